Background: an optimization exercise with open tools, aiming at small area and a short achievable clock period. Do not read the settings as production practice.
RTL that was checked went through simulation tests only; none was proved equivalent to the original.
Order is by start time. A run may have started before the one above it ended, and the first run may already hold edits.
Some runs may be left out. An edit can pass the tests and still lose a function that they never use.
The RTL of runs 1, 2 and 4 to 6 was laid out without a check of its function.
The flow treats the clock pin as an ideal source, which a real chip does not have.

===== design/flow/run.sh =====
#!/bin/bash
# synth_recipe.tcl (not shown) runs the flow's synth.tcl, then flattens the netlist and writes it again
# the make line also repeats each setting of config.mk as NAME=value (left out here)
make -C /OpenROAD-flow-scripts/flow DESIGN_CONFIG=/design/flow/config.mk WORK_HOME=/design/flow/orfs CLKGATE_MAP_FILE= SYNTH_SCRIPT=/design/flow/synth_recipe.tcl finish

===== design/flow/config.mk =====
export PLATFORM = sky130hd
export DESIGN_NAME = MemPUF
export DESIGN_NICKNAME = MemPUF
export VERILOG_FILES = /design/flow/design.v
export SDC_FILE = /design/flow/constraint.sdc
export NUM_CORES = 4
export LEC_CHECK = 0
export CAP_MARGIN = 20
export CORE_MARGIN = 2
export CORE_UTILIZATION = 40
export PLACE_DENSITY = 0.6
export SLEW_MARGIN = 20

===== design/flow/constraint.sdc =====
create_clock -name core_clock -period 10.0 [get_ports {clk}]
set_input_delay 2.0000 -clock core_clock [delete_from_list [all_inputs] [get_ports {clk}]]
set_output_delay 2.0000 -clock core_clock [all_outputs]
set_load 0.01 [all_outputs]

===== design/flow/design.v =====
`timescale 1ns/1ps
module MemRan #(
    parameter integer KA = 8,    
    parameter integer KB = 8     
)(
    input  wire clk,
    input  wire rst_n,
    input  wire vin_valid,
    input  wire act,             
    output reg  [4:0] s
);
    wire wrap = s[4] ? (s[3:0] == KB + 1) : (s[3:0] == KA + 1);
    always @(posedge clk or negedge rst_n) begin
        if (!rst_n)
            s <= 5'd0;
        else if (vin_valid) begin
            if (wrap)
                s <= 5'b10000;
            else if (act)
                s[3:0] <= s[3:0] + 4'd1;
        end
    end
endmodule
`timescale 1ns/1ps
module MemPUF (
    input  wire clk,
    input  wire rst_n,
    input  wire vin_valid,
    input  wire [7:0] C,
    output reg  [7:0] R
);
    wire [4:0] s0_77;
    MemRan #(.KA(7), .KB(7)) u_s0_77 (.clk(clk), .rst_n(rst_n), .vin_valid(vin_valid), .act(C[0]), .s(s0_77));
    wire w_s0_77 = s0_77[3];
    wire [4:0] s0_78;
    MemRan #(.KA(7), .KB(8)) u_s0_78 (.clk(clk), .rst_n(rst_n), .vin_valid(vin_valid), .act(C[0]), .s(s0_78));
    wire w_s0_78 = s0_78[3] & (~s0_78[4] | s0_78[0]);
    wire [4:0] s0_88;
    MemRan #(.KA(8), .KB(8)) u_s0_88 (.clk(clk), .rst_n(rst_n), .vin_valid(vin_valid), .act(C[0]), .s(s0_88));
    wire w_s0_88 = s0_88[3] & s0_88[0];
    wire [4:0] s1_77;
    MemRan #(.KA(7), .KB(7)) u_s1_77 (.clk(clk), .rst_n(rst_n), .vin_valid(vin_valid), .act(~C[0]), .s(s1_77));
    wire w_s1_77 = s1_77[3];
    wire [4:0] s1_88;
    MemRan #(.KA(8), .KB(8)) u_s1_88 (.clk(clk), .rst_n(rst_n), .vin_valid(vin_valid), .act(~C[0]), .s(s1_88));
    wire w_s1_88 = s1_88[3] & s1_88[0];
    wire [4:0] s2_77;
    MemRan #(.KA(7), .KB(7)) u_s2_77 (.clk(clk), .rst_n(rst_n), .vin_valid(vin_valid), .act(C[1]), .s(s2_77));
    wire w_s2_77 = s2_77[3];
    wire [4:0] s2_88;
    MemRan #(.KA(8), .KB(8)) u_s2_88 (.clk(clk), .rst_n(rst_n), .vin_valid(vin_valid), .act(C[1]), .s(s2_88));
    wire w_s2_88 = s2_88[3] & s2_88[0];
    wire [4:0] s3_77;
    MemRan #(.KA(7), .KB(7)) u_s3_77 (.clk(clk), .rst_n(rst_n), .vin_valid(vin_valid), .act(~C[1]), .s(s3_77));
    wire w_s3_77 = s3_77[3];
    wire [4:0] s3_78;
    MemRan #(.KA(7), .KB(8)) u_s3_78 (.clk(clk), .rst_n(rst_n), .vin_valid(vin_valid), .act(~C[1]), .s(s3_78));
    wire w_s3_78 = s3_78[3] & (~s3_78[4] | s3_78[0]);
    wire [4:0] s3_88;
    MemRan #(.KA(8), .KB(8)) u_s3_88 (.clk(clk), .rst_n(rst_n), .vin_valid(vin_valid), .act(~C[1]), .s(s3_88));
    wire w_s3_88 = s3_88[3] & s3_88[0];
    wire [4:0] s4_77;
    MemRan #(.KA(7), .KB(7)) u_s4_77 (.clk(clk), .rst_n(rst_n), .vin_valid(vin_valid), .act(C[2]), .s(s4_77));
    wire w_s4_77 = s4_77[3];
    wire [4:0] s4_88;
    MemRan #(.KA(8), .KB(8)) u_s4_88 (.clk(clk), .rst_n(rst_n), .vin_valid(vin_valid), .act(C[2]), .s(s4_88));
    wire w_s4_88 = s4_88[3] & s4_88[0];
    wire [4:0] s5_77;
    MemRan #(.KA(7), .KB(7)) u_s5_77 (.clk(clk), .rst_n(rst_n), .vin_valid(vin_valid), .act(~C[2]), .s(s5_77));
    wire w_s5_77 = s5_77[3];
    wire [4:0] s5_88;
    MemRan #(.KA(8), .KB(8)) u_s5_88 (.clk(clk), .rst_n(rst_n), .vin_valid(vin_valid), .act(~C[2]), .s(s5_88));
    wire w_s5_88 = s5_88[3] & s5_88[0];
    wire [4:0] s6_77;
    MemRan #(.KA(7), .KB(7)) u_s6_77 (.clk(clk), .rst_n(rst_n), .vin_valid(vin_valid), .act(C[3]), .s(s6_77));
    wire w_s6_77 = s6_77[3];
    wire [4:0] s6_88;
    MemRan #(.KA(8), .KB(8)) u_s6_88 (.clk(clk), .rst_n(rst_n), .vin_valid(vin_valid), .act(C[3]), .s(s6_88));
    wire w_s6_88 = s6_88[3] & s6_88[0];
    wire [4:0] s7_77;
    MemRan #(.KA(7), .KB(7)) u_s7_77 (.clk(clk), .rst_n(rst_n), .vin_valid(vin_valid), .act(~C[3]), .s(s7_77));
    wire w_s7_77 = s7_77[3];
    wire [4:0] s7_88;
    MemRan #(.KA(8), .KB(8)) u_s7_88 (.clk(clk), .rst_n(rst_n), .vin_valid(vin_valid), .act(~C[3]), .s(s7_88));
    wire w_s7_88 = s7_88[3] & s7_88[0];
    wire [4:0] s8_77;
    MemRan #(.KA(7), .KB(7)) u_s8_77 (.clk(clk), .rst_n(rst_n), .vin_valid(vin_valid), .act(C[4]), .s(s8_77));
    wire w_s8_77 = s8_77[3];
    wire [4:0] s8_88;
    MemRan #(.KA(8), .KB(8)) u_s8_88 (.clk(clk), .rst_n(rst_n), .vin_valid(vin_valid), .act(C[4]), .s(s8_88));
    wire w_s8_88 = s8_88[3] & s8_88[0];
    wire [4:0] s9_77;
    MemRan #(.KA(7), .KB(7)) u_s9_77 (.clk(clk), .rst_n(rst_n), .vin_valid(vin_valid), .act(~C[4]), .s(s9_77));
    wire w_s9_77 = s9_77[3];
    wire [4:0] s9_88;
    MemRan #(.KA(8), .KB(8)) u_s9_88 (.clk(clk), .rst_n(rst_n), .vin_valid(vin_valid), .act(~C[4]), .s(s9_88));
    wire w_s9_88 = s9_88[3] & s9_88[0];
    wire [4:0] s10_77;
    MemRan #(.KA(7), .KB(7)) u_s10_77 (.clk(clk), .rst_n(rst_n), .vin_valid(vin_valid), .act(C[5]), .s(s10_77));
    wire w_s10_77 = s10_77[3];
    wire [4:0] s10_88;
    MemRan #(.KA(8), .KB(8)) u_s10_88 (.clk(clk), .rst_n(rst_n), .vin_valid(vin_valid), .act(C[5]), .s(s10_88));
    wire w_s10_88 = s10_88[3] & s10_88[0];
    wire [4:0] s11_77;
    MemRan #(.KA(7), .KB(7)) u_s11_77 (.clk(clk), .rst_n(rst_n), .vin_valid(vin_valid), .act(~C[5]), .s(s11_77));
    wire w_s11_77 = s11_77[3];
    wire [4:0] s11_88;
    MemRan #(.KA(8), .KB(8)) u_s11_88 (.clk(clk), .rst_n(rst_n), .vin_valid(vin_valid), .act(~C[5]), .s(s11_88));
    wire w_s11_88 = s11_88[3] & s11_88[0];
    wire [4:0] s12_77;
    MemRan #(.KA(7), .KB(7)) u_s12_77 (.clk(clk), .rst_n(rst_n), .vin_valid(vin_valid), .act(C[6]), .s(s12_77));
    wire w_s12_77 = s12_77[3];
    wire [4:0] s12_88;
    MemRan #(.KA(8), .KB(8)) u_s12_88 (.clk(clk), .rst_n(rst_n), .vin_valid(vin_valid), .act(C[6]), .s(s12_88));
    wire w_s12_88 = s12_88[3] & s12_88[0];
    wire [4:0] s13_77;
    MemRan #(.KA(7), .KB(7)) u_s13_77 (.clk(clk), .rst_n(rst_n), .vin_valid(vin_valid), .act(~C[6]), .s(s13_77));
    wire w_s13_77 = s13_77[3];
    wire [4:0] s13_88;
    MemRan #(.KA(8), .KB(8)) u_s13_88 (.clk(clk), .rst_n(rst_n), .vin_valid(vin_valid), .act(~C[6]), .s(s13_88));
    wire w_s13_88 = s13_88[3] & s13_88[0];
    wire [4:0] s14_77;
    MemRan #(.KA(7), .KB(7)) u_s14_77 (.clk(clk), .rst_n(rst_n), .vin_valid(vin_valid), .act(C[7]), .s(s14_77));
    wire w_s14_77 = s14_77[3];
    wire [4:0] s14_78;
    MemRan #(.KA(7), .KB(8)) u_s14_78 (.clk(clk), .rst_n(rst_n), .vin_valid(vin_valid), .act(C[7]), .s(s14_78));
    wire w_s14_78 = s14_78[3] & (~s14_78[4] | s14_78[0]);
    wire [4:0] s14_88;
    MemRan #(.KA(8), .KB(8)) u_s14_88 (.clk(clk), .rst_n(rst_n), .vin_valid(vin_valid), .act(C[7]), .s(s14_88));
    wire w_s14_88 = s14_88[3] & s14_88[0];
    wire [4:0] s15_88;
    MemRan #(.KA(8), .KB(8)) u_s15_88 (.clk(clk), .rst_n(rst_n), .vin_valid(vin_valid), .act(~C[7]), .s(s15_88));
    wire w_s15_88 = s15_88[3] & s15_88[0];
    wire fs0 = s4_88[4] ^ s4_88[0] ^ s6_88[4];
    wire fc0 = (s4_88[4] & s4_88[0]) | (s4_88[4] & s6_88[4]) | (s4_88[0] & s6_88[4]);
    wire fs1 = s6_88[2] ^ s9_77[4] ^ s9_77[0];
    wire fc1 = (s6_88[2] & s9_77[4]) | (s6_88[2] & s9_77[0]) | (s9_77[4] & s9_77[0]);
    wire fs2 = s1_88[2] ^ s3_77[3] ^ s4_77[0];
    wire fc2 = (s1_88[2] & s3_77[3]) | (s1_88[2] & s4_77[0]) | (s3_77[3] & s4_77[0]);
    wire fs3 = s4_77[2] ^ s6_88[1] ^ s9_77[1];
    wire fc3 = (s4_77[2] & s6_88[1]) | (s4_77[2] & s9_77[1]) | (s6_88[1] & s9_77[1]);
    wire fs4 = s9_77[3] ^ s14_77[1] ^ ~s1_88[0];
    wire fc4 = (s9_77[3] & s14_77[1]) | (s9_77[3] & ~s1_88[0]) | (s14_77[1] & ~s1_88[0]);
    wire fs5 = s1_88[3] ^ s4_77[1] ^ s4_77[3];
    wire fc5 = (s1_88[3] & s4_77[1]) | (s1_88[3] & s4_77[3]) | (s4_77[1] & s4_77[3]);
    wire fs6 = s6_88[2] ^ s9_77[2] ^ s12_88[0];
    wire fc6 = (s6_88[2] & s9_77[2]) | (s6_88[2] & s12_88[0]) | (s9_77[2] & s12_88[0]);
    wire fs7 = ~s14_77[2] ^ s1_88[1] ^ s3_77[2];
    wire fc7 = (~s14_77[2] & s1_88[1]) | (~s14_77[2] & s3_77[2]) | (s1_88[1] & s3_77[2]);
    wire fs8 = s4_88[1] ^ s4_88[3];
    wire fc8 = s4_88[1] | s4_88[3];
    wire fs9 = s4_77[2] ^ s6_88[0] ^ s6_88[3];
    wire fc9 = (s4_77[2] & s6_88[0]) | (s4_77[2] & s6_88[3]) | (s6_88[0] & s6_88[3]);
    wire fs10 = s9_77[3] ^ s12_88[1] ^ s14_77[3];
    wire fc10 = (s9_77[3] & s12_88[1]) | (s9_77[3] & s14_77[3]) | (s12_88[1] & s14_77[3]);
    wire fs11 = s1_88[2] ^ s3_77[3] ^ s4_88[0];
    wire fc11 = (s1_88[2] & s3_77[3]) | (s1_88[2] & s4_88[0]) | (s3_77[3] & s4_88[0]);
    wire fs12 = s4_77[3] ^ s6_88[1] ^ s12_88[0];
    wire fc12 = (s4_77[3] & s6_88[1]) | (s4_77[3] & s12_88[0]) | (s6_88[1] & s12_88[0]);
    wire fs13 = s12_88[2] ^ s13_77[0] ^ ~s1_88[0];
    wire fc13 = (s12_88[2] & s13_77[0]) | (s12_88[2] & ~s1_88[0]) | (s13_77[0] & ~s1_88[0]);
    wire fs14 = s1_88[3] ^ s3_77[0] ^ s4_77[0];
    wire fc14 = (s1_88[3] & s3_77[0]) | (s1_88[3] & s4_77[0]) | (s3_77[0] & s4_77[0]);
    wire fs15 = s4_88[1] ^ s4_88[3] ^ s7_88[3];
    wire fc15 = (s4_88[1] & s4_88[3]) | (s4_88[1] & s7_88[3]) | (s4_88[3] & s7_88[3]);
    wire fs16 = s12_88[4] ^ s12_88[1] ^ s12_88[3];
    wire fc16 = (s12_88[4] & s12_88[1]) | (s12_88[4] & s12_88[3]) | (s12_88[1] & s12_88[3]);
    wire fs17 = s13_77[4] ^ s13_77[1] ^ s14_77[4];
    wire fc17 = (s13_77[4] & s13_77[1]) | (s13_77[4] & s14_77[4]) | (s13_77[1] & s14_77[4]);
    wire fs18 = fs0 ^ fs1 ^ ~s1_88[1];
    wire fc18 = (fs0 & fs1) | (fs0 & ~s1_88[1]) | (fs1 & ~s1_88[1]);
    wire fs19 = s3_77[4] ^ s3_77[1] ^ s4_77[4];
    wire fc19 = (s3_77[4] & s3_77[1]) | (s3_77[4] & s4_77[4]) | (s3_77[1] & s4_77[4]);
    wire fs20 = s4_77[1] ^ s4_88[2] ^ s7_88[4];
    wire fc20 = (s4_77[1] & s4_88[2]) | (s4_77[1] & s7_88[4]) | (s4_88[2] & s7_88[4]);
    wire fs21 = s1_88[0] ^ s3_77[0] ^ s4_77[0];
    wire fc21 = (s1_88[0] & s3_77[0]) | (s1_88[0] & s4_77[0]) | (s3_77[0] & s4_77[0]);
    wire fs22 = s4_88[1] ^ s6_88[3] ^ s9_77[1];
    wire fc22 = (s4_88[1] & s6_88[3]) | (s4_88[1] & s9_77[1]) | (s6_88[3] & s9_77[1]);
    wire fs23 = s12_88[2] ^ s13_77[2] ^ fc0;
    wire fc23 = (s12_88[2] & s13_77[2]) | (s12_88[2] & fc0) | (s13_77[2] & fc0);
    wire fs24 = ~fc1 ^ s1_88[2] ^ s3_77[2];
    wire fc24 = (~fc1 & s1_88[2]) | (~fc1 & s3_77[2]) | (s1_88[2] & s3_77[2]);
    wire fs25 = s4_77[2] ^ s4_88[3] ^ s7_88[0];
    wire fc25 = (s4_77[2] & s4_88[3]) | (s4_77[2] & s7_88[0]) | (s4_88[3] & s7_88[0]);
    wire fs26 = s11_88[0] ^ s11_88[2];
    wire fc26 = s11_88[0] | s11_88[2];
    wire fs27 = s1_88[1] ^ s3_77[1] ^ s4_77[1];
    wire fc27 = (s1_88[1] & s3_77[1]) | (s1_88[1] & s4_77[1]) | (s3_77[1] & s4_77[1]);
    wire fs28 = s4_88[2] ^ s9_77[2] ^ s12_88[3];
    wire fc28 = (s4_88[2] & s9_77[2]) | (s4_88[2] & s12_88[3]) | (s9_77[2] & s12_88[3]);
    wire fs29 = ~s13_77[3] ^ s1_88[3] ^ s3_77[3];
    wire fc29 = (~s13_77[3] & s1_88[3]) | (~s13_77[3] & s3_77[3]) | (s1_88[3] & s3_77[3]);
    wire fs30 = s4_77[3] ^ s7_88[1] ^ s9_77[0];
    wire fc30 = (s4_77[3] & s7_88[1]) | (s4_77[3] & s9_77[0]) | (s7_88[1] & s9_77[0]);
    wire fs31 = s11_88[1] ^ s11_88[3] ^ s13_77[1];
    wire fc31 = (s11_88[1] & s11_88[3]) | (s11_88[1] & s13_77[1]) | (s11_88[3] & s13_77[1]);
    wire fs32 = s1_88[2] ^ s3_77[2];
    wire fc32 = s1_88[2] & s3_77[2];
    wire fs33 = s1_88[0] ^ s3_77[1];
    wire fc33 = s1_88[0] & s3_77[1];
    wire fs34 = s1_88[1] ^ s3_77[2] ^ s4_77[1];
    wire fc34 = (s1_88[1] & s3_77[2]) | (s1_88[1] & s4_77[1]) | (s3_77[2] & s4_77[1]);
    wire fs35 = s6_88[0] ^ s9_77[0] ^ s9_77[2];
    wire fc35 = (s6_88[0] & s9_77[0]) | (s6_88[0] & s9_77[2]) | (s9_77[0] & s9_77[2]);
    wire fs36 = s14_77[0] ^ s3_77[0];
    wire fc36 = s14_77[0] & ~s3_77[0];
    wire fs37 = fs2 ^ fs3 ^ fs4;
    wire fc37 = (fs2 & fs3) | (fs2 & fs4) | (fs3 & fs4);
    wire fs38 = s3_77[1] ^ s4_88[0] ^ s4_88[2];
    wire fc38 = (s3_77[1] & s4_88[0]) | (s3_77[1] & s4_88[2]) | (s4_88[0] & s4_88[2]);
    wire fs39 = s7_88[0] ^ s7_88[2] ^ s11_88[0];
    wire fc39 = (s7_88[0] & s7_88[2]) | (s7_88[0] & s11_88[0]) | (s7_88[2] & s11_88[0]);
    wire fs40 = s11_88[3] ^ s12_88[3];
    wire fc40 = s11_88[3] | s12_88[3];
    wire fs41 = fc2 ^ fc3 ^ fc4;
    wire fc41 = (fc2 & fc3) | (fc2 & fc4) | (fc3 & fc4);
    wire fs42 = fs5 ^ fs6 ^ fs8;
    wire fc42 = (fs5 & fs6) | (fs5 & fs8) | (fs6 & fs8);
    wire fs43 = s7_88[1] ^ s7_88[3] ^ s11_88[1];
    wire fc43 = (s7_88[1] & s7_88[3]) | (s7_88[1] & s11_88[1]) | (s7_88[3] & s11_88[1]);
    wire fs44 = s13_77[1] ^ s14_77[0] ^ fs7;
    wire fc44 = (s13_77[1] & s14_77[0]) | (s13_77[1] & fs7) | (s14_77[0] & fs7);
    wire fs45 = fc5 ^ fc6 ^ fs9;
    wire fc45 = (fc5 & fc6) | (fc5 & fs9) | (fc6 & fs9);
    wire fs46 = ~fs10 ^ s4_88[2] ^ s7_88[2];
    wire fc46 = (~fs10 & s4_88[2]) | (~fs10 & s7_88[2]) | (s4_88[2] & s7_88[2]);
    wire fs47 = s11_88[2] ^ s13_77[2] ^ s14_77[1];
    wire fc47 = (s11_88[2] & s13_77[2]) | (s11_88[2] & s14_77[1]) | (s13_77[2] & s14_77[1]);
    wire fs48 = fc7 ^ fc8 ^ fs11;
    wire fc48 = (fc7 & fc8) | (fc7 & fs11) | (fc8 & fs11);
    wire fs49 = fc9 ^ fc10 ^ fs12;
    wire fc49 = (fc9 & fc10) | (fc9 & fs12) | (fc10 & fs12);
    wire fs50 = ~fs13 ^ s11_88[0] ^ s11_88[3];
    wire fc50 = (~fs13 & s11_88[0]) | (~fs13 & s11_88[3]) | (s11_88[0] & s11_88[3]);
    wire fs51 = s13_77[3] ^ s14_77[0] ^ s14_77[2];
    wire fc51 = (s13_77[3] & s14_77[0]) | (s13_77[3] & s14_77[2]) | (s14_77[0] & s14_77[2]);
    wire fs52 = fc11 ^ fs14 ^ fs15;
    wire fc52 = (fc11 & fs14) | (fc11 & fs15) | (fs14 & fs15);
    wire fs53 = fc12 ^ fc13 ^ fs16;
    wire fc53 = (fc12 & fc13) | (fc12 & fs16) | (fc13 & fs16);
    wire fs54 = fs17 ^ fs18 ^ ~s11_88[4];
    wire fc54 = (fs17 & fs18) | (fs17 & ~s11_88[4]) | (fs18 & ~s11_88[4]);
    wire fs55 = s11_88[1] ^ s14_77[1] ^ s14_77[3];
    wire fc55 = (s11_88[1] & s14_77[1]) | (s11_88[1] & s14_77[3]) | (s14_77[1] & s14_77[3]);
    wire fs56 = fc14 ^ fc15 ^ fs19;
    wire fc56 = (fc14 & fc15) | (fc14 & fs19) | (fc15 & fs19);
    wire fs57 = fc16 ^ fc17 ^ fc18;
    wire fc57 = (fc16 & fc17) | (fc16 & fc18) | (fc17 & fc18);
    wire fs58 = fs21 ^ fs22 ^ fs23;
    wire fc58 = (fs21 & fs22) | (fs21 & fs23) | (fs22 & fs23);
    wire fs59 = ~fs26 ^ s13_77[0] ^ s14_77[2];
    wire fc59 = (~fs26 & s13_77[0]) | (~fs26 & s14_77[2]) | (s13_77[0] & s14_77[2]);
    wire fs60 = fc19 ^ fc20 ^ fs24;
    wire fc60 = (fc19 & fc20) | (fc19 & fs24) | (fc20 & fs24);
    wire fs61 = fc21 ^ fc22 ^ fc23;
    wire fc61 = (fc21 & fc22) | (fc21 & fc23) | (fc22 & fc23);
    wire fs62 = fs27 ^ fs28 ^ ~s14_77[3];
    wire fc62 = (fs27 & fs28) | (fs27 & ~s14_77[3]) | (fs28 & ~s14_77[3]);
    wire fs63 = fc24 ^ fc25 ^ fc26;
    wire fc63 = (fc24 & fc25) | (fc24 & fc26) | (fc25 & fc26);
    wire fs64 = fs29 ^ fs30 ^ fs31;
    wire fc64 = (fs29 & fs30) | (fs29 & fs31) | (fs30 & fs31);
    wire fs65 = s4_77[2] ^ s4_88[3] ^ s9_77[3];
    wire fc65 = (s4_77[2] & s4_88[3]) | (s4_77[2] & s9_77[3]) | (s4_88[3] & s9_77[3]);
    wire fs66 = fc27 ^ fc28 ^ fs32;
    wire fc66 = (fc27 & fc28) | (fc27 & fs32) | (fc28 & fs32);
    wire fs67 = s7_88[2] ^ s9_77[1] ^ s11_88[2];
    wire fc67 = (s7_88[2] & s9_77[1]) | (s7_88[2] & s11_88[2]) | (s9_77[1] & s11_88[2]);
    wire fs68 = s13_77[2] ^ fc29 ^ fc30;
    wire fc68 = (s13_77[2] & fc29) | (s13_77[2] & fc30) | (fc29 & fc30);
    wire fs69 = s1_88[3] ^ s3_77[3] ^ s4_77[3];
    wire fc69 = (s1_88[3] & s3_77[3]) | (s1_88[3] & s4_77[3]) | (s3_77[3] & s4_77[3]);
    wire fs70 = ~fc32 ^ s7_88[3] ^ s9_77[2];
    wire fc70 = (~fc32 & s7_88[3]) | (~fc32 & s9_77[2]) | (s7_88[3] & s9_77[2]);
    wire fs71 = s3_77[0] ^ s4_77[0] ^ s7_88[0];
    wire fc71 = (s3_77[0] & s4_77[0]) | (s3_77[0] & s7_88[0]) | (s4_77[0] & s7_88[0]);
    wire fs72 = ~s11_88[0] ^ s4_88[0] ^ s6_88[0];
    wire fc72 = (~s11_88[0] & s4_88[0]) | (~s11_88[0] & s6_88[0]) | (s4_88[0] & s6_88[0]);
    wire fs73 = s9_77[0] ^ s9_77[3];
    wire fc73 = s9_77[0] | s9_77[3];
    wire fs74 = s3_77[1] ^ s4_77[1] ^ s7_88[1];
    wire fc74 = (s3_77[1] & s4_77[1]) | (s3_77[1] & s7_88[1]) | (s4_77[1] & s7_88[1]);
    wire fs75 = ~s11_88[1] ^ s4_88[1] ^ s6_88[1];
    wire fc75 = (~s11_88[1] & s4_88[1]) | (~s11_88[1] & s6_88[1]) | (s4_88[1] & s6_88[1]);
    wire fs76 = s9_77[1] ^ s12_88[1];
    wire fc76 = s9_77[1] | s12_88[1];
    wire fs77 = s3_77[2] ^ s4_77[2] ^ s7_88[2];
    wire fc77 = (s3_77[2] & s4_77[2]) | (s3_77[2] & s7_88[2]) | (s4_77[2] & s7_88[2]);
    wire fs78 = ~s11_88[2] ^ s4_88[2] ^ s6_88[2];
    wire fc78 = (~s11_88[2] & s4_88[2]) | (~s11_88[2] & s6_88[2]) | (s4_88[2] & s6_88[2]);
    wire fs79 = s9_77[2] ^ s12_88[2];
    wire fc79 = s9_77[2] | s12_88[2];
    wire fs80 = s3_77[3] ^ s4_77[3] ^ s7_88[3];
    wire fc80 = (s3_77[3] & s4_77[3]) | (s3_77[3] & s7_88[3]) | (s4_77[3] & s7_88[3]);
    wire fs81 = ~s11_88[3] ^ s4_88[3] ^ s6_88[3];
    wire fc81 = (~s11_88[3] & s4_88[3]) | (~s11_88[3] & s6_88[3]) | (s4_88[3] & s6_88[3]);
    wire fs82 = s9_77[3] ^ s12_88[3];
    wire fc82 = s9_77[3] | s12_88[3];
    wire fs83 = w_s4_88 ^ w_s6_88 ^ w_s9_77;
    wire fc83 = (w_s4_88 & w_s6_88) | (w_s4_88 & w_s9_77) | (w_s6_88 & w_s9_77);
    wire fs84 = w_s12_88 ^ w_s13_77 ^ w_s14_77;
    wire fc84 = (w_s12_88 & w_s13_77) | (w_s12_88 & w_s14_77) | (w_s13_77 & w_s14_77);
    wire fs85 = w_s3_77 ^ w_s4_77;
    wire fc85 = w_s3_77 | w_s4_77;
    wire fs86 = s4_77[0] ^ s9_77[1] ^ fs33;
    wire fc86 = (s4_77[0] & s9_77[1]) | (s4_77[0] & fs33) | (s9_77[1] & fs33);
    wire fs87 = s4_88[0] ^ s7_88[0];
    wire fc87 = s4_88[0] | s7_88[0];
    wire fs88 = fc33 ^ fs34 ^ fs35;
    wire fc88 = (fc33 & fs34) | (fc33 & fs35) | (fs34 & fs35);
    wire fs89 = s4_88[1] ^ s7_88[1] ^ s11_88[2];
    wire fc89 = (s4_88[1] & s7_88[1]) | (s4_88[1] & s11_88[2]) | (s7_88[1] & s11_88[2]);
    wire fs90 = s12_88[2] ^ s14_77[2];
    wire fc90 = s12_88[2] | s14_77[2];
    wire fs91 = fc34 ^ fc35 ^ fc36;
    wire fc91 = (fc34 & fc35) | (fc34 & fc36) | (fc35 & fc36);
    wire fs92 = fs37 ^ fs40 ^ ~s13_77[0];
    wire fc92 = (fs37 & fs40) | (fs37 & ~s13_77[0]) | (fs40 & ~s13_77[0]);
    wire fs93 = s14_77[3] ^ fs38 ^ fs39;
    wire fc93 = (s14_77[3] & fs38) | (s14_77[3] & fs39) | (fs38 & fs39);
    wire fs94 = fc37 ^ fs41 ^ fs42;
    wire fc94 = (fc37 & fs41) | (fc37 & fs42) | (fs41 & fs42);
    wire fs95 = fc38 ^ fc39 ^ fc40;
    wire fc95 = (fc38 & fc39) | (fc38 & fc40) | (fc39 & fc40);
    wire fs96 = fs43 ^ fs44 ^ ~1'b1;
    wire fc96 = (fs43 & fs44) | (fs43 & ~1'b1) | (fs44 & ~1'b1);
    wire fs97 = fc41 ^ fc42 ^ fs45;
    wire fc97 = (fc41 & fc42) | (fc41 & fs45) | (fc42 & fs45);
    wire fs98 = fc43 ^ fc44 ^ fs46;
    wire fc98 = (fc43 & fc44) | (fc43 & fs46) | (fc44 & fs46);
    wire fs99 = fs47 ^ fs48 ^ ~1'b1;
    wire fc99 = (fs47 & fs48) | (fs47 & ~1'b1) | (fs48 & ~1'b1);
    wire fs100 = fc45 ^ fs49 ^ ~fc46;
    wire fc100 = (fc45 & fs49) | (fc45 & ~fc46) | (fs49 & ~fc46);
    wire fs101 = fc47 ^ fc48 ^ fs50;
    wire fc101 = (fc47 & fc48) | (fc47 & fs50) | (fc48 & fs50);
    wire fs102 = fs51 ^ fs52 ^ ~1'b1;
    wire fc102 = (fs51 & fs52) | (fs51 & ~1'b1) | (fs52 & ~1'b1);
    wire fs103 = fc49 ^ fs53 ^ fs54;
    wire fc103 = (fc49 & fs53) | (fc49 & fs54) | (fs53 & fs54);
    wire fs104 = fs20 ^ fc50 ^ fc51;
    wire fc104 = (fs20 & fc50) | (fs20 & fc51) | (fc50 & fc51);
    wire fs105 = fc52 ^ fs55 ^ fs56;
    wire fc105 = (fc52 & fs55) | (fc52 & fs56) | (fs55 & fs56);
    wire fs106 = fc53 ^ fc54 ^ fs57;
    wire fc106 = (fc53 & fc54) | (fc53 & fs57) | (fc54 & fs57);
    wire fs107 = ~fs58 ^ fs25 ^ fc55;
    wire fc107 = (~fs58 & fs25) | (~fs58 & fc55) | (fs25 & fc55);
    wire fs108 = fc56 ^ fs59 ^ fs60;
    wire fc108 = (fc56 & fs59) | (fc56 & fs60) | (fs59 & fs60);
    wire fs109 = fc57 ^ fc58 ^ fs61;
    wire fc109 = (fc57 & fc58) | (fc57 & fs61) | (fc58 & fs61);
    wire fs110 = ~fs62 ^ fc59 ^ fc60;
    wire fc110 = (~fs62 & fc59) | (~fs62 & fc60) | (fc59 & fc60);
    wire fs111 = fs63 ^ fs64 ^ ~1'b1;
    wire fc111 = (fs63 & fs64) | (fs63 & ~1'b1) | (fs64 & ~1'b1);
    wire fs112 = fc61 ^ fc62 ^ fs65;
    wire fc112 = (fc61 & fc62) | (fc61 & fs65) | (fc62 & fs65);
    wire fs113 = ~fs66 ^ fc31 ^ fc63;
    wire fc113 = (~fs66 & fc31) | (~fs66 & fc63) | (fc31 & fc63);
    wire fs114 = fc64 ^ fs67 ^ fs68;
    wire fc114 = (fc64 & fs67) | (fc64 & fs68) | (fs67 & fs68);
    wire fs115 = fc65 ^ fc66 ^ fs69;
    wire fc115 = (fc65 & fc66) | (fc65 & fs69) | (fc66 & fs69);
    wire fs116 = s11_88[3] ^ s13_77[3] ^ fc67;
    wire fc116 = (s11_88[3] & s13_77[3]) | (s11_88[3] & fc67) | (s13_77[3] & fc67);
    wire fs117 = fc68 ^ fs70 ^ ~1'b1;
    wire fc117 = (fc68 & fs70) | (fc68 & ~1'b1) | (fs70 & ~1'b1);
    wire fs118 = fc69 ^ fs71 ^ fs73;
    wire fc118 = (fc69 & fs71) | (fc69 & fs73) | (fs71 & fs73);
    wire fs119 = s12_88[0] ^ s13_77[0] ^ s14_77[0];
    wire fc119 = (s12_88[0] & s13_77[0]) | (s12_88[0] & s14_77[0]) | (s13_77[0] & s14_77[0]);
    wire fs120 = fc70 ^ fs72 ^ ~1'b1;
    wire fc120 = (fc70 & fs72) | (fc70 & ~1'b1) | (fs72 & ~1'b1);
    wire fs121 = fc71 ^ fs74 ^ fs76;
    wire fc121 = (fc71 & fs74) | (fc71 & fs76) | (fs74 & fs76);
    wire fs122 = s13_77[1] ^ s14_77[1] ^ fc72;
    wire fc122 = (s13_77[1] & s14_77[1]) | (s13_77[1] & fc72) | (s14_77[1] & fc72);
    wire fs123 = fc73 ^ fs75 ^ ~1'b1;
    wire fc123 = (fc73 & fs75) | (fc73 & ~1'b1) | (fs75 & ~1'b1);
    wire fs124 = fc74 ^ fs77 ^ fs79;
    wire fc124 = (fc74 & fs77) | (fc74 & fs79) | (fs77 & fs79);
    wire fs125 = s13_77[2] ^ s14_77[2] ^ fc75;
    wire fc125 = (s13_77[2] & s14_77[2]) | (s13_77[2] & fc75) | (s14_77[2] & fc75);
    wire fs126 = fc76 ^ fs78 ^ ~1'b1;
    wire fc126 = (fc76 & fs78) | (fc76 & ~1'b1) | (fs78 & ~1'b1);
    wire fs127 = fc77 ^ fs80 ^ fs82;
    wire fc127 = (fc77 & fs80) | (fc77 & fs82) | (fs80 & fs82);
    wire fs128 = s13_77[3] ^ s14_77[3] ^ fc78;
    wire fc128 = (s13_77[3] & s14_77[3]) | (s13_77[3] & fc78) | (s14_77[3] & fc78);
    wire fs129 = fc79 ^ fs81 ^ ~1'b1;
    wire fc129 = (fc79 & fs81) | (fc79 & ~1'b1) | (fs81 & ~1'b1);
    wire fs130 = fc80 ^ fs83 ^ fs84;
    wire fc130 = (fc80 & fs83) | (fc80 & fs84) | (fs83 & fs84);
    wire fs131 = ~fs85 ^ w_s7_88 ^ w_s11_88;
    wire fc131 = (~fs85 & w_s7_88) | (~fs85 & w_s11_88) | (w_s7_88 & w_s11_88);
    wire fs132 = fc81 ^ fc82 ^ ~1'b1;
    wire fc132 = (fc81 & fc82) | (fc81 & ~1'b1) | (fc82 & ~1'b1);
    wire fs133 = s3_77[0] ^ s9_77[0];
    wire fc133 = s3_77[0] & s9_77[0];
    wire fs134 = fs86 ^ fs87 ^ ~s11_88[1];
    wire fc134 = (fs86 & fs87) | (fs86 & ~s11_88[1]) | (fs87 & ~s11_88[1]);
    wire fs135 = s12_88[1] ^ s14_77[1];
    wire fc135 = s12_88[1] | s14_77[1];
    wire fs136 = fc86 ^ fs88 ^ fs90;
    wire fc136 = (fc86 & fs88) | (fc86 & fs90) | (fs88 & fs90);
    wire fs137 = fs36 ^ fc87 ^ fs89;
    wire fc137 = (fs36 & fc87) | (fs36 & fs89) | (fc87 & fs89);
    wire fs138 = fc88 ^ fs91 ^ fs92;
    wire fc138 = (fc88 & fs91) | (fc88 & fs92) | (fs91 & fs92);
    wire fs139 = fc89 ^ fc90 ^ fs93;
    wire fc139 = (fc89 & fc90) | (fc89 & fs93) | (fc90 & fs93);
    wire fs140 = fc91 ^ fc92 ^ fs94;
    wire fc140 = (fc91 & fc92) | (fc91 & fs94) | (fc92 & fs94);
    wire fs141 = fc93 ^ fs95 ^ fs96;
    wire fc141 = (fc93 & fs95) | (fc93 & fs96) | (fs95 & fs96);
    wire fs142 = fc94 ^ fs97 ^ ~fc95;
    wire fc142 = (fc94 & fs97) | (fc94 & ~fc95) | (fs97 & ~fc95);
    wire fs143 = fc96 ^ fs98 ^ fs99;
    wire fc143 = (fc96 & fs98) | (fc96 & fs99) | (fs98 & fs99);
    wire fs144 = fc97 ^ fs100 ^ ~fc98;
    wire fc144 = (fc97 & fs100) | (fc97 & ~fc98) | (fs100 & ~fc98);
    wire fs145 = fc99 ^ fs101 ^ fs102;
    wire fc145 = (fc99 & fs101) | (fc99 & fs102) | (fs101 & fs102);
    wire fs146 = fc100 ^ fs103 ^ ~fc101;
    wire fc146 = (fc100 & fs103) | (fc100 & ~fc101) | (fs103 & ~fc101);
    wire fs147 = fc102 ^ fs104 ^ fs105;
    wire fc147 = (fc102 & fs104) | (fc102 & fs105) | (fs104 & fs105);
    wire fs148 = fc103 ^ fs106 ^ ~fc104;
    wire fc148 = (fc103 & fs106) | (fc103 & ~fc104) | (fs106 & ~fc104);
    wire fs149 = fc105 ^ fs107 ^ fs108;
    wire fc149 = (fc105 & fs107) | (fc105 & fs108) | (fs107 & fs108);
    wire fs150 = fc106 ^ fs109 ^ ~fc107;
    wire fc150 = (fc106 & fs109) | (fc106 & ~fc107) | (fs109 & ~fc107);
    wire fs151 = fc108 ^ fs110 ^ fs111;
    wire fc151 = (fc108 & fs110) | (fc108 & fs111) | (fs110 & fs111);
    wire fs152 = fc109 ^ fs112 ^ ~fc110;
    wire fc152 = (fc109 & fs112) | (fc109 & ~fc110) | (fs112 & ~fc110);
    wire fs153 = fc111 ^ fs113 ^ fs114;
    wire fc153 = (fc111 & fs113) | (fc111 & fs114) | (fs113 & fs114);
    wire fs154 = fc112 ^ fs115 ^ ~fc113;
    wire fc154 = (fc112 & fs115) | (fc112 & ~fc113) | (fs115 & ~fc113);
    wire fs155 = fc114 ^ fs116 ^ fs117;
    wire fc155 = (fc114 & fs116) | (fc114 & fs117) | (fs116 & fs117);
    wire fs156 = fc115 ^ fs118 ^ ~fc116;
    wire fc156 = (fc115 & fs118) | (fc115 & ~fc116) | (fs118 & ~fc116);
    wire fs157 = fc117 ^ fs119 ^ fs120;
    wire fc157 = (fc117 & fs119) | (fc117 & fs120) | (fs119 & fs120);
    wire fs158 = fc118 ^ fs121 ^ ~fc119;
    wire fc158 = (fc118 & fs121) | (fc118 & ~fc119) | (fs121 & ~fc119);
    wire fs159 = fc120 ^ fs122 ^ fs123;
    wire fc159 = (fc120 & fs122) | (fc120 & fs123) | (fs122 & fs123);
    wire fs160 = fc121 ^ fs124 ^ ~fc122;
    wire fc160 = (fc121 & fs124) | (fc121 & ~fc122) | (fs124 & ~fc122);
    wire fs161 = fc123 ^ fs125 ^ fs126;
    wire fc161 = (fc123 & fs125) | (fc123 & fs126) | (fs125 & fs126);
    wire fs162 = fc124 ^ fs127 ^ ~fc125;
    wire fc162 = (fc124 & fs127) | (fc124 & ~fc125) | (fs127 & ~fc125);
    wire fs163 = fc126 ^ fs128 ^ fs129;
    wire fc163 = (fc126 & fs128) | (fc126 & fs129) | (fs128 & fs129);
    wire fs164 = fc127 ^ fs130 ^ ~fc128;
    wire fc164 = (fc127 & fs130) | (fc127 & ~fc128) | (fs130 & ~fc128);
    wire fs165 = fc129 ^ fs131 ^ fs132;
    wire fc165 = (fc129 & fs131) | (fc129 & fs132) | (fs131 & fs132);
    wire fs166 = fc83 ^ fc84 ^ fc130;
    wire fc166 = (fc83 & fc84) | (fc83 & fc130) | (fc84 & fc130);
    wire fs167 = fc85 ^ fc131 ^ fc132;
    wire fc167 = (fc85 & fc131) | (fc85 & fc132) | (fc131 & fc132);
    wire fs168 = fs133 ^ s11_88[0];
    wire fc168 = fs133 & ~s11_88[0];
    wire fs169 = fc133 ^ fs134 ^ fs135;
    wire fc169 = (fc133 & fs134) | (fc133 & fs135) | (fs134 & fs135);
    wire fs170 = fc134 ^ fs136 ^ ~fc135;
    wire fc170 = (fc134 & fs136) | (fc134 & ~fc135) | (fs136 & ~fc135);
    wire fs171 = fc136 ^ fs138 ^ ~fc137;
    wire fc171 = (fc136 & fs138) | (fc136 & ~fc137) | (fs138 & ~fc137);
    wire fs172 = fc138 ^ fs140 ^ ~fc139;
    wire fc172 = (fc138 & fs140) | (fc138 & ~fc139) | (fs140 & ~fc139);
    wire fs173 = fc140 ^ fs142 ^ ~fc141;
    wire fc173 = (fc140 & fs142) | (fc140 & ~fc141) | (fs142 & ~fc141);
    wire fs174 = fc142 ^ fs144 ^ ~fc143;
    wire fc174 = (fc142 & fs144) | (fc142 & ~fc143) | (fs144 & ~fc143);
    wire fs175 = fc144 ^ fs146 ^ ~fc145;
    wire fc175 = (fc144 & fs146) | (fc144 & ~fc145) | (fs146 & ~fc145);
    wire fs176 = fc146 ^ fs148 ^ ~fc147;
    wire fc176 = (fc146 & fs148) | (fc146 & ~fc147) | (fs148 & ~fc147);
    wire fs177 = fc148 ^ fs150 ^ ~fc149;
    wire fc177 = (fc148 & fs150) | (fc148 & ~fc149) | (fs150 & ~fc149);
    wire fs178 = fc150 ^ fs152 ^ ~fc151;
    wire fc178 = (fc150 & fs152) | (fc150 & ~fc151) | (fs152 & ~fc151);
    wire fs179 = fc152 ^ fs154 ^ ~fc153;
    wire fc179 = (fc152 & fs154) | (fc152 & ~fc153) | (fs154 & ~fc153);
    wire fs180 = fc154 ^ fs156 ^ ~fc155;
    wire fc180 = (fc154 & fs156) | (fc154 & ~fc155) | (fs156 & ~fc155);
    wire fs181 = fc156 ^ fs158 ^ ~fc157;
    wire fc181 = (fc156 & fs158) | (fc156 & ~fc157) | (fs158 & ~fc157);
    wire fs182 = fc158 ^ fs160 ^ ~fc159;
    wire fc182 = (fc158 & fs160) | (fc158 & ~fc159) | (fs160 & ~fc159);
    wire fs183 = fc160 ^ fs162 ^ ~fc161;
    wire fc183 = (fc160 & fs162) | (fc160 & ~fc161) | (fs162 & ~fc161);
    wire fs184 = fc162 ^ fs164 ^ ~fc163;
    wire fc184 = (fc162 & fs164) | (fc162 & ~fc163) | (fs164 & ~fc163);
    wire fs185 = fc164 ^ fs166 ^ ~fc165;
    wire fc185 = (fc164 & fs166) | (fc164 & ~fc165) | (fs166 & ~fc165);
    wire fs186 = fc166 ^ fc167;
    wire fc186 = fc166 & ~fc167;
    wire fs187 = s12_88[0] ^ s14_77[0];
    wire fc187 = s12_88[0] | s14_77[0];
    wire fs188 = fc168 ^ fs169 ^ 1'b1;
    wire fc188 = (fc168 & fs169) | (fc168 & 1'b1) | (fs169 & 1'b1);
    wire fs189 = fc169 ^ fs170 ^ ~fs137;
    wire fc189 = (fc169 & fs170) | (fc169 & ~fs137) | (fs170 & ~fs137);
    wire fs190 = fc170 ^ fs171 ^ ~fs139;
    wire fc190 = (fc170 & fs171) | (fc170 & ~fs139) | (fs171 & ~fs139);
    wire fs191 = fc171 ^ fs172 ^ ~fs141;
    wire fc191 = (fc171 & fs172) | (fc171 & ~fs141) | (fs172 & ~fs141);
    wire fs192 = fc172 ^ fs173 ^ ~fs143;
    wire fc192 = (fc172 & fs173) | (fc172 & ~fs143) | (fs173 & ~fs143);
    wire fs193 = fc173 ^ fs174 ^ ~fs145;
    wire fc193 = (fc173 & fs174) | (fc173 & ~fs145) | (fs174 & ~fs145);
    wire fs194 = fc174 ^ fs175 ^ ~fs147;
    wire fc194 = (fc174 & fs175) | (fc174 & ~fs147) | (fs175 & ~fs147);
    wire fs195 = fc175 ^ fs176 ^ ~fs149;
    wire fc195 = (fc175 & fs176) | (fc175 & ~fs149) | (fs176 & ~fs149);
    wire fs196 = fc176 ^ fs177 ^ ~fs151;
    wire fc196 = (fc176 & fs177) | (fc176 & ~fs151) | (fs177 & ~fs151);
    wire fs197 = fc177 ^ fs178 ^ ~fs153;
    wire fc197 = (fc177 & fs178) | (fc177 & ~fs153) | (fs178 & ~fs153);
    wire fs198 = fc178 ^ fs179 ^ ~fs155;
    wire fc198 = (fc178 & fs179) | (fc178 & ~fs155) | (fs179 & ~fs155);
    wire fs199 = fc179 ^ fs180 ^ ~fs157;
    wire fc199 = (fc179 & fs180) | (fc179 & ~fs157) | (fs180 & ~fs157);
    wire fs200 = fc180 ^ fs181 ^ ~fs159;
    wire fc200 = (fc180 & fs181) | (fc180 & ~fs159) | (fs181 & ~fs159);
    wire fs201 = fc181 ^ fs182 ^ ~fs161;
    wire fc201 = (fc181 & fs182) | (fc181 & ~fs161) | (fs182 & ~fs161);
    wire fs202 = fc182 ^ fs183 ^ ~fs163;
    wire fc202 = (fc182 & fs183) | (fc182 & ~fs163) | (fs183 & ~fs163);
    wire fs203 = fc183 ^ fs184 ^ ~fs165;
    wire fc203 = (fc183 & fs184) | (fc183 & ~fs165) | (fs184 & ~fs165);
    wire fs204 = fc184 ^ fs185 ^ ~fs167;
    wire fc204 = (fc184 & fs185) | (fc184 & ~fs167) | (fs185 & ~fs167);
    wire fs205 = fc185 ^ ~fs186 ^ 1'b1;
    wire fc205 = (fc185 & ~fs186) | (fc185 & 1'b1) | (~fs186 & 1'b1);
    wire [19:0] ra0 = {fc186, fc204, fc203, fc202, fc201, fc200, fc199, fc198, fc197, fc196, fc195, fc194, fc193, fc192, fc191, fc190, fc189, fc188, ~fc187, ~fs168};
    wire [19:0] rb0 = {fc205, fs205, fs204, fs203, fs202, fs201, fs200, fs199, fs198, fs197, fs196, fs195, fs194, fs193, fs192, fs191, fs190, fs189, fs188, fs187};
    wire [19:0] sum0 = ra0 + rb0;
    wire fs206 = s0_88[4] ^ s0_88[1] ^ s1_88[1];
    wire fc206 = (s0_88[4] & s0_88[1]) | (s0_88[4] & s1_88[1]) | (s0_88[1] & s1_88[1]);
    wire fs207 = s2_88[4] ^ s2_88[1] ^ s3_88[4];
    wire fc207 = (s2_88[4] & s2_88[1]) | (s2_88[4] & s3_88[4]) | (s2_88[1] & s3_88[4]);
    wire fs208 = s3_88[2] ^ s4_77[4];
    wire fc208 = s3_88[2] & s4_77[4];
    wire fs209 = s0_88[3] ^ s2_88[3];
    wire fc209 = s0_88[3] & s2_88[3];
    wire fs210 = s0_88[0] ^ s1_88[0] ^ s2_88[0];
    wire fc210 = (s0_88[0] & s1_88[0]) | (s0_88[0] & s2_88[0]) | (s1_88[0] & s2_88[0]);
    wire fs211 = s3_88[1] ^ s5_88[0] ^ s5_88[2];
    wire fc211 = (s3_88[1] & s5_88[0]) | (s3_88[1] & s5_88[2]) | (s5_88[0] & s5_88[2]);
    wire fs212 = s5_77[4] ^ s5_88[1] ^ s5_88[3];
    wire fc212 = (s5_77[4] & s5_88[1]) | (s5_77[4] & s5_88[3]) | (s5_88[1] & s5_88[3]);
    wire fs213 = s6_88[4] ^ s10_77[4] ^ s11_77[4];
    wire fc213 = (s6_88[4] & s10_77[4]) | (s6_88[4] & s11_77[4]) | (s10_77[4] & s11_77[4]);
    wire fs214 = s12_77[4] ^ s12_77[3] ^ s13_77[4];
    wire fc214 = (s12_77[4] & s12_77[3]) | (s12_77[4] & s13_77[4]) | (s12_77[3] & s13_77[4]);
    wire fs215 = fs206 ^ fs207 ^ fs208;
    wire fc215 = (fs206 & fs207) | (fs206 & fs208) | (fs207 & fs208);
    wire fs216 = s1_88[4] ^ s1_88[3] ^ s5_77[1];
    wire fc216 = (s1_88[4] & s1_88[3]) | (s1_88[4] & s5_77[1]) | (s1_88[3] & s5_77[1]);
    wire fs217 = s5_77[3] ^ s5_88[4];
    wire fc217 = s5_77[3] | s5_88[4];
    wire fs218 = s0_88[0] ^ s0_88[2] ^ s1_88[2];
    wire fc218 = (s0_88[0] & s0_88[2]) | (s0_88[0] & s1_88[2]) | (s0_88[2] & s1_88[2]);
    wire fs219 = s2_88[2] ^ s3_88[0] ^ s3_88[3];
    wire fc219 = (s2_88[2] & s3_88[0]) | (s2_88[2] & s3_88[3]) | (s3_88[0] & s3_88[3]);
    wire fs220 = s5_88[2] ^ s6_77[0] ^ s6_88[0];
    wire fc220 = (s5_88[2] & s6_77[0]) | (s5_88[2] & s6_88[0]) | (s6_77[0] & s6_88[0]);
    wire fs221 = fc206 ^ fc207 ^ fc208;
    wire fc221 = (fc206 & fc207) | (fc206 & fc208) | (fc207 & fc208);
    wire fs222 = s1_88[0] ^ s5_77[2] ^ s5_88[0];
    wire fc222 = (s1_88[0] & s5_77[2]) | (s1_88[0] & s5_88[0]) | (s5_77[2] & s5_88[0]);
    wire fs223 = s6_77[2] ^ s7_88[2] ^ s10_77[0];
    wire fc223 = (s6_77[2] & s7_88[2]) | (s6_77[2] & s10_77[0]) | (s7_88[2] & s10_77[0]);
    wire fs224 = s11_77[3] ^ s12_77[0];
    wire fc224 = s11_77[3] | s12_77[0];
    wire fs225 = s0_88[1] ^ s0_88[3] ^ s1_88[3];
    wire fc225 = (s0_88[1] & s0_88[3]) | (s0_88[1] & s1_88[3]) | (s0_88[3] & s1_88[3]);
    wire fs226 = s2_88[3] ^ s3_88[1] ^ s5_88[3];
    wire fc226 = (s2_88[3] & s3_88[1]) | (s2_88[3] & s5_88[3]) | (s3_88[1] & s5_88[3]);
    wire fs227 = s6_77[1] ^ s6_88[1] ^ ~s1_88[1];
    wire fc227 = (s6_77[1] & s6_88[1]) | (s6_77[1] & ~s1_88[1]) | (s6_88[1] & ~s1_88[1]);
    wire fs228 = s5_77[3] ^ s5_88[1] ^ s6_77[3];
    wire fc228 = (s5_77[3] & s5_88[1]) | (s5_77[3] & s6_77[3]) | (s5_88[1] & s6_77[3]);
    wire fs229 = s0_88[2] ^ s2_88[2] ^ s5_77[2];
    wire fc229 = (s0_88[2] & s2_88[2]) | (s0_88[2] & s5_77[2]) | (s2_88[2] & s5_77[2]);
    wire fs230 = s5_88[0] ^ s6_88[0];
    wire fc230 = s5_88[0] & s6_88[0];
    wire fs231 = s5_77[3] ^ s5_88[1] ^ s6_77[0];
    wire fc231 = (s5_77[3] & s5_88[1]) | (s5_77[3] & s6_77[0]) | (s5_88[1] & s6_77[0]);
    wire fs232 = s6_88[1] ^ s10_77[2] ^ s13_77[0];
    wire fc232 = (s6_88[1] & s10_77[2]) | (s6_88[1] & s13_77[0]) | (s10_77[2] & s13_77[0]);
    wire fs233 = s13_77[3] ^ s14_78[3] ^ fs209;
    wire fc233 = (s13_77[3] & s14_78[3]) | (s13_77[3] & fs209) | (s14_78[3] & fs209);
    wire fs234 = s1_88[2] ^ s3_88[0] ^ s4_77[0];
    wire fc234 = (s1_88[2] & s3_88[0]) | (s1_88[2] & s4_77[0]) | (s3_88[0] & s4_77[0]);
    wire fs235 = s5_88[0] ^ s5_88[2] ^ s6_77[1];
    wire fc235 = (s5_88[0] & s5_88[2]) | (s5_88[0] & s6_77[1]) | (s5_88[2] & s6_77[1]);
    wire fs236 = s6_88[2] ^ s10_77[3] ^ s12_77[0];
    wire fc236 = (s6_88[2] & s10_77[3]) | (s6_88[2] & s12_77[0]) | (s10_77[3] & s12_77[0]);
    wire fs237 = s13_77[1] ^ fc209 ^ ~s1_88[0];
    wire fc237 = (s13_77[1] & fc209) | (s13_77[1] & ~s1_88[0]) | (fc209 & ~s1_88[0]);
    wire fs238 = s1_88[3] ^ s3_88[1] ^ s4_77[1];
    wire fc238 = (s1_88[3] & s3_88[1]) | (s1_88[3] & s4_77[1]) | (s3_88[1] & s4_77[1]);
    wire fs239 = s5_77[0] ^ s10_77[0];
    wire fc239 = s5_77[0] | s10_77[0];
    wire fs240 = s3_88[0] ^ s5_88[1] ^ s5_88[3];
    wire fc240 = (s3_88[0] & s5_88[1]) | (s3_88[0] & s5_88[3]) | (s5_88[1] & s5_88[3]);
    wire fs241 = s6_77[2] ^ s6_88[3] ^ s12_77[1];
    wire fc241 = (s6_77[2] & s6_88[3]) | (s6_77[2] & s12_77[1]) | (s6_88[3] & s12_77[1]);
    wire fs242 = ~s13_77[2] ^ s1_88[1] ^ s3_88[2];
    wire fc242 = (~s13_77[2] & s1_88[1]) | (~s13_77[2] & s3_88[2]) | (s1_88[1] & s3_88[2]);
    wire fs243 = s4_77[2] ^ s5_77[1] ^ s10_77[1];
    wire fc243 = (s4_77[2] & s5_77[1]) | (s4_77[2] & s10_77[1]) | (s5_77[1] & s10_77[1]);
    wire fs244 = s11_77[0] ^ s11_77[3] ^ s12_77[3];
    wire fc244 = (s11_77[0] & s11_77[3]) | (s11_77[0] & s12_77[3]) | (s11_77[3] & s12_77[3]);
    wire fs245 = s6_77[3] ^ s12_77[2] ^ s13_77[3];
    wire fc245 = (s6_77[3] & s12_77[2]) | (s6_77[3] & s13_77[3]) | (s12_77[2] & s13_77[3]);
    wire fs246 = fs210 ^ fs211 ^ ~s1_88[2];
    wire fc246 = (fs210 & fs211) | (fs210 & ~s1_88[2]) | (fs211 & ~s1_88[2]);
    wire fs247 = s3_88[3] ^ s4_77[3] ^ s5_77[0];
    wire fc247 = (s3_88[3] & s4_77[3]) | (s3_88[3] & s5_77[0]) | (s4_77[3] & s5_77[0]);
    wire fs248 = s5_77[2] ^ s6_77[0] ^ s7_88[0];
    wire fc248 = (s5_77[2] & s6_77[0]) | (s5_77[2] & s7_88[0]) | (s6_77[0] & s7_88[0]);
    wire fs249 = s10_77[2] ^ s11_77[1] ^ s12_77[0];
    wire fc249 = (s10_77[2] & s11_77[1]) | (s10_77[2] & s12_77[0]) | (s11_77[1] & s12_77[0]);
    wire fs250 = s13_77[1] ^ s15_88[0];
    wire fc250 = s13_77[1] | s15_88[0];
    wire fs251 = fc210 ^ fc211 ^ fs212;
    wire fc251 = (fc210 & fc211) | (fc210 & fs212) | (fc211 & fs212);
    wire fs252 = fs213 ^ fs214 ^ fs215;
    wire fc252 = (fs213 & fs214) | (fs213 & fs215) | (fs214 & fs215);
    wire fs253 = ~fs217 ^ s6_77[4] ^ s6_77[1];
    wire fc253 = (~fs217 & s6_77[4]) | (~fs217 & s6_77[1]) | (s6_77[4] & s6_77[1]);
    wire fs254 = s7_88[4] ^ s7_88[1] ^ s10_77[3];
    wire fc254 = (s7_88[4] & s7_88[1]) | (s7_88[4] & s10_77[3]) | (s7_88[1] & s10_77[3]);
    wire fs255 = s11_77[2] ^ s12_77[1] ^ s13_77[2];
    wire fc255 = (s11_77[2] & s12_77[1]) | (s11_77[2] & s13_77[2]) | (s12_77[1] & s13_77[2]);
    wire fs256 = s15_88[4] ^ s15_88[1] ^ s15_88[3];
    wire fc256 = (s15_88[4] & s15_88[1]) | (s15_88[4] & s15_88[3]) | (s15_88[1] & s15_88[3]);
    wire fs257 = fc212 ^ fc213 ^ fc214;
    wire fc257 = (fc212 & fc213) | (fc212 & fc214) | (fc213 & fc214);
    wire fs258 = fc215 ^ fs218 ^ fs219;
    wire fc258 = (fc215 & fs218) | (fc215 & fs219) | (fs218 & fs219);
    wire fs259 = fs220 ^ fs221 ^ fs224;
    wire fc259 = (fs220 & fs221) | (fs220 & fs224) | (fs221 & fs224);
    wire fs260 = s12_77[2] ^ s13_77[0] ^ s13_77[3];
    wire fc260 = (s12_77[2] & s13_77[0]) | (s12_77[2] & s13_77[3]) | (s13_77[0] & s13_77[3]);
    wire fs261 = s15_88[0] ^ s15_88[2] ^ fc216;
    wire fc261 = (s15_88[0] & s15_88[2]) | (s15_88[0] & fc216) | (s15_88[2] & fc216);
    wire fs262 = fc217 ^ fs222 ^ fs223;
    wire fc262 = (fc217 & fs222) | (fc217 & fs223) | (fs222 & fs223);
    wire fs263 = fc218 ^ fc219 ^ fc220;
    wire fc263 = (fc218 & fc219) | (fc218 & fc220) | (fc219 & fc220);
    wire fs264 = fc221 ^ fs225 ^ fs226;
    wire fc264 = (fc221 & fs225) | (fc221 & fs226) | (fs225 & fs226);
    wire fs265 = ~fs227 ^ s7_88[3] ^ s10_77[1];
    wire fc265 = (~fs227 & s7_88[3]) | (~fs227 & s10_77[1]) | (s7_88[3] & s10_77[1]);
    wire fs266 = s12_77[1] ^ s12_77[3] ^ s13_77[1];
    wire fc266 = (s12_77[1] & s12_77[3]) | (s12_77[1] & s13_77[1]) | (s12_77[3] & s13_77[1]);
    wire fs267 = s15_88[1] ^ s15_88[3] ^ fc222;
    wire fc267 = (s15_88[1] & s15_88[3]) | (s15_88[1] & fc222) | (s15_88[3] & fc222);
    wire fs268 = fc223 ^ fc224 ^ fs228;
    wire fc268 = (fc223 & fc224) | (fc223 & fs228) | (fc224 & fs228);
    wire fs269 = s0_88[2] ^ s3_88[2] ^ s6_77[2];
    wire fc269 = (s0_88[2] & s3_88[2]) | (s0_88[2] & s6_77[2]) | (s3_88[2] & s6_77[2]);
    wire fs270 = s6_88[2] ^ fc225 ^ fc226;
    wire fc270 = (s6_88[2] & fc225) | (s6_88[2] & fc226) | (fc225 & fc226);
    wire fs271 = ~fc227 ^ s1_88[2] ^ s5_88[2];
    wire fc271 = (~fc227 & s1_88[2]) | (~fc227 & s5_88[2]) | (s1_88[2] & s5_88[2]);
    wire fs272 = s10_77[2] ^ s12_77[2] ^ s13_77[2];
    wire fc272 = (s10_77[2] & s12_77[2]) | (s10_77[2] & s13_77[2]) | (s12_77[2] & s13_77[2]);
    wire fs273 = s0_88[3] ^ s3_88[3];
    wire fc273 = s0_88[3] & s3_88[3];
    wire fs274 = s1_88[0] ^ s5_88[0] ^ s6_77[0];
    wire fc274 = (s1_88[0] & s5_88[0]) | (s1_88[0] & s6_77[0]) | (s5_88[0] & s6_77[0]);
    wire fs275 = s7_88[0] ^ s15_88[0];
    wire fc275 = s7_88[0] & s15_88[0];
    wire fs276 = s1_88[1] ^ s5_88[1] ^ s6_77[1];
    wire fc276 = (s1_88[1] & s5_88[1]) | (s1_88[1] & s6_77[1]) | (s5_88[1] & s6_77[1]);
    wire fs277 = s7_88[1] ^ s15_88[1] ^ ~s0_88[1];
    wire fc277 = (s7_88[1] & s15_88[1]) | (s7_88[1] & ~s0_88[1]) | (s15_88[1] & ~s0_88[1]);
    wire fs278 = s2_88[1] ^ s3_88[1];
    wire fc278 = s2_88[1] | s3_88[1];
    wire fs279 = s1_88[2] ^ s5_88[2] ^ s6_77[2];
    wire fc279 = (s1_88[2] & s5_88[2]) | (s1_88[2] & s6_77[2]) | (s5_88[2] & s6_77[2]);
    wire fs280 = s7_88[2] ^ s15_88[2] ^ ~s0_88[2];
    wire fc280 = (s7_88[2] & s15_88[2]) | (s7_88[2] & ~s0_88[2]) | (s15_88[2] & ~s0_88[2]);
    wire fs281 = s2_88[2] ^ s3_88[2];
    wire fc281 = s2_88[2] | s3_88[2];
    wire fs282 = s1_88[3] ^ s5_88[3] ^ s6_77[3];
    wire fc282 = (s1_88[3] & s5_88[3]) | (s1_88[3] & s6_77[3]) | (s5_88[3] & s6_77[3]);
    wire fs283 = s7_88[3] ^ s15_88[3] ^ ~s0_88[3];
    wire fc283 = (s7_88[3] & s15_88[3]) | (s7_88[3] & ~s0_88[3]) | (s15_88[3] & ~s0_88[3]);
    wire fs284 = s2_88[3] ^ s3_88[3];
    wire fc284 = s2_88[3] | s3_88[3];
    wire fs285 = w_s0_88 ^ w_s2_88 ^ w_s3_88;
    wire fc285 = (w_s0_88 & w_s2_88) | (w_s0_88 & w_s3_88) | (w_s2_88 & w_s3_88);
    wire fs286 = w_s4_77 ^ w_s5_77 ^ w_s6_88;
    wire fc286 = (w_s4_77 & w_s5_77) | (w_s4_77 & w_s6_88) | (w_s5_77 & w_s6_88);
    wire fs287 = w_s10_77 ^ w_s11_77 ^ w_s12_77;
    wire fc287 = (w_s10_77 & w_s11_77) | (w_s10_77 & w_s12_77) | (w_s11_77 & w_s12_77);
    wire fs288 = s0_88[0] ^ s2_88[0];
    wire fc288 = s0_88[0] & s2_88[0];
    wire fs289 = s0_88[1] ^ s2_88[1] ^ s5_77[1];
    wire fc289 = (s0_88[1] & s2_88[1]) | (s0_88[1] & s5_77[1]) | (s2_88[1] & s5_77[1]);
    wire fs290 = s10_77[0] ^ s13_77[1];
    wire fc290 = s10_77[0] & s13_77[1];
    wire fs291 = s10_77[1] ^ s13_77[2] ^ s14_78[2];
    wire fc291 = (s10_77[1] & s13_77[2]) | (s10_77[1] & s14_78[2]) | (s13_77[2] & s14_78[2]);
    wire fs292 = fs229 ^ fs230 ^ ~s1_88[1];
    wire fc292 = (fs229 & fs230) | (fs229 & ~s1_88[1]) | (fs230 & ~s1_88[1]);
    wire fs293 = s4_77[2] ^ s11_77[0] ^ s11_77[2];
    wire fc293 = (s4_77[2] & s11_77[0]) | (s4_77[2] & s11_77[2]) | (s11_77[0] & s11_77[2]);
    wire fs294 = fc229 ^ fc230 ^ fs231;
    wire fc294 = (fc229 & fc230) | (fc229 & fs231) | (fc230 & fs231);
    wire fs295 = fs232 ^ fs233 ^ ~s4_77[3];
    wire fc295 = (fs232 & fs233) | (fs232 & ~s4_77[3]) | (fs233 & ~s4_77[3]);
    wire fs296 = s11_77[1] ^ s11_77[3] ^ s12_77[1];
    wire fc296 = (s11_77[1] & s11_77[3]) | (s11_77[1] & s12_77[1]) | (s11_77[3] & s12_77[1]);
    wire fs297 = s12_77[3] ^ s15_88[1];
    wire fc297 = s12_77[3] | s15_88[1];
    wire fs298 = fc231 ^ fc232 ^ fc233;
    wire fc298 = (fc231 & fc232) | (fc231 & fc233) | (fc232 & fc233);
    wire fs299 = fs235 ^ fs236 ^ fs237;
    wire fc299 = (fs235 & fs236) | (fs235 & fs237) | (fs236 & fs237);
    wire fs300 = ~fs239 ^ s11_77[2] ^ s12_77[2];
    wire fc300 = (~fs239 & s11_77[2]) | (~fs239 & s12_77[2]) | (s11_77[2] & s12_77[2]);
    wire fs301 = s15_88[0] ^ s15_88[2] ^ fc234;
    wire fc301 = (s15_88[0] & s15_88[2]) | (s15_88[0] & fc234) | (s15_88[2] & fc234);
    wire fs302 = fc235 ^ fc236 ^ fc237;
    wire fc302 = (fc235 & fc236) | (fc235 & fc237) | (fc236 & fc237);
    wire fs303 = fs240 ^ fs241 ^ ~s13_77[0];
    wire fc303 = (fs240 & fs241) | (fs240 & ~s13_77[0]) | (fs241 & ~s13_77[0]);
    wire fs304 = s15_88[1] ^ s15_88[3] ^ fc238;
    wire fc304 = (s15_88[1] & s15_88[3]) | (s15_88[1] & fc238) | (s15_88[3] & fc238);
    wire fs305 = fc239 ^ fs242 ^ fs243;
    wire fc305 = (fc239 & fs242) | (fc239 & fs243) | (fs242 & fs243);
    wire fs306 = fc240 ^ fc241 ^ fs245;
    wire fc306 = (fc240 & fc241) | (fc240 & fs245) | (fc241 & fs245);
    wire fs307 = fs246 ^ fs250 ^ ~s15_88[2];
    wire fc307 = (fs246 & fs250) | (fs246 & ~s15_88[2]) | (fs250 & ~s15_88[2]);
    wire fs308 = fc242 ^ fc243 ^ fc244;
    wire fc308 = (fc242 & fc243) | (fc242 & fc244) | (fc243 & fc244);
    wire fs309 = fs247 ^ fs248 ^ fs249;
    wire fc309 = (fs247 & fs248) | (fs247 & fs249) | (fs248 & fs249);
    wire fs310 = fc245 ^ fc246 ^ fs251;
    wire fc310 = (fc245 & fc246) | (fc245 & fs251) | (fc246 & fs251);
    wire fs311 = ~fs252 ^ fs216 ^ fc247;
    wire fc311 = (~fs252 & fs216) | (~fs252 & fc247) | (fs216 & fc247);
    wire fs312 = fc248 ^ fc249 ^ fc250;
    wire fc312 = (fc248 & fc249) | (fc248 & fc250) | (fc249 & fc250);
    wire fs313 = fs253 ^ fs254 ^ fs255;
    wire fc313 = (fs253 & fs254) | (fs253 & fs255) | (fs254 & fs255);
    wire fs314 = fc251 ^ fc252 ^ fs257;
    wire fc314 = (fc251 & fc252) | (fc251 & fs257) | (fc252 & fs257);
    wire fs315 = fs258 ^ fs259 ^ ~fc253;
    wire fc315 = (fs258 & fs259) | (fs258 & ~fc253) | (fs259 & ~fc253);
    wire fs316 = fc254 ^ fc255 ^ fc256;
    wire fc316 = (fc254 & fc255) | (fc254 & fc256) | (fc255 & fc256);
    wire fs317 = fs260 ^ fs261 ^ fs262;
    wire fc317 = (fs260 & fs261) | (fs260 & fs262) | (fs261 & fs262);
    wire fs318 = fc257 ^ fc258 ^ fc259;
    wire fc318 = (fc257 & fc258) | (fc257 & fc259) | (fc258 & fc259);
    wire fs319 = fs263 ^ fs264 ^ ~fc260;
    wire fc319 = (fs263 & fs264) | (fs263 & ~fc260) | (fs264 & ~fc260);
    wire fs320 = fc261 ^ fc262 ^ fs265;
    wire fc320 = (fc261 & fc262) | (fc261 & fs265) | (fc262 & fs265);
    wire fs321 = fs266 ^ fs267 ^ fs268;
    wire fc321 = (fs266 & fs267) | (fs266 & fs268) | (fs267 & fs268);
    wire fs322 = fc263 ^ fc264 ^ fs269;
    wire fc322 = (fc263 & fc264) | (fc263 & fs269) | (fc264 & fs269);
    wire fs323 = ~fs270 ^ s15_88[2] ^ fc228;
    wire fc323 = (~fs270 & s15_88[2]) | (~fs270 & fc228) | (s15_88[2] & fc228);
    wire fs324 = fc265 ^ fc266 ^ fc267;
    wire fc324 = (fc265 & fc266) | (fc265 & fc267) | (fc266 & fc267);
    wire fs325 = fc268 ^ fs271 ^ fs272;
    wire fc325 = (fc268 & fs271) | (fc268 & fs272) | (fs271 & fs272);
    wire fs326 = s6_77[3] ^ s6_88[3] ^ fc269;
    wire fc326 = (s6_77[3] & s6_88[3]) | (s6_77[3] & fc269) | (s6_88[3] & fc269);
    wire fs327 = fc270 ^ fs273 ^ ~s1_88[3];
    wire fc327 = (fc270 & fs273) | (fc270 & ~s1_88[3]) | (fs273 & ~s1_88[3]);
    wire fs328 = s5_88[3] ^ s10_77[3] ^ s12_77[3];
    wire fc328 = (s5_88[3] & s10_77[3]) | (s5_88[3] & s12_77[3]) | (s10_77[3] & s12_77[3]);
    wire fs329 = s13_77[3] ^ s15_88[3] ^ fc271;
    wire fc329 = (s13_77[3] & s15_88[3]) | (s13_77[3] & fc271) | (s15_88[3] & fc271);
    wire fs330 = fc273 ^ fs274 ^ fs275;
    wire fc330 = (fc273 & fs274) | (fc273 & fs275) | (fs274 & fs275);
    wire fs331 = s0_88[0] ^ s2_88[0] ^ s3_88[0];
    wire fc331 = (s0_88[0] & s2_88[0]) | (s0_88[0] & s3_88[0]) | (s2_88[0] & s3_88[0]);
    wire fs332 = s4_77[0] ^ s5_77[0] ^ s6_88[0];
    wire fc332 = (s4_77[0] & s5_77[0]) | (s4_77[0] & s6_88[0]) | (s5_77[0] & s6_88[0]);
    wire fs333 = s10_77[0] ^ s11_77[0] ^ s12_77[0];
    wire fc333 = (s10_77[0] & s11_77[0]) | (s10_77[0] & s12_77[0]) | (s11_77[0] & s12_77[0]);
    wire fs334 = fc274 ^ fc275 ^ fs276;
    wire fc334 = (fc274 & fc275) | (fc274 & fs276) | (fc275 & fs276);
    wire fs335 = fs277 ^ fs278 ^ ~s4_77[1];
    wire fc335 = (fs277 & fs278) | (fs277 & ~s4_77[1]) | (fs278 & ~s4_77[1]);
    wire fs336 = s5_77[1] ^ s6_88[1] ^ s10_77[1];
    wire fc336 = (s5_77[1] & s6_88[1]) | (s5_77[1] & s10_77[1]) | (s6_88[1] & s10_77[1]);
    wire fs337 = s11_77[1] ^ s12_77[1] ^ s13_77[1];
    wire fc337 = (s11_77[1] & s12_77[1]) | (s11_77[1] & s13_77[1]) | (s12_77[1] & s13_77[1]);
    wire fs338 = fc276 ^ fc277 ^ fs279;
    wire fc338 = (fc276 & fc277) | (fc276 & fs279) | (fc277 & fs279);
    wire fs339 = fs280 ^ fs281 ^ ~s4_77[2];
    wire fc339 = (fs280 & fs281) | (fs280 & ~s4_77[2]) | (fs281 & ~s4_77[2]);
    wire fs340 = s5_77[2] ^ s6_88[2] ^ s10_77[2];
    wire fc340 = (s5_77[2] & s6_88[2]) | (s5_77[2] & s10_77[2]) | (s6_88[2] & s10_77[2]);
    wire fs341 = s11_77[2] ^ s12_77[2] ^ s13_77[2];
    wire fc341 = (s11_77[2] & s12_77[2]) | (s11_77[2] & s13_77[2]) | (s12_77[2] & s13_77[2]);
    wire fs342 = fc279 ^ fc280 ^ fs282;
    wire fc342 = (fc279 & fc280) | (fc279 & fs282) | (fc280 & fs282);
    wire fs343 = fs283 ^ fs284 ^ ~s4_77[3];
    wire fc343 = (fs283 & fs284) | (fs283 & ~s4_77[3]) | (fs284 & ~s4_77[3]);
    wire fs344 = s5_77[3] ^ s6_88[3] ^ s10_77[3];
    wire fc344 = (s5_77[3] & s6_88[3]) | (s5_77[3] & s10_77[3]) | (s6_88[3] & s10_77[3]);
    wire fs345 = s11_77[3] ^ s12_77[3] ^ s13_77[3];
    wire fc345 = (s11_77[3] & s12_77[3]) | (s11_77[3] & s13_77[3]) | (s12_77[3] & s13_77[3]);
    wire fs346 = w_s13_77 ^ fc282 ^ fc283;
    wire fc346 = (w_s13_77 & fc282) | (w_s13_77 & fc283) | (fc282 & fc283);
    wire fs347 = fs285 ^ fs286 ^ fs287;
    wire fc347 = (fs285 & fs286) | (fs285 & fs287) | (fs286 & fs287);
    wire fs348 = w_s1_88 ^ w_s5_88 ^ w_s6_77;
    wire fc348 = (w_s1_88 & w_s5_88) | (w_s1_88 & w_s6_77) | (w_s5_88 & w_s6_77);
    wire fs349 = w_s7_88 ^ w_s15_88 ^ fc284;
    wire fc349 = (w_s7_88 & w_s15_88) | (w_s7_88 & fc284) | (w_s15_88 & fc284);
    wire fs350 = s5_77[0] ^ s13_77[0] ^ s14_78[0];
    wire fc350 = (s5_77[0] & s13_77[0]) | (s5_77[0] & s14_78[0]) | (s13_77[0] & s14_78[0]);
    wire fs351 = fs288 ^ s4_77[0];
    wire fc351 = fs288 & ~s4_77[0];
    wire fs352 = s14_78[1] ^ fc288 ^ fs289;
    wire fc352 = (s14_78[1] & fc288) | (s14_78[1] & fs289) | (fc288 & fs289);
    wire fs353 = ~fs290 ^ s1_88[0] ^ s4_77[1];
    wire fc353 = (~fs290 & s1_88[0]) | (~fs290 & s4_77[1]) | (s1_88[0] & s4_77[1]);
    wire fs354 = s11_77[1] ^ s12_77[1];
    wire fc354 = s11_77[1] | s12_77[1];
    wire fs355 = fc289 ^ fc290 ^ fs291;
    wire fc355 = (fc289 & fc290) | (fc289 & fs291) | (fc290 & fs291);
    wire fs356 = ~fs292 ^ s12_77[0] ^ s12_77[2];
    wire fc356 = (~fs292 & s12_77[0]) | (~fs292 & s12_77[2]) | (s12_77[0] & s12_77[2]);
    wire fs357 = s15_88[0] ^ s15_88[2] ^ fs293;
    wire fc357 = (s15_88[0] & s15_88[2]) | (s15_88[0] & fs293) | (s15_88[2] & fs293);
    wire fs358 = fc291 ^ fc292 ^ fs294;
    wire fc358 = (fc291 & fc292) | (fc291 & fs294) | (fc292 & fs294);
    wire fs359 = fs295 ^ fs297 ^ ~s15_88[3];
    wire fc359 = (fs295 & fs297) | (fs295 & ~s15_88[3]) | (fs297 & ~s15_88[3]);
    wire fs360 = fs234 ^ fc293 ^ fs296;
    wire fc360 = (fs234 & fc293) | (fs234 & fs296) | (fc293 & fs296);
    wire fs361 = fc294 ^ fc295 ^ fs298;
    wire fc361 = (fc294 & fc295) | (fc294 & fs298) | (fc295 & fs298);
    wire fs362 = ~fs299 ^ fs238 ^ fc296;
    wire fc362 = (~fs299 & fs238) | (~fs299 & fc296) | (fs238 & fc296);
    wire fs363 = fc297 ^ fs300 ^ fs301;
    wire fc363 = (fc297 & fs300) | (fc297 & fs301) | (fs300 & fs301);
    wire fs364 = fc298 ^ fc299 ^ fs302;
    wire fc364 = (fc298 & fc299) | (fc298 & fs302) | (fc299 & fs302);
    wire fs365 = ~fs303 ^ fs244 ^ fc300;
    wire fc365 = (~fs303 & fs244) | (~fs303 & fc300) | (fs244 & fc300);
    wire fs366 = fc301 ^ fs304 ^ fs305;
    wire fc366 = (fc301 & fs304) | (fc301 & fs305) | (fs304 & fs305);
    wire fs367 = fc302 ^ fc303 ^ fs306;
    wire fc367 = (fc302 & fc303) | (fc302 & fs306) | (fc303 & fs306);
    wire fs368 = ~fs307 ^ fc304 ^ fc305;
    wire fc368 = (~fs307 & fc304) | (~fs307 & fc305) | (fc304 & fc305);
    wire fs369 = fs308 ^ fs309 ^ ~1'b1;
    wire fc369 = (fs308 & fs309) | (fs308 & ~1'b1) | (fs309 & ~1'b1);
    wire fs370 = fc306 ^ fc307 ^ fs310;
    wire fc370 = (fc306 & fc307) | (fc306 & fs310) | (fc307 & fs310);
    wire fs371 = fs256 ^ fc308 ^ fc309;
    wire fc371 = (fs256 & fc308) | (fs256 & fc309) | (fc308 & fc309);
    wire fs372 = fs311 ^ fs312 ^ fs313;
    wire fc372 = (fs311 & fs312) | (fs311 & fs313) | (fs312 & fs313);
    wire fs373 = fc310 ^ fs314 ^ fs315;
    wire fc373 = (fc310 & fs314) | (fc310 & fs315) | (fs314 & fs315);
    wire fs374 = fc311 ^ fc312 ^ fc313;
    wire fc374 = (fc311 & fc312) | (fc311 & fc313) | (fc312 & fc313);
    wire fs375 = fs316 ^ fs317 ^ ~1'b1;
    wire fc375 = (fs316 & fs317) | (fs316 & ~1'b1) | (fs317 & ~1'b1);
    wire fs376 = fc314 ^ fc315 ^ fs318;
    wire fc376 = (fc314 & fc315) | (fc314 & fs318) | (fc315 & fs318);
    wire fs377 = ~fs319 ^ fc316 ^ fc317;
    wire fc377 = (~fs319 & fc316) | (~fs319 & fc317) | (fc316 & fc317);
    wire fs378 = fs320 ^ fs321 ^ ~1'b1;
    wire fc378 = (fs320 & fs321) | (fs320 & ~1'b1) | (fs321 & ~1'b1);
    wire fs379 = fc318 ^ fc319 ^ fs322;
    wire fc379 = (fc318 & fc319) | (fc318 & fs322) | (fc319 & fs322);
    wire fs380 = fc320 ^ fc321 ^ fs323;
    wire fc380 = (fc320 & fc321) | (fc320 & fs323) | (fc321 & fs323);
    wire fs381 = fs324 ^ fs325 ^ ~1'b1;
    wire fc381 = (fs324 & fs325) | (fs324 & ~1'b1) | (fs325 & ~1'b1);
    wire fs382 = fc322 ^ fs326 ^ fs327;
    wire fc382 = (fc322 & fs326) | (fc322 & fs327) | (fs326 & fs327);
    wire fs383 = fc272 ^ fc323 ^ fc324;
    wire fc383 = (fc272 & fc323) | (fc272 & fc324) | (fc323 & fc324);
    wire fs384 = fc325 ^ fs328 ^ fs329;
    wire fc384 = (fc325 & fs328) | (fc325 & fs329) | (fs328 & fs329);
    wire fs385 = fc326 ^ fc327 ^ fs330;
    wire fc385 = (fc326 & fc327) | (fc326 & fs330) | (fc327 & fs330);
    wire fs386 = s13_77[0] ^ fc328 ^ fc329;
    wire fc386 = (s13_77[0] & fc328) | (s13_77[0] & fc329) | (fc328 & fc329);
    wire fs387 = fs331 ^ fs332 ^ fs333;
    wire fc387 = (fs331 & fs332) | (fs331 & fs333) | (fs332 & fs333);
    wire fs388 = fc330 ^ fs334 ^ fs335;
    wire fc388 = (fc330 & fs334) | (fc330 & fs335) | (fs334 & fs335);
    wire fs389 = fc331 ^ fc332 ^ fc333;
    wire fc389 = (fc331 & fc332) | (fc331 & fc333) | (fc332 & fc333);
    wire fs390 = fs336 ^ fs337 ^ ~1'b1;
    wire fc390 = (fs336 & fs337) | (fs336 & ~1'b1) | (fs337 & ~1'b1);
    wire fs391 = fc334 ^ fc335 ^ fs338;
    wire fc391 = (fc334 & fc335) | (fc334 & fs338) | (fc335 & fs338);
    wire fs392 = ~fs339 ^ fc278 ^ fc336;
    wire fc392 = (~fs339 & fc278) | (~fs339 & fc336) | (fc278 & fc336);
    wire fs393 = fc337 ^ fs340 ^ fs341;
    wire fc393 = (fc337 & fs340) | (fc337 & fs341) | (fs340 & fs341);
    wire fs394 = fc338 ^ fc339 ^ fs342;
    wire fc394 = (fc338 & fc339) | (fc338 & fs342) | (fc339 & fs342);
    wire fs395 = ~fs343 ^ fc281 ^ fc340;
    wire fc395 = (~fs343 & fc281) | (~fs343 & fc340) | (fc281 & fc340);
    wire fs396 = fc341 ^ fs344 ^ fs345;
    wire fc396 = (fc341 & fs344) | (fc341 & fs345) | (fs344 & fs345);
    wire fs397 = fc342 ^ fc343 ^ fs346;
    wire fc397 = (fc342 & fc343) | (fc342 & fs346) | (fc343 & fs346);
    wire fs398 = ~fs347 ^ fc344 ^ fc345;
    wire fc398 = (~fs347 & fc344) | (~fs347 & fc345) | (fc344 & fc345);
    wire fs399 = fs348 ^ fs349 ^ ~1'b1;
    wire fc399 = (fs348 & fs349) | (fs348 & ~1'b1) | (fs349 & ~1'b1);
    wire fs400 = fc285 ^ fc286 ^ fc287;
    wire fc400 = (fc285 & fc286) | (fc285 & fc287) | (fc286 & fc287);
    wire fs401 = fc346 ^ fc347 ^ ~fc348;
    wire fc401 = (fc346 & fc347) | (fc346 & ~fc348) | (fc347 & ~fc348);
    wire fs402 = ~fs350 ^ s11_77[0] ^ s12_77[0];
    wire fc402 = (~fs350 & s11_77[0]) | (~fs350 & s12_77[0]) | (s11_77[0] & s12_77[0]);
    wire fs403 = fc350 ^ fc351 ^ fs352;
    wire fc403 = (fc350 & fc351) | (fc350 & fs352) | (fc351 & fs352);
    wire fs404 = fs354 ^ s15_88[1];
    wire fc404 = fs354 & ~s15_88[1];
    wire fs405 = fc352 ^ fs355 ^ ~fc353;
    wire fc405 = (fc352 & fs355) | (fc352 & ~fc353) | (fs355 & ~fc353);
    wire fs406 = fc354 ^ fs356 ^ fs357;
    wire fc406 = (fc354 & fs356) | (fc354 & fs357) | (fs356 & fs357);
    wire fs407 = fc355 ^ fs358 ^ fs359;
    wire fc407 = (fc355 & fs358) | (fc355 & fs359) | (fs358 & fs359);
    wire fs408 = fc356 ^ fc357 ^ fs360;
    wire fc408 = (fc356 & fc357) | (fc356 & fs360) | (fc357 & fs360);
    wire fs409 = fc358 ^ fc359 ^ fs361;
    wire fc409 = (fc358 & fc359) | (fc358 & fs361) | (fc359 & fs361);
    wire fs410 = fc360 ^ fs362 ^ fs363;
    wire fc410 = (fc360 & fs362) | (fc360 & fs363) | (fs362 & fs363);
    wire fs411 = fc361 ^ fs364 ^ ~fc362;
    wire fc411 = (fc361 & fs364) | (fc361 & ~fc362) | (fs364 & ~fc362);
    wire fs412 = fc363 ^ fs365 ^ fs366;
    wire fc412 = (fc363 & fs365) | (fc363 & fs366) | (fs365 & fs366);
    wire fs413 = fc364 ^ fs367 ^ ~fc365;
    wire fc413 = (fc364 & fs367) | (fc364 & ~fc365) | (fs367 & ~fc365);
    wire fs414 = fc366 ^ fs368 ^ fs369;
    wire fc414 = (fc366 & fs368) | (fc366 & fs369) | (fs368 & fs369);
    wire fs415 = fc367 ^ fs370 ^ ~fc368;
    wire fc415 = (fc367 & fs370) | (fc367 & ~fc368) | (fs370 & ~fc368);
    wire fs416 = fc369 ^ fs371 ^ fs372;
    wire fc416 = (fc369 & fs371) | (fc369 & fs372) | (fs371 & fs372);
    wire fs417 = fc370 ^ fs373 ^ ~fc371;
    wire fc417 = (fc370 & fs373) | (fc370 & ~fc371) | (fs373 & ~fc371);
    wire fs418 = fc372 ^ fs374 ^ fs375;
    wire fc418 = (fc372 & fs374) | (fc372 & fs375) | (fs374 & fs375);
    wire fs419 = fc373 ^ fs376 ^ ~fc374;
    wire fc419 = (fc373 & fs376) | (fc373 & ~fc374) | (fs376 & ~fc374);
    wire fs420 = fc375 ^ fs377 ^ fs378;
    wire fc420 = (fc375 & fs377) | (fc375 & fs378) | (fs377 & fs378);
    wire fs421 = fc376 ^ fs379 ^ ~fc377;
    wire fc421 = (fc376 & fs379) | (fc376 & ~fc377) | (fs379 & ~fc377);
    wire fs422 = fc378 ^ fs380 ^ fs381;
    wire fc422 = (fc378 & fs380) | (fc378 & fs381) | (fs380 & fs381);
    wire fs423 = fc379 ^ fs382 ^ ~fc380;
    wire fc423 = (fc379 & fs382) | (fc379 & ~fc380) | (fs382 & ~fc380);
    wire fs424 = fc381 ^ fs383 ^ fs384;
    wire fc424 = (fc381 & fs383) | (fc381 & fs384) | (fs383 & fs384);
    wire fs425 = fc382 ^ fs385 ^ ~fc383;
    wire fc425 = (fc382 & fs385) | (fc382 & ~fc383) | (fs385 & ~fc383);
    wire fs426 = fc384 ^ fs386 ^ fs387;
    wire fc426 = (fc384 & fs386) | (fc384 & fs387) | (fs386 & fs387);
    wire fs427 = fc385 ^ fs388 ^ ~fc386;
    wire fc427 = (fc385 & fs388) | (fc385 & ~fc386) | (fs388 & ~fc386);
    wire fs428 = fc387 ^ fs389 ^ fs390;
    wire fc428 = (fc387 & fs389) | (fc387 & fs390) | (fs389 & fs390);
    wire fs429 = fc388 ^ fs391 ^ ~fc389;
    wire fc429 = (fc388 & fs391) | (fc388 & ~fc389) | (fs391 & ~fc389);
    wire fs430 = fc390 ^ fs392 ^ fs393;
    wire fc430 = (fc390 & fs392) | (fc390 & fs393) | (fs392 & fs393);
    wire fs431 = fc391 ^ fs394 ^ ~fc392;
    wire fc431 = (fc391 & fs394) | (fc391 & ~fc392) | (fs394 & ~fc392);
    wire fs432 = fc393 ^ fs395 ^ fs396;
    wire fc432 = (fc393 & fs395) | (fc393 & fs396) | (fs395 & fs396);
    wire fs433 = fc394 ^ fs397 ^ ~fc395;
    wire fc433 = (fc394 & fs397) | (fc394 & ~fc395) | (fs397 & ~fc395);
    wire fs434 = fc396 ^ fs398 ^ fs399;
    wire fc434 = (fc396 & fs398) | (fc396 & fs399) | (fs398 & fs399);
    wire fs435 = fc397 ^ fs400 ^ fs401;
    wire fc435 = (fc397 & fs400) | (fc397 & fs401) | (fs400 & fs401);
    wire fs436 = fc349 ^ fc398 ^ fc399;
    wire fc436 = (fc349 & fc398) | (fc349 & fc399) | (fc398 & fc399);
    wire fs437 = s15_88[0] ^ fs351;
    wire fc437 = s15_88[0] | fs351;
    wire fs438 = ~fs403 ^ fs353 ^ fc402;
    wire fc438 = (~fs403 & fs353) | (~fs403 & fc402) | (fs353 & fc402);
    wire fs439 = fc403 ^ fc404 ^ fs405;
    wire fc439 = (fc403 & fc404) | (fc403 & fs405) | (fc404 & fs405);
    wire fs440 = fc405 ^ fs407 ^ ~fc406;
    wire fc440 = (fc405 & fs407) | (fc405 & ~fc406) | (fs407 & ~fc406);
    wire fs441 = fc407 ^ fs409 ^ ~fc408;
    wire fc441 = (fc407 & fs409) | (fc407 & ~fc408) | (fs409 & ~fc408);
    wire fs442 = fc409 ^ fs411 ^ ~fc410;
    wire fc442 = (fc409 & fs411) | (fc409 & ~fc410) | (fs411 & ~fc410);
    wire fs443 = fc411 ^ fs413 ^ ~fc412;
    wire fc443 = (fc411 & fs413) | (fc411 & ~fc412) | (fs413 & ~fc412);
    wire fs444 = fc413 ^ fs415 ^ ~fc414;
    wire fc444 = (fc413 & fs415) | (fc413 & ~fc414) | (fs415 & ~fc414);
    wire fs445 = fc415 ^ fs417 ^ ~fc416;
    wire fc445 = (fc415 & fs417) | (fc415 & ~fc416) | (fs417 & ~fc416);
    wire fs446 = fc417 ^ fs419 ^ ~fc418;
    wire fc446 = (fc417 & fs419) | (fc417 & ~fc418) | (fs419 & ~fc418);
    wire fs447 = fc419 ^ fs421 ^ ~fc420;
    wire fc447 = (fc419 & fs421) | (fc419 & ~fc420) | (fs421 & ~fc420);
    wire fs448 = fc421 ^ fs423 ^ ~fc422;
    wire fc448 = (fc421 & fs423) | (fc421 & ~fc422) | (fs423 & ~fc422);
    wire fs449 = fc423 ^ fs425 ^ ~fc424;
    wire fc449 = (fc423 & fs425) | (fc423 & ~fc424) | (fs425 & ~fc424);
    wire fs450 = fc425 ^ fs427 ^ ~fc426;
    wire fc450 = (fc425 & fs427) | (fc425 & ~fc426) | (fs427 & ~fc426);
    wire fs451 = fc427 ^ fs429 ^ ~fc428;
    wire fc451 = (fc427 & fs429) | (fc427 & ~fc428) | (fs429 & ~fc428);
    wire fs452 = fc429 ^ fs431 ^ ~fc430;
    wire fc452 = (fc429 & fs431) | (fc429 & ~fc430) | (fs431 & ~fc430);
    wire fs453 = fc431 ^ fs433 ^ ~fc432;
    wire fc453 = (fc431 & fs433) | (fc431 & ~fc432) | (fs433 & ~fc432);
    wire fs454 = fc433 ^ fs435 ^ ~fc434;
    wire fc454 = (fc433 & fs435) | (fc433 & ~fc434) | (fs435 & ~fc434);
    wire fs455 = fc400 ^ fc401 ^ fc435;
    wire fc455 = (fc400 & fc401) | (fc400 & fc435) | (fc401 & fc435);
    wire fs456 = fs437 ^ fs402;
    wire fc456 = fs437 & ~fs402;
    wire fs457 = fs404 ^ fc437 ^ fs438;
    wire fc457 = (fs404 & fc437) | (fs404 & fs438) | (fc437 & fs438);
    wire fs458 = ~fs439 ^ fs406 ^ fc438;
    wire fc458 = (~fs439 & fs406) | (~fs439 & fc438) | (fs406 & fc438);
    wire fs459 = fc439 ^ fs440 ^ ~fs408;
    wire fc459 = (fc439 & fs440) | (fc439 & ~fs408) | (fs440 & ~fs408);
    wire fs460 = fc440 ^ fs441 ^ ~fs410;
    wire fc460 = (fc440 & fs441) | (fc440 & ~fs410) | (fs441 & ~fs410);
    wire fs461 = fc441 ^ fs442 ^ ~fs412;
    wire fc461 = (fc441 & fs442) | (fc441 & ~fs412) | (fs442 & ~fs412);
    wire fs462 = fc442 ^ fs443 ^ ~fs414;
    wire fc462 = (fc442 & fs443) | (fc442 & ~fs414) | (fs443 & ~fs414);
    wire fs463 = fc443 ^ fs444 ^ ~fs416;
    wire fc463 = (fc443 & fs444) | (fc443 & ~fs416) | (fs444 & ~fs416);
    wire fs464 = fc444 ^ fs445 ^ ~fs418;
    wire fc464 = (fc444 & fs445) | (fc444 & ~fs418) | (fs445 & ~fs418);
    wire fs465 = fc445 ^ fs446 ^ ~fs420;
    wire fc465 = (fc445 & fs446) | (fc445 & ~fs420) | (fs446 & ~fs420);
    wire fs466 = fc446 ^ fs447 ^ ~fs422;
    wire fc466 = (fc446 & fs447) | (fc446 & ~fs422) | (fs447 & ~fs422);
    wire fs467 = fc447 ^ fs448 ^ ~fs424;
    wire fc467 = (fc447 & fs448) | (fc447 & ~fs424) | (fs448 & ~fs424);
    wire fs468 = fc448 ^ fs449 ^ ~fs426;
    wire fc468 = (fc448 & fs449) | (fc448 & ~fs426) | (fs449 & ~fs426);
    wire fs469 = fc449 ^ fs450 ^ ~fs428;
    wire fc469 = (fc449 & fs450) | (fc449 & ~fs428) | (fs450 & ~fs428);
    wire fs470 = fc450 ^ fs451 ^ ~fs430;
    wire fc470 = (fc450 & fs451) | (fc450 & ~fs430) | (fs451 & ~fs430);
    wire fs471 = fc451 ^ fs452 ^ ~fs432;
    wire fc471 = (fc451 & fs452) | (fc451 & ~fs432) | (fs452 & ~fs432);
    wire fs472 = fc452 ^ fs453 ^ ~fs434;
    wire fc472 = (fc452 & fs453) | (fc452 & ~fs434) | (fs453 & ~fs434);
    wire fs473 = fc453 ^ fs454 ^ ~fs436;
    wire fc473 = (fc453 & fs454) | (fc453 & ~fs436) | (fs454 & ~fs436);
    wire fs474 = fc454 ^ fs455 ^ ~fc436;
    wire fc474 = (fc454 & fs455) | (fc454 & ~fc436) | (fs455 & ~fc436);
    wire [20:0] ra1 = {1'b1, fc455, fc473, fc472, fc471, fc470, fc469, fc468, fc467, fc466, fc465, fc464, fc463, fc462, fc461, fc460, fc459, ~fc458, ~fc457, fc456, 1'b1};
    wire [20:0] rb1 = {1'b0, fc474, fs474, fs473, fs472, fs471, fs470, fs469, fs468, fs467, fs466, fs465, fs464, fs463, fs462, fs461, fs460, fs459, ~fs458, ~fs457, ~fs456};
    wire [20:0] sum1 = ra1 + rb1;
    wire fs475 = s0_77[4] ^ s1_77[3] ^ s1_88[4];
    wire fc475 = (s0_77[4] & s1_77[3]) | (s0_77[4] & s1_88[4]) | (s1_77[3] & s1_88[4]);
    wire fs476 = s1_88[1] ^ s2_77[1] ^ s2_77[3];
    wire fc476 = (s1_88[1] & s2_77[1]) | (s1_88[1] & s2_77[3]) | (s2_77[1] & s2_77[3]);
    wire fs477 = s3_88[0] ^ s3_88[3] ^ s4_77[4];
    wire fc477 = (s3_88[0] & s3_88[3]) | (s3_88[0] & s4_77[4]) | (s3_88[3] & s4_77[4]);
    wire fs478 = s4_88[0] ^ s5_77[0] ^ s5_77[2];
    wire fc478 = (s4_88[0] & s5_77[0]) | (s4_88[0] & s5_77[2]) | (s5_77[0] & s5_77[2]);
    wire fs479 = s6_77[4] ^ s6_77[2] ^ s7_77[0];
    wire fc479 = (s6_77[4] & s6_77[2]) | (s6_77[4] & s7_77[0]) | (s6_77[2] & s7_77[0]);
    wire fs480 = s8_77[4] ^ s12_88[4] ^ s13_77[4];
    wire fc480 = (s8_77[4] & s12_88[4]) | (s8_77[4] & s13_77[4]) | (s12_88[4] & s13_77[4]);
    wire fs481 = s1_77[0] ^ s1_88[0] ^ s1_88[2];
    wire fc481 = (s1_77[0] & s1_88[0]) | (s1_77[0] & s1_88[2]) | (s1_88[0] & s1_88[2]);
    wire fs482 = s2_77[0] ^ s2_77[2] ^ s3_88[1];
    wire fc482 = (s2_77[0] & s2_77[2]) | (s2_77[0] & s3_88[1]) | (s2_77[2] & s3_88[1]);
    wire fs483 = s0_77[0] ^ s0_77[2] ^ s1_77[1];
    wire fc483 = (s0_77[0] & s0_77[2]) | (s0_77[0] & s1_77[1]) | (s0_77[2] & s1_77[1]);
    wire fs484 = s1_88[0] ^ s1_88[2];
    wire fc484 = s1_88[0] & s1_88[2];
    wire fs485 = s0_77[1] ^ s0_77[3] ^ s1_77[2];
    wire fc485 = (s0_77[1] & s0_77[3]) | (s0_77[1] & s1_77[2]) | (s0_77[3] & s1_77[2]);
    wire fs486 = s1_88[1] ^ s1_88[3] ^ s2_77[2];
    wire fc486 = (s1_88[1] & s1_88[3]) | (s1_88[1] & s2_77[2]) | (s1_88[3] & s2_77[2]);
    wire fs487 = s4_77[3] ^ s4_88[2] ^ s5_77[2];
    wire fc487 = (s4_77[3] & s4_88[2]) | (s4_77[3] & s5_77[2]) | (s4_88[2] & s5_77[2]);
    wire fs488 = s6_77[2] ^ s6_88[1] ^ s6_88[3];
    wire fc488 = (s6_77[2] & s6_88[1]) | (s6_77[2] & s6_88[3]) | (s6_88[1] & s6_88[3]);
    wire fs489 = s8_77[1] ^ s8_77[3] ^ s8_88[1];
    wire fc489 = (s8_77[1] & s8_77[3]) | (s8_77[1] & s8_88[1]) | (s8_77[3] & s8_88[1]);
    wire fs490 = s9_88[1] ^ s9_88[3];
    wire fc490 = s9_88[1] & s9_88[3];
    wire fs491 = s0_77[2] ^ s1_77[0] ^ s1_77[3];
    wire fc491 = (s0_77[2] & s1_77[0]) | (s0_77[2] & s1_77[3]) | (s1_77[0] & s1_77[3]);
    wire fs492 = s1_88[2] ^ s2_77[0] ^ s2_77[3];
    wire fc492 = (s1_88[2] & s2_77[0]) | (s1_88[2] & s2_77[3]) | (s2_77[0] & s2_77[3]);
    wire fs493 = s3_88[0] ^ s4_88[3] ^ s5_77[3];
    wire fc493 = (s3_88[0] & s4_88[3]) | (s3_88[0] & s5_77[3]) | (s4_88[3] & s5_77[3]);
    wire fs494 = s6_77[3] ^ s6_88[2] ^ s8_77[2];
    wire fc494 = (s6_77[3] & s6_88[2]) | (s6_77[3] & s8_77[2]) | (s6_88[2] & s8_77[2]);
    wire fs495 = s8_88[2] ^ s9_88[2] ^ s12_77[1];
    wire fc495 = (s8_88[2] & s9_88[2]) | (s8_88[2] & s12_77[1]) | (s9_88[2] & s12_77[1]);
    wire fs496 = s12_88[2] ^ s13_77[1] ^ ~s4_77[1];
    wire fc496 = (s12_88[2] & s13_77[1]) | (s12_88[2] & ~s4_77[1]) | (s13_77[1] & ~s4_77[1]);
    wire fs497 = s4_88[1] ^ s6_77[1];
    wire fc497 = s4_88[1] | s6_77[1];
    wire fs498 = s0_77[3] ^ s1_77[1] ^ s1_88[3];
    wire fc498 = (s0_77[3] & s1_77[1]) | (s0_77[3] & s1_88[3]) | (s1_77[1] & s1_88[3]);
    wire fs499 = s2_77[1] ^ s3_88[1] ^ s5_77[0];
    wire fc499 = (s2_77[1] & s3_88[1]) | (s2_77[1] & s5_77[0]) | (s3_88[1] & s5_77[0]);
    wire fs500 = s6_77[0] ^ s6_88[3] ^ s8_77[3];
    wire fc500 = (s6_77[0] & s6_88[3]) | (s6_77[0] & s8_77[3]) | (s6_88[3] & s8_77[3]);
    wire fs501 = s8_88[3] ^ s9_88[3] ^ s12_77[2];
    wire fc501 = (s8_88[3] & s9_88[3]) | (s8_88[3] & s12_77[2]) | (s9_88[3] & s12_77[2]);
    wire fs502 = s12_88[3] ^ s13_77[2] ^ s15_88[0];
    wire fc502 = (s12_88[3] & s13_77[2]) | (s12_88[3] & s15_88[0]) | (s13_77[2] & s15_88[0]);
    wire fs503 = s0_77[0] ^ s4_77[0] ^ s4_77[2];
    wire fc503 = (s0_77[0] & s4_77[0]) | (s0_77[0] & s4_77[2]) | (s4_77[0] & s4_77[2]);
    wire fs504 = s4_88[2] ^ s6_77[2] ^ s6_88[1];
    wire fc504 = (s4_88[2] & s6_77[2]) | (s4_88[2] & s6_88[1]) | (s6_77[2] & s6_88[1]);
    wire fs505 = s7_77[0] ^ s7_77[2] ^ s8_88[1];
    wire fc505 = (s7_77[0] & s7_77[2]) | (s7_77[0] & s8_88[1]) | (s7_77[2] & s8_88[1]);
    wire fs506 = s1_77[2] ^ s1_88[0] ^ s2_77[0];
    wire fc506 = (s1_77[2] & s1_88[0]) | (s1_77[2] & s2_77[0]) | (s1_88[0] & s2_77[0]);
    wire fs507 = s2_77[2] ^ s3_88[2] ^ s5_77[1];
    wire fc507 = (s2_77[2] & s3_88[2]) | (s2_77[2] & s5_77[1]) | (s3_88[2] & s5_77[1]);
    wire fs508 = s6_77[1] ^ s12_77[3] ^ s13_77[3];
    wire fc508 = (s6_77[1] & s12_77[3]) | (s6_77[1] & s13_77[3]) | (s12_77[3] & s13_77[3]);
    wire fs509 = ~s15_88[1] ^ s0_77[1] ^ s4_77[1];
    wire fc509 = (~s15_88[1] & s0_77[1]) | (~s15_88[1] & s4_77[1]) | (s0_77[1] & s4_77[1]);
    wire fs510 = s4_77[3] ^ s4_88[3] ^ s6_77[3];
    wire fc510 = (s4_77[3] & s4_88[3]) | (s4_77[3] & s6_77[3]) | (s4_88[3] & s6_77[3]);
    wire fs511 = s6_88[2] ^ s7_77[1] ^ s7_77[3];
    wire fc511 = (s6_88[2] & s7_77[1]) | (s6_88[2] & s7_77[3]) | (s7_77[1] & s7_77[3]);
    wire fs512 = s8_88[2] ^ s9_88[1];
    wire fc512 = s8_88[2] | s9_88[1];
    wire fs513 = s15_88[0] ^ s15_88[2] ^ fs475;
    wire fc513 = (s15_88[0] & s15_88[2]) | (s15_88[0] & fs475) | (s15_88[2] & fs475);
    wire fs514 = fs476 ^ fs477 ^ fs478;
    wire fc514 = (fs476 & fs477) | (fs476 & fs478) | (fs477 & fs478);
    wire fs515 = fs479 ^ fs480 ^ ~s0_77[2];
    wire fc515 = (fs479 & fs480) | (fs479 & ~s0_77[2]) | (fs480 & ~s0_77[2]);
    wire fs516 = s1_77[4] ^ s2_77[4] ^ s3_88[4];
    wire fc516 = (s1_77[4] & s2_77[4]) | (s1_77[4] & s3_88[4]) | (s2_77[4] & s3_88[4]);
    wire fs517 = s4_77[2] ^ s4_88[4] ^ s5_77[4];
    wire fc517 = (s4_77[2] & s4_88[4]) | (s4_77[2] & s5_77[4]) | (s4_88[4] & s5_77[4]);
    wire fs518 = s6_77[0] ^ s6_88[4] ^ s6_88[3];
    wire fc518 = (s6_77[0] & s6_88[4]) | (s6_77[0] & s6_88[3]) | (s6_88[4] & s6_88[3]);
    wire fs519 = s7_77[2] ^ s8_88[4] ^ s8_88[3];
    wire fc519 = (s7_77[2] & s8_88[4]) | (s7_77[2] & s8_88[3]) | (s8_88[4] & s8_88[3]);
    wire fs520 = s9_88[2] ^ s12_77[4] ^ s12_77[2];
    wire fc520 = (s9_88[2] & s12_77[4]) | (s9_88[2] & s12_77[2]) | (s12_77[4] & s12_77[2]);
    wire fs521 = s4_88[1] ^ s5_77[1] ^ s5_77[3];
    wire fc521 = (s4_88[1] & s5_77[1]) | (s4_88[1] & s5_77[3]) | (s5_77[1] & s5_77[3]);
    wire fs522 = s6_77[3] ^ s7_77[1] ^ s12_77[0];
    wire fc522 = (s6_77[3] & s7_77[1]) | (s6_77[3] & s12_77[0]) | (s7_77[1] & s12_77[0]);
    wire fs523 = s15_88[1] ^ s15_88[3] ^ fc475;
    wire fc523 = (s15_88[1] & s15_88[3]) | (s15_88[1] & fc475) | (s15_88[3] & fc475);
    wire fs524 = fc476 ^ fc477 ^ fc478;
    wire fc524 = (fc476 & fc477) | (fc476 & fc478) | (fc477 & fc478);
    wire fs525 = fc479 ^ fc480 ^ fs481;
    wire fc525 = (fc479 & fc480) | (fc479 & fs481) | (fc480 & fs481);
    wire fs526 = ~fs482 ^ s0_77[3] ^ s4_77[3];
    wire fc526 = (~fs482 & s0_77[3]) | (~fs482 & s4_77[3]) | (s0_77[3] & s4_77[3]);
    wire fs527 = s6_77[1] ^ s6_88[0] ^ s7_77[3];
    wire fc527 = (s6_77[1] & s6_88[0]) | (s6_77[1] & s7_77[3]) | (s6_88[0] & s7_77[3]);
    wire fs528 = s8_77[0] ^ s8_88[0] ^ s9_88[3];
    wire fc528 = (s8_77[0] & s8_88[0]) | (s8_77[0] & s9_88[3]) | (s8_88[0] & s9_88[3]);
    wire fs529 = s12_77[3] ^ s12_88[1];
    wire fc529 = s12_77[3] | s12_88[1];
    wire fs530 = s1_77[1] ^ s1_88[1] ^ s1_88[3];
    wire fc530 = (s1_77[1] & s1_88[1]) | (s1_77[1] & s1_88[3]) | (s1_88[1] & s1_88[3]);
    wire fs531 = s2_77[1] ^ s2_77[3] ^ s3_88[2];
    wire fc531 = (s2_77[1] & s2_77[3]) | (s2_77[1] & s3_88[2]) | (s2_77[3] & s3_88[2]);
    wire fs532 = s4_88[2] ^ s5_77[2] ^ s7_77[2];
    wire fc532 = (s4_88[2] & s5_77[2]) | (s4_88[2] & s7_77[2]) | (s5_77[2] & s7_77[2]);
    wire fs533 = s12_77[1] ^ s12_88[0] ^ s15_88[2];
    wire fc533 = (s12_77[1] & s12_88[0]) | (s12_77[1] & s15_88[2]) | (s12_88[0] & s15_88[2]);
    wire fs534 = fc481 ^ fc482 ^ ~s3_88[0];
    wire fc534 = (fc481 & fc482) | (fc481 & ~s3_88[0]) | (fc482 & ~s3_88[0]);
    wire fs535 = s4_88[0] ^ s6_77[2] ^ s6_88[1];
    wire fc535 = (s4_88[0] & s6_77[2]) | (s4_88[0] & s6_88[1]) | (s6_77[2] & s6_88[1]);
    wire fs536 = s8_77[1] ^ s8_88[1] ^ s12_88[2];
    wire fc536 = (s8_77[1] & s8_88[1]) | (s8_77[1] & s12_88[2]) | (s8_88[1] & s12_88[2]);
    wire fs537 = s1_77[2] ^ s1_88[2] ^ s2_77[2];
    wire fc537 = (s1_77[2] & s1_88[2]) | (s1_77[2] & s2_77[2]) | (s1_88[2] & s2_77[2]);
    wire fs538 = s3_88[3] ^ s4_88[3] ^ s5_77[3];
    wire fc538 = (s3_88[3] & s4_88[3]) | (s3_88[3] & s5_77[3]) | (s4_88[3] & s5_77[3]);
    wire fs539 = s7_77[3] ^ s12_77[2] ^ s12_88[1];
    wire fc539 = (s7_77[3] & s12_77[2]) | (s7_77[3] & s12_88[1]) | (s12_77[2] & s12_88[1]);
    wire fs540 = s1_77[0] ^ s2_77[0];
    wire fc540 = s1_77[0] & s2_77[0];
    wire fs541 = s0_77[1] ^ s1_77[0] ^ s1_88[1];
    wire fc541 = (s0_77[1] & s1_77[0]) | (s0_77[1] & s1_88[1]) | (s1_77[0] & s1_88[1]);
    wire fs542 = s2_77[0] ^ s4_77[1];
    wire fc542 = s2_77[0] & s4_77[1];
    wire fs543 = s2_77[1] ^ s4_77[2] ^ s4_88[1];
    wire fc543 = (s2_77[1] & s4_77[2]) | (s2_77[1] & s4_88[1]) | (s4_77[2] & s4_88[1]);
    wire fs544 = s5_77[1] ^ s6_77[1] ^ s6_88[0];
    wire fc544 = (s5_77[1] & s6_77[1]) | (s5_77[1] & s6_88[0]) | (s6_77[1] & s6_88[0]);
    wire fs545 = s6_88[2] ^ s8_77[0] ^ s8_77[2];
    wire fc545 = (s6_88[2] & s8_77[0]) | (s6_88[2] & s8_77[2]) | (s8_77[0] & s8_77[2]);
    wire fs546 = s8_88[0] ^ s9_88[0] ^ s9_88[2];
    wire fc546 = (s8_88[0] & s9_88[0]) | (s8_88[0] & s9_88[2]) | (s9_88[0] & s9_88[2]);
    wire fs547 = s12_77[0] ^ s12_88[1] ^ s13_77[0];
    wire fc547 = (s12_77[0] & s12_88[1]) | (s12_77[0] & s13_77[0]) | (s12_88[1] & s13_77[0]);
    wire fs548 = s13_77[3] ^ fc483 ^ fc484;
    wire fc548 = (s13_77[3] & fc483) | (s13_77[3] & fc484) | (fc483 & fc484);
    wire fs549 = fs485 ^ fs486 ^ fs487;
    wire fc549 = (fs485 & fs486) | (fs485 & fs487) | (fs486 & fs487);
    wire fs550 = fs488 ^ fs489 ^ fs490;
    wire fc550 = (fs488 & fs489) | (fs488 & fs490) | (fs489 & fs490);
    wire fs551 = s4_77[0] ^ s4_88[0] ^ s6_77[0];
    wire fc551 = (s4_77[0] & s4_88[0]) | (s4_77[0] & s6_77[0]) | (s4_88[0] & s6_77[0]);
    wire fs552 = fc485 ^ fc486 ^ fc487;
    wire fc552 = (fc485 & fc486) | (fc485 & fc487) | (fc486 & fc487);
    wire fs553 = fc488 ^ fc489 ^ fc490;
    wire fc553 = (fc488 & fc489) | (fc488 & fc490) | (fc489 & fc490);
    wire fs554 = fs491 ^ fs492 ^ fs493;
    wire fc554 = (fs491 & fs492) | (fs491 & fs493) | (fs492 & fs493);
    wire fs555 = fs494 ^ fs495 ^ fs496;
    wire fc555 = (fs494 & fs495) | (fs494 & fs496) | (fs495 & fs496);
    wire fs556 = ~fs497 ^ s6_88[0] ^ s7_77[1];
    wire fc556 = (~fs497 & s6_88[0]) | (~fs497 & s7_77[1]) | (s6_88[0] & s7_77[1]);
    wire fs557 = s7_77[3] ^ s8_88[0];
    wire fc557 = s7_77[3] | s8_88[0];
    wire fs558 = fc491 ^ fc492 ^ fc493;
    wire fc558 = (fc491 & fc492) | (fc491 & fc493) | (fc492 & fc493);
    wire fs559 = fc494 ^ fc495 ^ fc496;
    wire fc559 = (fc494 & fc495) | (fc494 & fc496) | (fc495 & fc496);
    wire fs560 = fs498 ^ fs499 ^ fs500;
    wire fc560 = (fs498 & fs499) | (fs498 & fs500) | (fs499 & fs500);
    wire fs561 = fs501 ^ fs502 ^ ~s9_88[0];
    wire fc561 = (fs501 & fs502) | (fs501 & ~s9_88[0]) | (fs502 & ~s9_88[0]);
    wire fs562 = s12_77[0] ^ s12_88[1] ^ fc497;
    wire fc562 = (s12_77[0] & s12_88[1]) | (s12_77[0] & fc497) | (s12_88[1] & fc497);
    wire fs563 = fs503 ^ fs504 ^ fs505;
    wire fc563 = (fs503 & fs504) | (fs503 & fs505) | (fs504 & fs505);
    wire fs564 = fc498 ^ fc499 ^ fc500;
    wire fc564 = (fc498 & fc499) | (fc498 & fc500) | (fc499 & fc500);
    wire fs565 = fc501 ^ fc502 ^ fs506;
    wire fc565 = (fc501 & fc502) | (fc501 & fs506) | (fc502 & fs506);
    wire fs566 = fs507 ^ fs508 ^ fs512;
    wire fc566 = (fs507 & fs508) | (fs507 & fs512) | (fs508 & fs512);
    wire fs567 = s12_77[1] ^ s12_88[2] ^ s13_77[0];
    wire fc567 = (s12_77[1] & s12_88[2]) | (s12_77[1] & s13_77[0]) | (s12_88[2] & s13_77[0]);
    wire fs568 = fc503 ^ fc504 ^ fc505;
    wire fc568 = (fc503 & fc504) | (fc503 & fc505) | (fc504 & fc505);
    wire fs569 = fs509 ^ fs510 ^ fs511;
    wire fc569 = (fs509 & fs510) | (fs509 & fs511) | (fs510 & fs511);
    wire fs570 = fc506 ^ fc507 ^ fc508;
    wire fc570 = (fc506 & fc507) | (fc506 & fc508) | (fc507 & fc508);
    wire fs571 = fs513 ^ fs514 ^ fs515;
    wire fc571 = (fs513 & fs514) | (fs513 & fs515) | (fs514 & fs515);
    wire fs572 = s12_88[0] ^ s12_88[3] ^ s13_77[1];
    wire fc572 = (s12_88[0] & s12_88[3]) | (s12_88[0] & s13_77[1]) | (s12_88[3] & s13_77[1]);
    wire fs573 = s15_88[4] ^ fc509 ^ fc510;
    wire fc573 = (s15_88[4] & fc509) | (s15_88[4] & fc510) | (fc509 & fc510);
    wire fs574 = fc511 ^ fc512 ^ fs516;
    wire fc574 = (fc511 & fc512) | (fc511 & fs516) | (fc512 & fs516);
    wire fs575 = fs517 ^ fs518 ^ fs519;
    wire fc575 = (fs517 & fs518) | (fs517 & fs519) | (fs518 & fs519);
    wire fs576 = fc513 ^ fc514 ^ fc515;
    wire fc576 = (fc513 & fc514) | (fc513 & fc515) | (fc514 & fc515);
    wire fs577 = fs521 ^ fs522 ^ fs523;
    wire fc577 = (fs521 & fs522) | (fs521 & fs523) | (fs522 & fs523);
    wire fs578 = fs524 ^ fs525 ^ fs529;
    wire fc578 = (fs524 & fs525) | (fs524 & fs529) | (fs525 & fs529);
    wire fs579 = s13_77[2] ^ fc516 ^ fc517;
    wire fc579 = (s13_77[2] & fc516) | (s13_77[2] & fc517) | (fc516 & fc517);
    wire fs580 = fc518 ^ fc519 ^ fc520;
    wire fc580 = (fc518 & fc519) | (fc518 & fc520) | (fc519 & fc520);
    wire fs581 = fs526 ^ fs527 ^ fs528;
    wire fc581 = (fs526 & fs527) | (fs526 & fs528) | (fs527 & fs528);
    wire fs582 = fc521 ^ fc522 ^ fc523;
    wire fc582 = (fc521 & fc522) | (fc521 & fc523) | (fc522 & fc523);
    wire fs583 = fc524 ^ fc525 ^ fs530;
    wire fc583 = (fc524 & fc525) | (fc524 & fs530) | (fc525 & fs530);
    wire fs584 = fs531 ^ fs532 ^ fs533;
    wire fc584 = (fs531 & fs532) | (fs531 & fs533) | (fs532 & fs533);
    wire fs585 = ~fs534 ^ s13_77[3] ^ s15_88[0];
    wire fc585 = (~fs534 & s13_77[3]) | (~fs534 & s15_88[0]) | (s13_77[3] & s15_88[0]);
    wire fs586 = fc526 ^ fc527 ^ fc528;
    wire fc586 = (fc526 & fc527) | (fc526 & fc528) | (fc527 & fc528);
    wire fs587 = fc529 ^ fs535 ^ fs536;
    wire fc587 = (fc529 & fs535) | (fc529 & fs536) | (fs535 & fs536);
    wire fs588 = s15_88[3] ^ fc530 ^ fc531;
    wire fc588 = (s15_88[3] & fc530) | (s15_88[3] & fc531) | (fc530 & fc531);
    wire fs589 = fc532 ^ fc533 ^ fc534;
    wire fc589 = (fc532 & fc533) | (fc532 & fc534) | (fc533 & fc534);
    wire fs590 = fs537 ^ fs538 ^ fs539;
    wire fc590 = (fs537 & fs538) | (fs537 & fs539) | (fs538 & fs539);
    wire fs591 = s3_88[1] ^ s4_88[1] ^ s6_77[3];
    wire fc591 = (s3_88[1] & s4_88[1]) | (s3_88[1] & s6_77[3]) | (s4_88[1] & s6_77[3]);
    wire fs592 = s6_88[2] ^ s8_77[2] ^ s8_88[2];
    wire fc592 = (s6_88[2] & s8_77[2]) | (s6_88[2] & s8_88[2]) | (s8_77[2] & s8_88[2]);
    wire fs593 = s12_88[3] ^ s15_88[1] ^ fc535;
    wire fc593 = (s12_88[3] & s15_88[1]) | (s12_88[3] & fc535) | (s15_88[1] & fc535);
    wire fs594 = s1_77[3] ^ s1_88[3] ^ s2_77[3];
    wire fc594 = (s1_77[3] & s1_88[3]) | (s1_77[3] & s2_77[3]) | (s1_88[3] & s2_77[3]);
    wire fs595 = s12_77[3] ^ s12_88[2] ^ fc537;
    wire fc595 = (s12_77[3] & s12_88[2]) | (s12_77[3] & fc537) | (s12_88[2] & fc537);
    wire fs596 = fc538 ^ fc539 ^ ~s3_88[2];
    wire fc596 = (fc538 & fc539) | (fc538 & ~s3_88[2]) | (fc539 & ~s3_88[2]);
    wire fs597 = s4_88[2] ^ s6_88[3];
    wire fc597 = s4_88[2] | s6_88[3];
    wire fs598 = s3_88[0] ^ s4_88[0] ^ s5_77[0];
    wire fc598 = (s3_88[0] & s4_88[0]) | (s3_88[0] & s5_77[0]) | (s4_88[0] & s5_77[0]);
    wire fs599 = s6_88[0] ^ s8_88[0] ^ s12_77[0];
    wire fc599 = (s6_88[0] & s8_88[0]) | (s6_88[0] & s12_77[0]) | (s8_88[0] & s12_77[0]);
    wire fs600 = s12_88[3] ^ s15_88[0] ^ fs540;
    wire fc600 = (s12_88[3] & s15_88[0]) | (s12_88[3] & fs540) | (s15_88[0] & fs540);
    wire fs601 = s0_77[0] ^ s1_88[0] ^ s3_88[3];
    wire fc601 = (s0_77[0] & s1_88[0]) | (s0_77[0] & s3_88[3]) | (s1_88[0] & s3_88[3]);
    wire fs602 = s4_77[0] ^ s4_88[3] ^ s6_77[0];
    wire fc602 = (s4_77[0] & s4_88[3]) | (s4_77[0] & s6_77[0]) | (s4_88[3] & s6_77[0]);
    wire fs603 = s1_77[1] ^ s2_77[1] ^ s3_88[1];
    wire fc603 = (s1_77[1] & s2_77[1]) | (s1_77[1] & s3_88[1]) | (s2_77[1] & s3_88[1]);
    wire fs604 = s4_88[1] ^ s5_77[1] ^ s6_88[1];
    wire fc604 = (s4_88[1] & s5_77[1]) | (s4_88[1] & s6_88[1]) | (s5_77[1] & s6_88[1]);
    wire fs605 = s8_88[1] ^ s12_77[1] ^ s15_88[1];
    wire fc605 = (s8_88[1] & s12_77[1]) | (s8_88[1] & s15_88[1]) | (s12_77[1] & s15_88[1]);
    wire fs606 = ~fc540 ^ s0_77[1] ^ s1_88[1];
    wire fc606 = (~fc540 & s0_77[1]) | (~fc540 & s1_88[1]) | (s0_77[1] & s1_88[1]);
    wire fs607 = s4_77[1] ^ s6_77[1];
    wire fc607 = s4_77[1] | s6_77[1];
    wire fs608 = s1_77[2] ^ s2_77[2] ^ s3_88[2];
    wire fc608 = (s1_77[2] & s2_77[2]) | (s1_77[2] & s3_88[2]) | (s2_77[2] & s3_88[2]);
    wire fs609 = s4_88[2] ^ s5_77[2] ^ s6_88[2];
    wire fc609 = (s4_88[2] & s5_77[2]) | (s4_88[2] & s6_88[2]) | (s5_77[2] & s6_88[2]);
    wire fs610 = s8_88[2] ^ s12_77[2] ^ s15_88[2];
    wire fc610 = (s8_88[2] & s12_77[2]) | (s8_88[2] & s15_88[2]) | (s12_77[2] & s15_88[2]);
    wire fs611 = s0_77[2] ^ s1_88[2] ^ s4_77[2];
    wire fc611 = (s0_77[2] & s1_88[2]) | (s0_77[2] & s4_77[2]) | (s1_88[2] & s4_77[2]);
    wire fs612 = s6_77[2] ^ s8_77[2];
    wire fc612 = s6_77[2] | s8_77[2];
    wire fs613 = s1_77[3] ^ s2_77[3] ^ s3_88[3];
    wire fc613 = (s1_77[3] & s2_77[3]) | (s1_77[3] & s3_88[3]) | (s2_77[3] & s3_88[3]);
    wire fs614 = s4_88[3] ^ s5_77[3] ^ s6_88[3];
    wire fc614 = (s4_88[3] & s5_77[3]) | (s4_88[3] & s6_88[3]) | (s5_77[3] & s6_88[3]);
    wire fs615 = s8_88[3] ^ s12_77[3] ^ s15_88[3];
    wire fc615 = (s8_88[3] & s12_77[3]) | (s8_88[3] & s15_88[3]) | (s12_77[3] & s15_88[3]);
    wire fs616 = s0_77[3] ^ s1_88[3] ^ s4_77[3];
    wire fc616 = (s0_77[3] & s1_88[3]) | (s0_77[3] & s4_77[3]) | (s1_88[3] & s4_77[3]);
    wire fs617 = s6_77[3] ^ s8_77[3];
    wire fc617 = s6_77[3] | s8_77[3];
    wire fs618 = w_s0_77 ^ w_s1_88 ^ w_s4_77;
    wire fc618 = (w_s0_77 & w_s1_88) | (w_s0_77 & w_s4_77) | (w_s1_88 & w_s4_77);
    wire fs619 = w_s6_77 ^ w_s8_77 ^ w_s12_88;
    wire fc619 = (w_s6_77 & w_s8_77) | (w_s6_77 & w_s12_88) | (w_s8_77 & w_s12_88);
    wire fs620 = ~w_s13_77 ^ w_s1_77 ^ w_s2_77;
    wire fc620 = (~w_s13_77 & w_s1_77) | (~w_s13_77 & w_s2_77) | (w_s1_77 & w_s2_77);
    wire fs621 = w_s3_88 ^ w_s4_88 ^ w_s5_77;
    wire fc621 = (w_s3_88 & w_s4_88) | (w_s3_88 & w_s5_77) | (w_s4_88 & w_s5_77);
    wire fs622 = w_s6_88 ^ w_s8_88;
    wire fc622 = w_s6_88 | w_s8_88;
    wire fs623 = s0_77[0] ^ s1_88[0];
    wire fc623 = s0_77[0] & s1_88[0];
    wire fs624 = s4_88[0] ^ s5_77[0] ^ s6_77[0];
    wire fc624 = (s4_88[0] & s5_77[0]) | (s4_88[0] & s6_77[0]) | (s5_77[0] & s6_77[0]);
    wire fs625 = s6_88[1] ^ s8_77[1] ^ s9_88[1];
    wire fc625 = (s6_88[1] & s8_77[1]) | (s6_88[1] & s9_88[1]) | (s8_77[1] & s9_88[1]);
    wire fs626 = s13_77[1] ^ fs541;
    wire fc626 = s13_77[1] & fs541;
    wire fs627 = s12_88[0] ^ s13_77[2] ^ fs483;
    wire fc627 = (s12_88[0] & s13_77[2]) | (s12_88[0] & fs483) | (s13_77[2] & fs483);
    wire fs628 = fs484 ^ fc541 ^ fc542;
    wire fc628 = (fs484 & fc541) | (fs484 & fc542) | (fc541 & fc542);
    wire fs629 = fs543 ^ fs544 ^ fs545;
    wire fc629 = (fs543 & fs544) | (fs543 & fs545) | (fs544 & fs545);
    wire fs630 = fs546 ^ s7_77[1];
    wire fc630 = fs546 & ~s7_77[1];
    wire fs631 = fc543 ^ fc544 ^ fc545;
    wire fc631 = (fc543 & fc544) | (fc543 & fc545) | (fc544 & fc545);
    wire fs632 = fc546 ^ fs547 ^ fs548;
    wire fc632 = (fc546 & fs547) | (fc546 & fs548) | (fs547 & fs548);
    wire fs633 = fs549 ^ fs550 ^ ~s7_77[0];
    wire fc633 = (fs549 & fs550) | (fs549 & ~s7_77[0]) | (fs550 & ~s7_77[0]);
    wire fs634 = s7_77[2] ^ s8_88[3] ^ s12_88[3];
    wire fc634 = (s7_77[2] & s8_88[3]) | (s7_77[2] & s12_88[3]) | (s8_88[3] & s12_88[3]);
    wire fs635 = fc547 ^ fc548 ^ fc549;
    wire fc635 = (fc547 & fc548) | (fc547 & fc549) | (fc548 & fc549);
    wire fs636 = fc550 ^ fs552 ^ fs553;
    wire fc636 = (fc550 & fs552) | (fc550 & fs553) | (fs552 & fs553);
    wire fs637 = fs554 ^ fs555 ^ fs557;
    wire fc637 = (fs554 & fs555) | (fs554 & fs557) | (fs555 & fs557);
    wire fs638 = s12_88[0] ^ fc551 ^ fs556;
    wire fc638 = (s12_88[0] & fc551) | (s12_88[0] & fs556) | (fc551 & fs556);
    wire fs639 = fc552 ^ fc553 ^ fc554;
    wire fc639 = (fc552 & fc553) | (fc552 & fc554) | (fc553 & fc554);
    wire fs640 = fc555 ^ fs558 ^ fs559;
    wire fc640 = (fc555 & fs558) | (fc555 & fs559) | (fs558 & fs559);
    wire fs641 = fs560 ^ fs561 ^ ~fc556;
    wire fc641 = (fs560 & fs561) | (fs560 & ~fc556) | (fs561 & ~fc556);
    wire fs642 = fc557 ^ fs562 ^ fs563;
    wire fc642 = (fc557 & fs562) | (fc557 & fs563) | (fs562 & fs563);
    wire fs643 = fc558 ^ fc559 ^ fc560;
    wire fc643 = (fc558 & fc559) | (fc558 & fc560) | (fc559 & fc560);
    wire fs644 = fc561 ^ fs564 ^ fs565;
    wire fc644 = (fc561 & fs564) | (fc561 & fs565) | (fs564 & fs565);
    wire fs645 = ~fs566 ^ fc562 ^ fc563;
    wire fc645 = (~fs566 & fc562) | (~fs566 & fc563) | (fc562 & fc563);
    wire fs646 = fs567 ^ fs568 ^ fs569;
    wire fc646 = (fs567 & fs568) | (fs567 & fs569) | (fs568 & fs569);
    wire fs647 = fc564 ^ fc565 ^ fc566;
    wire fc647 = (fc564 & fc565) | (fc564 & fc566) | (fc565 & fc566);
    wire fs648 = fs570 ^ fs571 ^ ~fs520;
    wire fc648 = (fs570 & fs571) | (fs570 & ~fs520) | (fs571 & ~fs520);
    wire fs649 = fc567 ^ fc568 ^ fc569;
    wire fc649 = (fc567 & fc568) | (fc567 & fc569) | (fc568 & fc569);
    wire fs650 = fs572 ^ fs573 ^ fs574;
    wire fc650 = (fs572 & fs573) | (fs572 & fs574) | (fs573 & fs574);
    wire fs651 = fc570 ^ fc571 ^ fs576;
    wire fc651 = (fc570 & fc571) | (fc570 & fs576) | (fc571 & fs576);
    wire fs652 = fs577 ^ fs578 ^ ~fc572;
    wire fc652 = (fs577 & fs578) | (fs577 & ~fc572) | (fs578 & ~fc572);
    wire fs653 = fc573 ^ fc574 ^ fc575;
    wire fc653 = (fc573 & fc574) | (fc573 & fc575) | (fc574 & fc575);
    wire fs654 = fs579 ^ fs580 ^ fs581;
    wire fc654 = (fs579 & fs580) | (fs579 & fs581) | (fs580 & fs581);
    wire fs655 = fc576 ^ fc577 ^ fc578;
    wire fc655 = (fc576 & fc577) | (fc576 & fc578) | (fc577 & fc578);
    wire fs656 = fs582 ^ fs583 ^ fs584;
    wire fc656 = (fs582 & fs583) | (fs582 & fs584) | (fs583 & fs584);
    wire fs657 = fc579 ^ fc580 ^ fc581;
    wire fc657 = (fc579 & fc580) | (fc579 & fc581) | (fc580 & fc581);
    wire fs658 = fs585 ^ fs586 ^ fs587;
    wire fc658 = (fs585 & fs586) | (fs585 & fs587) | (fs586 & fs587);
    wire fs659 = fc582 ^ fc583 ^ fc584;
    wire fc659 = (fc582 & fc583) | (fc582 & fc584) | (fc583 & fc584);
    wire fs660 = fs588 ^ fs589 ^ fs590;
    wire fc660 = (fs588 & fs589) | (fs588 & fs590) | (fs589 & fs590);
    wire fs661 = fc536 ^ fc585 ^ fc586;
    wire fc661 = (fc536 & fc585) | (fc536 & fc586) | (fc585 & fc586);
    wire fs662 = fc587 ^ fs591 ^ fs592;
    wire fc662 = (fc587 & fs591) | (fc587 & fs592) | (fs591 & fs592);
    wire fs663 = fc588 ^ fc589 ^ fc590;
    wire fc663 = (fc588 & fc589) | (fc588 & fc590) | (fc589 & fc590);
    wire fs664 = fs594 ^ fs595 ^ fs596;
    wire fc664 = (fs594 & fs595) | (fs594 & fs596) | (fs595 & fs596);
    wire fs665 = ~fs597 ^ s8_77[3] ^ s8_88[3];
    wire fc665 = (~fs597 & s8_77[3]) | (~fs597 & s8_88[3]) | (s8_77[3] & s8_88[3]);
    wire fs666 = s15_88[2] ^ fc591 ^ fc592;
    wire fc666 = (s15_88[2] & fc591) | (s15_88[2] & fc592) | (fc591 & fc592);
    wire fs667 = fc594 ^ fc595 ^ fc596;
    wire fc667 = (fc594 & fc595) | (fc594 & fc596) | (fc595 & fc596);
    wire fs668 = fs598 ^ fs599 ^ fs600;
    wire fc668 = (fs598 & fs599) | (fs598 & fs600) | (fs599 & fs600);
    wire fs669 = s8_77[0] ^ s12_88[0] ^ s13_77[0];
    wire fc669 = (s8_77[0] & s12_88[0]) | (s8_77[0] & s13_77[0]) | (s12_88[0] & s13_77[0]);
    wire fs670 = s15_88[3] ^ fc597 ^ fs601;
    wire fc670 = (s15_88[3] & fc597) | (s15_88[3] & fs601) | (fc597 & fs601);
    wire fs671 = fc598 ^ fc599 ^ fc600;
    wire fc671 = (fc598 & fc599) | (fc598 & fc600) | (fc599 & fc600);
    wire fs672 = fs603 ^ fs604 ^ fs605;
    wire fc672 = (fs603 & fs604) | (fs603 & fs605) | (fs604 & fs605);
    wire fs673 = ~fs607 ^ s8_77[1] ^ s12_88[1];
    wire fc673 = (~fs607 & s8_77[1]) | (~fs607 & s12_88[1]) | (s8_77[1] & s12_88[1]);
    wire fs674 = s13_77[1] ^ fc601 ^ fc602;
    wire fc674 = (s13_77[1] & fc601) | (s13_77[1] & fc602) | (fc601 & fc602);
    wire fs675 = fc603 ^ fc604 ^ fc605;
    wire fc675 = (fc603 & fc604) | (fc603 & fc605) | (fc604 & fc605);
    wire fs676 = fs608 ^ fs609 ^ fs610;
    wire fc676 = (fs608 & fs609) | (fs608 & fs610) | (fs609 & fs610);
    wire fs677 = ~fs612 ^ s12_88[2] ^ s13_77[2];
    wire fc677 = (~fs612 & s12_88[2]) | (~fs612 & s13_77[2]) | (s12_88[2] & s13_77[2]);
    wire fs678 = fc606 ^ fc607 ^ fs611;
    wire fc678 = (fc606 & fc607) | (fc606 & fs611) | (fc607 & fs611);
    wire fs679 = fc608 ^ fc609 ^ fc610;
    wire fc679 = (fc608 & fc609) | (fc608 & fc610) | (fc609 & fc610);
    wire fs680 = fs613 ^ fs614 ^ fs615;
    wire fc680 = (fs613 & fs614) | (fs613 & fs615) | (fs614 & fs615);
    wire fs681 = ~fs617 ^ s12_88[3] ^ s13_77[3];
    wire fc681 = (~fs617 & s12_88[3]) | (~fs617 & s13_77[3]) | (s12_88[3] & s13_77[3]);
    wire fs682 = fc611 ^ fc612 ^ fs616;
    wire fc682 = (fc611 & fc612) | (fc611 & fs616) | (fc612 & fs616);
    wire fs683 = fc613 ^ fc614 ^ fc615;
    wire fc683 = (fc613 & fc614) | (fc613 & fc615) | (fc614 & fc615);
    wire fs684 = fs618 ^ fs619 ^ fs622;
    wire fc684 = (fs618 & fs619) | (fs618 & fs622) | (fs619 & fs622);
    wire fs685 = w_s12_77 ^ w_s15_88 ^ fc616;
    wire fc685 = (w_s12_77 & w_s15_88) | (w_s12_77 & fc616) | (w_s15_88 & fc616);
    wire fs686 = fc617 ^ fs620 ^ fs621;
    wire fc686 = (fc617 & fs620) | (fc617 & fs621) | (fs620 & fs621);
    wire fs687 = fc618 ^ fc619;
    wire fc687 = fc618 & fc619;
    wire fs688 = s4_77[0] ^ s6_88[0] ^ s8_77[0];
    wire fc688 = (s4_77[0] & s6_88[0]) | (s4_77[0] & s8_77[0]) | (s6_88[0] & s8_77[0]);
    wire fs689 = s9_88[0] ^ s13_77[0];
    wire fc689 = s9_88[0] & s13_77[0];
    wire fs690 = fs542 ^ fc623 ^ fs624;
    wire fc690 = (fs542 & fc623) | (fs542 & fs624) | (fc623 & fs624);
    wire fs691 = fs625 ^ fs626 ^ ~s7_77[0];
    wire fc691 = (fs625 & fs626) | (fs625 & ~s7_77[0]) | (fs626 & ~s7_77[0]);
    wire fs692 = s8_88[1] ^ s12_88[1];
    wire fc692 = s8_88[1] | s12_88[1];
    wire fs693 = fc624 ^ fc625 ^ fc626;
    wire fc693 = (fc624 & fc625) | (fc624 & fc626) | (fc625 & fc626);
    wire fs694 = fs627 ^ fs628 ^ fs629;
    wire fc694 = (fs627 & fs628) | (fs627 & fs629) | (fs628 & fs629);
    wire fs695 = s8_88[2] ^ s12_88[2] ^ fs630;
    wire fc695 = (s8_88[2] & s12_88[2]) | (s8_88[2] & fs630) | (s12_88[2] & fs630);
    wire fs696 = fc627 ^ fc628 ^ fc629;
    wire fc696 = (fc627 & fc628) | (fc627 & fc629) | (fc628 & fc629);
    wire fs697 = fc630 ^ fs631 ^ fs632;
    wire fc697 = (fc630 & fs631) | (fc630 & fs632) | (fs631 & fs632);
    wire fs698 = ~fs633 ^ fs551 ^ fs634;
    wire fc698 = (~fs633 & fs551) | (~fs633 & fs634) | (fs551 & fs634);
    wire fs699 = fc631 ^ fc632 ^ fc633;
    wire fc699 = (fc631 & fc632) | (fc631 & fc633) | (fc632 & fc633);
    wire fs700 = fs635 ^ fs636 ^ fs637;
    wire fc700 = (fs635 & fs636) | (fs635 & fs637) | (fs636 & fs637);
    wire fs701 = fc634 ^ fs638 ^ ~1'b1;
    wire fc701 = (fc634 & fs638) | (fc634 & ~1'b1) | (fs638 & ~1'b1);
    wire fs702 = fc635 ^ fc636 ^ fc637;
    wire fc702 = (fc635 & fc636) | (fc635 & fc637) | (fc636 & fc637);
    wire fs703 = fs639 ^ fs640 ^ fs641;
    wire fc703 = (fs639 & fs640) | (fs639 & fs641) | (fs640 & fs641);
    wire fs704 = fc638 ^ fs642 ^ ~1'b1;
    wire fc704 = (fc638 & fs642) | (fc638 & ~1'b1) | (fs642 & ~1'b1);
    wire fs705 = fc639 ^ fc640 ^ fc641;
    wire fc705 = (fc639 & fc640) | (fc639 & fc641) | (fc640 & fc641);
    wire fs706 = fs643 ^ fs644 ^ ~fc642;
    wire fc706 = (fs643 & fs644) | (fs643 & ~fc642) | (fs644 & ~fc642);
    wire fs707 = fs645 ^ fs646 ^ ~1'b1;
    wire fc707 = (fs645 & fs646) | (fs645 & ~1'b1) | (fs646 & ~1'b1);
    wire fs708 = fc643 ^ fc644 ^ fs647;
    wire fc708 = (fc643 & fc644) | (fc643 & fs647) | (fc644 & fs647);
    wire fs709 = ~fs648 ^ fs575 ^ fc645;
    wire fc709 = (~fs648 & fs575) | (~fs648 & fc645) | (fs575 & fc645);
    wire fs710 = fc646 ^ fs649 ^ fs650;
    wire fc710 = (fc646 & fs649) | (fc646 & fs650) | (fs649 & fs650);
    wire fs711 = fc647 ^ fc648 ^ fs651;
    wire fc711 = (fc647 & fc648) | (fc647 & fs651) | (fc648 & fs651);
    wire fs712 = ~fs652 ^ fc649 ^ fc650;
    wire fc712 = (~fs652 & fc649) | (~fs652 & fc650) | (fc649 & fc650);
    wire fs713 = fs653 ^ fs654 ^ ~1'b1;
    wire fc713 = (fs653 & fs654) | (fs653 & ~1'b1) | (fs654 & ~1'b1);
    wire fs714 = fc651 ^ fc652 ^ fs655;
    wire fc714 = (fc651 & fc652) | (fc651 & fs655) | (fc652 & fs655);
    wire fs715 = ~fs656 ^ fc653 ^ fc654;
    wire fc715 = (~fs656 & fc653) | (~fs656 & fc654) | (fc653 & fc654);
    wire fs716 = fs657 ^ fs658 ^ ~1'b1;
    wire fc716 = (fs657 & fs658) | (fs657 & ~1'b1) | (fs658 & ~1'b1);
    wire fs717 = fc655 ^ fc656 ^ fs659;
    wire fc717 = (fc655 & fc656) | (fc655 & fs659) | (fc656 & fs659);
    wire fs718 = ~fs660 ^ fs593 ^ fc657;
    wire fc718 = (~fs660 & fs593) | (~fs660 & fc657) | (fs593 & fc657);
    wire fs719 = fc658 ^ fs661 ^ fs662;
    wire fc719 = (fc658 & fs661) | (fc658 & fs662) | (fs661 & fs662);
    wire fs720 = fc659 ^ fc660 ^ fs663;
    wire fc720 = (fc659 & fc660) | (fc659 & fs663) | (fc660 & fs663);
    wire fs721 = ~fs664 ^ fc593 ^ fc661;
    wire fc721 = (~fs664 & fc593) | (~fs664 & fc661) | (fc593 & fc661);
    wire fs722 = fc662 ^ fs665 ^ fs666;
    wire fc722 = (fc662 & fs665) | (fc662 & fs666) | (fs665 & fs666);
    wire fs723 = fc663 ^ fc664 ^ fs667;
    wire fc723 = (fc663 & fc664) | (fc663 & fs667) | (fc664 & fs667);
    wire fs724 = ~fs668 ^ fs602 ^ fc665;
    wire fc724 = (~fs668 & fs602) | (~fs668 & fc665) | (fs602 & fc665);
    wire fs725 = fc666 ^ fs669 ^ fs670;
    wire fc725 = (fc666 & fs669) | (fc666 & fs670) | (fs669 & fs670);
    wire fs726 = fc667 ^ fc668 ^ fs671;
    wire fc726 = (fc667 & fc668) | (fc667 & fs671) | (fc668 & fs671);
    wire fs727 = ~fs672 ^ fs606 ^ fc669;
    wire fc727 = (~fs672 & fs606) | (~fs672 & fc669) | (fs606 & fc669);
    wire fs728 = fc670 ^ fs673 ^ fs674;
    wire fc728 = (fc670 & fs673) | (fc670 & fs674) | (fs673 & fs674);
    wire fs729 = fc671 ^ fc672 ^ fs675;
    wire fc729 = (fc671 & fc672) | (fc671 & fs675) | (fc672 & fs675);
    wire fs730 = ~fs676 ^ fc673 ^ fc674;
    wire fc730 = (~fs676 & fc673) | (~fs676 & fc674) | (fc673 & fc674);
    wire fs731 = fs677 ^ fs678 ^ ~1'b1;
    wire fc731 = (fs677 & fs678) | (fs677 & ~1'b1) | (fs678 & ~1'b1);
    wire fs732 = fc675 ^ fc676 ^ fs679;
    wire fc732 = (fc675 & fc676) | (fc675 & fs679) | (fc676 & fs679);
    wire fs733 = ~fs680 ^ fc677 ^ fc678;
    wire fc733 = (~fs680 & fc677) | (~fs680 & fc678) | (fc677 & fc678);
    wire fs734 = fs681 ^ fs682 ^ ~1'b1;
    wire fc734 = (fs681 & fs682) | (fs681 & ~1'b1) | (fs682 & ~1'b1);
    wire fs735 = fc679 ^ fc680 ^ fs683;
    wire fc735 = (fc679 & fc680) | (fc679 & fs683) | (fc680 & fs683);
    wire fs736 = ~fs684 ^ fc681 ^ fc682;
    wire fc736 = (~fs684 & fc681) | (~fs684 & fc682) | (fc681 & fc682);
    wire fs737 = fs685 ^ fs686 ^ ~1'b1;
    wire fc737 = (fs685 & fs686) | (fs685 & ~1'b1) | (fs686 & ~1'b1);
    wire fs738 = fc683 ^ fc684 ^ fs687;
    wire fc738 = (fc683 & fc684) | (fc683 & fs687) | (fc684 & fs687);
    wire fs739 = fc620 ^ fc621 ^ fc622;
    wire fc739 = (fc620 & fc621) | (fc620 & fc622) | (fc621 & fc622);
    wire fs740 = fc685 ^ fc686 ^ ~1'b1;
    wire fc740 = (fc685 & fc686) | (fc685 & ~1'b1) | (fc686 & ~1'b1);
    wire fs741 = fs623 ^ fs688 ^ fs689;
    wire fc741 = (fs623 & fs688) | (fs623 & fs689) | (fs688 & fs689);
    wire fs742 = fc688 ^ fc689 ^ fs690;
    wire fc742 = (fc688 & fc689) | (fc688 & fs690) | (fc689 & fs690);
    wire fs743 = fs691 ^ fs692;
    wire fc743 = fs691 & fs692;
    wire fs744 = fc690 ^ fc691 ^ fs693;
    wire fc744 = (fc690 & fc691) | (fc690 & fs693) | (fc691 & fs693);
    wire fs745 = ~fs694 ^ fc692 ^ fs695;
    wire fc745 = (~fs694 & fc692) | (~fs694 & fs695) | (fc692 & fs695);
    wire fs746 = fc693 ^ fc694 ^ fs696;
    wire fc746 = (fc693 & fc694) | (fc693 & fs696) | (fc694 & fs696);
    wire fs747 = ~fs697 ^ fc695 ^ fs698;
    wire fc747 = (~fs697 & fc695) | (~fs697 & fs698) | (fc695 & fs698);
    wire fs748 = fc696 ^ fc697 ^ fs699;
    wire fc748 = (fc696 & fc697) | (fc696 & fs699) | (fc697 & fs699);
    wire fs749 = ~fs700 ^ fc698 ^ fs701;
    wire fc749 = (~fs700 & fc698) | (~fs700 & fs701) | (fc698 & fs701);
    wire fs750 = fc699 ^ fc700 ^ fs702;
    wire fc750 = (fc699 & fc700) | (fc699 & fs702) | (fc700 & fs702);
    wire fs751 = ~fs703 ^ fc701 ^ fs704;
    wire fc751 = (~fs703 & fc701) | (~fs703 & fs704) | (fc701 & fs704);
    wire fs752 = fc702 ^ fc703 ^ fs705;
    wire fc752 = (fc702 & fc703) | (fc702 & fs705) | (fc703 & fs705);
    wire fs753 = ~fs706 ^ fc704 ^ fs707;
    wire fc753 = (~fs706 & fc704) | (~fs706 & fs707) | (fc704 & fs707);
    wire fs754 = fc705 ^ fc706 ^ fs708;
    wire fc754 = (fc705 & fc706) | (fc705 & fs708) | (fc706 & fs708);
    wire fs755 = fc707 ^ fs709 ^ fs710;
    wire fc755 = (fc707 & fs709) | (fc707 & fs710) | (fs709 & fs710);
    wire fs756 = fc708 ^ fs711 ^ ~fc709;
    wire fc756 = (fc708 & fs711) | (fc708 & ~fc709) | (fs711 & ~fc709);
    wire fs757 = fc710 ^ fs712 ^ fs713;
    wire fc757 = (fc710 & fs712) | (fc710 & fs713) | (fs712 & fs713);
    wire fs758 = fc711 ^ fs714 ^ ~fc712;
    wire fc758 = (fc711 & fs714) | (fc711 & ~fc712) | (fs714 & ~fc712);
    wire fs759 = fc713 ^ fs715 ^ fs716;
    wire fc759 = (fc713 & fs715) | (fc713 & fs716) | (fs715 & fs716);
    wire fs760 = fc714 ^ fs717 ^ ~fc715;
    wire fc760 = (fc714 & fs717) | (fc714 & ~fc715) | (fs717 & ~fc715);
    wire fs761 = fc716 ^ fs718 ^ fs719;
    wire fc761 = (fc716 & fs718) | (fc716 & fs719) | (fs718 & fs719);
    wire fs762 = fc717 ^ fs720 ^ ~fc718;
    wire fc762 = (fc717 & fs720) | (fc717 & ~fc718) | (fs720 & ~fc718);
    wire fs763 = fc719 ^ fs721 ^ fs722;
    wire fc763 = (fc719 & fs721) | (fc719 & fs722) | (fs721 & fs722);
    wire fs764 = fc720 ^ fs723 ^ ~fc721;
    wire fc764 = (fc720 & fs723) | (fc720 & ~fc721) | (fs723 & ~fc721);
    wire fs765 = fc722 ^ fs724 ^ fs725;
    wire fc765 = (fc722 & fs724) | (fc722 & fs725) | (fs724 & fs725);
    wire fs766 = fc723 ^ fs726 ^ ~fc724;
    wire fc766 = (fc723 & fs726) | (fc723 & ~fc724) | (fs726 & ~fc724);
    wire fs767 = fc725 ^ fs727 ^ fs728;
    wire fc767 = (fc725 & fs727) | (fc725 & fs728) | (fs727 & fs728);
    wire fs768 = fc726 ^ fs729 ^ ~fc727;
    wire fc768 = (fc726 & fs729) | (fc726 & ~fc727) | (fs729 & ~fc727);
    wire fs769 = fc728 ^ fs730 ^ fs731;
    wire fc769 = (fc728 & fs730) | (fc728 & fs731) | (fs730 & fs731);
    wire fs770 = fc729 ^ fs732 ^ ~fc730;
    wire fc770 = (fc729 & fs732) | (fc729 & ~fc730) | (fs732 & ~fc730);
    wire fs771 = fc731 ^ fs733 ^ fs734;
    wire fc771 = (fc731 & fs733) | (fc731 & fs734) | (fs733 & fs734);
    wire fs772 = fc732 ^ fs735 ^ ~fc733;
    wire fc772 = (fc732 & fs735) | (fc732 & ~fc733) | (fs735 & ~fc733);
    wire fs773 = fc734 ^ fs736 ^ fs737;
    wire fc773 = (fc734 & fs736) | (fc734 & fs737) | (fs736 & fs737);
    wire fs774 = fc735 ^ fs738 ^ ~fc736;
    wire fc774 = (fc735 & fs738) | (fc735 & ~fc736) | (fs738 & ~fc736);
    wire fs775 = fc737 ^ fs739 ^ fs740;
    wire fc775 = (fc737 & fs739) | (fc737 & fs740) | (fs739 & fs740);
    wire fs776 = fc687 ^ fc738 ^ ~fc739;
    wire fc776 = (fc687 & fc738) | (fc687 & ~fc739) | (fc738 & ~fc739);
    wire fs777 = 1'b1 ^ fc740;
    wire fc777 = 1'b1 & ~fc740;
    wire fs778 = fs741 ^ s8_88[0];
    wire fc778 = fs741 & ~s8_88[0];
    wire fs779 = fc741 ^ fs742 ^ fs743;
    wire fc779 = (fc741 & fs742) | (fc741 & fs743) | (fs742 & fs743);
    wire fs780 = fc742 ^ fc743 ^ fs744;
    wire fc780 = (fc742 & fc743) | (fc742 & fs744) | (fc743 & fs744);
    wire fs781 = fc744 ^ fs746 ^ ~fc745;
    wire fc781 = (fc744 & fs746) | (fc744 & ~fc745) | (fs746 & ~fc745);
    wire fs782 = fc746 ^ fs748 ^ ~fc747;
    wire fc782 = (fc746 & fs748) | (fc746 & ~fc747) | (fs748 & ~fc747);
    wire fs783 = fc748 ^ fs750 ^ ~fc749;
    wire fc783 = (fc748 & fs750) | (fc748 & ~fc749) | (fs750 & ~fc749);
    wire fs784 = fc750 ^ fs752 ^ ~fc751;
    wire fc784 = (fc750 & fs752) | (fc750 & ~fc751) | (fs752 & ~fc751);
    wire fs785 = fc752 ^ fs754 ^ ~fc753;
    wire fc785 = (fc752 & fs754) | (fc752 & ~fc753) | (fs754 & ~fc753);
    wire fs786 = fc754 ^ fs756 ^ ~fc755;
    wire fc786 = (fc754 & fs756) | (fc754 & ~fc755) | (fs756 & ~fc755);
    wire fs787 = fc756 ^ fs758 ^ ~fc757;
    wire fc787 = (fc756 & fs758) | (fc756 & ~fc757) | (fs758 & ~fc757);
    wire fs788 = fc758 ^ fs760 ^ ~fc759;
    wire fc788 = (fc758 & fs760) | (fc758 & ~fc759) | (fs760 & ~fc759);
    wire fs789 = fc760 ^ fs762 ^ ~fc761;
    wire fc789 = (fc760 & fs762) | (fc760 & ~fc761) | (fs762 & ~fc761);
    wire fs790 = fc762 ^ fs764 ^ ~fc763;
    wire fc790 = (fc762 & fs764) | (fc762 & ~fc763) | (fs764 & ~fc763);
    wire fs791 = fc764 ^ fs766 ^ ~fc765;
    wire fc791 = (fc764 & fs766) | (fc764 & ~fc765) | (fs766 & ~fc765);
    wire fs792 = fc766 ^ fs768 ^ ~fc767;
    wire fc792 = (fc766 & fs768) | (fc766 & ~fc767) | (fs768 & ~fc767);
    wire fs793 = fc768 ^ fs770 ^ ~fc769;
    wire fc793 = (fc768 & fs770) | (fc768 & ~fc769) | (fs770 & ~fc769);
    wire fs794 = fc770 ^ fs772 ^ ~fc771;
    wire fc794 = (fc770 & fs772) | (fc770 & ~fc771) | (fs772 & ~fc771);
    wire fs795 = fc772 ^ fs774 ^ ~fc773;
    wire fc795 = (fc772 & fs774) | (fc772 & ~fc773) | (fs774 & ~fc773);
    wire fs796 = fc774 ^ fs776 ^ ~fc775;
    wire fc796 = (fc774 & fs776) | (fc774 & ~fc775) | (fs776 & ~fc775);
    wire fs797 = fc776 ^ fc777;
    wire fc797 = fc776 & fc777;
    wire fs798 = s12_88[0] ^ fs778;
    wire fc798 = s12_88[0] | fs778;
    wire fs799 = fc778 ^ fs779 ^ 1'b1;
    wire fc799 = (fc778 & fs779) | (fc778 & 1'b1) | (fs779 & 1'b1);
    wire fs800 = fc779 ^ fs780 ^ ~fs745;
    wire fc800 = (fc779 & fs780) | (fc779 & ~fs745) | (fs780 & ~fs745);
    wire fs801 = fc780 ^ fs781 ^ ~fs747;
    wire fc801 = (fc780 & fs781) | (fc780 & ~fs747) | (fs781 & ~fs747);
    wire fs802 = fc781 ^ fs782 ^ ~fs749;
    wire fc802 = (fc781 & fs782) | (fc781 & ~fs749) | (fs782 & ~fs749);
    wire fs803 = fc782 ^ fs783 ^ ~fs751;
    wire fc803 = (fc782 & fs783) | (fc782 & ~fs751) | (fs783 & ~fs751);
    wire fs804 = fc783 ^ fs784 ^ ~fs753;
    wire fc804 = (fc783 & fs784) | (fc783 & ~fs753) | (fs784 & ~fs753);
    wire fs805 = fc784 ^ fs785 ^ ~fs755;
    wire fc805 = (fc784 & fs785) | (fc784 & ~fs755) | (fs785 & ~fs755);
    wire fs806 = fc785 ^ fs786 ^ ~fs757;
    wire fc806 = (fc785 & fs786) | (fc785 & ~fs757) | (fs786 & ~fs757);
    wire fs807 = fc786 ^ fs787 ^ ~fs759;
    wire fc807 = (fc786 & fs787) | (fc786 & ~fs759) | (fs787 & ~fs759);
    wire fs808 = fc787 ^ fs788 ^ ~fs761;
    wire fc808 = (fc787 & fs788) | (fc787 & ~fs761) | (fs788 & ~fs761);
    wire fs809 = fc788 ^ fs789 ^ ~fs763;
    wire fc809 = (fc788 & fs789) | (fc788 & ~fs763) | (fs789 & ~fs763);
    wire fs810 = fc789 ^ fs790 ^ ~fs765;
    wire fc810 = (fc789 & fs790) | (fc789 & ~fs765) | (fs790 & ~fs765);
    wire fs811 = fc790 ^ fs791 ^ ~fs767;
    wire fc811 = (fc790 & fs791) | (fc790 & ~fs767) | (fs791 & ~fs767);
    wire fs812 = fc791 ^ fs792 ^ ~fs769;
    wire fc812 = (fc791 & fs792) | (fc791 & ~fs769) | (fs792 & ~fs769);
    wire fs813 = fc792 ^ fs793 ^ ~fs771;
    wire fc813 = (fc792 & fs793) | (fc792 & ~fs771) | (fs793 & ~fs771);
    wire fs814 = fc793 ^ fs794 ^ ~fs773;
    wire fc814 = (fc793 & fs794) | (fc793 & ~fs773) | (fs794 & ~fs773);
    wire fs815 = fc794 ^ fs795 ^ ~fs775;
    wire fc815 = (fc794 & fs795) | (fc794 & ~fs775) | (fs795 & ~fs775);
    wire fs816 = fc795 ^ fs796 ^ ~fs777;
    wire fc816 = (fc795 & fs796) | (fc795 & ~fs777) | (fs796 & ~fs777);
    wire fs817 = fc796 ^ fs797 ^ 1'b1;
    wire fc817 = (fc796 & fs797) | (fc796 & 1'b1) | (fs797 & 1'b1);
    wire [20:0] ra2 = {fc797, fc816, fc815, fc814, fc813, fc812, fc811, fc810, fc809, fc808, fc807, fc806, fc805, fc804, fc803, fc802, fc801, fc800, fc799, ~fc798, 1'b1};
    wire [20:0] rb2 = {fc817, fs817, fs816, fs815, fs814, fs813, fs812, fs811, fs810, fs809, fs808, fs807, fs806, fs805, fs804, fs803, fs802, fs801, fs800, fs799, fs798};
    wire [20:0] sum2 = ra2 + rb2;
    wire fs818 = s0_78[4] ^ s0_78[3];
    wire fc818 = s0_78[4] & s0_78[3];
    wire fs819 = s0_78[3] ^ s1_88[3];
    wire fc819 = s0_78[3] & s1_88[3];
    wire fs820 = s0_88[0] ^ s0_88[3] ^ s1_88[3];
    wire fc820 = (s0_88[0] & s0_88[3]) | (s0_88[0] & s1_88[3]) | (s0_88[3] & s1_88[3]);
    wire fs821 = s2_88[4] ^ s2_88[1] ^ s4_77[3];
    wire fc821 = (s2_88[4] & s2_88[1]) | (s2_88[4] & s4_77[3]) | (s2_88[1] & s4_77[3]);
    wire fs822 = s5_77[4] ^ s5_77[0] ^ s5_77[2];
    wire fc822 = (s5_77[4] & s5_77[0]) | (s5_77[4] & s5_77[2]) | (s5_77[0] & s5_77[2]);
    wire fs823 = s6_88[4] ^ s6_88[0] ^ s6_88[2];
    wire fc823 = (s6_88[4] & s6_88[0]) | (s6_88[4] & s6_88[2]) | (s6_88[0] & s6_88[2]);
    wire fs824 = s7_88[4] ^ s8_77[3];
    wire fc824 = s7_88[4] & s8_77[3];
    wire fs825 = s0_88[1] ^ s2_88[2] ^ s4_77[0];
    wire fc825 = (s0_88[1] & s2_88[2]) | (s0_88[1] & s4_77[0]) | (s2_88[2] & s4_77[0]);
    wire fs826 = s5_77[1] ^ s5_77[3];
    wire fc826 = s5_77[1] & s5_77[3];
    wire fs827 = s0_78[2] ^ s1_88[2] ^ s5_88[1];
    wire fc827 = (s0_78[2] & s1_88[2]) | (s0_78[2] & s5_88[1]) | (s1_88[2] & s5_88[1]);
    wire fs828 = s5_88[2] ^ s6_88[0] ^ s7_88[2];
    wire fc828 = (s5_88[2] & s6_88[0]) | (s5_88[2] & s7_88[2]) | (s6_88[0] & s7_88[2]);
    wire fs829 = s15_88[0] ^ s15_88[3] ^ fs819;
    wire fc829 = (s15_88[0] & s15_88[3]) | (s15_88[0] & fs819) | (s15_88[3] & fs819);
    wire fs830 = s0_78[1] ^ s1_88[1] ^ s2_88[1];
    wire fc830 = (s0_78[1] & s1_88[1]) | (s0_78[1] & s2_88[1]) | (s1_88[1] & s2_88[1]);
    wire fs831 = s4_77[3] ^ s5_77[0];
    wire fc831 = s4_77[3] | s5_77[0];
    wire fs832 = s0_78[0] ^ s0_88[0] ^ s1_88[0];
    wire fc832 = (s0_78[0] & s0_88[0]) | (s0_78[0] & s1_88[0]) | (s0_88[0] & s1_88[0]);
    wire fs833 = s4_77[0] ^ s5_88[3] ^ s6_88[1];
    wire fc833 = (s4_77[0] & s5_88[3]) | (s4_77[0] & s6_88[1]) | (s5_88[3] & s6_88[1]);
    wire fs834 = s7_88[3] ^ s8_77[0] ^ s15_88[1];
    wire fc834 = (s7_88[3] & s8_77[0]) | (s7_88[3] & s15_88[1]) | (s8_77[0] & s15_88[1]);
    wire fs835 = ~fc819 ^ s0_78[2] ^ s1_88[2];
    wire fc835 = (~fc819 & s0_78[2]) | (~fc819 & s1_88[2]) | (s0_78[2] & s1_88[2]);
    wire fs836 = s2_88[2] ^ s5_77[1];
    wire fc836 = s2_88[2] | s5_77[1];
    wire fs837 = s0_78[1] ^ s0_88[1] ^ s1_88[1];
    wire fc837 = (s0_78[1] & s0_88[1]) | (s0_78[1] & s1_88[1]) | (s0_88[1] & s1_88[1]);
    wire fs838 = s4_77[1] ^ s5_77[0] ^ s6_88[0];
    wire fc838 = (s4_77[1] & s5_77[0]) | (s4_77[1] & s6_88[0]) | (s5_77[0] & s6_88[0]);
    wire fs839 = s6_88[2] ^ s8_77[1] ^ s15_88[2];
    wire fc839 = (s6_88[2] & s8_77[1]) | (s6_88[2] & s15_88[2]) | (s8_77[1] & s15_88[2]);
    wire fs840 = s0_78[3] ^ s1_88[3] ^ s2_88[3];
    wire fc840 = (s0_78[3] & s1_88[3]) | (s0_78[3] & s2_88[3]) | (s1_88[3] & s2_88[3]);
    wire fs841 = s5_77[2] ^ s5_88[0] ^ s5_88[2];
    wire fc841 = (s5_77[2] & s5_88[0]) | (s5_77[2] & s5_88[2]) | (s5_88[0] & s5_88[2]);
    wire fs842 = s0_78[2] ^ s0_88[2] ^ s1_88[2];
    wire fc842 = (s0_78[2] & s0_88[2]) | (s0_78[2] & s1_88[2]) | (s0_88[2] & s1_88[2]);
    wire fs843 = s2_88[0] ^ s4_77[2] ^ s5_77[1];
    wire fc843 = (s2_88[0] & s4_77[2]) | (s2_88[0] & s5_77[1]) | (s4_77[2] & s5_77[1]);
    wire fs844 = s6_88[1] ^ s6_88[3] ^ s8_77[2];
    wire fc844 = (s6_88[1] & s6_88[3]) | (s6_88[1] & s8_77[2]) | (s6_88[3] & s8_77[2]);
    wire fs845 = ~s15_88[3] ^ s5_77[3] ^ s5_88[1];
    wire fc845 = (~s15_88[3] & s5_77[3]) | (~s15_88[3] & s5_88[1]) | (s5_77[3] & s5_88[1]);
    wire fs846 = s5_88[3] ^ s7_88[1];
    wire fc846 = s5_88[3] | s7_88[1];
    wire fs847 = s15_88[0] ^ fs818 ^ fs820;
    wire fc847 = (s15_88[0] & fs818) | (s15_88[0] & fs820) | (fs818 & fs820);
    wire fs848 = fs821 ^ fs822 ^ fs823;
    wire fc848 = (fs821 & fs822) | (fs821 & fs823) | (fs822 & fs823);
    wire fs849 = ~fs824 ^ s0_88[4] ^ s1_88[4];
    wire fc849 = (~fs824 & s0_88[4]) | (~fs824 & s1_88[4]) | (s0_88[4] & s1_88[4]);
    wire fs850 = s4_77[4] ^ s5_88[4] ^ s5_88[2];
    wire fc850 = (s4_77[4] & s5_88[4]) | (s4_77[4] & s5_88[2]) | (s5_88[4] & s5_88[2]);
    wire fs851 = s7_88[2] ^ s8_77[4] ^ s8_77[1];
    wire fc851 = (s7_88[2] & s8_77[4]) | (s7_88[2] & s8_77[1]) | (s8_77[4] & s8_77[1]);
    wire fs852 = s12_88[4] ^ s12_88[1];
    wire fc852 = s12_88[4] | s12_88[1];
    wire fs853 = s6_88[1] ^ s6_88[3] ^ s7_88[0];
    wire fc853 = (s6_88[1] & s6_88[3]) | (s6_88[1] & s7_88[0]) | (s6_88[3] & s7_88[0]);
    wire fs854 = s8_77[0] ^ s15_88[1] ^ fc818;
    wire fc854 = (s8_77[0] & s15_88[1]) | (s8_77[0] & fc818) | (s15_88[1] & fc818);
    wire fs855 = fc820 ^ fc821 ^ fc822;
    wire fc855 = (fc820 & fc821) | (fc820 & fc822) | (fc821 & fc822);
    wire fs856 = fc823 ^ fc824 ^ fs825;
    wire fc856 = (fc823 & fc824) | (fc823 & fs825) | (fc824 & fs825);
    wire fs857 = ~fs826 ^ s1_88[0] ^ s5_88[3];
    wire fc857 = (~fs826 & s1_88[0]) | (~fs826 & s5_88[3]) | (s1_88[0] & s5_88[3]);
    wire fs858 = s7_88[3] ^ s8_77[2] ^ s12_88[2];
    wire fc858 = (s7_88[3] & s8_77[2]) | (s7_88[3] & s12_88[2]) | (s8_77[2] & s12_88[2]);
    wire fs859 = s0_88[2] ^ s2_88[3] ^ s4_77[1];
    wire fc859 = (s0_88[2] & s2_88[3]) | (s0_88[2] & s4_77[1]) | (s2_88[3] & s4_77[1]);
    wire fs860 = s5_77[2] ^ s6_88[2] ^ s7_88[1];
    wire fc860 = (s5_77[2] & s6_88[2]) | (s5_77[2] & s7_88[1]) | (s6_88[2] & s7_88[1]);
    wire fs861 = s8_77[1] ^ s15_88[2] ^ fc825;
    wire fc861 = (s8_77[1] & s15_88[2]) | (s8_77[1] & fc825) | (s15_88[2] & fc825);
    wire fs862 = ~fc826 ^ s0_88[0] ^ s1_88[1];
    wire fc862 = (~fc826 & s0_88[0]) | (~fc826 & s1_88[1]) | (s0_88[0] & s1_88[1]);
    wire fs863 = s5_77[0] ^ s8_77[3];
    wire fc863 = s5_77[0] | s8_77[3];
    wire fs864 = s0_88[3] ^ s4_77[2] ^ s5_77[3];
    wire fc864 = (s0_88[3] & s4_77[2]) | (s0_88[3] & s5_77[3]) | (s4_77[2] & s5_77[3]);
    wire fs865 = s6_88[3] ^ s7_88[2] ^ s8_77[2];
    wire fc865 = (s6_88[3] & s7_88[2]) | (s6_88[3] & s8_77[2]) | (s7_88[2] & s8_77[2]);
    wire fs866 = s0_88[0] ^ s1_88[0] ^ s4_77[0];
    wire fc866 = (s0_88[0] & s1_88[0]) | (s0_88[0] & s4_77[0]) | (s1_88[0] & s4_77[0]);
    wire fs867 = s5_88[0] ^ s8_77[0];
    wire fc867 = s5_88[0] & s8_77[0];
    wire fs868 = s0_88[1] ^ s1_88[1];
    wire fc868 = s0_88[1] & s1_88[1];
    wire fs869 = s0_88[2] ^ s1_88[2];
    wire fc869 = s0_88[2] & s1_88[2];
    wire fs870 = s0_88[3] ^ s1_88[3];
    wire fc870 = s0_88[3] & s1_88[3];
    wire fs871 = w_s0_78 ^ w_s2_88;
    wire fc871 = w_s0_78 & w_s2_88;
    wire fs872 = s0_78[1] ^ s1_88[1];
    wire fc872 = s0_78[1] & s1_88[1];
    wire fs873 = s7_88[1] ^ s15_88[2] ^ fs827;
    wire fc873 = (s7_88[1] & s15_88[2]) | (s7_88[1] & fs827) | (s15_88[2] & fs827);
    wire fs874 = s0_78[0] ^ s1_88[0] ^ s2_88[0];
    wire fc874 = (s0_78[0] & s1_88[0]) | (s0_78[0] & s2_88[0]) | (s1_88[0] & s2_88[0]);
    wire fs875 = s4_77[2] ^ s5_77[2];
    wire fc875 = s4_77[2] | s5_77[2];
    wire fs876 = fc827 ^ fs828 ^ fs829;
    wire fc876 = (fc827 & fs828) | (fc827 & fs829) | (fs828 & fs829);
    wire fs877 = ~fs831 ^ s5_77[3] ^ s5_88[0];
    wire fc877 = (~fs831 & s5_77[3]) | (~fs831 & s5_88[0]) | (s5_77[3] & s5_88[0]);
    wire fs878 = s6_88[3] ^ s8_77[1] ^ s8_77[3];
    wire fc878 = (s6_88[3] & s8_77[1]) | (s6_88[3] & s8_77[3]) | (s8_77[1] & s8_77[3]);
    wire fs879 = s12_88[1] ^ s12_88[3];
    wire fc879 = s12_88[1] | s12_88[3];
    wire fs880 = fc828 ^ fc829 ^ fs832;
    wire fc880 = (fc828 & fc829) | (fc828 & fs832) | (fc829 & fs832);
    wire fs881 = fs833 ^ fs834 ^ fs836;
    wire fc881 = (fs833 & fs834) | (fs833 & fs836) | (fs834 & fs836);
    wire fs882 = s5_88[1] ^ s8_77[2] ^ s12_88[2];
    wire fc882 = (s5_88[1] & s8_77[2]) | (s5_88[1] & s12_88[2]) | (s8_77[2] & s12_88[2]);
    wire fs883 = fc830 ^ fc831 ^ fs835;
    wire fc883 = (fc830 & fc831) | (fc830 & fs835) | (fc831 & fs835);
    wire fs884 = fc832 ^ fc833 ^ fc834;
    wire fc884 = (fc832 & fc833) | (fc832 & fc834) | (fc833 & fc834);
    wire fs885 = fs837 ^ fs838 ^ fs839;
    wire fc885 = (fs837 & fs838) | (fs837 & fs839) | (fs838 & fs839);
    wire fs886 = s7_88[0] ^ s8_77[3] ^ s12_88[3];
    wire fc886 = (s7_88[0] & s8_77[3]) | (s7_88[0] & s12_88[3]) | (s8_77[3] & s12_88[3]);
    wire fs887 = fc835 ^ fc836 ^ fs840;
    wire fc887 = (fc835 & fc836) | (fc835 & fs840) | (fc836 & fs840);
    wire fs888 = fc837 ^ fc838 ^ fc839;
    wire fc888 = (fc837 & fc838) | (fc837 & fc839) | (fc838 & fc839);
    wire fs889 = fs842 ^ fs843 ^ fs844;
    wire fc889 = (fs842 & fs843) | (fs842 & fs844) | (fs843 & fs844);
    wire fs890 = ~fs846 ^ s8_77[0] ^ s12_88[0];
    wire fc890 = (~fs846 & s8_77[0]) | (~fs846 & s12_88[0]) | (s8_77[0] & s12_88[0]);
    wire fs891 = fc840 ^ fc841 ^ fs845;
    wire fc891 = (fc840 & fc841) | (fc840 & fs845) | (fc841 & fs845);
    wire fs892 = fc842 ^ fc843 ^ fc844;
    wire fc892 = (fc842 & fc843) | (fc842 & fc844) | (fc843 & fc844);
    wire fs893 = fs847 ^ fs848 ^ fs852;
    wire fc893 = (fs847 & fs848) | (fs847 & fs852) | (fs848 & fs852);
    wire fs894 = s15_88[4] ^ fc845 ^ fc846;
    wire fc894 = (s15_88[4] & fc845) | (s15_88[4] & fc846) | (fc845 & fc846);
    wire fs895 = fs849 ^ fs850 ^ fs851;
    wire fc895 = (fs849 & fs850) | (fs849 & fs851) | (fs850 & fs851);
    wire fs896 = fc847 ^ fc848 ^ fs853;
    wire fc896 = (fc847 & fc848) | (fc847 & fs853) | (fc848 & fs853);
    wire fs897 = fs854 ^ fs855 ^ fs856;
    wire fc897 = (fs854 & fs855) | (fs854 & fs856) | (fs855 & fs856);
    wire fs898 = fc849 ^ fc850 ^ fc851;
    wire fc898 = (fc849 & fc850) | (fc849 & fc851) | (fc850 & fc851);
    wire fs899 = fc852 ^ fs857 ^ fs858;
    wire fc899 = (fc852 & fs857) | (fc852 & fs858) | (fs857 & fs858);
    wire fs900 = fc853 ^ fc854 ^ fc855;
    wire fc900 = (fc853 & fc854) | (fc853 & fc855) | (fc854 & fc855);
    wire fs901 = fc856 ^ fs859 ^ fs860;
    wire fc901 = (fc856 & fs859) | (fc856 & fs860) | (fs859 & fs860);
    wire fs902 = fs861 ^ fs863 ^ ~s12_88[3];
    wire fc902 = (fs861 & fs863) | (fs861 & ~s12_88[3]) | (fs863 & ~s12_88[3]);
    wire fs903 = s15_88[0] ^ fc857 ^ fc858;
    wire fc903 = (s15_88[0] & fc857) | (s15_88[0] & fc858) | (fc857 & fc858);
    wire fs904 = s15_88[3] ^ fc859 ^ fc860;
    wire fc904 = (s15_88[3] & fc859) | (s15_88[3] & fc860) | (fc859 & fc860);
    wire fs905 = fc861 ^ fs864 ^ fs865;
    wire fc905 = (fc861 & fs864) | (fc861 & fs865) | (fs864 & fs865);
    wire fs906 = s0_88[1] ^ s1_88[2] ^ s5_77[1];
    wire fc906 = (s0_88[1] & s1_88[2]) | (s0_88[1] & s5_77[1]) | (s1_88[2] & s5_77[1]);
    wire fs907 = s15_88[1] ^ fc862 ^ fc863;
    wire fc907 = (s15_88[1] & fc862) | (s15_88[1] & fc863) | (fc862 & fc863);
    wire fs908 = s4_77[3] ^ s7_88[3] ^ s8_77[3];
    wire fc908 = (s4_77[3] & s7_88[3]) | (s4_77[3] & s8_77[3]) | (s7_88[3] & s8_77[3]);
    wire fs909 = fc864 ^ fc865 ^ ~s0_88[2];
    wire fc909 = (fc864 & fc865) | (fc864 & ~s0_88[2]) | (fc865 & ~s0_88[2]);
    wire fs910 = s12_88[0] ^ s15_88[0] ^ fs866;
    wire fc910 = (s12_88[0] & s15_88[0]) | (s12_88[0] & fs866) | (s15_88[0] & fs866);
    wire fs911 = ~fs867 ^ s0_78[0] ^ s0_88[3];
    wire fc911 = (~fs867 & s0_78[0]) | (~fs867 & s0_88[3]) | (s0_78[0] & s0_88[3]);
    wire fs912 = s2_88[0] ^ s5_77[0] ^ s5_77[3];
    wire fc912 = (s2_88[0] & s5_77[0]) | (s2_88[0] & s5_77[3]) | (s5_77[0] & s5_77[3]);
    wire fs913 = s4_77[1] ^ s5_88[1] ^ s8_77[1];
    wire fc913 = (s4_77[1] & s5_88[1]) | (s4_77[1] & s8_77[1]) | (s5_88[1] & s8_77[1]);
    wire fs914 = s12_88[1] ^ s15_88[1] ^ fc866;
    wire fc914 = (s12_88[1] & s15_88[1]) | (s12_88[1] & fc866) | (s15_88[1] & fc866);
    wire fs915 = fc867 ^ fs868 ^ ~s0_78[1];
    wire fc915 = (fc867 & fs868) | (fc867 & ~s0_78[1]) | (fs868 & ~s0_78[1]);
    wire fs916 = s2_88[1] ^ s5_77[1];
    wire fc916 = s2_88[1] | s5_77[1];
    wire fs917 = s4_77[2] ^ s5_88[2] ^ s8_77[2];
    wire fc917 = (s4_77[2] & s5_88[2]) | (s4_77[2] & s8_77[2]) | (s5_88[2] & s8_77[2]);
    wire fs918 = s12_88[2] ^ s15_88[2] ^ fc868;
    wire fc918 = (s12_88[2] & s15_88[2]) | (s12_88[2] & fc868) | (s15_88[2] & fc868);
    wire fs919 = ~fs869 ^ s0_78[2] ^ s2_88[2];
    wire fc919 = (~fs869 & s0_78[2]) | (~fs869 & s2_88[2]) | (s0_78[2] & s2_88[2]);
    wire fs920 = s5_77[2] ^ s6_88[2] ^ s7_88[2];
    wire fc920 = (s5_77[2] & s6_88[2]) | (s5_77[2] & s7_88[2]) | (s6_88[2] & s7_88[2]);
    wire fs921 = s4_77[3] ^ s5_88[3] ^ s8_77[3];
    wire fc921 = (s4_77[3] & s5_88[3]) | (s4_77[3] & s8_77[3]) | (s5_88[3] & s8_77[3]);
    wire fs922 = s12_88[3] ^ s15_88[3] ^ fc869;
    wire fc922 = (s12_88[3] & s15_88[3]) | (s12_88[3] & fc869) | (s15_88[3] & fc869);
    wire fs923 = ~fs870 ^ s0_78[3] ^ s2_88[3];
    wire fc923 = (~fs870 & s0_78[3]) | (~fs870 & s2_88[3]) | (s0_78[3] & s2_88[3]);
    wire fs924 = s5_77[3] ^ s6_88[3] ^ s7_88[3];
    wire fc924 = (s5_77[3] & s6_88[3]) | (s5_77[3] & s7_88[3]) | (s6_88[3] & s7_88[3]);
    wire fs925 = w_s5_77 ^ w_s6_88 ^ w_s7_88;
    wire fc925 = (w_s5_77 & w_s6_88) | (w_s5_77 & w_s7_88) | (w_s6_88 & w_s7_88);
    wire fs926 = fc870 ^ fs871 ^ ~w_s0_88;
    wire fc926 = (fc870 & fs871) | (fc870 & ~w_s0_88) | (fs871 & ~w_s0_88);
    wire fs927 = w_s1_88 ^ w_s4_77 ^ w_s5_88;
    wire fc927 = (w_s1_88 & w_s4_77) | (w_s1_88 & w_s5_88) | (w_s4_77 & w_s5_88);
    wire fs928 = w_s8_77 ^ w_s12_88 ^ w_s15_88;
    wire fc928 = (w_s8_77 & w_s12_88) | (w_s8_77 & w_s15_88) | (w_s12_88 & w_s15_88);
    wire fs929 = s0_78[0] ^ s1_88[0] ^ s15_88[0];
    wire fc929 = (s0_78[0] & s1_88[0]) | (s0_78[0] & s15_88[0]) | (s1_88[0] & s15_88[0]);
    wire fs930 = s5_88[0] ^ s7_88[0] ^ s15_88[1];
    wire fc930 = (s5_88[0] & s7_88[0]) | (s5_88[0] & s15_88[1]) | (s7_88[0] & s15_88[1]);
    wire fs931 = ~fs872 ^ s4_77[1] ^ s5_77[1];
    wire fc931 = (~fs872 & s4_77[1]) | (~fs872 & s5_77[1]) | (s4_77[1] & s5_77[1]);
    wire fs932 = fc872 ^ fs873 ^ fs875;
    wire fc932 = (fc872 & fs873) | (fc872 & fs875) | (fs873 & fs875);
    wire fs933 = s6_88[2] ^ s8_77[0] ^ s8_77[2];
    wire fc933 = (s6_88[2] & s8_77[0]) | (s6_88[2] & s8_77[2]) | (s8_77[0] & s8_77[2]);
    wire fs934 = s12_88[0] ^ s12_88[2];
    wire fc934 = s12_88[0] | s12_88[2];
    wire fs935 = fc873 ^ fs876 ^ fs879;
    wire fc935 = (fc873 & fs876) | (fc873 & fs879) | (fs876 & fs879);
    wire fs936 = fs830 ^ fc874 ^ fc875;
    wire fc936 = (fs830 & fc874) | (fs830 & fc875) | (fc874 & fc875);
    wire fs937 = fs877 ^ fs878 ^ ~1'b1;
    wire fc937 = (fs877 & fs878) | (fs877 & ~1'b1) | (fs878 & ~1'b1);
    wire fs938 = fc876 ^ fs880 ^ fs881;
    wire fc938 = (fc876 & fs880) | (fc876 & fs881) | (fs880 & fs881);
    wire fs939 = fc877 ^ fc878 ^ fc879;
    wire fc939 = (fc877 & fc878) | (fc877 & fc879) | (fc878 & fc879);
    wire fs940 = fs882 ^ fs883 ^ ~1'b1;
    wire fc940 = (fs882 & fs883) | (fs882 & ~1'b1) | (fs883 & ~1'b1);
    wire fs941 = fc880 ^ fc881 ^ fs884;
    wire fc941 = (fc880 & fc881) | (fc880 & fs884) | (fc881 & fs884);
    wire fs942 = ~fs885 ^ fs841 ^ fc882;
    wire fc942 = (~fs885 & fs841) | (~fs885 & fc882) | (fs841 & fc882);
    wire fs943 = fc883 ^ fs886 ^ fs887;
    wire fc943 = (fc883 & fs886) | (fc883 & fs887) | (fs886 & fs887);
    wire fs944 = fc884 ^ fc885 ^ fs888;
    wire fc944 = (fc884 & fc885) | (fc884 & fs888) | (fc885 & fs888);
    wire fs945 = ~fs889 ^ fc886 ^ fc887;
    wire fc945 = (~fs889 & fc886) | (~fs889 & fc887) | (fc886 & fc887);
    wire fs946 = fs890 ^ fs891 ^ ~1'b1;
    wire fc946 = (fs890 & fs891) | (fs890 & ~1'b1) | (fs891 & ~1'b1);
    wire fs947 = fc888 ^ fc889 ^ fs892;
    wire fc947 = (fc888 & fc889) | (fc888 & fs892) | (fc889 & fs892);
    wire fs948 = ~fs893 ^ fc890 ^ fc891;
    wire fc948 = (~fs893 & fc890) | (~fs893 & fc891) | (fc890 & fc891);
    wire fs949 = fs894 ^ fs895 ^ ~1'b1;
    wire fc949 = (fs894 & fs895) | (fs894 & ~1'b1) | (fs895 & ~1'b1);
    wire fs950 = fc892 ^ fc893 ^ fs896;
    wire fc950 = (fc892 & fc893) | (fc892 & fs896) | (fc893 & fs896);
    wire fs951 = ~fs897 ^ fc894 ^ fc895;
    wire fc951 = (~fs897 & fc894) | (~fs897 & fc895) | (fc894 & fc895);
    wire fs952 = fs898 ^ fs899 ^ ~1'b1;
    wire fc952 = (fs898 & fs899) | (fs898 & ~1'b1) | (fs899 & ~1'b1);
    wire fs953 = fc896 ^ fc897 ^ fs900;
    wire fc953 = (fc896 & fc897) | (fc896 & fs900) | (fc897 & fs900);
    wire fs954 = fs901 ^ fs902 ^ ~fs862;
    wire fc954 = (fs901 & fs902) | (fs901 & ~fs862) | (fs902 & ~fs862);
    wire fs955 = fc898 ^ fc899 ^ fs903;
    wire fc955 = (fc898 & fc899) | (fc898 & fs903) | (fc899 & fs903);
    wire fs956 = fc900 ^ fc901 ^ fc902;
    wire fc956 = (fc900 & fc901) | (fc900 & fc902) | (fc901 & fc902);
    wire fs957 = fs904 ^ fs905 ^ ~fc903;
    wire fc957 = (fs904 & fs905) | (fs904 & ~fc903) | (fs905 & ~fc903);
    wire fs958 = fs906 ^ fs907 ^ ~1'b1;
    wire fc958 = (fs906 & fs907) | (fs906 & ~1'b1) | (fs907 & ~1'b1);
    wire fs959 = fc904 ^ fc905 ^ fs908;
    wire fc959 = (fc904 & fc905) | (fc904 & fs908) | (fc905 & fs908);
    wire fs960 = ~fs909 ^ s1_88[3] ^ s5_77[2];
    wire fc960 = (~fs909 & s1_88[3]) | (~fs909 & s5_77[2]) | (s1_88[3] & s5_77[2]);
    wire fs961 = s15_88[2] ^ fc906 ^ fc907;
    wire fc961 = (s15_88[2] & fc906) | (s15_88[2] & fc907) | (fc906 & fc907);
    wire fs962 = fc908 ^ fc909 ^ fs910;
    wire fc962 = (fc908 & fc909) | (fc908 & fs910) | (fc909 & fs910);
    wire fs963 = s6_88[0] ^ s7_88[0] ^ s15_88[3];
    wire fc963 = (s6_88[0] & s7_88[0]) | (s6_88[0] & s15_88[3]) | (s7_88[0] & s15_88[3]);
    wire fs964 = fs911 ^ fs912 ^ ~1'b1;
    wire fc964 = (fs911 & fs912) | (fs911 & ~1'b1) | (fs912 & ~1'b1);
    wire fs965 = fc910 ^ fs913 ^ fs914;
    wire fc965 = (fc910 & fs913) | (fc910 & fs914) | (fs913 & fs914);
    wire fs966 = fs915 ^ fs916 ^ ~s6_88[1];
    wire fc966 = (fs915 & fs916) | (fs915 & ~s6_88[1]) | (fs916 & ~s6_88[1]);
    wire fs967 = s7_88[1] ^ fc911 ^ fc912;
    wire fc967 = (s7_88[1] & fc911) | (s7_88[1] & fc912) | (fc911 & fc912);
    wire fs968 = fc913 ^ fc914 ^ fc915;
    wire fc968 = (fc913 & fc914) | (fc913 & fc915) | (fc914 & fc915);
    wire fs969 = fs917 ^ fs918 ^ ~fc916;
    wire fc969 = (fs917 & fs918) | (fs917 & ~fc916) | (fs918 & ~fc916);
    wire fs970 = fs919 ^ fs920 ^ ~1'b1;
    wire fc970 = (fs919 & fs920) | (fs919 & ~1'b1) | (fs920 & ~1'b1);
    wire fs971 = fc917 ^ fc918 ^ fs921;
    wire fc971 = (fc917 & fc918) | (fc917 & fs921) | (fc918 & fs921);
    wire fs972 = ~fs922 ^ fc919 ^ fc920;
    wire fc972 = (~fs922 & fc919) | (~fs922 & fc920) | (fc919 & fc920);
    wire fs973 = fs923 ^ fs924 ^ ~1'b1;
    wire fc973 = (fs923 & fs924) | (fs923 & ~1'b1) | (fs924 & ~1'b1);
    wire fs974 = fc921 ^ fc922 ^ fs925;
    wire fc974 = (fc921 & fc922) | (fc921 & fs925) | (fc922 & fs925);
    wire fs975 = ~fs926 ^ fc923 ^ fc924;
    wire fc975 = (~fs926 & fc923) | (~fs926 & fc924) | (fc923 & fc924);
    wire fs976 = fs927 ^ fs928 ^ ~1'b1;
    wire fc976 = (fs927 & fs928) | (fs927 & ~1'b1) | (fs928 & ~1'b1);
    wire fs977 = fc871 ^ fc925 ^ fc926;
    wire fc977 = (fc871 & fc925) | (fc871 & fc926) | (fc925 & fc926);
    wire fs978 = fc927 ^ fc928;
    wire fc978 = fc927 | fc928;
    wire fs979 = ~fs929 ^ s4_77[0] ^ s5_77[0];
    wire fc979 = (~fs929 & s4_77[0]) | (~fs929 & s5_77[0]) | (s4_77[0] & s5_77[0]);
    wire fs980 = fc929 ^ fs930 ^ ~s6_88[1];
    wire fc980 = (fc929 & fs930) | (fc929 & ~s6_88[1]) | (fs930 & ~s6_88[1]);
    wire fs981 = s8_77[1] ^ s12_88[1];
    wire fc981 = s8_77[1] | s12_88[1];
    wire fs982 = fc930 ^ fs932 ^ fs934;
    wire fc982 = (fc930 & fs932) | (fc930 & fs934) | (fs932 & fs934);
    wire fs983 = fs874 ^ fc931 ^ fs933;
    wire fc983 = (fs874 & fc931) | (fs874 & fs933) | (fc931 & fs933);
    wire fs984 = fc932 ^ fs935 ^ ~fc933;
    wire fc984 = (fc932 & fs935) | (fc932 & ~fc933) | (fs935 & ~fc933);
    wire fs985 = fc934 ^ fs936 ^ fs937;
    wire fc985 = (fc934 & fs936) | (fc934 & fs937) | (fs936 & fs937);
    wire fs986 = fc935 ^ fs938 ^ ~fc936;
    wire fc986 = (fc935 & fs938) | (fc935 & ~fc936) | (fs938 & ~fc936);
    wire fs987 = fc937 ^ fs939 ^ fs940;
    wire fc987 = (fc937 & fs939) | (fc937 & fs940) | (fs939 & fs940);
    wire fs988 = fc938 ^ fs941 ^ ~fc939;
    wire fc988 = (fc938 & fs941) | (fc938 & ~fc939) | (fs941 & ~fc939);
    wire fs989 = fc940 ^ fs942 ^ fs943;
    wire fc989 = (fc940 & fs942) | (fc940 & fs943) | (fs942 & fs943);
    wire fs990 = fc941 ^ fs944 ^ ~fc942;
    wire fc990 = (fc941 & fs944) | (fc941 & ~fc942) | (fs944 & ~fc942);
    wire fs991 = fc943 ^ fs945 ^ fs946;
    wire fc991 = (fc943 & fs945) | (fc943 & fs946) | (fs945 & fs946);
    wire fs992 = fc944 ^ fs947 ^ ~fc945;
    wire fc992 = (fc944 & fs947) | (fc944 & ~fc945) | (fs947 & ~fc945);
    wire fs993 = fc946 ^ fs948 ^ fs949;
    wire fc993 = (fc946 & fs948) | (fc946 & fs949) | (fs948 & fs949);
    wire fs994 = fc947 ^ fs950 ^ ~fc948;
    wire fc994 = (fc947 & fs950) | (fc947 & ~fc948) | (fs950 & ~fc948);
    wire fs995 = fc949 ^ fs951 ^ fs952;
    wire fc995 = (fc949 & fs951) | (fc949 & fs952) | (fs951 & fs952);
    wire fs996 = fc950 ^ fs953 ^ fs954;
    wire fc996 = (fc950 & fs953) | (fc950 & fs954) | (fs953 & fs954);
    wire fs997 = fc951 ^ fc952 ^ fs955;
    wire fc997 = (fc951 & fc952) | (fc951 & fs955) | (fc952 & fs955);
    wire fs998 = fc953 ^ fc954 ^ fs956;
    wire fc998 = (fc953 & fc954) | (fc953 & fs956) | (fc954 & fs956);
    wire fs999 = ~fs957 ^ fc955 ^ fs958;
    wire fc999 = (~fs957 & fc955) | (~fs957 & fs958) | (fc955 & fs958);
    wire fs1000 = fc956 ^ fc957 ^ fs959;
    wire fc1000 = (fc956 & fc957) | (fc956 & fs959) | (fc957 & fs959);
    wire fs1001 = fc958 ^ fs960 ^ fs961;
    wire fc1001 = (fc958 & fs960) | (fc958 & fs961) | (fs960 & fs961);
    wire fs1002 = fc959 ^ fs962 ^ ~fc960;
    wire fc1002 = (fc959 & fs962) | (fc959 & ~fc960) | (fs962 & ~fc960);
    wire fs1003 = fc961 ^ fs963 ^ fs964;
    wire fc1003 = (fc961 & fs963) | (fc961 & fs964) | (fs963 & fs964);
    wire fs1004 = fc962 ^ fs965 ^ fs966;
    wire fc1004 = (fc962 & fs965) | (fc962 & fs966) | (fs965 & fs966);
    wire fs1005 = fc963 ^ fc964 ^ fs967;
    wire fc1005 = (fc963 & fc964) | (fc963 & fs967) | (fc964 & fs967);
    wire fs1006 = fc965 ^ fc966 ^ fs968;
    wire fc1006 = (fc965 & fc966) | (fc965 & fs968) | (fc966 & fs968);
    wire fs1007 = ~fs969 ^ fc967 ^ fs970;
    wire fc1007 = (~fs969 & fc967) | (~fs969 & fs970) | (fc967 & fs970);
    wire fs1008 = fc968 ^ fc969 ^ fs971;
    wire fc1008 = (fc968 & fc969) | (fc968 & fs971) | (fc969 & fs971);
    wire fs1009 = fc970 ^ fs972 ^ fs973;
    wire fc1009 = (fc970 & fs972) | (fc970 & fs973) | (fs972 & fs973);
    wire fs1010 = fc971 ^ fs974 ^ ~fc972;
    wire fc1010 = (fc971 & fs974) | (fc971 & ~fc972) | (fs974 & ~fc972);
    wire fs1011 = fc973 ^ fs975 ^ fs976;
    wire fc1011 = (fc973 & fs975) | (fc973 & fs976) | (fs975 & fs976);
    wire fs1012 = fc974 ^ fs977 ^ fs978;
    wire fc1012 = (fc974 & fs977) | (fc974 & fs978) | (fs977 & fs978);
    wire fs1013 = fc975 ^ fc976 ^ ~1'b1;
    wire fc1013 = (fc975 & fc976) | (fc975 & ~1'b1) | (fc976 & ~1'b1);
    wire fs1014 = s6_88[0] ^ s8_77[0];
    wire fc1014 = s6_88[0] | s8_77[0];
    wire fs1015 = fs980 ^ fs981 ^ ~fs931;
    wire fc1015 = (fs980 & fs981) | (fs980 & ~fs931) | (fs981 & ~fs931);
    wire fs1016 = fc980 ^ fs982 ^ ~fc981;
    wire fc1016 = (fc980 & fs982) | (fc980 & ~fc981) | (fs982 & ~fc981);
    wire fs1017 = fc982 ^ fs984 ^ ~fc983;
    wire fc1017 = (fc982 & fs984) | (fc982 & ~fc983) | (fs984 & ~fc983);
    wire fs1018 = fc984 ^ fs986 ^ ~fc985;
    wire fc1018 = (fc984 & fs986) | (fc984 & ~fc985) | (fs986 & ~fc985);
    wire fs1019 = fc986 ^ fs988 ^ ~fc987;
    wire fc1019 = (fc986 & fs988) | (fc986 & ~fc987) | (fs988 & ~fc987);
    wire fs1020 = fc988 ^ fs990 ^ ~fc989;
    wire fc1020 = (fc988 & fs990) | (fc988 & ~fc989) | (fs990 & ~fc989);
    wire fs1021 = fc990 ^ fs992 ^ ~fc991;
    wire fc1021 = (fc990 & fs992) | (fc990 & ~fc991) | (fs992 & ~fc991);
    wire fs1022 = fc992 ^ fs994 ^ ~fc993;
    wire fc1022 = (fc992 & fs994) | (fc992 & ~fc993) | (fs994 & ~fc993);
    wire fs1023 = fc994 ^ fs996 ^ ~fc995;
    wire fc1023 = (fc994 & fs996) | (fc994 & ~fc995) | (fs996 & ~fc995);
    wire fs1024 = fc996 ^ fs998 ^ ~fc997;
    wire fc1024 = (fc996 & fs998) | (fc996 & ~fc997) | (fs998 & ~fc997);
    wire fs1025 = fc998 ^ fs1000 ^ ~fc999;
    wire fc1025 = (fc998 & fs1000) | (fc998 & ~fc999) | (fs1000 & ~fc999);
    wire fs1026 = fc1000 ^ fs1002 ^ ~fc1001;
    wire fc1026 = (fc1000 & fs1002) | (fc1000 & ~fc1001) | (fs1002 & ~fc1001);
    wire fs1027 = fc1002 ^ fs1004 ^ ~fc1003;
    wire fc1027 = (fc1002 & fs1004) | (fc1002 & ~fc1003) | (fs1004 & ~fc1003);
    wire fs1028 = fc1004 ^ fs1006 ^ ~fc1005;
    wire fc1028 = (fc1004 & fs1006) | (fc1004 & ~fc1005) | (fs1006 & ~fc1005);
    wire fs1029 = fc1006 ^ fs1008 ^ ~fc1007;
    wire fc1029 = (fc1006 & fs1008) | (fc1006 & ~fc1007) | (fs1008 & ~fc1007);
    wire fs1030 = fc1008 ^ fs1010 ^ ~fc1009;
    wire fc1030 = (fc1008 & fs1010) | (fc1008 & ~fc1009) | (fs1010 & ~fc1009);
    wire fs1031 = fc1010 ^ fs1012 ^ ~fc1011;
    wire fc1031 = (fc1010 & fs1012) | (fc1010 & ~fc1011) | (fs1012 & ~fc1011);
    wire fs1032 = fc977 ^ fc1012 ^ ~fc978;
    wire fc1032 = (fc977 & fc1012) | (fc977 & ~fc978) | (fc1012 & ~fc978);
    wire fs1033 = fs1014 ^ s12_88[0];
    wire fc1033 = fs1014 & ~s12_88[0];
    wire fs1034 = ~fs1015 ^ fc979 ^ fc1014;
    wire fc1034 = (~fs1015 & fc979) | (~fs1015 & fc1014) | (fc979 & fc1014);
    wire fs1035 = fc1015 ^ fs1016 ^ ~fs983;
    wire fc1035 = (fc1015 & fs1016) | (fc1015 & ~fs983) | (fs1016 & ~fs983);
    wire fs1036 = fc1016 ^ fs1017 ^ ~fs985;
    wire fc1036 = (fc1016 & fs1017) | (fc1016 & ~fs985) | (fs1017 & ~fs985);
    wire fs1037 = fc1017 ^ fs1018 ^ ~fs987;
    wire fc1037 = (fc1017 & fs1018) | (fc1017 & ~fs987) | (fs1018 & ~fs987);
    wire fs1038 = fc1018 ^ fs1019 ^ ~fs989;
    wire fc1038 = (fc1018 & fs1019) | (fc1018 & ~fs989) | (fs1019 & ~fs989);
    wire fs1039 = fc1019 ^ fs1020 ^ ~fs991;
    wire fc1039 = (fc1019 & fs1020) | (fc1019 & ~fs991) | (fs1020 & ~fs991);
    wire fs1040 = fc1020 ^ fs1021 ^ ~fs993;
    wire fc1040 = (fc1020 & fs1021) | (fc1020 & ~fs993) | (fs1021 & ~fs993);
    wire fs1041 = fc1021 ^ fs1022 ^ ~fs995;
    wire fc1041 = (fc1021 & fs1022) | (fc1021 & ~fs995) | (fs1022 & ~fs995);
    wire fs1042 = fc1022 ^ fs1023 ^ ~fs997;
    wire fc1042 = (fc1022 & fs1023) | (fc1022 & ~fs997) | (fs1023 & ~fs997);
    wire fs1043 = fc1023 ^ fs1024 ^ ~fs999;
    wire fc1043 = (fc1023 & fs1024) | (fc1023 & ~fs999) | (fs1024 & ~fs999);
    wire fs1044 = fc1024 ^ fs1025 ^ ~fs1001;
    wire fc1044 = (fc1024 & fs1025) | (fc1024 & ~fs1001) | (fs1025 & ~fs1001);
    wire fs1045 = fc1025 ^ fs1026 ^ ~fs1003;
    wire fc1045 = (fc1025 & fs1026) | (fc1025 & ~fs1003) | (fs1026 & ~fs1003);
    wire fs1046 = fc1026 ^ fs1027 ^ ~fs1005;
    wire fc1046 = (fc1026 & fs1027) | (fc1026 & ~fs1005) | (fs1027 & ~fs1005);
    wire fs1047 = fc1027 ^ fs1028 ^ ~fs1007;
    wire fc1047 = (fc1027 & fs1028) | (fc1027 & ~fs1007) | (fs1028 & ~fs1007);
    wire fs1048 = fc1028 ^ fs1029 ^ ~fs1009;
    wire fc1048 = (fc1028 & fs1029) | (fc1028 & ~fs1009) | (fs1029 & ~fs1009);
    wire fs1049 = fc1029 ^ fs1030 ^ ~fs1011;
    wire fc1049 = (fc1029 & fs1030) | (fc1029 & ~fs1011) | (fs1030 & ~fs1011);
    wire fs1050 = fc1030 ^ fs1031 ^ ~fs1013;
    wire fc1050 = (fc1030 & fs1031) | (fc1030 & ~fs1013) | (fs1031 & ~fs1013);
    wire fs1051 = fc1031 ^ fs1032 ^ ~fc1013;
    wire fc1051 = (fc1031 & fs1032) | (fc1031 & ~fc1013) | (fs1032 & ~fc1013);
    wire [19:0] ra3 = {fc1032, fc1050, fc1049, fc1048, fc1047, fc1046, fc1045, fc1044, fc1043, fc1042, fc1041, fc1040, fc1039, fc1038, fc1037, fc1036, fc1035, ~fc1034, fc1033, ~fs979};
    wire [19:0] rb3 = {fc1051, fs1051, fs1050, fs1049, fs1048, fs1047, fs1046, fs1045, fs1044, fs1043, fs1042, fs1041, fs1040, fs1039, fs1038, fs1037, fs1036, fs1035, ~fs1034, ~fs1033};
    wire [19:0] sum3 = ra3 + rb3;
    wire fs1052 = s3_78[4] ^ s4_88[4] ^ s4_88[2];
    wire fc1052 = (s3_78[4] & s4_88[4]) | (s3_78[4] & s4_88[2]) | (s4_88[4] & s4_88[2]);
    wire fs1053 = s6_77[4] ^ s7_77[4] ^ s7_77[3];
    wire fc1053 = (s6_77[4] & s7_77[4]) | (s6_77[4] & s7_77[3]) | (s7_77[4] & s7_77[3]);
    wire fs1054 = s7_88[2] ^ s9_77[4] ^ s10_77[4];
    wire fc1054 = (s7_88[2] & s9_77[4]) | (s7_88[2] & s10_77[4]) | (s9_77[4] & s10_77[4]);
    wire fs1055 = s11_88[4] ^ s11_88[0] ^ s12_88[3];
    wire fc1055 = (s11_88[4] & s11_88[0]) | (s11_88[4] & s12_88[3]) | (s11_88[0] & s12_88[3]);
    wire fs1056 = s14_77[4] ^ fs1052 ^ ~s0_77[4];
    wire fc1056 = (s14_77[4] & fs1052) | (s14_77[4] & ~s0_77[4]) | (fs1052 & ~s0_77[4]);
    wire fs1057 = s0_77[0] ^ s2_88[4];
    wire fc1057 = s0_77[0] | s2_88[4];
    wire fs1058 = s4_88[0] ^ s4_88[3] ^ s7_88[3];
    wire fc1058 = (s4_88[0] & s4_88[3]) | (s4_88[0] & s7_88[3]) | (s4_88[3] & s7_88[3]);
    wire fs1059 = s11_88[1] ^ fc1052 ^ ~s0_77[1];
    wire fc1059 = (s11_88[1] & fc1052) | (s11_88[1] & ~s0_77[1]) | (fc1052 & ~s0_77[1]);
    wire fs1060 = s2_88[0] ^ s2_88[2] ^ s6_77[1];
    wire fc1060 = (s2_88[0] & s2_88[2]) | (s2_88[0] & s6_77[1]) | (s2_88[2] & s6_77[1]);
    wire fs1061 = s7_77[1] ^ s7_88[0];
    wire fc1061 = s7_77[1] | s7_88[0];
    wire fs1062 = s0_77[0] ^ s4_88[1] ^ s11_88[2];
    wire fc1062 = (s0_77[0] & s4_88[1]) | (s0_77[0] & s11_88[2]) | (s4_88[1] & s11_88[2]);
    wire fs1063 = ~s13_77[0] ^ s0_77[2] ^ s2_88[1];
    wire fc1063 = (~s13_77[0] & s0_77[2]) | (~s13_77[0] & s2_88[1]) | (s0_77[2] & s2_88[1]);
    wire fs1064 = s2_88[2] ^ s3_78[0] ^ s4_88[0];
    wire fc1064 = (s2_88[2] & s3_78[0]) | (s2_88[2] & s4_88[0]) | (s3_78[0] & s4_88[0]);
    wire fs1065 = s7_77[3] ^ s7_88[2] ^ s10_77[3];
    wire fc1065 = (s7_77[3] & s7_88[2]) | (s7_77[3] & s10_77[3]) | (s7_88[2] & s10_77[3]);
    wire fs1066 = s13_77[3] ^ s14_77[3];
    wire fc1066 = s13_77[3] & s14_77[3];
    wire fs1067 = s2_88[3] ^ s3_78[1] ^ s4_88[1];
    wire fc1067 = (s2_88[3] & s3_78[1]) | (s2_88[3] & s4_88[1]) | (s3_78[1] & s4_88[1]);
    wire fs1068 = s7_77[0] ^ s7_88[3] ^ s12_88[0];
    wire fc1068 = (s7_77[0] & s7_88[3]) | (s7_77[0] & s12_88[0]) | (s7_88[3] & s12_88[0]);
    wire fs1069 = s0_77[1] ^ s0_77[3] ^ s2_88[1];
    wire fc1069 = (s0_77[1] & s0_77[3]) | (s0_77[1] & s2_88[1]) | (s0_77[3] & s2_88[1]);
    wire fs1070 = s6_77[0] ^ s6_77[2];
    wire fc1070 = s6_77[0] | s6_77[2];
    wire fs1071 = s3_78[2] ^ s4_88[0] ^ s4_88[2];
    wire fc1071 = (s3_78[2] & s4_88[0]) | (s3_78[2] & s4_88[2]) | (s4_88[0] & s4_88[2]);
    wire fs1072 = s7_77[1] ^ s7_88[0] ^ s12_88[1];
    wire fc1072 = (s7_77[1] & s7_88[0]) | (s7_77[1] & s12_88[1]) | (s7_88[0] & s12_88[1]);
    wire fs1073 = s0_77[2] ^ s2_88[2] ^ s6_77[1];
    wire fc1073 = (s0_77[2] & s2_88[2]) | (s0_77[2] & s6_77[1]) | (s2_88[2] & s6_77[1]);
    wire fs1074 = s6_77[3] ^ s7_88[2] ^ s9_77[2];
    wire fc1074 = (s6_77[3] & s7_88[2]) | (s6_77[3] & s9_77[2]) | (s7_88[2] & s9_77[2]);
    wire fs1075 = s3_78[3] ^ s4_88[1] ^ s4_88[3];
    wire fc1075 = (s3_78[3] & s4_88[1]) | (s3_78[3] & s4_88[3]) | (s4_88[1] & s4_88[3]);
    wire fs1076 = s7_77[2] ^ s7_88[1] ^ s12_88[2];
    wire fc1076 = (s7_77[2] & s7_88[1]) | (s7_77[2] & s12_88[2]) | (s7_88[1] & s12_88[2]);
    wire fs1077 = s0_77[3] ^ s2_88[0] ^ s2_88[3];
    wire fc1077 = (s0_77[3] & s2_88[0]) | (s0_77[3] & s2_88[3]) | (s2_88[0] & s2_88[3]);
    wire fs1078 = s6_77[2] ^ s7_88[3] ^ s9_77[0];
    wire fc1078 = (s6_77[2] & s7_88[3]) | (s6_77[2] & s9_77[0]) | (s7_88[3] & s9_77[0]);
    wire fs1079 = s9_77[3] ^ s10_77[0];
    wire fc1079 = s9_77[3] | s10_77[0];
    wire fs1080 = fs1053 ^ fs1054 ^ fs1055;
    wire fc1080 = (fs1053 & fs1054) | (fs1053 & fs1055) | (fs1054 & fs1055);
    wire fs1081 = fs1056 ^ fs1057 ^ ~s2_88[1];
    wire fc1081 = (fs1056 & fs1057) | (fs1056 & ~s2_88[1]) | (fs1057 & ~s2_88[1]);
    wire fs1082 = s6_77[0] ^ s6_77[3] ^ s7_77[0];
    wire fc1082 = (s6_77[0] & s6_77[3]) | (s6_77[0] & s7_77[0]) | (s6_77[3] & s7_77[0]);
    wire fs1083 = s7_88[4] ^ s9_77[1] ^ s10_77[1];
    wire fc1083 = (s7_88[4] & s9_77[1]) | (s7_88[4] & s10_77[1]) | (s9_77[1] & s10_77[1]);
    wire fs1084 = s11_88[2] ^ s12_88[4] ^ s12_88[1];
    wire fc1084 = (s11_88[2] & s12_88[4]) | (s11_88[2] & s12_88[1]) | (s12_88[4] & s12_88[1]);
    wire fs1085 = s13_77[4] ^ s13_77[0];
    wire fc1085 = s13_77[4] | s13_77[0];
    wire fs1086 = fc1053 ^ fc1054 ^ fc1055;
    wire fc1086 = (fc1053 & fc1054) | (fc1053 & fc1055) | (fc1054 & fc1055);
    wire fs1087 = fc1056 ^ fs1058 ^ fs1059;
    wire fc1087 = (fc1056 & fs1058) | (fc1056 & fs1059) | (fs1058 & fs1059);
    wire fs1088 = ~fs1061 ^ s9_77[0] ^ s9_77[2];
    wire fc1088 = (~fs1061 & s9_77[0]) | (~fs1061 & s9_77[2]) | (s9_77[0] & s9_77[2]);
    wire fs1089 = s10_77[0] ^ s10_77[2] ^ s11_88[3];
    wire fc1089 = (s10_77[0] & s10_77[2]) | (s10_77[0] & s11_88[3]) | (s10_77[2] & s11_88[3]);
    wire fs1090 = s12_88[0] ^ s12_88[2] ^ s13_77[1];
    wire fc1090 = (s12_88[0] & s12_88[2]) | (s12_88[0] & s13_77[1]) | (s12_88[2] & s13_77[1]);
    wire fs1091 = s14_77[1] ^ fc1057 ^ fs1060;
    wire fc1091 = (s14_77[1] & fc1057) | (s14_77[1] & fs1060) | (fc1057 & fs1060);
    wire fs1092 = fc1058 ^ fc1059 ^ fs1062;
    wire fc1092 = (fc1058 & fc1059) | (fc1058 & fs1062) | (fc1059 & fs1062);
    wire fs1093 = s2_88[3] ^ s6_77[2] ^ s7_77[2];
    wire fc1093 = (s2_88[3] & s6_77[2]) | (s2_88[3] & s7_77[2]) | (s6_77[2] & s7_77[2]);
    wire fs1094 = s7_88[1] ^ s9_77[1] ^ s9_77[3];
    wire fc1094 = (s7_88[1] & s9_77[1]) | (s7_88[1] & s9_77[3]) | (s9_77[1] & s9_77[3]);
    wire fs1095 = s10_77[1] ^ s10_77[3] ^ s12_88[1];
    wire fc1095 = (s10_77[1] & s10_77[3]) | (s10_77[1] & s12_88[1]) | (s10_77[3] & s12_88[1]);
    wire fs1096 = s12_88[3] ^ s13_77[2] ^ s14_77[2];
    wire fc1096 = (s12_88[3] & s13_77[2]) | (s12_88[3] & s14_77[2]) | (s13_77[2] & s14_77[2]);
    wire fs1097 = fc1060 ^ fc1061 ^ fs1063;
    wire fc1097 = (fc1060 & fc1061) | (fc1060 & fs1063) | (fc1061 & fs1063);
    wire fs1098 = s0_77[1] ^ s4_88[2] ^ s11_88[3];
    wire fc1098 = (s0_77[1] & s4_88[2]) | (s0_77[1] & s11_88[3]) | (s4_88[2] & s11_88[3]);
    wire fs1099 = s13_77[1] ^ fc1062 ^ ~s0_77[3];
    wire fc1099 = (s13_77[1] & fc1062) | (s13_77[1] & ~s0_77[3]) | (fc1062 & ~s0_77[3]);
    wire fs1100 = s2_88[2] ^ s6_77[3] ^ s7_77[3];
    wire fc1100 = (s2_88[2] & s6_77[3]) | (s2_88[2] & s7_77[3]) | (s6_77[3] & s7_77[3]);
    wire fs1101 = s7_88[2] ^ s9_77[2] ^ s10_77[2];
    wire fc1101 = (s7_88[2] & s9_77[2]) | (s7_88[2] & s10_77[2]) | (s9_77[2] & s10_77[2]);
    wire fs1102 = s12_88[2] ^ s13_77[3] ^ s14_77[3];
    wire fc1102 = (s12_88[2] & s13_77[3]) | (s12_88[2] & s14_77[3]) | (s13_77[3] & s14_77[3]);
    wire fs1103 = s0_77[0] ^ s0_77[3] ^ s2_88[0];
    wire fc1103 = (s0_77[0] & s0_77[3]) | (s0_77[0] & s2_88[0]) | (s0_77[3] & s2_88[0]);
    wire fs1104 = s7_88[0] ^ s12_88[0];
    wire fc1104 = s7_88[0] & s12_88[0];
    wire fs1105 = s0_77[1] ^ s2_88[1] ^ s7_88[1];
    wire fc1105 = (s0_77[1] & s2_88[1]) | (s0_77[1] & s7_88[1]) | (s2_88[1] & s7_88[1]);
    wire fs1106 = s12_88[1] ^ s13_77[1];
    wire fc1106 = s12_88[1] & s13_77[1];
    wire fs1107 = s0_77[2] ^ s2_88[2] ^ s7_88[2];
    wire fc1107 = (s0_77[2] & s2_88[2]) | (s0_77[2] & s7_88[2]) | (s2_88[2] & s7_88[2]);
    wire fs1108 = s12_88[2] ^ s13_77[2];
    wire fc1108 = s12_88[2] & s13_77[2];
    wire fs1109 = s0_77[3] ^ s2_88[3] ^ s7_88[3];
    wire fc1109 = (s0_77[3] & s2_88[3]) | (s0_77[3] & s7_88[3]) | (s2_88[3] & s7_88[3]);
    wire fs1110 = s12_88[3] ^ s13_77[3];
    wire fc1110 = s12_88[3] & s13_77[3];
    wire fs1111 = w_s3_78 ^ w_s4_88 ^ w_s6_77;
    wire fc1111 = (w_s3_78 & w_s4_88) | (w_s3_78 & w_s6_77) | (w_s4_88 & w_s6_77);
    wire fs1112 = s2_88[1] ^ s7_77[2] ^ s7_88[1];
    wire fc1112 = (s2_88[1] & s7_77[2]) | (s2_88[1] & s7_88[1]) | (s7_77[2] & s7_88[1]);
    wire fs1113 = s10_77[2] ^ s13_77[2];
    wire fc1113 = s10_77[2] & s13_77[2];
    wire fs1114 = fs1064 ^ fs1065 ^ fs1066;
    wire fc1114 = (fs1064 & fs1065) | (fs1064 & fs1066) | (fs1065 & fs1066);
    wire fs1115 = s0_77[0] ^ s0_77[2] ^ s2_88[0];
    wire fc1115 = (s0_77[0] & s0_77[2]) | (s0_77[0] & s2_88[0]) | (s0_77[2] & s2_88[0]);
    wire fs1116 = s3_78[3] ^ s6_77[1] ^ s7_88[0];
    wire fc1116 = (s3_78[3] & s6_77[1]) | (s3_78[3] & s7_88[0]) | (s6_77[1] & s7_88[0]);
    wire fs1117 = fc1064 ^ fc1065 ^ fc1066;
    wire fc1117 = (fc1064 & fc1065) | (fc1064 & fc1066) | (fc1065 & fc1066);
    wire fs1118 = fs1067 ^ fs1068 ^ fs1070;
    wire fc1118 = (fs1067 & fs1068) | (fs1067 & fs1070) | (fs1068 & fs1070);
    wire fs1119 = s7_88[1] ^ s9_77[1] ^ s11_88[2];
    wire fc1119 = (s7_88[1] & s9_77[1]) | (s7_88[1] & s11_88[2]) | (s9_77[1] & s11_88[2]);
    wire fs1120 = s12_88[3] ^ s13_77[1];
    wire fc1120 = s12_88[3] | s13_77[1];
    wire fs1121 = fc1067 ^ fc1068 ^ fs1071;
    wire fc1121 = (fc1067 & fc1068) | (fc1067 & fs1071) | (fc1068 & fs1071);
    wire fs1122 = ~fs1072 ^ s11_88[0] ^ s11_88[3];
    wire fc1122 = (~fs1072 & s11_88[0]) | (~fs1072 & s11_88[3]) | (s11_88[0] & s11_88[3]);
    wire fs1123 = s13_77[2] ^ s14_77[1] ^ fc1069;
    wire fc1123 = (s13_77[2] & s14_77[1]) | (s13_77[2] & fc1069) | (s14_77[1] & fc1069);
    wire fs1124 = fc1070 ^ fs1073 ^ fs1074;
    wire fc1124 = (fc1070 & fs1073) | (fc1070 & fs1074) | (fs1073 & fs1074);
    wire fs1125 = fc1071 ^ fc1072 ^ fs1075;
    wire fc1125 = (fc1071 & fc1072) | (fc1071 & fs1075) | (fc1072 & fs1075);
    wire fs1126 = fs1076 ^ fs1079 ^ ~s11_88[1];
    wire fc1126 = (fs1076 & fs1079) | (fs1076 & ~s11_88[1]) | (fs1079 & ~s11_88[1]);
    wire fs1127 = s12_88[0] ^ s13_77[3] ^ s14_77[2];
    wire fc1127 = (s12_88[0] & s13_77[3]) | (s12_88[0] & s14_77[2]) | (s13_77[3] & s14_77[2]);
    wire fs1128 = fc1073 ^ fc1074 ^ fs1077;
    wire fc1128 = (fc1073 & fc1074) | (fc1073 & fs1077) | (fc1074 & fs1077);
    wire fs1129 = fc1075 ^ fc1076 ^ fs1080;
    wire fc1129 = (fc1075 & fc1076) | (fc1075 & fs1080) | (fc1076 & fs1080);
    wire fs1130 = fs1081 ^ fs1085 ^ ~s14_77[0];
    wire fc1130 = (fs1081 & fs1085) | (fs1081 & ~s14_77[0]) | (fs1085 & ~s14_77[0]);
    wire fs1131 = s14_77[3] ^ fc1077 ^ fc1078;
    wire fc1131 = (s14_77[3] & fc1077) | (s14_77[3] & fc1078) | (fc1077 & fc1078);
    wire fs1132 = fc1079 ^ fs1082 ^ fs1083;
    wire fc1132 = (fc1079 & fs1082) | (fc1079 & fs1083) | (fs1082 & fs1083);
    wire fs1133 = fc1080 ^ fc1081 ^ fs1086;
    wire fc1133 = (fc1080 & fc1081) | (fc1080 & fs1086) | (fc1081 & fs1086);
    wire fs1134 = ~fs1087 ^ fc1082 ^ fc1083;
    wire fc1134 = (~fs1087 & fc1082) | (~fs1087 & fc1083) | (fc1082 & fc1083);
    wire fs1135 = fc1084 ^ fc1085 ^ fs1088;
    wire fc1135 = (fc1084 & fc1085) | (fc1084 & fs1088) | (fc1085 & fs1088);
    wire fs1136 = fs1089 ^ fs1090 ^ fs1091;
    wire fc1136 = (fs1089 & fs1090) | (fs1089 & fs1091) | (fs1090 & fs1091);
    wire fs1137 = fc1086 ^ fc1087 ^ fs1092;
    wire fc1137 = (fc1086 & fc1087) | (fc1086 & fs1092) | (fc1087 & fs1092);
    wire fs1138 = fc1088 ^ fc1089 ^ fc1090;
    wire fc1138 = (fc1088 & fc1089) | (fc1088 & fc1090) | (fc1089 & fc1090);
    wire fs1139 = fc1091 ^ fs1093 ^ fs1094;
    wire fc1139 = (fc1091 & fs1093) | (fc1091 & fs1094) | (fs1093 & fs1094);
    wire fs1140 = fs1095 ^ fs1096 ^ fs1097;
    wire fc1140 = (fs1095 & fs1096) | (fs1095 & fs1097) | (fs1096 & fs1097);
    wire fs1141 = fc1092 ^ fs1098 ^ fs1099;
    wire fc1141 = (fc1092 & fs1098) | (fc1092 & fs1099) | (fs1098 & fs1099);
    wire fs1142 = fc1063 ^ fc1093 ^ fc1094;
    wire fc1142 = (fc1063 & fc1093) | (fc1063 & fc1094) | (fc1093 & fc1094);
    wire fs1143 = fc1095 ^ fc1096 ^ fc1097;
    wire fc1143 = (fc1095 & fc1096) | (fc1095 & fc1097) | (fc1096 & fc1097);
    wire fs1144 = fs1100 ^ fs1101 ^ fs1102;
    wire fc1144 = (fs1100 & fs1101) | (fs1100 & fs1102) | (fs1101 & fs1102);
    wire fs1145 = s0_77[2] ^ s4_88[3] ^ s13_77[2];
    wire fc1145 = (s0_77[2] & s4_88[3]) | (s0_77[2] & s13_77[2]) | (s4_88[3] & s13_77[2]);
    wire fs1146 = fc1098 ^ fc1099 ^ ~s2_88[3];
    wire fc1146 = (fc1098 & fc1099) | (fc1098 & ~s2_88[3]) | (fc1099 & ~s2_88[3]);
    wire fs1147 = s7_88[3] ^ s9_77[3] ^ s10_77[3];
    wire fc1147 = (s7_88[3] & s9_77[3]) | (s7_88[3] & s10_77[3]) | (s9_77[3] & s10_77[3]);
    wire fs1148 = s12_88[3] ^ fc1100 ^ fc1101;
    wire fc1148 = (s12_88[3] & fc1100) | (s12_88[3] & fc1101) | (fc1100 & fc1101);
    wire fs1149 = s13_77[0] ^ s13_77[3] ^ fs1103;
    wire fc1149 = (s13_77[0] & s13_77[3]) | (s13_77[0] & fs1103) | (s13_77[3] & fs1103);
    wire fs1150 = ~fs1104 ^ s3_78[0] ^ s4_88[0];
    wire fc1150 = (~fs1104 & s3_78[0]) | (~fs1104 & s4_88[0]) | (s3_78[0] & s4_88[0]);
    wire fs1151 = s6_77[0] ^ s7_77[0] ^ s9_77[0];
    wire fc1151 = (s6_77[0] & s7_77[0]) | (s6_77[0] & s9_77[0]) | (s7_77[0] & s9_77[0]);
    wire fs1152 = s10_77[0] ^ s11_88[0] ^ s14_77[0];
    wire fc1152 = (s10_77[0] & s11_88[0]) | (s10_77[0] & s14_77[0]) | (s11_88[0] & s14_77[0]);
    wire fs1153 = fc1103 ^ fc1104 ^ fs1105;
    wire fc1153 = (fc1103 & fc1104) | (fc1103 & fs1105) | (fc1104 & fs1105);
    wire fs1154 = ~fs1106 ^ s3_78[1] ^ s4_88[1];
    wire fc1154 = (~fs1106 & s3_78[1]) | (~fs1106 & s4_88[1]) | (s3_78[1] & s4_88[1]);
    wire fs1155 = s6_77[1] ^ s7_77[1] ^ s9_77[1];
    wire fc1155 = (s6_77[1] & s7_77[1]) | (s6_77[1] & s9_77[1]) | (s7_77[1] & s9_77[1]);
    wire fs1156 = s10_77[1] ^ s11_88[1] ^ s14_77[1];
    wire fc1156 = (s10_77[1] & s11_88[1]) | (s10_77[1] & s14_77[1]) | (s11_88[1] & s14_77[1]);
    wire fs1157 = fc1105 ^ fc1106 ^ fs1107;
    wire fc1157 = (fc1105 & fc1106) | (fc1105 & fs1107) | (fc1106 & fs1107);
    wire fs1158 = ~fs1108 ^ s3_78[2] ^ s4_88[2];
    wire fc1158 = (~fs1108 & s3_78[2]) | (~fs1108 & s4_88[2]) | (s3_78[2] & s4_88[2]);
    wire fs1159 = s6_77[2] ^ s7_77[2] ^ s9_77[2];
    wire fc1159 = (s6_77[2] & s7_77[2]) | (s6_77[2] & s9_77[2]) | (s7_77[2] & s9_77[2]);
    wire fs1160 = s10_77[2] ^ s11_88[2] ^ s14_77[2];
    wire fc1160 = (s10_77[2] & s11_88[2]) | (s10_77[2] & s14_77[2]) | (s11_88[2] & s14_77[2]);
    wire fs1161 = fc1107 ^ fc1108 ^ fs1109;
    wire fc1161 = (fc1107 & fc1108) | (fc1107 & fs1109) | (fc1108 & fs1109);
    wire fs1162 = ~fs1110 ^ s3_78[3] ^ s4_88[3];
    wire fc1162 = (~fs1110 & s3_78[3]) | (~fs1110 & s4_88[3]) | (s3_78[3] & s4_88[3]);
    wire fs1163 = s6_77[3] ^ s7_77[3] ^ s9_77[3];
    wire fc1163 = (s6_77[3] & s7_77[3]) | (s6_77[3] & s9_77[3]) | (s7_77[3] & s9_77[3]);
    wire fs1164 = s10_77[3] ^ s11_88[3] ^ s14_77[3];
    wire fc1164 = (s10_77[3] & s11_88[3]) | (s10_77[3] & s14_77[3]) | (s11_88[3] & s14_77[3]);
    wire fs1165 = w_s7_77 ^ w_s9_77 ^ w_s10_77;
    wire fc1165 = (w_s7_77 & w_s9_77) | (w_s7_77 & w_s10_77) | (w_s9_77 & w_s10_77);
    wire fs1166 = w_s11_88 ^ w_s14_77 ^ fc1109;
    wire fc1166 = (w_s11_88 & w_s14_77) | (w_s11_88 & fc1109) | (w_s14_77 & fc1109);
    wire fs1167 = fc1110 ^ fs1111 ^ ~w_s0_77;
    wire fc1167 = (fc1110 & fs1111) | (fc1110 & ~w_s0_77) | (fs1111 & ~w_s0_77);
    wire fs1168 = w_s2_88 ^ w_s7_88 ^ w_s12_88;
    wire fc1168 = (w_s2_88 & w_s7_88) | (w_s2_88 & w_s12_88) | (w_s7_88 & w_s12_88);
    wire fs1169 = s2_88[0] ^ s7_77[1] ^ s7_88[0];
    wire fc1169 = (s2_88[0] & s7_77[1]) | (s2_88[0] & s7_88[0]) | (s7_77[1] & s7_88[0]);
    wire fs1170 = s10_77[1] ^ s13_77[1];
    wire fc1170 = s10_77[1] & s13_77[1];
    wire fs1171 = s14_77[2] ^ fs1112 ^ fs1113;
    wire fc1171 = (s14_77[2] & fs1112) | (s14_77[2] & fs1113) | (fs1112 & fs1113);
    wire fs1172 = s0_77[1] ^ s3_78[2] ^ s6_77[0];
    wire fc1172 = (s0_77[1] & s3_78[2]) | (s0_77[1] & s6_77[0]) | (s3_78[2] & s6_77[0]);
    wire fs1173 = s11_88[0] ^ s12_88[1];
    wire fc1173 = s11_88[0] | s12_88[1];
    wire fs1174 = fc1112 ^ fc1113 ^ fs1114;
    wire fc1174 = (fc1112 & fc1113) | (fc1112 & fs1114) | (fc1113 & fs1114);
    wire fs1175 = s9_77[0] ^ s11_88[1] ^ s12_88[2];
    wire fc1175 = (s9_77[0] & s11_88[1]) | (s9_77[0] & s12_88[2]) | (s11_88[1] & s12_88[2]);
    wire fs1176 = s13_77[0] ^ fs1115 ^ fs1116;
    wire fc1176 = (s13_77[0] & fs1115) | (s13_77[0] & fs1116) | (fs1115 & fs1116);
    wire fs1177 = fc1114 ^ fs1117 ^ fs1118;
    wire fc1177 = (fc1114 & fs1117) | (fc1114 & fs1118) | (fs1117 & fs1118);
    wire fs1178 = ~fs1120 ^ s14_77[0] ^ fs1069;
    wire fc1178 = (~fs1120 & s14_77[0]) | (~fs1120 & fs1069) | (s14_77[0] & fs1069);
    wire fs1179 = fc1115 ^ fc1116 ^ fs1119;
    wire fc1179 = (fc1115 & fc1116) | (fc1115 & fs1119) | (fc1116 & fs1119);
    wire fs1180 = fc1117 ^ fc1118 ^ fs1121;
    wire fc1180 = (fc1117 & fc1118) | (fc1117 & fs1121) | (fc1118 & fs1121);
    wire fs1181 = fc1119 ^ fc1120 ^ fs1122;
    wire fc1181 = (fc1119 & fc1120) | (fc1119 & fs1122) | (fc1120 & fs1122);
    wire fs1182 = fs1123 ^ fs1124 ^ ~1'b1;
    wire fc1182 = (fs1123 & fs1124) | (fs1123 & ~1'b1) | (fs1124 & ~1'b1);
    wire fs1183 = fc1121 ^ fs1125 ^ fs1126;
    wire fc1183 = (fc1121 & fs1125) | (fc1121 & fs1126) | (fs1125 & fs1126);
    wire fs1184 = fs1078 ^ fc1122 ^ fc1123;
    wire fc1184 = (fs1078 & fc1122) | (fs1078 & fc1123) | (fc1122 & fc1123);
    wire fs1185 = fc1124 ^ fs1127 ^ fs1128;
    wire fc1185 = (fc1124 & fs1127) | (fc1124 & fs1128) | (fs1127 & fs1128);
    wire fs1186 = fc1125 ^ fc1126 ^ fs1129;
    wire fc1186 = (fc1125 & fc1126) | (fc1125 & fs1129) | (fc1126 & fs1129);
    wire fs1187 = ~fs1130 ^ fs1084 ^ fc1127;
    wire fc1187 = (~fs1130 & fs1084) | (~fs1130 & fc1127) | (fs1084 & fc1127);
    wire fs1188 = fc1128 ^ fs1131 ^ fs1132;
    wire fc1188 = (fc1128 & fs1131) | (fc1128 & fs1132) | (fs1131 & fs1132);
    wire fs1189 = fc1129 ^ fc1130 ^ fs1133;
    wire fc1189 = (fc1129 & fc1130) | (fc1129 & fs1133) | (fc1130 & fs1133);
    wire fs1190 = fc1131 ^ fc1132 ^ fs1134;
    wire fc1190 = (fc1131 & fc1132) | (fc1131 & fs1134) | (fc1132 & fs1134);
    wire fs1191 = fs1135 ^ fs1136 ^ ~1'b1;
    wire fc1191 = (fs1135 & fs1136) | (fs1135 & ~1'b1) | (fs1136 & ~1'b1);
    wire fs1192 = fc1133 ^ fs1137 ^ ~fc1134;
    wire fc1192 = (fc1133 & fs1137) | (fc1133 & ~fc1134) | (fs1137 & ~fc1134);
    wire fs1193 = fc1135 ^ fc1136 ^ fs1138;
    wire fc1193 = (fc1135 & fc1136) | (fc1135 & fs1138) | (fc1136 & fs1138);
    wire fs1194 = fs1139 ^ fs1140 ^ ~1'b1;
    wire fc1194 = (fs1139 & fs1140) | (fs1139 & ~1'b1) | (fs1140 & ~1'b1);
    wire fs1195 = fc1137 ^ fs1141 ^ ~fc1138;
    wire fc1195 = (fc1137 & fs1141) | (fc1137 & ~fc1138) | (fs1141 & ~fc1138);
    wire fs1196 = fc1139 ^ fc1140 ^ fs1142;
    wire fc1196 = (fc1139 & fc1140) | (fc1139 & fs1142) | (fc1140 & fs1142);
    wire fs1197 = fs1143 ^ fs1144 ^ ~1'b1;
    wire fc1197 = (fs1143 & fs1144) | (fs1143 & ~1'b1) | (fs1144 & ~1'b1);
    wire fs1198 = fc1141 ^ fs1145 ^ fs1146;
    wire fc1198 = (fc1141 & fs1145) | (fc1141 & fs1146) | (fs1145 & fs1146);
    wire fs1199 = fc1102 ^ fc1142 ^ fc1143;
    wire fc1199 = (fc1102 & fc1142) | (fc1102 & fc1143) | (fc1142 & fc1143);
    wire fs1200 = fc1144 ^ fs1147 ^ fs1148;
    wire fc1200 = (fc1144 & fs1147) | (fc1144 & fs1148) | (fs1147 & fs1148);
    wire fs1201 = fc1145 ^ fc1146 ^ fs1149;
    wire fc1201 = (fc1145 & fc1146) | (fc1145 & fs1149) | (fc1146 & fs1149);
    wire fs1202 = fc1147 ^ fc1148 ^ fs1150;
    wire fc1202 = (fc1147 & fc1148) | (fc1147 & fs1150) | (fc1148 & fs1150);
    wire fs1203 = fs1151 ^ fs1152 ^ ~1'b1;
    wire fc1203 = (fs1151 & fs1152) | (fs1151 & ~1'b1) | (fs1152 & ~1'b1);
    wire fs1204 = fc1149 ^ fs1153 ^ ~fc1150;
    wire fc1204 = (fc1149 & fs1153) | (fc1149 & ~fc1150) | (fs1153 & ~fc1150);
    wire fs1205 = fc1151 ^ fc1152 ^ fs1154;
    wire fc1205 = (fc1151 & fc1152) | (fc1151 & fs1154) | (fc1152 & fs1154);
    wire fs1206 = fs1155 ^ fs1156 ^ ~1'b1;
    wire fc1206 = (fs1155 & fs1156) | (fs1155 & ~1'b1) | (fs1156 & ~1'b1);
    wire fs1207 = fc1153 ^ fs1157 ^ ~fc1154;
    wire fc1207 = (fc1153 & fs1157) | (fc1153 & ~fc1154) | (fs1157 & ~fc1154);
    wire fs1208 = fc1155 ^ fc1156 ^ fs1158;
    wire fc1208 = (fc1155 & fc1156) | (fc1155 & fs1158) | (fc1156 & fs1158);
    wire fs1209 = fs1159 ^ fs1160 ^ ~1'b1;
    wire fc1209 = (fs1159 & fs1160) | (fs1159 & ~1'b1) | (fs1160 & ~1'b1);
    wire fs1210 = fc1157 ^ fs1161 ^ ~fc1158;
    wire fc1210 = (fc1157 & fs1161) | (fc1157 & ~fc1158) | (fs1161 & ~fc1158);
    wire fs1211 = fc1159 ^ fc1160 ^ fs1162;
    wire fc1211 = (fc1159 & fc1160) | (fc1159 & fs1162) | (fc1160 & fs1162);
    wire fs1212 = fs1163 ^ fs1164 ^ ~1'b1;
    wire fc1212 = (fs1163 & fs1164) | (fs1163 & ~1'b1) | (fs1164 & ~1'b1);
    wire fs1213 = fc1161 ^ fs1165 ^ fs1166;
    wire fc1213 = (fc1161 & fs1165) | (fc1161 & fs1166) | (fs1165 & fs1166);
    wire fs1214 = ~fs1167 ^ w_s13_77 ^ fc1162;
    wire fc1214 = (~fs1167 & w_s13_77) | (~fs1167 & fc1162) | (w_s13_77 & fc1162);
    wire fs1215 = fc1163 ^ fc1164 ^ fs1168;
    wire fc1215 = (fc1163 & fc1164) | (fc1163 & fs1168) | (fc1164 & fs1168);
    wire fs1216 = fc1111 ^ fc1165 ^ fc1166;
    wire fc1216 = (fc1111 & fc1165) | (fc1111 & fc1166) | (fc1165 & fc1166);
    wire fs1217 = fc1167 ^ fc1168;
    wire fc1217 = fc1167 & ~fc1168;
    wire fs1218 = s7_77[0] ^ s10_77[0];
    wire fc1218 = s7_77[0] & s10_77[0];
    wire fs1219 = s14_77[1] ^ fs1169 ^ fs1170;
    wire fc1219 = (s14_77[1] & fs1169) | (s14_77[1] & fs1170) | (fs1169 & fs1170);
    wire fs1220 = s0_77[0] ^ s3_78[1];
    wire fc1220 = s0_77[0] | s3_78[1];
    wire fs1221 = fc1169 ^ fc1170 ^ fs1171;
    wire fc1221 = (fc1169 & fc1170) | (fc1169 & fs1171) | (fc1170 & fs1171);
    wire fs1222 = fs1173 ^ ~fs1172 ^ 1'b1;
    wire fc1222 = (fs1173 & ~fs1172) | (fs1173 & 1'b1) | (~fs1172 & 1'b1);
    wire fs1223 = fc1171 ^ fs1174 ^ ~fc1172;
    wire fc1223 = (fc1171 & fs1174) | (fc1171 & ~fc1172) | (fs1174 & ~fc1172);
    wire fs1224 = fc1173 ^ fs1175 ^ fs1176;
    wire fc1224 = (fc1173 & fs1175) | (fc1173 & fs1176) | (fs1175 & fs1176);
    wire fs1225 = fc1174 ^ fs1177 ^ ~fc1175;
    wire fc1225 = (fc1174 & fs1177) | (fc1174 & ~fc1175) | (fs1177 & ~fc1175);
    wire fs1226 = fc1176 ^ fs1178 ^ fs1179;
    wire fc1226 = (fc1176 & fs1178) | (fc1176 & fs1179) | (fs1178 & fs1179);
    wire fs1227 = fc1177 ^ fs1180 ^ ~fc1178;
    wire fc1227 = (fc1177 & fs1180) | (fc1177 & ~fc1178) | (fs1180 & ~fc1178);
    wire fs1228 = fc1179 ^ fs1181 ^ fs1182;
    wire fc1228 = (fc1179 & fs1181) | (fc1179 & fs1182) | (fs1181 & fs1182);
    wire fs1229 = fc1180 ^ fs1183 ^ ~fc1181;
    wire fc1229 = (fc1180 & fs1183) | (fc1180 & ~fc1181) | (fs1183 & ~fc1181);
    wire fs1230 = fc1182 ^ fs1184 ^ fs1185;
    wire fc1230 = (fc1182 & fs1184) | (fc1182 & fs1185) | (fs1184 & fs1185);
    wire fs1231 = fc1183 ^ fs1186 ^ ~fc1184;
    wire fc1231 = (fc1183 & fs1186) | (fc1183 & ~fc1184) | (fs1186 & ~fc1184);
    wire fs1232 = fc1185 ^ fs1187 ^ fs1188;
    wire fc1232 = (fc1185 & fs1187) | (fc1185 & fs1188) | (fs1187 & fs1188);
    wire fs1233 = fc1186 ^ fs1189 ^ ~fc1187;
    wire fc1233 = (fc1186 & fs1189) | (fc1186 & ~fc1187) | (fs1189 & ~fc1187);
    wire fs1234 = fc1188 ^ fs1190 ^ fs1191;
    wire fc1234 = (fc1188 & fs1190) | (fc1188 & fs1191) | (fs1190 & fs1191);
    wire fs1235 = fc1189 ^ fs1192 ^ ~fc1190;
    wire fc1235 = (fc1189 & fs1192) | (fc1189 & ~fc1190) | (fs1192 & ~fc1190);
    wire fs1236 = fc1191 ^ fs1193 ^ fs1194;
    wire fc1236 = (fc1191 & fs1193) | (fc1191 & fs1194) | (fs1193 & fs1194);
    wire fs1237 = fc1192 ^ fs1195 ^ ~fc1193;
    wire fc1237 = (fc1192 & fs1195) | (fc1192 & ~fc1193) | (fs1195 & ~fc1193);
    wire fs1238 = fc1194 ^ fs1196 ^ fs1197;
    wire fc1238 = (fc1194 & fs1196) | (fc1194 & fs1197) | (fs1196 & fs1197);
    wire fs1239 = fc1195 ^ fs1198 ^ ~fc1196;
    wire fc1239 = (fc1195 & fs1198) | (fc1195 & ~fc1196) | (fs1198 & ~fc1196);
    wire fs1240 = fc1197 ^ fs1199 ^ fs1200;
    wire fc1240 = (fc1197 & fs1199) | (fc1197 & fs1200) | (fs1199 & fs1200);
    wire fs1241 = fc1198 ^ fs1201 ^ ~fc1199;
    wire fc1241 = (fc1198 & fs1201) | (fc1198 & ~fc1199) | (fs1201 & ~fc1199);
    wire fs1242 = fc1200 ^ fs1202 ^ fs1203;
    wire fc1242 = (fc1200 & fs1202) | (fc1200 & fs1203) | (fs1202 & fs1203);
    wire fs1243 = fc1201 ^ fs1204 ^ ~fc1202;
    wire fc1243 = (fc1201 & fs1204) | (fc1201 & ~fc1202) | (fs1204 & ~fc1202);
    wire fs1244 = fc1203 ^ fs1205 ^ fs1206;
    wire fc1244 = (fc1203 & fs1205) | (fc1203 & fs1206) | (fs1205 & fs1206);
    wire fs1245 = fc1204 ^ fs1207 ^ ~fc1205;
    wire fc1245 = (fc1204 & fs1207) | (fc1204 & ~fc1205) | (fs1207 & ~fc1205);
    wire fs1246 = fc1206 ^ fs1208 ^ fs1209;
    wire fc1246 = (fc1206 & fs1208) | (fc1206 & fs1209) | (fs1208 & fs1209);
    wire fs1247 = fc1207 ^ fs1210 ^ ~fc1208;
    wire fc1247 = (fc1207 & fs1210) | (fc1207 & ~fc1208) | (fs1210 & ~fc1208);
    wire fs1248 = fc1209 ^ fs1211 ^ fs1212;
    wire fc1248 = (fc1209 & fs1211) | (fc1209 & fs1212) | (fs1211 & fs1212);
    wire fs1249 = fc1210 ^ fs1213 ^ ~fc1211;
    wire fc1249 = (fc1210 & fs1213) | (fc1210 & ~fc1211) | (fs1213 & ~fc1211);
    wire fs1250 = fc1212 ^ fs1214 ^ fs1215;
    wire fc1250 = (fc1212 & fs1214) | (fc1212 & fs1215) | (fs1214 & fs1215);
    wire fs1251 = fc1213 ^ fs1216 ^ ~fc1214;
    wire fc1251 = (fc1213 & fs1216) | (fc1213 & ~fc1214) | (fs1216 & ~fc1214);
    wire fs1252 = fc1215 ^ fs1217 ^ ~1'b1;
    wire fc1252 = (fc1215 & fs1217) | (fc1215 & ~1'b1) | (fs1217 & ~1'b1);
    wire fs1253 = s13_77[0] ^ s14_77[0];
    wire fc1253 = s13_77[0] & s14_77[0];
    wire fs1254 = fc1218 ^ fs1219 ^ fs1220;
    wire fc1254 = (fc1218 & fs1219) | (fc1218 & fs1220) | (fs1219 & fs1220);
    wire fs1255 = fc1219 ^ fs1221 ^ fs1222;
    wire fc1255 = (fc1219 & fs1221) | (fc1219 & fs1222) | (fs1221 & fs1222);
    wire fs1256 = fc1221 ^ fc1222 ^ fs1223;
    wire fc1256 = (fc1221 & fc1222) | (fc1221 & fs1223) | (fc1222 & fs1223);
    wire fs1257 = fc1223 ^ fs1225 ^ ~fc1224;
    wire fc1257 = (fc1223 & fs1225) | (fc1223 & ~fc1224) | (fs1225 & ~fc1224);
    wire fs1258 = fc1225 ^ fs1227 ^ ~fc1226;
    wire fc1258 = (fc1225 & fs1227) | (fc1225 & ~fc1226) | (fs1227 & ~fc1226);
    wire fs1259 = fc1227 ^ fs1229 ^ ~fc1228;
    wire fc1259 = (fc1227 & fs1229) | (fc1227 & ~fc1228) | (fs1229 & ~fc1228);
    wire fs1260 = fc1229 ^ fs1231 ^ ~fc1230;
    wire fc1260 = (fc1229 & fs1231) | (fc1229 & ~fc1230) | (fs1231 & ~fc1230);
    wire fs1261 = fc1231 ^ fs1233 ^ ~fc1232;
    wire fc1261 = (fc1231 & fs1233) | (fc1231 & ~fc1232) | (fs1233 & ~fc1232);
    wire fs1262 = fc1233 ^ fs1235 ^ ~fc1234;
    wire fc1262 = (fc1233 & fs1235) | (fc1233 & ~fc1234) | (fs1235 & ~fc1234);
    wire fs1263 = fc1235 ^ fs1237 ^ ~fc1236;
    wire fc1263 = (fc1235 & fs1237) | (fc1235 & ~fc1236) | (fs1237 & ~fc1236);
    wire fs1264 = fc1237 ^ fs1239 ^ ~fc1238;
    wire fc1264 = (fc1237 & fs1239) | (fc1237 & ~fc1238) | (fs1239 & ~fc1238);
    wire fs1265 = fc1239 ^ fs1241 ^ ~fc1240;
    wire fc1265 = (fc1239 & fs1241) | (fc1239 & ~fc1240) | (fs1241 & ~fc1240);
    wire fs1266 = fc1241 ^ fs1243 ^ ~fc1242;
    wire fc1266 = (fc1241 & fs1243) | (fc1241 & ~fc1242) | (fs1243 & ~fc1242);
    wire fs1267 = fc1243 ^ fs1245 ^ ~fc1244;
    wire fc1267 = (fc1243 & fs1245) | (fc1243 & ~fc1244) | (fs1245 & ~fc1244);
    wire fs1268 = fc1245 ^ fs1247 ^ ~fc1246;
    wire fc1268 = (fc1245 & fs1247) | (fc1245 & ~fc1246) | (fs1247 & ~fc1246);
    wire fs1269 = fc1247 ^ fs1249 ^ ~fc1248;
    wire fc1269 = (fc1247 & fs1249) | (fc1247 & ~fc1248) | (fs1249 & ~fc1248);
    wire fs1270 = fc1249 ^ fs1251 ^ ~fc1250;
    wire fc1270 = (fc1249 & fs1251) | (fc1249 & ~fc1250) | (fs1251 & ~fc1250);
    wire fs1271 = fc1216 ^ fc1217 ^ fc1251;
    wire fc1271 = (fc1216 & fc1217) | (fc1216 & fc1251) | (fc1217 & fc1251);
    wire fs1272 = fs1218 ^ fs1253;
    wire fc1272 = fs1218 & fs1253;
    wire fs1273 = fc1253 ^ fs1254 ^ ~s12_88[0];
    wire fc1273 = (fc1253 & fs1254) | (fc1253 & ~s12_88[0]) | (fs1254 & ~s12_88[0]);
    wire fs1274 = fc1254 ^ fs1255 ^ ~fc1220;
    wire fc1274 = (fc1254 & fs1255) | (fc1254 & ~fc1220) | (fs1255 & ~fc1220);
    wire fs1275 = fc1255 ^ fs1256 ^ ~fs1224;
    wire fc1275 = (fc1255 & fs1256) | (fc1255 & ~fs1224) | (fs1256 & ~fs1224);
    wire fs1276 = fc1256 ^ fs1257 ^ ~fs1226;
    wire fc1276 = (fc1256 & fs1257) | (fc1256 & ~fs1226) | (fs1257 & ~fs1226);
    wire fs1277 = fc1257 ^ fs1258 ^ ~fs1228;
    wire fc1277 = (fc1257 & fs1258) | (fc1257 & ~fs1228) | (fs1258 & ~fs1228);
    wire fs1278 = fc1258 ^ fs1259 ^ ~fs1230;
    wire fc1278 = (fc1258 & fs1259) | (fc1258 & ~fs1230) | (fs1259 & ~fs1230);
    wire fs1279 = fc1259 ^ fs1260 ^ ~fs1232;
    wire fc1279 = (fc1259 & fs1260) | (fc1259 & ~fs1232) | (fs1260 & ~fs1232);
    wire fs1280 = fc1260 ^ fs1261 ^ ~fs1234;
    wire fc1280 = (fc1260 & fs1261) | (fc1260 & ~fs1234) | (fs1261 & ~fs1234);
    wire fs1281 = fc1261 ^ fs1262 ^ ~fs1236;
    wire fc1281 = (fc1261 & fs1262) | (fc1261 & ~fs1236) | (fs1262 & ~fs1236);
    wire fs1282 = fc1262 ^ fs1263 ^ ~fs1238;
    wire fc1282 = (fc1262 & fs1263) | (fc1262 & ~fs1238) | (fs1263 & ~fs1238);
    wire fs1283 = fc1263 ^ fs1264 ^ ~fs1240;
    wire fc1283 = (fc1263 & fs1264) | (fc1263 & ~fs1240) | (fs1264 & ~fs1240);
    wire fs1284 = fc1264 ^ fs1265 ^ ~fs1242;
    wire fc1284 = (fc1264 & fs1265) | (fc1264 & ~fs1242) | (fs1265 & ~fs1242);
    wire fs1285 = fc1265 ^ fs1266 ^ ~fs1244;
    wire fc1285 = (fc1265 & fs1266) | (fc1265 & ~fs1244) | (fs1266 & ~fs1244);
    wire fs1286 = fc1266 ^ fs1267 ^ ~fs1246;
    wire fc1286 = (fc1266 & fs1267) | (fc1266 & ~fs1246) | (fs1267 & ~fs1246);
    wire fs1287 = fc1267 ^ fs1268 ^ ~fs1248;
    wire fc1287 = (fc1267 & fs1268) | (fc1267 & ~fs1248) | (fs1268 & ~fs1248);
    wire fs1288 = fc1268 ^ fs1269 ^ ~fs1250;
    wire fc1288 = (fc1268 & fs1269) | (fc1268 & ~fs1250) | (fs1269 & ~fs1250);
    wire fs1289 = fc1269 ^ fs1270 ^ ~fs1252;
    wire fc1289 = (fc1269 & fs1270) | (fc1269 & ~fs1252) | (fs1270 & ~fs1252);
    wire fs1290 = fc1270 ^ fs1271 ^ ~fc1252;
    wire fc1290 = (fc1270 & fs1271) | (fc1270 & ~fc1252) | (fs1271 & ~fc1252);
    wire [19:0] ra4 = {fc1271, fc1289, fc1288, fc1287, fc1286, fc1285, fc1284, fc1283, fc1282, fc1281, fc1280, fc1279, fc1278, fc1277, fc1276, fc1275, fc1274, fc1273, fc1272, ~s3_78[0]};
    wire [19:0] rb4 = {fc1290, fs1290, fs1289, fs1288, fs1287, fs1286, fs1285, fs1284, fs1283, fs1282, fs1281, fs1280, fs1279, fs1278, fs1277, fs1276, fs1275, fs1274, fs1273, fs1272};
    wire [19:0] sum4 = ra4 + rb4;
    wire fs1291 = s0_77[2] ^ s1_77[4];
    wire fc1291 = s0_77[2] & s1_77[4];
    wire fs1292 = s0_77[1] ^ s1_77[1] ^ s3_88[2];
    wire fc1292 = (s0_77[1] & s1_77[1]) | (s0_77[1] & s3_88[2]) | (s1_77[1] & s3_88[2]);
    wire fs1293 = s8_77[1] ^ s9_77[3];
    wire fc1293 = s8_77[1] & s9_77[3];
    wire fs1294 = s1_77[0] ^ s1_77[2] ^ s3_88[4];
    wire fc1294 = (s1_77[0] & s1_77[2]) | (s1_77[0] & s3_88[4]) | (s1_77[2] & s3_88[4]);
    wire fs1295 = s3_88[0] ^ s3_88[3] ^ s8_77[4];
    wire fc1295 = (s3_88[0] & s3_88[3]) | (s3_88[0] & s8_77[4]) | (s3_88[3] & s8_77[4]);
    wire fs1296 = s8_77[0] ^ s8_77[2] ^ s9_77[0];
    wire fc1296 = (s8_77[0] & s8_77[2]) | (s8_77[0] & s9_77[0]) | (s8_77[2] & s9_77[0]);
    wire fs1297 = s10_88[4] ^ s10_88[2] ^ s12_77[1];
    wire fc1297 = (s10_88[4] & s10_88[2]) | (s10_88[4] & s12_77[1]) | (s10_88[2] & s12_77[1]);
    wire fs1298 = s13_77[4] ^ s14_88[1] ^ s14_88[3];
    wire fc1298 = (s13_77[4] & s14_88[1]) | (s13_77[4] & s14_88[3]) | (s14_88[1] & s14_88[3]);
    wire fs1299 = fs1291 ^ s0_77[4];
    wire fc1299 = fs1291 & ~s0_77[4];
    wire fs1300 = s0_77[3] ^ s1_77[1] ^ s1_77[3];
    wire fc1300 = (s0_77[3] & s1_77[1]) | (s0_77[3] & s1_77[3]) | (s1_77[1] & s1_77[3]);
    wire fs1301 = s3_88[1] ^ s4_77[0] ^ s8_77[1];
    wire fc1301 = (s3_88[1] & s4_77[0]) | (s3_88[1] & s8_77[1]) | (s4_77[0] & s8_77[1]);
    wire fs1302 = s8_77[3] ^ s9_77[1] ^ s10_88[3];
    wire fc1302 = (s8_77[3] & s9_77[1]) | (s8_77[3] & s10_88[3]) | (s9_77[1] & s10_88[3]);
    wire fs1303 = s12_77[0] ^ s12_77[2];
    wire fc1303 = s12_77[0] & s12_77[2];
    wire fs1304 = s1_77[2] ^ s3_88[2] ^ s4_77[1];
    wire fc1304 = (s1_77[2] & s3_88[2]) | (s1_77[2] & s4_77[1]) | (s3_88[2] & s4_77[1]);
    wire fs1305 = s9_77[0] ^ s9_77[2] ^ s10_88[1];
    wire fc1305 = (s9_77[0] & s9_77[2]) | (s9_77[0] & s10_88[1]) | (s9_77[2] & s10_88[1]);
    wire fs1306 = s13_77[0] ^ s13_77[3] ^ ~s0_77[0];
    wire fc1306 = (s13_77[0] & s13_77[3]) | (s13_77[0] & ~s0_77[0]) | (s13_77[3] & ~s0_77[0]);
    wire fs1307 = s3_88[0] ^ s9_77[1] ^ s9_77[3];
    wire fc1307 = (s3_88[0] & s9_77[1]) | (s3_88[0] & s9_77[3]) | (s9_77[1] & s9_77[3]);
    wire fs1308 = s10_88[2] ^ s13_77[1] ^ s14_88[0];
    wire fc1308 = (s10_88[2] & s13_77[1]) | (s10_88[2] & s14_88[0]) | (s13_77[1] & s14_88[0]);
    wire fs1309 = s0_77[0] ^ s1_77[0] ^ s3_88[1];
    wire fc1309 = (s0_77[0] & s1_77[0]) | (s0_77[0] & s3_88[1]) | (s1_77[0] & s3_88[1]);
    wire fs1310 = s8_77[0] ^ s9_77[2] ^ s10_88[0];
    wire fc1310 = (s8_77[0] & s9_77[2]) | (s8_77[0] & s10_88[0]) | (s9_77[2] & s10_88[0]);
    wire fs1311 = s10_88[3] ^ s13_77[2];
    wire fc1311 = s10_88[3] & s13_77[2];
    wire fs1312 = s10_88[1] ^ s12_77[0] ^ s13_77[3];
    wire fc1312 = (s10_88[1] & s12_77[0]) | (s10_88[1] & s13_77[3]) | (s12_77[0] & s13_77[3]);
    wire fs1313 = s14_88[0] ^ s14_88[2] ^ fs1292;
    wire fc1313 = (s14_88[0] & s14_88[2]) | (s14_88[0] & fs1292) | (s14_88[2] & fs1292);
    wire fs1314 = ~fs1293 ^ s0_77[3] ^ s1_77[3];
    wire fc1314 = (~fs1293 & s0_77[3]) | (~fs1293 & s1_77[3]) | (s0_77[3] & s1_77[3]);
    wire fs1315 = s4_77[0] ^ s6_77[0] ^ s6_77[2];
    wire fc1315 = (s4_77[0] & s6_77[0]) | (s4_77[0] & s6_77[2]) | (s6_77[0] & s6_77[2]);
    wire fs1316 = s8_77[3] ^ s8_88[0];
    wire fc1316 = s8_77[3] | s8_88[0];
    wire fs1317 = fc1292 ^ fc1293 ^ fs1294;
    wire fc1317 = (fc1292 & fc1293) | (fc1292 & fs1294) | (fc1293 & fs1294);
    wire fs1318 = fs1295 ^ fs1296 ^ fs1297;
    wire fc1318 = (fs1295 & fs1296) | (fs1295 & fs1297) | (fs1296 & fs1297);
    wire fs1319 = ~fs1298 ^ s4_77[4] ^ s4_77[1];
    wire fc1319 = (~fs1298 & s4_77[4]) | (~fs1298 & s4_77[1]) | (s4_77[4] & s4_77[1]);
    wire fs1320 = s6_77[1] ^ s6_77[3] ^ s8_88[4];
    wire fc1320 = (s6_77[1] & s6_77[3]) | (s6_77[1] & s8_88[4]) | (s6_77[3] & s8_88[4]);
    wire fs1321 = s8_88[1] ^ s9_77[4] ^ s9_77[2];
    wire fc1321 = (s8_88[1] & s9_77[4]) | (s8_88[1] & s9_77[2]) | (s9_77[4] & s9_77[2]);
    wire fs1322 = s12_77[4] ^ s12_77[3];
    wire fc1322 = s12_77[4] | s12_77[3];
    wire fs1323 = s14_88[2] ^ fc1291 ^ fc1294;
    wire fc1323 = (s14_88[2] & fc1291) | (s14_88[2] & fc1294) | (fc1291 & fc1294);
    wire fs1324 = fc1295 ^ fc1296 ^ fc1297;
    wire fc1324 = (fc1295 & fc1296) | (fc1295 & fc1297) | (fc1296 & fc1297);
    wire fs1325 = fc1298 ^ fc1299 ^ fs1300;
    wire fc1325 = (fc1298 & fc1299) | (fc1298 & fs1300) | (fc1299 & fs1300);
    wire fs1326 = fs1301 ^ fs1302 ^ fs1303;
    wire fc1326 = (fs1301 & fs1302) | (fs1301 & fs1303) | (fs1302 & fs1303);
    wire fs1327 = s4_77[2] ^ s5_88[0] ^ s6_77[2];
    wire fc1327 = (s4_77[2] & s5_88[0]) | (s4_77[2] & s6_77[2]) | (s5_88[0] & s6_77[2]);
    wire fs1328 = s8_88[0] ^ s8_88[2] ^ s9_77[3];
    wire fc1328 = (s8_88[0] & s8_88[2]) | (s8_88[0] & s9_77[3]) | (s8_88[2] & s9_77[3]);
    wire fs1329 = s8_77[2] ^ s9_77[2] ^ s12_77[1];
    wire fc1329 = (s8_77[2] & s9_77[2]) | (s8_77[2] & s12_77[1]) | (s9_77[2] & s12_77[1]);
    wire fs1330 = s12_77[3] ^ s14_88[3] ^ fc1300;
    wire fc1330 = (s12_77[3] & s14_88[3]) | (s12_77[3] & fc1300) | (s14_88[3] & fc1300);
    wire fs1331 = fc1301 ^ fc1302 ^ fc1303;
    wire fc1331 = (fc1301 & fc1302) | (fc1301 & fc1303) | (fc1302 & fc1303);
    wire fs1332 = ~fs1304 ^ s1_77[0] ^ s4_77[3];
    wire fc1332 = (~fs1304 & s1_77[0]) | (~fs1304 & s4_77[3]) | (s1_77[0] & s4_77[3]);
    wire fs1333 = s5_88[1] ^ s6_77[3] ^ s8_77[0];
    wire fc1333 = (s5_88[1] & s6_77[3]) | (s5_88[1] & s8_77[0]) | (s6_77[3] & s8_77[0]);
    wire fs1334 = s8_88[1] ^ s8_88[3] ^ s13_77[3];
    wire fc1334 = (s8_88[1] & s8_88[3]) | (s8_88[1] & s13_77[3]) | (s8_88[3] & s13_77[3]);
    wire fs1335 = s1_77[3] ^ s3_88[3] ^ s4_77[2];
    wire fc1335 = (s1_77[3] & s3_88[3]) | (s1_77[3] & s4_77[2]) | (s3_88[3] & s4_77[2]);
    wire fs1336 = s8_77[3] ^ s9_77[3] ^ s12_77[2];
    wire fc1336 = (s8_77[3] & s9_77[3]) | (s8_77[3] & s12_77[2]) | (s9_77[3] & s12_77[2]);
    wire fs1337 = fc1304 ^ s1_77[1];
    wire fc1337 = fc1304 & ~s1_77[1];
    wire fs1338 = s9_77[1] ^ s10_88[0];
    wire fc1338 = s9_77[1] & s10_88[0];
    wire fs1339 = fs1305 ^ fs1306 ^ ~s1_77[0];
    wire fc1339 = (fs1305 & fs1306) | (fs1305 & ~s1_77[0]) | (fs1306 & ~s1_77[0]);
    wire fs1340 = s1_77[2] ^ s5_88[2] ^ s8_77[0];
    wire fc1340 = (s1_77[2] & s5_88[2]) | (s1_77[2] & s8_77[0]) | (s5_88[2] & s8_77[0]);
    wire fs1341 = s8_77[3] ^ s8_88[0];
    wire fc1341 = s8_77[3] | s8_88[0];
    wire fs1342 = fc1305 ^ fc1306 ^ fs1307;
    wire fc1342 = (fc1305 & fc1306) | (fc1305 & fs1307) | (fc1306 & fs1307);
    wire fs1343 = ~fs1308 ^ s0_77[1] ^ s1_77[1];
    wire fc1343 = (~fs1308 & s0_77[1]) | (~fs1308 & s1_77[1]) | (s0_77[1] & s1_77[1]);
    wire fs1344 = s1_77[3] ^ s5_88[3] ^ s6_77[0];
    wire fc1344 = (s1_77[3] & s5_88[3]) | (s1_77[3] & s6_77[0]) | (s5_88[3] & s6_77[0]);
    wire fs1345 = s8_77[1] ^ s8_88[1];
    wire fc1345 = s8_77[1] | s8_88[1];
    wire fs1346 = s14_88[1] ^ fc1307 ^ fc1308;
    wire fc1346 = (s14_88[1] & fc1307) | (s14_88[1] & fc1308) | (fc1307 & fc1308);
    wire fs1347 = fs1309 ^ fs1310 ^ fs1311;
    wire fc1347 = (fs1309 & fs1310) | (fs1309 & fs1311) | (fs1310 & fs1311);
    wire fs1348 = s0_77[2] ^ s1_77[2] ^ s6_77[1];
    wire fc1348 = (s0_77[2] & s1_77[2]) | (s0_77[2] & s6_77[1]) | (s1_77[2] & s6_77[1]);
    wire fs1349 = s8_77[2] ^ s8_88[2] ^ s9_77[0];
    wire fc1349 = (s8_77[2] & s8_88[2]) | (s8_77[2] & s9_77[0]) | (s8_88[2] & s9_77[0]);
    wire fs1350 = fc1309 ^ fc1310 ^ fc1311;
    wire fc1350 = (fc1309 & fc1310) | (fc1309 & fc1311) | (fc1310 & fc1311);
    wire fs1351 = fs1312 ^ fs1313 ^ fs1316;
    wire fc1351 = (fs1312 & fs1313) | (fs1312 & fs1316) | (fs1313 & fs1316);
    wire fs1352 = s8_88[3] ^ s9_77[1] ^ s12_77[2];
    wire fc1352 = (s8_88[3] & s9_77[1]) | (s8_88[3] & s12_77[2]) | (s9_77[1] & s12_77[2]);
    wire fs1353 = s13_77[0] ^ fs1314 ^ fs1315;
    wire fc1353 = (s13_77[0] & fs1314) | (s13_77[0] & fs1315) | (fs1314 & fs1315);
    wire fs1354 = fc1312 ^ fc1313 ^ fs1317;
    wire fc1354 = (fc1312 & fc1313) | (fc1312 & fs1317) | (fc1313 & fs1317);
    wire fs1355 = fs1318 ^ fs1322 ^ ~s13_77[1];
    wire fc1355 = (fs1318 & fs1322) | (fs1318 & ~s13_77[1]) | (fs1322 & ~s13_77[1]);
    wire fs1356 = fs1299 ^ fc1314 ^ fc1315;
    wire fc1356 = (fs1299 & fc1314) | (fs1299 & fc1315) | (fc1314 & fc1315);
    wire fs1357 = fc1316 ^ fs1319 ^ fs1320;
    wire fc1357 = (fc1316 & fs1319) | (fc1316 & fs1320) | (fs1319 & fs1320);
    wire fs1358 = fc1317 ^ fc1318 ^ fs1323;
    wire fc1358 = (fc1317 & fc1318) | (fc1317 & fs1323) | (fc1318 & fs1323);
    wire fs1359 = fs1324 ^ fs1325 ^ fs1326;
    wire fc1359 = (fs1324 & fs1325) | (fs1324 & fs1326) | (fs1325 & fs1326);
    wire fs1360 = s13_77[2] ^ fc1319 ^ fc1320;
    wire fc1360 = (s13_77[2] & fc1319) | (s13_77[2] & fc1320) | (fc1319 & fc1320);
    wire fs1361 = fc1321 ^ fc1322 ^ fs1327;
    wire fc1361 = (fc1321 & fc1322) | (fc1321 & fs1327) | (fc1322 & fs1327);
    wire fs1362 = fc1323 ^ fc1324 ^ fc1325;
    wire fc1362 = (fc1323 & fc1324) | (fc1323 & fc1325) | (fc1324 & fc1325);
    wire fs1363 = fc1326 ^ fs1329 ^ fs1330;
    wire fc1363 = (fc1326 & fs1329) | (fc1326 & fs1330) | (fs1329 & fs1330);
    wire fs1364 = ~fs1331 ^ fc1327 ^ fc1328;
    wire fc1364 = (~fs1331 & fc1327) | (~fs1331 & fc1328) | (fc1327 & fc1328);
    wire fs1365 = fs1332 ^ fs1333 ^ fs1334;
    wire fc1365 = (fs1332 & fs1333) | (fs1332 & fs1334) | (fs1333 & fs1334);
    wire fs1366 = fc1329 ^ fc1330 ^ fc1331;
    wire fc1366 = (fc1329 & fc1330) | (fc1329 & fc1331) | (fc1330 & fc1331);
    wire fs1367 = fs1335 ^ fs1336 ^ ~s5_88[2];
    wire fc1367 = (fs1335 & fs1336) | (fs1335 & ~s5_88[2]) | (fs1336 & ~s5_88[2]);
    wire fs1368 = s8_77[1] ^ s8_88[2] ^ fc1332;
    wire fc1368 = (s8_77[1] & s8_88[2]) | (s8_77[1] & fc1332) | (s8_88[2] & fc1332);
    wire fs1369 = fc1333 ^ fc1334 ^ fs1337;
    wire fc1369 = (fc1333 & fc1334) | (fc1333 & fs1337) | (fc1334 & fs1337);
    wire fs1370 = s4_77[3] ^ s12_77[3] ^ fc1335;
    wire fc1370 = (s4_77[3] & s12_77[3]) | (s4_77[3] & fc1335) | (s12_77[3] & fc1335);
    wire fs1371 = fc1336 ^ fc1337 ^ ~s1_77[2];
    wire fc1371 = (fc1336 & fc1337) | (fc1336 & ~s1_77[2]) | (fc1337 & ~s1_77[2]);
    wire fs1372 = s5_88[3] ^ s8_77[2];
    wire fc1372 = s5_88[3] | s8_77[2];
    wire fs1373 = s0_77[0] ^ s4_77[0] ^ s8_88[0];
    wire fc1373 = (s0_77[0] & s4_77[0]) | (s0_77[0] & s8_88[0]) | (s4_77[0] & s8_88[0]);
    wire fs1374 = s9_77[0] ^ s12_77[0] ^ ~s1_77[0];
    wire fc1374 = (s9_77[0] & s12_77[0]) | (s9_77[0] & ~s1_77[0]) | (s12_77[0] & ~s1_77[0]);
    wire fs1375 = s1_77[3] ^ s3_88[0] ^ s8_77[0];
    wire fc1375 = (s1_77[3] & s3_88[0]) | (s1_77[3] & s8_77[0]) | (s3_88[0] & s8_77[0]);
    wire fs1376 = s8_77[3] ^ s10_88[0];
    wire fc1376 = s8_77[3] | s10_88[0];
    wire fs1377 = s0_77[1] ^ s4_77[1] ^ s8_88[1];
    wire fc1377 = (s0_77[1] & s4_77[1]) | (s0_77[1] & s8_88[1]) | (s4_77[1] & s8_88[1]);
    wire fs1378 = s9_77[1] ^ s12_77[1] ^ ~s1_77[1];
    wire fc1378 = (s9_77[1] & s12_77[1]) | (s9_77[1] & ~s1_77[1]) | (s12_77[1] & ~s1_77[1]);
    wire fs1379 = s3_88[1] ^ s8_77[1];
    wire fc1379 = s3_88[1] | s8_77[1];
    wire fs1380 = s0_77[2] ^ s4_77[2] ^ s8_88[2];
    wire fc1380 = (s0_77[2] & s4_77[2]) | (s0_77[2] & s8_88[2]) | (s4_77[2] & s8_88[2]);
    wire fs1381 = s9_77[2] ^ s12_77[2] ^ ~s1_77[2];
    wire fc1381 = (s9_77[2] & s12_77[2]) | (s9_77[2] & ~s1_77[2]) | (s12_77[2] & ~s1_77[2]);
    wire fs1382 = s3_88[2] ^ s8_77[2];
    wire fc1382 = s3_88[2] | s8_77[2];
    wire fs1383 = s0_77[3] ^ s4_77[3] ^ s8_88[3];
    wire fc1383 = (s0_77[3] & s4_77[3]) | (s0_77[3] & s8_88[3]) | (s4_77[3] & s8_88[3]);
    wire fs1384 = s9_77[3] ^ s12_77[3] ^ ~s1_77[3];
    wire fc1384 = (s9_77[3] & s12_77[3]) | (s9_77[3] & ~s1_77[3]) | (s12_77[3] & ~s1_77[3]);
    wire fs1385 = s3_88[3] ^ s8_77[3];
    wire fc1385 = s3_88[3] | s8_77[3];
    wire fs1386 = w_s1_77 ^ w_s3_88 ^ w_s8_77;
    wire fc1386 = (w_s1_77 & w_s3_88) | (w_s1_77 & w_s8_77) | (w_s3_88 & w_s8_77);
    wire fs1387 = w_s10_88 ^ w_s13_77 ^ ~w_s0_77;
    wire fc1387 = (w_s10_88 & w_s13_77) | (w_s10_88 & ~w_s0_77) | (w_s13_77 & ~w_s0_77);
    wire fs1388 = w_s4_77 ^ w_s8_88;
    wire fc1388 = w_s4_77 | w_s8_88;
    wire fs1389 = s9_77[0] ^ s13_77[1] ^ ~s1_77[0];
    wire fc1389 = (s9_77[0] & s13_77[1]) | (s9_77[0] & ~s1_77[0]) | (s13_77[1] & ~s1_77[0]);
    wire fs1390 = s5_88[0] ^ s8_77[1];
    wire fc1390 = s5_88[0] | s8_77[1];
    wire fs1391 = s13_77[2] ^ fs1338 ^ ~s1_77[1];
    wire fc1391 = (s13_77[2] & fs1338) | (s13_77[2] & ~s1_77[1]) | (fs1338 & ~s1_77[1]);
    wire fs1392 = s5_88[1] ^ s8_77[2] ^ s8_88[2];
    wire fc1392 = (s5_88[1] & s8_77[2]) | (s5_88[1] & s8_88[2]) | (s8_77[2] & s8_88[2]);
    wire fs1393 = s10_88[2] ^ s12_77[2];
    wire fc1393 = s10_88[2] | s12_77[2];
    wire fs1394 = fc1338 ^ fs1339 ^ fs1341;
    wire fc1394 = (fc1338 & fs1339) | (fc1338 & fs1341) | (fs1339 & fs1341);
    wire fs1395 = s8_88[3] ^ s10_88[3] ^ s12_77[3];
    wire fc1395 = (s8_88[3] & s10_88[3]) | (s8_88[3] & s12_77[3]) | (s10_88[3] & s12_77[3]);
    wire fs1396 = s14_88[3] ^ fs1340 ^ ~1'b1;
    wire fc1396 = (s14_88[3] & fs1340) | (s14_88[3] & ~1'b1) | (fs1340 & ~1'b1);
    wire fs1397 = fc1339 ^ fs1342 ^ fs1345;
    wire fc1397 = (fc1339 & fs1342) | (fc1339 & fs1345) | (fs1342 & fs1345);
    wire fs1398 = s12_77[0] ^ fc1340 ^ fc1341;
    wire fc1398 = (s12_77[0] & fc1340) | (s12_77[0] & fc1341) | (fc1340 & fc1341);
    wire fs1399 = fs1343 ^ fs1344 ^ ~1'b1;
    wire fc1399 = (fs1343 & fs1344) | (fs1343 & ~1'b1) | (fs1344 & ~1'b1);
    wire fs1400 = fc1342 ^ fs1346 ^ fs1347;
    wire fc1400 = (fc1342 & fs1346) | (fc1342 & fs1347) | (fs1346 & fs1347);
    wire fs1401 = s12_77[1] ^ fc1343 ^ fc1344;
    wire fc1401 = (s12_77[1] & fc1343) | (s12_77[1] & fc1344) | (fc1343 & fc1344);
    wire fs1402 = fc1345 ^ fs1348 ^ fs1349;
    wire fc1402 = (fc1345 & fs1348) | (fc1345 & fs1349) | (fs1348 & fs1349);
    wire fs1403 = fc1346 ^ fc1347 ^ fs1350;
    wire fc1403 = (fc1346 & fc1347) | (fc1346 & fs1350) | (fc1347 & fs1350);
    wire fs1404 = ~fs1351 ^ fc1348 ^ fc1349;
    wire fc1404 = (~fs1351 & fc1348) | (~fs1351 & fc1349) | (fc1348 & fc1349);
    wire fs1405 = fs1352 ^ fs1353 ^ ~1'b1;
    wire fc1405 = (fs1352 & fs1353) | (fs1352 & ~1'b1) | (fs1353 & ~1'b1);
    wire fs1406 = fc1350 ^ fc1351 ^ fs1354;
    wire fc1406 = (fc1350 & fc1351) | (fc1350 & fs1354) | (fc1351 & fs1354);
    wire fs1407 = ~fs1355 ^ fs1321 ^ fc1352;
    wire fc1407 = (~fs1355 & fs1321) | (~fs1355 & fc1352) | (fs1321 & fc1352);
    wire fs1408 = fc1353 ^ fs1356 ^ fs1357;
    wire fc1408 = (fc1353 & fs1356) | (fc1353 & fs1357) | (fs1356 & fs1357);
    wire fs1409 = fc1354 ^ fc1355 ^ fs1358;
    wire fc1409 = (fc1354 & fc1355) | (fc1354 & fs1358) | (fc1355 & fs1358);
    wire fs1410 = ~fs1359 ^ fs1328 ^ fc1356;
    wire fc1410 = (~fs1359 & fs1328) | (~fs1359 & fc1356) | (fs1328 & fc1356);
    wire fs1411 = fc1357 ^ fs1360 ^ fs1361;
    wire fc1411 = (fc1357 & fs1360) | (fc1357 & fs1361) | (fs1360 & fs1361);
    wire fs1412 = fc1358 ^ fc1359 ^ fs1362;
    wire fc1412 = (fc1358 & fc1359) | (fc1358 & fs1362) | (fc1359 & fs1362);
    wire fs1413 = ~fs1363 ^ fc1360 ^ fc1361;
    wire fc1413 = (~fs1363 & fc1360) | (~fs1363 & fc1361) | (fc1360 & fc1361);
    wire fs1414 = fs1364 ^ fs1365 ^ ~1'b1;
    wire fc1414 = (fs1364 & fs1365) | (fs1364 & ~1'b1) | (fs1365 & ~1'b1);
    wire fs1415 = fc1362 ^ fc1363 ^ fs1366;
    wire fc1415 = (fc1362 & fc1363) | (fc1362 & fs1366) | (fc1363 & fs1366);
    wire fs1416 = ~fs1367 ^ fc1364 ^ fc1365;
    wire fc1416 = (~fs1367 & fc1364) | (~fs1367 & fc1365) | (fc1364 & fc1365);
    wire fs1417 = fs1368 ^ fs1369 ^ ~1'b1;
    wire fc1417 = (fs1368 & fs1369) | (fs1368 & ~1'b1) | (fs1369 & ~1'b1);
    wire fs1418 = fc1366 ^ fc1367 ^ fs1370;
    wire fc1418 = (fc1366 & fc1367) | (fc1366 & fs1370) | (fc1367 & fs1370);
    wire fs1419 = fs1371 ^ fs1372 ^ ~s8_88[3];
    wire fc1419 = (fs1371 & fs1372) | (fs1371 & ~s8_88[3]) | (fs1372 & ~s8_88[3]);
    wire fs1420 = fc1368 ^ fc1369 ^ ~1'b1;
    wire fc1420 = (fc1368 & fc1369) | (fc1368 & ~1'b1) | (fc1369 & ~1'b1);
    wire fs1421 = fc1370 ^ fc1371 ^ fs1373;
    wire fc1421 = (fc1370 & fc1371) | (fc1370 & fs1373) | (fc1371 & fs1373);
    wire fs1422 = fs1374 ^ fs1376 ^ ~s13_77[0];
    wire fc1422 = (fs1374 & fs1376) | (fs1374 & ~s13_77[0]) | (fs1376 & ~s13_77[0]);
    wire fs1423 = fc1372 ^ fs1375 ^ ~1'b1;
    wire fc1423 = (fc1372 & fs1375) | (fc1372 & ~1'b1) | (fs1375 & ~1'b1);
    wire fs1424 = fc1373 ^ fc1374 ^ fs1377;
    wire fc1424 = (fc1373 & fc1374) | (fc1373 & fs1377) | (fc1374 & fs1377);
    wire fs1425 = fs1378 ^ fs1379 ^ ~s10_88[1];
    wire fc1425 = (fs1378 & fs1379) | (fs1378 & ~s10_88[1]) | (fs1379 & ~s10_88[1]);
    wire fs1426 = s13_77[1] ^ fc1375 ^ fc1376;
    wire fc1426 = (s13_77[1] & fc1375) | (s13_77[1] & fc1376) | (fc1375 & fc1376);
    wire fs1427 = fc1377 ^ fc1378 ^ fs1380;
    wire fc1427 = (fc1377 & fc1378) | (fc1377 & fs1380) | (fc1378 & fs1380);
    wire fs1428 = fs1381 ^ fs1382 ^ ~s10_88[2];
    wire fc1428 = (fs1381 & fs1382) | (fs1381 & ~s10_88[2]) | (fs1382 & ~s10_88[2]);
    wire fs1429 = s13_77[2] ^ fc1379 ^ ~1'b1;
    wire fc1429 = (s13_77[2] & fc1379) | (s13_77[2] & ~1'b1) | (fc1379 & ~1'b1);
    wire fs1430 = fc1380 ^ fc1381 ^ fs1383;
    wire fc1430 = (fc1380 & fc1381) | (fc1380 & fs1383) | (fc1381 & fs1383);
    wire fs1431 = fs1384 ^ fs1385 ^ ~s10_88[3];
    wire fc1431 = (fs1384 & fs1385) | (fs1384 & ~s10_88[3]) | (fs1385 & ~s10_88[3]);
    wire fs1432 = s13_77[3] ^ fc1382 ^ ~1'b1;
    wire fc1432 = (s13_77[3] & fc1382) | (s13_77[3] & ~1'b1) | (fc1382 & ~1'b1);
    wire fs1433 = fc1383 ^ fc1384 ^ fs1386;
    wire fc1433 = (fc1383 & fc1384) | (fc1383 & fs1386) | (fc1384 & fs1386);
    wire fs1434 = fs1387 ^ fs1388 ^ ~w_s9_77;
    wire fc1434 = (fs1387 & fs1388) | (fs1387 & ~w_s9_77) | (fs1388 & ~w_s9_77);
    wire fs1435 = w_s12_77 ^ fc1385 ^ ~1'b1;
    wire fc1435 = (w_s12_77 & fc1385) | (w_s12_77 & ~1'b1) | (fc1385 & ~1'b1);
    wire fs1436 = ~s13_77[0] ^ s8_77[0] ^ s8_88[0];
    wire fc1436 = (~s13_77[0] & s8_77[0]) | (~s13_77[0] & s8_88[0]) | (s8_77[0] & s8_88[0]);
    wire fs1437 = fs1389 ^ fs1390 ^ ~s8_88[1];
    wire fc1437 = (fs1389 & fs1390) | (fs1389 & ~s8_88[1]) | (fs1390 & ~s8_88[1]);
    wire fs1438 = s10_88[1] ^ s12_77[1];
    wire fc1438 = s10_88[1] | s12_77[1];
    wire fs1439 = fc1389 ^ fs1391 ^ fs1393;
    wire fc1439 = (fc1389 & fs1391) | (fc1389 & fs1393) | (fs1391 & fs1393);
    wire fs1440 = s14_88[2] ^ fc1390 ^ fs1392;
    wire fc1440 = (s14_88[2] & fc1390) | (s14_88[2] & fs1392) | (fc1390 & fs1392);
    wire fs1441 = fc1391 ^ fs1394 ^ ~fc1392;
    wire fc1441 = (fc1391 & fs1394) | (fc1391 & ~fc1392) | (fs1394 & ~fc1392);
    wire fs1442 = fc1393 ^ fs1395 ^ fs1396;
    wire fc1442 = (fc1393 & fs1395) | (fc1393 & fs1396) | (fs1395 & fs1396);
    wire fs1443 = fc1394 ^ fs1397 ^ ~fc1395;
    wire fc1443 = (fc1394 & fs1397) | (fc1394 & ~fc1395) | (fs1397 & ~fc1395);
    wire fs1444 = fc1396 ^ fs1398 ^ fs1399;
    wire fc1444 = (fc1396 & fs1398) | (fc1396 & fs1399) | (fs1398 & fs1399);
    wire fs1445 = fc1397 ^ fs1400 ^ ~fc1398;
    wire fc1445 = (fc1397 & fs1400) | (fc1397 & ~fc1398) | (fs1400 & ~fc1398);
    wire fs1446 = fc1399 ^ fs1401 ^ fs1402;
    wire fc1446 = (fc1399 & fs1401) | (fc1399 & fs1402) | (fs1401 & fs1402);
    wire fs1447 = fc1400 ^ fs1403 ^ ~fc1401;
    wire fc1447 = (fc1400 & fs1403) | (fc1400 & ~fc1401) | (fs1403 & ~fc1401);
    wire fs1448 = fc1402 ^ fs1404 ^ fs1405;
    wire fc1448 = (fc1402 & fs1404) | (fc1402 & fs1405) | (fs1404 & fs1405);
    wire fs1449 = fc1403 ^ fs1406 ^ ~fc1404;
    wire fc1449 = (fc1403 & fs1406) | (fc1403 & ~fc1404) | (fs1406 & ~fc1404);
    wire fs1450 = fc1405 ^ fs1407 ^ fs1408;
    wire fc1450 = (fc1405 & fs1407) | (fc1405 & fs1408) | (fs1407 & fs1408);
    wire fs1451 = fc1406 ^ fs1409 ^ ~fc1407;
    wire fc1451 = (fc1406 & fs1409) | (fc1406 & ~fc1407) | (fs1409 & ~fc1407);
    wire fs1452 = fc1408 ^ fs1410 ^ fs1411;
    wire fc1452 = (fc1408 & fs1410) | (fc1408 & fs1411) | (fs1410 & fs1411);
    wire fs1453 = fc1409 ^ fs1412 ^ ~fc1410;
    wire fc1453 = (fc1409 & fs1412) | (fc1409 & ~fc1410) | (fs1412 & ~fc1410);
    wire fs1454 = fc1411 ^ fs1413 ^ fs1414;
    wire fc1454 = (fc1411 & fs1413) | (fc1411 & fs1414) | (fs1413 & fs1414);
    wire fs1455 = fc1412 ^ fs1415 ^ ~fc1413;
    wire fc1455 = (fc1412 & fs1415) | (fc1412 & ~fc1413) | (fs1415 & ~fc1413);
    wire fs1456 = fc1414 ^ fs1416 ^ fs1417;
    wire fc1456 = (fc1414 & fs1416) | (fc1414 & fs1417) | (fs1416 & fs1417);
    wire fs1457 = fc1415 ^ fs1418 ^ fs1419;
    wire fc1457 = (fc1415 & fs1418) | (fc1415 & fs1419) | (fs1418 & fs1419);
    wire fs1458 = fc1416 ^ fc1417 ^ fs1420;
    wire fc1458 = (fc1416 & fc1417) | (fc1416 & fs1420) | (fc1417 & fs1420);
    wire fs1459 = fc1418 ^ fc1419 ^ fs1421;
    wire fc1459 = (fc1418 & fc1419) | (fc1418 & fs1421) | (fc1419 & fs1421);
    wire fs1460 = ~fs1422 ^ fc1420 ^ fs1423;
    wire fc1460 = (~fs1422 & fc1420) | (~fs1422 & fs1423) | (fc1420 & fs1423);
    wire fs1461 = fc1421 ^ fc1422 ^ fs1424;
    wire fc1461 = (fc1421 & fc1422) | (fc1421 & fs1424) | (fc1422 & fs1424);
    wire fs1462 = ~fs1425 ^ fc1423 ^ fs1426;
    wire fc1462 = (~fs1425 & fc1423) | (~fs1425 & fs1426) | (fc1423 & fs1426);
    wire fs1463 = fc1424 ^ fc1425 ^ fs1427;
    wire fc1463 = (fc1424 & fc1425) | (fc1424 & fs1427) | (fc1425 & fs1427);
    wire fs1464 = ~fs1428 ^ fc1426 ^ fs1429;
    wire fc1464 = (~fs1428 & fc1426) | (~fs1428 & fs1429) | (fc1426 & fs1429);
    wire fs1465 = fc1427 ^ fc1428 ^ fs1430;
    wire fc1465 = (fc1427 & fc1428) | (fc1427 & fs1430) | (fc1428 & fs1430);
    wire fs1466 = ~fs1431 ^ fc1429 ^ fs1432;
    wire fc1466 = (~fs1431 & fc1429) | (~fs1431 & fs1432) | (fc1429 & fs1432);
    wire fs1467 = fc1430 ^ fc1431 ^ fs1433;
    wire fc1467 = (fc1430 & fc1431) | (fc1430 & fs1433) | (fc1431 & fs1433);
    wire fs1468 = ~fs1434 ^ fc1432 ^ fs1435;
    wire fc1468 = (~fs1434 & fc1432) | (~fs1434 & fs1435) | (fc1432 & fs1435);
    wire fs1469 = fc1386 ^ fc1387 ^ fc1433;
    wire fc1469 = (fc1386 & fc1387) | (fc1386 & fc1433) | (fc1387 & fc1433);
    wire fs1470 = ~fc1434 ^ fc1388 ^ fc1435;
    wire fc1470 = (~fc1434 & fc1388) | (~fc1434 & fc1435) | (fc1388 & fc1435);
    wire fs1471 = s10_88[0] ^ s12_77[0];
    wire fc1471 = s10_88[0] | s12_77[0];
    wire fs1472 = fs1437 ^ fs1438 ^ ~s14_88[1];
    wire fc1472 = (fs1437 & fs1438) | (fs1437 & ~s14_88[1]) | (fs1438 & ~s14_88[1]);
    wire fs1473 = fc1437 ^ fs1439 ^ ~fc1438;
    wire fc1473 = (fc1437 & fs1439) | (fc1437 & ~fc1438) | (fs1439 & ~fc1438);
    wire fs1474 = fc1439 ^ fs1441 ^ ~fc1440;
    wire fc1474 = (fc1439 & fs1441) | (fc1439 & ~fc1440) | (fs1441 & ~fc1440);
    wire fs1475 = fc1441 ^ fs1443 ^ ~fc1442;
    wire fc1475 = (fc1441 & fs1443) | (fc1441 & ~fc1442) | (fs1443 & ~fc1442);
    wire fs1476 = fc1443 ^ fs1445 ^ ~fc1444;
    wire fc1476 = (fc1443 & fs1445) | (fc1443 & ~fc1444) | (fs1445 & ~fc1444);
    wire fs1477 = fc1445 ^ fs1447 ^ ~fc1446;
    wire fc1477 = (fc1445 & fs1447) | (fc1445 & ~fc1446) | (fs1447 & ~fc1446);
    wire fs1478 = fc1447 ^ fs1449 ^ ~fc1448;
    wire fc1478 = (fc1447 & fs1449) | (fc1447 & ~fc1448) | (fs1449 & ~fc1448);
    wire fs1479 = fc1449 ^ fs1451 ^ ~fc1450;
    wire fc1479 = (fc1449 & fs1451) | (fc1449 & ~fc1450) | (fs1451 & ~fc1450);
    wire fs1480 = fc1451 ^ fs1453 ^ ~fc1452;
    wire fc1480 = (fc1451 & fs1453) | (fc1451 & ~fc1452) | (fs1453 & ~fc1452);
    wire fs1481 = fc1453 ^ fs1455 ^ ~fc1454;
    wire fc1481 = (fc1453 & fs1455) | (fc1453 & ~fc1454) | (fs1455 & ~fc1454);
    wire fs1482 = fc1455 ^ fs1457 ^ ~fc1456;
    wire fc1482 = (fc1455 & fs1457) | (fc1455 & ~fc1456) | (fs1457 & ~fc1456);
    wire fs1483 = fc1457 ^ fs1459 ^ ~fc1458;
    wire fc1483 = (fc1457 & fs1459) | (fc1457 & ~fc1458) | (fs1459 & ~fc1458);
    wire fs1484 = fc1459 ^ fs1461 ^ ~fc1460;
    wire fc1484 = (fc1459 & fs1461) | (fc1459 & ~fc1460) | (fs1461 & ~fc1460);
    wire fs1485 = fc1461 ^ fs1463 ^ ~fc1462;
    wire fc1485 = (fc1461 & fs1463) | (fc1461 & ~fc1462) | (fs1463 & ~fc1462);
    wire fs1486 = fc1463 ^ fs1465 ^ ~fc1464;
    wire fc1486 = (fc1463 & fs1465) | (fc1463 & ~fc1464) | (fs1465 & ~fc1464);
    wire fs1487 = fc1465 ^ fs1467 ^ ~fc1466;
    wire fc1487 = (fc1465 & fs1467) | (fc1465 & ~fc1466) | (fs1467 & ~fc1466);
    wire fs1488 = fc1467 ^ fs1469 ^ ~fc1468;
    wire fc1488 = (fc1467 & fs1469) | (fc1467 & ~fc1468) | (fs1469 & ~fc1468);
    wire fs1489 = fc1469 ^ fc1470;
    wire fc1489 = fc1469 & ~fc1470;
    wire fs1490 = fs1471 ^ s14_88[0];
    wire fc1490 = fs1471 & ~s14_88[0];
    wire fs1491 = ~fs1472 ^ fc1436 ^ fc1471;
    wire fc1491 = (~fs1472 & fc1436) | (~fs1472 & fc1471) | (fc1436 & fc1471);
    wire fs1492 = fc1472 ^ fs1473 ^ ~fs1440;
    wire fc1492 = (fc1472 & fs1473) | (fc1472 & ~fs1440) | (fs1473 & ~fs1440);
    wire fs1493 = fc1473 ^ fs1474 ^ ~fs1442;
    wire fc1493 = (fc1473 & fs1474) | (fc1473 & ~fs1442) | (fs1474 & ~fs1442);
    wire fs1494 = fc1474 ^ fs1475 ^ ~fs1444;
    wire fc1494 = (fc1474 & fs1475) | (fc1474 & ~fs1444) | (fs1475 & ~fs1444);
    wire fs1495 = fc1475 ^ fs1476 ^ ~fs1446;
    wire fc1495 = (fc1475 & fs1476) | (fc1475 & ~fs1446) | (fs1476 & ~fs1446);
    wire fs1496 = fc1476 ^ fs1477 ^ ~fs1448;
    wire fc1496 = (fc1476 & fs1477) | (fc1476 & ~fs1448) | (fs1477 & ~fs1448);
    wire fs1497 = fc1477 ^ fs1478 ^ ~fs1450;
    wire fc1497 = (fc1477 & fs1478) | (fc1477 & ~fs1450) | (fs1478 & ~fs1450);
    wire fs1498 = fc1478 ^ fs1479 ^ ~fs1452;
    wire fc1498 = (fc1478 & fs1479) | (fc1478 & ~fs1452) | (fs1479 & ~fs1452);
    wire fs1499 = fc1479 ^ fs1480 ^ ~fs1454;
    wire fc1499 = (fc1479 & fs1480) | (fc1479 & ~fs1454) | (fs1480 & ~fs1454);
    wire fs1500 = fc1480 ^ fs1481 ^ ~fs1456;
    wire fc1500 = (fc1480 & fs1481) | (fc1480 & ~fs1456) | (fs1481 & ~fs1456);
    wire fs1501 = fc1481 ^ fs1482 ^ ~fs1458;
    wire fc1501 = (fc1481 & fs1482) | (fc1481 & ~fs1458) | (fs1482 & ~fs1458);
    wire fs1502 = fc1482 ^ fs1483 ^ ~fs1460;
    wire fc1502 = (fc1482 & fs1483) | (fc1482 & ~fs1460) | (fs1483 & ~fs1460);
    wire fs1503 = fc1483 ^ fs1484 ^ ~fs1462;
    wire fc1503 = (fc1483 & fs1484) | (fc1483 & ~fs1462) | (fs1484 & ~fs1462);
    wire fs1504 = fc1484 ^ fs1485 ^ ~fs1464;
    wire fc1504 = (fc1484 & fs1485) | (fc1484 & ~fs1464) | (fs1485 & ~fs1464);
    wire fs1505 = fc1485 ^ fs1486 ^ ~fs1466;
    wire fc1505 = (fc1485 & fs1486) | (fc1485 & ~fs1466) | (fs1486 & ~fs1466);
    wire fs1506 = fc1486 ^ fs1487 ^ ~fs1468;
    wire fc1506 = (fc1486 & fs1487) | (fc1486 & ~fs1468) | (fs1487 & ~fs1468);
    wire fs1507 = fc1487 ^ fs1488 ^ ~fs1470;
    wire fc1507 = (fc1487 & fs1488) | (fc1487 & ~fs1470) | (fs1488 & ~fs1470);
    wire fs1508 = fc1488 ^ ~fs1489 ^ 1'b1;
    wire fc1508 = (fc1488 & ~fs1489) | (fc1488 & 1'b1) | (~fs1489 & 1'b1);
    wire [19:0] ra5 = {fc1489, fc1507, fc1506, fc1505, fc1504, fc1503, fc1502, fc1501, fc1500, fc1499, fc1498, fc1497, fc1496, fc1495, fc1494, fc1493, fc1492, ~fc1491, fc1490, ~fs1436};
    wire [19:0] rb5 = {fc1508, fs1508, fs1507, fs1506, fs1505, fs1504, fs1503, fs1502, fs1501, fs1500, fs1499, fs1498, fs1497, fs1496, fs1495, fs1494, fs1493, fs1492, ~fs1491, ~fs1490};
    wire [19:0] sum5 = ra5 + rb5;
    wire fs1509 = s1_77[4] ^ s1_77[0] ^ s1_77[3];
    wire fc1509 = (s1_77[4] & s1_77[0]) | (s1_77[4] & s1_77[3]) | (s1_77[0] & s1_77[3]);
    wire fs1510 = s3_77[4] ^ s4_77[2] ^ s7_88[4];
    wire fc1510 = (s3_77[4] & s4_77[2]) | (s3_77[4] & s7_88[4]) | (s4_77[2] & s7_88[4]);
    wire fs1511 = s7_88[0] ^ s7_88[2] ^ s8_77[2];
    wire fc1511 = (s7_88[0] & s7_88[2]) | (s7_88[0] & s8_77[2]) | (s7_88[2] & s8_77[2]);
    wire fs1512 = s1_77[3] ^ s4_77[0] ^ s4_77[2];
    wire fc1512 = (s1_77[3] & s4_77[0]) | (s1_77[3] & s4_77[2]) | (s4_77[0] & s4_77[2]);
    wire fs1513 = s1_77[0] ^ s4_77[1];
    wire fc1513 = s1_77[0] & s4_77[1];
    wire fs1514 = s1_77[1] ^ s4_77[0] ^ s4_77[2];
    wire fc1514 = (s1_77[1] & s4_77[0]) | (s1_77[1] & s4_77[2]) | (s4_77[0] & s4_77[2]);
    wire fs1515 = s5_77[2] ^ s7_88[0];
    wire fc1515 = s5_77[2] & s7_88[0];
    wire fs1516 = s9_88[4] ^ s9_88[2] ^ s10_88[4];
    wire fc1516 = (s9_88[4] & s9_88[2]) | (s9_88[4] & s10_88[4]) | (s9_88[2] & s10_88[4]);
    wire fs1517 = s10_88[0] ^ s10_88[2] ^ s12_77[4];
    wire fc1517 = (s10_88[0] & s10_88[2]) | (s10_88[0] & s12_77[4]) | (s10_88[2] & s12_77[4]);
    wire fs1518 = s12_77[2] ^ s12_88[2] ^ s15_88[4];
    wire fc1518 = (s12_77[2] & s12_88[2]) | (s12_77[2] & s15_88[4]) | (s12_88[2] & s15_88[4]);
    wire fs1519 = s15_88[3] ^ fs1509 ^ fs1510;
    wire fc1519 = (s15_88[3] & fs1509) | (s15_88[3] & fs1510) | (fs1509 & fs1510);
    wire fs1520 = fs1511 ^ s3_77[3];
    wire fc1520 = fs1511 & ~s3_77[3];
    wire fs1521 = s1_77[1] ^ s4_77[3] ^ s7_88[1];
    wire fc1521 = (s1_77[1] & s4_77[3]) | (s1_77[1] & s7_88[1]) | (s4_77[3] & s7_88[1]);
    wire fs1522 = s7_88[3] ^ s8_77[3] ^ s9_88[3];
    wire fc1522 = (s7_88[3] & s8_77[3]) | (s7_88[3] & s9_88[3]) | (s8_77[3] & s9_88[3]);
    wire fs1523 = s10_88[1] ^ s10_88[3] ^ s12_77[3];
    wire fc1523 = (s10_88[1] & s10_88[3]) | (s10_88[1] & s12_77[3]) | (s10_88[3] & s12_77[3]);
    wire fs1524 = s12_88[3] ^ s14_77[0] ^ fc1509;
    wire fc1524 = (s12_88[3] & s14_77[0]) | (s12_88[3] & fc1509) | (s14_77[0] & fc1509);
    wire fs1525 = s1_77[2] ^ s4_77[1] ^ s5_77[1];
    wire fc1525 = (s1_77[2] & s4_77[1]) | (s1_77[2] & s5_77[1]) | (s4_77[1] & s5_77[1]);
    wire fs1526 = s7_88[1] ^ s8_77[0];
    wire fc1526 = s7_88[1] & s8_77[0];
    wire fs1527 = s5_77[0] ^ s5_77[2] ^ s7_88[2];
    wire fc1527 = (s5_77[0] & s5_77[2]) | (s5_77[0] & s7_88[2]) | (s5_77[2] & s7_88[2]);
    wire fs1528 = s8_77[1] ^ s8_77[3] ^ s9_88[2];
    wire fc1528 = (s8_77[1] & s8_77[3]) | (s8_77[1] & s9_88[2]) | (s8_77[3] & s9_88[2]);
    wire fs1529 = s11_88[1] ^ s12_77[0] ^ s12_88[1];
    wire fc1529 = (s11_88[1] & s12_77[0]) | (s11_88[1] & s12_88[1]) | (s12_77[0] & s12_88[1]);
    wire fs1530 = s12_88[3] ^ s13_88[3] ^ s14_77[1];
    wire fc1530 = (s12_88[3] & s13_88[3]) | (s12_88[3] & s14_77[1]) | (s13_88[3] & s14_77[1]);
    wire fs1531 = s4_77[3] ^ s5_77[1] ^ s5_77[3];
    wire fc1531 = (s4_77[3] & s5_77[1]) | (s4_77[3] & s5_77[3]) | (s5_77[1] & s5_77[3]);
    wire fs1532 = s7_88[3] ^ s8_77[2] ^ s9_88[3];
    wire fc1532 = (s7_88[3] & s8_77[2]) | (s7_88[3] & s9_88[3]) | (s8_77[2] & s9_88[3]);
    wire fs1533 = s11_88[2] ^ s12_77[1] ^ s12_88[2];
    wire fc1533 = (s11_88[2] & s12_77[1]) | (s11_88[2] & s12_88[2]) | (s12_77[1] & s12_88[2]);
    wire fs1534 = s14_77[2] ^ s15_88[0] ^ fc1512;
    wire fc1534 = (s14_77[2] & s15_88[0]) | (s14_77[2] & fc1512) | (s15_88[0] & fc1512);
    wire fs1535 = ~fs1513 ^ s3_77[0] ^ s9_88[1];
    wire fc1535 = (~fs1513 & s3_77[0]) | (~fs1513 & s9_88[1]) | (s3_77[0] & s9_88[1]);
    wire fs1536 = s8_77[0] ^ s8_77[3] ^ s9_88[0];
    wire fc1536 = (s8_77[0] & s8_77[3]) | (s8_77[0] & s9_88[0]) | (s8_77[3] & s9_88[0]);
    wire fs1537 = s10_88[0] ^ s11_88[3] ^ s12_77[0];
    wire fc1537 = (s10_88[0] & s11_88[3]) | (s10_88[0] & s12_77[0]) | (s11_88[3] & s12_77[0]);
    wire fs1538 = s12_77[2] ^ s12_88[0] ^ s12_88[3];
    wire fc1538 = (s12_77[2] & s12_88[0]) | (s12_77[2] & s12_88[3]) | (s12_88[0] & s12_88[3]);
    wire fs1539 = s14_77[3] ^ s15_88[1] ^ fc1513;
    wire fc1539 = (s14_77[3] & s15_88[1]) | (s14_77[3] & fc1513) | (s15_88[1] & fc1513);
    wire fs1540 = fs1514 ^ fs1515 ^ ~s3_77[1];
    wire fc1540 = (fs1514 & fs1515) | (fs1514 & ~s3_77[1]) | (fs1515 & ~s3_77[1]);
    wire fs1541 = s9_88[2] ^ s10_88[2];
    wire fc1541 = s9_88[2] | s10_88[2];
    wire fs1542 = s1_77[2] ^ s4_77[1] ^ s4_77[3];
    wire fc1542 = (s1_77[2] & s4_77[1]) | (s1_77[2] & s4_77[3]) | (s4_77[1] & s4_77[3]);
    wire fs1543 = s5_77[3] ^ s7_88[1] ^ s8_77[1];
    wire fc1543 = (s5_77[3] & s7_88[1]) | (s5_77[3] & s8_77[1]) | (s7_88[1] & s8_77[1]);
    wire fs1544 = s9_88[1] ^ s10_88[1] ^ s12_77[1];
    wire fc1544 = (s9_88[1] & s10_88[1]) | (s9_88[1] & s12_77[1]) | (s10_88[1] & s12_77[1]);
    wire fs1545 = s12_77[3] ^ s12_88[1] ^ s15_88[2];
    wire fc1545 = (s12_77[3] & s12_88[1]) | (s12_77[3] & s15_88[2]) | (s12_88[1] & s15_88[2]);
    wire fs1546 = fc1514 ^ fc1515 ^ ~s3_77[2];
    wire fc1546 = (fc1514 & fc1515) | (fc1514 & ~s3_77[2]) | (fc1515 & ~s3_77[2]);
    wire fs1547 = s9_88[3] ^ s10_88[3] ^ s13_88[2];
    wire fc1547 = (s9_88[3] & s10_88[3]) | (s9_88[3] & s13_88[2]) | (s10_88[3] & s13_88[2]);
    wire fs1548 = fs1516 ^ fs1517 ^ fs1518;
    wire fc1548 = (fs1516 & fs1517) | (fs1516 & fs1518) | (fs1517 & fs1518);
    wire fs1549 = ~fs1519 ^ s4_77[4] ^ s5_77[4];
    wire fc1549 = (~fs1519 & s4_77[4]) | (~fs1519 & s5_77[4]) | (s4_77[4] & s5_77[4]);
    wire fs1550 = s5_77[0] ^ s8_77[4] ^ s11_88[4];
    wire fc1550 = (s5_77[0] & s8_77[4]) | (s5_77[0] & s11_88[4]) | (s8_77[4] & s11_88[4]);
    wire fs1551 = s11_88[0] ^ s12_77[0] ^ s12_88[4];
    wire fc1551 = (s11_88[0] & s12_77[0]) | (s11_88[0] & s12_88[4]) | (s12_77[0] & s12_88[4]);
    wire fs1552 = s12_88[0] ^ s13_88[4] ^ s13_88[3];
    wire fc1552 = (s12_88[0] & s13_88[4]) | (s12_88[0] & s13_88[3]) | (s13_88[4] & s13_88[3]);
    wire fs1553 = s14_77[4] ^ s14_77[3] ^ s15_88[0];
    wire fc1553 = (s14_77[4] & s14_77[3]) | (s14_77[4] & s15_88[0]) | (s14_77[3] & s15_88[0]);
    wire fs1554 = fc1510 ^ fc1511 ^ fc1516;
    wire fc1554 = (fc1510 & fc1511) | (fc1510 & fc1516) | (fc1511 & fc1516);
    wire fs1555 = fc1517 ^ fc1518 ^ fc1519;
    wire fc1555 = (fc1517 & fc1518) | (fc1517 & fc1519) | (fc1518 & fc1519);
    wire fs1556 = fc1520 ^ fs1521 ^ fs1522;
    wire fc1556 = (fc1520 & fs1521) | (fc1520 & fs1522) | (fs1521 & fs1522);
    wire fs1557 = fs1523 ^ fs1524 ^ ~s3_77[0];
    wire fc1557 = (fs1523 & fs1524) | (fs1523 & ~s3_77[0]) | (fs1524 & ~s3_77[0]);
    wire fs1558 = s5_77[1] ^ s11_88[1] ^ s12_77[1];
    wire fc1558 = (s5_77[1] & s11_88[1]) | (s5_77[1] & s12_77[1]) | (s11_88[1] & s12_77[1]);
    wire fs1559 = s12_88[1] ^ s13_88[0] ^ s15_88[1];
    wire fc1559 = (s12_88[1] & s13_88[0]) | (s12_88[1] & s15_88[1]) | (s13_88[0] & s15_88[1]);
    wire fs1560 = s1_77[2] ^ s5_77[0] ^ s7_88[2];
    wire fc1560 = (s1_77[2] & s5_77[0]) | (s1_77[2] & s7_88[2]) | (s5_77[0] & s7_88[2]);
    wire fs1561 = s10_88[2] ^ s14_77[1] ^ s15_88[0];
    wire fc1561 = (s10_88[2] & s14_77[1]) | (s10_88[2] & s15_88[0]) | (s14_77[1] & s15_88[0]);
    wire fs1562 = fc1521 ^ fc1522 ^ fc1523;
    wire fc1562 = (fc1521 & fc1522) | (fc1521 & fc1523) | (fc1522 & fc1523);
    wire fs1563 = ~fc1524 ^ s1_77[0] ^ s3_77[1];
    wire fc1563 = (~fc1524 & s1_77[0]) | (~fc1524 & s3_77[1]) | (s1_77[0] & s3_77[1]);
    wire fs1564 = s5_77[2] ^ s11_88[2] ^ s12_77[2];
    wire fc1564 = (s5_77[2] & s11_88[2]) | (s5_77[2] & s12_77[2]) | (s11_88[2] & s12_77[2]);
    wire fs1565 = s12_88[2] ^ s13_88[1] ^ s15_88[2];
    wire fc1565 = (s12_88[2] & s13_88[1]) | (s12_88[2] & s15_88[2]) | (s13_88[1] & s15_88[2]);
    wire fs1566 = s1_77[3] ^ s5_77[1] ^ s7_88[3];
    wire fc1566 = (s1_77[3] & s5_77[1]) | (s1_77[3] & s7_88[3]) | (s5_77[1] & s7_88[3]);
    wire fs1567 = s10_88[3] ^ s14_77[2] ^ s15_88[1];
    wire fc1567 = (s10_88[3] & s14_77[2]) | (s10_88[3] & s15_88[1]) | (s14_77[2] & s15_88[1]);
    wire fs1568 = s1_77[1] ^ s3_77[2] ^ s5_77[3];
    wire fc1568 = (s1_77[1] & s3_77[2]) | (s1_77[1] & s5_77[3]) | (s3_77[2] & s5_77[3]);
    wire fs1569 = s11_88[3] ^ s12_77[3] ^ s12_88[3];
    wire fc1569 = (s11_88[3] & s12_77[3]) | (s11_88[3] & s12_88[3]) | (s12_77[3] & s12_88[3]);
    wire fs1570 = s4_77[0] ^ s5_77[0] ^ s5_77[3];
    wire fc1570 = (s4_77[0] & s5_77[0]) | (s4_77[0] & s5_77[3]) | (s5_77[0] & s5_77[3]);
    wire fs1571 = s8_77[0] ^ s11_88[0] ^ s12_88[0];
    wire fc1571 = (s8_77[0] & s11_88[0]) | (s8_77[0] & s12_88[0]) | (s11_88[0] & s12_88[0]);
    wire fs1572 = s4_77[1] ^ s5_77[1] ^ s8_77[1];
    wire fc1572 = (s4_77[1] & s5_77[1]) | (s4_77[1] & s8_77[1]) | (s5_77[1] & s8_77[1]);
    wire fs1573 = s11_88[1] ^ s12_88[1];
    wire fc1573 = s11_88[1] & s12_88[1];
    wire fs1574 = s4_77[2] ^ s5_77[2] ^ s8_77[2];
    wire fc1574 = (s4_77[2] & s5_77[2]) | (s4_77[2] & s8_77[2]) | (s5_77[2] & s8_77[2]);
    wire fs1575 = s11_88[2] ^ s12_88[2];
    wire fc1575 = s11_88[2] & s12_88[2];
    wire fs1576 = s4_77[3] ^ s5_77[3] ^ s8_77[3];
    wire fc1576 = (s4_77[3] & s5_77[3]) | (s4_77[3] & s8_77[3]) | (s5_77[3] & s8_77[3]);
    wire fs1577 = s11_88[3] ^ s12_88[3];
    wire fc1577 = s11_88[3] & s12_88[3];
    wire fs1578 = w_s1_77 ^ w_s3_77 ^ w_s7_88;
    wire fc1578 = (w_s1_77 & w_s3_77) | (w_s1_77 & w_s7_88) | (w_s3_77 & w_s7_88);
    wire fs1579 = w_s9_88 ^ w_s10_88;
    wire fc1579 = w_s9_88 & w_s10_88;
    wire fs1580 = s1_77[1] ^ s4_77[0] ^ s5_77[0];
    wire fc1580 = (s1_77[1] & s4_77[0]) | (s1_77[1] & s5_77[0]) | (s4_77[0] & s5_77[0]);
    wire fs1581 = s7_88[0] ^ s8_77[1] ^ s9_88[0];
    wire fc1581 = (s7_88[0] & s8_77[1]) | (s7_88[0] & s9_88[0]) | (s8_77[1] & s9_88[0]);
    wire fs1582 = s8_77[2] ^ s9_88[1] ^ s11_88[0];
    wire fc1582 = (s8_77[2] & s9_88[1]) | (s8_77[2] & s11_88[0]) | (s9_88[1] & s11_88[0]);
    wire fs1583 = s12_88[0] ^ s12_88[2] ^ s13_88[2];
    wire fc1583 = (s12_88[0] & s12_88[2]) | (s12_88[0] & s13_88[2]) | (s12_88[2] & s13_88[2]);
    wire fs1584 = s14_77[0] ^ s14_77[2] ^ fs1525;
    wire fc1584 = (s14_77[0] & s14_77[2]) | (s14_77[0] & fs1525) | (s14_77[2] & fs1525);
    wire fs1585 = s14_77[3] ^ fs1512 ^ fc1525;
    wire fc1585 = (s14_77[3] & fs1512) | (s14_77[3] & fc1525) | (fs1512 & fc1525);
    wire fs1586 = fc1526 ^ fs1527 ^ fs1528;
    wire fc1586 = (fc1526 & fs1527) | (fc1526 & fs1528) | (fs1527 & fs1528);
    wire fs1587 = fs1529 ^ fs1530 ^ ~s3_77[3];
    wire fc1587 = (fs1529 & fs1530) | (fs1529 & ~s3_77[3]) | (fs1530 & ~s3_77[3]);
    wire fs1588 = s9_88[0] ^ s10_88[0];
    wire fc1588 = s9_88[0] | s10_88[0];
    wire fs1589 = fc1527 ^ fc1528 ^ fc1529;
    wire fc1589 = (fc1527 & fc1528) | (fc1527 & fc1529) | (fc1528 & fc1529);
    wire fs1590 = fc1530 ^ fs1531 ^ fs1532;
    wire fc1590 = (fc1530 & fs1531) | (fc1530 & fs1532) | (fs1531 & fs1532);
    wire fs1591 = fs1533 ^ fs1534 ^ ~s10_88[1];
    wire fc1591 = (fs1533 & fs1534) | (fs1533 & ~s10_88[1]) | (fs1534 & ~s10_88[1]);
    wire fs1592 = s10_88[3] ^ s13_88[0] ^ s14_77[0];
    wire fc1592 = (s10_88[3] & s13_88[0]) | (s10_88[3] & s14_77[0]) | (s13_88[0] & s14_77[0]);
    wire fs1593 = fc1531 ^ fc1532 ^ fc1533;
    wire fc1593 = (fc1531 & fc1532) | (fc1531 & fc1533) | (fc1532 & fc1533);
    wire fs1594 = fc1534 ^ fs1536 ^ fs1537;
    wire fc1594 = (fc1534 & fs1536) | (fc1534 & fs1537) | (fs1536 & fs1537);
    wire fs1595 = fs1538 ^ fs1539 ^ fs1540;
    wire fc1595 = (fs1538 & fs1539) | (fs1538 & fs1540) | (fs1539 & fs1540);
    wire fs1596 = ~fs1541 ^ s13_88[1] ^ s14_77[1];
    wire fc1596 = (~fs1541 & s13_88[1]) | (~fs1541 & s14_77[1]) | (s13_88[1] & s14_77[1]);
    wire fs1597 = fc1536 ^ fc1537 ^ fc1538;
    wire fc1597 = (fc1536 & fc1537) | (fc1536 & fc1538) | (fc1537 & fc1538);
    wire fs1598 = fc1539 ^ fc1540 ^ fs1542;
    wire fc1598 = (fc1539 & fc1540) | (fc1539 & fs1542) | (fc1540 & fs1542);
    wire fs1599 = fs1543 ^ fs1544 ^ fs1545;
    wire fc1599 = (fs1543 & fs1544) | (fs1543 & fs1545) | (fs1544 & fs1545);
    wire fs1600 = ~fs1546 ^ s14_77[2] ^ fc1541;
    wire fc1600 = (~fs1546 & s14_77[2]) | (~fs1546 & fc1541) | (s14_77[2] & fc1541);
    wire fs1601 = fc1542 ^ fc1543 ^ fc1544;
    wire fc1601 = (fc1542 & fc1543) | (fc1542 & fc1544) | (fc1543 & fc1544);
    wire fs1602 = fc1545 ^ fc1546 ^ fs1548;
    wire fc1602 = (fc1545 & fc1546) | (fc1545 & fs1548) | (fc1546 & fs1548);
    wire fs1603 = fs1520 ^ fc1547 ^ fs1549;
    wire fc1603 = (fs1520 & fc1547) | (fs1520 & fs1549) | (fc1547 & fs1549);
    wire fs1604 = fs1550 ^ fs1551 ^ fs1552;
    wire fc1604 = (fs1550 & fs1551) | (fs1550 & fs1552) | (fs1551 & fs1552);
    wire fs1605 = fc1548 ^ fs1554 ^ fs1555;
    wire fc1605 = (fc1548 & fs1554) | (fc1548 & fs1555) | (fs1554 & fs1555);
    wire fs1606 = fs1556 ^ fs1557 ^ ~fc1549;
    wire fc1606 = (fs1556 & fs1557) | (fs1556 & ~fc1549) | (fs1557 & ~fc1549);
    wire fs1607 = fc1550 ^ fc1551 ^ fc1552;
    wire fc1607 = (fc1550 & fc1551) | (fc1550 & fc1552) | (fc1551 & fc1552);
    wire fs1608 = fc1553 ^ fs1558 ^ fs1559;
    wire fc1608 = (fc1553 & fs1558) | (fc1553 & fs1559) | (fs1558 & fs1559);
    wire fs1609 = fc1554 ^ fc1555 ^ fc1556;
    wire fc1609 = (fc1554 & fc1555) | (fc1554 & fc1556) | (fc1555 & fc1556);
    wire fs1610 = fc1557 ^ fs1560 ^ fs1561;
    wire fc1610 = (fc1557 & fs1560) | (fc1557 & fs1561) | (fs1560 & fs1561);
    wire fs1611 = ~fs1562 ^ fc1558 ^ fc1559;
    wire fc1611 = (~fs1562 & fc1558) | (~fs1562 & fc1559) | (fc1558 & fc1559);
    wire fs1612 = fs1563 ^ fs1564 ^ fs1565;
    wire fc1612 = (fs1563 & fs1564) | (fs1563 & fs1565) | (fs1564 & fs1565);
    wire fs1613 = fc1560 ^ fc1561 ^ fc1562;
    wire fc1613 = (fc1560 & fc1561) | (fc1560 & fc1562) | (fc1561 & fc1562);
    wire fs1614 = fs1566 ^ fs1567 ^ ~s13_88[2];
    wire fc1614 = (fs1566 & fs1567) | (fs1566 & ~s13_88[2]) | (fs1567 & ~s13_88[2]);
    wire fs1615 = s15_88[3] ^ fc1563 ^ fc1564;
    wire fc1615 = (s15_88[3] & fc1563) | (s15_88[3] & fc1564) | (fc1563 & fc1564);
    wire fs1616 = fc1565 ^ fs1568 ^ fs1569;
    wire fc1616 = (fc1565 & fs1568) | (fc1565 & fs1569) | (fs1568 & fs1569);
    wire fs1617 = s5_77[2] ^ s14_77[3] ^ s15_88[2];
    wire fc1617 = (s5_77[2] & s14_77[3]) | (s5_77[2] & s15_88[2]) | (s14_77[3] & s15_88[2]);
    wire fs1618 = fc1566 ^ fc1567 ^ ~s1_77[2];
    wire fc1618 = (fc1566 & fc1567) | (fc1566 & ~s1_77[2]) | (fc1567 & ~s1_77[2]);
    wire fs1619 = s3_77[3] ^ s13_88[3];
    wire fc1619 = s3_77[3] | s13_88[3];
    wire fs1620 = s13_88[0] ^ s14_77[0] ^ s15_88[3];
    wire fc1620 = (s13_88[0] & s14_77[0]) | (s13_88[0] & s15_88[3]) | (s14_77[0] & s15_88[3]);
    wire fs1621 = fs1570 ^ fs1571 ^ ~s1_77[0];
    wire fc1621 = (fs1570 & fs1571) | (fs1570 & ~s1_77[0]) | (fs1571 & ~s1_77[0]);
    wire fs1622 = s1_77[3] ^ s3_77[0] ^ s7_88[0];
    wire fc1622 = (s1_77[3] & s3_77[0]) | (s1_77[3] & s7_88[0]) | (s3_77[0] & s7_88[0]);
    wire fs1623 = s9_88[0] ^ s10_88[0];
    wire fc1623 = s9_88[0] | s10_88[0];
    wire fs1624 = s13_88[1] ^ s14_77[1] ^ fc1570;
    wire fc1624 = (s13_88[1] & s14_77[1]) | (s13_88[1] & fc1570) | (s14_77[1] & fc1570);
    wire fs1625 = fc1571 ^ fs1572 ^ fs1573;
    wire fc1625 = (fc1571 & fs1572) | (fc1571 & fs1573) | (fs1572 & fs1573);
    wire fs1626 = s1_77[1] ^ s3_77[1] ^ s7_88[1];
    wire fc1626 = (s1_77[1] & s3_77[1]) | (s1_77[1] & s7_88[1]) | (s3_77[1] & s7_88[1]);
    wire fs1627 = s9_88[1] ^ s10_88[1] ^ s12_77[1];
    wire fc1627 = (s9_88[1] & s10_88[1]) | (s9_88[1] & s12_77[1]) | (s10_88[1] & s12_77[1]);
    wire fs1628 = s13_88[2] ^ s14_77[2] ^ fc1572;
    wire fc1628 = (s13_88[2] & s14_77[2]) | (s13_88[2] & fc1572) | (s14_77[2] & fc1572);
    wire fs1629 = fc1573 ^ fs1574 ^ fs1575;
    wire fc1629 = (fc1573 & fs1574) | (fc1573 & fs1575) | (fs1574 & fs1575);
    wire fs1630 = s1_77[2] ^ s3_77[2] ^ s7_88[2];
    wire fc1630 = (s1_77[2] & s3_77[2]) | (s1_77[2] & s7_88[2]) | (s3_77[2] & s7_88[2]);
    wire fs1631 = s9_88[2] ^ s10_88[2] ^ s12_77[2];
    wire fc1631 = (s9_88[2] & s10_88[2]) | (s9_88[2] & s12_77[2]) | (s10_88[2] & s12_77[2]);
    wire fs1632 = s13_88[3] ^ s14_77[3] ^ fc1574;
    wire fc1632 = (s13_88[3] & s14_77[3]) | (s13_88[3] & fc1574) | (s14_77[3] & fc1574);
    wire fs1633 = fc1575 ^ fs1576 ^ fs1577;
    wire fc1633 = (fc1575 & fs1576) | (fc1575 & fs1577) | (fs1576 & fs1577);
    wire fs1634 = s1_77[3] ^ s3_77[3] ^ s7_88[3];
    wire fc1634 = (s1_77[3] & s3_77[3]) | (s1_77[3] & s7_88[3]) | (s3_77[3] & s7_88[3]);
    wire fs1635 = s9_88[3] ^ s10_88[3] ^ s12_77[3];
    wire fc1635 = (s9_88[3] & s10_88[3]) | (s9_88[3] & s12_77[3]) | (s10_88[3] & s12_77[3]);
    wire fs1636 = w_s12_77 ^ w_s15_88 ^ fc1576;
    wire fc1636 = (w_s12_77 & w_s15_88) | (w_s12_77 & fc1576) | (w_s15_88 & fc1576);
    wire fs1637 = fc1577 ^ fs1578 ^ fs1579;
    wire fc1637 = (fc1577 & fs1578) | (fc1577 & fs1579) | (fs1578 & fs1579);
    wire fs1638 = w_s4_77 ^ w_s5_77 ^ w_s8_77;
    wire fc1638 = (w_s4_77 & w_s5_77) | (w_s4_77 & w_s8_77) | (w_s5_77 & w_s8_77);
    wire fs1639 = w_s11_88 ^ w_s12_88 ^ w_s13_88;
    wire fc1639 = (w_s11_88 & w_s12_88) | (w_s11_88 & w_s13_88) | (w_s12_88 & w_s13_88);
    wire fs1640 = s1_77[0] ^ s8_77[0] ^ s12_88[0];
    wire fc1640 = (s1_77[0] & s8_77[0]) | (s1_77[0] & s12_88[0]) | (s8_77[0] & s12_88[0]);
    wire fs1641 = s12_88[1] ^ s13_88[1] ^ s14_77[1];
    wire fc1641 = (s12_88[1] & s13_88[1]) | (s12_88[1] & s14_77[1]) | (s13_88[1] & s14_77[1]);
    wire fs1642 = fs1580 ^ fs1581 ^ ~s3_77[1];
    wire fc1642 = (fs1580 & fs1581) | (fs1580 & ~s3_77[1]) | (fs1581 & ~s3_77[1]);
    wire fs1643 = fs1526 ^ fc1580 ^ fc1581;
    wire fc1643 = (fs1526 & fc1580) | (fs1526 & fc1581) | (fc1580 & fc1581);
    wire fs1644 = fs1582 ^ fs1583 ^ fs1584;
    wire fc1644 = (fs1582 & fs1583) | (fs1582 & fs1584) | (fs1583 & fs1584);
    wire fs1645 = s3_77[2] ^ s10_88[1];
    wire fc1645 = s3_77[2] | s10_88[1];
    wire fs1646 = fc1582 ^ fc1583 ^ fc1584;
    wire fc1646 = (fc1582 & fc1583) | (fc1582 & fc1584) | (fc1583 & fc1584);
    wire fs1647 = fs1585 ^ fs1586 ^ fs1587;
    wire fc1647 = (fs1585 & fs1586) | (fs1585 & fs1587) | (fs1586 & fs1587);
    wire fs1648 = ~fs1588 ^ s10_88[2] ^ s11_88[3];
    wire fc1648 = (~fs1588 & s10_88[2]) | (~fs1588 & s11_88[3]) | (s10_88[2] & s11_88[3]);
    wire fs1649 = fc1585 ^ fc1586 ^ fc1587;
    wire fc1649 = (fc1585 & fc1586) | (fc1585 & fc1587) | (fc1586 & fc1587);
    wire fs1650 = fs1589 ^ fs1590 ^ fs1591;
    wire fc1650 = (fs1589 & fs1590) | (fs1589 & fs1591) | (fs1590 & fs1591);
    wire fs1651 = fs1535 ^ fc1588 ^ fs1592;
    wire fc1651 = (fs1535 & fc1588) | (fs1535 & fs1592) | (fc1588 & fs1592);
    wire fs1652 = fc1589 ^ fc1590 ^ fc1591;
    wire fc1652 = (fc1589 & fc1590) | (fc1589 & fc1591) | (fc1590 & fc1591);
    wire fs1653 = fs1593 ^ fs1594 ^ fs1595;
    wire fc1653 = (fs1593 & fs1594) | (fs1593 & fs1595) | (fs1594 & fs1595);
    wire fs1654 = fc1535 ^ fc1592 ^ fs1596;
    wire fc1654 = (fc1535 & fc1592) | (fc1535 & fs1596) | (fc1592 & fs1596);
    wire fs1655 = fc1593 ^ fc1594 ^ fc1595;
    wire fc1655 = (fc1593 & fc1594) | (fc1593 & fc1595) | (fc1594 & fc1595);
    wire fs1656 = fs1597 ^ fs1598 ^ fs1599;
    wire fc1656 = (fs1597 & fs1598) | (fs1597 & fs1599) | (fs1598 & fs1599);
    wire fs1657 = fs1547 ^ fc1596 ^ fs1600;
    wire fc1657 = (fs1547 & fc1596) | (fs1547 & fs1600) | (fc1596 & fs1600);
    wire fs1658 = fc1597 ^ fc1598 ^ fc1599;
    wire fc1658 = (fc1597 & fc1598) | (fc1597 & fc1599) | (fc1598 & fc1599);
    wire fs1659 = fs1601 ^ fs1602 ^ ~fs1553;
    wire fc1659 = (fs1601 & fs1602) | (fs1601 & ~fs1553) | (fs1602 & ~fs1553);
    wire fs1660 = fc1600 ^ fs1603 ^ fs1604;
    wire fc1660 = (fc1600 & fs1603) | (fc1600 & fs1604) | (fs1603 & fs1604);
    wire fs1661 = fc1601 ^ fc1602 ^ fs1605;
    wire fc1661 = (fc1601 & fc1602) | (fc1601 & fs1605) | (fc1602 & fs1605);
    wire fs1662 = ~fs1606 ^ fc1603 ^ fc1604;
    wire fc1662 = (~fs1606 & fc1603) | (~fs1606 & fc1604) | (fc1603 & fc1604);
    wire fs1663 = fs1607 ^ fs1608 ^ ~1'b1;
    wire fc1663 = (fs1607 & fs1608) | (fs1607 & ~1'b1) | (fs1608 & ~1'b1);
    wire fs1664 = fc1605 ^ fc1606 ^ fs1609;
    wire fc1664 = (fc1605 & fc1606) | (fc1605 & fs1609) | (fc1606 & fs1609);
    wire fs1665 = ~fs1610 ^ fc1607 ^ fc1608;
    wire fc1665 = (~fs1610 & fc1607) | (~fs1610 & fc1608) | (fc1607 & fc1608);
    wire fs1666 = fs1611 ^ fs1612 ^ ~1'b1;
    wire fc1666 = (fs1611 & fs1612) | (fs1611 & ~1'b1) | (fs1612 & ~1'b1);
    wire fs1667 = fc1609 ^ fc1610 ^ fs1613;
    wire fc1667 = (fc1609 & fc1610) | (fc1609 & fs1613) | (fc1610 & fs1613);
    wire fs1668 = ~fs1614 ^ fc1611 ^ fc1612;
    wire fc1668 = (~fs1614 & fc1611) | (~fs1614 & fc1612) | (fc1611 & fc1612);
    wire fs1669 = fs1615 ^ fs1616 ^ ~1'b1;
    wire fc1669 = (fs1615 & fs1616) | (fs1615 & ~1'b1) | (fs1616 & ~1'b1);
    wire fs1670 = fc1613 ^ fc1614 ^ fs1617;
    wire fc1670 = (fc1613 & fc1614) | (fc1613 & fs1617) | (fc1614 & fs1617);
    wire fs1671 = fs1618 ^ fs1619 ^ ~fc1568;
    wire fc1671 = (fs1618 & fs1619) | (fs1618 & ~fc1568) | (fs1619 & ~fc1568);
    wire fs1672 = fc1569 ^ fc1615 ^ fc1616;
    wire fc1672 = (fc1569 & fc1615) | (fc1569 & fc1616) | (fc1615 & fc1616);
    wire fs1673 = fc1617 ^ fc1618 ^ fs1620;
    wire fc1673 = (fc1617 & fc1618) | (fc1617 & fs1620) | (fc1618 & fs1620);
    wire fs1674 = fs1621 ^ fs1623 ^ ~s12_77[0];
    wire fc1674 = (fs1621 & fs1623) | (fs1621 & ~s12_77[0]) | (fs1623 & ~s12_77[0]);
    wire fs1675 = s15_88[0] ^ fc1619 ^ fs1622;
    wire fc1675 = (s15_88[0] & fc1619) | (s15_88[0] & fs1622) | (fc1619 & fs1622);
    wire fs1676 = fc1620 ^ fc1621 ^ fs1624;
    wire fc1676 = (fc1620 & fc1621) | (fc1620 & fs1624) | (fc1621 & fs1624);
    wire fs1677 = ~fs1625 ^ s15_88[1] ^ fc1622;
    wire fc1677 = (~fs1625 & s15_88[1]) | (~fs1625 & fc1622) | (s15_88[1] & fc1622);
    wire fs1678 = fc1623 ^ fs1626 ^ fs1627;
    wire fc1678 = (fc1623 & fs1626) | (fc1623 & fs1627) | (fs1626 & fs1627);
    wire fs1679 = fc1624 ^ fc1625 ^ fs1628;
    wire fc1679 = (fc1624 & fc1625) | (fc1624 & fs1628) | (fc1625 & fs1628);
    wire fs1680 = ~fs1629 ^ s15_88[2] ^ fc1626;
    wire fc1680 = (~fs1629 & s15_88[2]) | (~fs1629 & fc1626) | (s15_88[2] & fc1626);
    wire fs1681 = fc1627 ^ fs1630 ^ fs1631;
    wire fc1681 = (fc1627 & fs1630) | (fc1627 & fs1631) | (fs1630 & fs1631);
    wire fs1682 = fc1628 ^ fc1629 ^ fs1632;
    wire fc1682 = (fc1628 & fc1629) | (fc1628 & fs1632) | (fc1629 & fs1632);
    wire fs1683 = ~fs1633 ^ s15_88[3] ^ fc1630;
    wire fc1683 = (~fs1633 & s15_88[3]) | (~fs1633 & fc1630) | (s15_88[3] & fc1630);
    wire fs1684 = fc1631 ^ fs1634 ^ fs1635;
    wire fc1684 = (fc1631 & fs1634) | (fc1631 & fs1635) | (fs1634 & fs1635);
    wire fs1685 = fc1632 ^ fc1633 ^ fs1636;
    wire fc1685 = (fc1632 & fc1633) | (fc1632 & fs1636) | (fc1633 & fs1636);
    wire fs1686 = ~fs1637 ^ w_s14_77 ^ fc1634;
    wire fc1686 = (~fs1637 & w_s14_77) | (~fs1637 & fc1634) | (w_s14_77 & fc1634);
    wire fs1687 = fc1635 ^ fs1638 ^ fs1639;
    wire fc1687 = (fc1635 & fs1638) | (fc1635 & fs1639) | (fs1638 & fs1639);
    wire fs1688 = fc1578 ^ fc1579 ^ fc1636;
    wire fc1688 = (fc1578 & fc1579) | (fc1578 & fc1636) | (fc1579 & fc1636);
    wire fs1689 = ~fc1637 ^ fc1638 ^ fc1639;
    wire fc1689 = (~fc1637 & fc1638) | (~fc1637 & fc1639) | (fc1638 & fc1639);
    wire fs1690 = s13_88[0] ^ s14_77[0] ^ fs1640;
    wire fc1690 = (s13_88[0] & s14_77[0]) | (s13_88[0] & fs1640) | (s14_77[0] & fs1640);
    wire fs1691 = fc1640 ^ fs1641 ^ fs1642;
    wire fc1691 = (fc1640 & fs1641) | (fc1640 & fs1642) | (fs1641 & fs1642);
    wire fs1692 = s10_88[0] ^ s11_88[1];
    wire fc1692 = s10_88[0] | s11_88[1];
    wire fs1693 = fc1641 ^ fc1642 ^ fs1643;
    wire fc1693 = (fc1641 & fc1642) | (fc1641 & fs1643) | (fc1642 & fs1643);
    wire fs1694 = fs1644 ^ fs1645 ^ ~s11_88[2];
    wire fc1694 = (fs1644 & fs1645) | (fs1644 & ~s11_88[2]) | (fs1645 & ~s11_88[2]);
    wire fs1695 = fc1643 ^ fc1644 ^ fs1646;
    wire fc1695 = (fc1643 & fc1644) | (fc1643 & fs1646) | (fc1644 & fs1646);
    wire fs1696 = ~fs1647 ^ fc1645 ^ fs1648;
    wire fc1696 = (~fs1647 & fc1645) | (~fs1647 & fs1648) | (fc1645 & fs1648);
    wire fs1697 = fc1646 ^ fc1647 ^ fs1649;
    wire fc1697 = (fc1646 & fc1647) | (fc1646 & fs1649) | (fc1647 & fs1649);
    wire fs1698 = ~fs1650 ^ fc1648 ^ fs1651;
    wire fc1698 = (~fs1650 & fc1648) | (~fs1650 & fs1651) | (fc1648 & fs1651);
    wire fs1699 = fc1649 ^ fc1650 ^ fs1652;
    wire fc1699 = (fc1649 & fc1650) | (fc1649 & fs1652) | (fc1650 & fs1652);
    wire fs1700 = ~fs1653 ^ fc1651 ^ fs1654;
    wire fc1700 = (~fs1653 & fc1651) | (~fs1653 & fs1654) | (fc1651 & fs1654);
    wire fs1701 = fc1652 ^ fc1653 ^ fs1655;
    wire fc1701 = (fc1652 & fc1653) | (fc1652 & fs1655) | (fc1653 & fs1655);
    wire fs1702 = ~fs1656 ^ fc1654 ^ fs1657;
    wire fc1702 = (~fs1656 & fc1654) | (~fs1656 & fs1657) | (fc1654 & fs1657);
    wire fs1703 = fc1655 ^ fc1656 ^ fs1658;
    wire fc1703 = (fc1655 & fc1656) | (fc1655 & fs1658) | (fc1656 & fs1658);
    wire fs1704 = ~fs1659 ^ fc1657 ^ fs1660;
    wire fc1704 = (~fs1659 & fc1657) | (~fs1659 & fs1660) | (fc1657 & fs1660);
    wire fs1705 = fc1658 ^ fc1659 ^ fs1661;
    wire fc1705 = (fc1658 & fc1659) | (fc1658 & fs1661) | (fc1659 & fs1661);
    wire fs1706 = fc1660 ^ fs1662 ^ fs1663;
    wire fc1706 = (fc1660 & fs1662) | (fc1660 & fs1663) | (fs1662 & fs1663);
    wire fs1707 = fc1661 ^ fs1664 ^ ~fc1662;
    wire fc1707 = (fc1661 & fs1664) | (fc1661 & ~fc1662) | (fs1664 & ~fc1662);
    wire fs1708 = fc1663 ^ fs1665 ^ fs1666;
    wire fc1708 = (fc1663 & fs1665) | (fc1663 & fs1666) | (fs1665 & fs1666);
    wire fs1709 = fc1664 ^ fs1667 ^ ~fc1665;
    wire fc1709 = (fc1664 & fs1667) | (fc1664 & ~fc1665) | (fs1667 & ~fc1665);
    wire fs1710 = fc1666 ^ fs1668 ^ fs1669;
    wire fc1710 = (fc1666 & fs1668) | (fc1666 & fs1669) | (fs1668 & fs1669);
    wire fs1711 = fc1667 ^ fs1670 ^ fs1671;
    wire fc1711 = (fc1667 & fs1670) | (fc1667 & fs1671) | (fs1670 & fs1671);
    wire fs1712 = fc1668 ^ fc1669 ^ fs1672;
    wire fc1712 = (fc1668 & fc1669) | (fc1668 & fs1672) | (fc1669 & fs1672);
    wire fs1713 = fc1670 ^ fc1671 ^ fs1673;
    wire fc1713 = (fc1670 & fc1671) | (fc1670 & fs1673) | (fc1671 & fs1673);
    wire fs1714 = ~fs1674 ^ fc1672 ^ fs1675;
    wire fc1714 = (~fs1674 & fc1672) | (~fs1674 & fs1675) | (fc1672 & fs1675);
    wire fs1715 = fc1673 ^ fc1674 ^ fs1676;
    wire fc1715 = (fc1673 & fc1674) | (fc1673 & fs1676) | (fc1674 & fs1676);
    wire fs1716 = fc1675 ^ fs1677 ^ fs1678;
    wire fc1716 = (fc1675 & fs1677) | (fc1675 & fs1678) | (fs1677 & fs1678);
    wire fs1717 = fc1676 ^ fs1679 ^ ~fc1677;
    wire fc1717 = (fc1676 & fs1679) | (fc1676 & ~fc1677) | (fs1679 & ~fc1677);
    wire fs1718 = fc1678 ^ fs1680 ^ fs1681;
    wire fc1718 = (fc1678 & fs1680) | (fc1678 & fs1681) | (fs1680 & fs1681);
    wire fs1719 = fc1679 ^ fs1682 ^ ~fc1680;
    wire fc1719 = (fc1679 & fs1682) | (fc1679 & ~fc1680) | (fs1682 & ~fc1680);
    wire fs1720 = fc1681 ^ fs1683 ^ fs1684;
    wire fc1720 = (fc1681 & fs1683) | (fc1681 & fs1684) | (fs1683 & fs1684);
    wire fs1721 = fc1682 ^ fs1685 ^ ~fc1683;
    wire fc1721 = (fc1682 & fs1685) | (fc1682 & ~fc1683) | (fs1685 & ~fc1683);
    wire fs1722 = fc1684 ^ fs1686 ^ fs1687;
    wire fc1722 = (fc1684 & fs1686) | (fc1684 & fs1687) | (fs1686 & fs1687);
    wire fs1723 = fc1685 ^ fs1688 ^ ~fc1686;
    wire fc1723 = (fc1685 & fs1688) | (fc1685 & ~fc1686) | (fs1688 & ~fc1686);
    wire fs1724 = fc1687 ^ fs1689 ^ ~1'b1;
    wire fc1724 = (fc1687 & fs1689) | (fc1687 & ~1'b1) | (fs1689 & ~1'b1);
    wire fs1725 = fs1690 ^ s3_77[0];
    wire fc1725 = fs1690 & ~s3_77[0];
    wire fs1726 = fc1690 ^ fs1691 ^ fs1692;
    wire fc1726 = (fc1690 & fs1691) | (fc1690 & fs1692) | (fs1691 & fs1692);
    wire fs1727 = fc1691 ^ fs1693 ^ fs1694;
    wire fc1727 = (fc1691 & fs1693) | (fc1691 & fs1694) | (fs1693 & fs1694);
    wire fs1728 = fc1693 ^ fc1694 ^ fs1695;
    wire fc1728 = (fc1693 & fc1694) | (fc1693 & fs1695) | (fc1694 & fs1695);
    wire fs1729 = fc1695 ^ fs1697 ^ ~fc1696;
    wire fc1729 = (fc1695 & fs1697) | (fc1695 & ~fc1696) | (fs1697 & ~fc1696);
    wire fs1730 = fc1697 ^ fs1699 ^ ~fc1698;
    wire fc1730 = (fc1697 & fs1699) | (fc1697 & ~fc1698) | (fs1699 & ~fc1698);
    wire fs1731 = fc1699 ^ fs1701 ^ ~fc1700;
    wire fc1731 = (fc1699 & fs1701) | (fc1699 & ~fc1700) | (fs1701 & ~fc1700);
    wire fs1732 = fc1701 ^ fs1703 ^ ~fc1702;
    wire fc1732 = (fc1701 & fs1703) | (fc1701 & ~fc1702) | (fs1703 & ~fc1702);
    wire fs1733 = fc1703 ^ fs1705 ^ ~fc1704;
    wire fc1733 = (fc1703 & fs1705) | (fc1703 & ~fc1704) | (fs1705 & ~fc1704);
    wire fs1734 = fc1705 ^ fs1707 ^ ~fc1706;
    wire fc1734 = (fc1705 & fs1707) | (fc1705 & ~fc1706) | (fs1707 & ~fc1706);
    wire fs1735 = fc1707 ^ fs1709 ^ ~fc1708;
    wire fc1735 = (fc1707 & fs1709) | (fc1707 & ~fc1708) | (fs1709 & ~fc1708);
    wire fs1736 = fc1709 ^ fs1711 ^ ~fc1710;
    wire fc1736 = (fc1709 & fs1711) | (fc1709 & ~fc1710) | (fs1711 & ~fc1710);
    wire fs1737 = fc1711 ^ fs1713 ^ ~fc1712;
    wire fc1737 = (fc1711 & fs1713) | (fc1711 & ~fc1712) | (fs1713 & ~fc1712);
    wire fs1738 = fc1713 ^ fs1715 ^ ~fc1714;
    wire fc1738 = (fc1713 & fs1715) | (fc1713 & ~fc1714) | (fs1715 & ~fc1714);
    wire fs1739 = fc1715 ^ fs1717 ^ ~fc1716;
    wire fc1739 = (fc1715 & fs1717) | (fc1715 & ~fc1716) | (fs1717 & ~fc1716);
    wire fs1740 = fc1717 ^ fs1719 ^ ~fc1718;
    wire fc1740 = (fc1717 & fs1719) | (fc1717 & ~fc1718) | (fs1719 & ~fc1718);
    wire fs1741 = fc1719 ^ fs1721 ^ ~fc1720;
    wire fc1741 = (fc1719 & fs1721) | (fc1719 & ~fc1720) | (fs1721 & ~fc1720);
    wire fs1742 = fc1721 ^ fs1723 ^ ~fc1722;
    wire fc1742 = (fc1721 & fs1723) | (fc1721 & ~fc1722) | (fs1723 & ~fc1722);
    wire fs1743 = fc1688 ^ fc1723 ^ ~fc1689;
    wire fc1743 = (fc1688 & fc1723) | (fc1688 & ~fc1689) | (fc1723 & ~fc1689);
    wire fs1744 = s11_88[0] ^ fs1725;
    wire fc1744 = s11_88[0] | fs1725;
    wire fs1745 = fc1725 ^ fs1726 ^ 1'b1;
    wire fc1745 = (fc1725 & fs1726) | (fc1725 & 1'b1) | (fs1726 & 1'b1);
    wire fs1746 = fc1726 ^ fs1727 ^ ~fc1692;
    wire fc1746 = (fc1726 & fs1727) | (fc1726 & ~fc1692) | (fs1727 & ~fc1692);
    wire fs1747 = fc1727 ^ fs1728 ^ ~fs1696;
    wire fc1747 = (fc1727 & fs1728) | (fc1727 & ~fs1696) | (fs1728 & ~fs1696);
    wire fs1748 = fc1728 ^ fs1729 ^ ~fs1698;
    wire fc1748 = (fc1728 & fs1729) | (fc1728 & ~fs1698) | (fs1729 & ~fs1698);
    wire fs1749 = fc1729 ^ fs1730 ^ ~fs1700;
    wire fc1749 = (fc1729 & fs1730) | (fc1729 & ~fs1700) | (fs1730 & ~fs1700);
    wire fs1750 = fc1730 ^ fs1731 ^ ~fs1702;
    wire fc1750 = (fc1730 & fs1731) | (fc1730 & ~fs1702) | (fs1731 & ~fs1702);
    wire fs1751 = fc1731 ^ fs1732 ^ ~fs1704;
    wire fc1751 = (fc1731 & fs1732) | (fc1731 & ~fs1704) | (fs1732 & ~fs1704);
    wire fs1752 = fc1732 ^ fs1733 ^ ~fs1706;
    wire fc1752 = (fc1732 & fs1733) | (fc1732 & ~fs1706) | (fs1733 & ~fs1706);
    wire fs1753 = fc1733 ^ fs1734 ^ ~fs1708;
    wire fc1753 = (fc1733 & fs1734) | (fc1733 & ~fs1708) | (fs1734 & ~fs1708);
    wire fs1754 = fc1734 ^ fs1735 ^ ~fs1710;
    wire fc1754 = (fc1734 & fs1735) | (fc1734 & ~fs1710) | (fs1735 & ~fs1710);
    wire fs1755 = fc1735 ^ fs1736 ^ ~fs1712;
    wire fc1755 = (fc1735 & fs1736) | (fc1735 & ~fs1712) | (fs1736 & ~fs1712);
    wire fs1756 = fc1736 ^ fs1737 ^ ~fs1714;
    wire fc1756 = (fc1736 & fs1737) | (fc1736 & ~fs1714) | (fs1737 & ~fs1714);
    wire fs1757 = fc1737 ^ fs1738 ^ ~fs1716;
    wire fc1757 = (fc1737 & fs1738) | (fc1737 & ~fs1716) | (fs1738 & ~fs1716);
    wire fs1758 = fc1738 ^ fs1739 ^ ~fs1718;
    wire fc1758 = (fc1738 & fs1739) | (fc1738 & ~fs1718) | (fs1739 & ~fs1718);
    wire fs1759 = fc1739 ^ fs1740 ^ ~fs1720;
    wire fc1759 = (fc1739 & fs1740) | (fc1739 & ~fs1720) | (fs1740 & ~fs1720);
    wire fs1760 = fc1740 ^ fs1741 ^ ~fs1722;
    wire fc1760 = (fc1740 & fs1741) | (fc1740 & ~fs1722) | (fs1741 & ~fs1722);
    wire fs1761 = fc1741 ^ fs1742 ^ ~fs1724;
    wire fc1761 = (fc1741 & fs1742) | (fc1741 & ~fs1724) | (fs1742 & ~fs1724);
    wire fs1762 = fc1742 ^ fs1743 ^ ~fc1724;
    wire fc1762 = (fc1742 & fs1743) | (fc1742 & ~fc1724) | (fs1743 & ~fc1724);
    wire [19:0] ra6 = {fc1743, fc1761, fc1760, fc1759, fc1758, fc1757, fc1756, fc1755, fc1754, fc1753, fc1752, fc1751, fc1750, fc1749, fc1748, fc1747, fc1746, fc1745, ~fc1744, 1'b1};
    wire [19:0] rb6 = {fc1762, fs1762, fs1761, fs1760, fs1759, fs1758, fs1757, fs1756, fs1755, fs1754, fs1753, fs1752, fs1751, fs1750, fs1749, fs1748, fs1747, fs1746, fs1745, fs1744};
    wire [19:0] sum6 = ra6 + rb6;
    wire fs1763 = s0_77[4] ^ s2_77[4] ^ s2_77[0];
    wire fc1763 = (s0_77[4] & s2_77[4]) | (s0_77[4] & s2_77[0]) | (s2_77[4] & s2_77[0]);
    wire fs1764 = s2_77[3] ^ s3_77[1] ^ s4_77[4];
    wire fc1764 = (s2_77[3] & s3_77[1]) | (s2_77[3] & s4_77[4]) | (s3_77[1] & s4_77[4]);
    wire fs1765 = s4_77[3] ^ s7_77[4] ^ s7_88[2];
    wire fc1765 = (s4_77[3] & s7_77[4]) | (s4_77[3] & s7_88[2]) | (s7_77[4] & s7_88[2]);
    wire fs1766 = s10_77[4] ^ s10_77[0] ^ s12_77[1];
    wire fc1766 = (s10_77[4] & s10_77[0]) | (s10_77[4] & s12_77[1]) | (s10_77[0] & s12_77[1]);
    wire fs1767 = s12_77[3] ^ s13_77[2];
    wire fc1767 = s12_77[3] & s13_77[2];
    wire fs1768 = s2_77[1] ^ s3_77[2] ^ s7_88[3];
    wire fc1768 = (s2_77[1] & s3_77[2]) | (s2_77[1] & s7_88[3]) | (s3_77[2] & s7_88[3]);
    wire fs1769 = s9_77[0] ^ s10_77[1] ^ s12_77[2];
    wire fc1769 = (s9_77[0] & s10_77[1]) | (s9_77[0] & s12_77[2]) | (s10_77[1] & s12_77[2]);
    wire fs1770 = s13_77[3] ^ s14_77[0] ^ s15_88[1];
    wire fc1770 = (s13_77[3] & s14_77[0]) | (s13_77[3] & s15_88[1]) | (s14_77[0] & s15_88[1]);
    wire fs1771 = s2_77[2] ^ s3_77[3] ^ s9_77[1];
    wire fc1771 = (s2_77[2] & s3_77[3]) | (s2_77[2] & s9_77[1]) | (s3_77[3] & s9_77[1]);
    wire fs1772 = s2_77[0] ^ s3_77[2] ^ s4_77[0];
    wire fc1772 = (s2_77[0] & s3_77[2]) | (s2_77[0] & s4_77[0]) | (s3_77[2] & s4_77[0]);
    wire fs1773 = s9_77[3] ^ s10_77[3];
    wire fc1773 = s9_77[3] & s10_77[3];
    wire fs1774 = s2_77[1] ^ s3_77[3] ^ s4_77[1];
    wire fc1774 = (s2_77[1] & s3_77[3]) | (s2_77[1] & s4_77[1]) | (s3_77[3] & s4_77[1]);
    wire fs1775 = s7_88[0] ^ s12_77[1] ^ s13_77[0];
    wire fc1775 = (s7_88[0] & s12_77[1]) | (s7_88[0] & s13_77[0]) | (s12_77[1] & s13_77[0]);
    wire fs1776 = s2_77[2] ^ s3_77[0] ^ s4_77[2];
    wire fc1776 = (s2_77[2] & s3_77[0]) | (s2_77[2] & s4_77[2]) | (s3_77[0] & s4_77[2]);
    wire fs1777 = s7_88[1] ^ s12_77[0] ^ s12_77[2];
    wire fc1777 = (s7_88[1] & s12_77[0]) | (s7_88[1] & s12_77[2]) | (s12_77[0] & s12_77[2]);
    wire fs1778 = s13_77[1] ^ s13_77[3] ^ ~s4_77[0];
    wire fc1778 = (s13_77[1] & s13_77[3]) | (s13_77[1] & ~s4_77[0]) | (s13_77[3] & ~s4_77[0]);
    wire fs1779 = s7_77[3] ^ s9_77[0] ^ s9_77[2];
    wire fc1779 = (s7_77[3] & s9_77[0]) | (s7_77[3] & s9_77[2]) | (s9_77[0] & s9_77[2]);
    wire fs1780 = s15_88[0] ^ fs1763 ^ fs1764;
    wire fc1780 = (s15_88[0] & fs1763) | (s15_88[0] & fs1764) | (fs1763 & fs1764);
    wire fs1781 = fs1765 ^ fs1766 ^ fs1767;
    wire fc1781 = (fs1765 & fs1766) | (fs1765 & fs1767) | (fs1766 & fs1767);
    wire fs1782 = s0_77[0] ^ s4_77[1] ^ s7_88[4];
    wire fc1782 = (s0_77[0] & s4_77[1]) | (s0_77[0] & s7_88[4]) | (s4_77[1] & s7_88[4]);
    wire fs1783 = s9_77[4] ^ s9_77[1] ^ s9_77[3];
    wire fc1783 = (s9_77[4] & s9_77[1]) | (s9_77[4] & s9_77[3]) | (s9_77[1] & s9_77[3]);
    wire fs1784 = s11_88[4] ^ s11_88[1] ^ s11_88[3];
    wire fc1784 = (s11_88[4] & s11_88[1]) | (s11_88[4] & s11_88[3]) | (s11_88[1] & s11_88[3]);
    wire fs1785 = fc1763 ^ fc1764 ^ fc1765;
    wire fc1785 = (fc1763 & fc1764) | (fc1763 & fc1765) | (fc1764 & fc1765);
    wire fs1786 = fc1766 ^ fc1767 ^ fs1768;
    wire fc1786 = (fc1766 & fc1767) | (fc1766 & fs1768) | (fc1767 & fs1768);
    wire fs1787 = fs1769 ^ fs1770 ^ ~s0_77[1];
    wire fc1787 = (fs1769 & fs1770) | (fs1769 & ~s0_77[1]) | (fs1770 & ~s0_77[1]);
    wire fs1788 = s4_77[2] ^ s7_77[0] ^ s7_88[0];
    wire fc1788 = (s4_77[2] & s7_77[0]) | (s4_77[2] & s7_88[0]) | (s7_77[0] & s7_88[0]);
    wire fs1789 = s9_77[2] ^ s11_88[2] ^ s12_77[0];
    wire fc1789 = (s9_77[2] & s11_88[2]) | (s9_77[2] & s12_77[0]) | (s11_88[2] & s12_77[0]);
    wire fs1790 = s13_77[1] ^ s14_77[2];
    wire fc1790 = s13_77[1] | s14_77[2];
    wire fs1791 = s10_77[2] ^ s12_77[3] ^ s14_77[1];
    wire fc1791 = (s10_77[2] & s12_77[3]) | (s10_77[2] & s14_77[1]) | (s12_77[3] & s14_77[1]);
    wire fs1792 = s15_88[2] ^ fc1768 ^ fc1769;
    wire fc1792 = (s15_88[2] & fc1768) | (s15_88[2] & fc1769) | (fc1768 & fc1769);
    wire fs1793 = fc1770 ^ fs1771 ^ ~s0_77[2];
    wire fc1793 = (fc1770 & fs1771) | (fc1770 & ~s0_77[2]) | (fs1771 & ~s0_77[2]);
    wire fs1794 = s2_77[0] ^ s4_77[3] ^ s7_77[1];
    wire fc1794 = (s2_77[0] & s4_77[3]) | (s2_77[0] & s7_77[1]) | (s4_77[3] & s7_77[1]);
    wire fs1795 = s7_88[1] ^ s9_77[3] ^ s10_77[0];
    wire fc1795 = (s7_88[1] & s9_77[3]) | (s7_88[1] & s10_77[0]) | (s9_77[3] & s10_77[0]);
    wire fs1796 = s11_88[3] ^ s12_77[1] ^ s13_77[2];
    wire fc1796 = (s11_88[3] & s12_77[1]) | (s11_88[3] & s13_77[2]) | (s12_77[1] & s13_77[2]);
    wire fs1797 = s2_77[3] ^ s9_77[2] ^ s10_77[3];
    wire fc1797 = (s2_77[3] & s9_77[2]) | (s2_77[3] & s10_77[3]) | (s9_77[2] & s10_77[3]);
    wire fs1798 = s14_77[2] ^ s15_88[3] ^ fc1771;
    wire fc1798 = (s14_77[2] & s15_88[3]) | (s14_77[2] & fc1771) | (s15_88[3] & fc1771);
    wire fs1799 = s0_77[3] ^ s2_77[1] ^ s7_77[2];
    wire fc1799 = (s0_77[3] & s2_77[1]) | (s0_77[3] & s7_77[2]) | (s2_77[1] & s7_77[2]);
    wire fs1800 = s3_77[0] ^ s3_77[2] ^ s9_77[1];
    wire fc1800 = (s3_77[0] & s3_77[2]) | (s3_77[0] & s9_77[1]) | (s3_77[2] & s9_77[1]);
    wire fs1801 = s3_77[1] ^ s3_77[3] ^ s9_77[2];
    wire fc1801 = (s3_77[1] & s3_77[3]) | (s3_77[1] & s9_77[2]) | (s3_77[3] & s9_77[2]);
    wire fs1802 = s10_77[2] ^ s13_77[0] ^ s14_77[2];
    wire fc1802 = (s10_77[2] & s13_77[0]) | (s10_77[2] & s14_77[2]) | (s13_77[0] & s14_77[2]);
    wire fs1803 = s15_88[2] ^ s0_77[3];
    wire fc1803 = s15_88[2] & ~s0_77[3];
    wire fs1804 = s12_77[0] ^ s13_77[1] ^ s14_77[3];
    wire fc1804 = (s12_77[0] & s13_77[1]) | (s12_77[0] & s14_77[3]) | (s13_77[1] & s14_77[3]);
    wire fs1805 = s15_88[3] ^ fs1772 ^ fs1773;
    wire fc1805 = (s15_88[3] & fs1772) | (s15_88[3] & fs1773) | (fs1772 & fs1773);
    wire fs1806 = s7_77[1] ^ s9_77[0] ^ s11_88[0];
    wire fc1806 = (s7_77[1] & s9_77[0]) | (s7_77[1] & s11_88[0]) | (s9_77[0] & s11_88[0]);
    wire fs1807 = s11_88[2] ^ s14_77[0];
    wire fc1807 = s11_88[2] | s14_77[0];
    wire fs1808 = s13_77[2] ^ fc1772 ^ fc1773;
    wire fc1808 = (s13_77[2] & fc1772) | (s13_77[2] & fc1773) | (fc1772 & fc1773);
    wire fs1809 = fs1774 ^ fs1775 ^ ~s7_77[2];
    wire fc1809 = (fs1774 & fs1775) | (fs1774 & ~s7_77[2]) | (fs1775 & ~s7_77[2]);
    wire fs1810 = s9_77[1] ^ s11_88[1] ^ s11_88[3];
    wire fc1810 = (s9_77[1] & s11_88[1]) | (s9_77[1] & s11_88[3]) | (s11_88[1] & s11_88[3]);
    wire fs1811 = s14_77[1] ^ s15_88[0] ^ s15_88[2];
    wire fc1811 = (s14_77[1] & s15_88[0]) | (s14_77[1] & s15_88[2]) | (s15_88[0] & s15_88[2]);
    wire fs1812 = fc1774 ^ fc1775 ^ fs1776;
    wire fc1812 = (fc1774 & fc1775) | (fc1774 & fs1776) | (fc1775 & fs1776);
    wire fs1813 = fs1777 ^ fs1778 ^ ~s11_88[0];
    wire fc1813 = (fs1777 & fs1778) | (fs1777 & ~s11_88[0]) | (fs1778 & ~s11_88[0]);
    wire fs1814 = s11_88[2] ^ s14_77[0] ^ s14_77[2];
    wire fc1814 = (s11_88[2] & s14_77[0]) | (s11_88[2] & s14_77[2]) | (s14_77[0] & s14_77[2]);
    wire fs1815 = s15_88[1] ^ s15_88[3] ^ fs1779;
    wire fc1815 = (s15_88[1] & s15_88[3]) | (s15_88[1] & fs1779) | (s15_88[3] & fs1779);
    wire fs1816 = fc1776 ^ fc1777 ^ fc1778;
    wire fc1816 = (fc1776 & fc1777) | (fc1776 & fc1778) | (fc1777 & fc1778);
    wire fs1817 = fs1780 ^ fs1781 ^ ~s13_77[0];
    wire fc1817 = (fs1780 & fs1781) | (fs1780 & ~s13_77[0]) | (fs1781 & ~s13_77[0]);
    wire fs1818 = s14_77[1] ^ s14_77[3] ^ s15_88[2];
    wire fc1818 = (s14_77[1] & s14_77[3]) | (s14_77[1] & s15_88[2]) | (s14_77[3] & s15_88[2]);
    wire fs1819 = fc1779 ^ fs1782 ^ fs1783;
    wire fc1819 = (fc1779 & fs1782) | (fc1779 & fs1783) | (fs1782 & fs1783);
    wire fs1820 = fc1780 ^ fc1781 ^ fs1785;
    wire fc1820 = (fc1780 & fc1781) | (fc1780 & fs1785) | (fc1781 & fs1785);
    wire fs1821 = fs1786 ^ fs1787 ^ fs1790;
    wire fc1821 = (fs1786 & fs1787) | (fs1786 & fs1790) | (fs1787 & fs1790);
    wire fs1822 = s15_88[3] ^ fc1782 ^ fc1783;
    wire fc1822 = (s15_88[3] & fc1782) | (s15_88[3] & fc1783) | (fc1782 & fc1783);
    wire fs1823 = fc1784 ^ fs1788 ^ fs1789;
    wire fc1823 = (fc1784 & fs1788) | (fc1784 & fs1789) | (fs1788 & fs1789);
    wire fs1824 = fc1785 ^ fc1786 ^ fc1787;
    wire fc1824 = (fc1785 & fc1786) | (fc1785 & fc1787) | (fc1786 & fc1787);
    wire fs1825 = fs1791 ^ fs1792 ^ fs1793;
    wire fc1825 = (fs1791 & fs1792) | (fs1791 & fs1793) | (fs1792 & fs1793);
    wire fs1826 = s14_77[3] ^ fc1788 ^ fc1789;
    wire fc1826 = (s14_77[3] & fc1788) | (s14_77[3] & fc1789) | (fc1788 & fc1789);
    wire fs1827 = fc1790 ^ fs1794 ^ fs1795;
    wire fc1827 = (fc1790 & fs1794) | (fc1790 & fs1795) | (fs1794 & fs1795);
    wire fs1828 = fc1791 ^ fc1792 ^ fc1793;
    wire fc1828 = (fc1791 & fc1792) | (fc1791 & fc1793) | (fc1792 & fc1793);
    wire fs1829 = fs1797 ^ fs1798 ^ ~s7_88[2];
    wire fc1829 = (fs1797 & fs1798) | (fs1797 & ~s7_88[2]) | (fs1798 & ~s7_88[2]);
    wire fs1830 = s10_77[1] ^ s12_77[2] ^ s13_77[3];
    wire fc1830 = (s10_77[1] & s12_77[2]) | (s10_77[1] & s13_77[3]) | (s12_77[2] & s13_77[3]);
    wire fs1831 = fc1794 ^ fc1795 ^ fc1796;
    wire fc1831 = (fc1794 & fc1795) | (fc1794 & fc1796) | (fc1795 & fc1796);
    wire fs1832 = s9_77[3] ^ s14_77[3] ^ fc1797;
    wire fc1832 = (s9_77[3] & s14_77[3]) | (s9_77[3] & fc1797) | (s14_77[3] & fc1797);
    wire fs1833 = ~fc1798 ^ s2_77[2] ^ s7_77[3];
    wire fc1833 = (~fc1798 & s2_77[2]) | (~fc1798 & s7_77[3]) | (s2_77[2] & s7_77[3]);
    wire fs1834 = s7_88[3] ^ s10_77[2];
    wire fc1834 = s7_88[3] | s10_77[2];
    wire fs1835 = s7_88[0] ^ s9_77[0] ^ s11_88[0];
    wire fc1835 = (s7_88[0] & s9_77[0]) | (s7_88[0] & s11_88[0]) | (s9_77[0] & s11_88[0]);
    wire fs1836 = s0_77[0] ^ s2_77[0] ^ s2_77[3];
    wire fc1836 = (s0_77[0] & s2_77[0]) | (s0_77[0] & s2_77[3]) | (s2_77[0] & s2_77[3]);
    wire fs1837 = s7_88[1] ^ s9_77[1];
    wire fc1837 = s7_88[1] & s9_77[1];
    wire fs1838 = s7_88[2] ^ s9_77[2];
    wire fc1838 = s7_88[2] & s9_77[2];
    wire fs1839 = s7_88[3] ^ s9_77[3];
    wire fc1839 = s7_88[3] & s9_77[3];
    wire fs1840 = w_s0_77 ^ w_s2_77;
    wire fc1840 = w_s0_77 & w_s2_77;
    wire fs1841 = s3_77[1] ^ s9_77[0] ^ s10_77[0];
    wire fc1841 = (s3_77[1] & s9_77[0]) | (s3_77[1] & s10_77[0]) | (s9_77[0] & s10_77[0]);
    wire fs1842 = s14_77[0] ^ s15_88[0];
    wire fc1842 = s14_77[0] & s15_88[0];
    wire fs1843 = s10_77[1] ^ s14_77[1] ^ s15_88[1];
    wire fc1843 = (s10_77[1] & s14_77[1]) | (s10_77[1] & s15_88[1]) | (s14_77[1] & s15_88[1]);
    wire fs1844 = ~fs1800 ^ s0_77[2] ^ s2_77[2];
    wire fc1844 = (~fs1800 & s0_77[2]) | (~fs1800 & s2_77[2]) | (s0_77[2] & s2_77[2]);
    wire fs1845 = s7_77[2] ^ s11_88[0];
    wire fc1845 = s7_77[2] | s11_88[0];
    wire fs1846 = fc1800 ^ fs1801 ^ fs1802;
    wire fc1846 = (fc1800 & fs1801) | (fc1800 & fs1802) | (fs1801 & fs1802);
    wire fs1847 = s2_77[3] ^ s7_77[0] ^ s7_77[3];
    wire fc1847 = (s2_77[3] & s7_77[0]) | (s2_77[3] & s7_77[3]) | (s7_77[0] & s7_77[3]);
    wire fs1848 = s11_88[1] ^ s15_88[0] ^ fs1803;
    wire fc1848 = (s11_88[1] & s15_88[0]) | (s11_88[1] & fs1803) | (s15_88[0] & fs1803);
    wire fs1849 = fc1801 ^ fc1802 ^ fc1803;
    wire fc1849 = (fc1801 & fc1802) | (fc1801 & fc1803) | (fc1802 & fc1803);
    wire fs1850 = fs1804 ^ fs1805 ^ fs1807;
    wire fc1850 = (fs1804 & fs1805) | (fs1804 & fs1807) | (fs1805 & fs1807);
    wire fs1851 = s15_88[1] ^ fs1806 ^ ~1'b1;
    wire fc1851 = (s15_88[1] & fs1806) | (s15_88[1] & ~1'b1) | (fs1806 & ~1'b1);
    wire fs1852 = fc1804 ^ fc1805 ^ fs1808;
    wire fc1852 = (fc1804 & fc1805) | (fc1804 & fs1808) | (fc1805 & fs1808);
    wire fs1853 = ~fs1809 ^ fc1806 ^ fc1807;
    wire fc1853 = (~fs1809 & fc1806) | (~fs1809 & fc1807) | (fc1806 & fc1807);
    wire fs1854 = fs1810 ^ fs1811 ^ ~1'b1;
    wire fc1854 = (fs1810 & fs1811) | (fs1810 & ~1'b1) | (fs1811 & ~1'b1);
    wire fs1855 = fc1808 ^ fc1809 ^ fs1812;
    wire fc1855 = (fc1808 & fc1809) | (fc1808 & fs1812) | (fc1809 & fs1812);
    wire fs1856 = ~fs1813 ^ fc1810 ^ fc1811;
    wire fc1856 = (~fs1813 & fc1810) | (~fs1813 & fc1811) | (fc1810 & fc1811);
    wire fs1857 = fs1814 ^ fs1815 ^ ~1'b1;
    wire fc1857 = (fs1814 & fs1815) | (fs1814 & ~1'b1) | (fs1815 & ~1'b1);
    wire fs1858 = fc1812 ^ fc1813 ^ fs1816;
    wire fc1858 = (fc1812 & fc1813) | (fc1812 & fs1816) | (fc1813 & fs1816);
    wire fs1859 = ~fs1817 ^ fs1784 ^ fc1814;
    wire fc1859 = (~fs1817 & fs1784) | (~fs1817 & fc1814) | (fs1784 & fc1814);
    wire fs1860 = fc1815 ^ fs1818 ^ fs1819;
    wire fc1860 = (fc1815 & fs1818) | (fc1815 & fs1819) | (fs1818 & fs1819);
    wire fs1861 = fc1816 ^ fc1817 ^ fs1820;
    wire fc1861 = (fc1816 & fc1817) | (fc1816 & fs1820) | (fc1817 & fs1820);
    wire fs1862 = ~fs1821 ^ fc1818 ^ fc1819;
    wire fc1862 = (~fs1821 & fc1818) | (~fs1821 & fc1819) | (fc1818 & fc1819);
    wire fs1863 = fs1822 ^ fs1823 ^ ~1'b1;
    wire fc1863 = (fs1822 & fs1823) | (fs1822 & ~1'b1) | (fs1823 & ~1'b1);
    wire fs1864 = fc1820 ^ fc1821 ^ fs1824;
    wire fc1864 = (fc1820 & fc1821) | (fc1820 & fs1824) | (fc1821 & fs1824);
    wire fs1865 = ~fs1825 ^ fs1796 ^ fc1822;
    wire fc1865 = (~fs1825 & fs1796) | (~fs1825 & fc1822) | (fs1796 & fc1822);
    wire fs1866 = fc1823 ^ fs1826 ^ fs1827;
    wire fc1866 = (fc1823 & fs1826) | (fc1823 & fs1827) | (fs1826 & fs1827);
    wire fs1867 = fc1824 ^ fc1825 ^ fs1828;
    wire fc1867 = (fc1824 & fc1825) | (fc1824 & fs1828) | (fc1825 & fs1828);
    wire fs1868 = ~fs1829 ^ fs1799 ^ fc1826;
    wire fc1868 = (~fs1829 & fs1799) | (~fs1829 & fc1826) | (fs1799 & fc1826);
    wire fs1869 = fc1827 ^ fs1830 ^ fs1831;
    wire fc1869 = (fc1827 & fs1830) | (fc1827 & fs1831) | (fs1830 & fs1831);
    wire fs1870 = fc1828 ^ fc1829 ^ fs1832;
    wire fc1870 = (fc1828 & fc1829) | (fc1828 & fs1832) | (fc1829 & fs1832);
    wire fs1871 = ~fs1834 ^ s12_77[3] ^ fc1799;
    wire fc1871 = (~fs1834 & s12_77[3]) | (~fs1834 & fc1799) | (s12_77[3] & fc1799);
    wire fs1872 = fc1830 ^ fc1831 ^ fs1833;
    wire fc1872 = (fc1830 & fc1831) | (fc1830 & fs1833) | (fc1831 & fs1833);
    wire fs1873 = fc1832 ^ fs1835 ^ ~s4_77[0];
    wire fc1873 = (fc1832 & fs1835) | (fc1832 & ~s4_77[0]) | (fs1835 & ~s4_77[0]);
    wire fs1874 = s7_77[0] ^ s10_77[0] ^ s10_77[3];
    wire fc1874 = (s7_77[0] & s10_77[0]) | (s7_77[0] & s10_77[3]) | (s10_77[0] & s10_77[3]);
    wire fs1875 = fc1833 ^ fc1834 ^ fs1836;
    wire fc1875 = (fc1833 & fc1834) | (fc1833 & fs1836) | (fc1834 & fs1836);
    wire fs1876 = s11_88[1] ^ fc1835 ^ fs1837;
    wire fc1876 = (s11_88[1] & fc1835) | (s11_88[1] & fs1837) | (fc1835 & fs1837);
    wire fs1877 = s0_77[1] ^ s2_77[1] ^ s4_77[1];
    wire fc1877 = (s0_77[1] & s2_77[1]) | (s0_77[1] & s4_77[1]) | (s2_77[1] & s4_77[1]);
    wire fs1878 = s7_77[1] ^ s10_77[1] ^ fc1836;
    wire fc1878 = (s7_77[1] & s10_77[1]) | (s7_77[1] & fc1836) | (s10_77[1] & fc1836);
    wire fs1879 = s11_88[2] ^ fc1837 ^ fs1838;
    wire fc1879 = (s11_88[2] & fc1837) | (s11_88[2] & fs1838) | (fc1837 & fs1838);
    wire fs1880 = s0_77[2] ^ s2_77[2] ^ s4_77[2];
    wire fc1880 = (s0_77[2] & s2_77[2]) | (s0_77[2] & s4_77[2]) | (s2_77[2] & s4_77[2]);
    wire fs1881 = s7_77[2] ^ s10_77[2] ^ ~1'b1;
    wire fc1881 = (s7_77[2] & s10_77[2]) | (s7_77[2] & ~1'b1) | (s10_77[2] & ~1'b1);
    wire fs1882 = s11_88[3] ^ fc1838 ^ fs1839;
    wire fc1882 = (s11_88[3] & fc1838) | (s11_88[3] & fs1839) | (fc1838 & fs1839);
    wire fs1883 = s0_77[3] ^ s2_77[3] ^ s4_77[3];
    wire fc1883 = (s0_77[3] & s2_77[3]) | (s0_77[3] & s4_77[3]) | (s2_77[3] & s4_77[3]);
    wire fs1884 = s7_77[3] ^ s10_77[3] ^ ~1'b1;
    wire fc1884 = (s7_77[3] & s10_77[3]) | (s7_77[3] & ~1'b1) | (s10_77[3] & ~1'b1);
    wire fs1885 = w_s4_77 ^ w_s7_77 ^ w_s10_77;
    wire fc1885 = (w_s4_77 & w_s7_77) | (w_s4_77 & w_s10_77) | (w_s7_77 & w_s10_77);
    wire fs1886 = fc1839 ^ fs1840 ^ ~w_s7_88;
    wire fc1886 = (fc1839 & fs1840) | (fc1839 & ~w_s7_88) | (fs1840 & ~w_s7_88);
    wire fs1887 = w_s9_77 ^ w_s11_88 ^ ~1'b1;
    wire fc1887 = (w_s9_77 & w_s11_88) | (w_s9_77 & ~1'b1) | (w_s11_88 & ~1'b1);
    wire fs1888 = fs1841 ^ fs1842 ^ ~s0_77[1];
    wire fc1888 = (fs1841 & fs1842) | (fs1841 & ~s0_77[1]) | (fs1842 & ~s0_77[1]);
    wire fs1889 = fc1841 ^ fc1842 ^ fs1843;
    wire fc1889 = (fc1841 & fc1842) | (fc1841 & fs1843) | (fc1842 & fs1843);
    wire fs1890 = fs1845 ^ fs1844;
    wire fc1890 = fs1845 & ~fs1844;
    wire fs1891 = fc1843 ^ fs1846 ^ ~fc1844;
    wire fc1891 = (fc1843 & fs1846) | (fc1843 & ~fc1844) | (fs1846 & ~fc1844);
    wire fs1892 = fc1845 ^ fs1847 ^ fs1848;
    wire fc1892 = (fc1845 & fs1847) | (fc1845 & fs1848) | (fs1847 & fs1848);
    wire fs1893 = fc1846 ^ fs1849 ^ fs1850;
    wire fc1893 = (fc1846 & fs1849) | (fc1846 & fs1850) | (fs1849 & fs1850);
    wire fs1894 = fc1847 ^ fc1848 ^ fs1851;
    wire fc1894 = (fc1847 & fc1848) | (fc1847 & fs1851) | (fc1848 & fs1851);
    wire fs1895 = fc1849 ^ fc1850 ^ fs1852;
    wire fc1895 = (fc1849 & fc1850) | (fc1849 & fs1852) | (fc1850 & fs1852);
    wire fs1896 = fc1851 ^ fs1853 ^ fs1854;
    wire fc1896 = (fc1851 & fs1853) | (fc1851 & fs1854) | (fs1853 & fs1854);
    wire fs1897 = fc1852 ^ fs1855 ^ ~fc1853;
    wire fc1897 = (fc1852 & fs1855) | (fc1852 & ~fc1853) | (fs1855 & ~fc1853);
    wire fs1898 = fc1854 ^ fs1856 ^ fs1857;
    wire fc1898 = (fc1854 & fs1856) | (fc1854 & fs1857) | (fs1856 & fs1857);
    wire fs1899 = fc1855 ^ fs1858 ^ ~fc1856;
    wire fc1899 = (fc1855 & fs1858) | (fc1855 & ~fc1856) | (fs1858 & ~fc1856);
    wire fs1900 = fc1857 ^ fs1859 ^ fs1860;
    wire fc1900 = (fc1857 & fs1859) | (fc1857 & fs1860) | (fs1859 & fs1860);
    wire fs1901 = fc1858 ^ fs1861 ^ ~fc1859;
    wire fc1901 = (fc1858 & fs1861) | (fc1858 & ~fc1859) | (fs1861 & ~fc1859);
    wire fs1902 = fc1860 ^ fs1862 ^ fs1863;
    wire fc1902 = (fc1860 & fs1862) | (fc1860 & fs1863) | (fs1862 & fs1863);
    wire fs1903 = fc1861 ^ fs1864 ^ ~fc1862;
    wire fc1903 = (fc1861 & fs1864) | (fc1861 & ~fc1862) | (fs1864 & ~fc1862);
    wire fs1904 = fc1863 ^ fs1865 ^ fs1866;
    wire fc1904 = (fc1863 & fs1865) | (fc1863 & fs1866) | (fs1865 & fs1866);
    wire fs1905 = fc1864 ^ fs1867 ^ ~fc1865;
    wire fc1905 = (fc1864 & fs1867) | (fc1864 & ~fc1865) | (fs1867 & ~fc1865);
    wire fs1906 = fc1866 ^ fs1868 ^ fs1869;
    wire fc1906 = (fc1866 & fs1868) | (fc1866 & fs1869) | (fs1868 & fs1869);
    wire fs1907 = fc1867 ^ fs1870 ^ ~fc1868;
    wire fc1907 = (fc1867 & fs1870) | (fc1867 & ~fc1868) | (fs1870 & ~fc1868);
    wire fs1908 = fc1869 ^ fs1871 ^ fs1872;
    wire fc1908 = (fc1869 & fs1871) | (fc1869 & fs1872) | (fs1871 & fs1872);
    wire fs1909 = fc1870 ^ fs1873 ^ ~fc1871;
    wire fc1909 = (fc1870 & fs1873) | (fc1870 & ~fc1871) | (fs1873 & ~fc1871);
    wire fs1910 = fc1872 ^ fs1874 ^ fs1875;
    wire fc1910 = (fc1872 & fs1874) | (fc1872 & fs1875) | (fs1874 & fs1875);
    wire fs1911 = fc1873 ^ fs1876 ^ ~fc1874;
    wire fc1911 = (fc1873 & fs1876) | (fc1873 & ~fc1874) | (fs1876 & ~fc1874);
    wire fs1912 = fc1875 ^ fs1877 ^ fs1878;
    wire fc1912 = (fc1875 & fs1877) | (fc1875 & fs1878) | (fs1877 & fs1878);
    wire fs1913 = fc1876 ^ fs1879 ^ ~fc1877;
    wire fc1913 = (fc1876 & fs1879) | (fc1876 & ~fc1877) | (fs1879 & ~fc1877);
    wire fs1914 = fc1878 ^ fs1880 ^ fs1881;
    wire fc1914 = (fc1878 & fs1880) | (fc1878 & fs1881) | (fs1880 & fs1881);
    wire fs1915 = fc1879 ^ fs1882 ^ ~fc1880;
    wire fc1915 = (fc1879 & fs1882) | (fc1879 & ~fc1880) | (fs1882 & ~fc1880);
    wire fs1916 = fc1881 ^ fs1883 ^ fs1884;
    wire fc1916 = (fc1881 & fs1883) | (fc1881 & fs1884) | (fs1883 & fs1884);
    wire fs1917 = fc1882 ^ fs1885 ^ fs1886;
    wire fc1917 = (fc1882 & fs1885) | (fc1882 & fs1886) | (fs1885 & fs1886);
    wire fs1918 = fc1883 ^ fc1884 ^ fs1887;
    wire fc1918 = (fc1883 & fc1884) | (fc1883 & fs1887) | (fc1884 & fs1887);
    wire fs1919 = fc1840 ^ fc1885 ^ fc1886;
    wire fc1919 = (fc1840 & fc1885) | (fc1840 & fc1886) | (fc1885 & fc1886);
    wire fs1920 = 1'b1 ^ fc1887;
    wire fc1920 = 1'b1 & ~fc1887;
    wire fs1921 = s3_77[0] ^ s0_77[0];
    wire fc1921 = s3_77[0] & ~s0_77[0];
    wire fs1922 = ~fs1888 ^ s2_77[1] ^ s7_77[1];
    wire fc1922 = (~fs1888 & s2_77[1]) | (~fs1888 & s7_77[1]) | (s2_77[1] & s7_77[1]);
    wire fs1923 = fc1888 ^ fs1889 ^ ~fs1890;
    wire fc1923 = (fc1888 & fs1889) | (fc1888 & ~fs1890) | (fs1889 & ~fs1890);
    wire fs1924 = fc1889 ^ fc1890 ^ fs1891;
    wire fc1924 = (fc1889 & fc1890) | (fc1889 & fs1891) | (fc1890 & fs1891);
    wire fs1925 = fc1891 ^ fs1893 ^ ~fc1892;
    wire fc1925 = (fc1891 & fs1893) | (fc1891 & ~fc1892) | (fs1893 & ~fc1892);
    wire fs1926 = fc1893 ^ fs1895 ^ ~fc1894;
    wire fc1926 = (fc1893 & fs1895) | (fc1893 & ~fc1894) | (fs1895 & ~fc1894);
    wire fs1927 = fc1895 ^ fs1897 ^ ~fc1896;
    wire fc1927 = (fc1895 & fs1897) | (fc1895 & ~fc1896) | (fs1897 & ~fc1896);
    wire fs1928 = fc1897 ^ fs1899 ^ ~fc1898;
    wire fc1928 = (fc1897 & fs1899) | (fc1897 & ~fc1898) | (fs1899 & ~fc1898);
    wire fs1929 = fc1899 ^ fs1901 ^ ~fc1900;
    wire fc1929 = (fc1899 & fs1901) | (fc1899 & ~fc1900) | (fs1901 & ~fc1900);
    wire fs1930 = fc1901 ^ fs1903 ^ ~fc1902;
    wire fc1930 = (fc1901 & fs1903) | (fc1901 & ~fc1902) | (fs1903 & ~fc1902);
    wire fs1931 = fc1903 ^ fs1905 ^ ~fc1904;
    wire fc1931 = (fc1903 & fs1905) | (fc1903 & ~fc1904) | (fs1905 & ~fc1904);
    wire fs1932 = fc1905 ^ fs1907 ^ ~fc1906;
    wire fc1932 = (fc1905 & fs1907) | (fc1905 & ~fc1906) | (fs1907 & ~fc1906);
    wire fs1933 = fc1907 ^ fs1909 ^ ~fc1908;
    wire fc1933 = (fc1907 & fs1909) | (fc1907 & ~fc1908) | (fs1909 & ~fc1908);
    wire fs1934 = fc1909 ^ fs1911 ^ ~fc1910;
    wire fc1934 = (fc1909 & fs1911) | (fc1909 & ~fc1910) | (fs1911 & ~fc1910);
    wire fs1935 = fc1911 ^ fs1913 ^ ~fc1912;
    wire fc1935 = (fc1911 & fs1913) | (fc1911 & ~fc1912) | (fs1913 & ~fc1912);
    wire fs1936 = fc1913 ^ fs1915 ^ ~fc1914;
    wire fc1936 = (fc1913 & fs1915) | (fc1913 & ~fc1914) | (fs1915 & ~fc1914);
    wire fs1937 = fc1915 ^ fs1917 ^ ~fc1916;
    wire fc1937 = (fc1915 & fs1917) | (fc1915 & ~fc1916) | (fs1917 & ~fc1916);
    wire fs1938 = fc1917 ^ fs1919 ^ ~fc1918;
    wire fc1938 = (fc1917 & fs1919) | (fc1917 & ~fc1918) | (fs1919 & ~fc1918);
    wire fs1939 = fc1919 ^ fc1920;
    wire fc1939 = fc1919 & fc1920;
    wire fs1940 = s2_77[0] ^ s7_77[0];
    wire fc1940 = s2_77[0] | s7_77[0];
    wire fs1941 = fc1921 ^ ~fs1922 ^ 1'b1;
    wire fc1941 = (fc1921 & ~fs1922) | (fc1921 & 1'b1) | (~fs1922 & 1'b1);
    wire fs1942 = fs1923 ^ ~fc1922 ^ 1'b1;
    wire fc1942 = (fs1923 & ~fc1922) | (fs1923 & 1'b1) | (~fc1922 & 1'b1);
    wire fs1943 = fc1923 ^ fs1924 ^ ~fs1892;
    wire fc1943 = (fc1923 & fs1924) | (fc1923 & ~fs1892) | (fs1924 & ~fs1892);
    wire fs1944 = fc1924 ^ fs1925 ^ ~fs1894;
    wire fc1944 = (fc1924 & fs1925) | (fc1924 & ~fs1894) | (fs1925 & ~fs1894);
    wire fs1945 = fc1925 ^ fs1926 ^ ~fs1896;
    wire fc1945 = (fc1925 & fs1926) | (fc1925 & ~fs1896) | (fs1926 & ~fs1896);
    wire fs1946 = fc1926 ^ fs1927 ^ ~fs1898;
    wire fc1946 = (fc1926 & fs1927) | (fc1926 & ~fs1898) | (fs1927 & ~fs1898);
    wire fs1947 = fc1927 ^ fs1928 ^ ~fs1900;
    wire fc1947 = (fc1927 & fs1928) | (fc1927 & ~fs1900) | (fs1928 & ~fs1900);
    wire fs1948 = fc1928 ^ fs1929 ^ ~fs1902;
    wire fc1948 = (fc1928 & fs1929) | (fc1928 & ~fs1902) | (fs1929 & ~fs1902);
    wire fs1949 = fc1929 ^ fs1930 ^ ~fs1904;
    wire fc1949 = (fc1929 & fs1930) | (fc1929 & ~fs1904) | (fs1930 & ~fs1904);
    wire fs1950 = fc1930 ^ fs1931 ^ ~fs1906;
    wire fc1950 = (fc1930 & fs1931) | (fc1930 & ~fs1906) | (fs1931 & ~fs1906);
    wire fs1951 = fc1931 ^ fs1932 ^ ~fs1908;
    wire fc1951 = (fc1931 & fs1932) | (fc1931 & ~fs1908) | (fs1932 & ~fs1908);
    wire fs1952 = fc1932 ^ fs1933 ^ ~fs1910;
    wire fc1952 = (fc1932 & fs1933) | (fc1932 & ~fs1910) | (fs1933 & ~fs1910);
    wire fs1953 = fc1933 ^ fs1934 ^ ~fs1912;
    wire fc1953 = (fc1933 & fs1934) | (fc1933 & ~fs1912) | (fs1934 & ~fs1912);
    wire fs1954 = fc1934 ^ fs1935 ^ ~fs1914;
    wire fc1954 = (fc1934 & fs1935) | (fc1934 & ~fs1914) | (fs1935 & ~fs1914);
    wire fs1955 = fc1935 ^ fs1936 ^ ~fs1916;
    wire fc1955 = (fc1935 & fs1936) | (fc1935 & ~fs1916) | (fs1936 & ~fs1916);
    wire fs1956 = fc1936 ^ fs1937 ^ ~fs1918;
    wire fc1956 = (fc1936 & fs1937) | (fc1936 & ~fs1918) | (fs1937 & ~fs1918);
    wire fs1957 = fc1937 ^ fs1938 ^ ~fs1920;
    wire fc1957 = (fc1937 & fs1938) | (fc1937 & ~fs1920) | (fs1938 & ~fs1920);
    wire fs1958 = fc1938 ^ fs1939 ^ 1'b1;
    wire fc1958 = (fc1938 & fs1939) | (fc1938 & 1'b1) | (fs1939 & 1'b1);
    wire [20:0] ra7 = {1'b1, fc1939, fc1957, fc1956, fc1955, fc1954, fc1953, fc1952, fc1951, fc1950, fc1949, fc1948, fc1947, fc1946, fc1945, fc1944, fc1943, fc1942, fc1941, ~fc1940, ~fs1921};
    wire [20:0] rb7 = {1'b0, fc1958, fs1958, fs1957, fs1956, fs1955, fs1954, fs1953, fs1952, fs1951, fs1950, fs1949, fs1948, fs1947, fs1946, fs1945, fs1944, fs1943, fs1942, fs1941, fs1940};
    wire [20:0] sum7 = ra7 + rb7;
    always @(posedge clk or negedge rst_n) begin
        if (!rst_n) R <= 8'd0;
        else if (vin_valid) R <= {~sum7[20], ~sum6[19], ~sum5[19], ~sum4[19], ~sum3[19], ~sum2[20], ~sum1[20], ~sum0[19]};
    end
endmodule

==> flow_results.org, run 1 <==
** Synth
- The largest total area in the synthesized netlist belongs to sky130_fd_sc_hd__fa_1.
- In this run the cell area of the synthesized design comes to 55700 um2.
- Dividing the synthesized area by the synthesized cell count gives between 10 and 15 um2.
- The share of synthesized area in the top cell type comes to 0.618.
- Synthesis produced a netlist whose cell count is 5021.
- Netlist cell types :: 52
- Ranked by total cell area, the synthesized netlist is headed by sky130_fd_sc_hd__fa_1, sky130_fd_sc_hd__inv_1, sky130_fd_sc_hd__ha_1, sky130_fd_sc_hd__dfrtp_1, sky130_fd_sc_hd__nand2_1.
- Total of flip-flops plus latches after synthesis :: between 150 and 200
- Post-synth EDFFs :: 0
- The most used flip-flop cell after synthesis is sky130_fd_sc_hd__dfrtp_1.
- Post-synth ARST share :: 1.00
- Part of the Yosys area used for sequential elements :: 0.0795
- During synthesis, Yosys emitted a total of 4 warnings.

** Status
- The flow ran to the end and the layout has no timing, DRC or antenna violations.

** Final layout
- The register with the most flip-flops in the layout has 8 of them.
- Registers take around 4400 um2.
- Register with the most flip-flops :: R
- Proportion of layout cells with a drive suffix above 1 :: 0.0471
- Filler Cell Count :: between 10000 and 15000
- The net count of the finished layout is around 7400.
- The finished layout holds approximately 7000 standard cells, fillers aside.
- Multi-input combinational cell area :: between 40000 and 50000 um2
- Area grow syn2layout :: 7.71%

** Setup path
- Category of the worst setup path launch point :: flop
- Critical Path Source :: u_s6_77.s[2]$_DFFE_PN0P_
- By startpoint and endpoint, the worst setup path is classified as flop to flop.
- R2r endpoint :: R[2]$_DFFE_PN0P_
- STA classifies the critical path endpoint as a flop.
- CP required :: between 10 and 15 ns
- Data arrival time of the critical path :: 7.53 ns
- FF-to-FF path depth :: 21
- In this run the worst path has a maximum fanout of 12.
- The startpoint identified for the worst register-to-register timing path is u_s6_77.s[2]$_DFFE_PN0P_.
- Slack of the worst reg-to-reg path :: approximately 2.9 ns

** CTS
- Number of clock buffers inserted by TritonCTS :: 17
- Number of buffers on the longest clock path :: 2
- The number of setup buffers added after CTS is 0.
- CTS saw approximately 180 sinks.
- Maximum level of the CTS H-tree :: 4
- After clock tree synthesis, the flow added hold-fix buffers numbering 0.
- The tree is rooted in a sky130_fd_sc_hd__clkbuf_16.
- TritonCTS clock tree :: done
- After clock tree synthesis, the clock-pin slew on the worst setup and hold paths is approximately 0.080 ns.
- Post-cts repair resize count :: 0
- Worst-skew pair later-pin latency :: 0.55 ns

** STA
- Setup violations remaining at the end of the flow were counted as 0.
- For this run, the top clock speed supported by timing is about 0.14 GHz.
- Worst-case clock skew :: between 0.02 and 0.025 ns
- Total negative slack for setup checks :: 0 ns
- Setup repair after global routing left no endpoint under its margin.
- Final number of hold-violating endpoints :: 0
- Slew headroom :: 0.198
- The number of max-slew violations in the final report came to 0.
- For the pin with the worst max-slew slack, the measured transition is between 1 and 1.5 ns.
- The routed design could run at a clock period as short as roughly 7.1 ns.
- In the finished design, the share of the clock period the worst path needs comes to 0.713.

** Floorplan
- Standard-cell row count :: approximately 140
- For this configuration, the core starts out at a cell density of 0.404.
- Core area :: between 100000 and 150000 um2
- Measured along the x axis, the die boundary spans roughly 380 um.
- Die H :: about 380 um
- Io pins :: 19
- Die Outline Area :: around 140000 um2

** Placement
- HPWL after detailed placement :: approximately 180 mm
- Including well taps, the total number of placed cells is about 7000.
- Global placement routability congestion :: around 1.0
- Number of port buffers :: 18

** Global routing
- Via count of the first global-routing pass :: a little over 40000
- After global routing the overflow that remains totals 0.
- Entering global routing, the biggest net connects 107 pins.
- First-pass GRT wire length :: 316 mm
- Antenna violations before repair :: 7
- GR Util All Layers :: 0.327

** Routing
- Overall via count from detail_route :: ~38000
- Residual antenna-violating net count after detailed routing :: 0
- Detailed-route DRC error count :: 0
- Via density :: roughly 5.4
- Routed WL :: ~220 mm
- WL/cell :: about 31 um
- Detailed Route Iter0 Violations :: between 4000 and 5000
- First drt pass iteration count :: 6

** Worst hold path
- For hold timing, the worst endpoint is u_s14_78.s[4]$_DFFE_PN0P_.
- The startpoint identified for the worst hold timing path is u_s14_78.s[4]$_DFFE_PN0P_.
- Min-delay worst type :: flop to flop
- Along the worst hold path, the cell count comes to 1.

** Run
- Across the run, the number of max-cap violations was 0.
[cells in the final DEF (no fill, tap or decap), types with 28 or more instances in the layout]
cell type	instances
sky130_fd_sc_hd__ha_1	419
sky130_fd_sc_hd__inv_1	1875
sky130_fd_sc_hd__nor3_1	34
sky130_fd_sc_hd__fa_1	1720
sky130_fd_sc_hd__dfrtp_1	171
sky130_fd_sc_hd__a21o_1	28
sky130_fd_sc_hd__nand3_1	57
sky130_fd_sc_hd__nor2_1	60
sky130_fd_sc_hd__buf_4	176
sky130_fd_sc_hd__xnor2_1	33
sky130_fd_sc_hd__nand2_1	177
sky130_fd_sc_hd__nand4_1	29
sky130_fd_sc_hd__a21oi_1	76
sky130_fd_sc_hd__o21ai_0	132
[stage by stage]
stage	util	setup slack (ns)	cell area [um2]	hold slack, ns
2_1_floorplan	-	3.58	55700	0.426
3_3_place_gp	0.431	2.99	59400	0.458
3_5_place_dp	0.431	2.94	59400	0.471
4_1_cts	0.435	2.91	60000	0.490
5_1_grt	0.435	2.58	60000	0.520
6_report	0.436	2.87	60000	0.494
[cells in the mapped netlist (all sizes together), types with 9 or more instances]
| library cell | instances |
|---|---|
| a22o | 13 |
| a21o | 28 |
| nor3 | 34 |
| fa | 1720 |
| xnor2 | 33 |
| nor2 | 60 |
| nand2 | 177 |
| o31ai | 25 |
| a21oi | 76 |
| nand4 | 29 |
| mux2 | 18 |
| nand3 | 57 |
| o21ai | 132 |
| buf | 9 |
| dfrtp | 177 |
| and3 | 9 |
| inv | 1880 |
| ha | 419 |
| clkbuf | 21 |
[worst max-delay path by stage]
stage,slack [ns],endpoint
2_1_floorplan,3.58,R[6]$_DFFE_PN0P_
3_3_place_gp,2.99,R[2]$_DFFE_PN0P_
3_5_place_dp,2.94,R[2]$_DFFE_PN0P_
4_1_cts,2.91,R[2]$_DFFE_PN0P_
5_1_grt,2.58,R[2]$_DFFE_PN0P_
6_report,2.87,R[2]$_DFFE_PN0P_
[layout make-up]
type / instances / area share
multi-input combinational: 2934 / 0.735
tap: 1794 / 0.0374
antenna: 3 / 0.000125
timing repair buffer: 195 / 0.0257
sequential: 177 / 0.0739
clock buffer: 18 / 0.00732
inverter: 1880 / 0.118
clock inverter: 14 / 0.00288
[worst max-delay path, stage by stage, from the launching register on]
cell and delay [ns]:
sky130_fd_sc_hd__dfrtp_1 0.87, sky130_fd_sc_hd__inv_1 0.48, sky130_fd_sc_hd__fa_1 0.59, sky130_fd_sc_hd__fa_1 0.50
sky130_fd_sc_hd__inv_1 0.06, sky130_fd_sc_hd__fa_1 0.51, sky130_fd_sc_hd__inv_1 0.05, sky130_fd_sc_hd__fa_1 0.50
sky130_fd_sc_hd__inv_1 0.06, sky130_fd_sc_hd__fa_1 0.41, sky130_fd_sc_hd__inv_1 0.07, sky130_fd_sc_hd__fa_1 0.43
sky130_fd_sc_hd__fa_1 0.52, sky130_fd_sc_hd__inv_1 0.05, sky130_fd_sc_hd__fa_1 0.45, sky130_fd_sc_hd__ha_1 0.30
sky130_fd_sc_hd__a21oi_1 0.16, sky130_fd_sc_hd__o21ai_0 0.13, sky130_fd_sc_hd__a221o_1 0.37, sky130_fd_sc_hd__a211oi_2 0.21
sky130_fd_sc_hd__xnor2_1 0.14, sky130_fd_sc_hd__a21oi_1 0.08
[layer usage]
layer	GRT usage	share of wire	vias up
met5	0	0.00020	-
met4	0.202	0.080	6
met3	0.108	0.12	664
met2	0.480	0.43	2328
met1	0.418	0.37	20304
li1	-	-	14686
[logic make-up after synthesis]
group / after synthesis / share of synthesized area
buffers and inverters: 1910 / 0.129
AND/OR/NAND/NOR: 404 / 0.0332
adder cells (fa/ha/maj): 2139 / 0.712
XOR/XNOR: 38 / 0.00597
multiplexers: 24 / 0.00471
flip-flops: 177 / 0.0795
AO/OA/AOI/OAI: 329 / 0.0359
Power of run 1 is left out: the tool's default activity adds up to more than one toggle a clock period on the data nets, which glitch-free logic cannot reach.
==> run 2: too many edits to list; what changed since run 1 <==
design/flow/design.v: 4080 -> 4270 lines; modules unchanged: 0
  fa3: new, 4 lines
  ha2: new, 4 lines
  MemPUF: edited, 4056 -> 4260 lines, shown in part
  removed: MemRan
==> module fa3 as of run 2 <==
module fa3 (input wire a, input wire b, input wire c, output wire s, output wire co);
    assign s  = a ^ b ^ c;
    assign co = (a & b) | (a & c) | (b & c);
endmodule
==> module ha2 as of run 2 <==
module ha2 (input wire a, input wire b, output wire s, output wire co);
    assign s  = a ^ b;
    assign co = a & b;
endmodule
==> module MemPUF, changes in run 2, first 39 of 8248 lines <==
@@ -6,4046 +6,4250 @@
     output reg  [7:0] R
 );
-    wire [4:0] s0_77;
-    MemRan #(.KA(7), .KB(7)) u_s0_77 (.clk(clk), .rst_n(rst_n), .vin_valid(vin_valid), .act(C[0]), .s(s0_77));
+    reg  [4:0] s0_77;
+    wire wr_s0_77 = s0_77[4] ? (s0_77[3:0] == 4'd8) : (s0_77[3:0] == 4'd8);
+    always @(posedge clk or negedge rst_n)
+        if (!rst_n) s0_77 <= 5'd0;
+        else if (vin_valid) begin
+            if (wr_s0_77) s0_77 <= 5'b10000;
+            else if (C[0]) s0_77[3:0] <= s0_77[3:0] + 4'd1;
+        end
     wire w_s0_77 = s0_77[3];
-    wire [4:0] s0_78;
-    MemRan #(.KA(7), .KB(8)) u_s0_78 (.clk(clk), .rst_n(rst_n), .vin_valid(vin_valid), .act(C[0]), .s(s0_78));
+    reg  [4:0] s0_78;
+    wire wr_s0_78 = s0_78[4] ? (s0_78[3:0] == 4'd9) : (s0_78[3:0] == 4'd8);
+    always @(posedge clk or negedge rst_n)
+        if (!rst_n) s0_78 <= 5'd0;
+        else if (vin_valid) begin
+            if (wr_s0_78) s0_78 <= 5'b10000;
+            else if (C[0]) s0_78[3:0] <= s0_78[3:0] + 4'd1;
+        end
     wire w_s0_78 = s0_78[3] & (~s0_78[4] | s0_78[0]);
-    wire [4:0] s0_88;
-    MemRan #(.KA(8), .KB(8)) u_s0_88 (.clk(clk), .rst_n(rst_n), .vin_valid(vin_valid), .act(C[0]), .s(s0_88));
+    reg  [4:0] s0_88;
+    wire wr_s0_88 = s0_88[4] ? (s0_88[3:0] == 4'd9) : (s0_88[3:0] == 4'd9);
+    always @(posedge clk or negedge rst_n)
+        if (!rst_n) s0_88 <= 5'd0;
+        else if (vin_valid) begin
+            if (wr_s0_88) s0_88 <= 5'b10000;
+            else if (C[0]) s0_88[3:0] <= s0_88[3:0] + 4'd1;
+        end
     wire w_s0_88 = s0_88[3] & s0_88[0];
-    wire [4:0] s1_77;
-    MemRan #(.KA(7), .KB(7)) u_s1_77 (.clk(clk), .rst_n(rst_n), .vin_valid(vin_valid), .act(~C[0]), .s(s1_77));
+    reg  [4:0] s1_77;
--- a/design/flow/config.mk
+++ b/design/flow/config.mk
@@ -11,2 +11,3 @@
 export PLACE_DENSITY = 0.6
 export SLEW_MARGIN = 20
+export SYNTH_HIERARCHICAL = 1
==> run 2 against run 1 <==
Against the previous run:
- still clean on timing, DRC and antenna
- design area down 9.3%
- hold slack worse by 0.011 ns
- final cell count down 25%
- wire length down 9.2%
- via count down 14%
- critical endpoint unchanged
- highest routed layer unchanged
==> flow_results.org, run 2 <==
** Global routing
- Entering global routing, the biggest net connects 69 pins.
- Summed over all layers, the global routing overflow is 0.
- Via count of the first global-routing pass :: approximately 37000
- Across every metal layer, demand over resource in global routing totals 0.330.
- The first global-routing pass estimated 285 mm of wire.
- Antenna violations before repair :: 9

** CTS
- Clock-pin slew was measured on the worst setup and hold paths at approximately 0.090 ns.
- The H-tree generated during clock tree synthesis spans 4 levels.
- TritonCTS built the clock tree.
- The root buffer cell chosen for the clock tree is sky130_fd_sc_hd__clkbuf_16.
- For this design, the sink count on the clock tree is around 180.
- Hold repair after CTS inserted 0 buffers.
- Once the clock tree was built, the resizer swapped 0 gates to a different size.
- TritonCTS created 17 clock buffers.
- Counting along the longest clock path gives a buffer depth of 2.
- For the worst-skew pair, the clock arrives at the later sink with an insertion delay of 0.53 ns.
- After clock tree synthesis, the setup repair step added 0 buffers.

** Final layout
- Area grow syn2layout :: 8.74%
- Most frequent cells in the layout :: sky130_fd_sc_hd__fa_1, sky130_fd_sc_hd__ha_1, sky130_fd_sc_hd__buf_4
- Register with the most flip-flops :: R
- Of the cells placed in the final design, the portion with a size suffix greater than 1 is 0.0735.
- Final net count :: ~5700
- Most common cell after layout, fill and taps aside :: sky130_fd_sc_hd__fa_1
- The register with the most flip-flops in the layout has 8 of them.

** Setup path
- Crit-path slowest cell :: sky130_fd_sc_hd__clkinv_1
- Data arrives at the worst endpoint at 7.18 ns.
- Cell chain of the critical path :: buf_4 -> clkinv_1 -> buf_4 -> fa_1 -> fa_1 -> fa_1 -> fa_1 -> fa_1 -> fa_1 -> fa_1 -> ha_1 -> nand4_1 -> nor4_1 -> a22oi_1 -> and4_1 -> o31ai_1
- The worst setup path is captured at a flop.
- The critical path contains buffers and inverters numbering 3 combined.
- Grouping stages by cell kind, the critical path spends the most delay in adder cells.
- Slowest cell delay on critical path :: between 0.9 and 1 ns
- Cell repeated most along the worst path :: sky130_fd_sc_hd__fa_1
- Top fanout value on the critical path :: 8
- The critical path in this run is classified as flop to flop.
- Category of the worst setup path launch point :: flop
- CP required :: 10.44 ns

** Synth
- The synthesized design contains 0 enable-type register cells.
- After synthesis, the netlist uses 55 different library cells.
- Most instantiated library cell after synthesis :: sky130_fd_sc_hd__fa_1
- In the synthesized netlist the dominant register cell turns out to be sky130_fd_sc_hd__dfrtp_1.
- Commonest cells in the synthesized netlist :: sky130_fd_sc_hd__fa_1, sky130_fd_sc_hd__ha_1, sky130_fd_sc_hd__dfrtp_1, sky130_fd_sc_hd__inv_1, sky130_fd_sc_hd__nand2_1
- Post-synth ARST share :: 1.00
- After technology mapping, the gate count stands at roughly 3300.
- In this run the mean area of a mapped cell was between 15 and 20 um2.
- Yosys printed 7 warnings.
- Sorting the synthesized cells by area gives the leading types as sky130_fd_sc_hd__fa_1, sky130_fd_sc_hd__dfrtp_1, sky130_fd_sc_hd__ha_1, sky130_fd_sc_hd__inv_1, sky130_fd_sc_hd__nand2_1.
- Of the synthesized area, sequential elements account for 0.0885.
- The biggest area contributor in the post-synthesis netlist is sky130_fd_sc_hd__fa_1.
- Fraction of post-synthesis cell area in the top cell type by area :: 0.719
- Post-synthesis instance area :: around 50000 um2
- After synthesis the netlist holds a flip-flop and latch count of 177.

** STA
- Unrepaired setup endpoints after global routing :: false
- The clock arrives with about 0.021 ns of skew.
- Pins Over Slew Limit :: 0
- Final number of hold-violating endpoints :: 0
- In the final timing run, aggregate negative setup slack is 0 ns.
- Final setup violating endpoints :: 0
- Final worst path period share :: 0.673
- Fin crit period :: ~6.7 ns
- Slew of the pin with the lowest slew margin :: approximately 1.3 ns
- Slew headroom :: 0.160
- Peak Freq :: 0.148 GHz

** Placement
- Global placement routability congestion :: 1.04
- The HPWL after detailed placement is 159 mm.
- Number of port buffers :: 18

** Floorplan
- From left edge to right edge, the die measures 358 um.
- Die H :: between 300 and 400 um
- Starting density of the core :: 0.404
- Io pins :: 19
- The floorplan step defined a die boundary enclosing approximately 130000 um2.
- Standard-cell row count :: about 130
- Core area :: between 100000 and 150000 um2

** Routing
- WL/cell :: between 30 and 40 um
- In the routed layout, each cell is associated on average with a via count of 6.21.
- The detail route stage leaves a number of antenna-violating nets equal to 0.
- The first TritonRoute pass finished after 6 iterations.
- Routed WL :: roughly 200 mm
- Overall via count from detail_route :: ~33000
- In this run, the number of DRC markers left after iteration 0 of detailed routing was between 4000 and 5000.
- For this run, design rule violations remaining after detail routing come to 0.

** Status
- Result of the run :: finished clean

** Run
- Max-cap violations in this run came to 0.

** Worst hold path
- Min-delay worst type :: flop to flop
==> run 2: worst paths after layout <==
path                                       start               endpoint  slack [ns]  cells after the start
min reg2reg                s14_78[4]$_DFFE_PN0P_  s14_78[4]$_DFFE_PN0P_        0.48                      1
min in group asynchronous                  rst_n       R[7]$_DFFE_PN0P_        1.44                      1
max in group asynchronous                  rst_n   s6_88[3]$_DFFE_PN0P_        7.24                      3
max reg2reg                s13_77[1]$_DFFE_PN0P_       R[2]$_DFFE_PN0P_        3.27                     16
min                        s14_78[4]$_DFFE_PN0P_  s14_78[4]$_DFFE_PN0P_        0.48                      1
max                        s13_77[1]$_DFFE_PN0P_       R[2]$_DFFE_PN0P_        3.27                     16
==> run 2: layer usage <==
| metal | track usage | vias up | share of wire | routed length, um |
|---|---|---|---|---|
| li1 | - | 11331 | - | - |
| met1 | 0.426 | 17808 | 0.35 | 70000 |
| met2 | 0.471 | 2676 | 0.43 | 85400 |
| met3 | 0.129 | 768 | 0.14 | 28700 |
| met4 | 0.202 | 6 | 0.080 | 16100 |
| met5 | 0 | - | 0.00025 | 50 |
==> run 2: cells by family after synthesis <==
group                    synth area share
AND/OR/NAND/NOR                    0.0393
buffers and inverters              0.0156
adder cells (fa/ha/maj)             0.805
multiplexers                      0.00510
XOR/XNOR                          0.00787
other                           0.0000749
AO/OA/AOI/OAI                      0.0389
flip-flops                         0.0885
==> run 2: stage by stage <==
stage | utilization | cells | instance area [um2] | hold slack (ns) | worst slack [ns]
3_5_place_dp | 0.434 | 5209 | 53800 | 0.471 | 3.46
2_1_floorplan | - | 3400 | 50400 | 0.434 | 3.70
5_1_grt | 0.439 | 5241 | 54400 | 0.507 | 2.99
6_report | 0.439 | 5247 | 54400 | 0.483 | 3.27
4_1_cts | 0.439 | 5240 | 54400 | 0.490 | 3.50
3_3_place_gp | 0.434 | 5209 | 53800 | 0.460 | 3.62
==> run 2: per-module statistics from Yosys (local to each module, per instance) <==
module  flops+latches  area, um2
MemPUF            177      12100
fa3                 0       20.0
ha2                 0       12.5
==> run 2: cell type report <==
cell class / instances / area [um2]
inverter: 176 / 661
antenna: 6 / 15.0
multi-input combinational: 3019 / 45200
clock buffer: 17 / 425
clock inverter: 14 / 136
timing repair buffer: 201 / 1580
fill: 11218 / 69500
tap: 1637 / 2050
sequential: 177 / 4430
==> run 2: worst register-to-register path: cells and delay by family (launching register included) <==
kind	cells	cell delay [ns]
flops	1	0.33
buf+inv	3	1.73
compound gates	2	0.30
simple gates	3	0.65
fa+ha+maj	8	3.65
Power of run 2 is left out for the same reason.
--- run 3: outline of the changes from run 2 ---
design/flow/design.v: 4270 -> 4270 lines; modules unchanged: 2
  MemPUF: edited, 4260 -> 4260 lines, shown in part
==> module MemPUF, changes in run 3, first 31 of 5531 lines <==
@@ -313,67 +313,67 @@
     wire w_s15_88 = s15_88[3] & s15_88[0];
     wire fs0, fc0;
-    fa3 u_fa0 (.a(~s1_88[1]), .b(~s3_77[4]), .c(~s3_77[1]), .s(fs0), .co(fc0));
+    fa3 u_fa0 (.a(s12_88[1]), .b(s12_88[3]), .c(s13_77[1]), .s(fs0), .co(fc0));
     wire fs1, fc1;
-    fa3 u_fa1 (.a(~s4_77[4]), .b(~s4_77[1]), .c(s4_88[4]), .s(fs1), .co(fc1));
+    fa3 u_fa1 (.a(s4_88[0]), .b(s6_88[2]), .c(s9_77[0]), .s(fs1), .co(fc1));
     wire fs2, fc2;
-    fa3 u_fa2 (.a(~s1_88[0]), .b(s1_88[2]), .c(~s3_77[1]), .s(fs2), .co(fc2));
+    fa3 u_fa2 (.a(s14_77[1]), .b(s1_88[2]), .c(s3_77[3]), .s(fs2), .co(fc2));
     wire fs3, fc3;
-    fa3 u_fa3 (.a(s3_77[3]), .b(s4_77[0]), .c(s4_77[2]), .s(fs3), .co(fc3));
+    fa3 u_fa3 (.a(s4_77[0]), .b(s4_77[2]), .c(s6_88[1]), .s(fs3), .co(fc3));
     wire fs4, fc4;
-    fa3 u_fa4 (.a(~s4_88[0]), .b(~s4_88[2]), .c(s6_88[1]), .s(fs4), .co(fc4));
+    fa3 u_fa4 (.a(s9_77[1]), .b(s9_77[3]), .c(~s11_88[0]), .s(fs4), .co(fc4));
     wire fs5, fc5;
-    fa3 u_fa5 (.a(~s1_88[1]), .b(s1_88[3]), .c(~s3_77[2]), .s(fs5), .co(fc5));
+    fa3 u_fa5 (.a(s12_88[0]), .b(s14_77[2]), .c(s1_88[3]), .s(fs5), .co(fc5));
     wire fs6, fc6;
-    fa3 u_fa6 (.a(s4_77[1]), .b(s4_77[3]), .c(~s4_88[1]), .s(fs6), .co(fc6));
+    fa3 u_fa6 (.a(s4_77[1]), .b(s4_77[3]), .c(s6_88[2]), .s(fs6), .co(fc6));
     wire fs7, fc7;
-    fa3 u_fa7 (.a(~s4_88[3]), .b(s6_88[2]), .c(~s7_88[1]), .s(fs7), .co(fc7));
+    fa3 u_fa7 (.a(s9_77[2]), .b(~s11_88[1]), .c(~s13_77[1]), .s(fs7), .co(fc7));
     wire fs8, fc8;
-    ha2 u_ha8 (.a(~s7_88[3]), .b(s9_77[2]), .s(fs8), .co(fc8));
+    ha2 u_ha8 (.a(~s14_77[0]), .b(~s1_88[1]), .s(fs8), .co(fc8));
     wire fs9, fc9;
-    fa3 u_fa9 (.a(~s1_88[2]), .b(~s3_77[3]), .c(s4_77[2]), .s(fs9), .co(fc9));
--- a/design/flow/config.mk
+++ b/design/flow/config.mk
@@ -8,6 +8,7 @@
 export CAP_MARGIN = 20
 export CORE_MARGIN = 2
-export CORE_UTILIZATION = 40
-export PLACE_DENSITY = 0.6
+export CORE_UTILIZATION = 55
+export PLACE_DENSITY = 0.65
+export SETUP_SLACK_MARGIN = 4
 export SLEW_MARGIN = 20
 export SYNTH_HIERARCHICAL = 1
==> run 3 against run 2 <==
Against the previous run:
- still clean
- synthesized area is the same
- hold slack gained 0.0063 ns
- first-iteration DRC count is 5.9% higher
- via count grew 3.8%
- maximum frequency increased by 13%
- global-route usage increased by 17 points
- clock skew rose by 0.015 ns
- synthesized cell count stayed put
- largest cell class unchanged
==> flow_results.org, run 3 <==
** Status
- The flow ran to the end and the layout has no timing, DRC or antenna violations.

** Synth
- Fraction of post-synthesis cell area in the top cell type by area :: 0.719
- Most instantiated library cell after synthesis :: sky130_fd_sc_hd__fa_1
- Post-synth ARST share :: 1.00
- Count of warnings emitted by yosys :: 7
- Of the total synthesized cell area, the portion taken by AND, OR, NAND and NOR gates is 0.0393.
- Total of flip-flops plus latches after synthesis :: roughly 180
- In this run, synthesis inferred 0 flip-flops with an integrated enable.
- Main flop type after synthesis :: sky130_fd_sc_hd__dfrtp_1
- Sorting the synthesized cells by area gives the leading types as sky130_fd_sc_hd__fa_1, sky130_fd_sc_hd__dfrtp_1, sky130_fd_sc_hd__ha_1, sky130_fd_sc_hd__inv_1, sky130_fd_sc_hd__nand2_1.
- Main combinational cell family by area after synthesis :: adder cells
- Synthesis handed over a netlist of 3323 instances.
- Area fraction in compound gates after synthesis :: 0.0389
- Yosys mapped the design onto 55 distinct sky130hd cell types.
- Of the total synthesized cell area, the portion taken by XOR and XNOR cells is 0.00787.
- The average instance in the mapped netlist occupies 15.1 um2.
- After synthesis, the share of cell area in mux cells is 0.00510.
- The synthesized design spends more area on one cell type than any other, namely sky130_fd_sc_hd__fa_1.
- Of the total synthesized cell area, the portion taken by full adders, half adders and majority gates is 0.805.
- Post-synthesis instance area :: between 50000 and 60000 um2
- Part of the Yosys area used for sequential elements :: 0.0885
- Commonest cells in the synthesized netlist :: sky130_fd_sc_hd__fa_1, sky130_fd_sc_hd__ha_1, sky130_fd_sc_hd__dfrtp_1, sky130_fd_sc_hd__inv_1, sky130_fd_sc_hd__nand2_1

** Routing
- Overall via count from detail_route :: between 30000 and 40000
- Routed WL :: 220 mm
- The pre-antenna-repair detailed-routing pass consisted of 6 iterations.
- Once detail routing completed, the nets flagged for antenna violations numbered 0.
- After the first detailed-routing iteration, the DRC count stood at 4666.
- In the routed layout, each cell is associated on average with a via count of around 7.0.
- Detailed-route DRC error count :: 0
- Dividing the detail-routed wire length by the instance count gives 45.2 um.

** CTS
- Number of clock buffers inserted by TritonCTS :: 17
- The clock passes through at most 2 buffers.
- At the later pin of the worst-skew pair, clock insertion delay measures about 0.54 ns.
- Clock root buffer :: sky130_fd_sc_hd__clkbuf_16
- After clock tree synthesis, the clock-pin slew on the worst setup and hold paths is about 0.12 ns.
- The tree built by TritonCTS fans out to around 180 sinks.
- TritonCTS built the clock tree.
- Maximum level of the CTS H-tree :: 4
- # hold bufs at CTS :: 0

** Floorplan
- The floorplan has 110 rows.
- During I/O placement, the number of pins put on the boundary was 19.
- Die Outline Area :: approximately 93000 um2
- Starting density of the core :: 0.555
- Die H :: 306 um
- From left edge to right edge, the die measures a little over 300 um.
- Core area :: 90100 um2

** STA
- Slew headroom :: 0.199
- Final number of hold-violating endpoints :: 0
- Peak Freq :: between 0.15 and 0.2 GHz
- Worst-case clock skew :: between 0.03 and 0.04 ns
- Pins Over Slew Limit :: 0
- Dividing the final minimum period by the clock period gives 0.598.
- Fin crit period :: 5.98 ns
- Setup violations remaining at the end of the flow were counted as 0.
- At the pin with the least slew margin, the transition time is 1.20 ns.
- Total negative slack for setup checks :: 0 ns
- Setup repair after global routing could not meet its margin everywhere.

** Setup path
- The worst register-to-register path has a depth of 15.
- The startpoint identified for the worst register-to-register timing path is s9_88[3]$_DFFE_PN0P_.
- Data arrival time of the critical path :: approximately 6.4 ns
- The worst register-to-register path has a setup slack of around 4 ns.
- The worst setup path is captured at a flop.
- Type of the worst setup path :: flop to flop
- CP required :: around 10 ns
- Category of the worst setup path launch point :: flop
- Along the worst path, the maximum fanout reaches 8.
- Critical Path Source :: s9_88[3]$_DFFE_PN0P_
- R2r endpoint :: R[2]$_DFFE_PN0P_

** Worst hold path
- The path with the worst hold slack has its endpoint at s14_78[4]$_DFFE_PN0P_.
- Counting instances, the worst hold path has a depth of 1.
- The worst hold path begins at s14_78[4]$_DFFE_PN0P_.
- Min-delay worst type :: flop to flop

** Final layout
- The library cells used most frequently in the layout, excluding fill and tap cells, are sky130_fd_sc_hd__fa_1, sky130_fd_sc_hd__ha_1, sky130_fd_sc_hd__buf_4.
- From synthesis to final layout, the design area changed by 9.53%.
- Excluding fillers, the count of instances in the completed layout stands at 4862.
- Final net count :: approximately 5800
- More flip-flops sit in one register than any other, and that register is R.
- Of the cells placed in the final design, the portion with a size suffix greater than 1 is 0.110.
- Leaving out fill and tap cells, the most frequent cell in the layout is sky130_fd_sc_hd__fa_1.
- Max reg flops :: 8

** Placement
- Global placement routability congestion :: 1.03
- Cell total after placement :: 4741
- Input and output buffers added on the ports amount to 18.
- Detailed placement ended at an HPWL of between 150 and 200 mm.

** Global routing
- The first global-routing pass estimated roughly 310 mm of wire.
- GR Util All Layers :: 0.500
- The number of global-route vias before repair came to a little under 40000.
- Grt ovf :: 0
- Maximum number of pins on one net before global-route repair :: 80
- Antenna violations before repair :: 6

** Run
- Max-cap violations :: 0
[run 3: cell types whose count changed in the layout (fill, tap and decap cells not counted), sizes merged]
cell      delta
clkinvlp    +31
clkbuf       +2
inv         -39
diode        +1
buf         +72
clkinv       +9
[run 3: cell type report]
cell class              count  area, um2
flip-flops and latches    177       4480
diodes                      7       17.5
well taps                1176       1470
clock inverters            15        161
clock buffers              17        425
repair buffers            275       2340
inverters                 176        778
multi-input cells        3019      45200
fillers                  6986      35300
[run 3: critical path, stage by stage (launching register included)]
cell	delay, ns
sky130_fd_sc_hd__dfrtp_1	0.37
sky130_fd_sc_hd__buf_4	0.21
sky130_fd_sc_hd__inv_1	0.58
sky130_fd_sc_hd__fa_1	0.55
sky130_fd_sc_hd__fa_1	0.60
sky130_fd_sc_hd__fa_1	0.45
sky130_fd_sc_hd__fa_1	0.48
sky130_fd_sc_hd__fa_1	0.40
sky130_fd_sc_hd__fa_1	0.52
sky130_fd_sc_hd__fa_1	0.43
sky130_fd_sc_hd__ha_1	0.32
sky130_fd_sc_hd__nand4_1	0.13
sky130_fd_sc_hd__nor4_2	0.24
sky130_fd_sc_hd__a22oi_1	0.13
sky130_fd_sc_hd__and4_1	0.29
sky130_fd_sc_hd__o31ai_1	0.19
[run 3: through the flow]
stage / instance area, um2 / util / setup WS [ns] / hold slack, ns
2_1_floorplan: 50400 / - / 4.05 / 0.436
3_3_place_gp: 53200 / 0.590 / 3.53 / 0.460
3_5_place_dp: 53200 / 0.591 / 3.42 / 0.467
4_1_cts: 54200 / 0.601 / 3.96 / 0.487
5_1_grt: 54800 / 0.608 / 3.96 / 0.510
6_report: 54800 / 0.608 / 4.02 / 0.489
[run 3: what timing repair did]
item | 4_1_cts | 5_1_grt
setup endpoints to repair | 8 | 8
resized for setup | 45 | 78
buffers inserted | 33 | 49
cloned | 0 | 0
[run 3: worst max path at each step]
| stage | endpoint | slack [ns] | cells past startpoint |
|---|---|---|---|
| floorplan | R[2]$_DFFE_PN0P_ | 4.05 | 14 |
| global placement | R[4]$_DFFE_PN0P_ | 3.53 | 15 |
| detailed placement | R[4]$_DFFE_PN0P_ | 3.42 | 15 |
| CTS | R[4]$_DFFE_PN0P_ | 3.96 | 16 |
| global route | R[2]$_DFFE_PN0P_ | 3.96 | 14 |
| finish | R[2]$_DFFE_PN0P_ | 4.02 | 15 |
[run 3: per-module statistics from Yosys, one instance, submodules excluded]
module	cells inside	cell area [um2]	times used	flip-flops and latches
fa3	1	20.0	1799	0
MemPUF	1364	12100	1	177
ha2	1	12.5	160	0
[run 3: layer usage]
layer,track usage,wire (um),vias to the layer above
met5,0.0134,166,-
met4,0.367,21700,8
met3,0.217,32700,1016
met2,0.710,93300,2935
met1,0.611,71600,18379
li1,-,-,11481
[run 3: logic make-up after synthesis]
group,after synthesis
XOR/XNOR,45
buffers and inverters,204
adder cells (fa/ha/maj),2141
AO/OA/AOI/OAI,322
other,1
multiplexers,23
flip-flops,177
AND/OR/NAND/NOR,410
Power of run 3 is left out for the same reason.
--- run 4: outline of the changes from run 3 ---
design/flow/design.v: 4270 -> 4289 lines; modules unchanged: 2
  MemPUF: edited, 4260 -> 4279 lines, shown in part
==> module MemPUF, changes in run 4, first 39 of 6096 lines <==
@@ -312,3949 +312,3968 @@
         end
     wire w_s15_88 = s15_88[3] & s15_88[0];
+    wire m13_s0_77 = s0_77[1] | s0_77[3];
+    wire m13_s0_88 = s0_88[1] | s0_88[3];
+    wire m13_s10_77 = s10_77[1] | s10_77[3];
+    wire m13_s10_88 = s10_88[1] | s10_88[3];
+    wire m13_s11_77 = s11_77[1] | s11_77[3];
+    wire m13_s11_88 = s11_88[1] | s11_88[3];
+    wire m13_s12_77 = s12_77[1] | s12_77[3];
+    wire m13_s12_88 = s12_88[1] | s12_88[3];
+    wire m13_s13_77 = s13_77[1] | s13_77[3];
+    wire m13_s14_77 = s14_77[1] | s14_77[3];
+    wire m13_s14_88 = s14_88[1] | s14_88[3];
+    wire m13_s15_88 = s15_88[1] | s15_88[3];
+    wire m13_s1_77 = s1_77[1] | s1_77[3];
+    wire m13_s1_88 = s1_88[1] | s1_88[3];
+    wire m13_s2_77 = s2_77[1] | s2_77[3];
+    wire m13_s2_88 = s2_88[1] | s2_88[3];
+    wire m13_s3_77 = s3_77[1] | s3_77[3];
+    wire m13_s4_77 = s4_77[1] | s4_77[3];
+    wire m13_s4_88 = s4_88[1] | s4_88[3];
+    wire m13_s5_77 = s5_77[1] | s5_77[3];
+    wire m13_s5_88 = s5_88[1] | s5_88[3];
+    wire m13_s6_77 = s6_77[1] | s6_77[3];
+    wire m13_s6_88 = s6_88[1] | s6_88[3];
+    wire m13_s7_77 = s7_77[1] | s7_77[3];
+    wire m13_s7_88 = s7_88[1] | s7_88[3];
+    wire m13_s8_77 = s8_77[1] | s8_77[3];
+    wire m13_s8_88 = s8_88[1] | s8_88[3];
+    wire m13_s9_77 = s9_77[1] | s9_77[3];
+    wire m13_s9_88 = s9_88[1] | s9_88[3];
     wire fs0, fc0;
-    fa3 u_fa0 (.a(s12_88[1]), .b(s12_88[3]), .c(s13_77[1]), .s(fs0), .co(fc0));
+    fa3 u_fa0 (.a(m13_s12_88), .b(s13_77[1]), .c(s4_88[0]), .s(fs0), .co(fc0));
     wire fs1, fc1;
-    fa3 u_fa1 (.a(s4_88[0]), .b(s6_88[2]), .c(s9_77[0]), .s(fs1), .co(fc1));
+    fa3 u_fa1 (.a(m13_s9_77), .b(s14_77[1]), .c(s1_88[2]), .s(fs1), .co(fc1));
     wire fs2, fc2;
removed: design/flow/run.sh
==> design/flow/flow/run.sh (new file) <==
#!/bin/bash
# Standard layout, with the response registers' clock delayed after CTS
# (flow/skew.tcl, run as ORFS's POST_CTS hook).
set -euo pipefail
W=$(pwd)
export POST_CTS_TCL=$W/flow/skew.tcl
bash standard.sh finish > $W/standard_flow.log 2>&1
==> design/flow/flow/skew.tcl (new file) <==
# POST_CTS hook: delay the clock of the response registers R[*] so that the
# long paths from the cell-state registers into R get more of the cycle.
# Only register-to-register paths gain; R's paths to the outputs lose.
set skew_target [expr {[info exists ::env(R_SKEW_NS)] ? $::env(R_SKEW_NS) : 1.2}]
set block [ord::get_db_block]
set db [ord::get_db]
set rflops {}
set others {}
foreach inst [$block getInsts] {
  set m [[$inst getMaster] getName]
  if {![string match "*df*" $m]} { continue }
  if {[regexp {^R\\\[[0-9]+\\\]} [$inst getName]]} { lappend rflops $inst } else { lappend others $inst }
}
puts "skew: [llength $rflops] response registers, [llength $others] other registers"
set sx 0; set sy 0
foreach f $rflops { set sx [expr {$sx + [lindex [$f getLocation] 0]}]; set sy [expr {$sy + [lindex [$f getLocation] 1]}] }
set cx [expr {int($sx / [llength $rflops])}]; set cy [expr {int($sy / [llength $rflops])}]
set src [[[lindex $rflops 0] findITerm CLK] getNet]
puts "skew: source clock net [$src getName]"

proc clk_arr {inst} {
  set p [get_pins "[$inst getName]/CLK"]
  return [get_property $p arrival_max_rise]
}
proc avg_other {} {
  global others
  set s 0.0; set n 0
  foreach f $others { set s [expr {$s + [clk_arr $f]}]; incr n }
  return [expr {$s / $n}]
}

# final driver of the R clock pins
set drv_m [$db findMaster sky130_fd_sc_hd__clkbuf_4]
set dly_m [$db findMaster sky130_fd_sc_hd__clkdlybuf4s25_1]
set drv [odb::dbInst_create $block $drv_m "rskew_drv"]
$drv setLocation $cx $cy; $drv setPlacementStatus PLACED
set rnet [odb::dbNet_create $block "rskew_net_drv"]
$rnet setSigType CLOCK
foreach f $rflops { set it [$f findITerm CLK]; $it disconnect; $it connect $rnet }
[$drv findITerm X] connect $rnet
set head [$drv findITerm A]
$head connect $src
global_connect
estimate_parasitics -placement
set base [avg_other]
set d [expr {[clk_arr [lindex $rflops 0]] - $base}]
puts "skew: R clock arrives [format %.3f $d] ns after the mean register"
set k 0
while {$d < $skew_target - 0.12 && $k < 16} {
  # put one delay buffer in front of the chain
  set b [odb::dbInst_create $block $dly_m "rskew_dly$k"]
  $b setLocation $cx $cy; $b setPlacementStatus PLACED
  set n [odb::dbNet_create $block "rskew_net$k"]
  $n setSigType CLOCK
  $head disconnect
  $head connect $n
  [$b findITerm X] connect $n
  set head [$b findITerm A]
  $head connect $src
  global_connect
  incr k
  estimate_parasitics -placement
  set d [expr {[clk_arr [lindex $rflops 0]] - $base}]
  puts "skew: $k delay buffers, R clock arrives [format %.3f $d] ns after the mean register"
}
detailed_placement
estimate_parasitics -placement
repair_timing_helper
detailed_placement
check_placement -verbose
estimate_parasitics -placement
foreach f $rflops { puts "skew: [$f getName] clock [format %.3f [clk_arr $f]]" }
report_worst_slack -max
report_worst_slack -min
==> design/flow/standard.sh (new file) <==
#!/bin/bash
# synth_recipe.tcl (not shown) runs the flow's synth.tcl, then flattens the netlist and writes it again
# the make line also repeats each setting of config.mk as NAME=value (left out here)
make -C /OpenROAD-flow-scripts/flow DESIGN_CONFIG=/design/flow/config.mk WORK_HOME=/design/flow/orfs CLKGATE_MAP_FILE= SYNTH_SCRIPT=/design/flow/synth_recipe.tcl "${@:-finish}"
==> run 4 against run 3 <==
Against the previous run:
- synthesized cell count decreased by 4.5%
- synthesized area decreased by 7.6%
- the run now fails in 4_1_cts
==> flow_results.org, run 4 <==
** Floorplan
- Die X-Extent :: 294 um
- Standard-cell row count :: 106
- Pin placement for this block handled 19 I/O pins.
- Die H :: between 200 and 300 um
- For this configuration, the core starts out at a cell density of 0.554.

** Synth
- By instance count, the leading cell after synthesis is sky130_fd_sc_hd__fa_1.
- In this run, synthesis inferred 0 flip-flops with an integrated enable.
- Synthesis produced roughly 3200 cells.
- Counting instances in the post-synthesis netlist gives the leading cell types as sky130_fd_sc_hd__fa_1, sky130_fd_sc_hd__inv_1, sky130_fd_sc_hd__nand2_1, sky130_fd_sc_hd__ha_1, sky130_fd_sc_hd__dfrtp_1.
- After synthesis, the mean cell area works out to between 10 and 15 um2.
- Cell taking the most area after synthesis :: sky130_fd_sc_hd__fa_1
- After synthesis, the cell types taking the most area are sky130_fd_sc_hd__fa_1, sky130_fd_sc_hd__dfrtp_1, sky130_fd_sc_hd__ha_1, sky130_fd_sc_hd__inv_1, sky130_fd_sc_hd__nand2_1.
- Post-synth ARST share :: 1.00
- Count of warnings emitted by yosys :: 7
- Total of flip-flops plus latches after synthesis :: ~180
- After synthesis the cells add up to between 40000 and 50000 um2.
- The synthesized netlist contains 63 unique library cells.
- Main flop type after synthesis :: sky130_fd_sc_hd__dfrtp_1
- The share of synthesized area in the top cell type comes to 0.724.
- For this run, the register share of the synthesized area comes to 0.0958.

** Status
- Result of the run :: did not finish
- Halt Reason :: Error: cts.tcl, 90 can't read "others": no such variable
- Stage where the run ended :: 4_1_cts

** Placement
- Before CTS, the worst setup slack after placement is ~3.4 ns.
- Counting tap cells, the placed design contains a total of between 4000 and 5000 instances.
- Detailed placement ended at an HPWL of 164 mm.
- At the end of routability-driven placement, the weighted congestion stood at approximately 1.1.
- Number of port buffers :: 18

** CTS
- The clock drives roughly 180 sinks.
run 4: changes by cell type after synthesis, sizes merged, moves of 23 or more:
cell	previous run	this run
o22ai	6	40
ha	342	178
nand4	44	14
fa	1799	1673
nand2	157	180
a31oi	9	39
nor2	69	103
run 4: cell families after synthesis:
kind of cell	count (synthesis)	share of synthesized area
xor gates and xnor gates	40	0.00758
and+or+nand+nor	433	0.0414
AOI/OAI and AO/OA	419	0.0573
adders and majority gates	1867	0.776
other	1	0.0000811
muxes	17	0.00411
buffers and inverters	219	0.0178
DFF	177	0.0958
run 4: worst min path at each step:
stage | startpoint | to | slack, ns | depth (start not counted)
floorplan | s13_88[4]$_DFFE_PN0P_ | s13_88[4]$_DFFE_PN0P_ | 0.43 | 2
global placement | s13_88[4]$_DFFE_PN0P_ | s13_88[4]$_DFFE_PN0P_ | 0.45 | 2
detailed placement | s13_88[4]$_DFFE_PN0P_ | s13_88[4]$_DFFE_PN0P_ | 0.46 | 2
run 4: through the flow:
stage	instance area (um2)	util
3_5_place_dp	49200	0.590
3_3_place_gp	49200	0.590
2_1_floorplan	46500	-
run 4: modules after synthesis, one instance, submodules excluded:
module / flip-flops and latches / area, um2 / times used
MemPUF: 177 / 11000 / 1
fa3: 0 / 20.0 / 1673
ha2: 0 / 12.5 / 143
==> run 5: changes to the inputs <==
==> design/flow/flow/skew.tcl (replaced) <==
# POST_CTS hook: delay the clock of the response registers R[*] so that the
# long paths from the cell-state registers into R get more of the cycle.
# Only register-to-register paths gain; R's paths to the outputs lose.
# Each R register gets its own chain of delay buffers, placed beside it and
# fed from the clock net CTS gave it.
set skew_target [expr {[info exists ::env(R_SKEW_NS)] ? $::env(R_SKEW_NS) : 1.2}]
set block [ord::get_db_block]
set db [ord::get_db]
set rflops {}
set ::rskew_others {}
foreach inst [$block getInsts] {
  set m [[$inst getMaster] getName]
  if {![string match "*df*" $m]} { continue }
  if {[regexp {^R\\\[[0-9]+\\\]} [$inst getName]]} { lappend rflops $inst } else { lappend ::rskew_others $inst }
}
puts "skew: [llength $rflops] response registers, [llength $::rskew_others] other registers"

proc clk_arr {inst} {
  return [get_property [get_pins "[$inst getName]/CLK"] arrival_max_rise]
}
proc avg_other {} {
  set s 0.0; set n 0
  foreach f $::rskew_others { set s [expr {$s + [clk_arr $f]}]; incr n }
  return [expr {$s / $n}]
}

estimate_parasitics -placement
set base [avg_other]
set dly_m [$db findMaster sky130_fd_sc_hd__clkdlybuf4s25_1]
set id 0
foreach f $rflops {
  set it [$f findITerm CLK]
  set loc [$f getLocation]
  set k 0
  set d [expr {[clk_arr $f] - $base}]
  while {$d < $skew_target - 0.12 && $k < 12} {
    # one more delay buffer between the flop's clock pin and its driver
    set src [$it getNet]
    set b [odb::dbInst_create $block $dly_m "rskew_dly$id"]
    $b setLocation [lindex $loc 0] [lindex $loc 1]; $b setPlacementStatus PLACED
    set n [odb::dbNet_create $block "rskew_net$id"]
    $n setSigType CLOCK
    incr id
    $it disconnect
    $it connect $n
    [$b findITerm X] connect $n
    [$b findITerm A] connect $src
    global_connect
    incr k
    estimate_parasitics -placement
    set d [expr {[clk_arr $f] - $base}]
  }
  puts "skew: [$f getName] $k delay buffers, clock [format %.3f $d] ns after the mean register"
}
detailed_placement
estimate_parasitics -placement
repair_timing_helper
detailed_placement
check_placement -verbose
estimate_parasitics -placement
foreach f $rflops { puts "skew: [$f getName] clock [format %.3f [expr {[clk_arr $f] - [avg_other]}]]" }
report_worst_slack -max
report_worst_slack -min
==> run 5 against run 4 <==
Against the previous run:
- synthesized cell count did not move
- synthesized area did not move
- now clean on timing, DRC and antenna
==> flow_results.org, run 5 <==
** Synth
- Summed over all instances, the cell type with the most area after synthesis is sky130_fd_sc_hd__fa_1.
- Most instantiated library cell after synthesis :: sky130_fd_sc_hd__fa_1
- Count of mapped cells out of synthesis :: around 3200
- Synthesis inferred approximately 180 register bits.
- Counting instances in the post-synthesis netlist gives the leading cell types as sky130_fd_sc_hd__fa_1, sky130_fd_sc_hd__inv_1, sky130_fd_sc_hd__nand2_1, sky130_fd_sc_hd__ha_1, sky130_fd_sc_hd__dfrtp_1.
- In the post-synthesis netlist, the biggest area contributors are sky130_fd_sc_hd__fa_1, sky130_fd_sc_hd__dfrtp_1, sky130_fd_sc_hd__ha_1, sky130_fd_sc_hd__inv_1, sky130_fd_sc_hd__nand2_1.
- The most used flip-flop cell after synthesis is sky130_fd_sc_hd__dfrtp_1.
- For this run, the register share of the synthesized area comes to 0.0958.
- Yosys mapped a number of flops with a built-in enable equal to 0.
- Syn Area/Cell :: between 10 and 15 um2
- Netlist cell types :: between 60 and 70
- Of the post-synthesis cell area, the dominant cell type holds 0.724.
- Post-synth ARST share :: 1.00
- During synthesis, Yosys emitted a total of 7 warnings.
- Post-synthesis instance area :: around 46000 um2

** Routing
- First drt pass iteration count :: 6
- Overall via count from detail_route :: approximately 32000
- Once detail routing completed, the nets flagged for antenna violations numbered 0.
- In the final routed layout, each cell accounts on average for around 46 um.
- The routed design has between 200 and 250 mm of wire.
- In this run, the number of DRC markers left after iteration 0 of detailed routing was between 4000 and 5000.
- Detailed-route DRC error count :: 0
- Via density :: roughly 7.1

** Setup path
- CP Capture Type :: flop
- At the worst endpoint, the required time is between 10 and 15 ns.
- The most numerous cell type found on the critical path is sky130_fd_sc_hd__fa_1.
- STA puts the critical path data arrival time at between 6 and 7 ns.
- The worst register-to-register path ends at R[7]$_DFFE_PN0P_.
- STA classifies the critical path startpoint as a flop.
- For this design, the slowest cell found on the critical path is sky130_fd_sc_hd__ha_1.
- Top fanout value on the critical path :: 15
- FF-to-FF path depth :: 18
- Slack of the worst reg-to-reg path :: approximately 5 ns
- The number of buffers and inverters on the critical path is 4.
- The signal on the critical path passes through buf_6 -> clkinvlp_4 -> buf_4 -> nand2_1 -> inv_1 -> ha_1 -> fa_1 -> fa_1 -> fa_1 -> fa_1 -> fa_1 -> o22ai_1 -> o31ai_1 -> o21ai_0 -> a31oi_1 -> o22ai_1 -> o21ai_0 -> a221o_1.
- Slowest cell delay on critical path :: between 0.6 and 0.7 ns
- Kind of cell with the highest combined delay on the critical path :: adder cells
- The worst register-to-register path begins at s15_88[3]$_DFFE_PN0P_.
- The critical path runs through a total of 18 cells.
- Type of the worst setup path :: flop to flop

** CTS
- CTS saw 177 sinks.
- TritonCTS built the clock tree.
- CTS clock-pin slew for the worst setup and hold paths :: 0.09 ns
- Worst-skew pair later-pin latency :: approximately 1.9 ns

** Final layout
- Compared with the post-synthesis result, the final layout area differs by 8.93%.
- The count of cells in the finished layout, fillers not included, comes to ~4600.
- In the final layout, the multi-input gates occupy 41200 um2.
- The register with the most flip-flops in the layout has 8 of them.
- Once layout is complete, the utilization of the core stands at 0.604.
- Most common cell after layout, fill and taps aside :: sky130_fd_sc_hd__fa_1
- Most frequent cells in the layout :: sky130_fd_sc_hd__fa_1, sky130_fd_sc_hd__ha_1, sky130_fd_sc_hd__nand2_1
- Reg area :: 4450 um2
- The register with the most flip-flops in the final layout is R.
- Filler Cell Count :: 6501
- Final net count :: between 5000 and 6000
- In the final layout, the share of cells above drive strength 1 is 0.0828.

** Global routing
- The first global-routing pass estimated 294 mm of wire.
- In the global route stage, overall resource usage came out at 0.520.
- The number of global-route vias before repair came to around 37000.
- Grt ovf :: 0
- Maximum number of pins on one net before global-route repair :: 89
- The initial antenna violation count came to 7.

** STA
- Final setup violating endpoints :: 0
- Slew headroom :: 0.205
- Pins Over Slew Limit :: 0
- After layout, the minimum clock period comes to around 4.9 ns.
- Slew of the pin with the lowest slew margin :: between 1 and 1.5 ns
- Hold timing on the final database bottoms out at a slack of 0.175 ns.
- After routing, the total negative slack on setup checks comes to 0 ns.
- Final number of hold-violating endpoints :: 0
- Of the available clock period, the critical path in the final layout requires 0.493.
- Clock skew on the completed layout was measured at about 1.4 ns.
- For this run, the top clock speed supported by timing is 0.203 GHz.
- Setup repair after global routing left no endpoint under its margin.

** Floorplan
- Io pins :: 19
- For this configuration, the core starts out at a cell density of 0.554.
- Standard-cell row count :: 106
- Die H :: roughly 300 um
- After floorplanning, the core was sized to cover between 80000 and 90000 um2.
- Die Outline Area :: between 80000 and 90000 um2
- In this run the horizontal extent of the chip is about 290 um.

** Worst hold path
- Min-delay worst type :: flop to flop
- Startpoint of the most critical hold path :: s2_77[3]$_DFFE_PN0P_
- The path with the worst hold slack has its endpoint at R[7]$_DFFE_PN0P_.
- Number of cells on the worst hold path :: 6

** Placement
- Once placement completed, the tool counted placed cells totaling 4474.
- Global placement routability congestion :: between 1 and 1.5
- Number of port buffers :: 18
- HPWL after detailed placement :: 164 mm

** Run
- Across the run, the number of max-cap violations was 0.

** Status
- Result of the run :: finished clean
[run 5: cell counts after synthesis]
Identical to the previous run, type by type.
[run 5: worst min-delay path, cell delays in order (launching register included)]
cell,delay (ns)
sky130_fd_sc_hd__dfrtp_1,0.33
sky130_fd_sc_hd__buf_4,0.22
sky130_fd_sc_hd__fa_1,0.29
sky130_fd_sc_hd__fa_1,0.20
sky130_fd_sc_hd__ha_1,0.16
sky130_fd_sc_hd__and3_1,0.16
sky130_fd_sc_hd__a221o_1,0.10
[run 5: layout make-up, clock buffers not listed]
class | instances | area share
antenna | 3 | 0.000149
clock inverter | 14 | 0.00313
inverter | 188 | 0.0150
buffer | 40 | 0.00795
multi-input combinational | 2842 | 0.819
timing repair buffer | 199 | 0.0313
tap | 1080 | 0.0268
sequential | 177 | 0.0883
[run 5: logic make-up after synthesis]
| group | share of synthesized area |
|---|---|
| AOI/OAI and AO/OA | 0.0573 |
| other | 0.0000811 |
| DFF | 0.0958 |
| muxes | 0.00411 |
| xor gates and xnor gates | 0.00758 |
| buffers and inverters | 0.0178 |
| and+or+nand+nor | 0.0414 |
| adders and majority gates | 0.776 |
[run 5: how the worst max path moves through the flow]
stage | end | from | slack, ns
floorplan | R[2]$_DFFE_PN0P_ | s12_88[0]$_DFFE_PN0P_ | 4.05
global placement | R[2]$_DFFE_PN0P_ | s4_77[1]$_DFFE_PN0P_ | 3.42
detailed placement | R[2]$_DFFE_PN0P_ | s4_77[1]$_DFFE_PN0P_ | 3.42
global route | R[1]$_DFFE_PN0P_ | s7_88[4]$_DFFE_PN0P_ | 5.01
finish | R[7]$_DFFE_PN0P_ | s15_88[3]$_DFFE_PN0P_ | 5.07
[run 5: per-stage QoR]
stage                     setup WS (ns)  area, um2
after floorplan                    4.05      46500
after global placement             3.42      49200
after detailed placement           3.42      49200
after global routing               5.01      50400
final                              5.07      50400
[run 5: per-module statistics from Yosys (local to each module, per instance)]
| module | flops+latches | area (um2) | times used |
|---|---|---|---|
| MemPUF | 177 | 11000 | 1 |
| fa3 | 0 | 20.0 | 1673 |
| ha2 | 0 | 12.5 | 143 |
[run 5: metal layers]
| metal | track usage | share of wire | up-vias |
|---|---|---|---|
| met4 | 0.412 | 0.11 | 10 |
| li1 | - | - | 10919 |
| met5 | 0.0142 | 0.00086 | - |
| met2 | 0.725 | 0.42 | 2961 |
| met1 | 0.615 | 0.32 | 17457 |
| met3 | 0.252 | 0.16 | 1053 |
Power of run 5 is left out for the same reason.
==> run 6: changes to the inputs <==
--- a/design/flow/config.mk
+++ b/design/flow/config.mk
@@ -10,5 +10,5 @@
 export CORE_UTILIZATION = 55
 export PLACE_DENSITY = 0.65
-export SETUP_SLACK_MARGIN = 4
+export SETUP_SLACK_MARGIN = 3
 export SLEW_MARGIN = 20
 export SYNTH_HIERARCHICAL = 1
==> run 6 against run 5 <==
Against the previous run:
- sequential share of layout area about the same
- clock skew fell by 0.029 ns
- worst setup slack worse by 0.31 ns
- core utilization down 0.22 points
- sequential cell count unchanged
- critical path depth down 2
- wire length shrank 4.2%
- synthesized area unchanged
- maximum frequency fell by 5.8%
- global-route usage down 2.3 points
==> flow_results.org, run 6 <==
** Routing
- The first routing iteration left approximately 4400 violations.
- First drt pass iteration count :: 6
- WL/cell :: 44.1 um
- Detailed-route DRC error count :: 0
- Via density :: roughly 7.1
- Routed WL :: between 200 and 250 mm
- The routed layout has between 30000 and 40000 vias.
- The detail route stage leaves a number of antenna-violating nets equal to 0.

** Synth
- Cell taking the most area after synthesis :: sky130_fd_sc_hd__fa_1
- The share of synthesized area in the top cell type comes to 0.724.
- Counting flops and latches in the post-synthesis netlist gives 177.
- For this run, the register share of the synthesized area comes to 0.0958.
- Counting every instance in the synthesized netlist gives around 3200.
- The synthesized netlist occupies a cell area of approximately 46000 um2.
- Syn Area/Cell :: about 15 um2
- Most instantiated library cell after synthesis :: sky130_fd_sc_hd__fa_1
- In the synthesized netlist, the cells that appear most often are sky130_fd_sc_hd__fa_1, sky130_fd_sc_hd__inv_1, sky130_fd_sc_hd__nand2_1, sky130_fd_sc_hd__ha_1, sky130_fd_sc_hd__dfrtp_1.
- Among all flip-flop cells after synthesis, the most frequent one is sky130_fd_sc_hd__dfrtp_1.
- Count of warnings emitted by yosys :: 7
- Counting flops with a built-in enable in the synthesized netlist gives 0.
- Netlist cell types :: 63
- Synth top area cells :: sky130_fd_sc_hd__fa_1, sky130_fd_sc_hd__dfrtp_1, sky130_fd_sc_hd__ha_1, sky130_fd_sc_hd__inv_1, sky130_fd_sc_hd__nand2_1
- Post-synth ARST share :: 1.00

** Setup path
- Type of the worst setup path :: flop to flop
- Top fanout value on the critical path :: 9
- Startpoint of the most critical register-to-register path :: s6_77[1]$_DFFE_PN0P_
- Slack of the worst reg-to-reg path :: 4.76 ns
- Category of the worst setup path launch point :: flop
- CP required :: ~12 ns
- The critical path starts at s6_77[1]$_DFFE_PN0P_.
- The worst setup path is captured at a flop.
- Data arrival time of the critical path :: around 7.0 ns
- Counting cells, the worst reg-to-reg path comes to 16.

** STA
- At the pin with the least slew margin, the transition time is roughly 1.2 ns.
- Timing would allow up to roughly 0.19 GHz.
- Fin crit period :: between 5 and 6 ns
- Setup violations remaining at the end of the flow were counted as 0.
- Pins Over Slew Limit :: 0
- Setup repair after global routing left no endpoint under its margin.
- Slew headroom :: 0.217
- Of the available clock period, the critical path in the final layout requires 0.524.
- Summed over all failing endpoints, the final setup total negative slack is 0 ns.
- Final number of hold-violating endpoints :: 0
- Between clock sinks in the finished design, the worst skew comes to between 1 and 1.5 ns.

** Placement
- In this run, placement finished with an instance count of about 4500.
- Global placement routability congestion :: roughly 1.1
- Once placement finished, the instance area stood at between 40000 and 50000 um2.
- Detailed placement ended at an HPWL of approximately 160 mm.
- Number of port buffers :: 18

** Floorplan
- Die Outline Area :: between 80000 and 90000 um2
- The core region is 83400 um2.
- In this run the horizontal extent of the chip is 294 um.
- Measured along the y axis, the die boundary spans about 290 um.
- Io pins :: 19
- Standard-cell row count :: 106
- For this configuration, the core starts out at a cell density of 0.554.

** CTS
- CTS clock-pin slew for the worst setup and hold paths :: roughly 0.080 ns
- Worst-skew pair later-pin latency :: 1.88 ns
- The tree built by TritonCTS fans out to ~180 sinks.
- TritonCTS built the clock tree.

** Final layout
- Multi-input combinational cell area :: slightly above 40000 um2
- The library cell used most frequently in the layout, excluding fill and tap cells, is sky130_fd_sc_hd__fa_1.
- Reg area :: 4430 um2
- Fill cells in the final layout number approximately 6400.
- From synthesis to final layout, the design area changed by 8.54%.
- The register with the most flip-flops in the layout has 8 of them.
- Register with the most flip-flops :: R
- In the final layout, the share of cells above drive strength 1 is 0.0721.
- Final net count :: 5316
- In the layout the commonest cells are sky130_fd_sc_hd__fa_1, sky130_fd_sc_hd__inv_1, sky130_fd_sc_hd__nand2_1.
- Leaving out filler cells and counting taps, the final layout contains between 4000 and 5000.
- Once layout is done, the placed cells without fillers occupy 50200 um2.

** Global routing
- Across every metal layer, demand over resource in global routing totals 0.498.
- Antenna violations before repair :: 10
- The first global-routing pass estimated about 280 mm of wire.
- Entering global routing, the biggest net connects 111 pins.
- Grt ovf :: 0
- Via count of the first global-routing pass :: roughly 37000

** Worst hold path
- Min-delay worst type :: primary input to async pin

** Status
- The flow ran to the end and the layout has no timing, DRC or antenna violations.

** Run
- Max-cap violations :: 0
-- run 6: worst paths after layout --
path,end
min,R[2]$_DFFE_PN0P_
max in group asynchronous,s15_88[3]$_DFFE_PN0P_
max reg2reg,R[2]$_DFFE_PN0P_
min in group core_clock,R[7]$_DFFE_PN0P_
min reg2reg,R[7]$_DFFE_PN0P_
max,R[2]$_DFFE_PN0P_
-- run 6: metrics by stage --
step	setup WS, ns	hold slack, ns	util
after floorplan	3.93	0.431	-
after global placement	3.59	0.457	0.590
after detailed placement	3.57	0.455	0.590
after global routing	4.77	0.104	0.602
final	4.76	0.0830	0.602
-- run 6: metal layers --
metal	GRT usage	routed length, um	vias to the layer above
met5	0.00908	191	-
met2	0.686	82600	3169
met1	0.605	63800	17288
met4	0.381	21700	14
li1	-	-	10922
met3	0.236	32500	1120
-- run 6: per-module statistics from Yosys, one instance, submodules excluded --
module  flops+latches  area, um2  cells
ha2                 0       12.5      1
fa3                 0       20.0      1
MemPUF            177      11000   1357
-- run 6: cell families after synthesis --
logic type,Yosys count,share of synthesized area
adders and majority gates,1867,0.776
and+or+nand+nor,433,0.0414
AOI/OAI and AO/OA,419,0.0573
buffers and inverters,219,0.0178
DFF,177,0.0958
xor gates and xnor gates,40,0.00758
muxes,17,0.00411
other,1,0.0000811
-- run 6: critical path, stage by stage, from the launching register on --
cell	delay, ns
sky130_fd_sc_hd__dfrtp_1	0.84
sky130_fd_sc_hd__inv_1	0.45
sky130_fd_sc_hd__buf_4	0.34
sky130_fd_sc_hd__fa_1	0.53
sky130_fd_sc_hd__fa_1	0.47
sky130_fd_sc_hd__fa_1	0.59
sky130_fd_sc_hd__fa_1	0.45
sky130_fd_sc_hd__fa_1	0.40
sky130_fd_sc_hd__fa_1	0.52
sky130_fd_sc_hd__fa_1	0.47
sky130_fd_sc_hd__a31oi_1	0.22
sky130_fd_sc_hd__nor2_1	0.08
sky130_fd_sc_hd__maj3_1	0.37
sky130_fd_sc_hd__maj3_1	0.37
sky130_fd_sc_hd__a21oi_1	0.12
sky130_fd_sc_hd__o21ai_0	0.09
sky130_fd_sc_hd__a21o_1	0.18
-- run 6: area by class of cell, clock buffers not listed --
cell class | count | area share
clock inverter | 14 | 0.00282
antenna | 6 | 0.000299
timing repair buffer | 188 | 0.0293
buffer | 40 | 0.00798
inverter | 188 | 0.0141
multi-input combinational | 2842 | 0.822
sequential | 177 | 0.0883
tap | 1080 | 0.0269
Power of run 6 is left out for the same reason.
==> run 7: too many edits to list; what changed since run 6 <==
design/flow/design.v: 4289 -> 4034 lines; modules unchanged: 2
  MemPUF: edited, 4279 -> 4024 lines, shown in part
==> module MemPUF, changes in run 7, first 42 of 5949 lines <==
@@ -313,4 +313,5 @@
     wire w_s15_88 = s15_88[3] & s15_88[0];
     wire m13_s0_77 = s0_77[1] | s0_77[3];
+    wire m13_s0_78 = s0_78[1] | s0_78[3];
     wire m13_s0_88 = s0_88[1] | s0_88[3];
     wire m13_s10_77 = s10_77[1] | s10_77[3];
@@ -329,4 +330,6 @@
     wire m13_s2_88 = s2_88[1] | s2_88[3];
     wire m13_s3_77 = s3_77[1] | s3_77[3];
+    wire m13_s3_78 = s3_78[1] | s3_78[3];
+    wire m13_s3_88 = s3_88[1] | s3_88[3];
     wire m13_s4_77 = s4_77[1] | s4_77[3];
     wire m13_s4_88 = s4_88[1] | s4_88[3];
@@ -341,3935 +344,3677 @@
     wire m13_s9_77 = s9_77[1] | s9_77[3];
     wire m13_s9_88 = s9_88[1] | s9_88[3];
+    wire m23_s0_77 = s0_77[2] | s0_77[3];
+    wire m23_s0_78 = s0_78[2] | s0_78[3];
+    wire m23_s0_88 = s0_88[2] | s0_88[3];
+    wire m23_s10_77 = s10_77[2] | s10_77[3];
+    wire m23_s10_88 = s10_88[2] | s10_88[3];
+    wire m23_s11_88 = s11_88[2] | s11_88[3];
+    wire m23_s12_77 = s12_77[2] | s12_77[3];
+    wire m23_s12_88 = s12_88[2] | s12_88[3];
+    wire m23_s13_77 = s13_77[2] | s13_77[3];
+    wire m23_s13_88 = s13_88[2] | s13_88[3];
+    wire m23_s14_77 = s14_77[2] | s14_77[3];
+    wire m23_s14_88 = s14_88[2] | s14_88[3];
+    wire m23_s15_88 = s15_88[2] | s15_88[3];
+    wire m23_s1_77 = s1_77[2] | s1_77[3];
+    wire m23_s1_88 = s1_88[2] | s1_88[3];
+    wire m23_s2_77 = s2_77[2] | s2_77[3];
+    wire m23_s2_88 = s2_88[2] | s2_88[3];
+    wire m23_s3_77 = s3_77[2] | s3_77[3];
+    wire m23_s3_78 = s3_78[2] | s3_78[3];
+    wire m23_s3_88 = s3_88[2] | s3_88[3];
+    wire m23_s4_77 = s4_77[2] | s4_77[3];
+    wire m23_s4_88 = s4_88[2] | s4_88[3];
+    wire m23_s5_77 = s5_77[2] | s5_77[3];
+    wire m23_s5_88 = s5_88[2] | s5_88[3];
+    wire m23_s6_77 = s6_77[2] | s6_77[3];
+    wire m23_s6_88 = s6_88[2] | s6_88[3];
--- a/design/flow/config.mk
+++ b/design/flow/config.mk
@@ -10,5 +10,5 @@
 export CORE_UTILIZATION = 55
 export PLACE_DENSITY = 0.65
-export SETUP_SLACK_MARGIN = 3
+export SETUP_SLACK_MARGIN = 4
 export SLEW_MARGIN = 20
 export SYNTH_HIERARCHICAL = 1
==> run 7 against run 6 <==
Against the previous run:
- via count is 4.4% lower
- still clean on timing, DRC and antenna
- synthesized cell count is 2.9% lower
- design area is 4.7% lower
- wire length is 0.75% higher
- core utilization is 0.55 points higher
- worst setup slack worse by 0.011 ns
- die area is 5.7% lower
- sequential cell count stayed put
- critical path type is now flop to output pin
- clock skew is 0.028 ns higher
==> flow_results.org, run 7 <==
** Status
- Result of the run :: finished clean

** CTS
- TritonCTS clock tree :: done
- CTS clock-pin slew for the worst setup and hold paths :: about 0.080 ns
- Worst-skew pair later-pin latency :: between 1.5 and 2 ns
- Clock Sinks :: 177

** Final layout
- The register with the most flip-flops in the layout has 8 of them.
- Proportion of layout cells with a drive suffix above 1 :: 0.0927
- In the layout the commonest cells are sky130_fd_sc_hd__fa_1, sky130_fd_sc_hd__inv_1, sky130_fd_sc_hd__buf_4.
- Filler Cell Count :: ~6100
- Final net count :: about 5100
- Register with the most flip-flops :: R
- Most common cell after layout, fill and taps aside :: sky130_fd_sc_hd__fa_1
- Compared with the post-synthesis result, the final layout area differs by 9.73%.
- At the end of the flow the core is filled with cells to 0.607.

** Placement
- Before CTS, the worst setup slack after placement is about 3.0 ns.
- Summed over all nets, the half-perimeter wirelength after detailed placement is between 150 and 200 mm.
- At the end of routability-driven placement, the weighted congestion stood at approximately 1.1.
- Buffers placed on the I/O ports in this run total 18.

** Worst hold path
- The min-delay analysis places its worst path in the category primary input to async pin.

** Routing
- The detailed router finished its first iteration with between 4000 and 5000 violations.
- Before antenna repair, the detailed router went through 8 iterations.
- Overall via count from detail_route :: roughly 31000
- Routed WL :: 202 mm
- The detail route stage leaves a number of antenna-violating nets equal to 0.
- After detailed routing, the number of vias per cell comes to 6.99.
- For this run, design rule violations remaining after detail routing come to 0.
- WL/cell :: 45.5 um

** Synth
- Netlist cell types :: 61
- The synthesized design spends more area on one cell type than any other, namely sky130_fd_sc_hd__fa_1.
- Counting instances in the post-synthesis netlist gives the leading cell types as sky130_fd_sc_hd__fa_1, sky130_fd_sc_hd__inv_1, sky130_fd_sc_hd__nand2_1, sky130_fd_sc_hd__dfrtp_1, sky130_fd_sc_hd__ha_1.
- Part of the Yosys area used for sequential elements :: 0.102
- Syn Area/Cell :: roughly 14 um2
- Of the total synthesized cell area, the portion taken by XOR and XNOR cells is 0.0125.
- Synth top area cells :: sky130_fd_sc_hd__fa_1, sky130_fd_sc_hd__dfrtp_1, sky130_fd_sc_hd__ha_1, sky130_fd_sc_hd__inv_1, sky130_fd_sc_hd__nand2_1
- Most instantiated library cell after synthesis :: sky130_fd_sc_hd__fa_1
- Proportion of synthesized area in mux cells :: 0.00233
- Post-synth ARST share :: 1.00
- Area fraction in compound gates after synthesis :: 0.0565
- For this run, the number of Yosys warnings is 7.
- In the synthesized netlist the dominant register cell turns out to be sky130_fd_sc_hd__dfrtp_1.
- In this run, synthesis produced a sequential element count of around 180.
- In the synthesized netlist, the number of instances is just over 3000.
- The cell area that synthesis handed to floorplanning was 43600 um2.
- By area, the combinational part of the netlist is dominated by adder cells.
- Area fraction in and, or, nand and nor cells after synthesis :: 0.0495
- Synth Area in Adders :: 0.756
- Fraction of post-synthesis cell area in the top cell type by area :: 0.705
- Post-synth EDFFs :: 0

** Floorplan
- The initial utilization of the core area, before any placement, comes to 0.553.
- Standard-cell row count :: ~100
- The die covers ~80000 um2.
- The floorplan step set the die width to ~290 um.
- The die is around 290 um tall.
- Pin placement for this block handled 19 I/O pins.
- The total area inside the core boundary comes to 78700 um2.

** STA
- The number of max-slew violations in the final report is 0.
- Final setup violating endpoints :: 0
- Worst-case clock skew :: around 1.4 ns
- Fin crit period :: 5.25 ns
- Slew headroom :: 0.186
- In the finished design, the share of the clock period the worst path needs comes to 0.525.
- Total negative slack for setup checks :: 0 ns
- Unrepaired setup endpoints after global routing :: false
- The final number of hold-violating endpoints was 0.
- For the pin with the worst max-slew slack, the measured transition is 1.22 ns.
- Peak Freq :: ~0.19 GHz
- After layout, the worst setup slack is about 4.8 ns.

** Setup path
- At the worst endpoint, the arrival time is ~3.3 ns.
- Cell chain of the critical path :: clkdlybuf4s50_1
- Type of the worst setup path :: flop to output pin
- The kind of cell with the highest combined delay along the critical path is flip-flops.
- STA classifies the critical path startpoint as a flop.
- Crit-path slowest cell :: sky130_fd_sc_hd__dfrtp_1
- Top fanout value on the critical path :: 2
- Slowest cell delay on critical path :: 0.68 ns
- Buf+Inv Stages, Crit Path :: 1
- CP required :: 8.00 ns
- CP Capture Type :: output pin

** Global routing
- Maximum number of pins on one net before global-route repair :: 72
- The number of global-route vias before repair is roughly 35000.
- GR Util All Layers :: 0.528
- After global routing the overflow that remains totals 0.
- First-pass GRT wire length :: 282 mm
- The initial antenna violation count came to 5.

** Run
- Max-cap violations :: 0
[run 7: path summary, 6_finish.rpt]
path,from,end,slack [ns],cells after the start
max in group asynchronous,rst_n,s6_77[1]$_DFFE_PN0P_,6.21,3
setup reg to reg,s4_77[3]$_DFFE_PN0P_,R[7]$_DFFE_PN0P_,5.08,14
hold / removal,rst_n,R[4]$_DFFE_PN0P_,0.13,1
min in group core_clock,s7_77[3]$_DFFE_PN0P_,R[7]$_DFFE_PN0P_,0.28,7
setup / recovery,R[2]$_DFFE_PN0P_,R[2],4.75,1
hold reg to reg,s7_77[3]$_DFFE_PN0P_,R[7]$_DFFE_PN0P_,0.28,7
[run 7: layout make-up, clock buffers not listed]
cell class                 count  area [um2]  share of cell area
multi-input combinational   2724       38500               0.806
tap                         1050        1310              0.0275
inverter                     214         893              0.0187
sequential                   177        4450              0.0930
timing repair buffer         202        1600              0.0335
antenna                        4        10.0            0.000209
buffer                        40         400             0.00837
clock inverter                15         195             0.00408
[run 7: cells by family (layout without fill, tap and decap cells)]
group / Yosys count / in the layout
and+or+nand+nor: 485 / 485
adders and majority gates: 1715 / 1715
DFF: 177 / 177
muxes: 9 / 9
xor gates and xnor gates: 62 / 62
other: 1 / 72
buffers and inverters: 246 / 488
AOI/OAI and AO/OA: 385 / 385
[run 7: per-layer routing]
metal  vias up  routed length, um  track usage  share of wire
met5         -                 53            0        0.00026
met4         8              20500        0.403           0.10
met3       903              32200        0.249           0.16
met2      2829              83800        0.727           0.41
met1     16746              65900        0.649           0.33
li1      10581                  -            -              -
[run 7: per-module statistics from Yosys, one instance, submodules excluded]
| module | cells | flops+latches | copies in the design | area (um2) |
|---|---|---|---|---|
| MemPUF | 1409 | 177 | 1 | 11200 |
| fa3 | 1 | 0 | 1534 | 20.0 |
| ha2 | 1 | 0 | 137 | 12.5 |
[run 7: through the flow]
step	std cells	cell area, um2	hold WS, ns
final	4443	47800	0.125
after floorplan	3147	43800	0.431
after global routing	4439	47800	0.105
after detailed placement	4338	46400	0.464
after global placement	4338	46400	0.461
Power of run 7 is left out for the same reason.
==> run 8: changes to the inputs <==
--- a/design/flow/flow/skew.tcl
+++ b/design/flow/flow/skew.tcl
@@ -4,5 +4,4 @@
 # Each R register gets its own chain of delay buffers, placed beside it and
 # fed from the clock net CTS gave it.
-set skew_target [expr {[info exists ::env(R_SKEW_NS)] ? $::env(R_SKEW_NS) : 1.2}]
 set block [ord::get_db_block]
 set db [ord::get_db]
@@ -25,15 +24,28 @@
 }
 
+# the port buffers: a plain buffer instead of the slow delay cell that
+# buffer_ports picked, so the R outputs and the inputs keep their slack
+set pbuf_m [$db findMaster sky130_fd_sc_hd__buf_4]
+foreach inst [$block getInsts] {
+  if {[regexp {^(input|output)[0-9]+$} [$inst getName]] && [string match "*clkdlybuf*" [[$inst getMaster] getName]]} {
+    $inst swapMaster $pbuf_m
+  }
+}
 estimate_parasitics -placement
 set base [avg_other]
 set dly_m [$db findMaster sky130_fd_sc_hd__clkdlybuf4s25_1]
 set id 0
+# per register: add delay buffers while the paths into it have less slack
+# than its path to the output (each buffer moves both by about 0.27 ns)
 foreach f $rflops {
   set it [$f findITerm CLK]
   set loc [$f getLocation]
+  set dpin [get_pins "[$f getName]/D"]
+  set qpin [get_pins "[$f getName]/Q"]
   set k 0
-  set d [expr {[clk_arr $f] - $base}]
-  while {$d < $skew_target - 0.12 && $k < 12} {
-    # one more delay buffer between the flop's clock pin and its driver
+  while {$k < 12} {
+    set sd [get_property $dpin slack_max]
+    set sq [get_property $qpin slack_max]
+    if {$sq - $sd < 0.3} { break }
     set src [$it getNet]
     set b [odb::dbInst_create $block $dly_m "rskew_dly$id"]
@@ -49,7 +61,6 @@
     incr k
     estimate_parasitics -placement
-    set d [expr {[clk_arr $f] - $base}]
   }
-  puts "skew: [$f getName] $k delay buffers, clock [format %.3f $d] ns after the mean register"
+  puts "skew: [$f getName] $k delay buffers, clock [format %.3f [expr {[clk_arr $f] - $base}]] ns after the mean register, slack in [format %.3f [get_property $dpin slack_max]], out [format %.3f [get_property $qpin slack_max]]"
 }
 detailed_placement
==> run 8 against run 7 <==
Against the previous run:
- clock skew rose by 0.28 ns
- worst setup slack improved by 0.43 ns
- critical path depth unchanged
- global-route usage grew 0.081 points
- synthesized cell count did not move
- core utilization hardly changed
- hold slack got worse by 0.030 ns
- sequential share of layout area about the same
- final cell count rose by 0.16%
- synthesized area did not move
==> flow_results.org, run 8 <==
** STA
- Total negative slack for setup checks :: 0 ns
- The final number of hold-violating endpoints was 0.
- Setup violations remaining at the end of the flow were counted as 0.
- On the final layout, the worst hold slack is ~0.095 ns.
- Setup repair after global routing left no endpoint under its margin.
- The number of max-slew violations in the final report came to 0.
- Static timing analysis puts the maximum clock frequency at between 0.2 and 0.25 GHz.
- Worst-case clock skew :: about 1.7 ns
- The worst pin sits at a relative slew slack of 0.154.
- Final worst path period share :: 0.482
- For the pin with the worst max-slew slack, the measured transition is roughly 1.3 ns.
- Fin crit period :: around 4.8 ns

** Placement
- Routability-driven placement finished with a final weighted congestion of around 1.1.
- HPWL after detailed placement :: ~160 mm
- Buffers placed on the I/O ports in this run total 18.
- The number of placed instances, taps included, is 4338.

** Synth
- Part of the Yosys area used for sequential elements :: 0.102
- Synthesis produced just over 3000 cells.
- Summing every instance area after synthesis gives approximately 44000 um2.
- Yosys mapped the design onto between 60 and 70 distinct sky130hd cell types.
- Commonest cells in the synthesized netlist :: sky130_fd_sc_hd__fa_1, sky130_fd_sc_hd__inv_1, sky130_fd_sc_hd__nand2_1, sky130_fd_sc_hd__dfrtp_1, sky130_fd_sc_hd__ha_1
- Summed over all instances, the cell type with the most area after synthesis is sky130_fd_sc_hd__fa_1.
- Total of flip-flops plus latches after synthesis :: approximately 180
- The share of synthesized area in the top cell type comes to 0.705.
- Syn Area/Cell :: roughly 14 um2
- For this run, the number of Yosys warnings is 7.
- Post-synth EDFFs :: 0
- By area the synthesized netlist is led by sky130_fd_sc_hd__fa_1, sky130_fd_sc_hd__dfrtp_1, sky130_fd_sc_hd__ha_1, sky130_fd_sc_hd__inv_1, sky130_fd_sc_hd__nand2_1.
- After synthesis, the share of flip-flops with an asynchronous set or reset is 1.00.
- In the post-synthesis netlist, the cell with the most instances is sky130_fd_sc_hd__fa_1.
- Main flop type after synthesis :: sky130_fd_sc_hd__dfrtp_1

** Setup path
- For the worst setup path, the data arrival time is around 2.8 ns.
- Kind of cell with the highest combined delay on the critical path :: flip-flops
- Critical Path Source :: R[6]$_DFFE_PN0P_
- The worst register-to-register path has a setup slack of about 5.2 ns.
- The largest individual stage delay along the critical path comes from the cell sky130_fd_sc_hd__dfrtp_1.
- For the worst setup path, the data required time is 8.00 ns.
- Counting both buffers and inverters, the worst setup path holds a total of 1.
- The largest single stage delay on the critical path is approximately 0.50 ns.
- In this run the critical register-to-register path is launched from s4_77[3]$_DFFE_PN0P_.
- Traced cell by cell, the critical path runs through buf_4.
- The worst setup path is captured at an output pin.
- Category of the worst setup path launch point :: flop
- Top fanout value on the critical path :: 2
- Type of the worst setup path :: flop to output pin

** CTS
- Clock Sinks :: ~180
- CTS clock-pin slew for the worst setup and hold paths :: 0.08 ns
- TritonCTS built the clock tree.
- Worst-skew pair later-pin latency :: around 2.2 ns

** Worst hold path
- The worst hold path begins at s2_77[3]$_DFFE_PN0P_.
- Min-delay worst type :: flop to flop

** Global routing
- Via count of the first global-routing pass :: roughly 35000
- The first global-routing pass estimated 282 mm of wire.
- Grt ovf :: 0
- For this run, the total global-route usage over all layers was measured as 0.529.
- Entering global routing, the biggest net connects between 70 and 80 pins.
- Antenna violations before repair :: 4

** Routing
- Using the TritonRoute via totals, the vias-per-cell ratio works out to 7.00.
- The detail route stage leaves a number of antenna-violating nets equal to 0.
- Detailed routing inserted a total of 31143 vias.
- For this run, design rule violations remaining after detail routing come to 0.
- Before antenna repair, the detailed router went through 6 iterations.
- WL/cell :: roughly 46 um
- Detailed Route Iter0 Violations :: roughly 4300
- After detailed routing, the total wire length is just over 200 mm.

** Floorplan
- For this design the top-level I/O count stands at 19.
- The initialized floorplan defines between 100 and 150 standard-cell rows.
- The die covers about 81000 um2.
- Starting density of the core :: 0.553
- Core area :: 78700 um2
- From left edge to right edge, the die measures 285 um.
- Die H :: approximately 290 um

** Final layout
- After the flow finishes, the layout carries non-filler instances totaling roughly 4500.
- The final layout contains between 5000 and 6000 nets.
- The register with the most flip-flops in the layout has 8 of them.
- The top cell types in the final layout, fill and taps aside, are sky130_fd_sc_hd__fa_1, sky130_fd_sc_hd__buf_4, sky130_fd_sc_hd__inv_1.
- Once layout is complete, the utilization of the core stands at 0.608.
- Leaving out fill and tap cells, the most frequent cell in the layout is sky130_fd_sc_hd__fa_1.
- After filler insertion, the fill cell instance count of the layout stands at roughly 6100.
- Proportion of layout cells with a drive suffix above 1 :: 0.0971
- Register with the most flip-flops :: R
- The area growth from synthesis to layout is 9.82%.

** Run
- Max-cap violations :: 0

** Status
- Result of the run :: finished clean
run 8: cell families after synthesis:
group                      share of synthesized area
and+or+nand+nor                               0.0495
adders and majority gates                      0.756
DFF                                            0.102
AOI/OAI and AO/OA                             0.0565
buffers and inverters                         0.0212
muxes                                        0.00233
xor gates and xnor gates                      0.0125
other                                      0.0000861
run 8: per-layer routing:
metal  vias to the layer above  share of wire  GRT usage
met5                         -        0.00022          0
met4                         6           0.10      0.404
met3                       914           0.16      0.250
met2                      2928           0.41      0.727
met1                     16691           0.32      0.650
li1                      10604              -          -
run 8: final cells by class, clock buffers not listed:
| type | count | area [um2] | area share |
|---|---|---|---|
| Sequential cell | 177 | 4450 | 0.0930 |
| Inverter | 214 | 893 | 0.0187 |
| Timing Repair Buffer | 205 | 1590 | 0.0333 |
| Clock inverter | 15 | 195 | 0.00408 |
| Multi-Input combinational cell | 2724 | 38500 | 0.805 |
| Tap cell | 1050 | 1310 | 0.0275 |
| Buffer | 45 | 450 | 0.00941 |
| Antenna cell | 3 | 7.51 | 0.000157 |
run 8: per-module statistics from Yosys (local to each module, per instance):
module	cell area, um2	cells	copies in the design	flip-flops and latches
ha2	12.5	1	137	0
fa3	20.0	1	1534	0
MemPUF	11200	1409	1	177
run 8: path summary, 6_finish.rpt:
check	depth (start not counted)	to
max	1	R[6]
max in group asynchronous	4	s6_77[1]$_DFFE_PN0P_
min	7	R[7]$_DFFE_PN0P_
min in group asynchronous	2	R[4]$_DFFE_PN0P_
min reg2reg	7	R[7]$_DFFE_PN0P_
max reg2reg	14	R[2]$_DFFE_PN0P_
run 8: metrics by stage:
stage / setup slack, ns / area, um2
6_report: 5.18 / 47900
5_1_grt: 5.10 / 47800
3_5_place_dp: 3.04 / 46400
3_3_place_gp: 3.09 / 46400
2_1_floorplan: 4.20 / 43800
Power of run 8 is left out for the same reason.
==> run 9: changes to the inputs <==
--- a/design/flow/config.mk
+++ b/design/flow/config.mk
@@ -10,5 +10,5 @@
 export CORE_UTILIZATION = 55
 export PLACE_DENSITY = 0.65
-export SETUP_SLACK_MARGIN = 4
+export SETUP_SLACK_MARGIN = 4.5
 export SLEW_MARGIN = 20
 export SYNTH_HIERARCHICAL = 1
==> run 9 against run 8 <==
Against the previous run:
- largest cell class unchanged
- wire length increased by 3.3%
- final cell count grew 1.2%
- highest routed layer unchanged
- die area stayed put
- worst setup slack better by 0.12 ns
- still clean on timing, DRC and antenna
- via count up 3.1%
- core utilization up 1.2 points
- critical path type unchanged
- synthesized cell count unchanged
==> flow_results.org, run 9 <==
** STA
- The clock arrives with approximately 1.4 ns of skew.
- Setup repair after global routing left no endpoint under its margin.
- Final worst path period share :: 0.469
- Peak Freq :: 0.213 GHz
- Final setup violating endpoints :: 0
- At the pin with the least slew margin, the transition time is around 1.2 ns.
- Final number of hold-violating endpoints :: 0
- Measured against its own limit, the worst slew margin works out to 0.205.
- Setup total negative slack on the finished layout was measured at 0 ns.
- Fin crit period :: 4.69 ns
- The number of max-slew violations in the final report was 0.

** Final layout
- Most common cell after layout, fill and taps aside :: sky130_fd_sc_hd__fa_1
- Once layout is complete, the utilization of the core stands at 0.619.
- Ranked by flip-flop count, first place goes to R.
- For this run, the post-layout net count is 5150.
- Area grow syn2layout :: 11.9%
- Final standard cell count with taps included and fillers excluded :: about 4500
- Max reg flops :: 8
- Most frequent cells in the layout :: sky130_fd_sc_hd__fa_1, sky130_fd_sc_hd__buf_4, sky130_fd_sc_hd__ha_1
- Of the cells placed in the final design, the portion with a size suffix greater than 1 is 0.142.

** CTS
- CTS clock-pin slew for the worst setup and hold paths :: about 0.06 ns
- Worst-skew pair later-pin latency :: between 1.5 and 2 ns
- Counting every sink on the clock net gives between 150 and 200.
- TritonCTS built the clock tree.

** Placement
- The count of buffers added on input and output ports is 18.
- Including well taps, the total number of placed cells is between 4000 and 5000.
- Global placement routability congestion :: ~1.2
- After legalization and detailed placement, the total HPWL measured about 160 mm.

** Routing
- Routed WL :: about 210 mm
- The detail route stage leaves a number of antenna-violating nets equal to 0.
- The routed layout has 32093 vias.
- Via density :: approximately 7.1
- The first detailed-routing pass ran for 6 iterations.
- For this block, the initial DRC count from the detailed router was 4674.
- In the routed design, unresolved DRC markers number 0.
- WL/cell :: ~47 um

** Synth
- Of the total synthesized cell area, the portion taken by full adders, half adders and majority gates is 0.756.
- Post-synth EDFFs :: 0
- Ranked by total cell area, the synthesized netlist is headed by sky130_fd_sc_hd__fa_1, sky130_fd_sc_hd__dfrtp_1, sky130_fd_sc_hd__ha_1, sky130_fd_sc_hd__inv_1, sky130_fd_sc_hd__nand2_1.
- Fraction of post-synthesis cell area in the top cell type by area :: 0.705
- Ranked by instance count, the synthesized netlist is headed by sky130_fd_sc_hd__fa_1, sky130_fd_sc_hd__inv_1, sky130_fd_sc_hd__nand2_1, sky130_fd_sc_hd__dfrtp_1, sky130_fd_sc_hd__ha_1.
- Most instantiated library cell after synthesis :: sky130_fd_sc_hd__fa_1
- Of the total synthesized cell area, the portion taken by XOR and XNOR cells is 0.0125.
- Syn Area/Cell :: approximately 14 um2
- After synthesis, the largest family of logic cells by area is adder cells.
- Of the total synthesized cell area, the portion taken by AND, OR, NAND and NOR gates is 0.0495.
- During synthesis, Yosys emitted a total of 7 warnings.
- Cell taking the most area after synthesis :: sky130_fd_sc_hd__fa_1
- Area fraction in compound gates after synthesis :: 0.0565
- The cell area that synthesis handed to floorplanning was roughly 44000 um2.
- Part of the Yosys area used for sequential elements :: 0.102
- The netlist uses 61 different library cells.
- Proportion of synthesized area in mux cells :: 0.00233
- Total of flip-flops plus latches after synthesis :: approximately 180
- Synthesis produced 3080 cells.
- Of all flip-flops after synthesis, the portion carrying an async set or reset was 1.00.
- For this run, the leading register cell type out of synthesis is sky130_fd_sc_hd__dfrtp_1.

** Global routing
- The initial antenna violation count is 8.
- Maximum number of pins on one net before global-route repair :: between 90 and 100
- GR met3 Demand/Resource :: 0.295
- The first global-routing pass estimated 289 mm of wire.
- For this run, global-route usage on met1 was measured as 0.653.
- The layer flagged by global routing as most heavily used is met2.
- For met2 alone, demand over resource in global routing was 0.723.
- Grt ovf :: 0
- The number of global-route vias before repair came to between 30000 and 40000.
- For this run, the total global-route usage over all layers was measured as 0.544.

** Floorplan
- Standard-cell row count :: 103
- Io pins :: 19
- Starting density of the core :: 0.553
- The die covers slightly above 80000 um2.
- The die is about 290 um tall.
- Core area :: between 70000 and 80000 um2
- Die X-Extent :: 285 um

** Setup path
- Buf+Inv Stages, Crit Path :: 1
- The worst setup path is of the flop to output pin kind.
- Top fanout value on the critical path :: 2
- CP required :: about 8 ns
- Crit-path slowest cell :: sky130_fd_sc_hd__dfrtp_1
- Startpoint of the most critical register-to-register path :: s15_88[2]$_DFFE_PN0P_
- Tracing the worst setup path back leads to its startpoint at R[2]$_DFFE_PN0P_.
- Slowest cell delay on critical path :: ~0.65 ns
- CP Capture Type :: output pin
- The worst setup path is launched from a flop.
- Kind of cell with the highest combined delay on the critical path :: flip-flops
- Data arrives at the worst endpoint at roughly 2.7 ns.
- Cell chain of the critical path :: buf_4

** Status
- Result of the run :: finished clean

** Worst hold path
- The tightest min-delay check is of the primary input to async pin type.

** Run
- The tool flagged a number of max-cap violations equal to 0.
run 9: final cells by class, clock buffers not listed:
class,instances,area (um2)
tap,1050,1310
timing repair buffer,260,2160
inverter,214,1020
buffer,39,390
antenna,6,15.0
clock inverter,14,170
fill,6033,30000
sequential,177,4500
multi-input combinational,2724,38800
run 9: logic make-up after synthesis:
kind of cell / after synthesis
compound gates: 385
flops: 177
fa+ha+maj: 1715
xor+xnor: 62
mux: 9
other cells: 1
buf+inv: 246
simple gates: 485
run 9: layer usage:
| layer | routed length (um) | share of wire |
|---|---|---|
| met1 | 66300 | 0.32 |
| met2 | 83700 | 0.40 |
| met3 | 36200 | 0.17 |
| met4 | 22700 | 0.11 |
| met5 | 441 | 0.0021 |
run 9: modules after synthesis (local to each module, per instance):
module,cells,area [um2]
ha2,1,12.5
fa3,1,20.0
MemPUF,1409,11200
run 9: path summary, 6_finish.rpt:
check	endpoint	slack, ns	cells after the start
worst max-delay path	R[2]	5.31	1
min in group core_clock	R[5]$_DFFE_PN0P_	0.26	8
worst min-delay path	R[0]$_DFFE_PN0P_	0.15	1
max in group asynchronous	s12_88[2]$_DFFE_PN0P_	6.31	3
worst min register to register	R[5]$_DFFE_PN0P_	0.26	8
worst max register to register	R[7]$_DFFE_PN0P_	5.47	14
run 9: stage by stage:
step	hold slack, ns	setup slack (ns)	instance area [um2]
finish	0.153	5.31	48800
floorplan	0.431	4.46	43900
detailed placement	0.478	3.05	46300
global route	0.240	5.31	48800
global placement	0.457	3.23	46200
Power of run 9 is left out for the same reason.
==> run 10: changes to the inputs <==
--- a/design/flow/config.mk
+++ b/design/flow/config.mk
@@ -10,5 +10,5 @@
 export CORE_UTILIZATION = 55
 export PLACE_DENSITY = 0.65
-export SETUP_SLACK_MARGIN = 4.5
+export SETUP_SLACK_MARGIN = 5
 export SLEW_MARGIN = 20
 export SYNTH_HIERARCHICAL = 1
==> run 10 against run 9 <==
Against the previous run:
- largest cell class unchanged
- critical path depth is 13 higher
- synthesized area stayed put
- still clean
- final cell count is 1.2% higher
- register-to-register slack worse by 0.28 ns
- first-iteration DRC count is 6.5% higher
- clock skew is 0.10 ns lower
- design area is 2.2% higher
- critical endpoint is now R[2]$_DFFE_PN0P_
==> flow_results.org, run 10 <==
** Setup path
- Cell chain of the critical path :: clkinvlp_4 -> buf_6 -> fa_1 -> fa_1 -> fa_1 -> fa_1 -> fa_1 -> fa_1 -> a222oi_1 -> o211ai_1 -> a21oi_2 -> o31ai_4 -> a21oi_2 -> o41ai_1
- CP required :: ~11 ns
- Cell repeated most along the worst path :: sky130_fd_sc_hd__fa_1
- CP Capture Type :: flop
- Category of the worst setup path launch point :: flop
- Buf+Inv Stages, Crit Path :: 2
- Type of the worst setup path :: flop to flop
- Data on the critical path arrives at its endpoint at approximately 6.3 ns.
- On the worst path, the slowest cell contributes a delay of between 0.8 and 0.9 ns.
- The slowest stage of the critical path is the sky130_fd_sc_hd__fa_1 cell.
- Of all nets on the critical path, the largest fanout is 11.
- Kind of cell with the highest combined delay on the critical path :: adder cells

** STA
- Setup violations remaining at the end of the flow were counted as 0.
- Total negative slack for setup checks :: 0 ns
- Final worst path period share :: 0.481
- Unrepaired setup endpoints after global routing :: false
- At the pin with the least slew margin, the transition time is ~1.2 ns.
- Worst-case clock skew :: around 1.3 ns
- The final number of hold-violating endpoints came to 0.
- The worst path in the final design needs a cycle of between 4 and 5 ns, including I/O delays and setup.
- Slew headroom :: 0.187
- The number of max-slew violations in the final report was 0.
- Peak Freq :: ~0.21 GHz

** Floorplan
- The floorplan step set the die height to 285 um.
- For this configuration, the core starts out at a cell density of 0.553.
- Standard-cell row count :: 103
- After floorplanning, the core was sized to cover ~79000 um2.
- The floorplan step set the die width to around 290 um.
- The die covers between 80000 and 90000 um2.
- Io pins :: 19

** Synth
- Commonest cells in the synthesized netlist :: sky130_fd_sc_hd__fa_1, sky130_fd_sc_hd__inv_1, sky130_fd_sc_hd__nand2_1, sky130_fd_sc_hd__dfrtp_1, sky130_fd_sc_hd__ha_1
- Count of warnings emitted by yosys :: 7
- Of the post-synthesis cell area, the dominant cell type holds 0.705.
- Synth top area cells :: sky130_fd_sc_hd__fa_1, sky130_fd_sc_hd__dfrtp_1, sky130_fd_sc_hd__ha_1, sky130_fd_sc_hd__inv_1, sky130_fd_sc_hd__nand2_1
- Of the synthesized area, sequential elements account for 0.102.
- Post-synth EDFFs :: 0
- Post-synth ARST share :: 1.00
- Main flop type after synthesis :: sky130_fd_sc_hd__dfrtp_1
- Most instantiated library cell after synthesis :: sky130_fd_sc_hd__fa_1
- In this run, synthesis produced a sequential element count of approximately 180.
- Post-synthesis instance area :: roughly 44000 um2
- A synthesized cell averages about 14 um2.
- Synthesis produced around 3100 cells.
- Netlist cell types :: 61
- Cell taking the most area after synthesis :: sky130_fd_sc_hd__fa_1

** Final layout
- Filler Cell Count :: ~6000
- Leaving out fill and tap cells, the most frequent cells in the layout are sky130_fd_sc_hd__fa_1, sky130_fd_sc_hd__buf_4, sky130_fd_sc_hd__ha_1.
- Most common cell after layout, fill and taps aside :: sky130_fd_sc_hd__fa_1
- Register with the most flip-flops :: R
- Max reg flops :: 8
- The sequential cells in the finished layout cover a total of ~4600 um2.
- After the last flow step, the layout net total stands at between 5000 and 6000.
- Of the cells placed in the final design, the portion with a size suffix greater than 1 is 0.188.
- From synthesis to final layout, the design area changed by 14.4%.
- Summing all multi-input logic gate instances after layout gives roughly 40000 um2.

** Routing
- Detailed Route Iter0 Violations :: ~5000
- After detailed routing, the number of vias per cell comes to 7.17.
- After detailed routing, the number of remaining DRC violations is 0.
- Overall via count from detail_route :: 32668
- The first detailed-routing pass took 8 iterations.
- Routed WL :: 213 mm
- The detail route stage leaves a number of antenna-violating nets equal to 0.
- WL/cell :: 46.9 um

** CTS
- Clock-pin slew was measured on the worst setup and hold paths at around 0.080 ns.
- TritonCTS clock tree :: done
- Clock Sinks :: 177
- Worst-skew pair later-pin latency :: approximately 1.8 ns

** Placement
- Detailed placement ended at an HPWL of between 150 and 200 mm.
- Routability-driven placement finished with a final weighted congestion of 1.11.
- Number of port buffers :: 18

** Global routing
- Across every metal layer, demand over resource in global routing totals 0.555.
- First-pass GRT wire length :: approximately 300 mm
- The number of global-route vias before repair was ~37000.
- Entering global routing, the biggest net connects 64 pins.
- The initial antenna violation count was 9.
- Global routing finished with a remaining overflow of 0.

** Status
- The flow ran to the end and the layout has no timing, DRC or antenna violations.

** Run
- The tool flagged a number of max-cap violations equal to 0.

** Worst hold path
- Min-delay worst type :: primary input to async pin
run 10: cell counts after synthesis:
No cell type changed its count.
run 10: cells by family after synthesis:
kind of cell               count (synthesis)  share of synthesized area
and+or+nand+nor                          485                     0.0495
xor gates and xnor gates                  62                     0.0125
DFF                                      177                      0.102
adders and majority gates               1715                      0.756
AOI/OAI and AO/OA                        385                     0.0565
buffers and inverters                    246                     0.0212
other                                      1                  0.0000861
muxes                                      9                    0.00233
run 10: cell type report, clock buffers not listed:
| cell class | count | share of cell area |
|---|---|---|
| multi-input cells | 2724 | 0.784 |
| flip-flops and latches | 177 | 0.0920 |
| repair buffers | 315 | 0.0561 |
| well taps | 1050 | 0.0263 |
| inverters | 214 | 0.0224 |
| plain buffers | 35 | 0.00703 |
| clock inverters | 12 | 0.00246 |
| diodes | 8 | 0.000402 |
run 10: modules after synthesis (local to each module, per instance):
module / area [um2] / flops+latches / times used / cells
MemPUF: 11200 / 177 / 1 / 1409
fa3: 20.0 / 0 / 1534 / 1
ha2: 12.5 / 0 / 137 / 1
run 10: final timing paths:
kind | from | end | slack [ns] | cells after the start
max in group asynchronous | rst_n | s0_88[1]$_DFFE_PN0P_ | 6.96 | 2
worst min-delay path | rst_n | R[4]$_DFFE_PN0P_ | 0.24 | 1
min in group core_clock | s13_88[3]$_DFFE_PN0P_ | R[6]$_DFFE_PN0P_ | 0.31 | 7
worst min register to register | s13_88[3]$_DFFE_PN0P_ | R[6]$_DFFE_PN0P_ | 0.31 | 7
worst max-delay path | s12_88[0]$_DFFE_PN0P_ | R[2]$_DFFE_PN0P_ | 5.19 | 14
worst max register to register | s12_88[0]$_DFFE_PN0P_ | R[2]$_DFFE_PN0P_ | 5.19 | 14
run 10: worst register-to-register path, stage by stage (launching register included):
cell,delay [ns]
sky130_fd_sc_hd__dfrtp_2,0.41
sky130_fd_sc_hd__clkinvlp_4,0.41
sky130_fd_sc_hd__buf_6,0.41
sky130_fd_sc_hd__fa_1,0.85
sky130_fd_sc_hd__fa_1,0.55
sky130_fd_sc_hd__fa_1,0.54
sky130_fd_sc_hd__fa_1,0.47
sky130_fd_sc_hd__fa_1,0.48
sky130_fd_sc_hd__fa_1,0.53
sky130_fd_sc_hd__a222oi_1,0.40
sky130_fd_sc_hd__o211ai_1,0.17
sky130_fd_sc_hd__a21oi_2,0.20
sky130_fd_sc_hd__o31ai_4,0.12
sky130_fd_sc_hd__a21oi_2,0.14
sky130_fd_sc_hd__o41ai_1,0.07
run 10: metrics by stage:
step	cells	util	cell area, um2	hold slack [ns]	setup WS, ns
after global routing	4547	0.633	49800	0.161	5.13
after global placement	4296	0.587	46300	0.459	2.82
after floorplan	3147	-	44000	0.431	4.60
after detailed placement	4296	0.588	46300	0.468	2.77
final	4555	0.633	49900	0.241	5.19
run 10: per-layer routing:
layer	part of all wire	GRT usage	vias up
met5	0.0011	0.0227	-
met4	0.11	0.432	12
met1	0.31	0.639	17379
li1	-	-	10814
met3	0.18	0.339	1154
met2	0.40	0.745	3309
Power of run 10 is left out for the same reason.

what the ideal ports hide:
In the flow no input, the clock included, has a driving cell. The finished layouts below were timed again as built, in two steps. Step 1 assumes that a clkbuf_16 drives the clock port and a buf_2 every other input. Step 2, shift: input delay + t, output delay - t, t = (earliest + latest rising clock arrival at the registers) / 2. This alone moves slack from input paths to output paths. Slacks: ideal / step 1 / step 2; pairs: ideal / step 1.
| run | t, ns | setup slack, ns | latest minus earliest clock arrival (ns) | pins driven straight from the clock port |
|---|---|---|---|---|
| run 1 | 0.603 | 2.869 / 2.869 / 2.869 | 0.021 / 0.020 | 1 |
| run 2 | 0.591 | 3.266 / 3.266 / 3.266 | 0.023 / 0.023 | 1 |
| run 3 | 0.601 | 4.024 / 4.024 / 4.024 | 0.039 / 0.039 | 1 |
| run 5 | 1.292 | 5.067 / 5.067 / 4.346 | 1.398 / 1.397 | 1 |
| run 6 | 1.255 | 4.762 / 4.762 / 4.762 | 1.369 / 1.368 | 1 |
| run 7 | 1.292 | 4.752 / 4.682 / 4.752 | 1.397 / 1.397 | 1 |
| run 8 | 1.428 | 5.184 / 5.114 / 4.244 | 1.676 / 1.676 | 1 |
| run 9 | 1.288 | 5.307 / 5.234 / 4.675 | 1.399 / 1.399 | 1 |
| run 10 | 1.248 | 5.187 / 5.187 / 4.451 | 1.295 / 1.295 | 1 |
Clock arrivals are far apart in 6 of these runs, so t is only a midpoint there and step 2 fits no single register. For run 8, which loses most, drivers alone change the setup slack by -0.070 ns; drivers and shift together by -0.940 ns. The worst setup slack also covers recovery checks on asynchronous resets.
